Context: an optimization exercise on an open-source flow, tuned for small area. The choices shown serve that exercise and are no tape-out recipe. RTL that was checked went through simulation tests only; none was proved equivalent to the original. Order is by start time. A run may have started before the one above it ended, and the first run may already hold edits. Not every run is shown, and edits may drop behaviour that the tests do not exercise. The RTL of run 4 was laid out without a check of its function. No activity file was given, so power comes from the tool's default toggle rates.

## flow/run.sh

```bash
#!/bin/bash
# synth_recipe.tcl (not shown) runs the flow's synth.tcl, then flattens the netlist and writes it again
# the make line also repeats each setting of config.mk as NAME=value (left out here)
make -C /OpenROAD-flow-scripts/flow DESIGN_CONFIG=/design/flow/config.mk WORK_HOME=/design/flow/orfs CLKGATE_MAP_FILE= SYNTH_SCRIPT=/design/flow/synth_recipe.tcl finish
```

## flow/config.mk

```make
export PLATFORM = sky130hd
export DESIGN_NAME = PIO
export DESIGN_NICKNAME = PIO
export VERILOG_FILES = /design/flow/design.v
export SDC_FILE = /design/flow/constraint.sdc
export NUM_CORES = 4
export LEC_CHECK = 0
export CAP_MARGIN = 20
export CORE_MARGIN = 2
export CORE_UTILIZATION = 40
export SLEW_MARGIN = 20
```

## flow/constraint.sdc

```tcl
create_clock -name core_clock -period 8.0 [get_ports {user_clk}]
set_input_delay 1.6000 -clock core_clock [delete_from_list [all_inputs] [get_ports {user_clk}]]
set_output_delay 1.6000 -clock core_clock [all_outputs]
set_load 0.01 [all_outputs]
```

## flow/design.v

```verilog
`timescale 1ps/1ps
module PIO_TO_CTRL #(
  parameter TCQ = 1
) (
  input               clk,
  input               rst_n,
  input               req_compl,
  input               compl_done,
  input               cfg_to_turnoff,
  output  reg         cfg_turnoff_ok
  );
  reg                 trn_pending;
  always @ ( posedge clk ) begin
    if (!rst_n )
    begin
      trn_pending <= 0;
    end
    else
    begin
      if (!trn_pending && req_compl)
        trn_pending <= 1'b1;
      else if (compl_done)
        trn_pending <= 1'b0;
    end
  end
  always @ ( posedge clk ) begin
    if (!rst_n )
    begin
      cfg_turnoff_ok <= 1'b0;
    end
    else
    begin
      if ( cfg_to_turnoff  && !trn_pending)
        cfg_turnoff_ok <= 1'b1;
      else
        cfg_turnoff_ok <= 1'b0;
    end
  end
endmodule  
`default_nettype none
`timescale 1ps/1ps
module TX_MUX # (
	parameter C_DATA_WIDTH = 64,
	parameter TCQ = 1,
	parameter KEEP_WIDTH = C_DATA_WIDTH / 8
)(
	input wire clk,
	input wire sys_rst,
	input wire s_axis_tx_tready,
	output wire [C_DATA_WIDTH-1:0] s_axis_tx_tdata,
	output wire [KEEP_WIDTH-1:0] s_axis_tx_tkeep,
	output wire s_axis_tx_tlast,
	output wire s_axis_tx_tvalid,
	output wire tx_src_dsc,
	input wire s_axis_tx1_req,
	output reg s_axis_tx1_ack,
	output wire s_axis_tx1_tready,
	input wire [C_DATA_WIDTH-1:0] s_axis_tx1_tdata,
	input wire [KEEP_WIDTH-1:0] s_axis_tx1_tkeep,
	input wire s_axis_tx1_tlast,
	input wire s_axis_tx1_tvalid,
	input wire tx1_src_dsc,
	input wire s_axis_tx2_req,
	output reg s_axis_tx2_ack,
	output wire s_axis_tx2_tready,
	input wire [C_DATA_WIDTH-1:0] s_axis_tx2_tdata,
	input wire [KEEP_WIDTH-1:0] s_axis_tx2_tkeep,
	input wire s_axis_tx2_tlast,
	input wire s_axis_tx2_tvalid,
	input wire tx2_src_dsc
);
always @(posedge clk) begin
	if (sys_rst) begin
		s_axis_tx1_ack <= 1'b0;
		s_axis_tx2_ack <= 1'b0;
	end else begin
		case ({s_axis_tx2_ack, s_axis_tx1_ack})
		2'b00: begin
			if (s_axis_tx1_req)
				s_axis_tx1_ack <= 1'b1;
			else if (s_axis_tx2_req)
				s_axis_tx2_ack <= 1'b1;
			else begin
				s_axis_tx1_ack <= 1'b0;
				s_axis_tx2_ack <= 1'b0;
			end
		end
		2'b01: begin
			if (~s_axis_tx1_req) begin
				s_axis_tx1_ack <= 1'b0;
				if (s_axis_tx2_req)
					s_axis_tx2_ack <= 1'b1;
			end
		end
		2'b10: begin
			if (~s_axis_tx2_req) begin
				s_axis_tx2_ack <= 1'b0;
				if (s_axis_tx1_req)
					s_axis_tx1_ack <= 1'b1;
			end
		end
		2'b11: begin
		end
		endcase
	end
end
assign s_axis_tx1_tready= s_axis_tx_tready & s_axis_tx1_ack;
assign s_axis_tx2_tready= s_axis_tx_tready & s_axis_tx2_ack;
assign s_axis_tx_tdata  = s_axis_tx2_ack ? s_axis_tx2_tdata:  s_axis_tx1_tdata;
assign s_axis_tx_tkeep  = s_axis_tx2_ack ? s_axis_tx2_tkeep:  s_axis_tx1_tkeep;
assign s_axis_tx_tlast  = s_axis_tx2_ack ? s_axis_tx2_tlast:  s_axis_tx1_tlast;
assign s_axis_tx_tvalid = s_axis_tx2_ack ? s_axis_tx2_tvalid: s_axis_tx1_tvalid;
assign tx_src_dsc       = s_axis_tx2_ack ? tx2_src_dsc:       tx1_src_dsc;
endmodule  
`default_nettype wire
`default_nettype none
`timescale 1ps/1ps
module PIO_EP_MEM_ACCESS  #(
	parameter TCQ = 1
) (
	input wire clk,
	input wire sys_rst,
	output wire soft_reset,
	input wire [13:0] rd_addr,      
	input wire  [3:0] rd_be,        
	output wire [31:0] rd_data,      
	input wire [13:0] wr_addr,      
	input wire  [7:0] wr_be,        
	input wire [31:0] wr_data,      
	input wire        wr_en,        
	output wire       wr_busy,      
	output reg  [2:0] dma_testmode,
	output reg [31:2] dma_addrl,
	output reg [15:0] dma_addrh,
	output reg [31:2] dma_length,
	output reg [31:0] dma_para,
	input wire [31:0] dma_tx_pps,
	input wire [31:0] dma_tx_dw,
	input wire [31:0] dma_rx_pps,
	input wire [31:0] dma_rx_dw,
        input wire        user_lnk_up,
	input wire [15:0] cfg_command,
	input wire [15:0] cfg_dcommand,
	input wire [15:0] cfg_lcommand,
	input wire [15:0] cfg_dcommand2,
        output reg  [1:0] pl_directed_link_change,
        output reg  [1:0] pl_directed_link_width,
        output reg        pl_directed_link_speed,
        output reg        pl_directed_link_auton,
        input wire        pl_directed_change_done,
        input wire        pl_sel_lnk_rate,
        input wire [1:0]  pl_sel_lnk_width,
        input wire [5:0]  pl_ltssm_state,
	input wire [31:0] debug1,
	input wire [31:0] debug2,
	input wire [31:0] debug3,
	input wire [31:0] debug4
);
reg [31:0] read_data;
reg req_link_change;
reg req_link_speed;
reg [1:0] req_link_width;
always @(posedge clk) begin
	if (sys_rst) begin
		req_link_change <= 1'b0;
		req_link_speed <= 2'b0;
		req_link_width <= 2'b00;
		dma_testmode <= 3'b000;
		dma_addrl <= (32'h0000_0000 >> 2);
		dma_addrh <= 16'h0002;
		dma_length <= (32'h0000_0000 >> 2);
		dma_para <= 32'h0016_0A10;
		read_data <= 32'h0;
	end else begin
		req_link_change <= 1'b0;
		if (rd_addr[13:12] == 2'b01) begin  
		case (rd_addr[5:0])
			6'h00:  
				read_data[31:0] <= {3'h0, pl_sel_lnk_rate,  2'h0, pl_sel_lnk_width, 21'h0, dma_testmode};
			6'h01:  
				read_data[31:0] <= {dma_para[31:0]};
			6'h02:  
				read_data[31:0] <= {cfg_command, cfg_lcommand};
			6'h03: begin  
				case (cfg_dcommand[7:5])	 
				3'b000: read_data[31:16] <= 16'd128;
				3'b001: read_data[31:16] <= 16'd256;
				3'b010: read_data[31:16] <= 16'd512;
				3'b011: read_data[31:16] <= 16'd1024;
				3'b100: read_data[31:16] <= 16'd2048;
				3'b101: read_data[31:16] <= 16'd4096;
				default:read_data[31:16] <= 16'd000;
				endcase
				case (cfg_dcommand[14:12])	 
				3'b000: read_data[15:0] <= 16'd128;
				3'b001: read_data[15:0] <= 16'd256;
				3'b010: read_data[15:0] <= 16'd512;
				3'b011: read_data[15:0] <= 16'd1024;
				3'b100: read_data[15:0] <= 16'd2048;
				3'b101: read_data[15:0] <= 16'd4096;
				default: read_data[15:0] <= 16'd000;
				endcase
			end
			6'h04:  
				read_data[31:0] <= {32'h0, dma_addrh[15:0]};
			6'h05:  
				read_data[31:0] <= {dma_addrl[31:2],2'b00};
			6'h06:  
				read_data[31:0] <= {dma_length[31:2],2'b0};
			6'h08:  
				read_data[31:0] <= {dma_tx_pps[31:0]};
			6'h09:  
				read_data[31:0] <= {dma_tx_dw[31:0]};
			6'h0a:  
				read_data[31:0] <= {dma_rx_pps[31:0]};
			6'h0b:  
				read_data[31:0] <= {dma_rx_dw[31:0]};
			6'h10:  
				read_data[31:0] <= debug1;
			6'h11:  
				read_data[31:0] <= debug2;
			6'h12:  
				read_data[31:0] <= debug3;
			6'h13:  
				read_data[31:0] <= debug4;
			default: read_data[31:0] <= 32'h0;
		endcase
		end
		if (wr_addr[13:12] == 2'b01 && wr_en == 1'b1) begin  
			case (wr_addr[5:0])
				6'h00: begin  
					if (wr_be[0]) begin
						req_link_speed <= wr_data[28];
						req_link_width <= wr_data[25:24];
						req_link_change <= 1'b1;
					end
					if (wr_be[3])
						dma_testmode[2:0] <= wr_data[2:0];
				end
				6'h01: begin  
					if (wr_be[0])
						dma_para[31:24] <= wr_data[31:24];
					if (wr_be[1])
						dma_para[23:16] <= wr_data[23:16];
					if (wr_be[2])
						dma_para[15: 8] <= wr_data[15:8];
					if (wr_be[3])
						dma_para[ 7: 0] <= wr_data[7:0];
				end
				6'h04: begin  
					if (wr_be[2])
						dma_addrh[15: 8] <= wr_data[15:8];
					if (wr_be[3])
						dma_addrh[ 7: 0] <= wr_data[7:0];
				end
				6'h05: begin  
					if (wr_be[0])
						dma_addrl[31:24] <= wr_data[31:24];
					if (wr_be[1])
						dma_addrl[23:16] <= wr_data[23:16];
					if (wr_be[2])
						dma_addrl[15: 8] <= wr_data[15:8];
					if (wr_be[3])
						dma_addrl[ 7: 2] <= wr_data[7:2];
				end
				6'h06: begin  
					if (wr_be[0])
						dma_length[31:24] <= wr_data[31:24];
					if (wr_be[1])
						dma_length[23:16] <= wr_data[23:16];
					if (wr_be[2])
						dma_length[15: 8] <= wr_data[15:8];
					if (wr_be[3])
						dma_length[ 7: 2] <= wr_data[7:2];
				end
			endcase
		end
	end
end
parameter LC_IDLE  = 2'b00;
parameter LC_WAIT  = 2'b01;
parameter LC_WAIT2 = 2'b10;
reg [1:0] lc_state;
always @(posedge clk) begin
	if (sys_rst) begin
		lc_state <= LC_IDLE;
		pl_directed_link_change <= 2'b00;
        	pl_directed_link_speed <= 1'b00;
        	pl_directed_link_width <= 2'b00;
		pl_directed_link_auton <= 1'b0;
	end else begin
		case (lc_state)
		LC_IDLE: begin
			if (req_link_change && ((req_link_speed != pl_sel_lnk_rate) || (req_link_width != pl_sel_lnk_width))) begin
				lc_state <= LC_WAIT;
			end
		end
		LC_WAIT: begin
        		if (user_lnk_up && pl_ltssm_state == 6'h16) begin
				if (req_link_speed != pl_sel_lnk_rate) begin
					pl_directed_link_change[1] <= 1'b1;
        				pl_directed_link_speed <= req_link_speed;
				end
				if  (req_link_width != pl_sel_lnk_width) begin
					pl_directed_link_change[0] <= 1'b1;
        				pl_directed_link_width <= req_link_width;
				end
				pl_directed_link_auton <= 1'b0;
				lc_state <= LC_WAIT2;
			end
		end
		LC_WAIT2: begin
        		if (pl_directed_change_done || !user_lnk_up) begin
				pl_directed_link_change[1:0] <= 2'b00;
        			pl_directed_link_speed <= 1'b00;
        			pl_directed_link_width <= 2'b00;
				pl_directed_link_auton <= 1'b0;
				lc_state <= LC_IDLE;
			end
		end
		endcase
	end
end
assign soft_reset = req_link_change;
function [31:0] dec_data;
	input [1:0] sel;
	input [31:0] bar0;
	input [31:0] bar2;
	input [31:0] bios;
	case (sel)
		2'b00: dec_data = 32'h0;
		2'b01: dec_data = bar0;
		2'b10: dec_data = bar2;
		2'b11: dec_data = bios;
	endcase
endfunction
assign rd_data = dec_data(rd_addr[13:12], read_data, 32'h0, 32'h00);
assign wr_busy = 1'b0;
endmodule
`default_nettype wire
`timescale 1ps/1ps
module PIO_RX_ENGINE  #(
  parameter TCQ = 1,
  parameter C_DATA_WIDTH = 64,             
  parameter KEEP_WIDTH = C_DATA_WIDTH / 8                
) (
  input                         clk,
  input                         rst_n,
  input  [C_DATA_WIDTH-1:0]     m_axis_rx_tdata,
  input  [KEEP_WIDTH-1:0]       m_axis_rx_tkeep,
  input                         m_axis_rx_tlast,
  input                         m_axis_rx_tvalid,
  output reg                    m_axis_rx_tready,
  input    [21:0]               m_axis_rx_tuser,
  output reg         req_compl,
  output reg         req_compl_wd,
  input              compl_done,
  output reg [2:0]   req_tc,                         
  output reg         req_td,                         
  output reg         req_ep,                         
  output reg [1:0]   req_attr,                       
  output reg [9:0]   req_len,                        
  output reg [15:0]  req_rid,                        
  output reg [7:0]   req_tag,                        
  output reg [7:0]   req_be,                         
  output reg [15:0]  req_addr,                       
  output reg [13:0]  wr_addr,                        
  output reg [7:0]   wr_be,                          
  output reg [31:0]  wr_data,                        
  output reg         wr_en,                          
  input              wr_busy,                        
  input [3:0] dipsw ,
  input [7:0] debug
);
  localparam PIO_RX_MEM_RD32_FMT_TYPE = 7'b00_00000;
  localparam PIO_RX_MEM_WR32_FMT_TYPE = 7'b10_00000;
  localparam PIO_RX_MEM_RD64_FMT_TYPE = 7'b01_00000;
  localparam PIO_RX_MEM_WR64_FMT_TYPE = 7'b11_00000;
  localparam PIO_RX_IO_RD32_FMT_TYPE  = 7'b00_00010;
  localparam PIO_RX_IO_WR32_FMT_TYPE  = 7'b10_00010;
  localparam PIO_RX_RST_STATE            = 8'b00000000;
  localparam PIO_RX_MEM_RD32_DW1DW2      = 8'b00000001;
  localparam PIO_RX_MEM_WR32_DW1DW2      = 8'b00000010;
  localparam PIO_RX_MEM_RD64_DW1DW2      = 8'b00000100;
  localparam PIO_RX_MEM_WR64_DW1DW2      = 8'b00001000;
  localparam PIO_RX_MEM_WR64_DW3         = 8'b00010000;
  localparam PIO_RX_WAIT_STATE           = 8'b00100000;
  localparam PIO_RX_IO_WR_DW1DW2         = 8'b01000000;
  localparam PIO_RX_IO_MEM_WR_WAIT_STATE = 8'b10000000;
  reg [7:0]          state;
  reg [7:0]          tlp_type;
  wire               io_bar_hit_n;
  wire               mem32_bar_hit_n;
  wire               mem64_bar_hit_n;
  wire               erom_bar_hit_n;
  reg [1:0]          region_select;
  generate
    if (C_DATA_WIDTH == 64) begin : pio_rx_sm_64
      wire               sop;                    
      reg                in_packet_q;
      always@(posedge clk)
      begin
        if(!rst_n)
          in_packet_q <= 1'b0;
        else if (m_axis_rx_tvalid && m_axis_rx_tready && m_axis_rx_tlast)
          in_packet_q <= 1'b0;
        else if (sop && m_axis_rx_tready)
          in_packet_q <= 1'b1;
      end
      assign sop = !in_packet_q && m_axis_rx_tvalid;
      always @ ( posedge clk ) begin
        if (!rst_n )
        begin
          m_axis_rx_tready <= 1'b0;
          req_compl    <= 1'b0;
          req_compl_wd <= 1'b1;
          req_tc       <= 3'b0;
          req_td       <= 1'b0;
          req_ep       <= 1'b0;
          req_attr     <= 2'b0;
          req_len      <= 10'b0;
          req_rid      <= 16'b0;
          req_tag      <= 8'b0;
          req_be       <= 8'b0;
          req_addr     <= 16'b0;
          wr_be        <= 8'b0;
          wr_addr      <= 14'b0;
          wr_data      <= 32'b0;
          wr_en        <= 1'b0;
          state        <= PIO_RX_RST_STATE;
          tlp_type     <= 8'b0;
        end
        else
        begin
          wr_en        <= 1'b0;
          req_compl    <= 1'b0;
          case (state)
            PIO_RX_RST_STATE : begin
              m_axis_rx_tready <= 1'b1;
              req_compl_wd     <= 1'b1;
              if (sop)
              begin
                case (m_axis_rx_tdata[30:24])
                  PIO_RX_MEM_RD32_FMT_TYPE : begin
                    tlp_type     <= m_axis_rx_tdata[31:24];
                    req_len      <= m_axis_rx_tdata[9:0];
                    m_axis_rx_tready <= 1'b0;
                    if (m_axis_rx_tdata[9:0] != 10'b0)
                    begin
                      req_tc     <= m_axis_rx_tdata[22:20];
                      req_td     <= m_axis_rx_tdata[15];
                      req_ep     <= m_axis_rx_tdata[14];
                      req_attr   <= m_axis_rx_tdata[13:12];
                      req_len    <= m_axis_rx_tdata[9:0];
                      req_rid    <= m_axis_rx_tdata[63:48];
                      req_tag    <= m_axis_rx_tdata[47:40];
                      req_be     <= m_axis_rx_tdata[39:32];
                      state      <= PIO_RX_MEM_RD32_DW1DW2;
                    end  
                    else
                    begin
                      state        <= PIO_RX_RST_STATE;
                    end  
                  end  
                  PIO_RX_MEM_WR32_FMT_TYPE : begin
                    tlp_type     <= m_axis_rx_tdata[31:24];
                    req_len      <= m_axis_rx_tdata[9:0];
                    m_axis_rx_tready <= 1'b0;
                    if (m_axis_rx_tdata[9:0] == 10'b1)
                    begin
                      wr_be      <= m_axis_rx_tdata[39:32];
                      state      <= PIO_RX_MEM_WR32_DW1DW2;
                    end  
                    else
                    begin
                      state      <= PIO_RX_RST_STATE;
                    end  
                  end  
                  PIO_RX_MEM_RD64_FMT_TYPE : begin
                    tlp_type     <= m_axis_rx_tdata[31:24];
                    req_len      <= m_axis_rx_tdata[9:0];
                    m_axis_rx_tready <= 1'b0;
                    if (m_axis_rx_tdata[9:0] != 10'b0)
                    begin
                      req_tc     <= m_axis_rx_tdata[22:20];
                      req_td     <= m_axis_rx_tdata[15];
                      req_ep     <= m_axis_rx_tdata[14];
                      req_attr   <= m_axis_rx_tdata[13:12];
                      req_len    <= m_axis_rx_tdata[9:0];
                      req_rid    <= m_axis_rx_tdata[63:48];
                      req_tag    <= m_axis_rx_tdata[47:40];
                      req_be     <= m_axis_rx_tdata[39:32];
                      state        <= PIO_RX_MEM_RD64_DW1DW2;
                    end  
                    else
                    begin
                      state      <= PIO_RX_RST_STATE;
                    end  
                  end  
                  PIO_RX_MEM_WR64_FMT_TYPE : begin
                    tlp_type     <= m_axis_rx_tdata[31:24];
                    req_len      <= m_axis_rx_tdata[9:0];
                    if (m_axis_rx_tdata[9:0] == 10'b1) begin
                      wr_be      <= m_axis_rx_tdata[39:32];
                      state      <= PIO_RX_MEM_WR64_DW1DW2;
                    end  
                    else
                    begin
                      state      <= PIO_RX_RST_STATE;
                    end  
                  end  
                  PIO_RX_IO_RD32_FMT_TYPE : begin
                    tlp_type     <= m_axis_rx_tdata[31:24];
                    req_len      <= m_axis_rx_tdata[9:0];
                    m_axis_rx_tready <= 1'b0;
                    if (m_axis_rx_tdata[9:0] == 10'b1)
                    begin
                      req_tc     <= m_axis_rx_tdata[22:20];
                      req_td     <= m_axis_rx_tdata[15];
                      req_ep     <= m_axis_rx_tdata[14];
                      req_attr   <= m_axis_rx_tdata[13:12];
                      req_len    <= m_axis_rx_tdata[9:0];
                      req_rid    <= m_axis_rx_tdata[63:48];
                      req_tag    <= m_axis_rx_tdata[47:40];
                      req_be     <= m_axis_rx_tdata[39:32];
                      state      <= PIO_RX_MEM_RD32_DW1DW2;
                    end  
                    else
                    begin
                      state      <= PIO_RX_RST_STATE;
                    end  
                  end  
                  PIO_RX_IO_WR32_FMT_TYPE : begin
                    tlp_type     <= m_axis_rx_tdata[31:24];
                    req_len      <= m_axis_rx_tdata[9:0];
                    m_axis_rx_tready <= 1'b0;
                    if (m_axis_rx_tdata[9:0] == 10'b1)
                    begin
                      req_tc     <= m_axis_rx_tdata[22:20];
                      req_td     <= m_axis_rx_tdata[15];
                      req_ep     <= m_axis_rx_tdata[14];
                      req_attr   <= m_axis_rx_tdata[13:12];
                      req_len    <= m_axis_rx_tdata[9:0];
                      req_rid    <= m_axis_rx_tdata[63:48];
                      req_tag    <= m_axis_rx_tdata[47:40];
                      req_be     <= m_axis_rx_tdata[39:32];
                      wr_be      <= m_axis_rx_tdata[39:32];
                      state      <= PIO_RX_IO_WR_DW1DW2;
                    end  
                    else
                    begin
                      state        <= PIO_RX_RST_STATE;
                    end  
                  end  
                  default : begin  
                    state        <= PIO_RX_RST_STATE;
                  end  
                endcase
              end  
              else
                  state <= PIO_RX_RST_STATE;
            end  
            PIO_RX_MEM_RD32_DW1DW2 : begin
              if (m_axis_rx_tvalid)
              begin
                m_axis_rx_tready <= 1'b0;
                req_addr     <= {region_select[1:0],m_axis_rx_tdata[13:2], 2'b00};
                req_compl    <= 1'b1;
                req_compl_wd <= 1'b1;
                state        <= PIO_RX_WAIT_STATE;
              end  
              else
                state        <= PIO_RX_MEM_RD32_DW1DW2;
            end  
            PIO_RX_MEM_WR32_DW1DW2 : begin
              if (m_axis_rx_tvalid)
              begin
                wr_data      <= m_axis_rx_tdata[63:32];
                wr_en        <= 1'b1;
                m_axis_rx_tready <= 1'b0;
                wr_addr      <= {region_select[1:0],m_axis_rx_tdata[13:2]};
                state        <= PIO_RX_WAIT_STATE;
              end  
              else
                state        <= PIO_RX_MEM_WR32_DW1DW2;
            end  
            PIO_RX_MEM_RD64_DW1DW2 : begin
              if (m_axis_rx_tvalid)
              begin
                req_addr     <= {region_select[1:0],m_axis_rx_tdata[45:34], 2'b00};
                req_compl    <= 1'b1;
                req_compl_wd <= 1'b1;
                m_axis_rx_tready <= 1'b0;
                state        <= PIO_RX_WAIT_STATE;
              end  
              else
                state        <= PIO_RX_MEM_RD64_DW1DW2;
            end  
            PIO_RX_MEM_WR64_DW1DW2 : begin
              if (m_axis_rx_tvalid)
              begin
                m_axis_rx_tready <= 1'b0;
                wr_addr        <= {region_select[1:0],m_axis_rx_tdata[45:34]};
                state          <= PIO_RX_MEM_WR64_DW3;
              end  
              else
                state          <= PIO_RX_MEM_WR64_DW1DW2;
            end  
            PIO_RX_MEM_WR64_DW3 : begin
              if (m_axis_rx_tvalid)
              begin
                wr_data      <= m_axis_rx_tdata[31:0];
                wr_en        <= 1'b1;
                m_axis_rx_tready <= 1'b0;
                state        <= PIO_RX_WAIT_STATE;
              end  
              else
                 state        <= PIO_RX_MEM_WR64_DW3;
            end  
            PIO_RX_IO_WR_DW1DW2 : begin
              if (m_axis_rx_tvalid)
              begin
                wr_data         <= m_axis_rx_tdata[63:32];
                wr_en           <= 1'b1;
                m_axis_rx_tready  <= 1'b0;
                wr_addr         <= {region_select[1:0],m_axis_rx_tdata[13:2]};
                req_compl       <= 1'b1;
                req_compl_wd    <= 1'b0;
                state             <= PIO_RX_WAIT_STATE;
              end  
              else
                state             <= PIO_RX_IO_WR_DW1DW2;
            end  
            PIO_RX_WAIT_STATE : begin
              wr_en      <= 1'b0;
              req_compl  <= 1'b0;
              if ((tlp_type == PIO_RX_MEM_WR32_FMT_TYPE) && (!wr_busy))
              begin
                m_axis_rx_tready <= 1'b1;
                state        <= PIO_RX_RST_STATE;
              end  
              else if ((tlp_type == PIO_RX_IO_WR32_FMT_TYPE) && (!wr_busy))
              begin
                m_axis_rx_tready <= 1'b1;
                state        <= PIO_RX_RST_STATE;
              end  
              else if ((tlp_type == PIO_RX_MEM_WR64_FMT_TYPE) && (!wr_busy))
              begin
                m_axis_rx_tready <= 1'b1;
                state        <= PIO_RX_RST_STATE;
              end  
              else if ((tlp_type == PIO_RX_MEM_RD32_FMT_TYPE) && (compl_done))
              begin
                m_axis_rx_tready <= 1'b1;
                state        <= PIO_RX_RST_STATE;
              end  
              else if ((tlp_type == PIO_RX_IO_RD32_FMT_TYPE) && (compl_done))
              begin
                m_axis_rx_tready <= 1'b1;
                state        <= PIO_RX_RST_STATE;
              end  
              else if ((tlp_type == PIO_RX_MEM_RD64_FMT_TYPE) && (compl_done))
              begin
                m_axis_rx_tready <= 1'b1;
                state        <= PIO_RX_RST_STATE;
              end  
              else
                state        <= PIO_RX_WAIT_STATE;
            end  
            default : begin
              state        <= PIO_RX_RST_STATE;
            end  
          endcase
        end
      end
    end
    else if (C_DATA_WIDTH == 128) begin : pio_rx_sm_128
      wire               sof_present = m_axis_rx_tuser[14];
      wire               sof_right = !m_axis_rx_tuser[13] && sof_present;
      wire               sof_mid = m_axis_rx_tuser[13] && sof_present;
      always @ ( posedge clk ) begin
        if (!rst_n )
        begin
          m_axis_rx_tready <= 1'b0;
          req_compl    <= 1'b0;
          req_compl_wd <= 1'b1;
          req_tc       <= 3'b0;
          req_td       <= 1'b0;
          req_ep       <= 1'b0;
          req_attr     <= 2'b0;
          req_len      <= 10'b0;
          req_rid      <= 16'b0;
          req_tag      <= 8'b0;
          req_be       <= 8'b0;
          req_addr     <= 16'b0;
          wr_be        <= 8'b0;
          wr_addr      <= 14'b0;
          wr_data      <= 32'b0;
          wr_en        <= 1'b0;
          state        <= PIO_RX_RST_STATE;
          tlp_type     <= 8'b0;
        end  
        else
        begin
          wr_en        <= 1'b0;
          req_compl    <= 1'b0;
          case (state)
            PIO_RX_RST_STATE : begin
              m_axis_rx_tready  <= 1'b1;
              state             <= PIO_RX_RST_STATE;
              req_compl_wd      <= 1'b1;
              if ((m_axis_rx_tvalid) && (m_axis_rx_tready))
              begin
                if (sof_mid)
                begin
                  tlp_type          <= m_axis_rx_tdata[95:88];
                  req_len           <= m_axis_rx_tdata[73:64];
                  m_axis_rx_tready  <= 1'b0;
                  case (m_axis_rx_tdata[94:88])
                    PIO_RX_MEM_RD32_FMT_TYPE : begin
                      if (m_axis_rx_tdata[73:64] != 10'b0)
                      begin
                        req_tc       <= m_axis_rx_tdata[86:84];
                        req_td       <= m_axis_rx_tdata[79];
                        req_ep       <= m_axis_rx_tdata[78];
                        req_attr     <= m_axis_rx_tdata[77:76];
                        req_len      <= m_axis_rx_tdata[73:64];
                        req_rid      <= m_axis_rx_tdata[127:112];
                        req_tag      <= m_axis_rx_tdata[111:104];
                        req_be       <= m_axis_rx_tdata[103:96];
                        state        <= PIO_RX_MEM_RD32_DW1DW2;
                      end  
                      else
                      begin
                        state        <= PIO_RX_RST_STATE;
                      end  
                    end  
                    PIO_RX_MEM_WR32_FMT_TYPE : begin
                      if (m_axis_rx_tdata[73:64] == 10'b1)
                      begin
                        wr_be        <= m_axis_rx_tdata[103:96];
                        state        <= PIO_RX_MEM_WR32_DW1DW2;
                      end  
                      else
                      begin
                        state        <= PIO_RX_RST_STATE;
                      end  
                    end  
                    PIO_RX_MEM_RD64_FMT_TYPE : begin
                      if (m_axis_rx_tdata[73:64] != 10'b0)
                      begin
                        req_tc       <= m_axis_rx_tdata[86:84];
                        req_td       <= m_axis_rx_tdata[79];
                        req_ep       <= m_axis_rx_tdata[78];
                        req_attr     <= m_axis_rx_tdata[77:76];
                        req_len      <= m_axis_rx_tdata[73:64];
                        req_rid      <= m_axis_rx_tdata[127:112];
                        req_tag      <= m_axis_rx_tdata[111:104];
                        req_be       <= m_axis_rx_tdata[103:96];
                        state        <= PIO_RX_MEM_RD64_DW1DW2;
                      end  
                      else
                      begin
                        state        <= PIO_RX_RST_STATE;
                      end  
                    end  
                    PIO_RX_MEM_WR64_FMT_TYPE : begin
                      if (m_axis_rx_tdata[73:64] == 10'b1)
                      begin
                        wr_be        <= m_axis_rx_tdata[103:96];
                        state        <= PIO_RX_MEM_WR64_DW1DW2;
                      end  
                      else
                      begin
                        state        <= PIO_RX_RST_STATE;
                      end  
                    end  
                    PIO_RX_IO_RD32_FMT_TYPE : begin
                      if (m_axis_rx_tdata[73:64] == 10'b1)
                      begin
                        req_tc       <= m_axis_rx_tdata[86:84];
                        req_td       <= m_axis_rx_tdata[79];
                        req_ep       <= m_axis_rx_tdata[78];
                        req_attr     <= m_axis_rx_tdata[77:76];
                        req_len      <= m_axis_rx_tdata[73:64];
                        req_rid      <= m_axis_rx_tdata[127:112];
                        req_tag      <= m_axis_rx_tdata[111:104];
                        req_be       <= m_axis_rx_tdata[103:96];
                        state        <= PIO_RX_MEM_RD32_DW1DW2;
                      end  
                      else
                      begin
                        state        <= PIO_RX_RST_STATE;
                      end  
                    end  
                    PIO_RX_IO_WR32_FMT_TYPE : begin
                      if (m_axis_rx_tdata[73:64] == 10'b1)
                      begin
                        req_tc       <= m_axis_rx_tdata[86:84];
                        req_td       <= m_axis_rx_tdata[79];
                        req_ep       <= m_axis_rx_tdata[78];
                        req_attr     <= m_axis_rx_tdata[77:76];
                        req_len      <= m_axis_rx_tdata[73:64];
                        req_rid      <= m_axis_rx_tdata[127:112];
                        req_tag      <= m_axis_rx_tdata[111:104];
                        wr_be        <= m_axis_rx_tdata[103:96];
                        state        <= PIO_RX_MEM_WR32_DW1DW2;
                      end  
                      else
                      begin
                        state        <= PIO_RX_RST_STATE;
                      end  
                    end  
                    default : begin  
                      state        <= PIO_RX_RST_STATE;
                    end  
                  endcase  
                end
                else if (sof_right)
                begin
                  tlp_type        <= m_axis_rx_tdata[31:24];
                  req_len         <= m_axis_rx_tdata[9:0];
                  m_axis_rx_tready  <= 1'b0;
                  case (m_axis_rx_tdata[30:24])
                    PIO_RX_MEM_RD32_FMT_TYPE : begin
                      if (m_axis_rx_tdata[9:0] == 10'b1)
                      begin
                        req_tc       <= m_axis_rx_tdata[22:20];
                        req_td       <= m_axis_rx_tdata[15];
                        req_ep       <= m_axis_rx_tdata[14];
                        req_attr     <= m_axis_rx_tdata[13:12];
                        req_len      <= m_axis_rx_tdata[9:0];
                        req_rid      <= m_axis_rx_tdata[63:48];
                        req_tag      <= m_axis_rx_tdata[47:40];
                        req_be       <= m_axis_rx_tdata[39:32];
                        req_addr     <= {region_select[1:0], m_axis_rx_tdata[77:66],2'b00};
                        req_compl    <= 1'b1;
                        req_compl_wd <= 1'b1;
                        state        <= PIO_RX_WAIT_STATE;
                      end  
                      else
                      begin
                        state        <= PIO_RX_RST_STATE;
                      end  
                    end  
                    PIO_RX_MEM_WR32_FMT_TYPE : begin
                      if (m_axis_rx_tdata[9:0] == 10'b1)
                      begin
                        wr_be        <= m_axis_rx_tdata[39:32];
                        wr_data      <= m_axis_rx_tdata[127:96];
                        wr_en        <= 1'b1;
                        wr_addr      <= {region_select[1:0], m_axis_rx_tdata[77:66]};
                        wr_en        <= 1'b1;
                        state        <= PIO_RX_WAIT_STATE;
                      end  
                      else
                      begin
                          state        <= PIO_RX_RST_STATE;
                      end  
                    end  
                    PIO_RX_MEM_RD64_FMT_TYPE : begin
                      if (m_axis_rx_tdata[9:0] == 10'b1)
                      begin
                        req_tc       <= m_axis_rx_tdata[22:20];
                        req_td       <= m_axis_rx_tdata[15];
                        req_ep       <= m_axis_rx_tdata[14];
                        req_attr     <= m_axis_rx_tdata[13:12];
                        req_len      <= m_axis_rx_tdata[9:0];
                        req_rid      <= m_axis_rx_tdata[63:48];
                        req_tag      <= m_axis_rx_tdata[47:40];
                        req_be       <= m_axis_rx_tdata[39:32];
                        req_addr     <= {region_select[1:0], m_axis_rx_tdata[77:66],2'b00};
                        req_compl    <= 1'b1;
                        req_compl_wd <= 1'b1;
                        state        <= PIO_RX_WAIT_STATE;
                      end  
                      else
                      begin
                        state        <= PIO_RX_RST_STATE;
                      end  
                    end  
                    PIO_RX_MEM_WR64_FMT_TYPE : begin
                      if (m_axis_rx_tdata[9:0] == 10'b1)
                      begin
                        wr_be        <= m_axis_rx_tdata[39:32];
                        wr_addr      <= {region_select[1:0], m_axis_rx_tdata[77:66]};
                        state        <= PIO_RX_MEM_WR64_DW3;
                      end  
                      else
                      begin
                        state        <= PIO_RX_WAIT_STATE;
                      end  
                    end  
                    PIO_RX_IO_RD32_FMT_TYPE : begin
                      if (m_axis_rx_tdata[9:0] == 10'b1)
                      begin
                        req_tc       <= m_axis_rx_tdata[22:20];
                        req_td       <= m_axis_rx_tdata[15];
                        req_ep       <= m_axis_rx_tdata[14];
                        req_attr     <= m_axis_rx_tdata[13:12];
                        req_len      <= m_axis_rx_tdata[9:0];
                        req_rid      <= m_axis_rx_tdata[63:48];
                        req_tag      <= m_axis_rx_tdata[47:40];
                        req_be       <= m_axis_rx_tdata[39:32];
                        req_addr     <= {region_select[1:0], m_axis_rx_tdata[77:66],2'b00};
                        req_compl    <= 1'b1;
                        req_compl_wd <= 1'b1;
                        state        <= PIO_RX_WAIT_STATE;
                      end  
                      else
                      begin
                        state        <= PIO_RX_RST_STATE;
                      end  
                    end  
                    PIO_RX_IO_WR32_FMT_TYPE : begin
                      if (m_axis_rx_tdata[9:0] == 10'b1)
                      begin
                        wr_be        <= m_axis_rx_tdata[39:32];
                        req_tc       <= m_axis_rx_tdata[22:20];
                        req_td       <= m_axis_rx_tdata[15];
                        req_ep       <= m_axis_rx_tdata[14];
                        req_attr     <= m_axis_rx_tdata[13:12];
                        req_len      <= m_axis_rx_tdata[9:0];
                        req_rid      <= m_axis_rx_tdata[63:48];
                        req_tag      <= m_axis_rx_tdata[47:40];
                        wr_data      <= m_axis_rx_tdata[127:96];
                        wr_en        <= 1'b1;
                        wr_addr      <= {region_select[1:0], m_axis_rx_tdata[77:66]};
                        wr_en        <= 1'b1;
                        req_compl    <= 1'b1;
                        req_compl_wd <= 1'b0;
                        state        <= PIO_RX_WAIT_STATE;
                      end  
                      else
                      begin
                        state        <= PIO_RX_RST_STATE;
                      end  
                    end  
                  endcase  
                end  
              end
              else  
                state <= PIO_RX_RST_STATE;
            end  
            PIO_RX_MEM_WR64_DW3 : begin
              if (m_axis_rx_tvalid)
              begin
                wr_data        <= m_axis_rx_tdata[31:0];
                wr_en          <= 1'b1;
                state          <= PIO_RX_WAIT_STATE;
              end  
              else
              begin
                state          <= PIO_RX_MEM_WR64_DW3;
              end  
            end  
            PIO_RX_MEM_RD32_DW1DW2 : begin
              if (m_axis_rx_tvalid)
              begin
                m_axis_rx_tready  <= 1'b0;
                req_addr          <= {region_select[1:0], m_axis_rx_tdata[13:2], 2'b00};
                req_compl         <= 1'b1;
                req_compl_wd      <= 1'b1;
                state             <= PIO_RX_WAIT_STATE;
              end  
              else
              begin
                state             <= PIO_RX_MEM_RD32_DW1DW2;
              end  
            end  
            PIO_RX_MEM_WR32_DW1DW2 : begin
              if (m_axis_rx_tvalid)
              begin
                wr_data           <= m_axis_rx_tdata[63:32];
                wr_en             <= 1'b1;
                m_axis_rx_tready  <= 1'b0;
                wr_addr           <= {region_select[1:0], m_axis_rx_tdata[13:2]};
                state             <= PIO_RX_WAIT_STATE;
              end  
              else
              begin
                state             <= PIO_RX_MEM_WR32_DW1DW2;
              end  
            end  
            PIO_RX_IO_WR_DW1DW2 : begin
              if (m_axis_rx_tvalid)
              begin
                wr_data           <= m_axis_rx_tdata[63:32];
                wr_en             <= 1'b1;
                m_axis_rx_tready  <= 1'b0;
                wr_addr           <= {region_select[1:0], m_axis_rx_tdata[13:2]};
                req_compl         <= 1'b1;
                req_compl_wd      <= 1'b0;
                state             <= PIO_RX_WAIT_STATE;
              end  
              else
              begin
                state             <= PIO_RX_MEM_WR32_DW1DW2;
              end  
            end  
            PIO_RX_MEM_RD64_DW1DW2 : begin
              if (m_axis_rx_tvalid)
              begin
                req_addr         <= {region_select[1:0], m_axis_rx_tdata[13:2], 2'b00};
                req_compl        <= 1'b1;
                req_compl_wd     <= 1'b1;
                m_axis_rx_tready <= 1'b0;
                state            <= PIO_RX_WAIT_STATE;
              end  
              else
              begin
                state        <= PIO_RX_MEM_RD64_DW1DW2;
              end  
            end  
            PIO_RX_MEM_WR64_DW1DW2 : begin
              if (m_axis_rx_tvalid)
              begin
                m_axis_rx_tready  <= 1'b0;
                wr_addr           <= {region_select[1:0], m_axis_rx_tdata[13:2]};
                wr_data           <= m_axis_rx_tdata[95:64];
                wr_en             <= 1'b1;
                state             <= PIO_RX_WAIT_STATE;
              end  
              else
              begin
                state            <= PIO_RX_MEM_WR64_DW1DW2;
              end  
            end  
            PIO_RX_WAIT_STATE : begin
              wr_en      <= 1'b0;
              req_compl  <= 1'b0;
              if ((tlp_type == PIO_RX_MEM_WR32_FMT_TYPE) &&(!wr_busy))
              begin
                m_axis_rx_tready  <= 1'b1;
                state             <= PIO_RX_RST_STATE;
              end  
              else if ((tlp_type == PIO_RX_IO_WR32_FMT_TYPE) && (!wr_busy))
              begin
                m_axis_rx_tready <= 1'b1;
                state        <= PIO_RX_RST_STATE;
              end  
              else if ((tlp_type == PIO_RX_MEM_WR64_FMT_TYPE) && (!wr_busy))
              begin
                m_axis_rx_tready <= 1'b1;
                state        <= PIO_RX_RST_STATE;
              end  
              else if ((tlp_type == PIO_RX_MEM_RD32_FMT_TYPE) && (compl_done))
              begin
                m_axis_rx_tready <= 1'b1;
                state        <= PIO_RX_RST_STATE;
              end  
              else if ((tlp_type == PIO_RX_IO_RD32_FMT_TYPE) && (compl_done))
              begin
                m_axis_rx_tready <= 1'b1;
                state        <= PIO_RX_RST_STATE;
              end  
              else if ((tlp_type == PIO_RX_MEM_RD64_FMT_TYPE) && (compl_done))
              begin
                m_axis_rx_tready <= 1'b1;
                state        <= PIO_RX_RST_STATE;
              end  
              else
              begin
                state        <= PIO_RX_WAIT_STATE;
              end
            end  
            default : begin
              state        <= PIO_RX_RST_STATE;
            end  
          endcase
        end  
      end  
    end  
  endgenerate
assign    mem64_bar_hit_n = ~(m_axis_rx_tuser[4]);
assign    io_bar_hit_n = 1'b1;
assign    mem32_bar_hit_n = ~(m_axis_rx_tuser[2]);
assign    erom_bar_hit_n  = ~(m_axis_rx_tuser[8]);
  always @*
  begin
    case ({io_bar_hit_n, mem32_bar_hit_n, mem64_bar_hit_n, erom_bar_hit_n})
      4'b0111 : begin
        region_select = 2'b00;     
      end  
      4'b1011 : begin
        region_select = 2'b01;     
      end  
      4'b1101 : begin
        region_select = 2'b10;     
      end  
      4'b1110 : begin
        region_select = 2'b11;     
      end  
      default : begin
        region_select = 2'b00;     
      end  
    endcase  
  end
endmodule  
`default_nettype none
`timescale 1ps/1ps
module PIO_TX_ENGINE    #(
  parameter C_DATA_WIDTH = 64,
  parameter TCQ = 1,
  parameter KEEP_WIDTH = C_DATA_WIDTH / 8
)(
  input wire        clk,
  input wire        rst_n,
  output  reg                     s_axis_tx_req,
  input wire                      s_axis_tx_ack,
  input wire                      s_axis_tx_tready,
  output  reg [C_DATA_WIDTH-1:0]  s_axis_tx_tdata,
  output  reg [KEEP_WIDTH-1:0]    s_axis_tx_tkeep,
  output  reg                     s_axis_tx_tlast,
  output  reg                     s_axis_tx_tvalid,
  output wire                     tx_src_dsc,
  input wire                      req_compl,
  input wire                      req_compl_wd,
  output reg                      compl_done,
  input wire [2:0]                req_tc,
  input wire                      req_td,
  input wire                      req_ep,
  input wire [1:0]                req_attr,
  input wire [9:0]                req_len,
  input wire [15:0]               req_rid,
  input wire [7:0]                req_tag,
  input wire [7:0]                req_be,
  input wire [15:0]               req_addr,
  output wire [13:0]              rd_addr,
  output reg [3:0]                rd_be,
  input wire [31:0]               rd_data,
  input wire [15:0]               completer_id
);
localparam PIO_CPLD_FMT_TYPE      = 7'b10_01010;
localparam PIO_CPL_FMT_TYPE       = 7'b00_01010;
localparam PIO_TX_RST_STATE       = 2'b00;
localparam PIO_TX_CPLD_QW1_FIRST  = 2'b01;
localparam PIO_TX_CPLD_QW1_TEMP   = 2'b10;
localparam PIO_TX_CPLD_QW1        = 2'b11;
  reg [11:0]              byte_count;
  reg [6:0]               lower_addr;
  reg                     req_compl_q;
  reg                     req_compl_wd_q;
  reg                     compl_busy_i;
  wire                    compl_wd;
  assign tx_src_dsc = 1'b0;
  assign rd_addr = req_addr[15:2];
  always @(posedge clk) begin
    if (!rst_n)
    begin
     rd_be <= 0;
    end else begin
     rd_be <= req_be[3:0];
    end
  end
  always @ (rd_be) begin
    casex (rd_be[3:0])
      4'b1xx1 : byte_count = 12'h004;
      4'b01x1 : byte_count = 12'h003;
      4'b1x10 : byte_count = 12'h003;
      4'b0011 : byte_count = 12'h002;
      4'b0110 : byte_count = 12'h002;
      4'b1100 : byte_count = 12'h002;
      4'b0001 : byte_count = 12'h001;
      4'b0010 : byte_count = 12'h001;
      4'b0100 : byte_count = 12'h001;
      4'b1000 : byte_count = 12'h001;
      4'b0000 : byte_count = 12'h001;
      default : byte_count = 12'h001;
    endcase
  end
  always @ ( posedge clk ) begin
    if (!rst_n ) 
    begin
      req_compl_q      <= 1'b0;
      req_compl_wd_q   <= 1'b1;
    end  
    else
    begin
      req_compl_q      <= req_compl;
      req_compl_wd_q   <= req_compl_wd;
    end  
  end
    always @ (rd_be or req_addr or compl_wd) begin
    casex ({compl_wd, rd_be[3:0]})
       5'b1_0000 : lower_addr = {req_addr[6:2], 2'b00};
       5'b1_xxx1 : lower_addr = {req_addr[6:2], 2'b00};
       5'b1_xx10 : lower_addr = {req_addr[6:2], 2'b01};
       5'b1_x100 : lower_addr = {req_addr[6:2], 2'b10};
       5'b1_1000 : lower_addr = {req_addr[6:2], 2'b11};
       5'b0_xxxx : lower_addr = 8'h0;
       default   : lower_addr = 8'h0;
    endcase  
    end
  generate
    if (C_DATA_WIDTH == 64) begin : gen_cpl_64
      reg         [1:0]            state;
      assign compl_wd = req_compl_wd_q;
      always @ ( posedge clk ) begin
        if (!rst_n ) 
        begin
          s_axis_tx_tlast   <= 1'b0;
          s_axis_tx_tvalid  <= 1'b0;
          s_axis_tx_tdata   <= {C_DATA_WIDTH{1'b0}};
          s_axis_tx_tkeep   <= {KEEP_WIDTH{1'b0}};
          s_axis_tx_req     <= 1'b0;
          compl_done        <= 1'b0;
          compl_busy_i      <= 1'b0;
          state             <= PIO_TX_RST_STATE;
        end  
        else
        begin
          compl_done        <= 1'b0;
          if (req_compl_q ) 
            compl_busy_i <= 1'b1;
          case ( state )
            PIO_TX_RST_STATE : begin
              if (compl_busy_i) 
              begin
                s_axis_tx_req     <= 1'b1;
                s_axis_tx_tdata   <= {C_DATA_WIDTH{1'b0}};
                s_axis_tx_tkeep   <= 8'hFF;
                s_axis_tx_tlast   <= 1'b0;
                s_axis_tx_tvalid  <= 1'b0;
                  if (s_axis_tx_tready && s_axis_tx_ack)
                    state             <= PIO_TX_CPLD_QW1_FIRST;
                  else
                  state             <= PIO_TX_RST_STATE;
               end
              else
              begin
                s_axis_tx_req     <= 1'b0;
                s_axis_tx_tlast   <= 1'b0;
                s_axis_tx_tvalid  <= 1'b0;
                s_axis_tx_tdata   <= 64'b0;
                s_axis_tx_tkeep   <= 8'hFF;
                compl_done        <= 1'b0;
                state             <= PIO_TX_RST_STATE;
              end  
              end  
            PIO_TX_CPLD_QW1_FIRST : begin
              if (s_axis_tx_tready) begin
                s_axis_tx_tlast  <= 1'b0;
                s_axis_tx_tdata  <= {                       
                                      completer_id,              
                                      {3'b0},                    
                                      {1'b0},                    
                                      byte_count,                
                                      {1'b0},                    
                                      (req_compl_wd_q ?
                                      PIO_CPLD_FMT_TYPE :
                                      PIO_CPL_FMT_TYPE),         
                                      {1'b0},                    
                                      req_tc,                    
                                      {4'b0},                    
                                      req_td,                    
                                      req_ep,                    
                                      req_attr,                  
                                      {2'b0},                    
                                      req_len                    
                                      };
                s_axis_tx_tkeep   <= 8'hFF;
                state             <= PIO_TX_CPLD_QW1_TEMP;
                end
            else
                state             <= PIO_TX_RST_STATE;
               end  
            PIO_TX_CPLD_QW1_TEMP : begin   
                s_axis_tx_tvalid <= 1'b1;
                state             <= PIO_TX_CPLD_QW1;
            end
            PIO_TX_CPLD_QW1 : begin
              if (s_axis_tx_tready)
              begin
                s_axis_tx_tlast  <= 1'b1;
                s_axis_tx_tvalid <= 1'b1;
                s_axis_tx_tdata  <= {         
                                      rd_data,     
                                      req_rid,     
                                      req_tag,     
                                      {1'b0},      
                                      lower_addr   
                                      };
                if (req_compl_wd_q)
                  s_axis_tx_tkeep <= 8'hFF;
                else
                  s_axis_tx_tkeep <= 8'h0F;
                compl_done        <= 1'b1;
                compl_busy_i      <= 1'b0;
                state             <= PIO_TX_RST_STATE;
              end  
              else
                state             <= PIO_TX_CPLD_QW1;
            end  
            default : begin
              state             <= PIO_TX_RST_STATE;
            end
          endcase
        end  
      end
    end
    else if (C_DATA_WIDTH == 128) begin : gen_cpl_128
      reg                     hold_state;
      reg                     req_compl_q2;
      reg                     req_compl_wd_q2;
      assign compl_wd = req_compl_wd_q2;
      always @ ( posedge clk ) begin
        if (!rst_n ) 
        begin
          req_compl_q2      <= 1'b0;
          req_compl_wd_q2   <= 1'b0;
        end  
        else
        begin
          req_compl_q2      <= req_compl_q;
          req_compl_wd_q2   <= req_compl_wd_q;
        end  
      end
      always @ ( posedge clk ) begin
        if (!rst_n ) 
        begin
          s_axis_tx_tlast   <= 1'b0;
          s_axis_tx_tvalid  <= 1'b0;
          s_axis_tx_tdata   <= {C_DATA_WIDTH{1'b0}};
          s_axis_tx_tkeep   <= {KEEP_WIDTH{1'b0}};
          s_axis_tx_req     <= 1'b0;
          compl_done        <= 1'b0;
          hold_state        <= 1'b0;
        end  
        else
        begin
          if (req_compl_q2 | hold_state)
          begin
            if (s_axis_tx_tready & s_axis_tx_ack) 
            begin
              s_axis_tx_tlast   <= 1'b1;
              s_axis_tx_tvalid  <= 1'b1;
              s_axis_tx_tdata   <= {                    
                                  rd_data,                   
                                  req_rid,                   
                                  req_tag,                   
                                  {1'b0},                    
                                  lower_addr,                
                                  completer_id,              
                                  {3'b0},                    
                                  {1'b0},                    
                                  byte_count,                
                                  {1'b0},                    
                                  (req_compl_wd_q2 ?
                                  PIO_CPLD_FMT_TYPE :
                                  PIO_CPL_FMT_TYPE),         
                                  {1'b0},                    
                                  req_tc,                    
                                  {4'b0},                    
                                  req_td,                    
                                  req_ep,                    
                                  req_attr,                  
                                  {2'b0},                    
                                  req_len                    
                                  };
              if (req_compl_wd_q2)
                s_axis_tx_tkeep   <= 16'hFFFF;
              else
                s_axis_tx_tkeep   <= 16'h0FFF;
              compl_done        <= 1'b1;
              hold_state        <= 1'b0;
              s_axis_tx_req     <= 1'b0;
            end  
            else begin
              hold_state        <= 1'b1;
              s_axis_tx_req     <= 1'b1;
            end
          end  
          else
          begin
            s_axis_tx_tlast   <= 1'b0;
            s_axis_tx_tvalid  <= 1'b0;
            s_axis_tx_tdata   <= {C_DATA_WIDTH{1'b0}};
            s_axis_tx_tkeep   <= {KEEP_WIDTH{1'b1}};
            compl_done        <= 1'b0;
          end  
        end  
      end
    end
  endgenerate
endmodule  
`default_nettype wire
`default_nettype none
`timescale 1ps/1ps
module PIO_DMATEST # (
	parameter C_DATA_WIDTH = 64,
	parameter TCQ = 1,
	parameter KEEP_WIDTH = C_DATA_WIDTH / 8
)(
	input wire clk,
	input wire sys_rst,
	input wire soft_reset,
	input wire s_axis_other_req,
	output reg s_axis_tx_req,
	input wire s_axis_tx_ack,
	input wire s_axis_tx_tready,
	output reg [C_DATA_WIDTH-1:0] s_axis_tx_tdata,
	output reg [KEEP_WIDTH-1:0] s_axis_tx_tkeep,
	output reg s_axis_tx_tlast,
	output reg s_axis_tx_tvalid,
	output wire tx_src_dsc,
	input wire [15:0] cfg_completer_id,
	input wire [C_DATA_WIDTH-1:0] m_axis_rx_tdata,
	input wire [KEEP_WIDTH-1:0] m_axis_rx_tkeep,
	input wire m_axis_rx_tlast,
	input wire m_axis_rx_tvalid,
	input wire [21:0] m_axis_rx_tuser,
        input wire [15:0] cfg_command,
        input wire [15:0] cfg_dcommand,
        input wire [15:0] cfg_lcommand,
        input wire [15:0] cfg_dcommand2,
	input wire  [2:0] dma_testmode,
	input wire [31:2] dma_addrl,
	input wire [15:0] dma_addrh,
	input wire [31:2] dma_length,
	input wire [31:0] dma_para,
	output reg [31:0] dma_tx_pps,
	output reg [31:0] dma_tx_dw,
	output reg [31:0] dma_rx_pps,
	output reg [31:0] dma_rx_dw,
	output reg [31:0] debug1,
	output reg [31:0] debug2,
	output reg [31:0] debug3,
	output reg [31:0] debug4
);
wire sof_present = m_axis_rx_tuser[14];
wire sof_right = !m_axis_rx_tuser[13] & sof_present;
wire sof_mid = m_axis_rx_tuser[13] & sof_present;
wire eof_present = m_axis_rx_tuser[21];
reg oneshot_1sec;
reg [27:0] counter_1sec;
always @(posedge clk) begin
	if (sys_rst) begin
		counter_1sec <= 28'd2_500;
		oneshot_1sec <= 1'b0;
	end else begin
		oneshot_1sec <= 1'b0;
		if (counter_1sec != 28'd0) begin
			counter_1sec <= counter_1sec - 28'd1;
		end else begin
			oneshot_1sec <= 1'b1;
			counter_1sec <= 28'd2_500;
		end
	end
end
parameter TLP_TX_IDLE       = 3'b000;
parameter TLP_TX_WRITE      = 3'b001;
parameter TLP_TX_READ       = 3'b010;
parameter TLP_TX_READWAIT   = 3'b011;
parameter TLP_TX_READWRITE  = 3'b101;
parameter TLP_TX_LOOP       = 3'b100;
reg [2:0] tx_state;
reg [15:0] tlp_tx_count;
reg [7:0] tlp_rx_count;
reg [31:0] tlp_tx_pps;
reg [31:0] tlp_tx_dw;
reg [31:0] tlp_rx_pps;
reg [31:0] tlp_rx_dw;
reg [31:2] dma_addr;
reg [31:2] dma_len;
reg [7:0] tlp_tx_tag;
reg [7:0] tlp_rx_tag;
reg tx_done;
reg rx_done;
reg [15:0] tlp_remain;
always @(posedge clk) begin
	if (sys_rst) begin
		dma_addr <= 30'h0;
		dma_len <= 30'h0;
		tlp_tx_tag <= 8'h0;
		tlp_rx_tag <= 8'h0;
		tlp_tx_pps <= 32'h00;
		tlp_tx_dw <= 32'h00;
		dma_tx_pps <= 32'h00;
		dma_tx_dw <= 32'h00;
		tlp_tx_count <= 16'h0;
		s_axis_tx_req <= 1'b0;
		s_axis_tx_tvalid <= 1'b0;
		s_axis_tx_tlast <= 1'b0;
		s_axis_tx_tkeep <= 16'h0000;
		s_axis_tx_tdata <= 128'h00000000_00000000_00000000_00000000;
		tx_done <= 1'b0;
		tx_state <= TLP_TX_IDLE;
	end else begin
		tx_done <= 1'b0;
		if (oneshot_1sec) begin
			dma_tx_pps <= tlp_tx_pps;
			dma_tx_dw <= tlp_tx_dw;
			tlp_tx_pps <= 32'h00;
			tlp_tx_dw <= 32'h00;
		end
		case (tx_state)
		TLP_TX_IDLE: begin
			tlp_tx_count <= 16'h0;
			s_axis_tx_tvalid <= 1'b0;
			s_axis_tx_tlast <= 1'b0;
			s_axis_tx_tkeep <= 16'h0000;
			s_axis_tx_tdata <= 128'h00000000_00000000_00000000_00000000;
			if (dma_testmode != 3'h0 && s_axis_other_req == 1'b0) begin
				if (dma_addr == 30'h0) begin
					dma_addr <= dma_addrl;
					dma_len  <= dma_length;
				end
				s_axis_tx_req <= 1'b1;
				if (s_axis_tx_ack && s_axis_tx_tready)
					if (dma_testmode == 3'b001)
						tx_state <= TLP_TX_WRITE;
					else if (dma_testmode[1])
						tx_state <= TLP_TX_READ;
					else if (dma_testmode[2])
						tx_state <= TLP_TX_READWRITE;
			end else
				s_axis_tx_req <= 1'b0;
		end
		TLP_TX_WRITE: begin
			tlp_tx_count <= tlp_tx_count + 16'h1;
			case (tlp_tx_count)
			16'h0: begin
				s_axis_tx_tvalid <= 1'b1;
				s_axis_tx_tlast <= 1'b0;
				s_axis_tx_tkeep <= 16'hffff;
				s_axis_tx_tdata <= {{dma_addr, 2'b00}, {16'h00, dma_addrh}, cfg_completer_id, tlp_tx_tag[7:0], 8'hFF, 24'h600000, dma_para[7:0]};
			end
			16'h1: begin
				s_axis_tx_tvalid <= 1'b1;
				s_axis_tx_tlast <= 1'b0;
				s_axis_tx_tdata <= {tlp_tx_pps[31:0],96'hFFFF0000_FFFFFFFF_55D50040};
			end
			16'h2: begin
				s_axis_tx_tvalid <= 1'b1;
				s_axis_tx_tlast <= 1'b0;
				s_axis_tx_tdata <= 128'h0A5AC0A8_00004011_002E0000_08004500;
			end
			16'h3: begin
				s_axis_tx_tvalid <= 1'b1;
				s_axis_tx_tlast <= 1'b0;
				s_axis_tx_tdata <= 128'hCC00CC00_001A0000_02660D5E_0165C0A8;
			end
			16'h4: begin
				s_axis_tx_tvalid <= 1'b1;
				s_axis_tx_tlast <= 1'b1;
				s_axis_tx_tkeep <= 16'hffff;
				s_axis_tx_tdata <= 128'h40414243_3C3D3E3F_38393A3B_34353637;
				tx_done <= 1'b1;
				if (!oneshot_1sec) begin
					tlp_tx_pps <= tlp_tx_pps + 32'h1;
				end
				dma_addr <= dma_addr + {22'h00, dma_para[7:0]};
				dma_len <= dma_len - {22'h00, dma_para[7:0]};
				tlp_tx_tag <= tlp_tx_tag + 8'h1;
				if (dma_len == 30'h00) begin
					dma_addr <= dma_addrl;
					dma_len  <= dma_length;
				end
				if (s_axis_tx_tready && s_axis_other_req == 1'b0) begin
					tlp_tx_count <= 16'h0;
				end
			end
			default: begin
				s_axis_tx_tvalid <= 1'b0;
				s_axis_tx_tlast <= 1'b0;
				s_axis_tx_tkeep <= 16'h0000;
				s_axis_tx_tdata <= 128'h00000000_00000000_00000000_00000000;
				s_axis_tx_req <= 1'b0;
				tx_state <= TLP_TX_IDLE;
			end
			endcase
		end
		TLP_TX_READ: begin
			s_axis_tx_tvalid <= 1'b0;
			s_axis_tx_tlast <= 1'b0;
			s_axis_tx_tkeep <= 16'h0000;
			s_axis_tx_tdata <= 128'h00000000_00000000_00000000_00000000;
			tlp_tx_count <= tlp_tx_count + 16'h1;
			if (tlp_tx_count == dma_para[15:8]) begin
				tlp_tx_count <= 16'h0;
				if (tlp_remain <= dma_para[31:16]) begin
					tx_done <= 1'b1;
					s_axis_tx_tvalid <= 1'b1;
					s_axis_tx_tlast <= 1'b1;
					s_axis_tx_tkeep <= 16'hffff;
					s_axis_tx_tdata <= {{dma_addr, 2'b00}, {16'h0, dma_addrh}, cfg_completer_id, tlp_rx_tag[7:0], 8'hff, 24'h200000, dma_para[7:0]};
					if (!oneshot_1sec) begin
						tlp_tx_pps <= tlp_tx_pps + 32'h1;
						tlp_tx_dw <= tlp_tx_dw + {24'h0, dma_para[7:0]};
					end
					dma_addr <= dma_addr + {22'h00, dma_para[7:0]};
					dma_len <= dma_len - {22'h00, dma_para[7:0]};
					tlp_rx_tag <= tlp_rx_tag + 8'h1;
					if (dma_len == 30'h00) begin
						dma_addr <= dma_addrl;
						dma_len  <= dma_length;
					end
					if (s_axis_tx_tready && s_axis_other_req == 1'b0) begin
						if (dma_testmode[0] == 1'b0)
							tx_state <= TLP_TX_READ;
						else
							tx_state <= TLP_TX_READWAIT;
					end else begin
						s_axis_tx_req <= 1'b0;
						tx_state <= TLP_TX_IDLE;
					end
				end
				if (s_axis_tx_tready == 1'b0 || s_axis_other_req) begin
					s_axis_tx_req <= 1'b0;
					tx_state <= TLP_TX_IDLE;
				end
			end
		end
		TLP_TX_READWAIT: begin
			s_axis_tx_tvalid <= 1'b0;
			s_axis_tx_tlast <= 1'b0;
			s_axis_tx_tkeep <= 16'h0000;
			s_axis_tx_tdata <= 128'h00000000_00000000_00000000_00000000;
			if (s_axis_tx_tready == 1'b0 || s_axis_other_req) begin
				s_axis_tx_req <= 1'b0;
				tx_state <= TLP_TX_IDLE;
			end else if (rx_done)
				tx_state <= TLP_TX_READ;
		end
		TLP_TX_READWRITE: begin
			tx_state <= TLP_TX_IDLE;
		end
		TLP_TX_LOOP: begin
			s_axis_tx_tvalid <= 1'b0;
			s_axis_tx_tlast <= 1'b0;
			s_axis_tx_tkeep <= 16'h0000;
			s_axis_tx_tdata <= 128'h00000000_00000000_00000000_00000000;
			s_axis_tx_req <= 1'b0;
		end
		endcase
	end
end
assign tx_src_dsc = 1'b0;
always @(posedge clk) begin
	if (sys_rst) begin
		tlp_rx_pps <= 32'h00;
		tlp_rx_dw <= 32'h00;
		dma_rx_pps <= 32'h00;
		dma_rx_dw <= 32'h00;
		tlp_rx_count <= 8'h0;
		rx_done <= 1'b0;
		debug1 <= 32'h0;
		debug2 <= 32'h0;
		debug3 <= 32'h0;
	end else begin
		if (oneshot_1sec) begin
			dma_rx_pps <= tlp_rx_pps;
			dma_rx_dw <= tlp_rx_dw;
			tlp_rx_pps <= 32'h00;
			tlp_rx_dw <= 32'h00;
		end
		if (m_axis_rx_tvalid) begin
			if (sof_present) begin
				tlp_rx_count <= 8'h0;
				if ((m_axis_rx_tuser[13] == 1'b0 && m_axis_rx_tdata[30:24]==7'b1001010) || (m_axis_rx_tuser[13] == 1'b1 && m_axis_rx_tdata[94:88]==7'b1001010)) begin   
case (tlp_rx_pps)
32'h0: debug1 <= m_axis_rx_tdata[127:96];
32'h1: debug2 <= m_axis_rx_tdata[127:96];
32'h2: debug3 <= m_axis_rx_tdata[127:96];
endcase
					if (!oneshot_1sec) begin
						tlp_rx_pps <= tlp_rx_pps + 32'h1;
						tlp_rx_dw <= tlp_rx_dw + {22'h0, m_axis_rx_tuser[13] ? m_axis_rx_tdata[73:64] : m_axis_rx_tdata[9:0]};
					end
					rx_done <= 1'b1;
				end else
					rx_done <= 1'b0;
			end else begin
				tlp_rx_count <= tlp_rx_count + 8'h1;
				rx_done <= 1'b0;
			end
		end else
			rx_done <= 1'b0;
	end
end
always @(posedge clk) begin
	if (sys_rst || soft_reset) begin
		tlp_remain <= 16'd0;
		if (sys_rst)
			debug4 <= 32'h0;
	end else begin
debug4 <= {16'h0, tlp_remain};
		if (tx_done == 1'b1 && rx_done == 1'b0)
			tlp_remain <= tlp_remain + 16'd1;
		else if (tx_done == 1'b0 && rx_done == 1'b1)
			tlp_remain <= tlp_remain - 16'd1;
	end
end
endmodule  
`default_nettype wire
`timescale 1ps/1ps
module PIO_EP #(
  parameter C_DATA_WIDTH = 64,	     
  parameter KEEP_WIDTH = C_DATA_WIDTH / 8,	       
  parameter TCQ	= 1
) (
  input			 sys_rst,
  input			 clk,
  input			 rst_n,
  input                  user_lnk_up,
  output  [1:0]                 pl_directed_link_change,
  output  [1:0]                 pl_directed_link_width,
  output                        pl_directed_link_speed,
  output                        pl_directed_link_auton,
  input                         pl_directed_change_done,
  input                         pl_sel_lnk_rate,
  input [1:0]                   pl_sel_lnk_width,
  input [5:0]                   pl_ltssm_state,
  input			 s_axis_tx_tready,
  output  [C_DATA_WIDTH-1:0]    s_axis_tx_tdata,
  output  [KEEP_WIDTH-1:0]      s_axis_tx_tkeep,
  output			s_axis_tx_tlast,
  output			s_axis_tx_tvalid,
  output			tx_src_dsc,
  input   [C_DATA_WIDTH-1:0]    m_axis_rx_tdata,
  input   [KEEP_WIDTH-1:0]      m_axis_rx_tkeep,
  input			 m_axis_rx_tlast,
  input			 m_axis_rx_tvalid,
  output			m_axis_rx_tready,
  input   [21:0]		m_axis_rx_tuser,
  output			req_compl,
  output			compl_done,
  input   [15:0]		cfg_completer_id,
  input [15:0]                  cfg_command,
  input [15:0]                  cfg_dcommand,
  input [15:0]                  cfg_lcommand,
  input [15:0]                  cfg_dcommand2,
	input [3:0] dipsw,
	output [7:0] led
);
    wire  [13:0]      rd_addr;
    wire  [3:0]       rd_be;
    wire  [31:0]      rd_data;
    wire  [13:0]      wr_addr;
    wire  [7:0]       wr_be;
    wire  [31:0]      wr_data;
    wire	      wr_en;
    wire	      wr_busy;
    wire	      req_compl_int;
    wire	      req_compl_wd;
    wire	      compl_done_int;
    wire  [2:0]       req_tc;
    wire	      req_td;
    wire	      req_ep;
    wire  [1:0]       req_attr;
    wire  [9:0]       req_len;
    wire  [15:0]      req_rid;
    wire  [7:0]       req_tag;
    wire  [7:0]       req_be;
    wire  [15:0]      req_addr;
    wire              m_axis_rx_tready1;
    assign m_axis_rx_tready = 1'b1;  
wire  [2:0] dma_testmode;
wire [31:2] dma_addrl;
wire [15:0] dma_addrh;
wire [31:2] dma_length;
wire [31:0] dma_para;
wire [31:0] dma_tx_pps;
wire [31:0] dma_tx_dw;
wire [31:0] dma_rx_pps;
wire [31:0] dma_rx_dw;
wire soft_reset;
wire [7:0] debug = 8'h00;
wire [31:0] debug1, debug2, debug3, debug4;
    PIO_EP_MEM_ACCESS  #(
       .TCQ( TCQ )
       ) EP_MEM_inst (
      .sys_rst(sys_rst),        
      .clk(clk),	        
      .soft_reset(soft_reset),
      .rd_addr(rd_addr),      
      .rd_be(rd_be),	  
      .rd_data(rd_data),      
      .wr_addr(wr_addr),      
      .wr_be(wr_be),	  
      .wr_data(wr_data),      
      .wr_en(wr_en),	  
      .wr_busy(wr_busy),      
	.dma_testmode(dma_testmode),
	.dma_addrl(dma_addrl),
	.dma_addrh(dma_addrh),
	.dma_length(dma_length),
	.dma_para(dma_para),
	.dma_tx_pps(dma_tx_pps),
	.dma_tx_dw(dma_tx_dw),
	.dma_rx_pps(dma_rx_pps),
	.dma_rx_dw(dma_rx_dw),
        .user_lnk_up(user_lnk_up),
        .cfg_command( cfg_command ),
        .cfg_dcommand( cfg_dcommand ),
        .cfg_lcommand( cfg_lcommand ),
        .cfg_dcommand2( cfg_dcommand2 ),
        .pl_directed_link_auton( pl_directed_link_auton ),
        .pl_directed_link_change( pl_directed_link_change ),
        .pl_directed_link_speed( pl_directed_link_speed ),
        .pl_directed_link_width( pl_directed_link_width ),
        .pl_directed_change_done( pl_directed_change_done ),
        .pl_sel_lnk_rate ( pl_sel_lnk_rate ),
        .pl_sel_lnk_width ( pl_sel_lnk_width ),
        .pl_ltssm_state ( pl_ltssm_state ),
	.debug1(debug1),
	.debug2(debug2),
	.debug3(debug3),
	.debug4(debug4)
      );
  PIO_RX_ENGINE #(
    .C_DATA_WIDTH( C_DATA_WIDTH ),
    .KEEP_WIDTH( KEEP_WIDTH ),
    .TCQ( TCQ )
  ) EP_RX_inst (
    .clk(clk),			       
    .rst_n(rst_n),			   
    .m_axis_rx_tdata( m_axis_rx_tdata ),     
    .m_axis_rx_tkeep( m_axis_rx_tkeep ),     
    .m_axis_rx_tlast( m_axis_rx_tlast ),     
    .m_axis_rx_tvalid( m_axis_rx_tvalid ),   
    .m_axis_rx_tready( m_axis_rx_tready1 ),   
    .m_axis_rx_tuser ( m_axis_rx_tuser ),    
    .req_compl(req_compl_int),	       
    .req_compl_wd(req_compl_wd),	     
    .compl_done(compl_done_int),	     
    .req_tc(req_tc),			 
    .req_td(req_td),			 
    .req_ep(req_ep),			 
    .req_attr(req_attr),		     
    .req_len(req_len),		       
    .req_rid(req_rid),		       
    .req_tag(req_tag),		       
    .req_be(req_be),			 
    .req_addr(req_addr),		     
    .wr_addr(wr_addr),		       
    .wr_be(wr_be),			   
    .wr_data(wr_data),		       
    .wr_en(wr_en),			   
    .wr_busy(wr_busy),		       
    .dipsw(dipsw),
    .debug(debug)
  );
wire s_axis_tx1_req, s_axis_tx2_req;
wire s_axis_tx1_ack, s_axis_tx2_ack;
wire s_axis_tx1_tready, s_axis_tx2_tready;
wire [C_DATA_WIDTH-1:0] s_axis_tx1_tdata, s_axis_tx2_tdata;
wire [KEEP_WIDTH-1:0] s_axis_tx1_tkeep, s_axis_tx2_tkeep;
wire s_axis_tx1_tlast, s_axis_tx2_tlast;
wire s_axis_tx1_tvalid, s_axis_tx2_tvalid;
wire tx1_src_dsc, tx2_src_dsc;
TX_MUX # (
	.C_DATA_WIDTH( C_DATA_WIDTH ),
	.KEEP_WIDTH( KEEP_WIDTH ),
	.TCQ( TCQ )
) TXMUX_inst (
	.clk(clk),
	.sys_rst(sys_rst),
	.s_axis_tx_tready(s_axis_tx_tready),
	.s_axis_tx_tdata(s_axis_tx_tdata),
	.s_axis_tx_tkeep(s_axis_tx_tkeep),
	.s_axis_tx_tlast(s_axis_tx_tlast),
	.s_axis_tx_tvalid(s_axis_tx_tvalid),
	.tx_src_dsc(tx_src_dsc),
	.s_axis_tx1_req(s_axis_tx1_req),
	.s_axis_tx1_ack(s_axis_tx1_ack),
	.s_axis_tx1_tready(s_axis_tx1_tready),
	.s_axis_tx1_tdata(s_axis_tx1_tdata),
	.s_axis_tx1_tkeep(s_axis_tx1_tkeep),
	.s_axis_tx1_tlast(s_axis_tx1_tlast),
	.s_axis_tx1_tvalid(s_axis_tx1_tvalid),
	.tx1_src_dsc(tx1_src_dsc),
	.s_axis_tx2_req(s_axis_tx2_req),
	.s_axis_tx2_ack(s_axis_tx2_ack),
	.s_axis_tx2_tready(s_axis_tx2_tready),
	.s_axis_tx2_tdata(s_axis_tx2_tdata),
	.s_axis_tx2_tkeep(s_axis_tx2_tkeep),
	.s_axis_tx2_tlast(s_axis_tx2_tlast),
	.s_axis_tx2_tvalid(s_axis_tx2_tvalid),
	.tx2_src_dsc(tx2_src_dsc)
);
  PIO_TX_ENGINE #(
    .C_DATA_WIDTH( C_DATA_WIDTH ),
    .KEEP_WIDTH( KEEP_WIDTH ),
    .TCQ( TCQ )
  )EP_TX_inst(
    .clk(clk),				   
    .rst_n(rst_n),			       
    .s_axis_tx_req(s_axis_tx1_req),
    .s_axis_tx_ack(s_axis_tx1_ack),
    .s_axis_tx_tready( s_axis_tx1_tready ),       
    .s_axis_tx_tdata( s_axis_tx1_tdata ),	 
    .s_axis_tx_tkeep( s_axis_tx1_tkeep ),	 
    .s_axis_tx_tlast( s_axis_tx1_tlast ),	 
    .s_axis_tx_tvalid( s_axis_tx1_tvalid ),       
    .tx_src_dsc( tx1_src_dsc ),		   
    .req_compl(req_compl_int),		 
    .req_compl_wd(req_compl_wd),	       
    .compl_done(compl_done_int),		 
    .req_tc(req_tc),			   
    .req_td(req_td),			   
    .req_ep(req_ep),			   
    .req_attr(req_attr),		       
    .req_len(req_len),			 
    .req_rid(req_rid),			 
    .req_tag(req_tag),			 
    .req_be(req_be),			   
    .req_addr(req_addr),		       
    .rd_addr(rd_addr),			 
    .rd_be(rd_be),			     
    .rd_data(rd_data),			 
    .completer_id(cfg_completer_id)	    
    );
PIO_DMATEST # (
	.C_DATA_WIDTH( C_DATA_WIDTH ),
	.KEEP_WIDTH( KEEP_WIDTH ),
	.TCQ( TCQ )
) PIO_DMATEST_inst (
	.clk(clk),
	.sys_rst(sys_rst),
        .soft_reset(soft_reset),
	.s_axis_other_req(s_axis_tx1_req),
	.s_axis_tx_req(s_axis_tx2_req),
	.s_axis_tx_ack(s_axis_tx2_ack),
	.s_axis_tx_tready( s_axis_tx2_tready ),       
	.s_axis_tx_tdata( s_axis_tx2_tdata ),	 
	.s_axis_tx_tkeep( s_axis_tx2_tkeep ),	 
	.s_axis_tx_tlast( s_axis_tx2_tlast ),	 
	.s_axis_tx_tvalid( s_axis_tx2_tvalid ),       
	.tx_src_dsc( tx2_src_dsc ),		   
	.cfg_completer_id(cfg_completer_id),    
	.m_axis_rx_tdata( m_axis_rx_tdata ),     
	.m_axis_rx_tkeep( m_axis_rx_tkeep ),     
	.m_axis_rx_tlast( m_axis_rx_tlast ),     
	.m_axis_rx_tvalid( m_axis_rx_tvalid ),   
	.m_axis_rx_tuser ( m_axis_rx_tuser ),    
        .cfg_command( cfg_command ),
        .cfg_dcommand( cfg_dcommand ),
        .cfg_lcommand( cfg_lcommand ),
        .cfg_dcommand2( cfg_dcommand2 ),
	.dma_testmode(dma_testmode),
	.dma_addrl(dma_addrl),
	.dma_addrh(dma_addrh),
	.dma_length(dma_length),
	.dma_para(dma_para),
	.dma_tx_pps(dma_tx_pps),
	.dma_tx_dw(dma_tx_dw),
	.dma_rx_pps(dma_rx_pps),
	.dma_rx_dw(dma_rx_dw),
	.debug1(debug1),
	.debug2(debug2),
	.debug3(debug3),
	.debug4(debug4)
);
assign led = debug;
assign req_compl  = req_compl_int;
assign compl_done = compl_done_int;
endmodule  
`timescale 1ps/1ps
module PIO #(
  parameter C_DATA_WIDTH = 128,             
  parameter KEEP_WIDTH = C_DATA_WIDTH / 8,               
  parameter TCQ        = 1
)(
  input                         sys_rst,
  input                         user_clk,
  input                         user_reset,
  input                         user_lnk_up,
  output  [1:0]                 pl_directed_link_change,
  output  [1:0]                 pl_directed_link_width,
  output                        pl_directed_link_speed,
  output                        pl_directed_link_auton,
  input                         pl_directed_change_done,
  input                         pl_sel_lnk_rate,
  input [1:0]                   pl_sel_lnk_width,
  input [5:0]                   pl_ltssm_state,
  input                         s_axis_tx_tready,
  output  [C_DATA_WIDTH-1:0]    s_axis_tx_tdata,
  output  [KEEP_WIDTH-1:0]      s_axis_tx_tkeep,
  output                        s_axis_tx_tlast,
  output                        s_axis_tx_tvalid,
  output                        tx_src_dsc,
  input  [C_DATA_WIDTH-1:0]     m_axis_rx_tdata,
  input  [KEEP_WIDTH-1:0]       m_axis_rx_tkeep,
  input                         m_axis_rx_tlast,
  input                         m_axis_rx_tvalid,
  output                        m_axis_rx_tready,
  input    [21:0]               m_axis_rx_tuser,
  input                         cfg_to_turnoff,
  output                        cfg_turnoff_ok,
  input [15:0]                  cfg_completer_id,
  input [15:0]                  cfg_command,
  input [15:0]                  cfg_dcommand,
  input [15:0]                  cfg_lcommand,
  input [15:0]                  cfg_dcommand2,
	input [3:0] dipsw,
	output [7:0] led
);  
  wire          req_compl;
  wire          compl_done;
  reg           pio_reset_n;
  always @(posedge user_clk) begin
    if (user_reset)
        pio_reset_n <= 1'b0;
    else
        pio_reset_n <= user_lnk_up;
  end
  PIO_EP  #(
    .C_DATA_WIDTH( C_DATA_WIDTH ),
    .KEEP_WIDTH( KEEP_WIDTH ),
    .TCQ( TCQ )
  ) PIO_EP_inst (
    .sys_rst( sys_rst ),
    .clk( user_clk ),                              
    .rst_n( pio_reset_n ),                         
    .user_lnk_up( user_lnk_up ),
    .pl_directed_link_change( pl_directed_link_change ),
    .pl_directed_link_width( pl_directed_link_width ),
    .pl_directed_link_speed( pl_directed_link_speed ),
    .pl_directed_link_auton( pl_directed_link_auton ),
    .pl_directed_change_done ( pl_directed_change_done ),
    .pl_sel_lnk_rate ( pl_sel_lnk_rate ),
    .pl_sel_lnk_width ( pl_sel_lnk_width ),
    .pl_ltssm_state ( pl_ltssm_state ),
    .s_axis_tx_tready( s_axis_tx_tready ),         
    .s_axis_tx_tdata( s_axis_tx_tdata ),           
    .s_axis_tx_tkeep( s_axis_tx_tkeep ),           
    .s_axis_tx_tlast( s_axis_tx_tlast ),           
    .s_axis_tx_tvalid( s_axis_tx_tvalid ),         
    .tx_src_dsc( tx_src_dsc ),                     
    .m_axis_rx_tdata( m_axis_rx_tdata ),           
    .m_axis_rx_tkeep( m_axis_rx_tkeep ),           
    .m_axis_rx_tlast( m_axis_rx_tlast ),           
    .m_axis_rx_tvalid( m_axis_rx_tvalid ),         
    .m_axis_rx_tready( m_axis_rx_tready ),         
    .m_axis_rx_tuser ( m_axis_rx_tuser ),          
    .req_compl(req_compl),                         
    .compl_done(compl_done),                       
    .cfg_completer_id ( cfg_completer_id ),         
    .cfg_command( cfg_command ),
    .cfg_dcommand( cfg_dcommand ),
    .cfg_lcommand( cfg_lcommand ),
    .cfg_dcommand2( cfg_dcommand2 ),
	.dipsw(dipsw),
	.led(led)
  );
  PIO_TO_CTRL #(
    .TCQ( TCQ )
  ) PIO_TO_inst  (
    .clk( user_clk ),                        
    .rst_n( pio_reset_n ),                   
    .req_compl( req_compl ),                 
    .compl_done( compl_done ),               
    .cfg_to_turnoff( cfg_to_turnoff ),       
    .cfg_turnoff_ok( cfg_turnoff_ok )        
  );
endmodule  
```

==> results of run 1 <==
[final cells by class]
class | instances | area [um^2] | area share [%]
clock inverters | 43 | 638 | 1.14
inverters | 89 | 335 | 0.601
flip-flops and latches | 996 | 20100 | 36.1
multi-input cells | 3957 | 25400 | 45.5
repair buffers | 418 | 4060 | 7.29
clock buffers | 162 | 3290 | 5.90
diodes | 5 | 12.5 | 0.0224
well taps | 1536 | 1920 | 3.45
[metal layers]
metal	up-vias	GRT usage (%)
met5	-	0
met4	0	13.5
met3	330	5.08
met2	1970	44.5
met1	20700	40.6
li1	19800	-
[kinds of logic after synthesis]
family                   after synthesis  synth area share (%)
buffers and inverters                479                  4.17
adder cells (fa/ha/maj)               90                  2.46
multiplexers                         518                  11.2
XOR/XNOR                             135                  2.51
other                                  2                0.0159
flip-flops                           996                  42.6
AND/OR/NAND/NOR                     1966                  19.2
AO/OA/AOI/OAI                       1233                  17.8
[report_power, final]
group	internal [mW]	switching (mW)	leakage, nW
clock network	3.25	2.26	1.94
logic	0.222	0.369	12.4
registers	5.00	0.0335	8.09
[final timing paths]
| kind | from | end | cells past startpoint |
|---|---|---|---|
| worst max-delay path | m_axis_rx_tuser[13] | PIO_EP_inst.PIO_DMATEST_inst.tlp_rx_dw[26] | 12 |
| worst max register to register | PIO_EP_inst.PIO_DMATEST_inst.dma_len[15] | PIO_EP_inst.PIO_DMATEST_inst.dma_len[18] | 9 |
| worst min-delay path | PIO_EP_inst.EP_TX_inst.req_compl_q | flop | 1 |
| worst min register to register | PIO_EP_inst.EP_TX_inst.req_compl_q | flop | 1 |
[placed cells by master (no fill, tap or decap), types with 22 or more instances in the layout]
master and instances:
a22oi_1 137, a21o_1 53, a22o_1 56, o211a_1 65, nor4_1 46, nand2_1 521
a211oi_1 45, and2_1 88, a221oi_1 39, clkbuf_8 30, nand4_1 51, nor2b_1 30
and4_1 22, nor2_1 718, nor3_1 92, a21oi_1 313, buf_4 63, clkbuf_16 112
dfxtp_1 977, or4_1 28, nand3_1 163, mux2i_1 425, inv_1 86, xnor2_1 67
clkdlybuf4s50_1 350, mux2_2 93, ha_1 84, and3_1 50, a222oi_1 48, xor2_1 68
o21ai_0 226, a31oi_1 57, o21a_1 22, or3_1 35
[per-stage QoR]
step	total power, mW	utilization, %	hold WS, ns	area (um^2)	std cells
2_1_floorplan	5.44	-	0.411	47200	5432
3_3_place_gp	5.71	44.1	0.422	51800	6995
3_5_place_dp	5.72	44.1	0.417	51800	6995
4_1_cts	11.1	47.5	0.428	55700	7200
5_1_grt	11.4	47.5	0.449	55800	7203
6_report	11.1	47.5	0.426	55800	7206
[sequential cells by signal, summed over array words and instances, names as in the netlist, 28 cells and up]
signal,flops
PIO_EP_inst.PIO_DMATEST_inst.dma_len,30
PIO_EP_inst.PIO_DMATEST_inst.dma_addr,30
PIO_EP_inst.PIO_DMATEST_inst.debug2,32
PIO_EP_inst.EP_TX_inst.s_axis_tx_tdata,101
PIO_EP_inst.PIO_DMATEST_inst.debug3,32
PIO_EP_inst.PIO_DMATEST_inst.s_axis_tx_tdata,96
PIO_EP_inst.EP_MEM_inst.dma_addrl,30
PIO_EP_inst.EP_MEM_inst.read_data,32
PIO_EP_inst.PIO_DMATEST_inst.tlp_tx_pps,32
PIO_EP_inst.EP_RX_inst.wr_data,32
PIO_EP_inst.PIO_DMATEST_inst.tlp_tx_dw,32
PIO_EP_inst.EP_MEM_inst.dma_para,32
PIO_EP_inst.PIO_DMATEST_inst.dma_rx_dw,32
PIO_EP_inst.PIO_DMATEST_inst.dma_tx_dw,32
PIO_EP_inst.PIO_DMATEST_inst.debug1,32
PIO_EP_inst.PIO_DMATEST_inst.tlp_rx_pps,32
PIO_EP_inst.PIO_DMATEST_inst.dma_rx_pps,32
PIO_EP_inst.EP_MEM_inst.dma_length,30
PIO_EP_inst.PIO_DMATEST_inst.tlp_rx_dw,32
PIO_EP_inst.PIO_DMATEST_inst.dma_tx_pps,32
PIO_EP_inst.PIO_DMATEST_inst.counter_1sec,28
==> flow_summary.ini, run 1 <==
[sta]
worst-slew-pin-transition_ns = 1.26
max-slew-margin-rel_pct = 15.3
setup_tns_after_final_layout_ns = 0
maxSlewViolCount = 0
final-hold-violation-count = 0
worst_clock_skew_ns = 0.0397
min_period_over_period_pct = 63.4
finalSetupViolations = 0
min_period_ns = 5.07
unrepaired_setup_endpoints_after_global_routing = no
timing.fmax_ghz = 0.197
final_critical_path_setup_slack_ns = 2.93

[detailed_routing]
drc_errors = 0
viasPerCell = 5.93
dr.first_iter.drc_count = 5458
finalWirelength_um = 185000
wl_met1_um = 79400
drt.antenna.violating_nets = 0
detailroute.wirelength.met2_um = 80300
via_count = 42700
wl_met3_um = 16000
routed_wire_length_per_instance_um = 25.6
top_signal_layer_used = met4
drt_pre_antenna_iters = 9

[cells_and_area]
final_layout_size_suffix_gt1_share_pct = 7.71
nFillCells = 11200
final_nets = 5929
area_delta_synth_final_pct = 18.2

[hold_path]
hp-class = reg -> reg

[critical_path]
timing.critical_path.max_delay_family = compound AO/OA/AOI/OAI gates
endpoint_kind = flop
critPathMaxFanout = 16
critical-path-top-cell-by-count = o21a_1
cp.buffers_inverters = 1
timing.critical_path.arrival_ns = 5.67
timing.reg2reg.setup_slack_ns = 3.85
path_class = in -> reg
crit_required_ns = 8.60
crit_chain = clkdlybuf4s50_1 -> mux2_2 -> ha_1 -> fa_1 -> a21o_1 -> a21oi_1 -> nor2b_1 -> o21a_1 -> o21ai_0 -> o21a_1 -> and4b_1 -> mux2i_1
critical_path_slowest_stage_cell = clkdlybuf4s50_1
cp-start-kind = input port
max_stage_delay_ns = 0.94

[grt]
grt_pass1_vias = 38800
grt_max_degree = 152
global_route_wire_length_before_repair_um = 266000
globalRouteOverflowTotal = 0
grt_antenna_before_repair = 7
grtUsageTotal_pct = 29.4

[die]
chipWidth_um = 347
fp.dieH_um = 347
floorplan.core_area_um2 = 117000
rows = 126
floorplan_die_area_um2 = 121000
pin_count = 431
start_util_pct = 40.2

[power_and_ir_drop]
max-vdd-ir-drop_mv = 0.175
ratio_of_total_power_to_cell_area_nw_per_um2 = 200
leakage_nw = 22.4

[logic_synthesis]
ys_ff_latch = 996
synthesis.area_per_instance_um2 = 8.71
syn-instance-count = 5419
yosys-top-cells-count = 980 x dfxtp_1, 729 x nor2_1, 527 x nand2_1, 425 x mux2i_1, 313 x a21oi_1
synth_edf_count = 16
yosysMostFrequentCell = dfxtp_1
syn_area_um2 = 47200
post_synthesis_sequential_area_ratio_pct = 42.6
asyncSetResetFlopFracSynth_pct = 0
synth_top_cell_by_area = dfxtp_1
yosys_warnings = 7
synth_top_flop_cell = dfxtp_1
synth.area.top_cells = dfxtp_1 42%, mux2i_1 9.0%, nor2_1 5.8%
synthDistinctLibCells = 93
post-synth-top-area-fraction_pct = 41.6

[placement]
gpl.final_weighted_congestion = 0.965
place.detailed.hpwl_um = 133000
pre_cts_ws_ns = 2.19
place.port_buffers = 351

[status]
run_status = finished clean

[clock_network]
cts_resized = 0
clk_pin_slew_worst_paths_ns = 0.06
clock_tree.buffer_depth = 3
cts_hold_repair.buffers = 0
clock-root-buffer = clkbuf_16
h_tree_levels = 3
insertion_delay_ns = 0.73
post-cts-setup-buffers = 0
tritoncts = built
cts-buffers-inserted = 110
clkSinkCount = 996

[job]
max_cap_viol_count = 0
==> run 2: changes to the inputs <==
==> flow/design.v (replaced) <==
`timescale 1ps/1ps
module PIO_TO_CTRL #(
  parameter TCQ = 1
) (
  input               clk,
  input               rst_n,
  input               req_compl,
  input               compl_done,
  input               cfg_to_turnoff,
  output  reg         cfg_turnoff_ok
  );
  reg                 trn_pending;
  always @ ( posedge clk ) begin
    if (!rst_n )
    begin
      trn_pending <= 0;
    end
    else
    begin
      if (!trn_pending && req_compl)
        trn_pending <= 1'b1;
      else if (compl_done)
        trn_pending <= 1'b0;
    end
  end
  always @ ( posedge clk ) begin
    if (!rst_n )
    begin
      cfg_turnoff_ok <= 1'b0;
    end
    else
    begin
      if ( cfg_to_turnoff  && !trn_pending)
        cfg_turnoff_ok <= 1'b1;
      else
        cfg_turnoff_ok <= 1'b0;
    end
  end
endmodule  
`default_nettype none
`timescale 1ps/1ps
module TX_MUX # (
	parameter C_DATA_WIDTH = 64,
	parameter TCQ = 1,
	parameter KEEP_WIDTH = C_DATA_WIDTH / 8
)(
	input wire clk,
	input wire sys_rst,
	input wire s_axis_tx_tready,
	output wire [C_DATA_WIDTH-1:0] s_axis_tx_tdata,
	output wire [KEEP_WIDTH-1:0] s_axis_tx_tkeep,
	output wire s_axis_tx_tlast,
	output wire s_axis_tx_tvalid,
	output wire tx_src_dsc,
	input wire s_axis_tx1_req,
	output reg s_axis_tx1_ack,
	output wire s_axis_tx1_tready,
	input wire [C_DATA_WIDTH-1:0] s_axis_tx1_tdata,
	input wire [KEEP_WIDTH-1:0] s_axis_tx1_tkeep,
	input wire s_axis_tx1_tlast,
	input wire s_axis_tx1_tvalid,
	input wire tx1_src_dsc,
	input wire s_axis_tx2_req,
	output reg s_axis_tx2_ack,
	output wire s_axis_tx2_tready,
	input wire [C_DATA_WIDTH-1:0] s_axis_tx2_tdata,
	input wire [KEEP_WIDTH-1:0] s_axis_tx2_tkeep,
	input wire s_axis_tx2_tlast,
	input wire s_axis_tx2_tvalid,
	input wire tx2_src_dsc
);
always @(posedge clk) begin
	if (sys_rst) begin
		s_axis_tx1_ack <= 1'b0;
		s_axis_tx2_ack <= 1'b0;
	end else begin
		case ({s_axis_tx2_ack, s_axis_tx1_ack})
		2'b00: begin
			if (s_axis_tx1_req)
				s_axis_tx1_ack <= 1'b1;
			else if (s_axis_tx2_req)
				s_axis_tx2_ack <= 1'b1;
			else begin
				s_axis_tx1_ack <= 1'b0;
				s_axis_tx2_ack <= 1'b0;
			end
		end
		2'b01: begin
			if (~s_axis_tx1_req) begin
				s_axis_tx1_ack <= 1'b0;
				if (s_axis_tx2_req)
					s_axis_tx2_ack <= 1'b1;
			end
		end
		2'b10: begin
			if (~s_axis_tx2_req) begin
				s_axis_tx2_ack <= 1'b0;
				if (s_axis_tx1_req)
					s_axis_tx1_ack <= 1'b1;
			end
		end
		2'b11: begin
		end
		endcase
	end
end
assign s_axis_tx1_tready= s_axis_tx_tready & s_axis_tx1_ack;
assign s_axis_tx2_tready= s_axis_tx_tready & s_axis_tx2_ack;
assign s_axis_tx_tdata  = s_axis_tx2_ack ? s_axis_tx2_tdata:  s_axis_tx1_tdata;
assign s_axis_tx_tkeep  = s_axis_tx2_ack ? s_axis_tx2_tkeep:  s_axis_tx1_tkeep;
assign s_axis_tx_tlast  = s_axis_tx2_ack ? s_axis_tx2_tlast:  s_axis_tx1_tlast;
assign s_axis_tx_tvalid = s_axis_tx2_ack ? s_axis_tx2_tvalid: s_axis_tx1_tvalid;
assign tx_src_dsc       = s_axis_tx2_ack ? tx2_src_dsc:       tx1_src_dsc;
endmodule  
`default_nettype wire
`default_nettype none
`timescale 1ps/1ps
module PIO_EP_MEM_ACCESS  #(
	parameter TCQ = 1
) (
	input wire clk,
	input wire sys_rst,
	output wire soft_reset,
	input wire [13:0] rd_addr,      
	input wire  [3:0] rd_be,        
	output wire [31:0] rd_data,      
	input wire  [2:0] wr_tgt,       
	input wire  [3:0] wr_be,        
	input wire [31:0] wr_data,      
	input wire        wr_en,        
	output wire       wr_busy,      
	output reg  [2:0] dma_testmode,
	output reg [31:2] dma_addrl,
	output reg [15:0] dma_addrh,
	output reg [31:2] dma_length,
	output reg [31:0] dma_para,
	input wire [31:0] dma_tx_pps,
	input wire [31:0] dma_tx_dw,
	input wire [31:0] dma_rx_pps,
	input wire [31:0] dma_rx_dw,
        input wire        user_lnk_up,
	input wire [15:0] cfg_command,
	input wire [15:0] cfg_dcommand,
	input wire [15:0] cfg_lcommand,
	input wire [15:0] cfg_dcommand2,
        output reg  [1:0] pl_directed_link_change,
        output reg  [1:0] pl_directed_link_width,
        output reg        pl_directed_link_speed,
        output reg        pl_directed_link_auton,
        input wire        pl_directed_change_done,
        input wire        pl_sel_lnk_rate,
        input wire [1:0]  pl_sel_lnk_width,
        input wire [5:0]  pl_ltssm_state,
	input wire [31:0] debug1,
	input wire [31:0] debug2,
	input wire [31:0] debug3,
	input wire [31:0] debug4
);
reg [31:0] read_data;
reg req_link_change;
reg req_link_speed;
reg [1:0] req_link_width;
always @(posedge clk) begin
	if (sys_rst) begin
		req_link_change <= 1'b0;
		req_link_speed <= 2'b0;
		req_link_width <= 2'b00;
		dma_testmode <= 3'b000;
		dma_addrl <= (32'h0000_0000 >> 2);
		dma_addrh <= 16'h0002;
		dma_length <= (32'h0000_0000 >> 2);
		dma_para <= 32'h0016_0A10;
		read_data <= 32'h0;
	end else begin
		req_link_change <= 1'b0;
		if (rd_addr[13:12] == 2'b01) begin  
		case (rd_addr[5:0])
			6'h00:  
				read_data[31:0] <= {3'h0, pl_sel_lnk_rate,  2'h0, pl_sel_lnk_width, 21'h0, dma_testmode};
			6'h01:  
				read_data[31:0] <= {dma_para[31:0]};
			6'h02:  
				read_data[31:0] <= {cfg_command, cfg_lcommand};
			6'h03: begin  
				case (cfg_dcommand[7:5])	 
				3'b000: read_data[31:16] <= 16'd128;
				3'b001: read_data[31:16] <= 16'd256;
				3'b010: read_data[31:16] <= 16'd512;
				3'b011: read_data[31:16] <= 16'd1024;
				3'b100: read_data[31:16] <= 16'd2048;
				3'b101: read_data[31:16] <= 16'd4096;
				default:read_data[31:16] <= 16'd000;
				endcase
				case (cfg_dcommand[14:12])	 
				3'b000: read_data[15:0] <= 16'd128;
				3'b001: read_data[15:0] <= 16'd256;
				3'b010: read_data[15:0] <= 16'd512;
				3'b011: read_data[15:0] <= 16'd1024;
				3'b100: read_data[15:0] <= 16'd2048;
				3'b101: read_data[15:0] <= 16'd4096;
				default: read_data[15:0] <= 16'd000;
				endcase
			end
			6'h04:  
				read_data[31:0] <= {32'h0, dma_addrh[15:0]};
			6'h05:  
				read_data[31:0] <= {dma_addrl[31:2],2'b00};
			6'h06:  
				read_data[31:0] <= {dma_length[31:2],2'b0};
			6'h08:  
				read_data[31:0] <= {dma_tx_pps[31:0]};
			6'h09:  
				read_data[31:0] <= {dma_tx_dw[31:0]};
			6'h0a:  
				read_data[31:0] <= {dma_rx_pps[31:0]};
			6'h0b:  
				read_data[31:0] <= {dma_rx_dw[31:0]};
			6'h10:  
				read_data[31:0] <= debug1;
			6'h11:  
				read_data[31:0] <= debug2;
			6'h12:  
				read_data[31:0] <= debug3;
			6'h13:  
				read_data[31:0] <= debug4;
			default: read_data[31:0] <= 32'h0;
		endcase
		end
		if (wr_en == 1'b1) begin  
			case (wr_tgt)
				3'd1: begin  
					if (wr_be[0]) begin
						req_link_speed <= wr_data[28];
						req_link_width <= wr_data[25:24];
						req_link_change <= 1'b1;
					end
					if (wr_be[3])
						dma_testmode[2:0] <= wr_data[2:0];
				end
				3'd2: begin  
					if (wr_be[0])
						dma_para[31:24] <= wr_data[31:24];
					if (wr_be[1])
						dma_para[23:16] <= wr_data[23:16];
					if (wr_be[2])
						dma_para[15: 8] <= wr_data[15:8];
					if (wr_be[3])
						dma_para[ 7: 0] <= wr_data[7:0];
				end
				3'd3: begin  
					if (wr_be[2])
						dma_addrh[15: 8] <= wr_data[15:8];
					if (wr_be[3])
						dma_addrh[ 7: 0] <= wr_data[7:0];
				end
				3'd4: begin  
					if (wr_be[0])
						dma_addrl[31:24] <= wr_data[31:24];
					if (wr_be[1])
						dma_addrl[23:16] <= wr_data[23:16];
					if (wr_be[2])
						dma_addrl[15: 8] <= wr_data[15:8];
					if (wr_be[3])
						dma_addrl[ 7: 2] <= wr_data[7:2];
				end
				3'd5: begin  
					if (wr_be[0])
						dma_length[31:24] <= wr_data[31:24];
					if (wr_be[1])
						dma_length[23:16] <= wr_data[23:16];
					if (wr_be[2])
						dma_length[15: 8] <= wr_data[15:8];
					if (wr_be[3])
						dma_length[ 7: 2] <= wr_data[7:2];
				end
			default: ;
			endcase
		end
	end
end
parameter LC_IDLE  = 2'b00;
parameter LC_WAIT  = 2'b01;
parameter LC_WAIT2 = 2'b10;
reg [1:0] lc_state;
always @(posedge clk) begin
	if (sys_rst) begin
		lc_state <= LC_IDLE;
		pl_directed_link_change <= 2'b00;
        	pl_directed_link_speed <= 1'b00;
        	pl_directed_link_width <= 2'b00;
		pl_directed_link_auton <= 1'b0;
	end else begin
		case (lc_state)
		LC_IDLE: begin
			if (req_link_change && ((req_link_speed != pl_sel_lnk_rate) || (req_link_width != pl_sel_lnk_width))) begin
				lc_state <= LC_WAIT;
			end
		end
		LC_WAIT: begin
        		if (user_lnk_up && pl_ltssm_state == 6'h16) begin
				if (req_link_speed != pl_sel_lnk_rate) begin
					pl_directed_link_change[1] <= 1'b1;
        				pl_directed_link_speed <= req_link_speed;
				end
				if  (req_link_width != pl_sel_lnk_width) begin
					pl_directed_link_change[0] <= 1'b1;
        				pl_directed_link_width <= req_link_width;
				end
				pl_directed_link_auton <= 1'b0;
				lc_state <= LC_WAIT2;
			end
		end
		LC_WAIT2: begin
        		if (pl_directed_change_done || !user_lnk_up) begin
				pl_directed_link_change[1:0] <= 2'b00;
        			pl_directed_link_speed <= 1'b00;
        			pl_directed_link_width <= 2'b00;
				pl_directed_link_auton <= 1'b0;
				lc_state <= LC_IDLE;
			end
		end
		endcase
	end
end
assign soft_reset = req_link_change;
function [31:0] dec_data;
	input [1:0] sel;
	input [31:0] bar0;
	input [31:0] bar2;
	input [31:0] bios;
	case (sel)
		2'b00: dec_data = 32'h0;
		2'b01: dec_data = bar0;
		2'b10: dec_data = bar2;
		2'b11: dec_data = bios;
	endcase
endfunction
assign rd_data = dec_data(rd_addr[13:12], read_data, 32'h0, 32'h00);
assign wr_busy = 1'b0;
endmodule
`default_nettype wire
`timescale 1ps/1ps
module PIO_RX_ENGINE  #(
  parameter TCQ = 1,
  parameter C_DATA_WIDTH = 64,
  parameter KEEP_WIDTH = C_DATA_WIDTH / 8
) (
  input                         clk,
  input                         rst_n,
  input  [C_DATA_WIDTH-1:0]     m_axis_rx_tdata,
  input                         m_axis_rx_tvalid,
  input    [21:0]               m_axis_rx_tuser,
  output reg         req_compl,
  output reg         req_compl_wd,
  input              compl_done,
  output reg [2:0]   req_tc,
  output reg         req_td,
  output reg         req_ep,
  output reg [1:0]   req_attr,
  output reg [9:0]   req_len,
  output reg [15:0]  req_rid,
  output reg [7:0]   req_tag,
  output reg [3:0]   req_be,
  output reg         req_bar0,       
  output reg [5:0]   req_idx,        
  output reg [2:0]   wr_tgt,         
  output reg [3:0]   wr_be,
  output reg [31:0]  wr_data,
  output reg         wr_en
);
  localparam S_RST   = 3'd0;
  localparam S_RD    = 3'd1;    
  localparam S_WR32  = 3'd2;    
  localparam S_WR64  = 3'd3;    
  localparam S_DW3   = 3'd4;    
  localparam S_WAITW = 3'd5;    
  localparam S_WAITR = 3'd6;    
  localparam S_WAITS = 3'd7;    
  localparam T_NONE = 3'd0;
  localparam T_R00  = 3'd1;
  localparam T_R01  = 3'd2;
  localparam T_R04  = 3'd3;
  localparam T_R05  = 3'd4;
  localparam T_R06  = 3'd5;
  reg [2:0] state;
  reg       stuck;
  reg       rx_ready;
  wire sof_present = m_axis_rx_tuser[14];
  wire sof_mid     = m_axis_rx_tuser[13];
  wire bar0 = m_axis_rx_tuser[2] & ~m_axis_rx_tuser[4] & ~m_axis_rx_tuser[8];
  wire [63:0] hdr = sof_mid ? m_axis_rx_tdata[127:64] : m_axis_rx_tdata[63:0];
  wire [6:0]  fmt_type = hdr[30:24];
  wire        fmt_b7   = hdr[31];
  wire [9:0]  len      = hdr[9:0];
  wire        len1     = (len == 10'd1);
  wire        lennz    = (len != 10'd0);
  wire is_rd32 = (fmt_type == 7'b00_00000);
  wire is_wr32 = (fmt_type == 7'b10_00000);
  wire is_rd64 = (fmt_type == 7'b01_00000);
  wire is_wr64 = (fmt_type == 7'b11_00000);
  wire is_iord = (fmt_type == 7'b00_00010);
  wire is_iowr = (fmt_type == 7'b10_00010);
  function [2:0] tgt;
    input       b0;
    input [5:0] idx;
    begin
      if (!b0)
        tgt = T_NONE;
      else case (idx)
        6'h00: tgt = T_R00;
        6'h01: tgt = T_R01;
        6'h04: tgt = T_R04;
        6'h05: tgt = T_R05;
        6'h06: tgt = T_R06;
        default: tgt = T_NONE;
      endcase
    end
  endfunction
  wire sop = m_axis_rx_tvalid && rx_ready && sof_present;
  wire ld_rd_mid  = sof_mid && (((is_rd32 || is_rd64) && lennz) || (is_iord && len1));
  wire ld_rd_rt   = !sof_mid && (is_rd32 || is_rd64 || is_iord) && len1;
  wire ld_io      = is_iowr && len1;
  wire ld_wbe     = (is_wr32 || is_wr64 || is_iowr) && len1;
  always @(posedge clk) begin
    if (sop) begin
      req_len <= len;
      if (ld_rd_mid || ld_rd_rt || ld_io) begin
        req_tc   <= hdr[22:20];
        req_td   <= hdr[15];
        req_ep   <= hdr[14];
        req_attr <= hdr[13:12];
        req_rid  <= hdr[63:48];
        req_tag  <= hdr[47:40];
      end
      if (ld_wbe)
        wr_be <= hdr[35:32];
      stuck <= fmt_b7;
    end
    if (sop && !sof_mid && (is_wr32 || is_iowr)) begin
      wr_data <= m_axis_rx_tdata[127:96];
    end else if (state == S_WR32) begin
      wr_data <= m_axis_rx_tdata[63:32];
    end else if (state == S_WR64) begin
      wr_data <= m_axis_rx_tdata[95:64];
    end else begin
      wr_data <= m_axis_rx_tdata[31:0];
    end
    if (sop && !sof_mid)
      wr_tgt <= tgt(bar0, m_axis_rx_tdata[71:66]);
    else if (state == S_WR32 || state == S_WR64)
      wr_tgt <= tgt(bar0, m_axis_rx_tdata[7:2]);
  end
  always @(posedge clk) begin
    if (!rst_n) begin
      rx_ready     <= 1'b0;
      req_compl    <= 1'b0;
      req_compl_wd <= 1'b1;
      req_be       <= 4'b0;
      req_bar0     <= 1'b0;
      req_idx      <= 6'b0;
      wr_en        <= 1'b0;
      state        <= S_RST;
    end else begin
      wr_en        <= 1'b0;
      req_compl    <= 1'b0;
      case (state)
        S_RST: begin
          rx_ready     <= 1'b1;
          req_compl_wd <= 1'b1;
          if (sop) begin
            rx_ready <= 1'b0;
            if (sof_mid) begin
              if (ld_rd_mid)
                req_be <= hdr[35:32];
              if (ld_rd_mid)
                state <= S_RD;
              else if ((is_wr32 || is_iowr) && len1)
                state <= S_WR32;
              else if (is_wr64 && len1)
                state <= S_WR64;
            end else begin
              if (ld_rd_rt) begin
                req_be    <= hdr[35:32];
                req_bar0  <= bar0;
                req_idx   <= m_axis_rx_tdata[71:66];
                req_compl <= 1'b1;
                state     <= fmt_b7 ? S_WAITS : S_WAITR;
              end else if ((is_wr32 || is_iowr) && len1) begin
                wr_en     <= 1'b1;
                if (is_iowr) begin
                  req_compl    <= 1'b1;
                  req_compl_wd <= 1'b0;
                end
                state     <= fmt_b7 ? S_WAITS : S_WAITW;
              end else if (is_wr64) begin
                if (len1)
                  state <= S_DW3;
                else
                  state <= fmt_b7 ? S_WAITS : S_WAITW;
              end
            end
          end
        end
        S_RD: if (m_axis_rx_tvalid) begin
          req_bar0     <= bar0;
          req_idx      <= m_axis_rx_tdata[7:2];
          req_compl    <= 1'b1;
          req_compl_wd <= 1'b1;
          state        <= stuck ? S_WAITS : S_WAITR;
        end
        S_WR32, S_WR64, S_DW3: if (m_axis_rx_tvalid) begin
          wr_en <= 1'b1;
          state <= stuck ? S_WAITS : S_WAITW;
        end
        S_WAITW: begin
          rx_ready <= 1'b1;
          state    <= S_RST;
        end
        S_WAITR: if (compl_done) begin
          rx_ready <= 1'b1;
          state    <= S_RST;
        end
        default: ;
      endcase
    end
  end
endmodule  
`default_nettype none
`timescale 1ps/1ps
module PIO_TX_ENGINE    #(
  parameter C_DATA_WIDTH = 64,
  parameter TCQ = 1,
  parameter KEEP_WIDTH = C_DATA_WIDTH / 8
)(
  input wire        clk,
  input wire        rst_n,
  output  reg                     s_axis_tx_req,
  input wire                      s_axis_tx_ack,
  input wire                      s_axis_tx_tready,
  output  reg [C_DATA_WIDTH-1:0]  s_axis_tx_tdata,
  output  reg [KEEP_WIDTH-1:0]    s_axis_tx_tkeep,
  output  reg                     s_axis_tx_tlast,
  output  reg                     s_axis_tx_tvalid,
  output wire                     tx_src_dsc,
  input wire                      req_compl,
  input wire                      req_compl_wd,
  output reg                      compl_done,
  input wire [2:0]                req_tc,
  input wire                      req_td,
  input wire                      req_ep,
  input wire [1:0]                req_attr,
  input wire [9:0]                req_len,
  input wire [15:0]               req_rid,
  input wire [7:0]                req_tag,
  input wire [3:0]                req_be,
  input wire [15:0]               req_addr,
  output wire [13:0]              rd_addr,
  output reg [3:0]                rd_be,
  input wire [31:0]               rd_data,
  input wire [15:0]               completer_id
);
localparam PIO_CPLD_FMT_TYPE      = 7'b10_01010;
localparam PIO_CPL_FMT_TYPE       = 7'b00_01010;
localparam PIO_TX_RST_STATE       = 2'b00;
localparam PIO_TX_CPLD_QW1_FIRST  = 2'b01;
localparam PIO_TX_CPLD_QW1_TEMP   = 2'b10;
localparam PIO_TX_CPLD_QW1        = 2'b11;
  reg [11:0]              byte_count;
  reg [6:0]               lower_addr;
  reg                     req_compl_q;
  reg                     req_compl_wd_q;
  reg                     compl_busy_i;
  wire                    compl_wd;
  assign tx_src_dsc = 1'b0;
  assign rd_addr = req_addr[15:2];
  always @(posedge clk) begin
    if (!rst_n)
    begin
     rd_be <= 0;
    end else begin
     rd_be <= req_be[3:0];
    end
  end
  always @ (rd_be) begin
    casex (rd_be[3:0])
      4'b1xx1 : byte_count = 12'h004;
      4'b01x1 : byte_count = 12'h003;
      4'b1x10 : byte_count = 12'h003;
      4'b0011 : byte_count = 12'h002;
      4'b0110 : byte_count = 12'h002;
      4'b1100 : byte_count = 12'h002;
      4'b0001 : byte_count = 12'h001;
      4'b0010 : byte_count = 12'h001;
      4'b0100 : byte_count = 12'h001;
      4'b1000 : byte_count = 12'h001;
      4'b0000 : byte_count = 12'h001;
      default : byte_count = 12'h001;
    endcase
  end
  always @ ( posedge clk ) begin
    if (!rst_n ) 
    begin
      req_compl_q      <= 1'b0;
      req_compl_wd_q   <= 1'b1;
    end  
    else
    begin
      req_compl_q      <= req_compl;
      req_compl_wd_q   <= req_compl_wd;
    end  
  end
    always @ (rd_be or req_addr or compl_wd) begin
    casex ({compl_wd, rd_be[3:0]})
       5'b1_0000 : lower_addr = {req_addr[6:2], 2'b00};
       5'b1_xxx1 : lower_addr = {req_addr[6:2], 2'b00};
       5'b1_xx10 : lower_addr = {req_addr[6:2], 2'b01};
       5'b1_x100 : lower_addr = {req_addr[6:2], 2'b10};
       5'b1_1000 : lower_addr = {req_addr[6:2], 2'b11};
       5'b0_xxxx : lower_addr = 8'h0;
       default   : lower_addr = 8'h0;
    endcase  
    end
  generate
    if (C_DATA_WIDTH == 64) begin : gen_cpl_64
      reg         [1:0]            state;
      assign compl_wd = req_compl_wd_q;
      always @ ( posedge clk ) begin
        if (!rst_n ) 
        begin
          s_axis_tx_tlast   <= 1'b0;
          s_axis_tx_tvalid  <= 1'b0;
          s_axis_tx_tdata   <= {C_DATA_WIDTH{1'b0}};
          s_axis_tx_tkeep   <= {KEEP_WIDTH{1'b0}};
          s_axis_tx_req     <= 1'b0;
          compl_done        <= 1'b0;
          compl_busy_i      <= 1'b0;
          state             <= PIO_TX_RST_STATE;
        end  
        else
        begin
          compl_done        <= 1'b0;
          if (req_compl_q ) 
            compl_busy_i <= 1'b1;
          case ( state )
            PIO_TX_RST_STATE : begin
              if (compl_busy_i) 
              begin
                s_axis_tx_req     <= 1'b1;
                s_axis_tx_tdata   <= {C_DATA_WIDTH{1'b0}};
                s_axis_tx_tkeep   <= 8'hFF;
                s_axis_tx_tlast   <= 1'b0;
                s_axis_tx_tvalid  <= 1'b0;
                  if (s_axis_tx_tready && s_axis_tx_ack)
                    state             <= PIO_TX_CPLD_QW1_FIRST;
                  else
                  state             <= PIO_TX_RST_STATE;
               end
              else
              begin
                s_axis_tx_req     <= 1'b0;
                s_axis_tx_tlast   <= 1'b0;
                s_axis_tx_tvalid  <= 1'b0;
                s_axis_tx_tdata   <= 64'b0;
                s_axis_tx_tkeep   <= 8'hFF;
                compl_done        <= 1'b0;
                state             <= PIO_TX_RST_STATE;
              end  
              end  
            PIO_TX_CPLD_QW1_FIRST : begin
              if (s_axis_tx_tready) begin
                s_axis_tx_tlast  <= 1'b0;
                s_axis_tx_tdata  <= {                       
                                      completer_id,              
                                      {3'b0},                    
                                      {1'b0},                    
                                      byte_count,                
                                      {1'b0},                    
                                      (req_compl_wd_q ?
                                      PIO_CPLD_FMT_TYPE :
                                      PIO_CPL_FMT_TYPE),         
                                      {1'b0},                    
                                      req_tc,                    
                                      {4'b0},                    
                                      req_td,                    
                                      req_ep,                    
                                      req_attr,                  
                                      {2'b0},                    
                                      req_len                    
                                      };
                s_axis_tx_tkeep   <= 8'hFF;
                state             <= PIO_TX_CPLD_QW1_TEMP;
                end
            else
                state             <= PIO_TX_RST_STATE;
               end  
            PIO_TX_CPLD_QW1_TEMP : begin   
                s_axis_tx_tvalid <= 1'b1;
                state             <= PIO_TX_CPLD_QW1;
            end
            PIO_TX_CPLD_QW1 : begin
              if (s_axis_tx_tready)
              begin
                s_axis_tx_tlast  <= 1'b1;
                s_axis_tx_tvalid <= 1'b1;
                s_axis_tx_tdata  <= {         
                                      rd_data,     
                                      req_rid,     
                                      req_tag,     
                                      {1'b0},      
                                      lower_addr   
                                      };
                if (req_compl_wd_q)
                  s_axis_tx_tkeep <= 8'hFF;
                else
                  s_axis_tx_tkeep <= 8'h0F;
                compl_done        <= 1'b1;
                compl_busy_i      <= 1'b0;
                state             <= PIO_TX_RST_STATE;
              end  
              else
                state             <= PIO_TX_CPLD_QW1;
            end  
            default : begin
              state             <= PIO_TX_RST_STATE;
            end
          endcase
        end  
      end
    end
    else if (C_DATA_WIDTH == 128) begin : gen_cpl_128
      reg                     hold_state;
      reg                     req_compl_q2;
      reg                     req_compl_wd_q2;
      assign compl_wd = req_compl_wd_q2;
      always @ ( posedge clk ) begin
        if (!rst_n ) 
        begin
          req_compl_q2      <= 1'b0;
          req_compl_wd_q2   <= 1'b0;
        end  
        else
        begin
          req_compl_q2      <= req_compl_q;
          req_compl_wd_q2   <= req_compl_wd_q;
        end  
      end
      always @ ( posedge clk ) begin
        if (!rst_n ) 
        begin
          s_axis_tx_tlast   <= 1'b0;
          s_axis_tx_tvalid  <= 1'b0;
          s_axis_tx_tdata   <= {C_DATA_WIDTH{1'b0}};
          s_axis_tx_tkeep   <= {KEEP_WIDTH{1'b0}};
          s_axis_tx_req     <= 1'b0;
          compl_done        <= 1'b0;
          hold_state        <= 1'b0;
        end  
        else
        begin
          if (req_compl_q2 | hold_state)
          begin
            if (s_axis_tx_tready & s_axis_tx_ack) 
            begin
              s_axis_tx_tlast   <= 1'b1;
              s_axis_tx_tvalid  <= 1'b1;
              s_axis_tx_tdata   <= {                    
                                  rd_data,                   
                                  req_rid,                   
                                  req_tag,                   
                                  {1'b0},                    
                                  lower_addr,                
                                  completer_id,              
                                  {3'b0},                    
                                  {1'b0},                    
                                  byte_count,                
                                  {1'b0},                    
                                  (req_compl_wd_q2 ?
                                  PIO_CPLD_FMT_TYPE :
                                  PIO_CPL_FMT_TYPE),         
                                  {1'b0},                    
                                  req_tc,                    
                                  {4'b0},                    
                                  req_td,                    
                                  req_ep,                    
                                  req_attr,                  
                                  {2'b0},                    
                                  req_len                    
                                  };
              if (req_compl_wd_q2)
                s_axis_tx_tkeep   <= 16'hFFFF;
              else
                s_axis_tx_tkeep   <= 16'h0FFF;
              compl_done        <= 1'b1;
              hold_state        <= 1'b0;
              s_axis_tx_req     <= 1'b0;
            end  
            else begin
              hold_state        <= 1'b1;
              s_axis_tx_req     <= 1'b1;
            end
          end  
          else
          begin
            s_axis_tx_tlast   <= 1'b0;
            s_axis_tx_tvalid  <= 1'b0;
            s_axis_tx_tdata   <= {C_DATA_WIDTH{1'b0}};
            s_axis_tx_tkeep   <= {KEEP_WIDTH{1'b1}};
            compl_done        <= 1'b0;
          end  
        end  
      end
    end
  endgenerate
endmodule  
`default_nettype wire
`default_nettype none
`timescale 1ps/1ps
module PIO_DMATEST # (
	parameter C_DATA_WIDTH = 64,
	parameter TCQ = 1,
	parameter KEEP_WIDTH = C_DATA_WIDTH / 8
)(
	input wire clk,
	input wire sys_rst,
	input wire soft_reset,
	input wire s_axis_other_req,
	output reg s_axis_tx_req,
	input wire s_axis_tx_ack,
	input wire s_axis_tx_tready,
	output wire [C_DATA_WIDTH-1:0] s_axis_tx_tdata,
	output wire [KEEP_WIDTH-1:0] s_axis_tx_tkeep,
	output wire s_axis_tx_tlast,
	output wire s_axis_tx_tvalid,
	output wire tx_src_dsc,
	input wire [15:0] cfg_completer_id,
	input wire [C_DATA_WIDTH-1:0] m_axis_rx_tdata,
	input wire [KEEP_WIDTH-1:0] m_axis_rx_tkeep,
	input wire m_axis_rx_tlast,
	input wire m_axis_rx_tvalid,
	input wire [21:0] m_axis_rx_tuser,
	input wire [15:0] cfg_command,
	input wire [15:0] cfg_dcommand,
	input wire [15:0] cfg_lcommand,
	input wire [15:0] cfg_dcommand2,
	input wire  [2:0] dma_testmode,
	input wire [31:2] dma_addrl,
	input wire [15:0] dma_addrh,
	input wire [31:2] dma_length,
	input wire [31:0] dma_para,
	output wire [31:0] dma_tx_pps,
	output wire [31:0] dma_tx_dw,
	output wire [31:0] dma_rx_pps,
	output wire [31:0] dma_rx_dw,
	output reg [31:0] debug1,
	output reg [31:0] debug2,
	output reg [31:0] debug3,
	output wire [31:0] debug4
);
wire sof_present = m_axis_rx_tuser[14];
reg oneshot_1sec;
reg [11:0] counter_1sec;
always @(posedge clk) begin
	if (sys_rst) begin
		counter_1sec <= 12'd2500;
		oneshot_1sec <= 1'b0;
	end else begin
		oneshot_1sec <= (counter_1sec == 12'd0);
		if (counter_1sec != 12'd0)
			counter_1sec <= counter_1sec - 12'd1;
		else
			counter_1sec <= 12'd2500;
	end
end
localparam TLP_TX_IDLE      = 2'd0;
localparam TLP_TX_WRITE     = 2'd1;
localparam TLP_TX_READ      = 2'd2;
localparam TLP_TX_READWAIT  = 2'd3;
localparam K_ZERO = 3'd0;
localparam K_W1   = 3'd1;
localparam K_W2   = 3'd2;
localparam K_W3   = 3'd3;
localparam K_W4   = 3'd4;
localparam K_WH   = 3'd5;	 
localparam K_RH   = 3'd6;	 
reg [1:0] tx_state;
reg rw_wait;
reg [15:0] tlp_tx_count;
reg [11:0] tlp_tx_pps;
reg [19:0] tlp_tx_dw;
reg [11:0] tlp_rx_pps;
reg [21:0] tlp_rx_dw;
reg [11:0] st_tx_pps;
reg [19:0] st_tx_dw;
reg [11:0] st_rx_pps;
reg [21:0] st_rx_dw;
reg [31:2] dma_addr;
reg [31:2] dma_len;
reg [7:0] tlp_tx_tag;
reg [7:0] tlp_rx_tag;
reg tx_done;
reg rx_done;
reg [15:0] tlp_remain;
reg [15:0] debug4_r;
reg [2:0]  kind;
reg [31:0] b_hi;	 
reg [15:0] b_ah;	 
reg [15:0] b_cid;	 
reg [7:0]  b_tag;	 
reg [7:0]  b_len;	 
wire read_fire = (tlp_tx_count == {8'h00, dma_para[15:8]});
wire read_send = read_fire && (tlp_remain <= dma_para[31:16]);
wire go_on = s_axis_tx_tready && !s_axis_other_req;
always @(posedge clk) begin
	if (sys_rst) begin
		dma_addr <= 30'h0;
		dma_len <= 30'h0;
		tlp_tx_tag <= 8'h0;
		tlp_rx_tag <= 8'h0;
		tlp_tx_pps <= 12'h0;
		tlp_tx_dw <= 20'h0;
		st_tx_pps <= 12'h0;
		st_tx_dw <= 20'h0;
		tlp_tx_count <= 16'h0;
		s_axis_tx_req <= 1'b0;
		kind <= K_ZERO;
		tx_done <= 1'b0;
		tx_state <= TLP_TX_IDLE;
		rw_wait <= 1'b0;
	end else begin
		tx_done <= 1'b0;
		rw_wait <= 1'b0;
		kind <= K_ZERO;
		if (oneshot_1sec) begin
			st_tx_pps <= tlp_tx_pps;
			st_tx_dw <= tlp_tx_dw;
			tlp_tx_pps <= 12'h0;
			tlp_tx_dw <= 20'h0;
		end
		case (tx_state)
		TLP_TX_IDLE: begin
			tlp_tx_count <= 16'h0;
			if (rw_wait) begin
			end else if (dma_testmode != 3'h0 && s_axis_other_req == 1'b0) begin
				if (dma_addr == 30'h0) begin
					dma_addr <= dma_addrl;
					dma_len  <= dma_length;
				end
				s_axis_tx_req <= 1'b1;
				if (s_axis_tx_ack && s_axis_tx_tready) begin
					if (dma_testmode == 3'b001)
						tx_state <= TLP_TX_WRITE;
					else if (dma_testmode[1])
						tx_state <= TLP_TX_READ;
					else if (dma_testmode[2])
						rw_wait <= 1'b1;
				end
			end else
				s_axis_tx_req <= 1'b0;
		end
		TLP_TX_WRITE: begin
			tlp_tx_count <= tlp_tx_count + 16'h1;
			case (tlp_tx_count[2:0])
			3'd0: kind <= K_WH;
			3'd1: kind <= K_W1;
			3'd2: kind <= K_W2;
			3'd3: kind <= K_W3;
			3'd4: begin
				kind <= K_W4;
				tx_done <= 1'b1;
				if (!oneshot_1sec)
					tlp_tx_pps <= tlp_tx_pps + 12'h1;
				dma_addr <= dma_addr + {22'h00, dma_para[7:0]};
				dma_len <= dma_len - {22'h00, dma_para[7:0]};
				tlp_tx_tag <= tlp_tx_tag + 8'h1;
				if (dma_len == 30'h00) begin
					dma_addr <= dma_addrl;
					dma_len  <= dma_length;
				end
				if (go_on)
					tlp_tx_count <= 16'h0;
			end
			default: begin
				s_axis_tx_req <= 1'b0;
				tx_state <= TLP_TX_IDLE;
			end
			endcase
		end
		TLP_TX_READ: begin
			tlp_tx_count <= tlp_tx_count + 16'h1;
			if (read_fire) begin
				tlp_tx_count <= 16'h0;
				if (read_send) begin
					tx_done <= 1'b1;
					kind <= K_RH;
					if (!oneshot_1sec) begin
						tlp_tx_pps <= tlp_tx_pps + 12'h1;
						tlp_tx_dw <= tlp_tx_dw + {12'h0, dma_para[7:0]};
					end
					dma_addr <= dma_addr + {22'h00, dma_para[7:0]};
					dma_len <= dma_len - {22'h00, dma_para[7:0]};
					tlp_rx_tag <= tlp_rx_tag + 8'h1;
					if (dma_len == 30'h00) begin
						dma_addr <= dma_addrl;
						dma_len  <= dma_length;
					end
					if (go_on && dma_testmode[0])
						tx_state <= TLP_TX_READWAIT;
				end
				if (!go_on) begin
					s_axis_tx_req <= 1'b0;
					tx_state <= TLP_TX_IDLE;
				end
			end
		end
		TLP_TX_READWAIT: begin
			if (!go_on) begin
				s_axis_tx_req <= 1'b0;
				tx_state <= TLP_TX_IDLE;
			end else if (rx_done)
				tx_state <= TLP_TX_READ;
		end
		endcase
	end
end
always @(posedge clk) begin
	if (tx_state == TLP_TX_WRITE && tlp_tx_count[2:0] == 3'd1)
		b_hi <= {20'h0, tlp_tx_pps};
	else
		b_hi <= {dma_addr, 2'b00};
	b_ah <= dma_addrh;
	b_cid <= cfg_completer_id;
	b_tag <= (tx_state == TLP_TX_WRITE) ? tlp_tx_tag : tlp_rx_tag;
	b_len <= dma_para[7:0];
end
wire k_wh = (kind == K_WH);
wire k_rh = (kind == K_RH);
wire k_h  = k_wh | k_rh;
wire k_w1 = (kind == K_W1);
wire k_w2 = (kind == K_W2);
wire k_w3 = (kind == K_W3);
wire k_w4 = (kind == K_W4);
assign s_axis_tx_tvalid = (kind != K_ZERO);
assign s_axis_tx_tlast  = k_w4 | k_rh;
assign s_axis_tx_tkeep  = {KEEP_WIDTH{s_axis_tx_tvalid}};
assign s_axis_tx_tdata  =
	({128{k_h}}  & {b_hi, 16'h0, b_ah, b_cid, b_tag, 8'hFF, 8'h00, 8'h00, 8'h00, b_len}) |
	({128{k_wh}} & 128'h00000000_00000000_00000000_60000000) |
	({128{k_rh}} & 128'h00000000_00000000_00000000_20000000) |
	({128{k_w1}} & {b_hi, 96'hFFFF0000_FFFFFFFF_55D50040}) |
	({128{k_w2}} & 128'h0A5AC0A8_00004011_002E0000_08004500) |
	({128{k_w3}} & 128'hCC00CC00_001A0000_02660D5E_0165C0A8) |
	({128{k_w4}} & 128'h40414243_3C3D3E3F_38393A3B_34353637);
assign tx_src_dsc = 1'b0;
wire cpld = m_axis_rx_tuser[13] ? (m_axis_rx_tdata[94:88] == 7'b1001010)
                                : (m_axis_rx_tdata[30:24] == 7'b1001010);
wire rx_hit = m_axis_rx_tvalid && sof_present && cpld;
always @(posedge clk) begin
	if (sys_rst) begin
		tlp_rx_pps <= 12'h0;
		tlp_rx_dw <= 22'h0;
		st_rx_pps <= 12'h0;
		st_rx_dw <= 22'h0;
		rx_done <= 1'b0;
		debug1 <= 32'h0;
		debug2 <= 32'h0;
		debug3 <= 32'h0;
	end else begin
		if (oneshot_1sec) begin
			st_rx_pps <= tlp_rx_pps;
			st_rx_dw <= tlp_rx_dw;
			tlp_rx_pps <= 12'h0;
			tlp_rx_dw <= 22'h0;
		end
		rx_done <= rx_hit;
		if (rx_hit) begin
			if (tlp_rx_pps == 12'd0) debug1 <= m_axis_rx_tdata[127:96];
			if (tlp_rx_pps == 12'd1) debug2 <= m_axis_rx_tdata[127:96];
			if (tlp_rx_pps == 12'd2) debug3 <= m_axis_rx_tdata[127:96];
			if (!oneshot_1sec) begin
				tlp_rx_pps <= tlp_rx_pps + 12'h1;
				tlp_rx_dw <= tlp_rx_dw + {12'h0, m_axis_rx_tuser[13] ? m_axis_rx_tdata[73:64] : m_axis_rx_tdata[9:0]};
			end
		end
	end
end
always @(posedge clk) begin
	if (sys_rst || soft_reset) begin
		tlp_remain <= 16'd0;
		if (sys_rst)
			debug4_r <= 16'h0;
	end else begin
		debug4_r <= tlp_remain;
		if (tx_done == 1'b1 && rx_done == 1'b0)
			tlp_remain <= tlp_remain + 16'd1;
		else if (tx_done == 1'b0 && rx_done == 1'b1)
			tlp_remain <= tlp_remain - 16'd1;
	end
end
assign dma_tx_pps = {20'h0, st_tx_pps};
assign dma_tx_dw  = {12'h0, st_tx_dw};
assign dma_rx_pps = {20'h0, st_rx_pps};
assign dma_rx_dw  = {10'h0, st_rx_dw};
assign debug4     = {16'h0, debug4_r};
endmodule
`default_nettype wire
`timescale 1ps/1ps
module PIO_EP #(
  parameter C_DATA_WIDTH = 64,	     
  parameter KEEP_WIDTH = C_DATA_WIDTH / 8,	       
  parameter TCQ	= 1
) (
  input			 sys_rst,
  input			 clk,
  input			 rst_n,
  input                  user_lnk_up,
  output  [1:0]                 pl_directed_link_change,
  output  [1:0]                 pl_directed_link_width,
  output                        pl_directed_link_speed,
  output                        pl_directed_link_auton,
  input                         pl_directed_change_done,
  input                         pl_sel_lnk_rate,
  input [1:0]                   pl_sel_lnk_width,
  input [5:0]                   pl_ltssm_state,
  input			 s_axis_tx_tready,
  output  [C_DATA_WIDTH-1:0]    s_axis_tx_tdata,
  output  [KEEP_WIDTH-1:0]      s_axis_tx_tkeep,
  output			s_axis_tx_tlast,
  output			s_axis_tx_tvalid,
  output			tx_src_dsc,
  input   [C_DATA_WIDTH-1:0]    m_axis_rx_tdata,
  input   [KEEP_WIDTH-1:0]      m_axis_rx_tkeep,
  input			 m_axis_rx_tlast,
  input			 m_axis_rx_tvalid,
  output			m_axis_rx_tready,
  input   [21:0]		m_axis_rx_tuser,
  output			req_compl,
  output			compl_done,
  input   [15:0]		cfg_completer_id,
  input [15:0]                  cfg_command,
  input [15:0]                  cfg_dcommand,
  input [15:0]                  cfg_lcommand,
  input [15:0]                  cfg_dcommand2,
	input [3:0] dipsw,
	output [7:0] led
);
    wire  [13:0]      rd_addr;
    wire  [3:0]       rd_be;
    wire  [31:0]      rd_data;
    wire  [2:0]       wr_tgt;
    wire  [3:0]       wr_be;
    wire  [31:0]      wr_data;
    wire	      wr_en;
    wire	      wr_busy;
    wire	      req_compl_int;
    wire	      req_compl_wd;
    wire	      compl_done_int;
    wire  [2:0]       req_tc;
    wire	      req_td;
    wire	      req_ep;
    wire  [1:0]       req_attr;
    wire  [9:0]       req_len;
    wire  [15:0]      req_rid;
    wire  [7:0]       req_tag;
    wire  [3:0]       req_be;
    wire              req_bar0;
    wire  [5:0]       req_idx;
    wire  [15:0]      req_addr = {1'b0, req_bar0, 6'b0, req_idx, 2'b00};
    wire              m_axis_rx_tready1;
    assign m_axis_rx_tready = 1'b1;  
wire  [2:0] dma_testmode;
wire [31:2] dma_addrl;
wire [15:0] dma_addrh;
wire [31:2] dma_length;
wire [31:0] dma_para;
wire [31:0] dma_tx_pps;
wire [31:0] dma_tx_dw;
wire [31:0] dma_rx_pps;
wire [31:0] dma_rx_dw;
wire soft_reset;
wire [7:0] debug = 8'h00;
wire [31:0] debug1, debug2, debug3, debug4;
    PIO_EP_MEM_ACCESS  #(
       .TCQ( TCQ )
       ) EP_MEM_inst (
      .sys_rst(sys_rst),        
      .clk(clk),	        
      .soft_reset(soft_reset),
      .rd_addr(rd_addr),      
      .rd_be(rd_be),	  
      .rd_data(rd_data),      
      .wr_tgt(wr_tgt),        
      .wr_be(wr_be),	  
      .wr_data(wr_data),      
      .wr_en(wr_en),	  
      .wr_busy(wr_busy),      
	.dma_testmode(dma_testmode),
	.dma_addrl(dma_addrl),
	.dma_addrh(dma_addrh),
	.dma_length(dma_length),
	.dma_para(dma_para),
	.dma_tx_pps(dma_tx_pps),
	.dma_tx_dw(dma_tx_dw),
	.dma_rx_pps(dma_rx_pps),
	.dma_rx_dw(dma_rx_dw),
        .user_lnk_up(user_lnk_up),
        .cfg_command( cfg_command ),
        .cfg_dcommand( cfg_dcommand ),
        .cfg_lcommand( cfg_lcommand ),
        .cfg_dcommand2( cfg_dcommand2 ),
        .pl_directed_link_auton( pl_directed_link_auton ),
        .pl_directed_link_change( pl_directed_link_change ),
        .pl_directed_link_speed( pl_directed_link_speed ),
        .pl_directed_link_width( pl_directed_link_width ),
        .pl_directed_change_done( pl_directed_change_done ),
        .pl_sel_lnk_rate ( pl_sel_lnk_rate ),
        .pl_sel_lnk_width ( pl_sel_lnk_width ),
        .pl_ltssm_state ( pl_ltssm_state ),
	.debug1(debug1),
	.debug2(debug2),
	.debug3(debug3),
	.debug4(debug4)
      );
  PIO_RX_ENGINE #(
    .C_DATA_WIDTH( C_DATA_WIDTH ),
    .KEEP_WIDTH( KEEP_WIDTH ),
    .TCQ( TCQ )
  ) EP_RX_inst (
    .clk(clk),
    .rst_n(rst_n),
    .m_axis_rx_tdata( m_axis_rx_tdata ),
    .m_axis_rx_tvalid( m_axis_rx_tvalid ),
    .m_axis_rx_tuser ( m_axis_rx_tuser ),
    .req_compl(req_compl_int),
    .req_compl_wd(req_compl_wd),
    .compl_done(compl_done_int),
    .req_tc(req_tc),
    .req_td(req_td),
    .req_ep(req_ep),
    .req_attr(req_attr),
    .req_len(req_len),
    .req_rid(req_rid),
    .req_tag(req_tag),
    .req_be(req_be),
    .req_bar0(req_bar0),
    .req_idx(req_idx),
    .wr_tgt(wr_tgt),
    .wr_be(wr_be),
    .wr_data(wr_data),
    .wr_en(wr_en)
  );
wire s_axis_tx1_req, s_axis_tx2_req;
wire s_axis_tx1_ack, s_axis_tx2_ack;
wire s_axis_tx1_tready, s_axis_tx2_tready;
wire [C_DATA_WIDTH-1:0] s_axis_tx1_tdata, s_axis_tx2_tdata;
wire [KEEP_WIDTH-1:0] s_axis_tx1_tkeep, s_axis_tx2_tkeep;
wire s_axis_tx1_tlast, s_axis_tx2_tlast;
wire s_axis_tx1_tvalid, s_axis_tx2_tvalid;
wire tx1_src_dsc, tx2_src_dsc;
TX_MUX # (
	.C_DATA_WIDTH( C_DATA_WIDTH ),
	.KEEP_WIDTH( KEEP_WIDTH ),
	.TCQ( TCQ )
) TXMUX_inst (
	.clk(clk),
	.sys_rst(sys_rst),
	.s_axis_tx_tready(s_axis_tx_tready),
	.s_axis_tx_tdata(s_axis_tx_tdata),
	.s_axis_tx_tkeep(s_axis_tx_tkeep),
	.s_axis_tx_tlast(s_axis_tx_tlast),
	.s_axis_tx_tvalid(s_axis_tx_tvalid),
	.tx_src_dsc(tx_src_dsc),
	.s_axis_tx1_req(s_axis_tx1_req),
	.s_axis_tx1_ack(s_axis_tx1_ack),
	.s_axis_tx1_tready(s_axis_tx1_tready),
	.s_axis_tx1_tdata(s_axis_tx1_tdata),
	.s_axis_tx1_tkeep(s_axis_tx1_tkeep),
	.s_axis_tx1_tlast(s_axis_tx1_tlast),
	.s_axis_tx1_tvalid(s_axis_tx1_tvalid),
	.tx1_src_dsc(tx1_src_dsc),
	.s_axis_tx2_req(s_axis_tx2_req),
	.s_axis_tx2_ack(s_axis_tx2_ack),
	.s_axis_tx2_tready(s_axis_tx2_tready),
	.s_axis_tx2_tdata(s_axis_tx2_tdata),
	.s_axis_tx2_tkeep(s_axis_tx2_tkeep),
	.s_axis_tx2_tlast(s_axis_tx2_tlast),
	.s_axis_tx2_tvalid(s_axis_tx2_tvalid),
	.tx2_src_dsc(tx2_src_dsc)
);
  PIO_TX_ENGINE #(
    .C_DATA_WIDTH( C_DATA_WIDTH ),
    .KEEP_WIDTH( KEEP_WIDTH ),
    .TCQ( TCQ )
  )EP_TX_inst(
    .clk(clk),				   
    .rst_n(rst_n),			       
    .s_axis_tx_req(s_axis_tx1_req),
    .s_axis_tx_ack(s_axis_tx1_ack),
    .s_axis_tx_tready( s_axis_tx1_tready ),       
    .s_axis_tx_tdata( s_axis_tx1_tdata ),	 
    .s_axis_tx_tkeep( s_axis_tx1_tkeep ),	 
    .s_axis_tx_tlast( s_axis_tx1_tlast ),	 
    .s_axis_tx_tvalid( s_axis_tx1_tvalid ),       
    .tx_src_dsc( tx1_src_dsc ),		   
    .req_compl(req_compl_int),		 
    .req_compl_wd(req_compl_wd),	       
    .compl_done(compl_done_int),		 
    .req_tc(req_tc),			   
    .req_td(req_td),			   
    .req_ep(req_ep),			   
    .req_attr(req_attr),		       
    .req_len(req_len),			 
    .req_rid(req_rid),			 
    .req_tag(req_tag),			 
    .req_be(req_be),			   
    .req_addr(req_addr),		       
    .rd_addr(rd_addr),			 
    .rd_be(rd_be),			     
    .rd_data(rd_data),			 
    .completer_id(cfg_completer_id)	    
    );
PIO_DMATEST # (
	.C_DATA_WIDTH( C_DATA_WIDTH ),
	.KEEP_WIDTH( KEEP_WIDTH ),
	.TCQ( TCQ )
) PIO_DMATEST_inst (
	.clk(clk),
	.sys_rst(sys_rst),
        .soft_reset(soft_reset),
	.s_axis_other_req(s_axis_tx1_req),
	.s_axis_tx_req(s_axis_tx2_req),
	.s_axis_tx_ack(s_axis_tx2_ack),
	.s_axis_tx_tready( s_axis_tx2_tready ),       
	.s_axis_tx_tdata( s_axis_tx2_tdata ),	 
	.s_axis_tx_tkeep( s_axis_tx2_tkeep ),	 
	.s_axis_tx_tlast( s_axis_tx2_tlast ),	 
	.s_axis_tx_tvalid( s_axis_tx2_tvalid ),       
	.tx_src_dsc( tx2_src_dsc ),		   
	.cfg_completer_id(cfg_completer_id),    
	.m_axis_rx_tdata( m_axis_rx_tdata ),     
	.m_axis_rx_tkeep( m_axis_rx_tkeep ),     
	.m_axis_rx_tlast( m_axis_rx_tlast ),     
	.m_axis_rx_tvalid( m_axis_rx_tvalid ),   
	.m_axis_rx_tuser ( m_axis_rx_tuser ),    
        .cfg_command( cfg_command ),
        .cfg_dcommand( cfg_dcommand ),
        .cfg_lcommand( cfg_lcommand ),
        .cfg_dcommand2( cfg_dcommand2 ),
	.dma_testmode(dma_testmode),
	.dma_addrl(dma_addrl),
	.dma_addrh(dma_addrh),
	.dma_length(dma_length),
	.dma_para(dma_para),
	.dma_tx_pps(dma_tx_pps),
	.dma_tx_dw(dma_tx_dw),
	.dma_rx_pps(dma_rx_pps),
	.dma_rx_dw(dma_rx_dw),
	.debug1(debug1),
	.debug2(debug2),
	.debug3(debug3),
	.debug4(debug4)
);
assign led = debug;
assign req_compl  = req_compl_int;
assign compl_done = compl_done_int;
endmodule  
`timescale 1ps/1ps
module PIO #(
  parameter C_DATA_WIDTH = 128,             
  parameter KEEP_WIDTH = C_DATA_WIDTH / 8,               
  parameter TCQ        = 1
)(
  input                         sys_rst,
  input                         user_clk,
  input                         user_reset,
  input                         user_lnk_up,
  output  [1:0]                 pl_directed_link_change,
  output  [1:0]                 pl_directed_link_width,
  output                        pl_directed_link_speed,
  output                        pl_directed_link_auton,
  input                         pl_directed_change_done,
  input                         pl_sel_lnk_rate,
  input [1:0]                   pl_sel_lnk_width,
  input [5:0]                   pl_ltssm_state,
  input                         s_axis_tx_tready,
  output  [C_DATA_WIDTH-1:0]    s_axis_tx_tdata,
  output  [KEEP_WIDTH-1:0]      s_axis_tx_tkeep,
  output                        s_axis_tx_tlast,
  output                        s_axis_tx_tvalid,
  output                        tx_src_dsc,
  input  [C_DATA_WIDTH-1:0]     m_axis_rx_tdata,
  input  [KEEP_WIDTH-1:0]       m_axis_rx_tkeep,
  input                         m_axis_rx_tlast,
  input                         m_axis_rx_tvalid,
  output                        m_axis_rx_tready,
  input    [21:0]               m_axis_rx_tuser,
  input                         cfg_to_turnoff,
  output                        cfg_turnoff_ok,
  input [15:0]                  cfg_completer_id,
  input [15:0]                  cfg_command,
  input [15:0]                  cfg_dcommand,
  input [15:0]                  cfg_lcommand,
  input [15:0]                  cfg_dcommand2,
	input [3:0] dipsw,
	output [7:0] led
);  
  wire          req_compl;
  wire          compl_done;
  reg           pio_reset_n;
  always @(posedge user_clk) begin
    if (user_reset)
        pio_reset_n <= 1'b0;
    else
        pio_reset_n <= user_lnk_up;
  end
  PIO_EP  #(
    .C_DATA_WIDTH( C_DATA_WIDTH ),
    .KEEP_WIDTH( KEEP_WIDTH ),
    .TCQ( TCQ )
  ) PIO_EP_inst (
    .sys_rst( sys_rst ),
    .clk( user_clk ),                              
    .rst_n( pio_reset_n ),                         
    .user_lnk_up( user_lnk_up ),
    .pl_directed_link_change( pl_directed_link_change ),
    .pl_directed_link_width( pl_directed_link_width ),
    .pl_directed_link_speed( pl_directed_link_speed ),
    .pl_directed_link_auton( pl_directed_link_auton ),
    .pl_directed_change_done ( pl_directed_change_done ),
    .pl_sel_lnk_rate ( pl_sel_lnk_rate ),
    .pl_sel_lnk_width ( pl_sel_lnk_width ),
    .pl_ltssm_state ( pl_ltssm_state ),
    .s_axis_tx_tready( s_axis_tx_tready ),         
    .s_axis_tx_tdata( s_axis_tx_tdata ),           
    .s_axis_tx_tkeep( s_axis_tx_tkeep ),           
    .s_axis_tx_tlast( s_axis_tx_tlast ),           
    .s_axis_tx_tvalid( s_axis_tx_tvalid ),         
    .tx_src_dsc( tx_src_dsc ),                     
    .m_axis_rx_tdata( m_axis_rx_tdata ),           
    .m_axis_rx_tkeep( m_axis_rx_tkeep ),           
    .m_axis_rx_tlast( m_axis_rx_tlast ),           
    .m_axis_rx_tvalid( m_axis_rx_tvalid ),         
    .m_axis_rx_tready( m_axis_rx_tready ),         
    .m_axis_rx_tuser ( m_axis_rx_tuser ),          
    .req_compl(req_compl),                         
    .compl_done(compl_done),                       
    .cfg_completer_id ( cfg_completer_id ),         
    .cfg_command( cfg_command ),
    .cfg_dcommand( cfg_dcommand ),
    .cfg_lcommand( cfg_lcommand ),
    .cfg_dcommand2( cfg_dcommand2 ),
	.dipsw(dipsw),
	.led(led)
  );
  PIO_TO_CTRL #(
    .TCQ( TCQ )
  ) PIO_TO_inst  (
    .clk( user_clk ),                        
    .rst_n( pio_reset_n ),                   
    .req_compl( req_compl ),                 
    .compl_done( compl_done ),               
    .cfg_to_turnoff( cfg_to_turnoff ),       
    .cfg_turnoff_ok( cfg_turnoff_ok )        
  );
endmodule  
==> run 2 against run 1 <==
Flip-flop and latch count decreased by 172. Sequential power fell by 15%. Critical path depth is 7 lower. Worst hold slack worse by 0.067 ns. Critical endpoint is now s_axis_tx_tdata[122].
==> flow_summary.ini, run 2 <==
[cells_and_area]
final_layout_size_suffix_gt1_share_pct = 7.16
area_delta_synth_final_pct = 19.1
nFillCells = 9335
multi_input_area_um2 = 20100
instances_no_fill = 6069
regMostFlops = PIO_EP_inst.EP_TX_inst.s_axis_tx_tdata
largest_register_ffs = 101
area_taken_by_flip_flops_and_latches_um2 = 17200
final_nets = 5079
mostFrequentLayoutCell = dfxtp_1
post-route-util_pct = 48.0
final_cell_mix = 755 x dfxtp_1, 543 x nand2_1, 481 x nor2_1

[clock_network]
cts-buffers-inserted = 90
clkSinkCount = 824
tritoncts = built
clock-root-buffer = clkbuf_16
clk_pin_slew_worst_paths_ns = 0.06
post-cts-setup-buffers = 0
h_tree_levels = 3
cts_resized = 0
clock_tree.buffer_depth = 3
cts_hold_repair.buffers = 0
insertion_delay_ns = 0.68

[sta]
max-slew-margin-rel_pct = 15.8
final_critical_path_setup_slack_ns = 2.47
setup_tns_after_final_layout_ns = 0
finalSetupViolations = 0
maxSlewViolCount = 0
final-hold-violation-count = 0
timing.fmax_ghz = 0.181
min_period_ns = 5.53
min_period_over_period_pct = 69.1
worst-slew-pin-transition_ns = 1.26
worst_clock_skew_ns = 0.0356
unrepaired_setup_endpoints_after_global_routing = no

[logic_synthesis]
post_synthesis_sequential_area_ratio_pct = 44.1
post_synth_xor_area_fraction_pct = 1.64
syn-instance-count = 4532
yosysMostFrequentCell = dfxtp_1
synth.area.top_cells = dfxtp_1 39%, mux2i_1 6.8%, a21oi_1 6.0%
synth_top_cell_by_area = dfxtp_1
post-synth-top-area-fraction_pct = 39.1
synthSimpleGateAreaFrac_pct = 19.0
synthDistinctLibCells = 89
synth_edf_count = 65
synth_fa_ha_area_share_pct = 3.15
synthesis.area_per_instance_um2 = 8.58
ys_ff_latch = 824
synth_compound_gate_area_share_pct = 18.7
synth_top_flop_cell = dfxtp_1
yosys-top-cells-count = 759 x dfxtp_1, 548 x nand2_1, 492 x nor2_1, 465 x a21oi_1, 264 x mux2i_1
yosys_warnings = 7
mux_contribution_to_synthesized_area_pct = 8.62
asyncSetResetFlopFracSynth_pct = 0
syn_area_um2 = 38900
main_combinational_cell_family_by_area_after_synthesis = simple AND/OR/NAND/NOR gates

[critical_path]
worstSetupStartpoint = PIO_EP_inst.PIO_DMATEST_inst.kind[1]
critPathMaxFanout = 20
crit_required_ns = 6.40
timing.critical_path.arrival_ns = 3.93
path_class = reg -> out
crit-reg2reg-launch = PIO_EP_inst.EP_MEM_inst.dma_para[17]
worst_r2r_path_depth = 11
endpoint_kind = primary output
cp-start-kind = flop
reg2reg_to = PIO_EP_inst.PIO_DMATEST_inst.dma_addr[31]
timing.reg2reg.setup_slack_ns = 3.65
setup.worst_path.end = s_axis_tx_tdata[122]

[detailed_routing]
viasPerCell = 5.90
drc_errors = 0
drt_pre_antenna_iters = 9
dr.first_iter.drc_count = 4506
finalWirelength_um = 155000
drt.antenna.violating_nets = 0
via_count = 35800
routed_wire_length_per_instance_um = 25.5

[die]
start_util_pct = 40.3
rows = 114
floorplan_die_area_um2 = 99700
fp.dieH_um = 316
chipWidth_um = 316
pin_count = 431
floorplan.core_area_um2 = 96600

[grt]
grt_pass1_vias = 32100
grt_antenna_before_repair = 12
grtUsageTotal_pct = 30.1
globalRouteOverflowTotal = 0
global_route_wire_length_before_repair_um = 221000
grt_max_degree = 103

[power_and_ir_drop]
max-vdd-ir-drop_mv = 0.147
ratio_of_total_power_to_cell_area_nw_per_um2 = 199
leakage_nw = 17.1

[status]
run_status = finished clean

[placement]
numPlacedInstances = 5899
place.port_buffers = 351
gpl.final_weighted_congestion = 0.978
pre_cts_ws_ns = 2.61
place.detailed.hpwl_um = 114000

[job]
max_cap_viol_count = 0

[hold_path]
hp-class = reg -> reg
[run 2: cell types whose count changed after synthesis, moves of 37 or more]
cell      previous run  this run
o21ai_0            228       159
edfxtp_1            16        65
xor2_1              68        30
a21oi_1            313       465
nor2_1             729       492
mux2i_1            425       264
a22oi_1            137        86
o211a_1             65        13
a31oi_1             58        21
clkbuf_1           293       251
dfxtp_1            980       759
[run 2: worst max-delay path: stages, from the launching register on]
cell and delay [ns]:
dfxtp_1 0.84, nand2_1 0.68, nor2_1 0.79, a21oi_1 0.08, a21oi_1 0.28, clkdlybuf4s50_1 0.58
[run 2: cells by family after synthesis]
logic type / after synthesis
buffers and inverters: 449
multiplexers: 327
other: 2
adder cells (fa/ha/maj): 95
AO/OA/AOI/OAI: 1135
AND/OR/NAND/NOR: 1627
flip-flops: 824
XOR/XNOR: 73
[run 2: worst min path at each step]
stage                                         start                                   end  slack (ns)  cells past startpoint
5_1_grt        PIO_EP_inst.EP_MEM_inst.dma_addrh[6]  PIO_EP_inst.PIO_DMATEST_inst.b_ah[6]        0.37                      0
3_5_place_dp   PIO_EP_inst.EP_MEM_inst.dma_addrh[9]  PIO_EP_inst.PIO_DMATEST_inst.b_ah[9]        0.36                      0
4_1_cts        PIO_EP_inst.EP_MEM_inst.dma_addrh[6]  PIO_EP_inst.PIO_DMATEST_inst.b_ah[6]        0.35                      0
2_1_floorplan  PIO_EP_inst.EP_MEM_inst.dma_addrh[3]  PIO_EP_inst.PIO_DMATEST_inst.b_ah[3]        0.35                      0
6_report       PIO_EP_inst.EP_MEM_inst.dma_addrh[6]  PIO_EP_inst.PIO_DMATEST_inst.b_ah[6]        0.36                      0
3_3_place_gp   PIO_EP_inst.EP_MEM_inst.dma_addrh[9]  PIO_EP_inst.PIO_DMATEST_inst.b_ah[9]        0.36                      0
[run 2: layout make-up]
type / count / area share (%)
Multi-Input combinational cell: 3272 / 43.4
Sequential cell: 824 / 37.0
Timing Repair Buffer: 414 / 8.65
Clock buffer: 138 / 5.85
Tap cell: 1276 / 3.45
Inverter: 114 / 0.924
Clock inverter: 27 / 0.718
Antenna cell: 4 / 0.0216
[run 2: where the power goes]
group          switching, mW  leakage [nW]  total (mW)  internal [mW]
Combinational          0.383          8.83       0.636          0.253
Sequential            0.0635          6.77        4.28           4.21
Clock                   1.79          1.50        4.32           2.53
[run 2: per-layer routing]
metal	part of all wire, %	wire length, um	track usage, %
met4	4.6	7070	12.2
met2	42	65600	44.6
met1	42	65400	41.4
met3	11	16300	7.87
met5	0.11	174	0
[run 2: per-stage QoR]
step | hold slack [ns] | power [mW] | instance area [um^2]
2_1_floorplan | 0.350 | 4.67 | 38900
4_1_cts | 0.353 | 9.24 | 46300
5_1_grt | 0.368 | 9.47 | 46300
3_5_place_dp | 0.362 | 4.98 | 43200
6_report | 0.359 | 9.23 | 46300
3_3_place_gp | 0.356 | 4.97 | 43200
==> run 3: changes to the inputs <==
--- a/flow/config.mk
+++ b/flow/config.mk
@@ -9,3 +9,4 @@
 export CORE_MARGIN = 2
 export CORE_UTILIZATION = 40
+export CTS_BUF_LIST = sky130_fd_sc_hd__clkbuf_4 sky130_fd_sc_hd__clkbuf_8
 export SLEW_MARGIN = 20
==> run 3 against run 2 <==
Still clean. Combinational power about the same. Critical path depth is the same. Via count increased by 0.78%. Synthesized area is the same. Critical path type unchanged. Largest cell class unchanged. Highest routed layer unchanged.
==> flow_summary.ini, run 3 <==
[grt]
grtUsageTotal_pct = 30.2
grt_max_degree = 103
globalRouteOverflowTotal = 0
grt_antenna_before_repair = 15
global_route_wire_length_before_repair_um = 221000
grt_pass1_vias = 32400

[clock_network]
cts_hold_repair.buffers = 0
cts_resized = 0
post-cts-setup-buffers = 0
cts-buffers-inserted = 143
clock-root-buffer = clkbuf_8
clk_pin_slew_worst_paths_ns = 0.06
tritoncts = built
h_tree_levels = 4
insertion_delay_ns = 0.85
clock_tree.buffer_depth = 3
clkSinkCount = 824

[placement]
gpl.final_weighted_congestion = 0.978
place.detailed.hpwl_um = 114000
numPlacedInstances = 5899
pre_cts_ws_ns = 2.61
dpl-instance-area_um2 = 43200
place.port_buffers = 351

[logic_synthesis]
syn_area_um2 = 38900
synth_edf_count = 65
ys_ff_latch = 824
yosys-top-cells-count = 759 x dfxtp_1, 548 x nand2_1, 492 x nor2_1, 465 x a21oi_1, 264 x mux2i_1
synth.area.top_cells = dfxtp_1 39%, mux2i_1 6.8%, a21oi_1 6.0%
yosys_warnings = 7
asyncSetResetFlopFracSynth_pct = 0
post-synth-top-area-fraction_pct = 39.1
synth_top_flop_cell = dfxtp_1
yosysMostFrequentCell = dfxtp_1
post_synthesis_sequential_area_ratio_pct = 44.1
syn-instance-count = 4532
synthesis.area_per_instance_um2 = 8.58
synthDistinctLibCells = 89
synth_top_cell_by_area = dfxtp_1

[critical_path]
cp-start-kind = flop
endpoint_kind = primary output
critPathMaxFanout = 20
crit_required_ns = 6.40
timing.critical_path.arrival_ns = 4.11
path_class = reg -> out

[detailed_routing]
routed_wire_length_per_instance_um = 25.1
drt_pre_antenna_iters = 9
drt.antenna.violating_nets = 0
via_count = 36100
finalWirelength_um = 155000
dr.first_iter.drc_count = 4401
drc_errors = 0
viasPerCell = 5.86

[cells_and_area]
final_layout_size_suffix_gt1_share_pct = 9.37
post-route-util_pct = 48.0
largest_register_ffs = 101
nFillCells = 9427
final_cell_mix = 755 x dfxtp_1, 543 x nand2_1, 481 x nor2_1
multi_input_area_um2 = 20100
regMostFlops = PIO_EP_inst.EP_TX_inst.s_axis_tx_tdata
mostFrequentLayoutCell = dfxtp_1
area_delta_synth_final_pct = 19.3
area_taken_by_flip_flops_and_latches_um2 = 17200
final_nets = 5132
finalInstanceArea_um2 = 46400
instances_no_fill = 6158

[power_and_ir_drop]
max-vdd-ir-drop_mv = 0.158
leakage_nw = 17.3
ratio_of_total_power_to_cell_area_nw_per_um2 = 196
power.total_mw = 9.10

[sta]
worst-slew-pin-transition_ns = 1.19
setup_tns_after_final_layout_ns = 0
final-hold-violation-count = 0
min_period_ns = 5.71
timing.fmax_ghz = 0.175
final_critical_path_setup_slack_ns = 2.29
unrepaired_setup_endpoints_after_global_routing = no
worst_clock_skew_ns = 0.0591
hold_slack_ns = 0.348
max-slew-margin-rel_pct = 20.3
maxSlewViolCount = 0
finalSetupViolations = 0
min_period_over_period_pct = 71.4

[die]
floorplan_die_area_um2 = 99700
fp.dieH_um = 316
start_util_pct = 40.3
chipWidth_um = 316
pin_count = 431
rows = 114
floorplan.core_area_um2 = 96600

[job]
max_cap_viol_count = 0

[status]
run_status = finished clean

[hold_path]
hp-class = reg -> reg
-- run 3: cell types whose count changed in the layout (fill, tap and decap cells not counted), sizes merged --
cell,delta
clkinv,+7
clkbuf,+77
clkinvlp,-1
bufinv,-3
inv,+9
-- run 3: per-layer routing --
metal / wire (um) / global-route usage (%) / vias to the layer above
met5: 119 / 0 / -
met4: 7010 / 13.0 / 16
met3: 17100 / 8.63 / 315
met2: 65300 / 44.5 / 1785
met1: 65200 / 41.1 / 17300
li1: - / - / 16600
-- run 3: kinds of logic after synthesis --
group | Yosys count | share of synthesized area [%]
AOI/OAI and AO/OA | 1135 | 18.7
xor gates and xnor gates | 73 | 1.64
adders and majority gates | 95 | 3.15
buffers and inverters | 449 | 4.75
DFF | 824 | 44.1
muxes | 327 | 8.62
other | 2 | 0.0193
and+or+nand+nor | 1627 | 19.0
-- run 3: layout make-up --
cell class | instances | area share (%)
Antenna cell | 4 | 0.0216
Clock buffer | 215 | 5.84
Clock inverter | 39 | 0.828
Inverter | 114 | 0.923
Multi-Input combinational cell | 3272 | 43.3
Sequential cell | 824 | 37.0
Tap cell | 1276 | 3.44
Timing Repair Buffer | 414 | 8.64
-- run 3: path summary, 6_finish.rpt --
path	start	to	slack (ns)	depth (start not counted)
hold reg to reg	PIO_EP_inst.EP_MEM_inst.dma_addrh[6]	PIO_EP_inst.PIO_DMATEST_inst.b_ah[6]	0.35	0
hold / removal	PIO_EP_inst.EP_MEM_inst.dma_addrh[6]	PIO_EP_inst.PIO_DMATEST_inst.b_ah[6]	0.35	0
setup / recovery	PIO_EP_inst.PIO_DMATEST_inst.kind[1]	s_axis_tx_tdata[107]	2.29	5
setup reg to reg	PIO_EP_inst.EP_MEM_inst.dma_para[17]	PIO_EP_inst.PIO_DMATEST_inst.dma_addr[31]	3.62	11
-- run 3: critical path, cell delays in order (launching register included) --
cell and delay (ns):
dfxtp_1 0.83, nand2_1 0.69, nor2_1 0.80, a21oi_1 0.11, a21oi_1 0.26, clkdlybuf4s50_1 0.59
-- run 3: report_power, final --
part	leakage [nW]	switching (mW)	internal, mW
Sequential	6.77	0.0634	4.21
Combinational	8.83	0.382	0.253
Clock	1.65	1.89	2.30
==> run 4: changes to the inputs <==
--- a/flow/design.v
+++ b/flow/design.v
@@ -107,5 +107,5 @@
 assign s_axis_tx1_tready= s_axis_tx_tready & s_axis_tx1_ack;
 assign s_axis_tx2_tready= s_axis_tx_tready & s_axis_tx2_ack;
-assign s_axis_tx_tdata  = s_axis_tx2_ack ? s_axis_tx2_tdata:  s_axis_tx1_tdata;
+assign s_axis_tx_tdata  = s_axis_tx2_tdata | (s_axis_tx1_tdata & {C_DATA_WIDTH{s_axis_tx1_tvalid & ~s_axis_tx2_ack}});
 assign s_axis_tx_tkeep  = s_axis_tx2_ack ? s_axis_tx2_tkeep:  s_axis_tx1_tkeep;
 assign s_axis_tx_tlast  = s_axis_tx2_ack ? s_axis_tx2_tlast:  s_axis_tx1_tlast;
@@ -122,12 +122,11 @@
 	input wire sys_rst,
 	output wire soft_reset,
-	input wire [13:0] rd_addr,      
-	input wire  [3:0] rd_be,        
-	output wire [31:0] rd_data,      
+	input wire        rd_bar0,      
+	input wire  [5:0] rd_idx,       
+	output wire [31:0] rd_data,
 	input wire  [2:0] wr_tgt,       
-	input wire  [3:0] wr_be,        
-	input wire [31:0] wr_data,      
-	input wire        wr_en,        
-	output wire       wr_busy,      
+	input wire  [3:0] wr_be,
+	input wire [31:0] wr_data,
+	input wire        wr_en,
 	output reg  [2:0] dma_testmode,
 	output reg [31:2] dma_addrl,
@@ -135,25 +134,26 @@
 	output reg [31:2] dma_length,
 	output reg [31:0] dma_para,
-	input wire [31:0] dma_tx_pps,
-	input wire [31:0] dma_tx_dw,
-	input wire [31:0] dma_rx_pps,
-	input wire [31:0] dma_rx_dw,
-        input wire        user_lnk_up,
-	input wire [15:0] cfg_command,
-	input wire [15:0] cfg_dcommand,
-	input wire [15:0] cfg_lcommand,
-	input wire [15:0] cfg_dcommand2,
-        output reg  [1:0] pl_directed_link_change,
-        output reg  [1:0] pl_directed_link_width,
-        output reg        pl_directed_link_speed,
-        output reg        pl_directed_link_auton,
-        input wire        pl_directed_change_done,
-        input wire        pl_sel_lnk_rate,
-        input wire [1:0]  pl_sel_lnk_width,
-        input wire [5:0]  pl_ltssm_state,
+	input wire        st_valid,
+	input wire [11:0] dma_tx_pps,
+	input wire [19:0] dma_tx_dw,
+	input wire [11:0] dma_rx_pps,
+	input wire [21:0] dma_rx_dw,
+	input wire  [2:0] debug_valid,
 	input wire [31:0] debug1,
 	input wire [31:0] debug2,
 	input wire [31:0] debug3,
-	input wire [31:0] debug4
+	input wire [15:0] debug4,
+	input wire        user_lnk_up,
+	input wire [15:0] cfg_command,
+	input wire [15:0] cfg_dcommand,
+	input wire [15:0] cfg_lcommand,
+	output reg  [1:0] pl_directed_link_change,
+	output reg  [1:0] pl_directed_link_width,
+	output reg        pl_directed_link_speed,
+	output wire       pl_directed_link_auton,
+	input wire        pl_directed_change_done,
+	input wire        pl_sel_lnk_rate,
+	input wire  [1:0] pl_sel_lnk_width,
+	input wire  [5:0] pl_ltssm_state
 );
 reg [31:0] read_data;
@@ -161,125 +161,81 @@
 reg req_link_speed;
 reg [1:0] req_link_width;
+function [15:0] size_bytes;
+	input [2:0] code;
+	case (code)
+	3'b000: size_bytes = 16'd128;
+	3'b001: size_bytes = 16'd256;
+	3'b010: size_bytes = 16'd512;
+	3'b011: size_bytes = 16'd1024;
+	3'b100: size_bytes = 16'd2048;
+	3'b101: size_bytes = 16'd4096;
+	default: size_bytes = 16'd0;
+	endcase
+endfunction
+wire nr = ~sys_rst;
+wire s00 = (rd_idx == 6'h00) & nr;
+wire s01 = (rd_idx == 6'h01) & nr;
+wire s02 = (rd_idx == 6'h02) & nr;
+wire s03 = (rd_idx == 6'h03) & nr;
+wire s04 = (rd_idx == 6'h04) & nr;
+wire s05 = (rd_idx == 6'h05) & nr;
+wire s06 = (rd_idx == 6'h06) & nr;
+wire s08 = (rd_idx == 6'h08) & st_valid & nr;
+wire s09 = (rd_idx == 6'h09) & st_valid & nr;
+wire s0a = (rd_idx == 6'h0a) & st_valid & nr;
+wire s0b = (rd_idx == 6'h0b) & st_valid & nr;
+wire s10 = (rd_idx == 6'h10) & debug_valid[0] & nr;
+wire s11 = (rd_idx == 6'h11) & debug_valid[1] & nr;
+wire s12 = (rd_idx == 6'h12) & debug_valid[2] & nr;
+wire s13 = (rd_idx == 6'h13) & nr;
+wire [31:0] rd_mux =
+	({32{s00}} & {3'h0, pl_sel_lnk_rate, 2'h0, pl_sel_lnk_width, 21'h0, dma_testmode}) |
+	({32{s01}} & dma_para) |
+	({32{s02}} & {cfg_command, cfg_lcommand}) |
+	({32{s03}} & {size_bytes(cfg_dcommand[7:5]), size_bytes(cfg_dcommand[14:12])}) |
+	({32{s04}} & {16'h0, dma_addrh}) |
+	({32{s05}} & {dma_addrl, 2'b00}) |
+	({32{s06}} & {dma_length, 2'b00}) |
+	({32{s08}} & {20'h0, dma_tx_pps}) |
+	({32{s09}} & {12'h0, dma_tx_dw}) |
+	({32{s0a}} & {20'h0, dma_rx_pps}) |
+	({32{s0b}} & {10'h0, dma_rx_dw}) |
+	({32{s10}} & debug1) |
+	({32{s11}} & debug2) |
+	({32{s12}} & debug3) |
+	({32{s13}} & {16'h0, debug4});
+wire [31:0] wd = wr_data & {32{nr}};
+wire we0 = wr_en && (wr_tgt == 3'd1);
+wire we1 = wr_en && (wr_tgt == 3'd2);
+wire we4 = wr_en && (wr_tgt == 3'd3);
+wire we5 = wr_en && (wr_tgt == 3'd4);
+wire we6 = wr_en && (wr_tgt == 3'd5);
 always @(posedge clk) begin
-	if (sys_rst) begin
-		req_link_change <= 1'b0;
-		req_link_speed <= 2'b0;
-		req_link_width <= 2'b00;
-		dma_testmode <= 3'b000;
-		dma_addrl <= (32'h0000_0000 >> 2);
-		dma_addrh <= 16'h0002;
-		dma_length <= (32'h0000_0000 >> 2);
-		dma_para <= 32'h0016_0A10;
-		read_data <= 32'h0;
-	end else begin
-		req_link_change <= 1'b0;
-		if (rd_addr[13:12] == 2'b01) begin  
-		case (rd_addr[5:0])
-			6'h00:  
-				read_data[31:0] <= {3'h0, pl_sel_lnk_rate,  2'h0, pl_sel_lnk_width, 21'h0, dma_testmode};
-			6'h01:  
-				read_data[31:0] <= {dma_para[31:0]};
-			6'h02:  
-				read_data[31:0] <= {cfg_command, cfg_lcommand};
-			6'h03: begin  
-				case (cfg_dcommand[7:5])	 
-				3'b000: read_data[31:16] <= 16'd128;
-				3'b001: read_data[31:16] <= 16'd256;
-				3'b010: read_data[31:16] <= 16'd512;
-				3'b011: read_data[31:16] <= 16'd1024;
-				3'b100: read_data[31:16] <= 16'd2048;
-				3'b101: read_data[31:16] <= 16'd4096;
-				default:read_data[31:16] <= 16'd000;
-				endcase
-				case (cfg_dcommand[14:12])	 
-				3'b000: read_data[15:0] <= 16'd128;
-				3'b001: read_data[15:0] <= 16'd256;
-				3'b010: read_data[15:0] <= 16'd512;
-				3'b011: read_data[15:0] <= 16'd1024;
-				3'b100: read_data[15:0] <= 16'd2048;
-				3'b101: read_data[15:0] <= 16'd4096;
-				default: read_data[15:0] <= 16'd000;
-				endcase
-			end
-			6'h04:  
-				read_data[31:0] <= {32'h0, dma_addrh[15:0]};
-			6'h05:  
-				read_data[31:0] <= {dma_addrl[31:2],2'b00};
-			6'h06:  
-				read_data[31:0] <= {dma_length[31:2],2'b0};
-			6'h08:  
-				read_data[31:0] <= {dma_tx_pps[31:0]};
-			6'h09:  
-				read_data[31:0] <= {dma_tx_dw[31:0]};
-			6'h0a:  
-				read_data[31:0] <= {dma_rx_pps[31:0]};
-			6'h0b:  
-				read_data[31:0] <= {dma_rx_dw[31:0]};
-			6'h10:  
-				read_data[31:0] <= debug1;
-			6'h11:  
-				read_data[31:0] <= debug2;
-			6'h12:  
-				read_data[31:0] <= debug3;
-			6'h13:  
-				read_data[31:0] <= debug4;
-			default: read_data[31:0] <= 32'h0;
-		endcase
-		end
-		if (wr_en == 1'b1) begin  
-			case (wr_tgt)
-				3'd1: begin  
-					if (wr_be[0]) begin
-						req_link_speed <= wr_data[28];
-						req_link_width <= wr_data[25:24];
-						req_link_change <= 1'b1;
-					end
-					if (wr_be[3])
-						dma_testmode[2:0] <= wr_data[2:0];
-				end
-				3'd2: begin  
-					if (wr_be[0])
-						dma_para[31:24] <= wr_data[31:24];
-					if (wr_be[1])
-						dma_para[23:16] <= wr_data[23:16];
-					if (wr_be[2])
-						dma_para[15: 8] <= wr_data[15:8];
-					if (wr_be[3])
-						dma_para[ 7: 0] <= wr_data[7:0];
-				end
-				3'd3: begin  
-					if (wr_be[2])
-						dma_addrh[15: 8] <= wr_data[15:8];
-					if (wr_be[3])
-						dma_addrh[ 7: 0] <= wr_data[7:0];
-				end
-				3'd4: begin  
-					if (wr_be[0])
-						dma_addrl[31:24] <= wr_data[31:24];
-					if (wr_be[1])
-						dma_addrl[23:16] <= wr_data[23:16];
-					if (wr_be[2])
-						dma_addrl[15: 8] <= wr_data[15:8];
-					if (wr_be[3])
-						dma_addrl[ 7: 2] <= wr_data[7:2];
-				end
-				3'd5: begin  
-					if (wr_be[0])
-						dma_length[31:24] <= wr_data[31:24];
-					if (wr_be[1])
-						dma_length[23:16] <= wr_data[23:16];
-					if (wr_be[2])
-						dma_length[15: 8] <= wr_data[15:8];
-					if (wr_be[3])
-						dma_length[ 7: 2] <= wr_data[7:2];
-				end
-			default: ;
-			endcase
-		end
+	if (sys_rst | rd_bar0)
+		read_data <= rd_mux;
+	req_link_change <= we0 & wr_be[0] & nr;
+	if (sys_rst | (we0 & wr_be[0])) begin
+		req_link_speed <= wd[28];
+		req_link_width <= wd[25:24];
 	end
+	if (sys_rst | (we0 & wr_be[3])) dma_testmode <= wd[2:0];
+	if (sys_rst | (we1 & wr_be[0])) dma_para[31:24] <= wd[31:24];
+	if (sys_rst | (we1 & wr_be[1])) dma_para[23:16] <= wd[23:16] | {3'b000, sys_rst, 1'b0, sys_rst, sys_rst, 1'b0};
+	if (sys_rst | (we1 & wr_be[2])) dma_para[15: 8] <= wd[15:8] | {4'b0000, sys_rst, 1'b0, sys_rst, 1'b0};
+	if (sys_rst | (we1 & wr_be[3])) dma_para[ 7: 0] <= wd[7:0] | {3'b000, sys_rst, 4'b0000};
+	if (sys_rst | (we4 & wr_be[2])) dma_addrh[15: 8] <= wd[15:8];
+	if (sys_rst | (we4 & wr_be[3])) dma_addrh[ 7: 0] <= wd[7:0] | {6'b000000, sys_rst, 1'b0};
+	if (sys_rst | (we5 & wr_be[0])) dma_addrl[31:24] <= wd[31:24];
+	if (sys_rst | (we5 & wr_be[1])) dma_addrl[23:16] <= wd[23:16];
+	if (sys_rst | (we5 & wr_be[2])) dma_addrl[15: 8] <= wd[15:8];
+	if (sys_rst | (we5 & wr_be[3])) dma_addrl[ 7: 2] <= wd[7:2];
+	if (sys_rst | (we6 & wr_be[0])) dma_length[31:24] <= wd[31:24];
+	if (sys_rst | (we6 & wr_be[1])) dma_length[23:16] <= wd[23:16];
+	if (sys_rst | (we6 & wr_be[2])) dma_length[15: 8] <= wd[15:8];
+	if (sys_rst | (we6 & wr_be[3])) dma_length[ 7: 2] <= wd[7:2];
 end
-parameter LC_IDLE  = 2'b00;
-parameter LC_WAIT  = 2'b01;
-parameter LC_WAIT2 = 2'b10;
+localparam LC_IDLE  = 2'b00;
+localparam LC_WAIT  = 2'b01;
+localparam LC_WAIT2 = 2'b10;
 reg [1:0] lc_state;
 always @(posedge clk) begin
@@ -287,55 +243,40 @@
 		lc_state <= LC_IDLE;
 		pl_directed_link_change <= 2'b00;
-        	pl_directed_link_speed <= 1'b00;
-        	pl_directed_link_width <= 2'b00;
-		pl_directed_link_auton <= 1'b0;
+		pl_directed_link_speed <= 1'b0;
+		pl_directed_link_width <= 2'b00;
 	end else begin
 		case (lc_state)
 		LC_IDLE: begin
-			if (req_link_change && ((req_link_speed != pl_sel_lnk_rate) || (req_link_width != pl_sel_lnk_width))) begin
+			if (req_link_change && ((req_link_speed != pl_sel_lnk_rate) || (req_link_width != pl_sel_lnk_width)))
 				lc_state <= LC_WAIT;
-			end
 		end
 		LC_WAIT: begin
-        		if (user_lnk_up && pl_ltssm_state == 6'h16) begin
+			if (user_lnk_up && pl_ltssm_state == 6'h16) begin
 				if (req_link_speed != pl_sel_lnk_rate) begin
 					pl_directed_link_change[1] <= 1'b1;
-        				pl_directed_link_speed <= req_link_speed;
+					pl_directed_link_speed <= req_link_speed;
 				end
-				if  (req_link_width != pl_sel_lnk_width) begin
+				if (req_link_width != pl_sel_lnk_width) begin
 					pl_directed_link_change[0] <= 1'b1;
-        				pl_directed_link_width <= req_link_width;
+					pl_directed_link_width <= req_link_width;
 				end
-				pl_directed_link_auton <= 1'b0;
 				lc_state <= LC_WAIT2;
 			end
 		end
 		LC_WAIT2: begin
-        		if (pl_directed_change_done || !user_lnk_up) begin
-				pl_directed_link_change[1:0] <= 2'b00;
-        			pl_directed_link_speed <= 1'b00;
-        			pl_directed_link_width <= 2'b00;
-				pl_directed_link_auton <= 1'b0;
+			if (pl_directed_change_done || !user_lnk_up) begin
+				pl_directed_link_change <= 2'b00;
+				pl_directed_link_speed <= 1'b0;
+				pl_directed_link_width <= 2'b00;
 				lc_state <= LC_IDLE;
 			end
 		end
+		default: ;
 		endcase
 	end
 end
+assign pl_directed_link_auton = 1'b0;
 assign soft_reset = req_link_change;
-function [31:0] dec_data;
-	input [1:0] sel;
-	input [31:0] bar0;
-	input [31:0] bar2;
-	input [31:0] bios;
-	case (sel)
-		2'b00: dec_data = 32'h0;
-		2'b01: dec_data = bar0;
-		2'b10: dec_data = bar2;
-		2'b11: dec_data = bios;
-	endcase
-endfunction
-assign rd_data = dec_data(rd_addr[13:12], read_data, 32'h0, 32'h00);
-assign wr_busy = 1'b0;
+assign rd_data = rd_bar0 ? read_data : 32'h0;
 endmodule
 `default_nettype wire
@@ -538,12 +479,12 @@
   input wire                      s_axis_tx_ack,
   input wire                      s_axis_tx_tready,
-  output  reg [C_DATA_WIDTH-1:0]  s_axis_tx_tdata,
-  output  reg [KEEP_WIDTH-1:0]    s_axis_tx_tkeep,
-  output  reg                     s_axis_tx_tlast,
+  output  reg [C_DATA_WIDTH-1:0]  s_axis_tx_tdata,    
+  output  wire [KEEP_WIDTH-1:0]   s_axis_tx_tkeep,
+  output  wire                    s_axis_tx_tlast,
   output  reg                     s_axis_tx_tvalid,
   output wire                     tx_src_dsc,
   input wire                      req_compl,
   input wire                      req_compl_wd,
-  output reg                      compl_done,
+  output wire                     compl_done,
   input wire [2:0]                req_tc,
   input wire                      req_td,
@@ -554,7 +495,5 @@
   input wire [7:0]                req_tag,
   input wire [3:0]                req_be,
-  input wire [15:0]               req_addr,
-  output wire [13:0]              rd_addr,
-  output reg [3:0]                rd_be,
+  input wire [4:0]                req_addr,      
   input wire [31:0]               rd_data,
   input wire [15:0]               completer_id
@@ -562,24 +501,14 @@
 localparam PIO_CPLD_FMT_TYPE      = 7'b10_01010;
 localparam PIO_CPL_FMT_TYPE       = 7'b00_01010;
-localparam PIO_TX_RST_STATE       = 2'b00;
-localparam PIO_TX_CPLD_QW1_FIRST  = 2'b01;
-localparam PIO_TX_CPLD_QW1_TEMP   = 2'b10;
-localparam PIO_TX_CPLD_QW1        = 2'b11;
-  reg [11:0]              byte_count;
-  reg [6:0]               lower_addr;
-  reg                     req_compl_q;
-  reg                     req_compl_wd_q;
-  reg                     compl_busy_i;
-  wire                    compl_wd;
+  reg [3:0]   rd_be;
+  reg [11:0]  byte_count;
+  reg [6:0]   lower_addr;
+  reg         req_compl_q, req_compl_wd_q;
+  reg         req_compl_q2, req_compl_wd_q2;
+  reg         hold_state;
+  reg         keep_hi, keep_lo;
   assign tx_src_dsc = 1'b0;
-  assign rd_addr = req_addr[15:2];
-  always @(posedge clk) begin
-    if (!rst_n)
-    begin
-     rd_be <= 0;
-    end else begin
-     rd_be <= req_be[3:0];
-    end
-  end
+  always @(posedge clk)
+    rd_be <= req_be;
   always @ (rd_be) begin
     casex (rd_be[3:0])
@@ -598,218 +527,82 @@
     endcase
   end
-  always @ ( posedge clk ) begin
-    if (!rst_n ) 
-    begin
-      req_compl_q      <= 1'b0;
-      req_compl_wd_q   <= 1'b1;
-    end  
-    else
-    begin
-      req_compl_q      <= req_compl;
-      req_compl_wd_q   <= req_compl_wd;
-    end  
+  always @ (rd_be or req_addr or req_compl_wd_q2) begin
+    casex ({req_compl_wd_q2, rd_be[3:0]})
+       5'b1_0000 : lower_addr = {req_addr[4:0], 2'b00};
+       5'b1_xxx1 : lower_addr = {req_addr[4:0], 2'b00};
+       5'b1_xx10 : lower_addr = {req_addr[4:0], 2'b01};
+       5'b1_x100 : lower_addr = {req_addr[4:0], 2'b10};
+       5'b1_1000 : lower_addr = {req_addr[4:0], 2'b11};
+       default   : lower_addr = 7'h0;
+    endcase
   end
-    always @ (rd_be or req_addr or compl_wd) begin
-    casex ({compl_wd, rd_be[3:0]})
-       5'b1_0000 : lower_addr = {req_addr[6:2], 2'b00};
-       5'b1_xxx1 : lower_addr = {req_addr[6:2], 2'b00};
-       5'b1_xx10 : lower_addr = {req_addr[6:2], 2'b01};
-       5'b1_x100 : lower_addr = {req_addr[6:2], 2'b10};
-       5'b1_1000 : lower_addr = {req_addr[6:2], 2'b11};
-       5'b0_xxxx : lower_addr = 8'h0;
-       default   : lower_addr = 8'h0;
-    endcase  
-    end
-  generate
-    if (C_DATA_WIDTH == 64) begin : gen_cpl_64
-      reg         [1:0]            state;
-      assign compl_wd = req_compl_wd_q;
-      always @ ( posedge clk ) begin
-        if (!rst_n ) 
-        begin
-          s_axis_tx_tlast   <= 1'b0;
-          s_axis_tx_tvalid  <= 1'b0;
-          s_axis_tx_tdata   <= {C_DATA_WIDTH{1'b0}};
-          s_axis_tx_tkeep   <= {KEEP_WIDTH{1'b0}};
-          s_axis_tx_req     <= 1'b0;
-          compl_done        <= 1'b0;
-          compl_busy_i      <= 1'b0;
-          state             <= PIO_TX_RST_STATE;
-        end  
-        else
-        begin
-          compl_done        <= 1'b0;
-          if (req_compl_q ) 
-            compl_busy_i <= 1'b1;
-          case ( state )
-            PIO_TX_RST_STATE : begin
-              if (compl_busy_i) 
-              begin
-                s_axis_tx_req     <= 1'b1;
-                s_axis_tx_tdata   <= {C_DATA_WIDTH{1'b0}};
-                s_axis_tx_tkeep   <= 8'hFF;
-                s_axis_tx_tlast   <= 1'b0;
-                s_axis_tx_tvalid  <= 1'b0;
-                  if (s_axis_tx_tready && s_axis_tx_ack)
-                    state             <= PIO_TX_CPLD_QW1_FIRST;
-                  else
-                  state             <= PIO_TX_RST_STATE;
-               end
-              else
-              begin
-                s_axis_tx_req     <= 1'b0;
-                s_axis_tx_tlast   <= 1'b0;
-                s_axis_tx_tvalid  <= 1'b0;
-                s_axis_tx_tdata   <= 64'b0;
-                s_axis_tx_tkeep   <= 8'hFF;
-                compl_done        <= 1'b0;
-                state             <= PIO_TX_RST_STATE;
-              end  
-              end  
-            PIO_TX_CPLD_QW1_FIRST : begin
-              if (s_axis_tx_tready) begin
-                s_axis_tx_tlast  <= 1'b0;
-                s_axis_tx_tdata  <= {                       
-                                      completer_id,              
-                                      {3'b0},                    
-                                      {1'b0},                    
-                                      byte_count,                
-                                      {1'b0},                    
-                                      (req_compl_wd_q ?
-                                      PIO_CPLD_FMT_TYPE :
-                                      PIO_CPL_FMT_TYPE),         
-                                      {1'b0},                    
-                                      req_tc,                    
-                                      {4'b0},                    
-                                      req_td,                    
-                                      req_ep,                    
-                                      req_attr,                  
-                                      {2'b0},                    
-                                      req_len                    
-                                      };
-                s_axis_tx_tkeep   <= 8'hFF;
-                state             <= PIO_TX_CPLD_QW1_TEMP;
-                end
-            else
-                state             <= PIO_TX_RST_STATE;
-               end  
-            PIO_TX_CPLD_QW1_TEMP : begin   
-                s_axis_tx_tvalid <= 1'b1;
-                state             <= PIO_TX_CPLD_QW1;
-            end
-            PIO_TX_CPLD_QW1 : begin
-              if (s_axis_tx_tready)
-              begin
-                s_axis_tx_tlast  <= 1'b1;
-                s_axis_tx_tvalid <= 1'b1;
-                s_axis_tx_tdata  <= {         
-                                      rd_data,     
-                                      req_rid,     
-                                      req_tag,     
-                                      {1'b0},      
-                                      lower_addr   
-                                      };
-                if (req_compl_wd_q)
-                  s_axis_tx_tkeep <= 8'hFF;
-                else
-                  s_axis_tx_tkeep <= 8'h0F;
-                compl_done        <= 1'b1;
-                compl_busy_i      <= 1'b0;
-                state             <= PIO_TX_RST_STATE;
-              end  
-              else
-                state             <= PIO_TX_CPLD_QW1;
-            end  
-            default : begin
-              state             <= PIO_TX_RST_STATE;
-            end
-          endcase
-        end  
-      end
+  always @ ( posedge clk ) begin
+    if (!rst_n) begin
+      req_compl_q     <= 1'b0;
+      req_compl_wd_q  <= 1'b1;
+      req_compl_q2    <= 1'b0;
+      req_compl_wd_q2 <= 1'b0;
+    end else begin
+      req_compl_q     <= req_compl;
+      req_compl_wd_q  <= req_compl_wd;
+      req_compl_q2    <= req_compl_q;
+      req_compl_wd_q2 <= req_compl_wd_q;
     end
-    else if (C_DATA_WIDTH == 128) begin : gen_cpl_128
-      reg                     hold_state;
-      reg                     req_compl_q2;
-      reg                     req_compl_wd_q2;
-      assign compl_wd = req_compl_wd_q2;
-      always @ ( posedge clk ) begin
-        if (!rst_n ) 
-        begin
-          req_compl_q2      <= 1'b0;
-          req_compl_wd_q2   <= 1'b0;
-        end  
-        else
-        begin
-          req_compl_q2      <= req_compl_q;
-          req_compl_wd_q2   <= req_compl_wd_q;
-        end  
-      end
-      always @ ( posedge clk ) begin
-        if (!rst_n ) 
-        begin
-          s_axis_tx_tlast   <= 1'b0;
-          s_axis_tx_tvalid  <= 1'b0;
-          s_axis_tx_tdata   <= {C_DATA_WIDTH{1'b0}};
-          s_axis_tx_tkeep   <= {KEEP_WIDTH{1'b0}};
-          s_axis_tx_req     <= 1'b0;
-          compl_done        <= 1'b0;
-          hold_state        <= 1'b0;
-        end  
-        else
-        begin
-          if (req_compl_q2 | hold_state)
-          begin
-            if (s_axis_tx_tready & s_axis_tx_ack) 
-            begin
-              s_axis_tx_tlast   <= 1'b1;
-              s_axis_tx_tvalid  <= 1'b1;
-              s_axis_tx_tdata   <= {                    
-                                  rd_data,                   
-                                  req_rid,                   
-                                  req_tag,                   
-                                  {1'b0},                    
-                                  lower_addr,                
-                                  completer_id,              
-                                  {3'b0},                    
-                                  {1'b0},                    
-                                  byte_count,                
-                                  {1'b0},                    
-                                  (req_compl_wd_q2 ?
-                                  PIO_CPLD_FMT_TYPE :
-                                  PIO_CPL_FMT_TYPE),         
-                                  {1'b0},                    
-                                  req_tc,                    
-                                  {4'b0},                    
-                                  req_td,                    
-                                  req_ep,                    
-                                  req_attr,                  
-                                  {2'b0},                    
-                                  req_len                    
-                                  };
-              if (req_compl_wd_q2)
-                s_axis_tx_tkeep   <= 16'hFFFF;
-              else
-                s_axis_tx_tkeep   <= 16'h0FFF;
-              compl_done        <= 1'b1;
-              hold_state        <= 1'b0;
-              s_axis_tx_req     <= 1'b0;
-            end  
-            else begin
-              hold_state        <= 1'b1;
-              s_axis_tx_req     <= 1'b1;
-            end
-          end  
-          else
-          begin
-            s_axis_tx_tlast   <= 1'b0;
-            s_axis_tx_tvalid  <= 1'b0;
-            s_axis_tx_tdata   <= {C_DATA_WIDTH{1'b0}};
-            s_axis_tx_tkeep   <= {KEEP_WIDTH{1'b1}};
-            compl_done        <= 1'b0;
-          end  
-        end  
+  end
+  wire pending = req_compl_q2 | hold_state;
+  wire send    = pending & s_axis_tx_tready & s_axis_tx_ack;
+  always @ ( posedge clk ) begin
+    if (send)
+      s_axis_tx_tdata <= {
+                          rd_data,                   
+                          req_rid,                   
+                          req_tag,                   
+                          {1'b0},                    
+                          lower_addr,                
+                          completer_id,              
+                          {3'b0},                    
+                          {1'b0},                    
+                          byte_count,                
+                          {1'b0},                    
+                          (req_compl_wd_q2 ?
+                          PIO_CPLD_FMT_TYPE :
+                          PIO_CPL_FMT_TYPE),         
+                          {1'b0},                    
+                          req_tc,                    
+                          {4'b0},                    
+                          req_td,                    
+                          req_ep,                    
+                          req_attr,                  
+                          {2'b0},                    
+                          req_len                    
+                          };
+  end
+  always @ ( posedge clk ) begin
+    if (!rst_n) begin
+      s_axis_tx_tvalid  <= 1'b0;
+      keep_hi           <= 1'b0;
+      keep_lo           <= 1'b0;
+      s_axis_tx_req     <= 1'b0;
+      hold_state        <= 1'b0;
+    end else if (pending) begin
+      if (send) begin
+        s_axis_tx_tvalid  <= 1'b1;
+        keep_hi           <= req_compl_wd_q2;
+        keep_lo           <= 1'b1;
+        hold_state        <= 1'b0;
+        s_axis_tx_req     <= 1'b0;
+      end else begin
+        hold_state        <= 1'b1;
+        s_axis_tx_req     <= 1'b1;
       end
+    end else begin
+      s_axis_tx_tvalid  <= 1'b0;
+      keep_hi           <= 1'b1;
+      keep_lo           <= 1'b1;
     end
-  endgenerate
+  end
+  assign s_axis_tx_tlast = s_axis_tx_tvalid;
+  assign compl_done      = s_axis_tx_tvalid;
+  assign s_axis_tx_tkeep = {{4{keep_hi}}, {12{keep_lo}}};
 endmodule  
 `default_nettype wire
@@ -848,12 +641,14 @@
 	input wire [31:2] dma_length,
 	input wire [31:0] dma_para,
-	output wire [31:0] dma_tx_pps,
-	output wire [31:0] dma_tx_dw,
-	output wire [31:0] dma_rx_pps,
-	output wire [31:0] dma_rx_dw,
+	output reg        st_valid,
+	output wire [11:0] dma_tx_pps,
+	output wire [19:0] dma_tx_dw,
+	output wire [11:0] dma_rx_pps,
+	output wire [21:0] dma_rx_dw,
+	output reg  [2:0] debug_valid,
 	output reg [31:0] debug1,
 	output reg [31:0] debug2,
 	output reg [31:0] debug3,
-	output wire [31:0] debug4
+	output wire [15:0] debug4
 );
 wire sof_present = m_axis_rx_tuser[14];
@@ -914,12 +709,8 @@
 	if (sys_rst) begin
 		dma_addr <= 30'h0;
-		dma_len <= 30'h0;
 		tlp_tx_tag <= 8'h0;
 		tlp_rx_tag <= 8'h0;
 		tlp_tx_pps <= 12'h0;
 		tlp_tx_dw <= 20'h0;
-		st_tx_pps <= 12'h0;
-		st_tx_dw <= 20'h0;
-		tlp_tx_count <= 16'h0;
 		s_axis_tx_req <= 1'b0;
 		kind <= K_ZERO;
@@ -932,6 +723,4 @@
 		kind <= K_ZERO;
 		if (oneshot_1sec) begin
-			st_tx_pps <= tlp_tx_pps;
-			st_tx_dw <= tlp_tx_dw;
 			tlp_tx_pps <= 12'h0;
 			tlp_tx_dw <= 20'h0;
@@ -1033,13 +822,13 @@
 	b_len <= dma_para[7:0];
 end
-wire k_wh = (kind == K_WH);
-wire k_rh = (kind == K_RH);
+wire k_wh = (kind == K_WH) & s_axis_tx_ack;
+wire k_rh = (kind == K_RH) & s_axis_tx_ack;
 wire k_h  = k_wh | k_rh;
-wire k_w1 = (kind == K_W1);
-wire k_w2 = (kind == K_W2);
-wire k_w3 = (kind == K_W3);
-wire k_w4 = (kind == K_W4);
+wire k_w1 = (kind == K_W1) & s_axis_tx_ack;
+wire k_w2 = (kind == K_W2) & s_axis_tx_ack;
+wire k_w3 = (kind == K_W3) & s_axis_tx_ack;
+wire k_w4 = (kind == K_W4) & s_axis_tx_ack;
 assign s_axis_tx_tvalid = (kind != K_ZERO);
-assign s_axis_tx_tlast  = k_w4 | k_rh;
+assign s_axis_tx_tlast  = (kind == K_W4) | (kind == K_RH);
 assign s_axis_tx_tkeep  = {KEEP_WIDTH{s_axis_tx_tvalid}};
 assign s_axis_tx_tdata  =
@@ -1059,14 +848,8 @@
 		tlp_rx_pps <= 12'h0;
 		tlp_rx_dw <= 22'h0;
-		st_rx_pps <= 12'h0;
-		st_rx_dw <= 22'h0;
 		rx_done <= 1'b0;
-		debug1 <= 32'h0;
-		debug2 <= 32'h0;
-		debug3 <= 32'h0;
+		debug_valid <= 3'b000;
 	end else begin
 		if (oneshot_1sec) begin
-			st_rx_pps <= tlp_rx_pps;
-			st_rx_dw <= tlp_rx_dw;
 			tlp_rx_pps <= 12'h0;
 			tlp_rx_dw <= 22'h0;
@@ -1074,7 +857,7 @@
 		rx_done <= rx_hit;
 		if (rx_hit) begin
-			if (tlp_rx_pps == 12'd0) debug1 <= m_axis_rx_tdata[127:96];
-			if (tlp_rx_pps == 12'd1) debug2 <= m_axis_rx_tdata[127:96];
-			if (tlp_rx_pps == 12'd2) debug3 <= m_axis_rx_tdata[127:96];
+			if (tlp_rx_pps == 12'd0) debug_valid[0] <= 1'b1;
+			if (tlp_rx_pps == 12'd1) debug_valid[1] <= 1'b1;
+			if (tlp_rx_pps == 12'd2) debug_valid[2] <= 1'b1;
 			if (!oneshot_1sec) begin
 				tlp_rx_pps <= tlp_rx_pps + 12'h1;
@@ -1085,4 +868,21 @@
 end
 always @(posedge clk) begin
+	if (oneshot_1sec) begin
+		st_tx_pps <= tlp_tx_pps;
+		st_tx_dw <= tlp_tx_dw;
+		st_rx_pps <= tlp_rx_pps;
+		st_rx_dw <= tlp_rx_dw;
+	end
+	if (rx_hit && tlp_rx_pps == 12'd0) debug1 <= m_axis_rx_tdata[127:96];
+	if (rx_hit && tlp_rx_pps == 12'd1) debug2 <= m_axis_rx_tdata[127:96];
+	if (rx_hit && tlp_rx_pps == 12'd2) debug3 <= m_axis_rx_tdata[127:96];
+end
+always @(posedge clk) begin
+	if (sys_rst)
+		st_valid <= 1'b0;
+	else if (oneshot_1sec)
+		st_valid <= 1'b1;
+end
+always @(posedge clk) begin
 	if (sys_rst || soft_reset) begin
 		tlp_remain <= 16'd0;
@@ -1097,9 +897,9 @@
 	end
 end
-assign dma_tx_pps = {20'h0, st_tx_pps};
-assign dma_tx_dw  = {12'h0, st_tx_dw};
-assign dma_rx_pps = {20'h0, st_rx_pps};
-assign dma_rx_dw  = {10'h0, st_rx_dw};
-assign debug4     = {16'h0, debug4_r};
+assign dma_tx_pps = st_tx_pps;
+assign dma_tx_dw  = st_tx_dw;
+assign dma_rx_pps = st_rx_pps;
+assign dma_rx_dw  = st_rx_dw;
+assign debug4     = debug4_r;
 endmodule
 `default_nettype wire
@@ -1173,51 +973,54 @@
 wire [31:2] dma_length;
 wire [31:0] dma_para;
-wire [31:0] dma_tx_pps;
-wire [31:0] dma_tx_dw;
-wire [31:0] dma_rx_pps;
-wire [31:0] dma_rx_dw;
+wire        st_valid;
+wire [11:0] dma_tx_pps;
+wire [19:0] dma_tx_dw;
+wire [11:0] dma_rx_pps;
+wire [21:0] dma_rx_dw;
+wire  [2:0] debug_valid;
 wire soft_reset;
 wire [7:0] debug = 8'h00;
-wire [31:0] debug1, debug2, debug3, debug4;
+wire [31:0] debug1, debug2, debug3;
+wire [15:0] debug4;
     PIO_EP_MEM_ACCESS  #(
        .TCQ( TCQ )
        ) EP_MEM_inst (
-      .sys_rst(sys_rst),        
-      .clk(clk),	        
+      .sys_rst(sys_rst),
+      .clk(clk),
       .soft_reset(soft_reset),
-      .rd_addr(rd_addr),      
-      .rd_be(rd_be),	  
-      .rd_data(rd_data),      
-      .wr_tgt(wr_tgt),        
-      .wr_be(wr_be),	  
-      .wr_data(wr_data),      
-      .wr_en(wr_en),	  
-      .wr_busy(wr_busy),      
-	.dma_testmode(dma_testmode),
-	.dma_addrl(dma_addrl),
-	.dma_addrh(dma_addrh),
-	.dma_length(dma_length),
-	.dma_para(dma_para),
-	.dma_tx_pps(dma_tx_pps),
-	.dma_tx_dw(dma_tx_dw),
-	.dma_rx_pps(dma_rx_pps),
-	.dma_rx_dw(dma_rx_dw),
-        .user_lnk_up(user_lnk_up),
-        .cfg_command( cfg_command ),
-        .cfg_dcommand( cfg_dcommand ),
-        .cfg_lcommand( cfg_lcommand ),
-        .cfg_dcommand2( cfg_dcommand2 ),
-        .pl_directed_link_auton( pl_directed_link_auton ),
-        .pl_directed_link_change( pl_directed_link_change ),
-        .pl_directed_link_speed( pl_directed_link_speed ),
-        .pl_directed_link_width( pl_directed_link_width ),
-        .pl_directed_change_done( pl_directed_change_done ),
-        .pl_sel_lnk_rate ( pl_sel_lnk_rate ),
-        .pl_sel_lnk_width ( pl_sel_lnk_width ),
-        .pl_ltssm_state ( pl_ltssm_state ),
-	.debug1(debug1),
-	.debug2(debug2),
-	.debug3(debug3),
-	.debug4(debug4)
+      .rd_bar0(req_bar0),
+      .rd_idx(req_idx),
+      .rd_data(rd_data),
+      .wr_tgt(wr_tgt),
+      .wr_be(wr_be),
+      .wr_data(wr_data),
+      .wr_en(wr_en),
+      .dma_testmode(dma_testmode),
+      .dma_addrl(dma_addrl),
+      .dma_addrh(dma_addrh),
+      .dma_length(dma_length),
+      .dma_para(dma_para),
+      .st_valid(st_valid),
+      .dma_tx_pps(dma_tx_pps),
+      .dma_tx_dw(dma_tx_dw),
+      .dma_rx_pps(dma_rx_pps),
+      .dma_rx_dw(dma_rx_dw),
+      .debug_valid(debug_valid),
+      .debug1(debug1),
+      .debug2(debug2),
+      .debug3(debug3),
+      .debug4(debug4),
+      .user_lnk_up(user_lnk_up),
+      .cfg_command( cfg_command ),
+      .cfg_dcommand( cfg_dcommand ),
+      .cfg_lcommand( cfg_lcommand ),
+      .pl_directed_link_auton( pl_directed_link_auton ),
+      .pl_directed_link_change( pl_directed_link_change ),
+      .pl_directed_link_speed( pl_directed_link_speed ),
+      .pl_directed_link_width( pl_directed_link_width ),
+      .pl_directed_change_done( pl_directed_change_done ),
+      .pl_sel_lnk_rate ( pl_sel_lnk_rate ),
+      .pl_sel_lnk_width ( pl_sel_lnk_width ),
+      .pl_ltssm_state ( pl_ltssm_state )
       );
   PIO_RX_ENGINE #(
@@ -1313,7 +1116,5 @@
     .req_tag(req_tag),			 
     .req_be(req_be),			   
-    .req_addr(req_addr),		       
-    .rd_addr(rd_addr),			 
-    .rd_be(rd_be),			     
+    .req_addr(req_idx[4:0]),
     .rd_data(rd_data),			 
     .completer_id(cfg_completer_id)	    
@@ -1351,8 +1152,10 @@
 	.dma_length(dma_length),
 	.dma_para(dma_para),
+	.st_valid(st_valid),
 	.dma_tx_pps(dma_tx_pps),
 	.dma_tx_dw(dma_tx_dw),
 	.dma_rx_pps(dma_rx_pps),
 	.dma_rx_dw(dma_rx_dw),
+	.debug_valid(debug_valid),
 	.debug1(debug1),
 	.debug2(debug2),
==> flow/flow/run.sh (new file) <==
#!/bin/bash
# Standard ORFS layout (standard.sh, standard synthesis) with two changes:
#  - port buffers use sky130_fd_sc_hd__buf_1 (every port still gets its own buffer);
#  - clock tree: no dummy loads, and the buffers and sink clusters set below.
# make's full output goes to flow_make.log; each ORFS step logs under orfs/logs/.
set -euo pipefail
bash standard.sh \
  "BUFFER_PORTS_ARGS=-buffer_cell sky130_fd_sc_hd__buf_1" \
  "CTS_ARGS=-sink_clustering_enable -repair_clock_nets -dont_use_dummy_load" \
  finish > flow_make.log 2>&1 || { tail -50 flow_make.log; exit 1; }
tail -5 flow_make.log
==> flow/standard.sh (new file) <==
#!/bin/bash
# synth_recipe.tcl (not shown) runs the flow's synth.tcl, then flattens the netlist and writes it again
# the make line also repeats each setting of config.mk as NAME=value (left out here)
make -C /OpenROAD-flow-scripts/flow DESIGN_CONFIG=/design/flow/config.mk WORK_HOME=/design/flow/orfs CLKGATE_MAP_FILE= SYNTH_SCRIPT=/design/flow/synth_recipe.tcl "${@:-finish}"
--- a/flow/config.mk
+++ b/flow/config.mk
@@ -9,4 +9,3 @@
 export CORE_MARGIN = 2
 export CORE_UTILIZATION = 40
-export CTS_BUF_LIST = sky130_fd_sc_hd__clkbuf_4 sky130_fd_sc_hd__clkbuf_8
 export SLEW_MARGIN = 20
removed: flow/run.sh
==> run 4 against run 3 <==
Still clean. Clock skew rose by 0.0013 ns. Critical path depth increased by 8. Count of clock-buffer cells in the layout fell by 129. First-iteration DRC count shrank 17%. Routed wire length decreased by 19%. Critical path type is now in -> reg. Largest cell class is now flip-flops and latches.
==> flow_summary.ini, run 4 <==
[status]
run_status = finished clean

[cells_and_area]
regMostFlops = PIO_EP_inst.EP_TX_inst.s_axis_tx_tdata
nFillCells = 8673
largest_register_ffs = 100
area_delta_synth_final_pct = 12.2
mostFrequentLayoutCell = edfxtp_1
final_layout_size_suffix_gt1_share_pct = 7.45
final_nets = 3908
final_cell_mix = 519 x edfxtp_1, 349 x buf_1, 307 x dfxtp_1
instances_no_fill = 4790
post-route-util_pct = 45.4

[logic_synthesis]
main_combinational_cell_family_by_area_after_synthesis = compound AO/OA/AOI/OAI gates
asyncSetResetFlopFracSynth_pct = 0
synth_top_flop_cell = edfxtp_1
yosys_warnings = 7
synth.area.top_cells = edfxtp_1 42%, dfxtp_1 17%, ha_1 3.0%
post-synth-top-area-fraction_pct = 41.9
mux_contribution_to_synthesized_area_pct = 3.52
synth_top_cell_by_area = edfxtp_1
synthSimpleGateAreaFrac_pct = 13.8
synthDistinctLibCells = 82
synth_edf_count = 519
synthesis.area_per_instance_um2 = 11.4
synth_compound_gate_area_share_pct = 14.5
yosys-top-cells-count = 519 x edfxtp_1, 309 x dfxtp_1, 266 x nand2_1, 227 x nor2_1, 162 x o21ai_0
post_synthesis_sequential_area_ratio_pct = 58.5
yosysMostFrequentCell = edfxtp_1
ys_ff_latch = 828
syn-instance-count = 3265
post_synth_xor_area_fraction_pct = 2.85
synth_fa_ha_area_share_pct = 3.29
syn_area_um2 = 37200

[die]
start_util_pct = 40.5
floorplan.core_area_um2 = 91900
rows = 111
fp.dieH_um = 309
pin_count = 431
chipWidth_um = 309
floorplan_die_area_um2 = 95500

[hold_path]
whs_endpoint = PIO_EP_inst.EP_TX_inst.rd_be[0]
timing.hold.worst.start = PIO_EP_inst.EP_RX_inst.req_be[0]
hold-path-cell-count = 0
hp-class = reg -> reg

[power_and_ir_drop]
leakage_nw = 14.8
max-vdd-ir-drop_mv = 0.161
ratio_of_total_power_to_cell_area_nw_per_um2 = 234

[critical_path]
reg2reg_to = PIO_EP_inst.PIO_DMATEST_inst.tlp_tx_dw[18]
endpoint_kind = flop
timing.reg2reg.setup_slack_ns = 4.00
crit_required_ns = 8.58
worst_r2r_path_depth = 11
cp-start-kind = input port
timing.critical_path.arrival_ns = 5.70
cp.buffers_inverters = 2
timing.critical_path.max_delay_family = compound AO/OA/AOI/OAI gates
critical-path-top-cell-by-count = o21ai_0
crit_chain = clkbuf_2 -> o21ai_0 -> ha_1 -> inv_1 -> fa_1 -> nor2b_1 -> o21ai_0 -> a21oi_1 -> nor3_1 -> o31ai_1 -> nand3_1 -> or4_1 -> nand2_1
max_stage_delay_ns = 0.70
critical_path_slowest_stage_cell = o31ai_1
path_class = in -> reg
crit-reg2reg-launch = PIO_EP_inst.EP_MEM_inst.dma_para[30]
critPathMaxFanout = 21

[grt]
grtUsageTotal_pct = 25.5
global_route_wire_length_before_repair_um = 177000
grt_antenna_before_repair = 7
globalRouteOverflowTotal = 0
grt_max_degree = 66
grt_pass1_vias = 25600

[job]
max_cap_viol_count = 0

[detailed_routing]
routed_wire_length_per_instance_um = 26.1
dr.first_iter.drc_count = 3650
drt.antenna.violating_nets = 0
drc_errors = 0
finalWirelength_um = 125000
drt_pre_antenna_iters = 9
viasPerCell = 5.82
via_count = 27900

[clock_network]
insertion_delay_ns = 0.65
h_tree_levels = 3
clk_pin_slew_worst_paths_ns = 0.06
clock-root-buffer = clkbuf_16
cts_resized = 0
clkSinkCount = 828
clock_tree.buffer_depth = 3
tritoncts = built
post-cts-setup-buffers = 0
cts-buffers-inserted = 86
cts_hold_repair.buffers = 0

[placement]
place.port_buffers = 351
numPlacedInstances = 4700
gpl.final_weighted_congestion = 0.923
pre_cts_ws_ns = 2.32
place.detailed.hpwl_um = 92200

[sta]
final_critical_path_setup_slack_ns = 2.88
worst_clock_skew_ns = 0.0604
unrepaired_setup_endpoints_after_global_routing = no
setup_tns_after_final_layout_ns = 0
hold_slack_ns = 0.351
final-hold-violation-count = 0
max-slew-margin-rel_pct = 20.4
finalSetupViolations = 0
maxSlewViolCount = 0
min_period_ns = 5.12
worst-slew-pin-transition_ns = 1.19
min_period_over_period_pct = 64.0
timing.fmax_ghz = 0.195
run 4: logic make-up (layout without fill, tap and decap cells):
kind of cell / Yosys count / count (layout)
xor gates and xnor gates: 121 / 121
buffers and inverters: 300 / 565
other: 2 / 19
adders and majority gates: 95 / 95
AOI/OAI and AO/OA: 766 / 766
DFF: 828 / 828
and+or+nand+nor: 1031 / 1031
muxes: 122 / 122
run 4: where the power goes:
group	total, mW	switching (mW)	internal, mW
sequential	5.05	0.245	4.80
combinational	1.31	0.819	0.492
clock	3.43	1.55	1.88
run 4: cell type report:
class	count	area, um^2	share of cell area [%]
inverter	85	319	0.764
timing repair buffer	394	1650	3.94
antenna	4	10.0	0.0240
multi-input combinational	2150	14300	34.3
clock buffer	86	2150	5.15
tap	1243	1560	3.72
sequential	828	21800	52.1
run 4: routing by layer:
metal | up-vias | routed length (um) | global-route usage [%]
met3 | 195 | 13200 | 5.95
met2 | 1373 | 55100 | 38.2
met5 | - | 7 | 0
met4 | 2 | 3500 | 6.93
met1 | 13700 | 53400 | 36.9
li1 | 12600 | - | -
run 4: stage by stage:
stage	instance area, um^2	power (mW)
global placement	39600	6.40
finish	41800	9.79
global route	41800	10.1
detailed placement	39600	6.42
CTS	41800	9.79
floorplan	37300	6.02
run 4: worst max path at each step:
stage	start	end	cells after the start
after floorplan	s_axis_tx_tready	PIO_EP_inst.EP_TX_inst.s_axis_tx_tdata[0]	2
final	m_axis_rx_tuser[13]	PIO_EP_inst.PIO_DMATEST_inst.tlp_rx_dw[20]	13
after global placement	m_axis_rx_tuser[13]	PIO_EP_inst.PIO_DMATEST_inst.tlp_rx_dw[20]	13
after detailed placement	m_axis_rx_tuser[13]	PIO_EP_inst.PIO_DMATEST_inst.tlp_rx_dw[20]	13
after CTS	m_axis_rx_tuser[13]	PIO_EP_inst.PIO_DMATEST_inst.tlp_rx_dw[20]	13
after global routing	m_axis_rx_tuser[13]	PIO_EP_inst.PIO_DMATEST_inst.tlp_rx_dw[20]	13
run 4: worst register-to-register path: cells and delay by family (launching register included):
kind	cells	cell delay (ns)
and+or+nand+nor	3	0.91
AOI/OAI and AO/OA	5	1.83
DFF	1	0.45
adders and majority gates	1	0.25
buffers and inverters	2	0.48
==> run 5: changes to the inputs <==
--- a/flow/design.v
+++ b/flow/design.v
@@ -654,15 +654,16 @@
 wire sof_present = m_axis_rx_tuser[14];
 reg oneshot_1sec;
-reg [11:0] counter_1sec;
+reg [11:0] lfsr_1sec;
+wire lfsr_end = (lfsr_1sec == 12'he9d);
 always @(posedge clk) begin
 	if (sys_rst) begin
-		counter_1sec <= 12'd2500;
+		lfsr_1sec <= 12'h001;
 		oneshot_1sec <= 1'b0;
 	end else begin
-		oneshot_1sec <= (counter_1sec == 12'd0);
-		if (counter_1sec != 12'd0)
-			counter_1sec <= counter_1sec - 12'd1;
+		oneshot_1sec <= lfsr_end;
+		if (lfsr_end)
+			lfsr_1sec <= 12'h001;
 		else
-			counter_1sec <= 12'd2500;
+			lfsr_1sec <= {lfsr_1sec[10:0], lfsr_1sec[11] ^ lfsr_1sec[10] ^ lfsr_1sec[9] ^ lfsr_1sec[3]};
 	end
 end
==> flow/flow/run.sh (replaced) <==
#!/bin/bash
# Standard ORFS layout (standard.sh, standard synthesis) with two changes:
#  - port buffers use sky130_fd_sc_hd__buf_1 (every port still gets its own buffer);
#  - clock tree: no dummy loads; clkbuf_16 root and trunk, clkbuf_8 leaf buffers
#    driving sink clusters of up to 11 flip-flops within 50 um.
# make's full output goes to flow_make.log; each ORFS step logs under orfs/logs/.
set -euo pipefail
bash standard.sh \
  "BUFFER_PORTS_ARGS=-buffer_cell sky130_fd_sc_hd__buf_1" \
  "CTS_ARGS=-sink_clustering_enable -repair_clock_nets -dont_use_dummy_load -buf_list {sky130_fd_sc_hd__clkbuf_8 sky130_fd_sc_hd__clkbuf_16} -root_buf sky130_fd_sc_hd__clkbuf_16 -tree_buf sky130_fd_sc_hd__clkbuf_16 -sink_clustering_buffer sky130_fd_sc_hd__clkbuf_8 -sink_clustering_size 11 -sink_clustering_max_diameter 50" \
  finish > flow_make.log 2>&1 || { tail -50 flow_make.log; exit 1; }
tail -5 flow_make.log
==> run 5 against run 4 <==
Synthesized area is 0.39% lower. Clock power fell by 25%. Count of clock-buffer cells in the layout increased by 5. Register-to-register slack worse by 0.43 ns. Critical path type is now reg -> out.
==> flow_summary.ini, run 5 <==
[status]
run_status = finished clean

[critical_path]
path_class = reg -> out
max_stage_delay_ns = 0.69
crit-reg2reg-launch = PIO_EP_inst.PIO_DMATEST_inst.dma_len[11]
timing.critical_path.arrival_ns = 3.85
endpoint_kind = primary output
cp-start-kind = flop
critPathMaxFanout = 24
reg2reg_to = PIO_EP_inst.PIO_DMATEST_inst.dma_addr[12]
timing.reg2reg.setup_slack_ns = 3.57
crit_chain = nand2_1 -> nor3_2 -> buf_4 -> or2_2 -> a21o_1 -> buf_1
worstSetupStartpoint = PIO_EP_inst.TXMUX_inst.s_axis_tx2_ack
critical_path_slowest_stage_cell = dfxtp_1
critical_path_cell_count = 6
crit_required_ns = 6.40
timing.critical_path.max_delay_family = simple AND/OR/NAND/NOR gates
worst_r2r_path_depth = 9
cp.buffers_inverters = 2

[job]
max_cap_viol_count = 0

[logic_synthesis]
synth_fa_ha_area_share_pct = 3.27
synthesis.area_per_instance_um2 = 11.4
main_combinational_cell_family_by_area_after_synthesis = compound AO/OA/AOI/OAI gates
syn_area_um2 = 37100
synth.area.top_cells = edfxtp_1 42%, dfxtp_1 17%, ha_1 3.0%
asyncSetResetFlopFracSynth_pct = 0
post-synth-top-area-fraction_pct = 42.0
ys_ff_latch = 828
mux_contribution_to_synthesized_area_pct = 3.42
synth_edf_count = 519
post_synth_xor_area_fraction_pct = 2.74
post_synthesis_sequential_area_ratio_pct = 58.7
synthDistinctLibCells = 78
yosys-top-cells-count = 519 x edfxtp_1, 309 x dfxtp_1, 251 x nand2_1, 234 x nor2_1, 177 x a21oi_1
syn-instance-count = 3244
synthSimpleGateAreaFrac_pct = 13.9
synth_top_flop_cell = edfxtp_1
synth_compound_gate_area_share_pct = 14.4
yosys_warnings = 7
yosysMostFrequentCell = edfxtp_1
synth_top_cell_by_area = edfxtp_1

[cells_and_area]
regMostFlops = PIO_EP_inst.EP_TX_inst.s_axis_tx_tdata
mostFrequentLayoutCell = edfxtp_1
nFillCells = 8701
finalInstanceArea_um2 = 40900
instances_no_fill = 4783
final_layout_size_suffix_gt1_share_pct = 7.66
area_delta_synth_final_pct = 10.3
largest_register_ffs = 100
final_cell_mix = 519 x edfxtp_1, 349 x buf_1, 307 x dfxtp_1
final_nets = 3901

[detailed_routing]
drt.antenna.violating_nets = 0
drt_pre_antenna_iters = 8
dr.first_iter.drc_count = 3556
finalWirelength_um = 129000
via_count = 27900
drc_errors = 0
routed_wire_length_per_instance_um = 27.0
viasPerCell = 5.83

[clock_network]
insertion_delay_ns = 0.63
clk_pin_slew_worst_paths_ns = 0.08
clkSinkCount = 828
cts_hold_repair.buffers = 0
cts_resized = 0
h_tree_levels = 3
tritoncts = built
clock_tree.buffer_depth = 3
post-cts-setup-buffers = 0
cts-buffers-inserted = 91
clock-root-buffer = clkbuf_16

[grt]
grt_pass1_vias = 25600
grt_antenna_before_repair = 16
global_route_wire_length_before_repair_um = 180000
grt_max_degree = 79
grtUsageTotal_pct = 26.4
globalRouteOverflowTotal = 0

[die]
fp.dieH_um = 308
rows = 111
floorplan.core_area_um2 = 91800
floorplan_die_area_um2 = 95100
chipWidth_um = 308
start_util_pct = 40.4
pin_count = 431

[sta]
finalSetupViolations = 0
min_period_ns = 5.45
min_period_over_period_pct = 68.1
max-slew-margin-rel_pct = 20.6
worst_clock_skew_ns = 0.0466
maxSlewViolCount = 0
setup_tns_after_final_layout_ns = 0
worst-slew-pin-transition_ns = 1.19
timing.fmax_ghz = 0.184
final-hold-violation-count = 0
unrepaired_setup_endpoints_after_global_routing = no

[hold_path]
timing.hold.worst.start = PIO_EP_inst.EP_MEM_inst.dma_addrh[13]
hp-class = reg -> reg
hold-path-cell-count = 0
whs_endpoint = PIO_EP_inst.PIO_DMATEST_inst.b_ah[13]

[placement]
place.port_buffers = 351
numPlacedInstances = 4688
place.detailed.hpwl_um = 94500
dpl-instance-area_um2 = 39500
gpl.final_weighted_congestion = 0.941

[power_and_ir_drop]
max-vdd-ir-drop_mv = 0.128
leakage_nw = 14.4
ratio_of_total_power_to_cell_area_nw_per_um2 = 218
power.total_mw = 8.91
run 5: area by class of cell:
class | instances | area [um^2] | share of cell area [%]
Inverter | 83 | 312 | 0.762
Antenna cell | 3 | 7.51 | 0.0184
Clock buffer | 91 | 1350 | 3.31
Multi-Input combinational cell | 2132 | 14200 | 34.7
Tap cell | 1243 | 1560 | 3.80
Timing Repair Buffer | 403 | 1710 | 4.19
Sequential cell | 828 | 21800 | 53.2
run 5: worst reg2reg max path: stages, from the launching register on:
cell,delay (ns)
edfxtp_1,0.47
or4_4,0.63
or3_1,0.52
or3_4,0.46
o31ai_4,0.68
buf_4,0.80
nor2_1,0.29
a32o_1,0.32
nand2_1,0.06
a21oi_1,0.07
run 5: stage by stage:
step | hold WS (ns) | util (%) | setup WS [ns]
final | 0.350 | 44.6 | 2.55
after global routing | 0.355 | 44.6 | 2.44
after CTS | 0.357 | 44.5 | 2.58
after detailed placement | 0.347 | 43.1 | 2.47
after global placement | 0.344 | 43.1 | 2.51
after floorplan | 0.330 | - | 1.57
run 5: cells by family after synthesis:
| group | Yosys count |
|---|---|
| xor+xnor | 116 |
| mux | 119 |
| buf+inv | 297 |
| fa+ha+maj | 94 |
| other cells | 2 |
| flops | 828 |
| compound gates | 761 |
| simple gates | 1027 |
run 5: worst max path at each step:
stage / to / slack [ns]
finish: s_axis_tx_tdata[20] / 2.55
CTS: s_axis_tx_tdata[20] / 2.58
global placement: PIO_EP_inst.PIO_DMATEST_inst.tlp_rx_dw[21] / 2.51
floorplan: PIO_EP_inst.EP_TX_inst.s_axis_tx_tdata[0] / 1.57
global route: s_axis_tx_tdata[20] / 2.44
detailed placement: PIO_EP_inst.PIO_DMATEST_inst.tlp_rx_dw[21] / 2.47
run 5: power by group:
group / switching [mW] / internal [mW] / total, mW
sequential: 0.210 / 4.78 / 4.99
combinational: 0.883 / 0.459 / 1.34
clock: 1.46 / 1.12 / 2.57
total: 2.55 / 6.36 / 8.91
run 5: metal layers:
layer,GRT usage (%),part of all wire (%)
met5,0,0.062
met4,10.0,4.1
met3,8.27,11
met2,40.3,45
met1,35.0,41
==> run 6: changes to the inputs <==
==> flow/run.sh (new file) <==
#!/bin/bash
# synth_recipe.tcl (not shown) runs the flow's synth.tcl, then flattens the netlist and writes it again
# the make line also repeats each setting of config.mk as NAME=value (left out here)
make -C /OpenROAD-flow-scripts/flow DESIGN_CONFIG=/design/flow/config.mk WORK_HOME=/design/flow/orfs CLKGATE_MAP_FILE= SYNTH_SCRIPT=/design/flow/synth_recipe.tcl finish
removed: flow/flow/run.sh
removed: flow/standard.sh
==> run 6 against run 5 <==
Critical path depth grew 2. Sequential power is essentially flat. Cell count increased by 1.4%. Design area rose by 8.9%. Largest cell class unchanged. Largest power group unchanged. Highest routed layer unchanged.
==> flow_summary.ini, run 6 <==
[status]
run_status = finished clean

[detailed_routing]
detailroute.wirelength.met2_um = 60000
drt_pre_antenna_iters = 6
viasPerCell = 5.80
top_signal_layer_used = met5
via_count = 28100
wl_met1_um = 53500
finalWirelength_um = 131000
drc_errors = 0
wl_met3_um = 12700
routed_wire_length_per_instance_um = 27.0
dr.first_iter.drc_count = 3538
drt.antenna.violating_nets = 0

[sta]
worst_clock_skew_ns = 0.0211
min_period_over_period_pct = 67.7
max-slew-margin-rel_pct = 22.1
timing.fmax_ghz = 0.185
min_period_ns = 5.41
setup_tns_after_final_layout_ns = 0
final-hold-violation-count = 0
maxSlewViolCount = 0
unrepaired_setup_endpoints_after_global_routing = no
finalSetupViolations = 0
worst-slew-pin-transition_ns = 1.17

[logic_synthesis]
synth_top_flop_cell = edfxtp_1
synth.area.top_cells = edfxtp_1 42%, dfxtp_1 17%, ha_1 3.0%
synthDistinctLibCells = 78
post-synth-top-area-fraction_pct = 42.0
syn-instance-count = 3244
synthesis.area_per_instance_um2 = 11.4
yosys_warnings = 7
ys_ff_latch = 828
asyncSetResetFlopFracSynth_pct = 0
syn_area_um2 = 37100
synth_top_cell_by_area = edfxtp_1
yosysMostFrequentCell = edfxtp_1
synth_edf_count = 519
post_synthesis_sequential_area_ratio_pct = 58.7
yosys-top-cells-count = 519 x edfxtp_1, 309 x dfxtp_1, 251 x nand2_1, 234 x nor2_1, 177 x a21oi_1

[die]
start_util_pct = 40.4
pin_count = 431
floorplan_die_area_um2 = 95100
fp.dieH_um = 308
rows = 111
floorplan.core_area_um2 = 91800
chipWidth_um = 308

[clock_network]
clk_pin_slew_worst_paths_ns = 0.06
clock_tree.buffer_depth = 3
clock-root-buffer = clkbuf_16
cts-buffers-inserted = 86
tritoncts = built
insertion_delay_ns = 0.65
cts_hold_repair.buffers = 0
cts_resized = 0
h_tree_levels = 3
clkSinkCount = 828
post-cts-setup-buffers = 0

[power_and_ir_drop]
combPwrFrac_pct = 13.8
max-vdd-ir-drop_mv = 0.197
power_report.internal_total_mw = 7.61
power.share.switching_pct = 27.4
leakage_nw = 16.0
ratio_of_total_power_to_cell_area_nw_per_um2 = 235
power.total_mw = 10.5
part_of_the_total_power_dissipated_in_the_clock_network_pct = 38.5
power.share.sequential_pct = 47.7
total_switching_power_mw = 2.87

[critical_path]
timing.critical_path.arrival_ns = 3.81
path_class = reg -> out
endpoint_kind = primary output
crit_required_ns = 6.40
cp-start-kind = flop
critPathMaxFanout = 12

[cells_and_area]
final_layout_size_suffix_gt1_share_pct = 8.59
regMostFlops = PIO_EP_inst.EP_TX_inst.s_axis_tx_tdata
largest_register_ffs = 100
nFillCells = 8320
mostFrequentLayoutCell = edfxtp_1
final_nets = 3896
count_of_antenna_diodes_in_the_layout = 0
final_cell_mix = 519 x edfxtp_1, 349 x clkdlybuf4s50_1, 307 x dfxtp_1
area_delta_synth_final_pct = 20.1

[grt]
grt_pass1_vias = 25800
grtUsageTotal_pct = 26.8
grt_antenna_before_repair = 6
global_route_wire_length_before_repair_um = 184000
globalRouteOverflowTotal = 0
grt_max_degree = 78

[placement]
place.port_buffers = 351
place.detailed.hpwl_um = 95800
gpl.final_weighted_congestion = 0.923

[job]
max_cap_viol_count = 0

[hold_path]
hp-class = reg -> reg
-- run 6: changes by cell type in the layout (fill, tap and decap cells not counted), moves of 3 or more --
cell,previous run,this run
clkbuf_8,82,8
clkbuf_16,9,92
buf_1,349,0
clkinv_2,0,15
diode_2,3,0
clkdlybuf4s50_1,0,349
inv_6,0,3
clkinvlp_4,0,4
clkinv_1,0,8
clkbuf_1,0,23
-- run 6: cell families (layout without fill, tap and decap cells) --
| kind of cell | Yosys count | after routing | share of synthesized area [%] |
|---|---|---|---|
| flip-flops | 828 | 828 | 58.7 |
| other | 2 | 15 | 0.0203 |
| AO/OA/AOI/OAI | 761 | 761 | 14.4 |
| buffers and inverters | 297 | 648 | 3.46 |
| XOR/XNOR | 116 | 116 | 2.74 |
| adder cells (fa/ha/maj) | 94 | 94 | 3.27 |
| AND/OR/NAND/NOR | 1027 | 1027 | 13.9 |
| multiplexers | 119 | 119 | 3.42 |
-- run 6: path summary, 6_finish.rpt --
path	from	end	slack, ns	cells past startpoint
setup / recovery	PIO_EP_inst.TXMUX_inst.s_axis_tx2_ack	s_axis_tx_tdata[68]	2.59	8
hold / removal	PIO_EP_inst.EP_RX_inst.req_be[0]	PIO_EP_inst.EP_TX_inst.rd_be[0]	0.35	0
setup reg to reg	PIO_EP_inst.PIO_DMATEST_inst.dma_len[11]	PIO_EP_inst.PIO_DMATEST_inst.dma_addr[14]	3.61	9
hold reg to reg	PIO_EP_inst.EP_RX_inst.req_be[0]	PIO_EP_inst.EP_TX_inst.rd_be[0]	0.35	0
-- run 6: layout make-up --
class / count / area [um^2] / area share, %
Sequential cell: 828 / 21800 / 48.9
Multi-Input combinational cell: 2132 / 14200 / 31.8
Timing Repair Buffer: 403 / 3890 / 8.74
Clock buffer: 124 / 2500 / 5.62
Tap cell: 1243 / 1560 / 3.49
Clock inverter: 38 / 322 / 0.722
Inverter: 83 / 312 / 0.700
-- run 6: critical path, stage by stage, from the launching register on --
cell	delay, ns
dfxtp_1	0.66
inv_1	0.27
nor2_1	0.20
nand2_1	0.34
nor2_1	0.20
buf_4	0.31
or2_2	0.37
a221o_1	0.23
clkdlybuf4s50_1	0.56
-- run 6: power groups by stage --
stage               Combinational [mW]  Clock, mW  Sequential [mW]
finish                            1.44       4.04             5.00
global route                      1.56       4.23             5.02
CTS                               1.42       4.05             4.99
detailed placement                1.41          0             5.08
global placement                  1.39          0             5.08
floorplan                        0.963          0             4.98
-- run 6: metrics by stage --
step                util (%)  cells  area (um^2)  setup slack, ns  hold WS, ns
floorplan                  -   3257        37100             1.57        0.330
global placement        45.4   4688        41700             2.57        0.342
detailed placement      45.4   4688        41700             2.54        0.340
CTS                     48.5   4850        44500             2.57        0.353
global route            48.5   4851        44500             2.33        0.366
finish                  48.5   4851        44500             2.59        0.354
-- run 6: routing by layer --
layer  vias up  GRT usage [%]
met4         6           9.19
met2      1449           42.3
li1      12600              -
met5         -              0
met3       259           6.17
met1     13800           36.2
==> run 7: changes to the inputs <==
==> flow/flow/run.sh (new file) <==
#!/bin/bash
# Standard ORFS layout (standard.sh, standard synthesis) with two changes:
#  - port buffers use sky130_fd_sc_hd__buf_1 (every port still gets its own buffer);
#  - clock tree: no dummy loads; clkbuf_16 root and trunk, clkbuf_4 leaf buffers
#    driving sink clusters of up to 8 flip-flops within 40 um.
# make's full output goes to flow_make.log; each ORFS step logs under orfs/logs/.
set -euo pipefail
bash standard.sh \
  "BUFFER_PORTS_ARGS=-buffer_cell sky130_fd_sc_hd__buf_1" \
  "CTS_ARGS=-sink_clustering_enable -repair_clock_nets -dont_use_dummy_load -buf_list {sky130_fd_sc_hd__clkbuf_4 sky130_fd_sc_hd__clkbuf_16} -root_buf sky130_fd_sc_hd__clkbuf_16 -tree_buf sky130_fd_sc_hd__clkbuf_16 -sink_clustering_buffer sky130_fd_sc_hd__clkbuf_4 -sink_clustering_size 8 -sink_clustering_max_diameter 40" \
  finish > flow_make.log 2>&1 || { tail -50 flow_make.log; exit 1; }
tail -5 flow_make.log
==> flow/standard.sh (new file) <==
#!/bin/bash
# synth_recipe.tcl (not shown) runs the flow's synth.tcl, then flattens the netlist and writes it again
# the make line also repeats each setting of config.mk as NAME=value (left out here)
make -C /OpenROAD-flow-scripts/flow DESIGN_CONFIG=/design/flow/config.mk WORK_HOME=/design/flow/orfs CLKGATE_MAP_FILE= SYNTH_SCRIPT=/design/flow/synth_recipe.tcl "${@:-finish}"
removed: flow/run.sh
==> run 7 against run 6 <==
Routed wire length shrank 1.2%. Synthesized area is the same. Maximum frequency grew 0.43%. Non-clock buffer count is the same. Clock skew grew 0.032 ns. Sequential power is essentially flat. Critical path depth shrank 2. Register-to-register slack lost 0.03 ns.
==> flow_summary.ini, run 7 <==
[logic_synthesis]
syn_area_um2 = 37100
synth.area.top_cells = edfxtp_1 42%, dfxtp_1 17%, ha_1 3.0%
ys_ff_latch = 828
asyncSetResetFlopFracSynth_pct = 0
yosys-top-cells-count = 519 x edfxtp_1, 309 x dfxtp_1, 251 x nand2_1, 234 x nor2_1, 177 x a21oi_1
yosys_warnings = 7
post_synthesis_sequential_area_ratio_pct = 58.7
syn-instance-count = 3244
synth_edf_count = 519
post-synth-top-area-fraction_pct = 42.0
yosysMostFrequentCell = edfxtp_1
synthDistinctLibCells = 78
synth_top_flop_cell = edfxtp_1
synthesis.area_per_instance_um2 = 11.4
synth_top_cell_by_area = edfxtp_1

[detailed_routing]
viasPerCell = 5.86
drt_pre_antenna_iters = 6
finalWirelength_um = 129000
drc_errors = 0
routed_wire_length_per_instance_um = 26.9
drt.antenna.violating_nets = 0
via_count = 28200
dr.first_iter.drc_count = 3436

[critical_path]
worst_r2r_path_depth = 9
timing.critical_path.arrival_ns = 3.79
path_class = reg -> out
reg2reg_to = PIO_EP_inst.PIO_DMATEST_inst.dma_addr[14]
timing.reg2reg.setup_slack_ns = 3.58
crit_required_ns = 6.40
max_stage_delay_ns = 0.67
critical_path_slowest_stage_cell = dfxtp_1
endpoint_kind = primary output
crit-reg2reg-launch = PIO_EP_inst.PIO_DMATEST_inst.dma_len[11]
critPathMaxFanout = 24
crit_chain = nand2_1 -> nor3_2 -> buf_4 -> or2_2 -> a221o_1 -> buf_1
cp-start-kind = flop

[cells_and_area]
nFillCells = 8790
mostFrequentLayoutCell = edfxtp_1
largest_register_ffs = 100
regMostFlops = PIO_EP_inst.EP_TX_inst.s_axis_tx_tdata
final_nets = 3930
final_layout_size_suffix_gt1_share_pct = 8.41
area_delta_synth_final_pct = 9.53
instances_no_fill = 4813
final_cell_mix = 519 x edfxtp_1, 349 x buf_1, 307 x dfxtp_1

[job]
max_cap_viol_count = 0

[sta]
final-hold-violation-count = 0
max-slew-margin-rel_pct = 22.3
min_period_over_period_pct = 67.4
maxSlewViolCount = 0
setup_tns_after_final_layout_ns = 0
worst_clock_skew_ns = 0.0527
min_period_ns = 5.39
finalSetupViolations = 0
timing.fmax_ghz = 0.186
worst-slew-pin-transition_ns = 1.16
unrepaired_setup_endpoints_after_global_routing = no

[die]
chipWidth_um = 308
floorplan.core_area_um2 = 91800
pin_count = 431
fp.dieH_um = 308
rows = 111
floorplan_die_area_um2 = 95100
start_util_pct = 40.4

[hold_path]
whs_endpoint = PIO_EP_inst.EP_TX_inst.rd_be[3]
timing.hold.worst.start = PIO_EP_inst.EP_RX_inst.req_be[3]
hp-class = reg -> reg
hold-path-cell-count = 0

[power_and_ir_drop]
leakage_nw = 14.4
power.total_mw = 8.62
max-vdd-ir-drop_mv = 0.120
ratio_of_total_power_to_cell_area_nw_per_um2 = 212

[placement]
place.detailed.hpwl_um = 94500
numPlacedInstances = 4688
place.port_buffers = 351
gpl.final_weighted_congestion = 0.941

[clock_network]
cts_hold_repair.buffers = 0
clock_tree.buffer_depth = 3
clk_pin_slew_worst_paths_ns = 0.09
h_tree_levels = 3
cts-buffers-inserted = 120
tritoncts = built
clkSinkCount = 828
clock-root-buffer = clkbuf_16
insertion_delay_ns = 0.64
post-cts-setup-buffers = 0
cts_resized = 0

[grt]
globalRouteOverflowTotal = 0
grt_antenna_before_repair = 11
grt_pass1_vias = 25900
global_route_wire_length_before_repair_um = 182000
grtUsageTotal_pct = 26.4
grt_max_degree = 79

[status]
run_status = finished clean
==> run 7: cell count changes in the layout (fill, tap and decap cells not counted), moves of 3 or more <==
cell             change
buf_1              +349
clkbuf_1            -23
clkbuf_16           -83
clkbuf_4           +113
clkbuf_8             -8
clkdlybuf4s50_1    -349
clkinv_1             -8
clkinv_2            -15
clkinvlp_4           -4
diode_2              +4
inv_6                -3
==> run 7: cells by family after synthesis <==
logic type,share of synthesized area (%)
compound gates,14.4
mux,3.42
simple gates,13.9
fa+ha+maj,3.27
other cells,0.0203
buf+inv,3.46
xor+xnor,2.74
flops,58.7
==> run 7: how the worst max path moves through the flow <==
stage	slack [ns]	endpoint	from	depth (start not counted)
floorplan	1.57	PIO_EP_inst.EP_TX_inst.s_axis_tx_tdata[0]	s_axis_tx_tready	2
global placement	2.51	PIO_EP_inst.PIO_DMATEST_inst.tlp_rx_dw[21]	m_axis_rx_tuser[13]	12
detailed placement	2.47	PIO_EP_inst.PIO_DMATEST_inst.tlp_rx_dw[21]	m_axis_rx_tuser[13]	12
CTS	2.57	s_axis_tx_tdata[20]	PIO_EP_inst.TXMUX_inst.s_axis_tx2_ack	6
global route	2.46	s_axis_tx_tdata[48]	PIO_EP_inst.TXMUX_inst.s_axis_tx2_ack	6
finish	2.61	s_axis_tx_tdata[48]	PIO_EP_inst.TXMUX_inst.s_axis_tx2_ack	6
==> run 7: layer usage <==
layer  share of wire, %  track usage, %  vias to the layer above
met1                 41            35.9                    14000
met5               0.13               0                        -
met3                 10            7.10                      222
met2                 45            40.6                     1351
li1                   -               -                    12700
met4                3.4            9.38                        8
==> run 7: metrics by stage <==
step / util [%] / hold WS (ns) / setup WS (ns) / cell area, um^2
after floorplan: - / 0.330 / 1.57 / 37100
after global placement: 43.1 / 0.344 / 2.51 / 39500
after detailed placement: 43.1 / 0.347 / 2.47 / 39500
after CTS: 44.2 / 0.363 / 2.57 / 40600
after global routing: 44.2 / 0.367 / 2.46 / 40600
final: 44.2 / 0.364 / 2.61 / 40600
==> run 7: critical path: cells and delay by family (launching register included) <==
kind	cells	cell delay, ns
and+or+nand+nor	3	1.54
AOI/OAI and AO/OA	1	0.22
buffers and inverters	2	0.72
DFF	1	0.67
==> run 7: power breakdown <==
group / internal [mW] / total [mW] / switching, mW / leakage (nW)
clock: 0.847 / 2.28 / 1.44 / 0.622
combinational: 0.459 / 1.35 / 0.888 / 6.44
sequential: 4.78 / 4.99 / 0.211 / 7.29
==> run 7: layout make-up <==
cell class / instances / area [um^2] / area share (%)
diodes: 4 / 10.0 / 0.0247
flip-flops and latches: 828 / 21800 / 53.6
multi-input cells: 2132 / 14200 / 34.9
repair buffers: 403 / 1710 / 4.22
well taps: 1243 / 1560 / 3.83
inverters: 83 / 312 / 0.767
clock buffers: 120 / 1060 / 2.61
==> run 8: changes to the inputs <==
--- a/flow/config.mk
+++ b/flow/config.mk
@@ -6,6 +6,6 @@
 export NUM_CORES = 4
 export LEC_CHECK = 0
-export CAP_MARGIN = 20
+export CAP_MARGIN = 0
 export CORE_MARGIN = 2
 export CORE_UTILIZATION = 40
-export SLEW_MARGIN = 20
+export SLEW_MARGIN = 0
==> run 8 against run 7 <==
Count of clock-buffer cells in the layout stayed put. Core utilization hardly changed. Clock power hardly changed. Non-clock buffer count is 1 lower. First-iteration DRC count is 4.7% lower. Sequential share of layout area hardly changed. Setup slack worse by 0.020 ns. Routed wire length hardly changed. Cell count hardly changed. Maximum frequency is 0.38% lower. Sequential power hardly changed. Global-route usage hardly changed. Largest power group unchanged. Highest routed layer unchanged.
==> flow_summary.ini, run 8 <==
[sta]
final_critical_path_setup_slack_ns = 2.59
min_period_over_period_pct = 67.6
max-slew-margin-rel_pct = 3.32
timing.fmax_ghz = 0.185
unrepaired_setup_endpoints_after_global_routing = no
final-hold-violation-count = 0
maxSlewViolCount = 0
finalSetupViolations = 0
min_period_ns = 5.41
worst_clock_skew_ns = 0.0517
worst-slew-pin-transition_ns = 1.45
hold_slack_ns = 0.364
setup_tns_after_final_layout_ns = 0

[grt]
grt_pass1_vias = 26000
grt_antenna_before_repair = 12
grtUsageTotal_pct = 26.4
grt_max_degree = 79
global_route_wire_length_before_repair_um = 182000
globalRouteOverflowTotal = 0

[cells_and_area]
final_nets = 3929
final_layout_size_suffix_gt1_share_pct = 8.33
finalInstanceArea_um2 = 40600
instances_no_fill = 4809
regMostFlops = PIO_EP_inst.EP_TX_inst.s_axis_tx_tdata
mostFrequentLayoutCell = edfxtp_1
largest_register_ffs = 100
post-route-util_pct = 44.2
final_cell_mix = 519 x edfxtp_1, 349 x buf_1, 307 x dfxtp_1
area_delta_synth_final_pct = 9.47

[logic_synthesis]
syn_area_um2 = 37100
synthesis.area_per_instance_um2 = 11.4
post_synthesis_sequential_area_ratio_pct = 58.7
synth_edf_count = 519
synth.area.top_cells = edfxtp_1 42%, dfxtp_1 17%, ha_1 3.0%
asyncSetResetFlopFracSynth_pct = 0
synth_top_cell_by_area = edfxtp_1
syn-instance-count = 3244
yosysMostFrequentCell = edfxtp_1
yosys-top-cells-count = 519 x edfxtp_1, 309 x dfxtp_1, 251 x nand2_1, 234 x nor2_1, 177 x a21oi_1
synth_top_flop_cell = edfxtp_1
synthDistinctLibCells = 78
ys_ff_latch = 828
post-synth-top-area-fraction_pct = 42.0
yosys_warnings = 7

[placement]
place.detailed.hpwl_um = 94500
dpl-instance-area_um2 = 39500
numPlacedInstances = 4688
gpl.final_weighted_congestion = 0.941
pre_cts_ws_ns = 2.47
place.port_buffers = 351

[clock_network]
cts_hold_repair.buffers = 0
post-cts-setup-buffers = 0
h_tree_levels = 3
tritoncts = built
insertion_delay_ns = 0.64
cts_resized = 0
clkSinkCount = 828
clock-root-buffer = clkbuf_16
clock_tree.buffer_depth = 3
clk_pin_slew_worst_paths_ns = 0.09
cts-buffers-inserted = 120

[power_and_ir_drop]
combPwrFrac_pct = 15.6
max-vdd-ir-drop_mv = 0.119
ratio_of_total_power_to_cell_area_nw_per_um2 = 212
power.share.sequential_pct = 57.9
total_switching_power_mw = 2.53
power.share.switching_pct = 29.4
leakage_nw = 14.3
power.total_mw = 8.62
part_of_the_total_power_dissipated_in_the_clock_network_pct = 26.5
power_report.internal_total_mw = 6.08

[detailed_routing]
drt.antenna.violating_nets = 0
drc_errors = 0
viasPerCell = 5.84
top_signal_layer_used = met5
dr.first_iter.drc_count = 3276
via_count = 28100
wl_met3_um = 13400
drt_pre_antenna_iters = 6
detailroute.wirelength.met2_um = 58400
finalWirelength_um = 129000
routed_wire_length_per_instance_um = 26.9
wl_met1_um = 53000

[critical_path]
critPathMaxFanout = 24
path_class = reg -> out
crit_required_ns = 6.40
endpoint_kind = primary output
timing.critical_path.arrival_ns = 3.81
cp-start-kind = flop

[job]
max_cap_viol_count = 0

[die]
floorplan.core_area_um2 = 91800
rows = 111
start_util_pct = 40.4
chipWidth_um = 308
fp.dieH_um = 308
floorplan_die_area_um2 = 95100
pin_count = 431

[hold_path]
hp-class = reg -> reg

[status]
run_status = finished clean
run 8: layout make-up:
| type | count | area (um^2) |
|---|---|---|
| Fill cell | 8785 | 51200 |
| Sequential cell | 828 | 21800 |
| Multi-Input combinational cell | 2132 | 14200 |
| Timing Repair Buffer | 402 | 1710 |
| Tap cell | 1243 | 1560 |
| Clock buffer | 120 | 1060 |
| Inverter | 83 | 312 |
| Antenna cell | 1 | 2.50 |
run 8: logic make-up (layout without fill, tap and decap cells):
logic type	Yosys count	in the layout	share of synthesized area [%]
XOR/XNOR	116	116	2.74
buffers and inverters	297	605	3.46
adder cells (fa/ha/maj)	94	94	3.27
AO/OA/AOI/OAI	761	761	14.4
AND/OR/NAND/NOR	1027	1027	13.9
multiplexers	119	119	3.42
other	2	16	0.0203
flip-flops	828	828	58.7
run 8: path summary, 6_finish.rpt:
| path | slack [ns] | start | cells after the start | end |
|---|---|---|---|---|
| max reg2reg | 3.57 | PIO_EP_inst.PIO_DMATEST_inst.dma_len[11] | 9 | PIO_EP_inst.PIO_DMATEST_inst.dma_addr[14] |
| min | 0.36 | PIO_EP_inst.EP_RX_inst.req_be[3] | 0 | PIO_EP_inst.EP_TX_inst.rd_be[3] |
| max | 2.59 | PIO_EP_inst.TXMUX_inst.s_axis_tx2_ack | 6 | s_axis_tx_tdata[20] |
| min reg2reg | 0.36 | PIO_EP_inst.EP_RX_inst.req_be[3] | 0 | PIO_EP_inst.EP_TX_inst.rd_be[3] |
run 8: power groups by stage:
| stage | Combinational, mW | Sequential, mW | Clock, mW |
|---|---|---|---|
| 3_3_place_gp | 1.30 | 5.08 | 0 |
| 5_1_grt | 1.47 | 5.01 | 2.48 |
| 3_5_place_dp | 1.31 | 5.08 | 0 |
| 6_report | 1.35 | 4.99 | 2.28 |
| 2_1_floorplan | 0.963 | 4.98 | 0 |
| 4_1_cts | 1.32 | 4.98 | 2.31 |
run 8: metal layers:
layer	GRT usage (%)	up-vias
met3	7.10	238
met4	9.33	10
met5	0	-
met1	35.9	13800
met2	40.6	1379
li1	-	12700
run 8: worst max-delay path: stages, from the launching register on:
cell and delay [ns]:
dfxtp_1 0.67, nand2_1 0.29, nor3_2 0.68, buf_4 0.53
or2_2 0.59, a21o_1 0.14, buf_1 0.26
==> run 9: changes to the inputs <==
==> flow/flow/run.sh (replaced) <==
#!/bin/bash
# Standard ORFS layout (standard.sh, standard synthesis) with two changes:
#  - port buffers use sky130_fd_sc_hd__buf_1 (every port still gets its own buffer);
#  - clock tree: no dummy loads; clkbuf_16 root and trunk, clkbuf_4 leaf buffers
#    driving sink clusters of up to 9 flip-flops within 45 um.
# make's full output goes to flow_make.log; each ORFS step logs under orfs/logs/.
set -euo pipefail
bash standard.sh \
  "BUFFER_PORTS_ARGS=-buffer_cell sky130_fd_sc_hd__buf_1" \
  "CTS_ARGS=-sink_clustering_enable -repair_clock_nets -dont_use_dummy_load -buf_list {sky130_fd_sc_hd__clkbuf_4 sky130_fd_sc_hd__clkbuf_16} -root_buf sky130_fd_sc_hd__clkbuf_16 -tree_buf sky130_fd_sc_hd__clkbuf_16 -sink_clustering_buffer sky130_fd_sc_hd__clkbuf_4 -sink_clustering_size 9 -sink_clustering_max_diameter 45" \
  finish > flow_make.log 2>&1 || { tail -50 flow_make.log; exit 1; }
tail -5 flow_make.log
--- a/flow/config.mk
+++ b/flow/config.mk
@@ -6,6 +6,6 @@
 export NUM_CORES = 4
 export LEC_CHECK = 0
-export CAP_MARGIN = 0
+export CAP_MARGIN = 20
 export CORE_MARGIN = 2
 export CORE_UTILIZATION = 40
-export SLEW_MARGIN = 0
+export SLEW_MARGIN = 20
==> run 9 against run 8 <==
Total power is 0.69% lower. Flip-flop and latch count stayed put. Die area stayed put. Critical path type unchanged. Highest routed layer unchanged. Non-clock buffer count is 1 higher.
==> flow_summary.ini, run 9 <==
[status]
run_status = finished clean

[grt]
global_route_wire_length_before_repair_um = 182000
grt_pass1_vias = 25900
grtUsageTotal_pct = 26.4
grt_max_degree = 79
globalRouteOverflowTotal = 0
grt_antenna_before_repair = 11

[job]
max_cap_viol_count = 0

[critical_path]
timing.reg2reg.setup_slack_ns = 3.57
path_class = reg -> out
reg2reg_to = PIO_EP_inst.PIO_DMATEST_inst.dma_addr[14]
critPathMaxFanout = 24
setup.worst_path.end = s_axis_tx_tdata[20]
worst_r2r_path_depth = 9
crit_required_ns = 6.40
cp-start-kind = flop
endpoint_kind = primary output
worstSetupStartpoint = PIO_EP_inst.TXMUX_inst.s_axis_tx2_ack
timing.critical_path.arrival_ns = 3.86
crit-reg2reg-launch = PIO_EP_inst.PIO_DMATEST_inst.dma_len[11]

[logic_synthesis]
ys_ff_latch = 828
synth_compound_gate_area_share_pct = 14.4
main_combinational_cell_family_by_area_after_synthesis = compound AO/OA/AOI/OAI gates
synthSimpleGateAreaFrac_pct = 13.9
post-synth-top-area-fraction_pct = 42.0
mux_contribution_to_synthesized_area_pct = 3.42
post_synthesis_sequential_area_ratio_pct = 58.7
asyncSetResetFlopFracSynth_pct = 0
yosys-top-cells-count = 519 x edfxtp_1, 309 x dfxtp_1, 251 x nand2_1, 234 x nor2_1, 177 x a21oi_1
synth_fa_ha_area_share_pct = 3.27
yosys_warnings = 7
synthDistinctLibCells = 78
syn-instance-count = 3244
synth_top_cell_by_area = edfxtp_1
syn_area_um2 = 37100
synth_edf_count = 519
synth_top_flop_cell = edfxtp_1
synthesis.area_per_instance_um2 = 11.4
post_synth_xor_area_fraction_pct = 2.74
yosysMostFrequentCell = edfxtp_1
synth.area.top_cells = edfxtp_1 42%, dfxtp_1 17%, ha_1 3.0%

[detailed_routing]
drc_errors = 0
finalWirelength_um = 130000
dr.first_iter.drc_count = 3579
routed_wire_length_per_instance_um = 27.0
viasPerCell = 5.86
via_count = 28200
drt.antenna.violating_nets = 0
drt_pre_antenna_iters = 7

[clock_network]
cts-buffers-inserted = 110
cts_resized = 0
insertion_delay_ns = 0.63
clkSinkCount = 828
tritoncts = built
post-cts-setup-buffers = 0
clk_pin_slew_worst_paths_ns = 0.10
clock-root-buffer = clkbuf_16
clock_tree.buffer_depth = 3
cts_hold_repair.buffers = 0
h_tree_levels = 3

[power_and_ir_drop]
max-vdd-ir-drop_mv = 0.120
power.total_mw = 8.56
ratio_of_total_power_to_cell_area_nw_per_um2 = 211
leakage_nw = 14.3

[die]
start_util_pct = 40.4
floorplan.core_area_um2 = 91800
rows = 111
fp.dieH_um = 308
pin_count = 431
floorplan_die_area_um2 = 95100
chipWidth_um = 308

[cells_and_area]
final_cell_mix = 519 x edfxtp_1, 349 x buf_1, 307 x dfxtp_1
mostFrequentLayoutCell = edfxtp_1
largest_register_ffs = 100
final_layout_size_suffix_gt1_share_pct = 8.16
final_nets = 3920
instances_no_fill = 4802
regMostFlops = PIO_EP_inst.EP_TX_inst.s_axis_tx_tdata
area_delta_synth_final_pct = 9.32
post-route-util_pct = 44.1

[sta]
maxSlewViolCount = 0
final-hold-violation-count = 0
finalSetupViolations = 0
worst-slew-pin-transition_ns = 1.18
timing.fmax_ghz = 0.183
setup_tns_after_final_layout_ns = 0
min_period_ns = 5.46
min_period_over_period_pct = 68.2
max-slew-margin-rel_pct = 20.0
unrepaired_setup_endpoints_after_global_routing = no
worst_clock_skew_ns = 0.0583

[placement]
numPlacedInstances = 4688
gpl.final_weighted_congestion = 0.941
place.detailed.hpwl_um = 94500
place.port_buffers = 351

[hold_path]
hp-class = reg -> reg
==> run 9: critical path: stages, from the launching register on <==
cell,delay [ns]
dfxtp_1,0.68
nand2_1,0.29
nor3_2,0.71
buf_4,0.52
or2_2,0.60
a21o_1,0.15
buf_1,0.27
==> run 9: cell families after synthesis <==
| logic type | Yosys count |
|---|---|
| compound gates | 761 |
| xor+xnor | 116 |
| fa+ha+maj | 94 |
| buf+inv | 297 |
| flops | 828 |
| mux | 119 |
| other cells | 2 |
| simple gates | 1027 |
==> run 9: routing by layer <==
metal | vias up | wire [um] | GRT usage [%]
met3 | 259 | 13400 | 7.21
met2 | 1359 | 58100 | 40.7
met5 | - | 60 | 0
li1 | 12600 | - | -
met1 | 13900 | 53300 | 35.9
met4 | 10 | 4810 | 9.03
==> run 9: final cells by class <==
cell class | instances | area (um^2)
clock buffer | 110 | 983
sequential | 828 | 21800
tap | 1243 | 1560
timing repair buffer | 403 | 1710
antenna | 3 | 7.51
fill | 8789 | 51300
multi-input combinational | 2132 | 14200
inverter | 83 | 312
==> run 9: worst min path at each step <==
stage                                     start                         endpoint  depth (start not counted)
2_1_floorplan  PIO_EP_inst.EP_RX_inst.req_be[0]  PIO_EP_inst.EP_TX_inst.rd_be[0]                          0
3_3_place_gp   PIO_EP_inst.EP_RX_inst.req_be[1]  PIO_EP_inst.EP_TX_inst.rd_be[1]                          0
3_5_place_dp   PIO_EP_inst.EP_RX_inst.req_be[0]  PIO_EP_inst.EP_TX_inst.rd_be[0]                          0
4_1_cts        PIO_EP_inst.EP_RX_inst.req_be[1]  PIO_EP_inst.EP_TX_inst.rd_be[1]                          0
5_1_grt        PIO_EP_inst.EP_RX_inst.req_be[1]  PIO_EP_inst.EP_TX_inst.rd_be[1]                          0
6_report       PIO_EP_inst.EP_RX_inst.req_be[3]  PIO_EP_inst.EP_TX_inst.rd_be[3]                          0
==> run 9: through the flow <==
step                      hold WS (ns)  cell area (um^2)  worst slack (ns)
after floorplan                  0.330             37100              1.57
after global placement           0.344             39500              2.51
after detailed placement         0.347             39500              2.47
after CTS                        0.356             40500              2.58
after global routing             0.364             40500              2.43
final                            0.363             40500              2.54
==> run 9: power breakdown <==
part	internal, mW	switching, mW	leakage (nW)
Clock	0.791	1.43	0.576
Sequential	4.78	0.211	7.29
Combinational	0.459	0.888	6.44
Total	6.03	2.53	14.3
==> run 10: changes to the inputs <==
--- a/flow/design.v
+++ b/flow/design.v
@@ -694,5 +694,5 @@
 reg [7:0] tlp_tx_tag;
 reg [7:0] tlp_rx_tag;
-reg tx_done;
+wire tx_done;
 reg rx_done;
 reg [15:0] tlp_remain;
@@ -716,9 +716,7 @@
 		s_axis_tx_req <= 1'b0;
 		kind <= K_ZERO;
-		tx_done <= 1'b0;
 		tx_state <= TLP_TX_IDLE;
 		rw_wait <= 1'b0;
 	end else begin
-		tx_done <= 1'b0;
 		rw_wait <= 1'b0;
 		kind <= K_ZERO;
@@ -757,5 +755,4 @@
 			3'd4: begin
 				kind <= K_W4;
-				tx_done <= 1'b1;
 				if (!oneshot_1sec)
 					tlp_tx_pps <= tlp_tx_pps + 12'h1;
@@ -781,6 +778,5 @@
 				tlp_tx_count <= 16'h0;
 				if (read_send) begin
-					tx_done <= 1'b1;
-					kind <= K_RH;
+						kind <= K_RH;
 					if (!oneshot_1sec) begin
 						tlp_tx_pps <= tlp_tx_pps + 12'h1;
@@ -842,4 +838,5 @@
 	({128{k_w4}} & 128'h40414243_3C3D3E3F_38393A3B_34353637);
 assign tx_src_dsc = 1'b0;
+assign tx_done = (kind == K_W4) | (kind == K_RH);
 wire cpld = m_axis_rx_tuser[13] ? (m_axis_rx_tdata[94:88] == 7'b1001010)
                                 : (m_axis_rx_tdata[30:24] == 7'b1001010);
==> flow/flow/run.sh (replaced) <==
#!/bin/bash
# Standard ORFS layout (standard.sh, standard synthesis) with two changes:
#  - port buffers use sky130_fd_sc_hd__buf_1 (every port still gets its own buffer);
#  - clock tree: no dummy loads; clkbuf_16 root and trunk, clkbuf_4 leaf buffers
#    driving sink clusters of up to 8 flip-flops within 40 um.
# make's full output goes to flow_make.log; each ORFS step logs under orfs/logs/.
set -euo pipefail
bash standard.sh \
  "BUFFER_PORTS_ARGS=-buffer_cell sky130_fd_sc_hd__buf_1" \
  "CTS_ARGS=-sink_clustering_enable -repair_clock_nets -dont_use_dummy_load -buf_list {sky130_fd_sc_hd__clkbuf_4 sky130_fd_sc_hd__clkbuf_16} -root_buf sky130_fd_sc_hd__clkbuf_16 -tree_buf sky130_fd_sc_hd__clkbuf_16 -sink_clustering_buffer sky130_fd_sc_hd__clkbuf_4 -sink_clustering_size 8 -sink_clustering_max_diameter 40" \
  finish > flow_make.log 2>&1 || { tail -50 flow_make.log; exit 1; }
tail -5 flow_make.log
==> run 10 against run 9 <==
Still clean on timing, DRC and antenna. Combinational power rose by 5%. Critical path depth did not move. Synthesized area fell by 0.16%. Flip-flop and latch count fell by 1. Sequential power barely moved. Global-route usage fell by 0.30 points. Critical path type unchanged. Largest power group unchanged.
==> flow_summary.ini, run 10 <==
[detailed_routing]
dr.first_iter.drc_count = 3362
drc_errors = 0
drt_pre_antenna_iters = 10
drt.antenna.violating_nets = 0
via_count = 28100
finalWirelength_um = 127000
routed_wire_length_per_instance_um = 26.2
viasPerCell = 5.82

[critical_path]
critical_path_slowest_stage_cell = and2_1
endpoint_kind = primary output
max_stage_delay_ns = 0.67
cp.buffers_inverters = 1
cp-start-kind = flop
crit_chain = nand2b_1 -> nor2_1 -> and2_1 -> or2_2 -> a21o_1 -> buf_1
critPathMaxFanout = 13
timing.critical_path.arrival_ns = 3.78
path_class = reg -> out
timing.critical_path.max_delay_family = simple AND/OR/NAND/NOR gates
crit_required_ns = 6.40

[status]
run_status = finished clean

[logic_synthesis]
syn_area_um2 = 37000
yosys-top-cells-count = 519 x edfxtp_1, 311 x nand2_1, 308 x dfxtp_1, 235 x nor2_1, 190 x a21oi_1
yosysMostFrequentCell = edfxtp_1
syn-instance-count = 3293
synth_top_flop_cell = edfxtp_1
post-synth-top-area-fraction_pct = 42.1
synth.area.top_cells = edfxtp_1 42%, dfxtp_1 17%, nand2_1 3.2%
yosys_warnings = 7
post_synthesis_sequential_area_ratio_pct = 58.8
asyncSetResetFlopFracSynth_pct = 0
synthDistinctLibCells = 81
synthesis.area_per_instance_um2 = 11.2
synth_top_cell_by_area = edfxtp_1
synth_edf_count = 519
ys_ff_latch = 827

[power_and_ir_drop]
max-vdd-ir-drop_mv = 0.188
leakage_nw = 14.4
power.total_mw = 8.94
ratio_of_total_power_to_cell_area_nw_per_um2 = 219

[placement]
gpl.final_weighted_congestion = 0.928
place.port_buffers = 351
dpl-instance-area_um2 = 39500
place.detailed.hpwl_um = 94300

[die]
pin_count = 431
chipWidth_um = 308
rows = 111
floorplan.core_area_um2 = 91700
fp.dieH_um = 308
start_util_pct = 40.4
floorplan_die_area_um2 = 95000

[sta]
maxSlewViolCount = 0
worst-slew-pin-transition_ns = 1.16
min_period_over_period_pct = 67.3
unrepaired_setup_endpoints_after_global_routing = no
max-slew-margin-rel_pct = 22.6
setup_tns_after_final_layout_ns = 0
final-hold-violation-count = 0
hold_slack_ns = 0.365
finalSetupViolations = 0
min_period_ns = 5.38
timing.fmax_ghz = 0.186
worst_clock_skew_ns = 0.0785

[cells_and_area]
nFillCells = 8623
regMostFlops = PIO_EP_inst.EP_TX_inst.s_axis_tx_tdata
finalInstanceArea_um2 = 40800
final_cell_mix = 519 x edfxtp_1, 349 x buf_1, 310 x nand2_1
final_layout_size_suffix_gt1_share_pct = 8.51
area_delta_synth_final_pct = 10.3
mostFrequentLayoutCell = edfxtp_1
final_nets = 4007
largest_register_ffs = 100

[clock_network]
clk_pin_slew_worst_paths_ns = 0.09
cts-buffers-inserted = 140
insertion_delay_ns = 0.71
clock_tree.buffer_depth = 3
clkSinkCount = 827
h_tree_levels = 4
post-cts-setup-buffers = 0
cts_resized = 0
tritoncts = built
clock-root-buffer = clkbuf_16
cts_hold_repair.buffers = 0

[grt]
globalRouteOverflowTotal = 0
global_route_wire_length_before_repair_um = 178000
grtUsageTotal_pct = 26.1
grt_max_degree = 68
grt_pass1_vias = 25800
grt_antenna_before_repair = 17

[job]
max_cap_viol_count = 0

[hold_path]
hp-class = reg -> reg
==> run 10: path summary, 6_finish.rpt <==
path | start | endpoint | slack [ns] | cells after the start
setup reg to reg | PIO_EP_inst.PIO_DMATEST_inst.kind[2] | PIO_EP_inst.PIO_DMATEST_inst.tlp_remain[15] | 3.81 | 12
hold / removal | PIO_EP_inst.EP_RX_inst.req_len[8] | PIO_EP_inst.EP_TX_inst.s_axis_tx_tdata[8] | 0.37 | 0
hold reg to reg | PIO_EP_inst.EP_RX_inst.req_len[8] | PIO_EP_inst.EP_TX_inst.s_axis_tx_tdata[8] | 0.37 | 0
setup / recovery | PIO_EP_inst.TXMUX_inst.s_axis_tx2_ack | s_axis_tx_tdata[21] | 2.62 | 6
==> run 10: metal layers <==
| metal | up-vias | global-route usage, % | wire, um | share of wire [%] |
|---|---|---|---|---|
| met5 | - | 0.517 | 126 | 0.099 |
| met1 | 13500 | 35.5 | 52000 | 41 |
| li1 | 12800 | - | - | - |
| met3 | 258 | 7.17 | 13300 | 11 |
| met4 | 12 | 12.6 | 6160 | 4.9 |
| met2 | 1455 | 38.4 | 55100 | 43 |
==> run 10: per-stage QoR <==
step / std cells / util, % / setup slack, ns
6_report: 4833 / 44.6 / 2.62
2_1_floorplan: 3306 / - / 1.57
3_5_place_dp: 4689 / 43.1 / 2.42
3_3_place_gp: 4688 / 43.0 / 2.48
4_1_cts: 4829 / 44.5 / 2.54
5_1_grt: 4830 / 44.5 / 2.59
==> run 10: layout make-up <==
class | instances | area [um^2] | share of cell area (%)
antenna | 4 | 10.0 | 0.0245
clock buffer | 140 | 1350 | 3.30
inverter | 93 | 349 | 0.855
multi-input combinational | 2178 | 14100 | 34.6
sequential | 827 | 21800 | 53.3
tap | 1186 | 1480 | 3.63
timing repair buffer | 405 | 1750 | 4.28
==> run 10: report_power, final <==
group | switching (mW) | internal, mW | leakage (nW)
registers | 0.204 | 4.79 | 7.30
clock network | 1.45 | 1.08 | 0.775
logic | 0.938 | 0.479 | 6.34
==> run 10: logic make-up after synthesis <==
| group | after synthesis | synth area share (%) |
|---|---|---|
| muxes | 115 | 3.31 |
| xor gates and xnor gates | 109 | 2.58 |
| DFF | 827 | 58.8 |
| AOI/OAI and AO/OA | 782 | 14.4 |
| adders and majority gates | 95 | 3.31 |
| and+or+nand+nor | 1062 | 14.1 |
| buffers and inverters | 301 | 3.46 |
| other | 2 | 0.0203 |
==> run 11: changes to the inputs <==
--- a/flow/design.v
+++ b/flow/design.v
@@ -707,11 +707,16 @@
 wire read_send = read_fire && (tlp_remain <= dma_para[31:16]);
 wire go_on = s_axis_tx_tready && !s_axis_other_req;
+wire in_idle  = (tx_state == TLP_TX_IDLE);
+wire in_write = (tx_state == TLP_TX_WRITE);
+wire in_read  = (tx_state == TLP_TX_READ);
+wire w4       = in_write && (tlp_tx_count[2:0] == 3'd4);    
+wire rsend    = in_read && read_send;                       
+wire adv      = w4 || rsend;                                
+wire idle_go  = in_idle && !rw_wait && dma_testmode != 3'h0 && s_axis_other_req == 1'b0;
+wire reload   = (idle_go && dma_addr == 30'h0) || (adv && dma_len == 30'h00);
+wire cnt_clr  = in_idle || (tx_state == TLP_TX_READWAIT) || (w4 && go_on) || (in_read && read_fire);
+wire [7:0] adv_len = adv ? dma_para[7:0] : 8'h00;
 always @(posedge clk) begin
 	if (sys_rst) begin
-		dma_addr <= 30'h0;
-		tlp_tx_tag <= 8'h0;
-		tlp_rx_tag <= 8'h0;
-		tlp_tx_pps <= 12'h0;
-		tlp_tx_dw <= 20'h0;
 		s_axis_tx_req <= 1'b0;
 		kind <= K_ZERO;
@@ -721,17 +726,8 @@
 		rw_wait <= 1'b0;
 		kind <= K_ZERO;
-		if (oneshot_1sec) begin
-			tlp_tx_pps <= 12'h0;
-			tlp_tx_dw <= 20'h0;
-		end
 		case (tx_state)
 		TLP_TX_IDLE: begin
-			tlp_tx_count <= 16'h0;
 			if (rw_wait) begin
-			end else if (dma_testmode != 3'h0 && s_axis_other_req == 1'b0) begin
-				if (dma_addr == 30'h0) begin
-					dma_addr <= dma_addrl;
-					dma_len  <= dma_length;
-				end
+			end else if (idle_go) begin
 				s_axis_tx_req <= 1'b1;
 				if (s_axis_tx_ack && s_axis_tx_tready) begin
@@ -747,5 +743,4 @@
 		end
 		TLP_TX_WRITE: begin
-			tlp_tx_count <= tlp_tx_count + 16'h1;
 			case (tlp_tx_count[2:0])
 			3'd0: kind <= K_WH;
@@ -753,18 +748,5 @@
 			3'd2: kind <= K_W2;
 			3'd3: kind <= K_W3;
-			3'd4: begin
-				kind <= K_W4;
-				if (!oneshot_1sec)
-					tlp_tx_pps <= tlp_tx_pps + 12'h1;
-				dma_addr <= dma_addr + {22'h00, dma_para[7:0]};
-				dma_len <= dma_len - {22'h00, dma_para[7:0]};
-				tlp_tx_tag <= tlp_tx_tag + 8'h1;
-				if (dma_len == 30'h00) begin
-					dma_addr <= dma_addrl;
-					dma_len  <= dma_length;
-				end
-				if (go_on)
-					tlp_tx_count <= 16'h0;
-			end
+			3'd4: kind <= K_W4;
 			default: begin
 				s_axis_tx_req <= 1'b0;
@@ -774,20 +756,7 @@
 		end
 		TLP_TX_READ: begin
-			tlp_tx_count <= tlp_tx_count + 16'h1;
 			if (read_fire) begin
-				tlp_tx_count <= 16'h0;
 				if (read_send) begin
-						kind <= K_RH;
-					if (!oneshot_1sec) begin
-						tlp_tx_pps <= tlp_tx_pps + 12'h1;
-						tlp_tx_dw <= tlp_tx_dw + {12'h0, dma_para[7:0]};
-					end
-					dma_addr <= dma_addr + {22'h00, dma_para[7:0]};
-					dma_len <= dma_len - {22'h00, dma_para[7:0]};
-					tlp_rx_tag <= tlp_rx_tag + 8'h1;
-					if (dma_len == 30'h00) begin
-						dma_addr <= dma_addrl;
-						dma_len  <= dma_length;
-					end
+					kind <= K_RH;
 					if (go_on && dma_testmode[0])
 						tx_state <= TLP_TX_READWAIT;
@@ -810,4 +779,24 @@
 end
 always @(posedge clk) begin
+	tlp_tx_count <= cnt_clr ? 16'h0 : tlp_tx_count + 16'h1;
+	dma_len      <= reload ? dma_length : dma_len - {22'h00, adv_len};
+	if (sys_rst) begin
+		dma_addr   <= 30'h0;
+		tlp_tx_tag <= 8'h0;
+		tlp_rx_tag <= 8'h0;
+	end else begin
+		dma_addr   <= reload ? dma_addrl : dma_addr + {22'h00, adv_len};
+		tlp_tx_tag <= tlp_tx_tag + {7'h00, w4};
+		tlp_rx_tag <= tlp_rx_tag + {7'h00, rsend};
+	end
+	if (sys_rst || oneshot_1sec) begin
+		tlp_tx_pps <= 12'h0;
+		tlp_tx_dw  <= 20'h0;
+	end else begin
+		tlp_tx_pps <= tlp_tx_pps + {11'h000, adv};
+		tlp_tx_dw  <= tlp_tx_dw + {12'h000, rsend ? dma_para[7:0] : 8'h00};
+	end
+end
+always @(posedge clk) begin
 	if (tx_state == TLP_TX_WRITE && tlp_tx_count[2:0] == 3'd1)
 		b_hi <= {20'h0, tlp_tx_pps};
@@ -842,15 +831,10 @@
                                 : (m_axis_rx_tdata[30:24] == 7'b1001010);
 wire rx_hit = m_axis_rx_tvalid && sof_present && cpld;
+wire [9:0] rx_len = m_axis_rx_tuser[13] ? m_axis_rx_tdata[73:64] : m_axis_rx_tdata[9:0];
 always @(posedge clk) begin
 	if (sys_rst) begin
-		tlp_rx_pps <= 12'h0;
-		tlp_rx_dw <= 22'h0;
 		rx_done <= 1'b0;
 		debug_valid <= 3'b000;
 	end else begin
-		if (oneshot_1sec) begin
-			tlp_rx_pps <= 12'h0;
-			tlp_rx_dw <= 22'h0;
-		end
 		rx_done <= rx_hit;
 		if (rx_hit) begin
@@ -858,10 +842,13 @@
 			if (tlp_rx_pps == 12'd1) debug_valid[1] <= 1'b1;
 			if (tlp_rx_pps == 12'd2) debug_valid[2] <= 1'b1;
-			if (!oneshot_1sec) begin
-				tlp_rx_pps <= tlp_rx_pps + 12'h1;
-				tlp_rx_dw <= tlp_rx_dw + {12'h0, m_axis_rx_tuser[13] ? m_axis_rx_tdata[73:64] : m_axis_rx_tdata[9:0]};
-			end
 		end
 	end
+	if (sys_rst || oneshot_1sec) begin
+		tlp_rx_pps <= 12'h0;
+		tlp_rx_dw <= 22'h0;
+	end else begin
+		tlp_rx_pps <= tlp_rx_pps + {11'h000, rx_hit};
+		tlp_rx_dw <= tlp_rx_dw + {12'h000, rx_hit ? rx_len : 10'h000};
+	end
 end
 always @(posedge clk) begin
@@ -882,4 +869,6 @@
 		st_valid <= 1'b1;
 end
+wire rem_inc = tx_done && !rx_done;
+wire rem_dec = !tx_done && rx_done;
 always @(posedge clk) begin
 	if (sys_rst || soft_reset) begin
@@ -889,8 +878,5 @@
 	end else begin
 		debug4_r <= tlp_remain;
-		if (tx_done == 1'b1 && rx_done == 1'b0)
-			tlp_remain <= tlp_remain + 16'd1;
-		else if (tx_done == 1'b0 && rx_done == 1'b1)
-			tlp_remain <= tlp_remain - 16'd1;
+		tlp_remain <= tlp_remain + {{15{rem_dec}}, rem_inc | rem_dec};
 	end
 end
==> run 11 against run 10 <==
First-iteration DRC count shrank 4.9%. Flip-flop and latch count stayed put. Design area fell by 3.2%. Non-clock buffer count shrank 7. Synthesized area down 3.4%. Count of clock-buffer cells in the layout is 8 lower. Synthesized cell count fell by 5.8%. Cell count is 4.1% lower. Core utilization grew 0.10 points. Routed wire length decreased by 3.5%.
==> flow_summary.ini, run 11 <==
[grt]
grt-busiest-layer = met2
global_route_wire_length_before_repair_um = 171000
gr-usage-met1_pct = 36.4
grt_max_degree = 70
grtUsageTotal_pct = 25.9
grt_antenna_before_repair = 11
globalRouteOverflowTotal = 0
gr-usage-met3_pct = 4.88
grt_use_met2_pct = 39.6
grt_pass1_vias = 24700

[sta]
timing.fmax_ghz = 0.173
unrepaired_setup_endpoints_after_global_routing = no
min_period_over_period_pct = 72.3
worst-slew-pin-transition_ns = 1.12
hold_slack_ns = 0.342
worst_clock_skew_ns = 0.0599
finalSetupViolations = 0
min_period_ns = 5.78
setup_tns_after_final_layout_ns = 0
maxSlewViolCount = 0
final-hold-violation-count = 0
max-slew-margin-rel_pct = 24.2

[cells_and_area]
nFillCells = 8391
finalInstanceArea_um2 = 39500
final_layout_size_suffix_gt1_share_pct = 8.74
largest_register_ffs = 100
final_nets = 3831
mostFrequentLayoutCell = edfxtp_1
final_cell_mix = 473 x edfxtp_1, 352 x dfxtp_1, 349 x buf_1
area_delta_synth_final_pct = 10.6
regMostFlops = PIO_EP_inst.EP_TX_inst.s_axis_tx_tdata

[logic_synthesis]
synthDistinctLibCells = 79
synthesis.area_per_instance_um2 = 11.5
post_synthesis_sequential_area_ratio_pct = 59.6
synth_top_cell_by_area = edfxtp_1
syn-instance-count = 3101
synth_top_flop_cell = edfxtp_1
yosysMostFrequentCell = edfxtp_1
synth_edf_count = 473
syn_area_um2 = 35700
asyncSetResetFlopFracSynth_pct = 0
yosys_warnings = 7
yosys-top-cells-count = 473 x edfxtp_1, 354 x dfxtp_1, 261 x nand2_1, 250 x nor2_1, 144 x a21oi_1
post-synth-top-area-fraction_pct = 39.7
ys_ff_latch = 827
synth.area.top_cells = edfxtp_1 40%, dfxtp_1 20%, ha_1 3.2%

[clock_network]
h_tree_levels = 4
cts-buffers-inserted = 132
clock_tree.buffer_depth = 3
insertion_delay_ns = 0.68
clk_pin_slew_worst_paths_ns = 0.09
tritoncts = built
cts_hold_repair.buffers = 0
cts_resized = 0
clock-root-buffer = clkbuf_16
clkSinkCount = 827
post-cts-setup-buffers = 0

[placement]
dpl-instance-area_um2 = 38200
gpl.final_weighted_congestion = 0.923
place.port_buffers = 351
place.detailed.hpwl_um = 89400

[status]
run_status = finished clean

[detailed_routing]
viasPerCell = 5.75
dr.first_iter.drc_count = 3198
drc_errors = 0
via_count = 26600
routed_wire_length_per_instance_um = 26.4
drt.antenna.violating_nets = 0
drt_pre_antenna_iters = 30
finalWirelength_um = 122000

[die]
chipWidth_um = 303
floorplan_die_area_um2 = 91800
rows = 109
pin_count = 431
fp.dieH_um = 303
floorplan.core_area_um2 = 88500
start_util_pct = 40.4

[critical_path]
timing.critical_path.arrival_ns = 6.39
timing.reg2reg.setup_slack_ns = 2.22
worstSetupStartpoint = PIO_EP_inst.PIO_DMATEST_inst.tlp_tx_count[11]
path_class = reg -> reg
endpoint_kind = flop
crit_required_ns = 8.60
crit-reg2reg-launch = PIO_EP_inst.PIO_DMATEST_inst.tlp_tx_count[11]
cp-start-kind = flop
critPathMaxFanout = 8

[job]
max_cap_viol_count = 0

[hold_path]
hp-class = reg -> reg
timing.hold.worst.start = PIO_EP_inst.EP_RX_inst.req_be[3]

[power_and_ir_drop]
max-vdd-ir-drop_mv = 0.292
leakage_nw = 14.5
ratio_of_total_power_to_cell_area_nw_per_um2 = 230
run 11: cell types whose count changed in the layout (fill, tap and decap cells not counted), moves of 11 or more:
cell / before / now
xor2_1: 51 / 83
a21oi_1: 189 / 141
nor2_1: 225 / 242
or4_1: 20 / 5
edfxtp_1: 519 / 473
a211oi_1: 25 / 13
nand2_1: 310 / 260
inv_1: 93 / 82
a31oi_1: 20 / 6
o31ai_1: 25 / 6
dfxtp_1: 306 / 352
and3_1: 40 / 29
o21ai_0: 159 / 108
run 11: layer usage:
layer	wire length [um]	vias to the layer above
li1	-	12000
met1	51800	12900
met2	55100	1370
met3	10700	244
met4	4680	14
met5	91	-
run 11: metrics by stage:
| stage | util (%) | power, mW | worst slack, ns | cells |
|---|---|---|---|---|
| final | 44.7 | 9.08 | 2.22 | 4633 |
| after floorplan | - | 6.27 | 1.57 | 3114 |
| after global routing | 44.7 | 9.47 | 1.78 | 4630 |
| after detailed placement | 43.2 | 6.63 | 1.99 | 4497 |
| after CTS | 44.6 | 9.09 | 2.34 | 4629 |
| after global placement | 43.1 | 6.62 | 2.02 | 4497 |
run 11: cells by family after synthesis:
group | share of synthesized area (%)
AND/OR/NAND/NOR | 13.9
flip-flops | 59.6
AO/OA/AOI/OAI | 12.9
buffers and inverters | 3.28
XOR/XNOR | 3.58
multiplexers | 3.34
adder cells (fa/ha/maj) | 3.49
other | 0.0210
run 11: worst max-delay path: stages, from the launching register on:
cell and delay (ns):
dfxtp_1 0.36, nor4_1 0.38, nand4_1 0.14, nor4_1 0.73
nand2_1 0.16, a21oi_1 0.48, buf_4 0.32, and2_1 0.16
ha_1 0.16, inv_1 0.06, fa_1 0.39, nor2b_1 0.16
o21ai_0 0.13, a21boi_0 0.25, o21ai_0 0.15, a21oi_1 0.62
o21ai_0 0.39, or4_1 0.48, a21oi_1 0.15
run 11: power breakdown:
part           leakage (nW)  switching (mW)  total, mW  internal (mW)
registers              7.42           0.241       5.00           4.76
logic                  6.29            1.03       1.58          0.542
clock network         0.739            1.47       2.50           1.04
total                  14.5            2.74       9.08           6.34
run 11: cell type report:
class | count | area, um^2 | area share [%]
Multi-Input combinational cell | 2026 | 13500 | 34.1
Antenna cell | 3 | 7.51 | 0.0190
Clock buffer | 132 | 1290 | 3.26
Inverter | 82 | 308 | 0.779
Tap cell | 1165 | 1460 | 3.69
Timing Repair Buffer | 398 | 1700 | 4.30
Sequential cell | 827 | 21300 | 53.9
run 11: worst paths after layout:
| check | end | depth (start not counted) |
|---|---|---|
| setup / recovery | PIO_EP_inst.PIO_DMATEST_inst.tlp_tx_dw[18] | 18 |
| hold / removal | PIO_EP_inst.EP_TX_inst.rd_be[3] | 0 |
| setup reg to reg | PIO_EP_inst.PIO_DMATEST_inst.tlp_tx_dw[18] | 18 |
| hold reg to reg | PIO_EP_inst.EP_TX_inst.rd_be[3] | 0 |
==> run 12: changes to the inputs <==
==> flow/flow/run.sh (replaced) <==
#!/bin/bash
# Standard ORFS layout (standard.sh, standard synthesis) with two changes:
#  - port buffers use sky130_fd_sc_hd__buf_1 (every port still gets its own buffer);
#  - clock tree: no dummy loads; clkbuf_16 root and trunk, clkbuf_4 leaf buffers
#    driving sink clusters of up to 9 flip-flops within 40 um.
# make's full output goes to flow_make.log; each ORFS step logs under orfs/logs/.
set -euo pipefail
bash standard.sh \
  "BUFFER_PORTS_ARGS=-buffer_cell sky130_fd_sc_hd__buf_1" \
  "CTS_ARGS=-sink_clustering_enable -repair_clock_nets -dont_use_dummy_load -buf_list {sky130_fd_sc_hd__clkbuf_4 sky130_fd_sc_hd__clkbuf_16} -root_buf sky130_fd_sc_hd__clkbuf_16 -tree_buf sky130_fd_sc_hd__clkbuf_16 -sink_clustering_buffer sky130_fd_sc_hd__clkbuf_4 -sink_clustering_size 9 -sink_clustering_max_diameter 40" \
  finish > flow_make.log 2>&1 || { tail -50 flow_make.log; exit 1; }
tail -5 flow_make.log
==> run 12 against run 11 <==
Routed wire length down 0.26%. Still clean on timing, DRC and antenna. Combinational power about the same. Register-to-register slack worse by 0.08 ns. Worst hold slack better by 0.019 ns. Critical path type unchanged. Global-route usage down 0.18 points. First-iteration DRC count up 1.6%.
==> flow_summary.ini, run 12 <==
[die]
chipWidth_um = 303
fp.dieH_um = 303
pin_count = 431
start_util_pct = 40.4
floorplan_die_area_um2 = 91800
rows = 109
floorplan.core_area_um2 = 88500

[placement]
gpl.final_weighted_congestion = 0.923
place.detailed.hpwl_um = 89400
dpl-instance-area_um2 = 38200
place.port_buffers = 351

[cells_and_area]
post-route-util_pct = 44.4
mostFrequentLayoutCell = edfxtp_1
final_cell_mix = 473 x edfxtp_1, 352 x dfxtp_1, 349 x buf_1
regMostFlops = PIO_EP_inst.EP_TX_inst.s_axis_tx_tdata
area_delta_synth_final_pct = 9.93
final_layout_size_suffix_gt1_share_pct = 8.40
finalInstanceArea_um2 = 39300
largest_register_ffs = 100
final_nets = 3818

[logic_synthesis]
synth_edf_count = 473
post-synth-top-area-fraction_pct = 39.7
synthDistinctLibCells = 79
syn-instance-count = 3101
yosys-top-cells-count = 473 x edfxtp_1, 354 x dfxtp_1, 261 x nand2_1, 250 x nor2_1, 144 x a21oi_1
asyncSetResetFlopFracSynth_pct = 0
synth.area.top_cells = edfxtp_1 40%, dfxtp_1 20%, ha_1 3.2%
syn_area_um2 = 35700
yosys_warnings = 7
yosysMostFrequentCell = edfxtp_1
synth_top_cell_by_area = edfxtp_1
synthesis.area_per_instance_um2 = 11.5
post_synthesis_sequential_area_ratio_pct = 59.6
ys_ff_latch = 827
synth_top_flop_cell = edfxtp_1

[job]
max_cap_viol_count = 0

[detailed_routing]
finalWirelength_um = 122000
routed_wire_length_per_instance_um = 26.4
drt.antenna.violating_nets = 0
dr.first_iter.drc_count = 3248
drc_errors = 0
via_count = 26600
viasPerCell = 5.75
drt_pre_antenna_iters = 30

[critical_path]
critPathMaxFanout = 8
timing.critical_path.arrival_ns = 6.40
crit_required_ns = 8.54
endpoint_kind = flop
cp-start-kind = flop
path_class = reg -> reg

[clock_network]
post-cts-setup-buffers = 0
cts_resized = 0
tritoncts = built
clock-root-buffer = clkbuf_16
cts-buffers-inserted = 119
cts_hold_repair.buffers = 0
clkSinkCount = 827
clk_pin_slew_worst_paths_ns = 0.11
h_tree_levels = 3
insertion_delay_ns = 0.63
clock_tree.buffer_depth = 3

[grt]
grt_max_degree = 70
grt_pass1_vias = 24600
globalRouteOverflowTotal = 0
grt_antenna_before_repair = 10
grtUsageTotal_pct = 25.7
global_route_wire_length_before_repair_um = 171000

[status]
run_status = finished clean

[hold_path]
hp-class = reg -> reg

[sta]
max-slew-margin-rel_pct = 23.8
min_period_over_period_pct = 73.3
timing.fmax_ghz = 0.171
finalSetupViolations = 0
unrepaired_setup_endpoints_after_global_routing = no
setup_tns_after_final_layout_ns = 0
worst-slew-pin-transition_ns = 1.13
min_period_ns = 5.86
worst_clock_skew_ns = 0.0663
final-hold-violation-count = 0
maxSlewViolCount = 0

[power_and_ir_drop]
max-vdd-ir-drop_mv = 0.277
power.total_mw = 8.84
leakage_nw = 14.3
ratio_of_total_power_to_cell_area_nw_per_um2 = 225
==> run 12: through the flow <==
step / cells / hold WS [ns] / setup WS [ns]
final: 4621 / 0.360 / 2.14
after global routing: 4617 / 0.371 / 1.74
after CTS: 4616 / 0.359 / 2.32
after detailed placement: 4497 / 0.340 / 1.99
after global placement: 4497 / 0.340 / 2.02
after floorplan: 3114 / 0.331 / 1.57
==> run 12: worst max-delay path, cell delays in order (launching register included) <==
cell and delay [ns]:
dfxtp_1 0.37, nor4_1 0.40, nand4_1 0.15, nor4_1 0.79
nand2_1 0.18, a21oi_1 0.47, buf_4 0.32, and2_1 0.16
ha_1 0.16, inv_1 0.06, fa_1 0.39, nor2b_1 0.16
o21ai_0 0.13, a21boi_0 0.25, o21ai_0 0.16, a21oi_1 0.60
o21ai_0 0.38, or4_1 0.47, a21oi_1 0.15
==> run 12: final timing paths <==
kind,slack [ns],startpoint,depth (start not counted),endpoint
worst max-delay path,2.14,PIO_EP_inst.PIO_DMATEST_inst.tlp_tx_count[11],18,PIO_EP_inst.PIO_DMATEST_inst.tlp_tx_dw[18]
worst min-delay path,0.36,PIO_EP_inst.EP_RX_inst.req_be[1],0,PIO_EP_inst.EP_TX_inst.rd_be[1]
worst max register to register,2.14,PIO_EP_inst.PIO_DMATEST_inst.tlp_tx_count[11],18,PIO_EP_inst.PIO_DMATEST_inst.tlp_tx_dw[18]
worst min register to register,0.36,PIO_EP_inst.EP_RX_inst.req_be[1],0,PIO_EP_inst.EP_TX_inst.rd_be[1]
==> run 12: metal layers <==
layer / vias to the layer above / routed length, um / global-route usage, %
met5: - / 66 / 0
met4: 10 / 4100 / 8.78
met3: 220 / 10800 / 4.68
met2: 1327 / 55600 / 39.7
met1: 13000 / 51400 / 36.4
li1: 12000 / - / -
==> run 12: cell type report <==
type | instances | area, um^2
well taps | 1165 | 1460
diodes | 4 | 10.0
fillers | 8383 | 49200
repair buffers | 398 | 1700
inverters | 82 | 308
flip-flops and latches | 827 | 21300
multi-input cells | 2026 | 13500
clock buffers | 119 | 1050
==> run 12: cells by family after synthesis <==
family / Yosys count / synth area share (%)
flip-flops: 827 / 59.6
buffers and inverters: 261 / 3.28
XOR/XNOR: 146 / 3.58
multiplexers: 111 / 3.34
other: 2 / 0.0210
adder cells (fa/ha/maj): 97 / 3.49
AND/OR/NAND/NOR: 1008 / 13.9
AO/OA/AOI/OAI: 649 / 12.9
==> run 12: power by group <==
part / leakage (nW) / total, mW / switching, mW / internal, mW
clock network: 0.617 / 2.27 / 1.42 / 0.841
registers: 7.42 / 5.00 / 0.239 / 4.76
logic: 6.29 / 1.58 / 1.03 / 0.543
total: 14.3 / 8.84 / 2.70 / 6.14
==> run 13: changes to the inputs <==
==> flow/flow/run.sh (replaced) <==
#!/bin/bash
# Standard ORFS layout (standard.sh) with these changes:
#  - synthesis is the standard flow's own script with an area-oriented ABC script
#    (flow/synth.tcl, flow/abc_area.script); the flip-flops are the same;
#  - port buffers use sky130_fd_sc_hd__buf_1 (every port still gets its own buffer);
#  - clock tree: no dummy loads; clkbuf_16 root and trunk, clkbuf_4 leaf buffers
#    driving sink clusters of up to 9 flip-flops within 40 um.
# make's full output goes to flow_make.log; each ORFS step logs under orfs/logs/.
set -euo pipefail
WORK=$(pwd)
bash standard.sh \
  "SYNTH_SCRIPT=$WORK/flow/synth.tcl" \
  "BUFFER_PORTS_ARGS=-buffer_cell sky130_fd_sc_hd__buf_1" \
  "CTS_ARGS=-sink_clustering_enable -repair_clock_nets -dont_use_dummy_load -buf_list {sky130_fd_sc_hd__clkbuf_4 sky130_fd_sc_hd__clkbuf_16} -root_buf sky130_fd_sc_hd__clkbuf_16 -tree_buf sky130_fd_sc_hd__clkbuf_16 -sink_clustering_buffer sky130_fd_sc_hd__clkbuf_4 -sink_clustering_size 9 -sink_clustering_max_diameter 40" \
  finish > flow_make.log 2>&1 || { tail -50 flow_make.log; exit 1; }
tail -5 flow_make.log
==> flow/flow/abc_area.script (new file) <==
&get -n
&st
&syn2
&dch
&nf -R 1000 -p
&put
==> flow/flow/synth.tcl (new file) <==
# The standard flow's synthesis script (synth_recipe.tcl, in the folder above this one),
# with one change: ABC maps the combinational logic with an area-oriented
# script (abc_area.script beside this file) instead of ORFS's delay-oriented
# one.  The flip-flops, which dfflibmap maps before ABC runs, are untouched.
set my_abc_script [file join [file dirname [file normalize [info script]]] abc_area.script]
proc abc {args} {
  set i [lsearch -exact $args -script]
  if {$i >= 0} {
    lset args [expr {$i + 1}] $::my_abc_script
  }
  yosys abc {*}$args
}
source [file join [file dirname [file dirname [file normalize [info script]]]] synth_recipe.tcl]
==> run 13 against run 12 <==
Via count shrank 1.4%. Setup slack worse by 0.14 ns. Combinational power is 41% lower. Cell count is 2.3% lower. Sequential power decreased by 1%. Global-route usage up 1.2 points. Maximum frequency decreased by 2.4%. Non-clock buffer count up 4. Clock skew shrank 0.016 ns. Synthesized area decreased by 4.0%. Count of clock-buffer cells in the layout increased by 11. Routed wire length barely moved. Critical path type unchanged. Largest cell class unchanged. Highest routed layer unchanged.
==> flow_summary.ini, run 13 <==
[cells_and_area]
area_delta_synth_final_pct = 12.9
instances_no_fill = 4513
final_nets = 3731
area_taken_by_flip_flops_and_latches_um2 = 21300
regMostFlops = PIO_EP_inst.EP_TX_inst.s_axis_tx_tdata
final_layout_size_suffix_gt1_share_pct = 6.36
finalInstanceArea_um2 = 38700
nFillCells = 8010
final_cell_mix = 473 x edfxtp_1, 353 x dfxtp_1, 349 x buf_1
multi_input_area_um2 = 12700
largest_register_ffs = 100
mostFrequentLayoutCell = edfxtp_1

[clock_network]
cts_hold_repair.buffers = 0
clkSinkCount = 827
h_tree_levels = 4
clk_pin_slew_worst_paths_ns = 0.10
clock-root-buffer = clkbuf_16
insertion_delay_ns = 0.70
clock_tree.buffer_depth = 3
tritoncts = built
cts-buffers-inserted = 130
post-cts-setup-buffers = 0
cts_resized = 0

[power_and_ir_drop]
power.total_mw = 8.36
ratio_of_total_power_to_cell_area_nw_per_um2 = 216
max-vdd-ir-drop_mv = 0.211
leakage_nw = 13.9

[logic_synthesis]
synth_top_cell_by_area = edfxtp_1
yosys-top-cells-count = 473 x edfxtp_1, 354 x dfxtp_1, 275 x nor2_1, 260 x nand2_1, 120 x a21oi_1
synth.area.top_cells = edfxtp_1 41%, dfxtp_1 21%, ha_1 3.3%
post-synth-top-area-fraction_pct = 41.4
syn-instance-count = 2853
synthesis.area_per_instance_um2 = 12.0
yosysMostFrequentCell = edfxtp_1
ys_ff_latch = 827
yosys_warnings = 7
syn_area_um2 = 34300
synth_top_flop_cell = edfxtp_1
synth_edf_count = 473
post_synthesis_sequential_area_ratio_pct = 62.1
asyncSetResetFlopFracSynth_pct = 0
synthDistinctLibCells = 63

[critical_path]
worst_r2r_path_depth = 23
timing.reg2reg.setup_slack_ns = 2.00
timing.critical_path.max_delay_family = simple AND/OR/NAND/NOR gates
worstSetupStartpoint = PIO_EP_inst.PIO_DMATEST_inst.tlp_tx_count[12]
crit-reg2reg-launch = PIO_EP_inst.PIO_DMATEST_inst.tlp_tx_count[12]
path_class = reg -> reg
crit_required_ns = 8.54
cp-start-kind = flop
cp.buffers_inverters = 2
crit_chain = or4_1 -> nor4_1 -> nand4_1 -> nor2_1 -> clkinv_1 -> o21ai_0 -> buf_4 -> and2_0 -> ha_1 -> fa_1 -> nand3b_1 -> nand2_1 -> a21o_1 -> a21oi_1 -> nor2_1 -> nor2_1 -> nand2_1 -> nor4b_1 -> nand2_1 -> nor3_1 -> nor3b_1 -> xnor2_1 -> o21ai_0
critPathMaxFanout = 10
reg2reg_to = PIO_EP_inst.PIO_DMATEST_inst.dma_len[30]
endpoint_kind = flop
timing.critical_path.arrival_ns = 6.55
critical_path_slowest_stage_cell = nor4_1
max_stage_delay_ns = 0.67

[grt]
grt_max_degree = 106
grt_antenna_before_repair = 6
global_route_wire_length_before_repair_um = 173000
grt_pass1_vias = 25300
grtUsageTotal_pct = 27.0
globalRouteOverflowTotal = 0

[sta]
max-slew-margin-rel_pct = 22.0
maxSlewViolCount = 0
final_critical_path_setup_slack_ns = 2.00
worst-slew-pin-transition_ns = 1.16
min_period_ns = 6.00
worst_clock_skew_ns = 0.0505
unrepaired_setup_endpoints_after_global_routing = no
final-hold-violation-count = 0
min_period_over_period_pct = 75.1
finalSetupViolations = 0
setup_tns_after_final_layout_ns = 0
timing.fmax_ghz = 0.167

[detailed_routing]
drt_pre_antenna_iters = 10
viasPerCell = 5.81
finalWirelength_um = 122000
dr.first_iter.drc_count = 3024
drc_errors = 0
drt.antenna.violating_nets = 0
via_count = 26200
routed_wire_length_per_instance_um = 27.0

[placement]
numPlacedInstances = 4378
pre_cts_ws_ns = 1.53
dpl-instance-area_um2 = 37400
place.port_buffers = 351
place.detailed.hpwl_um = 85300
gpl.final_weighted_congestion = 0.928

[hold_path]
timing.hold.worst.start = PIO_EP_inst.EP_RX_inst.req_be[2]
whs_endpoint = PIO_EP_inst.EP_TX_inst.rd_be[2]
hp-class = reg -> reg
hold-path-cell-count = 0

[die]
floorplan.core_area_um2 = 85000
rows = 107
start_util_pct = 40.3
chipWidth_um = 297
pin_count = 431
floorplan_die_area_um2 = 88100
fp.dieH_um = 297

[job]
max_cap_viol_count = 0

[status]
run_status = finished clean
## run 13: layout make-up
class	count	area share, %
Multi-Input combinational cell	1936	32.9
Tap cell	1144	3.70
Sequential cell	827	55.0
Inverter	70	0.685
Clock buffer	130	3.29
Timing Repair Buffer	402	4.46
Antenna cell	4	0.0258
## run 13: logic make-up (layout without fill, tap and decap cells)
kind of cell    count (synthesis)  count (layout)  share of synthesized area, %
simple gates                 1040            1040                          14.8
flops                         827             827                          62.1
compound gates                593             593                          12.6
xor+xnor                      120             120                          3.06
buf+inv                       103             602                          1.49
fa+ha+maj                      96              96                          3.61
mux                            72              72                          2.33
other cells                     2              19                        0.0219
## run 13: routing by layer
layer | share of wire [%] | GRT usage [%] | vias up
li1 | - | - | 11800
met1 | 41 | 35.7 | 12900
met2 | 47 | 43.9 | 1259
met3 | 8.4 | 5.27 | 214
met4 | 3.2 | 9.83 | 4
met5 | 0.020 | 0 | -
## run 13: stage by stage
step	hold WS, ns	utilization [%]
floorplan	0.330	-
global placement	0.336	44.0
detailed placement	0.340	44.0
CTS	0.357	45.5
global route	0.363	45.5
finish	0.356	45.6
## run 13: how the worst max path moves through the flow
stage	to	slack, ns	depth (start not counted)
global placement	PIO_EP_inst.PIO_DMATEST_inst.tlp_rx_dw[20]	1.64	20
floorplan	PIO_EP_inst.EP_TX_inst.s_axis_tx_tdata[0]	1.60	2
finish	PIO_EP_inst.PIO_DMATEST_inst.dma_len[30]	2.00	23
detailed placement	PIO_EP_inst.PIO_DMATEST_inst.tlp_rx_dw[20]	1.53	20
CTS	PIO_EP_inst.PIO_DMATEST_inst.dma_len[30]	2.16	23
global route	PIO_EP_inst.PIO_DMATEST_inst.dma_len[30]	1.56	28
## run 13: where the power goes
| part | internal (mW) | leakage (nW) | total (mW) | switching, mW |
|---|---|---|---|---|
| Clock | 1.03 | 0.729 | 2.49 | 1.46 |
| Combinational | 0.345 | 5.79 | 0.939 | 0.593 |
| Sequential | 4.73 | 7.41 | 4.93 | 0.204 |
| Total | 6.10 | 13.9 | 8.36 | 2.26 |
==> run 14: changes to the inputs <==
==> flow/flow/run.sh (replaced) <==
#!/bin/bash
# Standard ORFS layout (standard.sh) with these changes:
#  - synthesis is the standard flow's own script with an area-oriented ABC script
#    (flow/synth.tcl, flow/abc_area.script); the flip-flops are the same;
#  - port buffers use sky130_fd_sc_hd__buf_1 (every port still gets its own buffer);
#  - clock tree: no dummy loads; clkbuf_16 root and trunk, clkbuf_4 leaf buffers
#    driving sink clusters of up to 9 flip-flops within 45 um.
# make's full output goes to flow_make.log; each ORFS step logs under orfs/logs/.
set -euo pipefail
WORK=$(pwd)
bash standard.sh \
  "SYNTH_SCRIPT=$WORK/flow/synth.tcl" \
  "BUFFER_PORTS_ARGS=-buffer_cell sky130_fd_sc_hd__buf_1" \
  "CTS_ARGS=-sink_clustering_enable -repair_clock_nets -dont_use_dummy_load -buf_list {sky130_fd_sc_hd__clkbuf_4 sky130_fd_sc_hd__clkbuf_16} -root_buf sky130_fd_sc_hd__clkbuf_16 -tree_buf sky130_fd_sc_hd__clkbuf_16 -sink_clustering_buffer sky130_fd_sc_hd__clkbuf_4 -sink_clustering_size 9 -sink_clustering_max_diameter 45" \
  finish > flow_make.log 2>&1 || { tail -50 flow_make.log; exit 1; }
tail -5 flow_make.log
==> flow/flow/abc_area.script (replaced) <==
&get -n
&st
&dc2
&dch -f
&nf -R 1000 -p -F 8 -A 4
&put
==> run 14 against run 13 <==
Setup slack lost 0.090 ns. Maximum frequency shrank 1.5%. Total power grew 1.2%. Design area shrank 0.93%. Critical endpoint is now PIO_EP_inst.PIO_DMATEST_inst.dma_len[29]. Largest power group unchanged. Largest cell class unchanged. Critical path depth grew 3. Cell count shrank 0.97%. Global-route usage shrank 1.5 points. Clock power shrank about 10%. Synthesized area shrank 0.46%. Sequential share of layout area grew 0.52 points. Clock skew grew 0.034 ns.
==> flow_summary.ini, run 14 <==
[status]
run_status = finished clean

[sta]
setup_tns_after_final_layout_ns = 0
maxSlewViolCount = 0
worst-slew-pin-transition_ns = 1.15
max-slew-margin-rel_pct = 23.2
finalSetupViolations = 0
worst_clock_skew_ns = 0.0848
unrepaired_setup_endpoints_after_global_routing = no
final_critical_path_setup_slack_ns = 1.91
min_period_ns = 6.09
final-hold-violation-count = 0
min_period_over_period_pct = 76.2
timing.fmax_ghz = 0.164

[clock_network]
clock-root-buffer = clkbuf_16
cts_hold_repair.buffers = 0
cts_resized = 0
cts-buffers-inserted = 116
h_tree_levels = 3
clock_tree.buffer_depth = 3
insertion_delay_ns = 0.65
clkSinkCount = 827
post-cts-setup-buffers = 0
tritoncts = built
clk_pin_slew_worst_paths_ns = 0.10

[cells_and_area]
final_layout_size_suffix_gt1_share_pct = 6.02
regMostFlops = PIO_EP_inst.EP_TX_inst.s_axis_tx_tdata
mostFrequentLayoutCell = edfxtp_1
largest_register_ffs = 100
final_cell_mix = 473 x edfxtp_1, 353 x dfxtp_1, 349 x buf_1
area_delta_synth_final_pct = 12.4
final_nets = 3689
nFillCells = 8006

[logic_synthesis]
yosysMostFrequentCell = edfxtp_1
synth_top_flop_cell = edfxtp_1
post_synthesis_sequential_area_ratio_pct = 62.4
synth.area.top_cells = edfxtp_1 42%, dfxtp_1 21%, ha_1 3.3%
synth_top_cell_by_area = edfxtp_1
yosys-top-cells-count = 473 x edfxtp_1, 354 x dfxtp_1, 240 x nand2_1, 197 x a21oi_1, 190 x nor2_1
asyncSetResetFlopFracSynth_pct = 0
synth_edf_count = 473
syn-instance-count = 2828
syn_area_um2 = 34100
post-synth-top-area-fraction_pct = 41.6
synthesis.area_per_instance_um2 = 12.1
ys_ff_latch = 827
synthDistinctLibCells = 62
yosys_warnings = 7

[placement]
gpl.final_weighted_congestion = 0.940
place.detailed.hpwl_um = 82300
pre_cts_ws_ns = 1.60
place.port_buffers = 351

[die]
floorplan.core_area_um2 = 84900
pin_count = 431
fp.dieH_um = 296
chipWidth_um = 296
rows = 107
floorplan_die_area_um2 = 87700
start_util_pct = 40.2

[detailed_routing]
via_count = 25500
dr.first_iter.drc_count = 3276
drt.antenna.violating_nets = 0
finalWirelength_um = 114000
drt_pre_antenna_iters = 7
routed_wire_length_per_instance_um = 25.6
viasPerCell = 5.71
drc_errors = 0

[power_and_ir_drop]
power.total_mw = 8.46
max-vdd-ir-drop_mv = 0.245
leakage_nw = 13.9
ratio_of_total_power_to_cell_area_nw_per_um2 = 220

[critical_path]
critical_path_slowest_stage_cell = a2111o_1
worstSetupStartpoint = PIO_EP_inst.EP_MEM_inst.dma_para[17]
cp-start-kind = flop
max_stage_delay_ns = 0.56
path_class = reg -> reg
critical-path-top-cell-by-count = a21oi_1
critPathMaxFanout = 10
timing.critical_path.arrival_ns = 6.58
crit-reg2reg-launch = PIO_EP_inst.EP_MEM_inst.dma_para[17]
crit_required_ns = 8.48
worst_r2r_path_depth = 26
endpoint_kind = flop

[grt]
global_route_wire_length_before_repair_um = 161000
grt_max_degree = 87
grtUsageTotal_pct = 25.5
grt_pass1_vias = 23500
globalRouteOverflowTotal = 0
grt_antenna_before_repair = 12

[hold_path]
timing.hold.worst.start = PIO_EP_inst.EP_RX_inst.req_len[2]
hold-path-cell-count = 0
hp-class = reg -> reg

[job]
max_cap_viol_count = 0
==> run 14: changes by cell type in the layout (fill, tap and decap cells not counted), sizes merged, moves of 15 or more <==
| cell | delta |
|---|---|
| nand2 | -20 |
| xor2 | -34 |
| nor2 | -85 |
| a222oi | -22 |
| o31ai | -25 |
| a221oi | +15 |
| o21ai | +31 |
| mux2i | +15 |
| a22o | +27 |
| a22oi | +22 |
| o22ai | -20 |
| a21oi | +77 |
==> run 14: cells by family after synthesis <==
kind of cell | after synthesis | share of synthesized area [%]
flops | 827 | 62.4
simple gates | 946 | 14.0
buf+inv | 110 | 1.57
fa+ha+maj | 96 | 3.63
xor+xnor | 75 | 1.92
mux | 80 | 2.55
other cells | 2 | 0.0220
compound gates | 692 | 14.0
==> run 14: cell type report <==
cell class | count | area, um^2 | area share, %
antenna | 2 | 5.00 | 0.0130
clock buffer | 116 | 1030 | 2.68
inverter | 77 | 289 | 0.753
multi-input combinational | 1904 | 12600 | 32.9
tap | 1144 | 1430 | 3.73
sequential | 827 | 21300 | 55.5
timing repair buffer | 399 | 1710 | 4.47
==> run 14: through the flow <==
step           hold slack (ns)  cell area [um^2]  utilization [%]  instances
6_report                 0.375             38400             45.2       4469
5_1_grt                  0.381             38400             45.2       4468
4_1_cts                  0.368             38300             45.1       4465
3_5_place_dp             0.355             37300             43.9       4349
3_3_place_gp             0.352             37300             43.9       4349
2_1_floorplan            0.330             34200                -       2841
==> run 14: where the power goes <==
part           leakage (nW)  total (mW)  internal (mW)  switching, mW
clock                 0.603        2.23          0.824           1.40
sequential             7.47        4.97           4.74          0.225
combinational          5.80        1.27          0.469          0.797
==> run 14: path summary, 6_finish.rpt <==
check                           slack, ns                                        end
worst max-delay path                 1.91   PIO_EP_inst.PIO_DMATEST_inst.dma_len[29]
worst min-delay path                 0.38  PIO_EP_inst.EP_TX_inst.s_axis_tx_tdata[2]
worst max register to register       1.91   PIO_EP_inst.PIO_DMATEST_inst.dma_len[29]
worst min register to register       0.38  PIO_EP_inst.EP_TX_inst.s_axis_tx_tdata[2]
==> run 14: per-layer routing <==
metal | part of all wire (%) | vias to the layer above | global-route usage [%]
met4 | 3.7 | 4 | 9.39
li1 | - | 11800 | -
met3 | 9.8 | 193 | 5.21
met2 | 45 | 1318 | 39.3
met1 | 42 | 12200 | 35.5
met5 | 0.020 | - | 0
==> run 14: worst max-delay path: cells and delay by family (launching register included) <==
kind	cells	cell delay, ns
compound gates	11	2.35
xor+xnor	1	0.15
fa+ha+maj	2	0.67
buf+inv	2	0.29
flops	1	0.38
simple gates	10	2.07
==> run 15: changes to the inputs <==
==> flow/flow/abc_area.script (replaced) <==
&get -n
&st
&deepsyn -T 60
&dc2
&dch -f
&nf -R 1000 -p -F 8 -A 4
&put
==> run 15 against run 14 <==
Count of clock-buffer cells in the layout did not move. Core utilization rose by 0.23 points. Still clean on timing, DRC and antenna. Critical path type unchanged. Setup slack got worse by 1.1 ns. Synthesized cell count fell by 2.5%.
==> flow_summary.ini, run 15 <==
[detailed_routing]
finalWirelength_um = 114000
drt.antenna.violating_nets = 0
routed_wire_length_per_instance_um = 26.2
via_count = 25400
viasPerCell = 5.83
dr.first_iter.drc_count = 3031
drc_errors = 0
drt_pre_antenna_iters = 9

[logic_synthesis]
post-synth-top-area-fraction_pct = 42.1
synthesis.area_per_instance_um2 = 12.2
synth.area.top_cells = edfxtp_1 42%, dfxtp_1 21%, ha_1 3.4%
post_synthesis_sequential_area_ratio_pct = 63.1
synthDistinctLibCells = 64
syn_area_um2 = 33700
yosys_warnings = 7
syn-instance-count = 2757
synth_top_cell_by_area = edfxtp_1
synth_edf_count = 473
synth_top_flop_cell = edfxtp_1
yosys-top-cells-count = 473 x edfxtp_1, 354 x dfxtp_1, 195 x nand2_1, 172 x nor2_1, 152 x a21oi_1
ys_ff_latch = 827
yosysMostFrequentCell = edfxtp_1
asyncSetResetFlopFracSynth_pct = 0

[clock_network]
cts-buffers-inserted = 116
cts_hold_repair.buffers = 0
h_tree_levels = 3
insertion_delay_ns = 0.64
clk_pin_slew_worst_paths_ns = 0.11
clock_tree.buffer_depth = 3
clock-root-buffer = clkbuf_16
cts_resized = 0
post-cts-setup-buffers = 0
clkSinkCount = 827
tritoncts = built

[hold_path]
hp-class = reg -> reg

[critical_path]
max_stage_delay_ns = 0.43
crit_required_ns = 8.51
path_class = reg -> reg
critical_path_slowest_stage_cell = or4_1
cp-start-kind = flop
endpoint_kind = flop
timing.critical_path.arrival_ns = 7.73
timing.reg2reg.setup_slack_ns = 0.78
critical-path-top-cell-by-count = nand2_1
critPathMaxFanout = 4

[power_and_ir_drop]
power.share.switching_pct = 30.1
max-vdd-ir-drop_mv = 0.207
power.share.sequential_pct = 56.9
power_report.internal_total_mw = 6.18
ratio_of_total_power_to_cell_area_nw_per_um2 = 233
power.total_mw = 8.84
total_switching_power_mw = 2.66
combPwrFrac_pct = 18.1
leakage_nw = 14.0
part_of_the_total_power_dissipated_in_the_clock_network_pct = 25.0

[sta]
min_period_ns = 7.22
final-hold-violation-count = 0
finalSetupViolations = 0
worst-slew-pin-transition_ns = 1.16
timing.fmax_ghz = 0.139
max-slew-margin-rel_pct = 21.9
worst_clock_skew_ns = 0.0795
min_period_over_period_pct = 90.2
unrepaired_setup_endpoints_after_global_routing = no
setup_tns_after_final_layout_ns = 0
maxSlewViolCount = 0

[grt]
grtUsageTotal_pct = 25.8
grt_pass1_vias = 23900
grt_max_degree = 70
globalRouteOverflowTotal = 0
grt_antenna_before_repair = 9
global_route_wire_length_before_repair_um = 162000

[placement]
place.detailed.hpwl_um = 83300
gpl.final_weighted_congestion = 0.903
dpl-instance-area_um2 = 36900
place.port_buffers = 351

[die]
floorplan.core_area_um2 = 83600
pin_count = 431
floorplan_die_area_um2 = 86700
rows = 106
start_util_pct = 40.4
chipWidth_um = 294
fp.dieH_um = 294

[cells_and_area]
area_delta_synth_final_pct = 12.5
regMostFlops = PIO_EP_inst.EP_TX_inst.s_axis_tx_tdata
largest_register_ffs = 100
post-route-util_pct = 45.4
finalInstanceArea_um2 = 38000
final_nets = 3640
final_cell_mix = 473 x edfxtp_1, 353 x dfxtp_1, 349 x buf_1
multi_input_area_um2 = 12100
area_taken_by_flip_flops_and_latches_um2 = 21300
mostFrequentLayoutCell = edfxtp_1
final_layout_size_suffix_gt1_share_pct = 6.69
nFillCells = 7828

[job]
max_cap_viol_count = 0

[status]
run_status = finished clean
-- run 15: power by group through the flow --
stage	clock network, mW	registers (mW)	logic, mW
global placement	0	5.12	1.56
CTS	2.25	5.02	1.59
global route	2.41	5.06	1.76
floorplan	0	5.03	1.11
detailed placement	0	5.12	1.58
finish	2.21	5.03	1.60
-- run 15: path summary, 6_finish.rpt --
| kind | from | endpoint | cells after the start |
|---|---|---|---|
| setup / recovery | PIO_EP_inst.EP_MEM_inst.dma_para[18] | PIO_EP_inst.PIO_DMATEST_inst.dma_len[31] | 40 |
| hold / removal | PIO_EP_inst.EP_RX_inst.req_be[0] | PIO_EP_inst.EP_TX_inst.rd_be[0] | 0 |
| hold reg to reg | PIO_EP_inst.EP_RX_inst.req_be[0] | PIO_EP_inst.EP_TX_inst.rd_be[0] | 0 |
| setup reg to reg | PIO_EP_inst.EP_MEM_inst.dma_para[18] | PIO_EP_inst.PIO_DMATEST_inst.dma_len[31] | 40 |
-- run 15: area by class of cell --
type                       count  area share, %
multi-input combinational   1829           31.9
sequential                   827           56.1
antenna                        4         0.0264
tap                         1080           3.56
inverter                      81          0.801
timing repair buffer         421           4.88
clock buffer                 116           2.71
-- run 15: cell families after synthesis --
family          after synthesis  share of synthesized area [%]
flops                       827                           63.1
compound gates              680                           14.2
fa+ha+maj                    96                           3.67
buf+inv                     114                           1.64
simple gates                932                           14.2
mux                          65                           2.13
other cells                   2                         0.0223
xor+xnor                     41                           1.06
-- run 15: critical path, delay by kind of cell (launching register included) --
kind                     cells  cell delay (ns)
AO/OA/AOI/OAI               13             1.88
XOR/XNOR                     1             0.13
adder cells (fa/ha/maj)      2             0.62
buffers and inverters        3             0.44
flip-flops                   1             0.39
AND/OR/NAND/NOR             21             3.60
-- run 15: routing by layer --
layer	up-vias	GRT usage, %	wire, um
li1	11600	-	-
met1	12400	35.0	47100
met2	1270	41.3	52900
met3	202	5.35	10800
met4	4	8.30	3510
met5	-	0	29
-- run 15: through the flow --
stage | setup WS [ns] | instances | hold slack (ns)
3_5_place_dp | 0.646 | 4238 | 0.332
2_1_floorplan | 0.618 | 2770 | 0.324
3_3_place_gp | 0.734 | 4238 | 0.331
5_1_grt | 0.123 | 4357 | 0.348
4_1_cts | 0.722 | 4354 | 0.337
6_report | 0.781 | 4358 | 0.334
==> run 16: changes to the inputs <==
==> flow/flow/abc_area.script (replaced) <==
&get -n
&st
&deepsyn -T 150
&dc2
&dch -f
&nf -R 1000 -p -F 8 -A 4
&put
==> run 16 against run 15 <==
Clock power about the same. Count of clock-buffer cells in the layout did not move. Design area stayed put. Maximum frequency is the same. Routed wire length stayed put. Synthesized area unchanged. Non-clock buffer count stayed put. Largest power group unchanged.
==> flow_summary.ini, run 16 <==
[die]
rows = 106
start_util_pct = 40.4
fp.dieH_um = 294
floorplan.core_area_um2 = 83600
chipWidth_um = 294
floorplan_die_area_um2 = 86700
pin_count = 431

[cells_and_area]
final_cell_mix = 473 x edfxtp_1, 353 x dfxtp_1, 349 x buf_1
post-route-util_pct = 45.4
multi_input_area_um2 = 12100
largest_register_ffs = 100
area_taken_by_flip_flops_and_latches_um2 = 21300
regMostFlops = PIO_EP_inst.EP_TX_inst.s_axis_tx_tdata
instances_no_fill = 4358
finalInstanceArea_um2 = 38000
nFillCells = 7828
mostFrequentLayoutCell = edfxtp_1
final_layout_size_suffix_gt1_share_pct = 6.69
area_delta_synth_final_pct = 12.5
final_nets = 3640

[sta]
unrepaired_setup_endpoints_after_global_routing = no
final_critical_path_setup_slack_ns = 0.781
worst_clock_skew_ns = 0.0795
min_period_over_period_pct = 90.2
max-slew-margin-rel_pct = 21.9
setup_tns_after_final_layout_ns = 0
hold_slack_ns = 0.334
finalSetupViolations = 0
timing.fmax_ghz = 0.139
worst-slew-pin-transition_ns = 1.16
min_period_ns = 7.22
final-hold-violation-count = 0
maxSlewViolCount = 0

[critical_path]
timing.critical_path.arrival_ns = 7.73
endpoint_kind = flop
worstSetupStartpoint = PIO_EP_inst.EP_MEM_inst.dma_para[18]
critical_path_slowest_stage_cell = or4_1
path_class = reg -> reg
critPathMaxFanout = 4
max_stage_delay_ns = 0.43
crit_required_ns = 8.51
cp-start-kind = flop
critical-path-top-cell-by-count = nand2_1
crit-reg2reg-launch = PIO_EP_inst.EP_MEM_inst.dma_para[18]

[power_and_ir_drop]
leakage_nw = 14.0
power.total_mw = 8.84
ratio_of_total_power_to_cell_area_nw_per_um2 = 233
max-vdd-ir-drop_mv = 0.207

[detailed_routing]
finalWirelength_um = 114000
routed_wire_length_per_instance_um = 26.2
drt_pre_antenna_iters = 9
via_count = 25400
drc_errors = 0
drt.antenna.violating_nets = 0
dr.first_iter.drc_count = 3031
viasPerCell = 5.83

[logic_synthesis]
post_synthesis_sequential_area_ratio_pct = 63.1
yosys_warnings = 7
synth_compound_gate_area_share_pct = 14.2
post-synth-top-area-fraction_pct = 42.1
synth.area.top_cells = edfxtp_1 42%, dfxtp_1 21%, ha_1 3.4%
synth_fa_ha_area_share_pct = 3.67
synth_top_cell_by_area = edfxtp_1
ys_ff_latch = 827
yosys-top-cells-count = 473 x edfxtp_1, 354 x dfxtp_1, 195 x nand2_1, 172 x nor2_1, 152 x a21oi_1
syn-instance-count = 2757
synth_top_flop_cell = edfxtp_1
post_synth_xor_area_fraction_pct = 1.06
synthesis.area_per_instance_um2 = 12.2
mux_contribution_to_synthesized_area_pct = 2.13
syn_area_um2 = 33700
synth_edf_count = 473
yosysMostFrequentCell = edfxtp_1
synthSimpleGateAreaFrac_pct = 14.2
asyncSetResetFlopFracSynth_pct = 0
main_combinational_cell_family_by_area_after_synthesis = simple AND/OR/NAND/NOR gates
synthDistinctLibCells = 64

[placement]
pre_cts_ws_ns = 0.646
dpl-instance-area_um2 = 36900
numPlacedInstances = 4238
place.detailed.hpwl_um = 83300
gpl.final_weighted_congestion = 0.903
place.port_buffers = 351

[job]
max_cap_viol_count = 0

[grt]
global_route_wire_length_before_repair_um = 162000
grt_antenna_before_repair = 9
grt_pass1_vias = 23900
grt_max_degree = 70
grtUsageTotal_pct = 25.8
globalRouteOverflowTotal = 0

[status]
run_status = finished clean

[clock_network]
cts-buffers-inserted = 116
post-cts-setup-buffers = 0
insertion_delay_ns = 0.64
clock_tree.buffer_depth = 3
clock-root-buffer = clkbuf_16
clk_pin_slew_worst_paths_ns = 0.11
h_tree_levels = 3
clkSinkCount = 827
tritoncts = built

[hold_path]
timing.hold.worst.start = PIO_EP_inst.EP_RX_inst.req_be[0]
hp-class = reg -> reg
==> run 16: cell counts in the layout (fill, tap and decap cells not counted) <==
Identical to the previous run, type by type.
==> run 16: worst paths after layout <==
path         slack (ns)                                  endpoint  depth (start not counted)
max                0.78  PIO_EP_inst.PIO_DMATEST_inst.dma_len[31]                         40
min                0.33           PIO_EP_inst.EP_TX_inst.rd_be[0]                          0
max reg2reg        0.78  PIO_EP_inst.PIO_DMATEST_inst.dma_len[31]                         40
min reg2reg        0.33           PIO_EP_inst.EP_TX_inst.rd_be[0]                          0
==> run 16: cells by family after synthesis <==
family | count (synthesis)
XOR/XNOR | 41
AO/OA/AOI/OAI | 680
other | 2
buffers and inverters | 114
AND/OR/NAND/NOR | 932
flip-flops | 827
adder cells (fa/ha/maj) | 96
multiplexers | 65
==> run 16: routing by layer <==
metal	wire, um	global-route usage [%]	part of all wire, %	vias up
met3	10800	5.35	9.5	202
met4	3510	8.30	3.1	4
li1	-	-	-	11600
met5	29	0	0.025	-
met1	47100	35.0	41	12400
met2	52900	41.3	46	1270
==> run 16: final cells by class <==
class,instances,share of cell area (%)
multi-input combinational,1829,31.9
inverter,81,0.801
antenna,4,0.0264
clock buffer,116,2.71
timing repair buffer,421,4.88
sequential,827,56.1
tap,1080,3.56
==> run 16: power by group <==
group	internal, mW	leakage [nW]	switching, mW
registers	4.78	7.30	0.247
clock network	0.824	0.603	1.38
logic	0.572	6.05	1.03
total	6.18	14.0	2.66
==> run 16: repair_timing <==
item / in CTS / in global routing
hold buffers: 0 / 0
resized for setup: 0 / 1
endpoints found under the setup margin: 0 / 1
==> run 16: worst max-delay path: cells and delay by family (launching register included) <==
family / cells / cell delay [ns]
AOI/OAI and AO/OA: 13 / 1.88
xor gates and xnor gates: 1 / 0.13
adders and majority gates: 2 / 0.62
buffers and inverters: 3 / 0.44
DFF: 1 / 0.39
and+or+nand+nor: 21 / 3.60

==> static timing again, ports no longer ideal <==
No port has a modelled driver above. Below, the same layouts with a new extraction and two added sets of constraints.
Step 1 (the two cells are an assumption about what drives the block):
set clk [get_ports {user_clk}]
set_driving_cell -lib_cell sky130_fd_sc_hd__clkbuf_16 $clk
set_driving_cell -lib_cell sky130_fd_sc_hd__buf_2 [delete_from_list [all_inputs] $clk]
Step 2 also shifts input and output timing later by t, the mid clock arrival at the registers, as if the neighbouring blocks saw the same clock.
Three values: no drivers, after step 1, after step 2; two values: the first two.
run	t, ns	setup slack, ns	worst setup path after step 2	latest minus earliest clock arrival (ns)
run 1	0.789	2.930 / 2.974 / 2.185	input to register	0.039 / 0.040
run 2	0.738	2.468 / 2.394 / 2.488	input to register	0.037 / 0.037
run 3	0.891	2.290 / 2.223 / 2.498	input to register	0.062 / 0.062
run 4	0.694	2.883 / 2.915 / 2.222	input to register	0.061 / 0.061
run 5	0.679	2.552 / 2.481 / 2.355	input to register	0.047 / 0.047
run 6	0.708	2.588 / 2.520 / 2.473	input to register	0.024 / 0.023
run 7	0.683	2.611 / 2.543 / 2.416	input to register	0.053 / 0.053
run 8	0.685	2.591 / 2.522 / 2.383	input to register	0.052 / 0.053
run 9	0.673	2.544 / 2.475 / 2.396	input to register	0.059 / 0.059
run 10	0.743	2.619 / 2.551 / 2.368	input to register	0.082 / 0.082
run 11	0.730	2.217 / 2.217 / 1.889	input to register	0.077 / 0.076
run 12	0.673	2.138 / 2.138 / 1.880	input to register	0.086 / 0.086
run 13	0.746	1.995 / 1.995 / 1.484	input to register	0.055 / 0.055
run 14	0.673	1.905 / 1.905 / 1.643	input to register	0.087 / 0.087
run 15	0.668	0.781 / 0.781 / 0.614	input to register	0.086 / 0.086
run 16	0.668	0.781 / 0.781 / 0.614	input to register	0.086 / 0.086
After both steps every run listed still meets setup and hold. The setup slack of run 1, which loses most, moves by +0.044 ns with the drivers and by -0.745 ns with both steps.
